What follows belongs to an exercise in optimizing a design on an open flow for small area, a short achievable clock period and few clock cycles; a production flow would make more cautious choices.
RTL that was checked went through simulation tests only; none was proved equivalent to the original.
Order is by start time. A run may have started before the one above it ended, and the first run may already hold edits.
The series may have gaps, and a smaller design here may also do less where the tests do not look.
Only the layout flow was run in runs 2 to 5, 9 to 11, 18, 19, 31 to 33, 35, 38 and 40; the RTL was not checked for function there.

File: flow/run.sh
#!/bin/bash
# synth_recipe.tcl (not shown) runs the flow's synth.tcl, then flattens the netlist and writes it again
# the make line also repeats each setting of config.mk as NAME=value (left out here)
make -C /OpenROAD-flow-scripts/flow DESIGN_CONFIG=/design/flow/config.mk WORK_HOME=/design/flow/orfs CLKGATE_MAP_FILE= SYNTH_SCRIPT=/design/flow/synth_recipe.tcl finish
File: flow/config.mk
export PLATFORM = sky130hd
export DESIGN_NAME = Bin2BCD
export DESIGN_NICKNAME = Bin2BCD
export VERILOG_FILES = /design/flow/design.v
export SDC_FILE = /design/flow/constraint.sdc
export NUM_CORES = 4
export LEC_CHECK = 0
export CAP_MARGIN = 20
export CORE_MARGIN = 2
export CORE_UTILIZATION = 40
export SLEW_MARGIN = 20
File: flow/constraint.sdc
create_clock -name core_clock -period 3.0 [get_ports {clk}]
set_input_delay 0.6000 -clock core_clock [delete_from_list [all_inputs] [get_ports {clk}]]
set_output_delay 0.6000 -clock core_clock [all_outputs]
set_load 0.01 [all_outputs]
File: flow/design.v
`timescale 1ns / 1ps
module Bin2BCD(
    input clk,
    input rst,
    input en,
    input [11:0] bin_d_in,
    output [15:0] bcd_d_out,
    output rdy
    );
    parameter IDLE = 3'b000;
    parameter SETUP = 3'b001;
    parameter ADD = 3'b010;
    parameter SHIFT = 3'b011;
    parameter DONE = 3'b100;
    reg [11:0] bin_data;
    reg [27:0] bcd_data;
    reg [2:0] state;
    reg busy;
    reg [3:0] sh_counter;
    reg [1:0] add_counter;
    reg result_rdy;
    always @(posedge clk)
        if(rst)
            begin
                state <= IDLE;
                busy <= 0;
                sh_counter <= 0;
                add_counter <= 0;
                result_rdy <= 0;
            end
        else
        begin
            if(en)
                begin
                    if(~busy)
                        begin
                        bcd_data <= {16'b0, bin_d_in};
                        state <= SETUP;
                        end
                end
            case(state)
                IDLE:
                    begin
                        result_rdy <=0;
                        busy <= 0;
                    end
                SETUP:
                    begin
                        busy <= 1;
                        state <= ADD;
                    end
                ADD:
                    begin
                    case(add_counter)
                        0:
                            begin
                                if(bcd_data[15:12] > 4)
                                begin
                                    bcd_data[27:12] <= bcd_data[27:12] + 3;
                                end
                                add_counter <= add_counter + 1;
                            end
                        1:
                            begin
                                if(bcd_data[19:16] > 4)
                                begin
                                    bcd_data[27:16] <= bcd_data[27:16] + 3;
                                end
                                add_counter <= add_counter + 1;
                            end
                        2:
                            begin
                                if((add_counter == 2) && (bcd_data[23:20] > 4))
                                begin
                                    bcd_data[27:20] <= bcd_data[27:20] + 3;
                                end
                                add_counter <= add_counter + 1;
                            end
                        3:
                            begin
                                if((add_counter == 3) && (bcd_data[27:24] > 4))
                                begin
                                    bcd_data[27:24] <= bcd_data[27:24] + 3;
                                end
                                add_counter <= 0;
                                state   <= SHIFT;
                            end
                    endcase
                    end
                SHIFT:
                    begin
                    sh_counter <= sh_counter + 1;
                    bcd_data <= bcd_data <<1;
                    if (sh_counter == 11)
                        begin
                            sh_counter <= 0;
                            state <= DONE;
                        end
                    else
                        begin
                            state <= ADD;
                        end
                    end
                DONE:
                    begin
                        result_rdy <= 1;
                        state <= IDLE;
                    end
                    default:
                        begin
                            state <= IDLE;
                        end
             endcase
        end
        assign bcd_d_out = bcd_data[27:12];
        assign rdy = result_rdy;
endmodule
==> results of run 1 <==
[metal layers]
metal / track usage (%) / up-vias
li1: - / 1526
met3: 3.76 / 26
met4: 8.93 / 0
met2: 33.4 / 147
met5: 0 / -
met1: 28.8 / 1461
[final cells by class]
| type | instances | area [µm²] |
|---|---|---|
| Inverter | 23 | 88.8 |
| Timing Repair Buffer | 44 | 408 |
| Clock buffer | 6 | 82.6 |
| Tap cell | 105 | 131 |
| Fill cell | 804 | 4520 |
| Multi-Input combinational cell | 311 | 1910 |
| Sequential cell | 39 | 1060 |
| Clock inverter | 2 | 15.0 |
[kinds of logic after synthesis]
group / Yosys count
AND/OR/NAND/NOR: 159
AO/OA/AOI/OAI: 125
buffers and inverters: 73
flip-flops: 39
adder cells (fa/ha/maj): 16
XOR/XNOR: 8
multiplexers: 3
[synth_stat cells, drive strengths merged, types with 2 or more instances]
library cell	n	area [µm²]
a211oi	4	30.0
a32oi	3	33.8
o2111a	2	22.5
nand4	2	18.8
inv	23	88.8
o22ai	5	31.3
nand2b	8	50.1
o221ai	4	35.0
or3	3	18.8
and2b	2	15.0
nor3	12	60.1
and3	6	37.5
a21oi	30	150
nand3	9	45.0
a221oi	4	35.0
xnor2	5	43.8
edfxtp	28	841
xor2	3	26.3
o211ai	6	45.0
o2111ai	4	35.0
dfxtp	11	220
nor2b	7	43.8
nor3b	3	22.5
ha	16	200
clkbuf	19	85.1
nor2	22	82.6
a31oi	12	75.1
a311oi	2	17.5
o21ai	26	130
and2	4	25.0
a21bo	2	20.0
o31ai	5	37.5
a222oi	2	20.0
a22oi	2	15.0
mux2i	2	20.0
buf	31	241
nand2	68	255
and3b	2	17.5
o31a	2	17.5
nor4	6	37.5
[final timing paths]
| path | to | cells past startpoint | slack (ns) | start |
|---|---|---|---|---|
| hold reg to reg | sh_counter[1] | 2 | 0.48 | sh_counter[1] |
| setup / recovery | bcd_data[26] | 7 | 0.53 | bcd_data[20] |
| hold / removal | sh_counter[1] | 2 | 0.48 | sh_counter[1] |
| setup reg to reg | bcd_data[26] | 7 | 0.53 | bcd_data[20] |
[registers in the layout (all words and copies together), names as in the netlist]
name and cells:
sh_counter 4, result_rdy 1, add_counter 2, busy 1, bcd_data 28, state 3
[worst max-delay path: cells and delay by family (launching register included)]
family | cells | cell delay (ns)
AND/OR/NAND/NOR | 1 | 0.18
buffers and inverters | 1 | 0.20
AO/OA/AOI/OAI | 4 | 0.98
adder cells (fa/ha/maj) | 1 | 0.28
flip-flops | 1 | 0.59
[stage by stage]
stage,setup slack [ns],cells,hold WS [ns],util (%),cell area (µm²)
2_1_floorplan,0.924,423,0.453,-,3390
3_3_place_gp,0.637,522,0.463,43.8,3600
3_5_place_dp,0.576,522,0.471,43.8,3600
4_1_cts,0.585,530,0.483,45.0,3700
5_1_grt,0.363,530,0.518,45.0,3700
6_report,0.526,530,0.479,45.0,3700
==> summary.md, run 1 <==
| Metric | Value |
|---|---|
| Total GRT Usage | `21.3%` |
| DIE AREA | `0.00923 mm²` |
| Routed met3 length | `703 µm` |
| Arrival @ worst endpoint | `2.53 ns` |
| Via count of the first global-routing pass | `2,876` |
| Crit-path max FO | `11` |
| Mapped cell area | `0.00339 mm²` |
| Clock Latency Late Sink | `0.31 ns` |
| Starting Density | `41.3%` |
| Area delta synth->final | `9.15%` |
| Critical-path cell list | `inv_1, ha_1, nand2b_1, a32oi_2, a31oi_1, o31ai_1, a31oi_1` |
| Wirelength, routed | `9400 µm` |
| CTS clk-pin slew, worst paths | `0.10 ns` |
| Max-cap violations | `0` |
| H-tree depth | `2` |
| Antenna violations before repair | `0` |
| Avg Cell Area, Syn | `8.01 µm²` |
| Synth Net Count | `454` |
| Worst slew pin tran | `0.663 ns` |
| Distinct cells, synth | `64` |
| Routed Antenna Nets | `0` |
| Clock Path Buffers | `2` |
| Num Clock Sinks | `39` |
| Slew headroom | `55.8%` |
| Initial DRC count | `359` |
| Adder-Cell Fraction of Synth Area | `5.91%` |
| Largest family of logic cells by synthesized area | `compound AO/OA/AOI/OAI gates` |
| Most frequent cells in the layout | `nand2_1 (68), clkdlybuf4s50_1 (31), a21oi_1 (30), edfxtp_1 (28), o21ai_0 (26)` |
| Synth Area in XOR/XNOR | `2.07%` |
| M1 WL | `4120 µm` |
| Top-Level Pins | `32` |
| Maximum number of pins on one net before global-route repair | `18` |
| Slowest CP cell | `edfxtp_1` |
| CP Class | `reg -> reg` |
| Post-synth EDFFs | `28` |
| Hold_buf cts | `0` |
| Final critical-path required period | `2.47 ns` |
| Worst setup skew after layout | `0.0131 ns` |
| Worst Setup Start Kind | `flop` |
| Mux contribution to synthesized area | `0.923%` |
| Die Y-Extent | `96.1 µm` |
| Synth Register Bits | `39` |
| CTS tree | `done` |
| Routed wire length per instance | `17.7 µm` |
| DRC viols | `0` |
| Final hold violations | `0` |
| Async set-or-reset flop fraction in the synthesized netlist | `0%` |
| Syn Inst Count | `423` |
| Sequential share of the synthesized area | `31.3%` |
| IO Port Bufs | `31` |
| Vias | `3,160` |
| 1st-pass router iterations | `5` |
| Root Driver | `clkbuf_8` |
| Gp weighted congestion | `0.903` |
| Final Setup Violations | `0` |
| CP Capture Type | `flop` |
| Most used DFF post-synth | `edfxtp_1` |
| Met2 Routed Length | `4300 µm` |
| Synth warnings | `1` |
| Compound-cell area share of the yosys netlist | `24.8%` |
| RSZ-0062 raised after global routing | `no` |
| Setup Buffers After CTS | `0` |
| Drt via density | `5.96` |
| Setup TNS | `0 ns` |
| Fin crit share | `82.5%` |
| First-pass GRT wire length | `14,900 µm` |
| Post-DP HPWL | `6550 µm` |
| Post-synthesis simple-gate area fraction | `22.7%` |
| N_diodes | `0` |
| Commonest non-fill, non-tap cell in the layout | `nand2_1` |
| Worst path most repeated cell | `a31oi_1` |
| Worst hold-check path type | `reg -> reg` |
| Status | `finished clean` |
| Uppermost layer routed | `met4` |
| Fin nets | `455` |
| Core area | `0.00822 mm²` |
| Critical Path RT | `3.06 ns` |
| Post-cts resize count | `0` |
| CP peak stage delay | `0.59 ns` |
| Pins Over Slew Limit | `0` |
| Row count | `33` |
| Grt total ovfl | `0` |
| CTS Buf Count | `5` |
| Fmax | `404 MHz` |
| Die width | `96.1 µm` |
| Share of cells above drive strength 1 | `6.82%` |
Testbench counts, summed over its fixed seeds: cycles 131,072.
Power of run 1 is not shown: the default activity estimate is doubtful for this run.
==> run 2: changes to the inputs <==
==> flow/design.v (replaced) <==
module Bin2BCD(
    input clk,
    input rst,
    input en,
    input [11:0] bin_d_in,
    output [15:0] bcd_d_out,
    output rdy
    );
    reg [11:0] bin_q;
    reg        rdy_q;
    always @(posedge clk) begin
        if (en) bin_q <= bin_d_in;
        rdy_q <= en & ~rst;
    end
    function [3:0] add3(input [3:0] d);
        add3 = (d > 4) ? d + 4'd3 : d;
    endfunction
    reg [27:0] s;
    integer i;
    always @* begin
        s = {16'b0, bin_q};
        for (i = 0; i < 12; i = i + 1) begin
            s[15:12] = add3(s[15:12]);
            s[19:16] = add3(s[19:16]);
            s[23:20] = add3(s[23:20]);
            s[27:24] = add3(s[27:24]);
            s = s << 1;
        end
    end
    assign bcd_d_out = s[27:12];
    assign rdy = rdy_q;
endmodule
==> run 2 against run 1 <==
Net effect: now fails the layout checks on setup timing; final area increased by 61%; wire length is 38% higher; sequential share of layout area shrank 22 points; area after synthesis is 11% lower; non-clock buffer count up 221; count of clock-buffer cells in the layout down 3; critical path depth increased by 22; first-iteration DRC count decreased by 25%; fmax is 62% lower; synthesized cell count down 7.1%; global-route usage rose by 5.0 points; critical endpoint is now bcd_d_out[5]; highest routed layer unchanged.
==> summary.md, run 2 <==
| Metric | Value |
|---|---|
| Gp weighted congestion | `0.918` |
| Fmax | `153 MHz` |
| RSZ-0062 raised after global routing | `yes` |
| Hold path depth | `2` |
| Starting Density | `41.4%` |
| Status | `complete, but fails checks` |
| Critical path depth in cells | `29` |
| IO Port Bufs | `30` |
| Critical Path RT | `2.40 ns` |
| Top-area cell type share of the netlist area | `12.0%` |
| H-tree depth | `1` |
| Hold_buf cts | `0` |
| Synth top cells by count | `nor2_1 (40), nand2_1 (22), inv_1 (21), a21oi_1 (19), ha_1 (18)` |
| Worst Setup Start Kind | `flop` |
| Most common cell in the netlist | `nor2_1` |
| Share of cells above drive strength 1 | `61.3%` |
| Core area | `0.00725 mm²` |
| Clock Path Buffers | `2` |
| Routed wire length per instance | `17.5 µm` |
| Crit. Startpoint | `bin_q[9]` |
| Commonest non-fill, non-tap cell in the layout | `buf_4` |
| Most used DFF post-synth | `edfxtp_1` |
| Row count | `31` |
| Initial DRC count | `271` |
| Worst slew pin tran | `0.769 ns` |
| Fin crit share | `218%` |
| Root Driver | `clkbuf_8` |
| Post-DP Area | `0.00492 mm²` |
| Top-Level Pins | `32` |
| Num Clock Sinks | `13` |
| Vias | `4,381` |
| Largest area contributor in the netlist | `edfxtp_1` |
| Grt total ovfl | `0` |
| CP peak stage delay | `0.43 ns` |
| Arrival @ worst endpoint | `5.94 ns` |
| WP buf/inv | `5` |
| DIE AREA | `0.00821 mm²` |
| Max-cap violations | `0` |
| Synth warnings | `1` |
| Die Y-Extent | `90.6 µm` |
| Delay-heaviest family, CP | `simple AND/OR/NAND/NOR gates` |
| CTS tree | `done` |
| Final WS setup | `-3.54 ns` |
| Final hold violations | `0` |
| Sequential share of the synthesized area | `12.7%` |
| CTS Buf Count | `3` |
| Worst path most repeated cell | `ha_4` |
| Routed Antenna Nets | `0` |
| DRC viols | `0` |
| Max reg flops | `12` |
| CP Capture Type | `output port` |
| Via count of the first global-routing pass | `4,044` |
| 1st-pass router iterations | `5` |
| Antenna violations before repair | `0` |
| Hold path startpoint | `rst` |
| Reg with most FFs | `bin_q` |
| First-pass GRT wire length | `18,400 µm` |
| CP Class | `reg -> out` |
| Fill count | `442` |
| Final Setup Violations | `14` |
| Maximum number of pins on one net before global-route repair | `14` |
| Fin nets | `673` |
| N_diodes | `0` |
| Synth Net Count | `426` |
| Total GRT Usage | `26.3%` |
| Most frequent cells in the layout | `buf_4 (213), nor2_1 (29), buf_6 (21), clkdlybuf4s50_1 (16), nand2_1 (15)` |
| Drt via density | `5.94` |
| Synth Register Bits | `13` |
| CTS clk-pin slew, worst paths | `0.08 ns` |
| Die width | `90.6 µm` |
| Synth top area cells | `edfxtp_1 (12%), ha_1 (7.5%), nor2_1 (5.0%)` |
| SO Faults | `setup timing` |
| WHS | `0.870 ns` |
| Mapped cell area | `0.00300 mm²` |
| Slew headroom | `48.6%` |
| Pins Over Slew Limit | `0` |
| Post-DP HPWL | `7840 µm` |
| Top flop regs | `bin_q: 12 flops, rdy_q: 1 flops` |
| Wirelength, routed | `13,000 µm` |
| Avg Cell Area, Syn | `7.64 µm²` |
| Syn Inst Count | `393` |
| Crit-path max FO | `8` |
| Slowest CP cell | `or3b_4` |
| Distinct cells, synth | `90` |
| Worst hold-check path type | `in -> reg` |
| Post-route cell area | `0.00595 mm²` |
| Post-synth EDFFs | `12` |
| Area delta synth->final | `98.4%` |
| Async set-or-reset flop fraction in the synthesized netlist | `0%` |
| Final critical-path required period | `6.54 ns` |
| Hold endpoint | `rdy_q` |
| Final core occ | `82.1%` |
run 2: cell types whose count changed after synthesis, sizes merged, moves of 10 or more:
cell    delta
edfxtp    -16
nand2     -45
buf       -22
dfxtp     -10
a21oi     -10
nor2      +21
run 2: per-stage QoR:
step	cells	TNS, ns	worst slack [ns]
floorplan	393	-39.45	-3.16
global placement	663	-45.28	-3.50
detailed placement	663	-48.30	-3.82
CTS	705	-44.09	-3.44
global route	738	-48.30	-3.75
finish	738	-45.36	-3.54
run 2: area by class of cell:
| class | count | area [µm²] | area share [%] |
|---|---|---|---|
| Multi-Input combinational cell | 335 | 3210 | 54.0 |
| Inverter | 22 | 90.1 | 1.51 |
| Clock buffer | 3 | 41.3 | 0.693 |
| Timing Repair Buffer | 265 | 2100 | 35.3 |
| Tap cell | 99 | 124 | 2.08 |
| Sequential cell | 13 | 380 | 6.39 |
| Clock inverter | 1 | 5.00 | 0.0841 |
run 2: repair_timing:
item	in CTS	in global routing
resized for setup	109	59
buffers inserted	39	34
pin swaps	44	34
setup endpoints to repair	14	14
run 2: how the worst max path moves through the flow:
stage              endpoint  slack, ns
2_1_floorplan  bcd_d_out[6]      -3.16
3_3_place_gp   bcd_d_out[6]      -3.50
3_5_place_dp   bcd_d_out[6]      -3.82
4_1_cts        bcd_d_out[6]      -3.44
5_1_grt        bcd_d_out[6]      -3.75
6_report       bcd_d_out[5]      -3.54
run 2: logic make-up (layout without fill, tap and decap cells):
family | Yosys count | count (layout) | synth area share [%]
flip-flops | 13 | 13 | 12.7
AO/OA/AOI/OAI | 146 | 146 | 37.2
multiplexers | 14 | 14 | 4.79
buffers and inverters | 45 | 291 | 6.59
adder cells (fa/ha/maj) | 21 | 21 | 8.50
XOR/XNOR | 11 | 11 | 4.29
other | 1 | 1 | 0.125
AND/OR/NAND/NOR | 142 | 142 | 25.8
run 2: metal layers:
| metal | GRT usage [%] | up-vias | routed length [µm] |
|---|---|---|---|
| met3 | 2.09 | 34 | 644 |
| met1 | 33.3 | 2115 | 5280 |
| met2 | 48.6 | 200 | 6750 |
| met5 | 0 | - | 0 |
| li1 | - | 2032 | - |
| met4 | 5.38 | 0 | 275 |
Power of run 2 is not shown: the default activity estimate is doubtful for this run.
==> run 3: changes to the inputs <==
==> flow/design.v (replaced) <==
module Bin2BCD(
    input clk,
    input rst,
    input en,
    input [11:0] bin_d_in,
    output [15:0] bcd_d_out,
    output rdy
    );
    function [3:0] add3(input [3:0] d);
        case (d)
            4'd5: add3 = 4'd8;
            4'd6: add3 = 4'd9;
            4'd7: add3 = 4'd10;
            4'd8: add3 = 4'd11;
            4'd9: add3 = 4'd12;
            default: add3 = d;
        endcase
    endfunction
    reg [27:0] s;
    integer i;
    always @* begin
        s = {16'b0, bin_d_in};
        for (i = 0; i < 12; i = i + 1) begin
            s[15:12] = add3(s[15:12]);
            s[19:16] = add3(s[19:16]);
            s[23:20] = add3(s[23:20]);
            s[27:24] = add3(s[27:24]);
            s = s << 1;
        end
    end
    reg [15:0] bcd_q;
    reg        rdy_q;
    always @(posedge clk) begin
        if (en) bcd_q <= s[27:12];
        rdy_q <= en & ~rst;
    end
    assign bcd_d_out = bcd_q;
    assign rdy = rdy_q;
endmodule
==> run 3 against run 2 <==
Net effect: critical endpoint is now bcd_q[9]; sequential share of layout area rose by 3.8 points; non-clock buffer count fell by 87; synthesized cell count fell by 12%; final cell count fell by 22%; fmax rose by 81%; highest routed layer unchanged; via count fell by 25%; the layout still fails its checks (setup timing); critical path depth fell by 14; worst hold slack improved by 0.023 ns.
==> summary.md, run 3 <==
| Metric | Value |
|---|---|
| CTS tree | `done` |
| Synth warnings | `1` |
| CTS clk-pin slew, worst paths | `0.06 ns` |
| Syn Inst Count | `345` |
| Wirelength, routed | `8770 µm` |
| Synth top area cells | `edfxtp_1 (18%), o21ai_0 (6.3%), nor2_1 (5.4%)` |
| Die Y-Extent | `84 µm` |
| DRC viols | `0` |
| Fill count | `425` |
| Area delta synth->final | `80.3%` |
| Synth top cells by count | `nor2_1 (37), o21ai_0 (32), nand2_1 (30), a21oi_1 (24), clkbuf_1 (17)` |
| Num Clock Sinks | `16` |
| 1st-pass router iterations | `4` |
| Worst hold-check path type | `in -> reg` |
| Gp weighted congestion | `0.948` |
| Avg Cell Area, Syn | `7.42 µm²` |
| Die width | `84 µm` |
| Root Driver | `clkbuf_8` |
| Sequential share of the synthesized area | `18.4%` |
| Reg with most FFs | `bcd_q` |
| Synth Net Count | `360` |
| Top-Level Pins | `32` |
| Max-cap violations | `0` |
| Distinct cells, synth | `84` |
| Final critical-path required period | `3.60 ns` |
| Setup WS pre-CTS | `-1.16 ns` |
| Drt via density | `5.74` |
| Post-DP HPWL | `5600 µm` |
| RSZ-0062 raised after global routing | `yes` |
| Synth Register Bits | `16` |
| Critical Path RT | `2.99 ns` |
| Most frequent cells in the layout | `buf_4 (122), nor2_1 (29), nand2_1 (25), clkdlybuf4s50_1 (24), buf_6 (22)` |
| H-tree depth | `1` |
| Routed Antenna Nets | `0` |
| Crit-path max FO | `5` |
| Pins Over Slew Limit | `0` |
| Fmax | `277 MHz` |
| N_diodes | `0` |
| Starting Density | `40.8%` |
| Async set-or-reset flop fraction in the synthesized netlist | `0%` |
| Most common cell in the netlist | `nor2_1` |
| Slowest CP cell | `or4_4` |
| Final Setup Violations | `14` |
| Delay-heaviest family, CP | `simple AND/OR/NAND/NOR gates` |
| Final hold violations | `0` |
| Routed wire length per instance | `15.3 µm` |
| Mapped cell area | `0.00256 mm²` |
| Crit. Startpoint | `bin_d_in[11]` |
| IO Port Bufs | `30` |
| Setup TNS | `-6.17 ns` |
| Share of cells above drive strength 1 | `51.9%` |
| Hold path depth | `2` |
| Via count of the first global-routing pass | `3,275` |
| Core area | `0.00628 mm²` |
| Critical path depth in cells | `15` |
| Slew headroom | `56.7%` |
| Worst slew pin tran | `0.648 ns` |
| Post-synth EDFFs | `15` |
| Total GRT Usage | `24.1%` |
| CTS Buf Count | `3` |
| Clock Path Buffers | `2` |
| Hold_buf cts | `0` |
| Fin nets | `511` |
| First-pass GRT wire length | `14,600 µm` |
| CP peak stage delay | `0.46 ns` |
| Max reg flops | `15` |
| Antenna violations before repair | `0` |
| Maximum number of pins on one net before global-route repair | `19` |
| SO Faults | `setup timing` |
| CP Class | `in -> reg` |
| Worst Setup Start Kind | `input pin` |
| Grt total ovfl | `0` |
| CP Capture Type | `flop` |
| Status | `complete, but fails checks` |
| Final WS setup | `-0.605 ns` |
| Vias | `3,281` |
| Top-area cell type share of the netlist area | `17.6%` |
| Fin crit share | `120%` |
| Most used DFF post-synth | `edfxtp_1` |
| DIE AREA | `0.00706 mm²` |
| Top flop regs | `bcd_q: 15 flops, rdy_q: 1 flops` |
| Critical Path End | `bcd_q[9]` |
| Initial DRC count | `178` |
| Arrival @ worst endpoint | `3.59 ns` |
| Commonest non-fill, non-tap cell in the layout | `buf_4` |
| Row count | `29` |
| Critical-path cell list | `buf_8, buf_6, or3b_4, a32oi_4, nor3_4, buf_6, nor2_4, nor3_4, o41ai_4, o221ai_2, or4_4, a31oi_4, nor2_4, mux2_4, o211ai_2` |
| WP buf/inv | `3` |
| Largest area contributor in the netlist | `edfxtp_1` |
## run 3: cell count changes in the layout (fill, tap and decap cells not counted), moves of 7 or more
cell | previous run | this run
buf_2 | 13 | 3
clkdlybuf4s50_1 | 16 | 24
buf_4 | 213 | 122
nor3_1 | 13 | 5
a21oi_1 | 11 | 18
o21ai_0 | 6 | 21
nand2_1 | 15 | 25
## run 3: worst min path at each step
stage                     from     to  slack (ns)
final                      rst  rdy_q        0.89
after global routing       rst  rdy_q        0.91
after CTS                  rst  rdy_q        0.90
after detailed placement   rst  rdy_q        1.14
after global placement     rst  rdy_q        1.14
after floorplan            rst  rdy_q        0.67
## run 3: cell type report
cell class                 count  area (µm²)  share of cell area, %
clock buffer                   4        55.1                   1.19
sequential                    16         470                   10.2
tap                           77        96.3                   2.09
multi-input combinational    288        2430                   52.6
timing repair buffer         178        1530                   33.1
inverter                       9        36.3                  0.786
## run 3: routing by layer
metal	GRT usage (%)	up-vias	part of all wire [%]
met3	2.08	22	3.5
li1	-	1603	-
met5	0	-	0
met4	8.21	0	2.2
met2	44.4	94	51
met1	29.3	1562	43
## run 3: what timing repair did
| item | CTS | global route |
|---|---|---|
| endpoints found under the setup margin | 14 | 14 |
| pin swaps | 31 | 22 |
| gates resized for setup | 97 | 39 |
| setup buffers | 28 | 11 |
| cloned | 3 | 0 |
## run 3: cells by family after synthesis
| group | synth area share, % |
|---|---|
| AO/OA/AOI/OAI | 37.6 |
| XOR/XNOR | 2.39 |
| adder cells (fa/ha/maj) | 0.782 |
| buffers and inverters | 7.92 |
| flip-flops | 18.4 |
| multiplexers | 4.59 |
| other | 0.146 |
| AND/OR/NAND/NOR | 28.2 |
## run 3: through the flow
stage,hold slack [ns],util (%),area (µm²),cells
after global placement,1.14,60.2,3780,529
after floorplan,0.672,-,2750,345
after CTS,0.897,70.1,4400,564
final,0.893,73.5,4610,572
after global routing,0.906,73.5,4610,572
after detailed placement,1.14,60.2,3780,529
Power of run 3 is not shown: the default activity estimate is doubtful for this run.
==> run 4: changes to the inputs <==
==> flow/design.v (replaced) <==
module Bin2BCD(
    input clk,
    input rst,
    input en,
    input [11:0] bin_d_in,
    output [15:0] bcd_d_out,
    output rdy
    );
    function [3:0] add3(input [3:0] d);
        case (d)
            4'd5: add3 = 4'd8;
            4'd6: add3 = 4'd9;
            4'd7: add3 = 4'd10;
            4'd8: add3 = 4'd11;
            4'd9: add3 = 4'd12;
            default: add3 = d;
        endcase
    endfunction
    reg [21:0] a;
    integer i;
    always @* begin
        a = {10'b0, bin_d_in};
        for (i = 0; i < 8; i = i + 1) begin
            a[15:12] = add3(a[15:12]);
            a[19:16] = add3(a[19:16]);
            a = a << 1;
        end
    end
    reg [13:0] mid_q;    
    reg        rdy_q;
    always @(posedge clk) begin
        if (en) mid_q <= a[21:8];
        rdy_q <= en & ~rst;
    end
    reg [27:0] s;
    integer j;
    always @* begin
        s = {6'b0, mid_q, 8'b0};
        for (j = 0; j < 4; j = j + 1) begin
            s[15:12] = add3(s[15:12]);
            s[19:16] = add3(s[19:16]);
            s[23:20] = add3(s[23:20]);
            s[27:24] = add3(s[27:24]);
            s = s << 1;
        end
    end
    assign bcd_d_out = s[27:12];
    assign rdy = rdy_q;
endmodule
==> run 4 against run 3 <==
Net effect: the layout still fails its checks (setup timing); area after synthesis is 2.1% higher; global-route usage is 2.9 points lower; worst hold slack worse by 0.0058 ns; synthesized cell count is 8.7% higher; utilization is 10 points lower; fmax is 9.2% higher; via count is 0.88% higher; final cell count is 2.8% lower; critical path depth is 6 lower; flip-flop and latch count is 1 lower; critical path type is now reg -> out.
==> summary.md, run 4 <==
| Metric | Value |
|---|---|
| Status | `complete, but fails checks` |
| SO Faults | `setup timing` |
| Maximum number of pins on one net before global-route repair | `25` |
| Die Y-Extent | `84.8 µm` |
| Grt total ovfl | `0` |
| Commonest non-fill, non-tap cell in the layout | `buf_4` |
| Area delta synth->final | `53.4%` |
| Compound-cell area share of the yosys netlist | `35.4%` |
| DIE AREA | `0.00719 mm²` |
| CP Capture Type | `output port` |
| N_diodes | `0` |
| Total GRT Usage | `21.2%` |
| Wirelength, routed | `8180 µm` |
| IO Port Bufs | `30` |
| CP peak stage delay | `0.47 ns` |
| Synth Register Bits | `15` |
| Async set-or-reset flop fraction in the synthesized netlist | `0%` |
| Most frequent cells in the layout | `buf_4 (94), o21ai_0 (26), a21oi_1 (25), nor2_1 (24), nand2_1 (20)` |
| Post-synthesis simple-gate area fraction | `35.6%` |
| RSZ-0062 raised after global routing | `yes` |
| Fin nets | `495` |
| Max reg flops | `14` |
| Top-Level Pins | `32` |
| WP buf/inv | `2` |
| Critical-path cell list | `buf_4, nor4bb_4, a21o_4, o41ai_4, and3_4, a21oi_4, a22o_1, or3_1, buf_2` |
| Largest area contributor in the netlist | `edfxtp_1` |
| Mapped cell area | `0.00261 mm²` |
| 1st-pass router iterations | `5` |
| Core area | `0.00635 mm²` |
| M1 GR Usage | `30.0%` |
| Num Clock Sinks | `15` |
| Synth top area cells | `edfxtp_1 (16%), a21oi_1 (5.7%), o21ai_0 (5.4%)` |
| Fill count | `522` |
| WHS | `0.887 ns` |
| Mux contribution to synthesized area | `2.16%` |
| Starting Density | `41.1%` |
| Root Driver | `clkbuf_8` |
| Gp weighted congestion | `0.912` |
| Storage cell area | `440 µm²` |
| Top flop regs | `mid_q: 14 flops, rdy_q: 1 flops` |
| Synth top cells by count | `a21oi_1 (30), nor2_1 (28), o21ai_0 (28), clkbuf_1 (23), nand2_1 (22)` |
| Non-Filler Instances | `556` |
| Grt met2 use | `35.2%` |
| Share of cells above drive strength 1 | `38.8%` |
| Final hold violations | `0` |
| Antenna violations before repair | `0` |
| Arrival @ worst endpoint | `2.70 ns` |
| DRC viols | `0` |
| Die width | `84.8 µm` |
| Grt met3 use | `1.17%` |
| GRT busiest layer | `met2` |
| Initial DRC count | `286` |
| Inst Count DP | `525` |
| Final Setup Violations | `13` |
| Worst hold-check path type | `in -> reg` |
| Most used DFF post-synth | `edfxtp_1` |
| Synth Net Count | `390` |
| Fin crit share | `110%` |
| Drt via density | `5.95` |
| Most common cell in the netlist | `a21oi_1` |
| Sequential share of the synthesized area | `16.9%` |
| Syn Inst Count | `375` |
| Routed wire length per instance | `14.7 µm` |
| Critical Path RT | `2.40 ns` |
| Row count | `29` |
| Routed Antenna Nets | `0` |
| Final WS setup | `-0.302 ns` |
| Worst slew pin tran | `0.612 ns` |
| Area occupied by multi-input gates | `0.00228 mm²` |
| CTS Buf Count | `3` |
| Slowest CP cell | `edfxtp_1` |
| Delay-heaviest family, CP | `compound AO/OA/AOI/OAI gates` |
| Vias | `3,310` |
| Hold_buf cts | `0` |
| Distinct cells, synth | `76` |
| Via count of the first global-routing pass | `2,939` |
| Pins Over Slew Limit | `0` |
| Avg Cell Area, Syn | `6.97 µm²` |
| Fmax | `303 MHz` |
| CTS tree | `done` |
| Synth warnings | `1` |
| CTS clk-pin slew, worst paths | `0.06 ns` |
| Adder-Cell Fraction of Synth Area | `0.383%` |
| Top-area cell type share of the netlist area | `16.1%` |
| Post-synth EDFFs | `14` |
| H-tree depth | `1` |
| Slew headroom | `59.1%` |
| Clock Path Buffers | `2` |
| CP Class | `reg -> out` |
| Crit-path max FO | `5` |
| Max-cap violations | `0` |
| Worst Setup Start Kind | `flop` |
| Reg with most FFs | `mid_q` |
| Final core occ | `63.1%` |
| Largest family of logic cells by synthesized area | `simple AND/OR/NAND/NOR gates` |
| Post-DP HPWL | `5710 µm` |
| Final critical-path required period | `3.30 ns` |
| Synth Area in XOR/XNOR | `1.68%` |
| First-pass GRT wire length | `13,100 µm` |
[run 4: area by class of cell]
cell class	instances	share of cell area [%]
Clock buffer	3	1.03
Inverter	11	1.03
Sequential cell	15	11.0
Tap cell	77	2.40
Timing Repair Buffer	136	27.4
Multi-Input combinational cell	313	56.9
Clock inverter	1	0.187
[run 4: repair_timing]
item / in CTS / in global routing
pin swaps: 23 / 18
endpoints found under the hold margin: 0 / 0
resized for setup: 85 / 47
setup buffers: 20 / 7
endpoints found under the setup margin: 13 / 14
[run 4: final timing paths]
path	startpoint	to	slack, ns	cells past startpoint
setup / recovery	mid_q[6]	bcd_d_out[9]	-0.30	9
hold / removal	rst	rdy_q	0.89	2
[run 4: cells by family after synthesis]
kind of cell / count (synthesis)
muxes: 5
xor gates and xnor gates: 5
other: 1
DFF: 15
buffers and inverters: 47
and+or+nand+nor: 163
AOI/OAI and AO/OA: 138
adders and majority gates: 1
[run 4: through the flow]
stage	area (µm²)	TNS [ns]	worst slack, ns
after floorplan	2610	0	0.143
after global placement	3440	-3.36	-0.385
after detailed placement	3440	-4.01	-0.442
after CTS	3770	-2.09	-0.301
after global routing	4010	-3.43	-0.398
final	4010	-2.15	-0.302
[run 4: routing by layer]
layer | vias up | wire, µm
li1 | 1635 | -
met1 | 1549 | 3760
met2 | 115 | 3920
met3 | 11 | 404
met4 | 0 | 99
met5 | - | 0
Power of run 4 is not shown: the default activity estimate is doubtful for this run.
==> run 5: changes to the inputs <==
--- a/flow/design.v
+++ b/flow/design.v
@@ -16,17 +16,19 @@
             default: add3 = d;
         endcase
     endfunction
-    reg [21:0] a;
+    reg [27:0] a;
     integer i;
     always @* begin
-        a = {10'b0, bin_d_in};
+        a = {16'b0, bin_d_in};
         for (i = 0; i < 8; i = i + 1) begin
             a[15:12] = add3(a[15:12]);
             a[19:16] = add3(a[19:16]);
+            a[23:20] = add3(a[23:20]);
+            a[27:24] = add3(a[27:24]);
             a = a << 1;
         end
     end
-    reg [13:0] mid_q;    
+    reg [13:0] mid_q;
     reg        rdy_q;
     always @(posedge clk) begin
         if (en) mid_q <= a[21:8];
@@ -35,7 +37,8 @@
     reg [27:0] s;
     integer j;
     always @* begin
-        s = {6'b0, mid_q, 8'b0};
+        s = 28'b0;
+        s[21:8] = mid_q;
         for (j = 0; j < 4; j = j + 1) begin
             s[15:12] = add3(s[15:12]);
             s[19:16] = add3(s[19:16]);
--- a/flow/config.mk
+++ b/flow/config.mk
@@ -5,6 +5,7 @@
 export SDC_FILE = /design/flow/constraint.sdc
 export NUM_CORES = 4
 export LEC_CHECK = 0
+export ABC_AREA = 1
 export CAP_MARGIN = 20
 export CORE_MARGIN = 2
 export CORE_UTILIZATION = 40
==> run 5 against run 4 <==
Net effect: still fails the layout checks on setup timing; critical path depth up 9; count of clock-buffer cells in the layout unchanged; global-route usage down 5.2 points; worst hold slack worse by 0.025 ns; fmax up 9.3%; final area down 28%; die area down 22%; flip-flop and latch count unchanged; critical path type unchanged; highest routed layer unchanged.
==> summary.md, run 5 <==
| Metric | Value |
|---|---|
| Post-DP HPWL | `3280 µm` |
| Root Driver | `clkbuf_8` |
| Total GRT Usage | `16.0%` |
| Initial DRC count | `52` |
| RSZ-0062 raised after global routing | `yes` |
| Final critical-path required period | `3.02 ns` |
| Wirelength, routed | `4330 µm` |
| Async set-or-reset flop fraction in the synthesized netlist | `0%` |
| Num Clock Sinks | `15` |
| Reg with most FFs | `mid_q` |
| CP Class | `reg -> out` |
| Gp weighted congestion | `0.839` |
| 1st-pass router iterations | `4` |
| Synth Net Count | `350` |
| Commonest non-fill, non-tap cell in the layout | `nand2_1` |
| Vias | `2,178` |
| Critical Path RT | `2.40 ns` |
| Area occupied by multi-input gates | `0.00157 mm²` |
| Grt total ovfl | `0` |
| Arrival @ worst endpoint | `2.42 ns` |
| DRC viols | `0` |
| Storage cell area | `440 µm²` |
| Synth top area cells | `edfxtp_1 (21%), nand2_1 (15%), nand3_1 (8.2%)` |
| Most common cell in the netlist | `nand2_1` |
| Drt via density | `4.66` |
| Routed wire length per instance | `9.28 µm` |
| Core area | `0.00479 mm²` |
| Fmax | `331 MHz` |
| CTS clk-pin slew, worst paths | `0.07 ns` |
| Fin nets | `416` |
| First-pass GRT wire length | `7360 µm` |
| Max-cap violations | `0` |
| Sequential share of the synthesized area | `21.9%` |
| Avg Cell Area, Syn | `6.01 µm²` |
| Most frequent cells in the layout | `nand2_1 (62), inv_1 (36), buf_4 (32), nor2_1 (31), nand2_2 (30)` |
| Starting Density | `42.1%` |
| Largest area contributor in the netlist | `edfxtp_1` |
| Post-synth EDFFs | `14` |
| SO Faults | `setup timing` |
| Synth top cells by count | `nand2_1 (80), nor2_1 (44), inv_1 (41), nand3_1 (33), inv_2 (23)` |
| Worst hold-check path type | `in -> reg` |
| Fill count | `489` |
| Final Setup Violations | `2` |
| DIE AREA | `0.00562 mm²` |
| Routed Antenna Nets | `0` |
| Die Y-Extent | `74.9 µm` |
| Crit-path max FO | `6` |
| Row count | `25` |
| Worst Setup Start Kind | `flop` |
| Synth warnings | `1` |
| Max reg flops | `14` |
| Fin crit share | `101%` |
| Pins Over Slew Limit | `0` |
| Area delta synth->final | `44.1%` |
| Status | `complete, but fails checks` |
| CP Capture Type | `output port` |
| Share of cells above drive strength 1 | `42.0%` |
| CTS tree | `done` |
| Worst slew pin tran | `0.665 ns` |
| Synth Register Bits | `15` |
| N_diodes | `0` |
| Final WS setup | `-0.0195 ns` |
| Top-Level Pins | `32` |
| Most used DFF post-synth | `edfxtp_1` |
| Top flop regs | `mid_q: 14 flops, rdy_q: 1 flops` |
| Inst Count DP | `448` |
| Die width | `74.9 µm` |
| Slew headroom | `55.5%` |
| Maximum number of pins on one net before global-route repair | `16` |
| Clock Path Buffers | `2` |
| IO Port Bufs | `30` |
| Via count of the first global-routing pass | `1,896` |
| Mapped cell area | `0.00201 mm²` |
| Syn Inst Count | `335` |
| Top-area cell type share of the netlist area | `20.9%` |
| Non-Filler Instances | `467` |
| Antenna violations before repair | `0` |
| Final hold violations | `0` |
| CTS Buf Count | `3` |
| Distinct cells, synth | `25` |
| H-tree depth | `1` |
run 5: cell types whose count changed in the layout (fill, tap and decap cells not counted), sizes merged, moves of 6 or more:
cell and delta:
a21o -7, and3 -6, nand2b -11, nor3 -19, nor2b -15, nand3 +30
a21oi -22, a31oi -8, inv +55, buf -76, nor2 +25, o21ai -7
nand2 +85
run 5: final cells by class:
type                            count  share of cell area (%)
Multi-Input combinational cell    254                    54.0
Timing Repair Buffer               63                    17.8
Inverter                           64                    8.54
Tap cell                           67                    2.89
Sequential cell                    15                    15.2
Clock inverter                      1                   0.172
Clock buffer                        3                    1.42
run 5: kinds of logic (layout without fill, tap and decap cells):
logic type	Yosys count	count (layout)	synth area share [%]
buffers and inverters	66	131	12.7
other	1	1	0.186
DFF	15	15	21.9
and+or+nand+nor	211	211	53.8
AOI/OAI and AO/OA	42	42	11.5
run 5: stage by stage:
stage	utilization (%)	setup TNS (ns)	setup slack (ns)	hold slack, ns	instance area (µm²)
after floorplan	-	0	0.526	0.671	2010
after global placement	52.6	-0.162	-0.0749	1.12	2520
after detailed placement	52.6	-0.504	-0.118	1.13	2520
after CTS	56.0	-0.468	-0.193	0.858	2680
after global routing	60.6	-1.40	-0.194	0.889	2900
final	60.6	-0.0389	-0.0195	0.862	2900
run 5: worst paths after layout:
check / startpoint / to / slack, ns / cells past startpoint
min: rst / rdy_q / 0.86 / 2
max: mid_q[7] / bcd_d_out[7] / -0.02 / 18
run 5: layer usage:
metal	part of all wire, %	routed length [µm]	track usage (%)
met2	51	2190	28.0
met1	46	2010	20.8
met5	0	0	0
met4	0.81	35	4.76
met3	2.2	97	1.47
run 5: critical path, cell delays in order, from the launching register on:
cell      delay [ns]
edfxtp_1        0.48
inv_2           0.13
nand3_1         0.09
nand2_1         0.10
nand2_2         0.08
inv_2           0.10
nand2_4         0.07
inv_4           0.07
nand2_4         0.07
nand3_4         0.11
nand3_4         0.10
nand2_4         0.12
nand2_4         0.05
nor2_4          0.13
nand3_2         0.12
nand2_2         0.11
nand2_2         0.06
o21ai_2         0.05
buf_2           0.14
run 5: repair_timing:
| item | CTS | global route |
|---|---|---|
| setup buffers | 7 | 8 |
| hold buffers | 0 | 0 |
| cloned | 0 | 0 |
| gates resized for setup | 40 | 75 |
| pin swaps | 15 | 32 |
| setup endpoints to repair | 12 | 13 |
Power of run 5 is not shown: the default activity estimate is doubtful for this run.
==> run 6: changes to the inputs <==
--- a/flow/design.v
+++ b/flow/design.v
@@ -20,7 +20,7 @@
     integer i;
     always @* begin
         a = {16'b0, bin_d_in};
-        for (i = 0; i < 8; i = i + 1) begin
+        for (i = 0; i < 9; i = i + 1) begin
             a[15:12] = add3(a[15:12]);
             a[19:16] = add3(a[19:16]);
             a[23:20] = add3(a[23:20]);
@@ -31,15 +31,15 @@
     reg [13:0] mid_q;
     reg        rdy_q;
     always @(posedge clk) begin
-        if (en) mid_q <= a[21:8];
+        if (en) mid_q <= a[22:9];
         rdy_q <= en & ~rst;
     end
     reg [27:0] s;
     integer j;
     always @* begin
         s = 28'b0;
-        s[21:8] = mid_q;
-        for (j = 0; j < 4; j = j + 1) begin
+        s[22:9] = mid_q;
+        for (j = 0; j < 3; j = j + 1) begin
             s[15:12] = add3(s[15:12]);
             s[19:16] = add3(s[19:16]);
             s[23:20] = add3(s[23:20]);
==> run 6 against run 5 <==
Net effect: now clean on timing, DRC and antenna; count of clock-buffer cells in the layout increased by 1; via count is 12% lower; utilization is 1.4 points higher; first-iteration DRC count fell by 31%; highest routed layer unchanged.
==> summary.md, run 6 <==
| Metric | Value |
|---|---|
| Status | `finished clean` |
| Gp weighted congestion | `0.860` |
| Synth top cells by count | `nand2_1 (78), inv_1 (53), nor2_1 (35), nand3_1 (28), o21ai_0 (24)` |
| Hold path depth | `2` |
| CP Class | `reg -> out` |
| First-pass GRT wire length | `6350 µm` |
| Synth warnings | `1` |
| Largest area contributor in the netlist | `edfxtp_1` |
| Hold_buf cts | `0` |
| Initial DRC count | `36` |
| N_diodes | `0` |
| CP peak stage delay | `0.41 ns` |
| Critical Path RT | `2.40 ns` |
| Most common cell in the netlist | `nand2_1` |
| Crit-path max FO | `3` |
| Core area | `0.00400 mm²` |
| Async set-or-reset flop fraction in the synthesized netlist | `0%` |
| Root Driver | `clkbuf_8` |
| Routed wire length per instance | `9.79 µm` |
| Wirelength, routed | `3960 µm` |
| Die Y-Extent | `68.6 µm` |
| Antenna violations before repair | `0` |
| Slew headroom | `52.2%` |
| RSZ-0062 raised after global routing | `yes` |
| Reg with most FFs | `mid_q` |
| Top-area cell type share of the netlist area | `25.2%` |
| Max reg flops | `14` |
| Pins Over Slew Limit | `0` |
| Total GRT Usage | `17.0%` |
| DRC viols | `0` |
| IO Port Bufs | `30` |
| Mapped cell area | `0.00167 mm²` |
| Distinct cells, synth | `29` |
| Synth Net Count | `301` |
| Post-synth EDFFs | `14` |
| Worst slew pin tran | `0.715 ns` |
| WHS | `0.877 ns` |
| Syn Inst Count | `286` |
| Max-cap violations | `0` |
| Top flop regs | `mid_q: 14 flops, rdy_q: 1 flops` |
| Most frequent cells in the layout | `nand2_1 (64), inv_1 (49), buf_4 (36), nand3_1 (25), nor2_1 (24)` |
| WP buf/inv | `6` |
| Synth top area cells | `edfxtp_1 (25%), nand2_1 (18%), inv_1 (12%)` |
| Clock Path Buffers | `2` |
| Post-DP HPWL | `2980 µm` |
| Delay-heaviest family, CP | `buffers and inverters` |
| Worst path most repeated cell | `buf_4` |
| Fmax | `340 MHz` |
| Sequential share of the synthesized area | `26.4%` |
| 1st-pass router iterations | `4` |
| Fin nets | `371` |
| Area delta synth->final | `48.6%` |
| Hold path startpoint | `rst` |
| Num Clock Sinks | `15` |
| Final hold violations | `0` |
| Arrival @ worst endpoint | `2.34 ns` |
| Worst hold-check path type | `in -> reg` |
| H-tree depth | `1` |
| Critical-path cell list | `buf_4, buf_4, nor3_2, a21oi_2, inv_1, nor2_4, o21ai_4, nand2_1, nor2_2, inv_1, o211ai_1, buf_4, nand3_2, nand3_1, buf_2` |
| Top-Level Pins | `32` |
| Slowest CP cell | `edfxtp_1` |
| Fin crit share | `98.0%` |
| DIE AREA | `0.00471 mm²` |
| Drt via density | `4.74` |
| Die width | `68.6 µm` |
| CP Capture Type | `output port` |
| Share of cells above drive strength 1 | `33.5%` |
| CTS clk-pin slew, worst paths | `0.06 ns` |
| CTS tree | `done` |
| Maximum number of pins on one net before global-route repair | `16` |
| Vias | `1,921` |
| Row count | `23` |
| CTS Buf Count | `3` |
| Hold endpoint | `rdy_q` |
| Grt total ovfl | `0` |
| Routed Antenna Nets | `0` |
| Worst Setup Start Kind | `flop` |
| Avg Cell Area, Syn | `5.84 µm²` |
| Commonest non-fill, non-tap cell in the layout | `nand2_1` |
| Most used DFF post-synth | `edfxtp_1` |
| Final critical-path required period | `2.94 ns` |
| Starting Density | `41.8%` |
| Final Setup Violations | `0` |
| Synth Register Bits | `15` |
| Final core occ | `62.1%` |
| Via count of the first global-routing pass | `1,645` |
## run 6: changes by cell type after synthesis, sizes merged, moves of 3 or more
cell	before	now
nand3	44	30
nor2	54	37
o21ai	26	32
nand2	108	85
a21oi	10	7
inv	64	60
## run 6: how the worst max path moves through the flow
stage                     startpoint           end  slack (ns)  cells past startpoint
final                       mid_q[4]  bcd_d_out[5]        0.06                     15
after global routing        mid_q[9]  bcd_d_out[5]        -0.1                     13
after CTS                   mid_q[4]  bcd_d_out[8]      -0.003                     15
after detailed placement    mid_q[8]  bcd_d_out[8]       -0.13                     11
after global placement      mid_q[4]  bcd_d_out[5]       -0.07                     15
after floorplan             mid_q[7]  bcd_d_out[9]        0.41                     12
## run 6: kinds of logic after synthesis
group,count (synthesis),share of synthesized area [%]
buffers and inverters,62,14.4
DFF,15,26.4
and+or+nand+nor,159,41.0
other,1,0.225
AOI/OAI and AO/OA,49,18.0
## run 6: metrics by stage
stage	worst slack [ns]	cell area [µm²]	instances	TNS [ns]
3_3_place_gp	-0.0661	2240	394	-0.229
6_report	0.0594	2480	405	0
3_5_place_dp	-0.132	2240	394	-0.620
5_1_grt	-0.0982	2480	405	-0.439
2_1_floorplan	0.407	1670	286	0
4_1_cts	-0.00336	2320	401	-0.00336
## run 6: timing repair
item                       CTS  global route
pin swaps                    5            13
setup endpoints to repair   12            17
resized for setup           33            72
setup buffers                3             4
## run 6: layout make-up
cell class	count	area [µm²]
Clock buffer	4	45.0
Fill cell	409	1520
Inverter	60	228
Multi-Input combinational cell	209	1170
Sequential cell	15	440
Tap cell	50	62.6
Timing Repair Buffer	67	538
## run 6: routing by layer
metal	track usage, %	wire length, µm	vias to the layer above
met2	30.5	1970	23
met1	21.4	1870	842
met4	6.00	38	0
met3	1.14	84	2
met5	0	0	-
li1	-	-	1054
Testbench counts for the RTL of run 6, summed over its fixed seeds: cycles 4,096.
Power of run 6 is not shown: the default activity estimate is doubtful for this run.
==> run 7: changes to the inputs <==
--- a/flow/config.mk
+++ b/flow/config.mk
@@ -9,4 +9,5 @@
 export CAP_MARGIN = 20
 export CORE_MARGIN = 2
 export CORE_UTILIZATION = 40
+export SETUP_SLACK_MARGIN = 0.5
 export SLEW_MARGIN = 20
==> run 7 against run 6 <==
Net effect: still clean; final area up 16%; count of clock-buffer cells in the layout shrank 1; critical path type unchanged; synthesized cell count is the same; area after synthesis did not move; final cell count rose by 5.9%; utilization increased by 9.7 points; sequential share of layout area shrank 2.4 points; via count grew 10%; non-clock buffer count rose by 24; critical endpoint is now bcd_d_out[7].
==> summary.md, run 7 <==
| Metric | Value |
|---|---|
| Status | `finished clean` |
| Routed wire length per instance | `11.4 µm` |
| Starting Density | `41.8%` |
| Final critical-path required period | `2.95 ns` |
| Arrival @ worst endpoint | `2.35 ns` |
| Antenna violations before repair | `0` |
| Synth Register Bits | `15` |
| Root Driver | `clkbuf_8` |
| Grt total ovfl | `0` |
| Synth warnings | `1` |
| Most common cell in the netlist | `nand2_1` |
| Sequential share of the synthesized area | `26.4%` |
| Top-Level Pins | `32` |
| Routed Antenna Nets | `0` |
| Reg with most FFs | `mid_q` |
| Wirelength, routed | `4910 µm` |
| CTS Buf Count | `3` |
| Largest area contributor in the netlist | `edfxtp_1` |
| Mux contribution to synthesized area | `0%` |
| Num Clock Sinks | `15` |
| Post-DP HPWL | `3070 µm` |
| Worst hold-check path type | `in -> reg` |
| Compound-cell area share of the yosys netlist | `18.0%` |
| Async set-or-reset flop fraction in the synthesized netlist | `0%` |
| Die Y-Extent | `68.6 µm` |
| Max reg flops | `14` |
| DRC viols | `0` |
| Row count | `23` |
| Commonest non-fill, non-tap cell in the layout | `buf_4` |
| Synth top cells by count | `nand2_1 (78), inv_1 (53), nor2_1 (35), nand3_1 (28), o21ai_0 (24)` |
| Critical-path cell list | `buf_4, nand2_4, nor2_4, a21oi_4, nand2_4, o21ai_4, nand2_2, nor2_4, inv_2, o211ai_1, buf_4, nand2_1, o21ai_1, buf_2` |
| Most used DFF post-synth | `edfxtp_1` |
| Synth Net Count | `301` |
| Fin nets | `395` |
| Vias | `2,113` |
| Maximum number of pins on one net before global-route repair | `16` |
| Crit-path max FO | `3` |
| Critical Path RT | `2.40 ns` |
| CP Capture Type | `output port` |
| Via count of the first global-routing pass | `1,924` |
| Largest family of logic cells by synthesized area | `simple AND/OR/NAND/NOR gates` |
| Fmax | `338 MHz` |
| Synth Area in XOR/XNOR | `0%` |
| Post-synth EDFFs | `14` |
| N_diodes | `0` |
| Post-synthesis simple-gate area fraction | `41.0%` |
| CTS clk-pin slew, worst paths | `0.06 ns` |
| Syn Inst Count | `286` |
| Core area | `0.00400 mm²` |
| Slowest CP cell | `edfxtp_1` |
| Area delta synth->final | `71.9%` |
| Initial DRC count | `83` |
| H-tree depth | `1` |
| First-pass GRT wire length | `7410 µm` |
| Final Setup Violations | `0` |
| Fin crit share | `98.5%` |
| Share of cells above drive strength 1 | `50.1%` |
| CP Class | `reg -> out` |
| Pins Over Slew Limit | `0` |
| Worst slew pin tran | `0.729 ns` |
| Final hold violations | `0` |
| Area occupied by multi-input gates | `0.00137 mm²` |
| Gp weighted congestion | `0.820` |
| CTS tree | `done` |
| Adder-Cell Fraction of Synth Area | `0%` |
| Avg Cell Area, Syn | `5.84 µm²` |
| Top-area cell type share of the netlist area | `25.2%` |
| Fill count | `328` |
| 1st-pass router iterations | `4` |
| Top flop regs | `mid_q: 14 flops, rdy_q: 1 flops` |
| Max-cap violations | `0` |
| Worst Setup Start Kind | `flop` |
| Slew headroom | `51.2%` |
| Clock Path Buffers | `2` |
| Total GRT Usage | `20.3%` |
| Storage cell area | `440 µm²` |
| Drt via density | `4.93` |
| Distinct cells, synth | `29` |
| CP peak stage delay | `0.43 ns` |
| Die width | `68.6 µm` |
| RSZ-0062 raised after global routing | `yes` |
| Synth top area cells | `edfxtp_1 (25%), nand2_1 (18%), inv_1 (12%)` |
| DIE AREA | `0.00471 mm²` |
| Hold path depth | `2` |
| Final core occ | `71.8%` |
| Mapped cell area | `0.00167 mm²` |
| Most frequent cells in the layout | `buf_4 (54), nand2_1 (52), inv_1 (37), nand2_2 (22), nor2_1 (22)` |
| Hold_buf cts | `0` |
| IO Port Bufs | `30` |
## run 7: cell counts after synthesis
Identical to the previous run, type by type.
## run 7: metal layers
layer  track usage (%)  vias to the layer above  part of all wire [%]
met1              21.4                      962                    40
met4              8.25                        0                   2.3
met2              40.6                       36                    56
met5                 0                        -                     0
li1                  -                     1104                     -
met3              1.46                       11                   1.9
## run 7: per-stage QoR
step           hold WS, ns  setup TNS (ns)  std cells  worst slack, ns  area (µm²)
2_1_floorplan        0.671               0        286            0.515        1670
3_3_place_gp          1.13          -0.128        392          -0.0415        2230
3_5_place_dp          1.13          -0.244        392          -0.0564        2230
4_1_cts              0.871               0        421            0.157        2580
5_1_grt              0.786          -0.177        429          -0.0864        2870
6_report             0.773               0        429           0.0450        2870
## run 7: area by class of cell
type	instances	share of cell area, %
clock buffers	3	1.44
well taps	50	2.18
repair buffers	91	25.1
flip-flops and latches	15	15.3
multi-input cells	209	47.7
inverters	60	8.02
clock inverters	1	0.174
## run 7: path summary, 6_finish.rpt
check                     from            to  slack, ns
hold / removal    bin_d_in[11]     mid_q[13]       0.77
setup / recovery      mid_q[6]  bcd_d_out[7]       0.05
## run 7: kinds of logic after synthesis
logic type | Yosys count
and+or+nand+nor | 159
buffers and inverters | 62
AOI/OAI and AO/OA | 49
DFF | 15
other | 1
## run 7: worst max-delay path: cells and delay by family, from the launching register on
family	cells	cell delay, ns
and+or+nand+nor	6	0.50
buffers and inverters	4	0.51
AOI/OAI and AO/OA	4	0.68
DFF	1	0.43
## run 7: repair_timing
item	CTS	global route
resized for setup	125	75
setup endpoints to repair	21	21
setup buffers	25	8
pin swaps	32	33
Power of run 7 is not shown: the default activity estimate is doubtful for this run.
==> run 8: changes to the inputs <==
--- a/flow/config.mk
+++ b/flow/config.mk
@@ -9,5 +9,5 @@
 export CAP_MARGIN = 20
 export CORE_MARGIN = 2
 export CORE_UTILIZATION = 40
-export SETUP_SLACK_MARGIN = 0.5
+export SETUP_SLACK_MARGIN = 0.8
 export SLEW_MARGIN = 20
==> run 8 against run 7 <==
Net effect: now fails the layout checks on setup timing; global-route usage shrank 0.71 points; sequential share of layout area shrank 1.2 points; final area grew 8.6%; final cell count shrank 1.9%; wire length grew 1.3%; worst hold slack gained 0.018 ns; first-iteration DRC count shrank 52%; count of clock-buffer cells in the layout is the same; die area is the same; setup slack lost 0.074 ns; critical path depth grew 3; utilization grew 6.2 points; highest routed layer unchanged.
==> summary.md, run 8 <==
| Metric | Value |
|---|---|
| Largest area contributor in the netlist | `edfxtp_1` |
| Most used DFF post-synth | `edfxtp_1` |
| Slowest CP cell | `edfxtp_1` |
| Num Clock Sinks | `15` |
| Commonest non-fill, non-tap cell in the layout | `buf_4` |
| DRC viols | `0` |
| Die width | `68.6 µm` |
| Synth Net Count | `301` |
| Root Driver | `clkbuf_8` |
| Critical-path cell list | `inv_2, nand2_4, nand2_4, o21ai_2, or2_4, nand2_4, inv_4, nand2_4, nand2_4, nor2_4, inv_2, o211ai_1, buf_4, buf_6, nand3_2, nand3_2, buf_6` |
| Routed Antenna Nets | `0` |
| Worst Setup Start Kind | `flop` |
| Clock Path Buffers | `2` |
| Top-Level Pins | `32` |
| WP buf/inv | `6` |
| Row count | `23` |
| Final Setup Violations | `2` |
| IO Port Bufs | `30` |
| Final critical-path required period | `3.03 ns` |
| Core area | `0.00400 mm²` |
| Most common cell in the netlist | `nand2_1` |
| Distinct cells, synth | `29` |
| Syn Inst Count | `286` |
| Via count of the first global-routing pass | `1,818` |
| Worst slew pin tran | `0.696 ns` |
| Fmax | `330 MHz` |
| First-pass GRT wire length | `7210 µm` |
| Synth warnings | `1` |
| Mapped cell area | `0.00167 mm²` |
| Pins Over Slew Limit | `0` |
| Async set-or-reset flop fraction in the synthesized netlist | `0%` |
| Reg with most FFs | `mid_q` |
| Area delta synth->final | `86.7%` |
| CP peak stage delay | `0.43 ns` |
| WHS | `0.791 ns` |
| Slew headroom | `53.5%` |
| Synth Register Bits | `15` |
| RSZ-0062 raised after global routing | `yes` |
| Arrival @ worst endpoint | `2.43 ns` |
| Share of cells above drive strength 1 | `63.9%` |
| Gp weighted congestion | `0.792` |
| Delay-heaviest family, CP | `simple AND/OR/NAND/NOR gates` |
| Wirelength, routed | `4970 µm` |
| Sequential share of the synthesized area | `26.4%` |
| CP Capture Type | `output port` |
| Drt via density | `5.03` |
| Avg Cell Area, Syn | `5.84 µm²` |
| Starting Density | `41.8%` |
| Post-synth EDFFs | `14` |
| Post-DP HPWL | `2910 µm` |
| CTS Buf Count | `3` |
| CTS tree | `done` |
| Vias | `2,119` |
| Worst path most repeated cell | `nand2_4` |
| Initial DRC count | `40` |
| Status | `complete, but fails checks` |
| Top flop regs | `mid_q: 14 flops, rdy_q: 1 flops` |
| Fin crit share | `101%` |
| Setup TNS | `-0.0293 ns` |
| 1st-pass router iterations | `4` |
| Synth top area cells | `edfxtp_1 (25%), nand2_1 (18%), inv_1 (12%)` |
| CP Class | `reg -> out` |
| Most frequent cells in the layout | `buf_4 (43), nand2_2 (35), nand2_1 (32), inv_1 (27), inv_2 (26)` |
| Final hold violations | `0` |
| Fin nets | `387` |
| Crit-path max FO | `4` |
| Worst hold-check path type | `in -> reg` |
| Antenna violations before repair | `0` |
| Max-cap violations | `0` |
| Max reg flops | `14` |
| Die Y-Extent | `68.6 µm` |
| H-tree depth | `1` |
| Synth top cells by count | `nand2_1 (78), inv_1 (53), nor2_1 (35), nand3_1 (28), o21ai_0 (24)` |
| DIE AREA | `0.00471 mm²` |
| Top-area cell type share of the netlist area | `25.2%` |
| Maximum number of pins on one net before global-route repair | `16` |
| CTS clk-pin slew, worst paths | `0.07 ns` |
| Routed wire length per instance | `11.8 µm` |
| Critical Path RT | `2.40 ns` |
| N_diodes | `0` |
| Final WS setup | `-0.0289 ns` |
| Grt total ovfl | `0` |
| Total GRT Usage | `19.6%` |
| SO Faults | `setup timing` |
-- run 8: cell counts after synthesis --
Identical to the previous run, type by type.
-- run 8: cell families after synthesis --
family | after synthesis | share of synthesized area [%]
other cells | 1 | 0.225
flops | 15 | 26.4
compound gates | 49 | 18.0
simple gates | 159 | 41.0
buf+inv | 62 | 14.4
-- run 8: worst paths after layout --
path                        start  cells after the start      endpoint  slack (ns)
worst min-delay path  bin_d_in[9]                      2     mid_q[13]        0.79
worst max-delay path     mid_q[4]                     17  bcd_d_out[5]       -0.03
-- run 8: metrics by stage --
step / worst slack [ns] / cells / cell area (µm²) / utilization [%]
2_1_floorplan: 0.656 / 286 / 1760 / -
3_3_place_gp: -0.0294 / 380 / 2220 / 55.6
3_5_place_dp: -0.0809 / 380 / 2220 / 55.6
4_1_cts: 0.0540 / 415 / 2700 / 67.5
5_1_grt: -0.179 / 421 / 3120 / 77.9
6_report: -0.0289 / 421 / 3120 / 77.9
-- run 8: final cells by class --
class                      instances  area (µm²)
clock buffer                       3        41.3
multi-input combinational        209        1620
sequential                        15         440
fill                             270         882
tap                               50        62.6
inverter                          60         243
clock inverter                     1        5.00
timing repair buffer              83         702
-- run 8: layer usage --
layer	vias to the layer above	track usage, %	wire length [µm]
li1	1090	-	-
met1	992	23.6	1960
met2	31	36.7	2830
met3	6	1.30	103
met4	0	6.00	72
met5	-	0	0
-- run 8: what timing repair did --
item | CTS | global route
hold endpoints to repair | 0 | 0
buffers inserted | 31 | 6
setup endpoints to repair | 22 | 21
pin swaps | 48 | 45
resized for setup | 153 | 113
gates cloned | 0 | 0
hold buffers | 0 | 0
Power of run 8 is not shown: the default activity estimate is doubtful for this run.
==> run 9: changes to the inputs <==
--- a/flow/design.v
+++ b/flow/design.v
@@ -20,7 +20,7 @@
     integer i;
     always @* begin
         a = {16'b0, bin_d_in};
-        for (i = 0; i < 9; i = i + 1) begin
+        for (i = 0; i < 10; i = i + 1) begin
             a[15:12] = add3(a[15:12]);
             a[19:16] = add3(a[19:16]);
             a[23:20] = add3(a[23:20]);
@@ -28,18 +28,18 @@
             a = a << 1;
         end
     end
-    reg [13:0] mid_q;
+    reg [14:0] mid_q;
     reg        rdy_q;
     always @(posedge clk) begin
-        if (en) mid_q <= a[22:9];
+        if (en) mid_q <= a[24:10];
         rdy_q <= en & ~rst;
     end
     reg [27:0] s;
     integer j;
     always @* begin
         s = 28'b0;
-        s[22:9] = mid_q;
-        for (j = 0; j < 3; j = j + 1) begin
+        s[24:10] = mid_q;
+        for (j = 0; j < 2; j = j + 1) begin
             s[15:12] = add3(s[15:12]);
             s[19:16] = add3(s[19:16]);
             s[23:20] = add3(s[23:20]);
--- a/flow/config.mk
+++ b/flow/config.mk
@@ -9,5 +9,5 @@
 export CAP_MARGIN = 20
 export CORE_MARGIN = 2
 export CORE_UTILIZATION = 40
-export SETUP_SLACK_MARGIN = 0.8
+export SETUP_SLACK_MARGIN = 0.5
 export SLEW_MARGIN = 20
==> run 9 against run 8 <==
Net effect: now clean on timing, DRC and antenna; first-iteration DRC count fell by 18%; global-route usage shrank 0.70 points; utilization shrank 1.8 points; count of clock-buffer cells in the layout rose by 1; wire length rose by 14%; critical endpoint is now mid_q[5]; largest cell class unchanged.
==> summary.md, run 9 <==
| Metric | Value |
|---|---|
| Critical Path RT | `3.00 ns` |
| CTS Buf Count | `3` |
| Sequential share of the synthesized area | `26.5%` |
| Via count of the first global-routing pass | `2,031` |
| Final hold violations | `0` |
| Maximum number of pins on one net before global-route repair | `17` |
| Post-synth EDFFs | `15` |
| Worst slew pin tran | `0.722 ns` |
| Arrival @ worst endpoint | `2.63 ns` |
| Reg with most FFs | `mid_q` |
| Fin nets | `395` |
| Status | `finished clean` |
| 1st-pass router iterations | `4` |
| CP Capture Type | `flop` |
| Mapped cell area | `0.00177 mm²` |
| Max reg flops | `15` |
| Final critical-path required period | `2.63 ns` |
| IO Port Bufs | `30` |
| H-tree depth | `1` |
| Inst Count DP | `382` |
| Core area | `0.00432 mm²` |
| Initial DRC count | `33` |
| Synth top area cells | `edfxtp_1 (25%), nand2_1 (17%), inv_1 (10%)` |
| Top-Level Pins | `32` |
| WHS | `0.874 ns` |
| Worst Setup Start Kind | `input pin` |
| Synth Net Count | `301` |
| Share of cells above drive strength 1 | `60.9%` |
| Final Setup Violations | `0` |
| Most frequent cells in the layout | `buf_4 (47), nand2_2 (36), nand2_1 (36), inv_1 (32), nor2_1 (20)` |
| Post-DP Area | `0.00224 mm²` |
| Distinct cells, synth | `31` |
| Total GRT Usage | `18.9%` |
| CTS clk-pin slew, worst paths | `0.06 ns` |
| Die width | `70.6 µm` |
| CP Class | `in -> reg` |
| First-pass GRT wire length | `7890 µm` |
| CTS tree | `done` |
| RSZ-0062 raised after global routing | `yes` |
| Hold_buf cts | `0` |
| Slew headroom | `51.7%` |
| Grt total ovfl | `0` |
| Crit-path max FO | `5` |
| Pins Over Slew Limit | `0` |
| Antenna violations before repair | `0` |
| Root Driver | `clkbuf_8` |
| Synth Register Bits | `16` |
| Setup TNS | `0 ns` |
| N_diodes | `0` |
| Gp weighted congestion | `0.837` |
| Max-cap violations | `0` |
| DRC viols | `0` |
| Area delta synth->final | `85.8%` |
| Async set-or-reset flop fraction in the synthesized netlist | `0%` |
| Hold path depth | `2` |
| Wirelength, routed | `5680 µm` |
| Synth warnings | `1` |
| Starting Density | `41.0%` |
| Routed Antenna Nets | `0` |
| Fin crit share | `87.6%` |
| Worst hold-check path type | `in -> reg` |
| Drt via density | `5.08` |
| Routed wire length per instance | `13.2 µm` |
| Most common cell in the netlist | `nand2_1` |
| Num Clock Sinks | `16` |
| Top-area cell type share of the netlist area | `25.4%` |
| Die Y-Extent | `70.6 µm` |
| Syn Inst Count | `286` |
| Row count | `24` |
| DIE AREA | `0.00498 mm²` |
| Top flop regs | `mid_q: 15 flops, rdy_q: 1 flops` |
| Clock Path Buffers | `2` |
| Avg Cell Area, Syn | `6.20 µm²` |
| Post-DP HPWL | `2890 µm` |
| Synth top cells by count | `nand2_1 (78), inv_1 (47), nor2_1 (31), nand3_1 (24), edfxtp_1 (15)` |
| Most used DFF post-synth | `edfxtp_1` |
| Commonest non-fill, non-tap cell in the layout | `buf_4` |
| Non-Filler Instances | `431` |
| Vias | `2,189` |
| Fmax | `381 MHz` |
| Post-route cell area | `0.00329 mm²` |
| Largest area contributor in the netlist | `edfxtp_1` |
## run 9: stage by stage
step | util (%) | worst slack (ns)
floorplan | - | 0.560
global placement | 51.9 | -0.201
detailed placement | 51.9 | -0.188
CTS | 63.9 | 0.352
global route | 76.2 | 0.231
finish | 76.2 | 0.372
## run 9: layout make-up
cell class,instances,area [µm²]
multi-input cells,210,1650
clock buffers,4,55.1
inverters,57,251
repair buffers,92,800
flip-flops and latches,16,470
fillers,297,1030
well taps,52,65.1
## run 9: path summary, 6_finish.rpt
kind                    to         start
setup / recovery  mid_q[5]  bin_d_in[10]
hold / removal       rdy_q           rst
## run 9: what timing repair did
| action | 4_1_cts | 5_1_grt |
|---|---|---|
| pin swaps | 50 | 74 |
| buffers inserted | 31 | 14 |
| setup endpoints to repair | 23 | 23 |
| resized for setup | 119 | 141 |
| endpoints found under the hold margin | 0 | 0 |
## run 9: layer usage
layer / GRT usage, % / share of wire (%) / wire, µm
met1: 20.6 / 38 / 2140
met3: 1.71 / 1.8 / 105
met5: 0 / 0 / 0
met2: 36.6 / 58 / 3300
met4: 8.60 / 2.3 / 133
## run 9: worst max-delay path, stage by stage
cell     delay, ns
buf_6         0.10
o21ai_4       0.19
nand2_4       0.08
nand2_2       0.08
nand2_2       0.06
nand3_2       0.08
nand2_2       0.09
nand2_2       0.10
nand2_4       0.10
nand2_2       0.09
nand2_2       0.08
inv_2         0.08
nor2_4        0.04
buf_4         0.13
o21ai_4       0.19
nor2_1        0.08
nand2_2       0.09
nand2_2       0.06
nand2_1       0.08
nand2_2       0.07
nand2_1       0.08
o21ai_1       0.06
## run 9: logic make-up after synthesis
group	synth area share (%)
simple gates	42.9
buf+inv	13.3
compound gates	16.5
xor+xnor	0.494
other cells	0.212
flops	26.5
Power of run 9 is not shown: the default activity estimate is doubtful for this run.
==> run 10: changes to the inputs <==
--- a/flow/design.v
+++ b/flow/design.v
@@ -20,7 +20,7 @@
     integer i;
     always @* begin
         a = {16'b0, bin_d_in};
-        for (i = 0; i < 10; i = i + 1) begin
+        for (i = 0; i < 11; i = i + 1) begin
             a[15:12] = add3(a[15:12]);
             a[19:16] = add3(a[19:16]);
             a[23:20] = add3(a[23:20]);
@@ -31,15 +31,15 @@
     reg [14:0] mid_q;
     reg        rdy_q;
     always @(posedge clk) begin
-        if (en) mid_q <= a[24:10];
+        if (en) mid_q <= a[25:11];
         rdy_q <= en & ~rst;
     end
     reg [27:0] s;
     integer j;
     always @* begin
         s = 28'b0;
-        s[24:10] = mid_q;
-        for (j = 0; j < 2; j = j + 1) begin
+        s[25:11] = mid_q;
+        for (j = 0; j < 1; j = j + 1) begin
             s[15:12] = add3(s[15:12]);
             s[19:16] = add3(s[19:16]);
             s[23:20] = add3(s[23:20]);
==> run 10 against run 9 <==
Net effect: final area shrank 13%; die area decreased by 1.6%; worst hold slack improved by 0.0078 ns; global-route usage fell by 2.3 points; synthesized cell count is 0.35% higher; utilization is 8.7 points lower; highest routed layer unchanged; flip-flop and latch count is the same; sequential share of layout area increased by 2.1 points; setup slack lost 0.24 ns; wire length fell by 25%; area after synthesis fell by 1.7%; non-clock buffer count is 23 lower.
==> summary.md, run 10 <==
| Metric | Value |
|---|---|
| Worst hold-check path type | `in -> reg` |
| Hold_buf cts | `0` |
| Drt via density | `4.83` |
| Critical Path RT | `3.00 ns` |
| Synth top area cells | `edfxtp_1 (26%), nand2_1 (18%), inv_1 (8.6%)` |
| Worst path most repeated cell | `nand2_1` |
| Routed Antenna Nets | `0` |
| CP Capture Type | `flop` |
| Crit-path max FO | `6` |
| CP Class | `in -> reg` |
| Mapped cell area | `0.00174 mm²` |
| Worst slew pin tran | `0.694 ns` |
| Synth Register Bits | `16` |
| Via count of the first global-routing pass | `1,725` |
| First-pass GRT wire length | `6950 µm` |
| Final hold violations | `0` |
| Max reg flops | `15` |
| Final core occ | `67.5%` |
| Commonest non-fill, non-tap cell in the layout | `nand2_1` |
| Final critical-path required period | `2.87 ns` |
| Routed wire length per instance | `10.4 µm` |
| Core area | `0.00426 mm²` |
| Top-area cell type share of the netlist area | `25.8%` |
| Crit. Startpoint | `bin_d_in[9]` |
| Reg with most FFs | `mid_q` |
| Critical-path cell list | `buf_6, buf_6, nor2_4, nand2_2, nand3_2, nand2_4, nand3_4, nand3_4, nand2_4, nand3_4, o21ai_1, nand2_4, nand2_1, nand2_2, nor2_4, nor2_4, o21ai_2, nand2_1, nand2_2, nor2_1, nand2_1, nand2_1` |
| CTS clk-pin slew, worst paths | `0.06 ns` |
| Post-DP HPWL | `2930 µm` |
| Most frequent cells in the layout | `nand2_1 (53), inv_1 (36), buf_4 (34), clkdlybuf4s50_1 (25), nand2_2 (24)` |
| Die Y-Extent | `70.0 µm` |
| CP peak stage delay | `0.22 ns` |
| Total GRT Usage | `16.6%` |
| Pins Over Slew Limit | `0` |
| Vias | `1,970` |
| Clock Path Buffers | `2` |
| Hold path startpoint | `rst` |
| Distinct cells, synth | `23` |
| Slowest CP cell | `o21ai_1` |
| Fin nets | `372` |
| Hold path depth | `2` |
| Final Setup Violations | `0` |
| Synth top cells by count | `nand2_1 (82), inv_1 (40), nand3_1 (29), nor2_1 (27), inv_2 (16)` |
| Num Clock Sinks | `16` |
| CTS Buf Count | `3` |
| Arrival @ worst endpoint | `2.86 ns` |
| Fin crit share | `95.6%` |
| Largest area contributor in the netlist | `edfxtp_1` |
| Root Driver | `clkbuf_8` |
| DRC viols | `0` |
| Area delta synth->final | `65.0%` |
| Share of cells above drive strength 1 | `44.9%` |
| Avg Cell Area, Syn | `6.07 µm²` |
| Gp weighted congestion | `0.804` |
| Status | `finished clean` |
| Top flop regs | `mid_q: 15 flops, rdy_q: 1 flops` |
| Maximum number of pins on one net before global-route repair | `17` |
| Row count | `24` |
| Top-Level Pins | `32` |
| Setup TNS | `0 ns` |
| Initial DRC count | `111` |
| Fmax | `349 MHz` |
| Hold endpoint | `rdy_q` |
| 1st-pass router iterations | `4` |
| Max-cap violations | `0` |
| Antenna violations before repair | `0` |
| Setup WS pre-CTS | `-0.497 ns` |
| Post-synth EDFFs | `15` |
| Die width | `70.0 µm` |
| Most common cell in the netlist | `nand2_1` |
| DIE AREA | `0.00490 mm²` |
| Wirelength, routed | `4250 µm` |
| Most used DFF post-synth | `edfxtp_1` |
| Synth warnings | `1` |
| Slew headroom | `53.6%` |
| Starting Density | `40.9%` |
| H-tree depth | `1` |
| Worst Setup Start Kind | `input pin` |
| IO Port Bufs | `30` |
| CTS tree | `done` |
| Syn Inst Count | `287` |
| N_diodes | `0` |
| RSZ-0062 raised after global routing | `yes` |
| Synth Net Count | `302` |
| Grt total ovfl | `0` |
| Sequential share of the synthesized area | `27.0%` |
| Async set-or-reset flop fraction in the synthesized netlist | `0%` |
| Final WS setup | `0.131 ns` |
==> run 10: cell types whose count changed in the layout (fill, tap and decap cells not counted), moves of 6 or more <==
cell | before | now
buf_4 | 47 | 34
buf_6 | 18 | 6
clkdlybuf4s50_1 | 13 | 25
nand2_1 | 36 | 53
nand2_2 | 36 | 24
nand3_1 | 7 | 14
nor2_4 | 14 | 8
==> run 10: kinds of logic after synthesis <==
logic type	count (synthesis)	synth area share, %
AO/OA/AOI/OAI	37	13.8
AND/OR/NAND/NOR	173	45.2
flip-flops	16	27.0
other	1	0.215
buffers and inverters	60	13.8
==> run 10: worst max path at each step <==
stage,to
floorplan,mid_q[6]
global placement,mid_q[6]
detailed placement,mid_q[6]
CTS,mid_q[11]
global route,mid_q[8]
finish,mid_q[8]
==> run 10: critical path, delay by kind of cell <==
family          cells  cell delay, ns
buf+inv             2            0.21
simple gates       18            1.67
compound gates      2            0.37
==> run 10: repair_timing <==
item,CTS,global route
endpoints found under the setup margin,13,13
pin swaps,40,36
buffers inserted,9,2
gates cloned,0,0
hold endpoints to repair,0,0
gates resized for setup,68,47
==> run 10: cell type report <==
class	instances	area, µm²
Clock buffer	4	45.0
Fill cell	376	1390
Inverter	56	215
Multi-Input combinational cell	211	1480
Sequential cell	16	470
Tap cell	52	65.1
Timing Repair Buffer	69	597
==> run 10: through the flow <==
stage | hold slack (ns) | cell area (µm²) | cells
3_3_place_gp | 1.13 | 2360 | 393
6_report | 0.882 | 2880 | 408
4_1_cts | 0.882 | 2660 | 406
5_1_grt | 0.900 | 2880 | 408
3_5_place_dp | 1.13 | 2360 | 393
2_1_floorplan | 0.671 | 1810 | 287
==> run 10: per-layer routing <==
metal | up-vias | part of all wire [%] | global-route usage [%]
li1 | 1059 | - | -
met1 | 888 | 45 | 21.5
met2 | 21 | 53 | 29.5
met3 | 2 | 1.6 | 1.01
met4 | 0 | 0.52 | 5.13
met5 | - | 0 | 0
Power of run 10 is not shown: the default activity estimate is doubtful for this run.
==> run 11: changes to the inputs <==
==> flow/design.v (replaced) <==
module Bin2BCD(
    input clk,
    input rst,
    input en,
    input [11:0] bin_d_in,
    output [15:0] bcd_d_out,
    output rdy
    );
    wire [13:0] mid;
    wire p_new_n27, p_new_n28, p_new_n29, p_new_n30, p_new_n31, p_new_n32, p_new_n33, p_new_n34, p_new_n35, p_new_n36, p_new_n37, p_new_n38, p_new_n39, p_new_n40, p_new_n41, p_new_n42, p_new_n43, p_new_n44, p_new_n45, p_new_n46, p_new_n47, p_new_n48, p_new_n49, p_new_n50, p_new_n51, p_new_n52, p_new_n53, p_new_n54, p_new_n55, p_new_n56, p_new_n57, p_new_n58, p_new_n59, p_new_n60, p_new_n61, p_new_n62, p_new_n63, p_new_n64, p_new_n65, p_new_n66, p_new_n67, p_new_n68, p_new_n69, p_new_n70, p_new_n71, p_new_n72, p_new_n73, p_new_n74, p_new_n75, p_new_n76, p_new_n77, p_new_n78, p_new_n79, p_new_n80, p_new_n81, p_new_n83, p_new_n84, p_new_n86, p_new_n87, p_new_n89, p_new_n91, p_new_n92, p_new_n93, p_new_n94, p_new_n95, p_new_n96, p_new_n97, p_new_n98, p_new_n99, p_new_n100, p_new_n101, p_new_n102, p_new_n103, p_new_n104, p_new_n105, p_new_n106, p_new_n107, p_new_n108, p_new_n109, p_new_n110, p_new_n111, p_new_n112, p_new_n113, p_new_n114, p_new_n115, p_new_n117, p_new_n118, p_new_n120;
    assign p_new_n27 = ~bin_d_in[9] & bin_d_in[11];
    assign p_new_n28 = bin_d_in[10] & ~p_new_n27;
    assign p_new_n29 = ~bin_d_in[8] & p_new_n28;
    assign p_new_n30 = bin_d_in[9] & ~bin_d_in[11];
    assign p_new_n31 = ~bin_d_in[10] & p_new_n27;
    assign p_new_n32 = bin_d_in[8] & p_new_n31;
    assign p_new_n33 = p_new_n27 & ~p_new_n32;
    assign p_new_n34 = ~p_new_n30 & ~p_new_n33;
    assign p_new_n35 = ~p_new_n29 & ~p_new_n34;
    assign p_new_n36 = ~bin_d_in[8] & ~p_new_n31;
    assign p_new_n37 = ~p_new_n28 & ~p_new_n32;
    assign p_new_n38 = ~p_new_n36 & p_new_n37;
    assign p_new_n39 = p_new_n29 & p_new_n30;
    assign p_new_n40 = ~p_new_n38 & ~p_new_n39;
    assign p_new_n41 = ~bin_d_in[7] & p_new_n40;
    assign p_new_n42 = p_new_n35 & p_new_n41;
    assign p_new_n43 = ~bin_d_in[8] & ~p_new_n30;
    assign p_new_n44 = p_new_n28 & ~p_new_n43;
    assign p_new_n45 = ~p_new_n37 & ~p_new_n44;
    assign p_new_n46 = bin_d_in[7] & p_new_n45;
    assign p_new_n47 = ~p_new_n42 & ~p_new_n46;
    assign p_new_n48 = ~bin_d_in[7] & p_new_n45;
    assign p_new_n49 = p_new_n35 & ~p_new_n41;
    assign p_new_n50 = ~p_new_n45 & ~p_new_n49;
    assign p_new_n51 = ~bin_d_in[7] & ~p_new_n50;
    assign p_new_n52 = ~p_new_n40 & ~p_new_n51;
    assign p_new_n53 = ~p_new_n48 & ~p_new_n52;
    assign p_new_n54 = ~bin_d_in[6] & ~p_new_n53;
    assign p_new_n55 = bin_d_in[7] & p_new_n50;
    assign p_new_n56 = ~p_new_n51 & ~p_new_n55;
    assign p_new_n57 = p_new_n54 & p_new_n56;
    assign p_new_n58 = ~p_new_n53 & ~p_new_n57;
    assign p_new_n59 = p_new_n47 & ~p_new_n58;
    assign p_new_n60 = bin_d_in[6] & p_new_n59;
    assign p_new_n61 = ~bin_d_in[6] & ~p_new_n59;
    assign p_new_n62 = ~p_new_n60 & ~p_new_n61;
    assign p_new_n63 = ~bin_d_in[5] & p_new_n62;
    assign p_new_n64 = p_new_n56 & ~p_new_n61;
    assign p_new_n65 = ~p_new_n54 & ~p_new_n64;
    assign p_new_n66 = p_new_n63 & p_new_n65;
    assign p_new_n67 = bin_d_in[6] & ~p_new_n47;
    assign p_new_n68 = ~p_new_n57 & ~p_new_n67;
    assign p_new_n69 = bin_d_in[5] & ~p_new_n68;
    assign p_new_n70 = ~p_new_n66 & ~p_new_n69;
    assign p_new_n71 = ~bin_d_in[5] & ~p_new_n68;
    assign p_new_n72 = ~p_new_n63 & p_new_n65;
    assign p_new_n73 = p_new_n68 & ~p_new_n72;
    assign p_new_n74 = ~bin_d_in[5] & ~p_new_n73;
    assign p_new_n75 = ~p_new_n62 & ~p_new_n74;
    assign p_new_n76 = ~p_new_n71 & ~p_new_n75;
    assign p_new_n77 = ~bin_d_in[4] & ~p_new_n76;
    assign p_new_n78 = bin_d_in[5] & p_new_n73;
    assign p_new_n79 = ~p_new_n74 & ~p_new_n78;
    assign p_new_n80 = p_new_n77 & p_new_n79;
    assign p_new_n81 = ~p_new_n76 & ~p_new_n80;
    assign mid[7] = ~p_new_n70 | p_new_n81;
    assign p_new_n83 = bin_d_in[4] & mid[7];
    assign p_new_n84 = ~bin_d_in[4] & ~mid[7];
    assign mid[4] = ~p_new_n83 & ~p_new_n84;
    assign p_new_n86 = ~bin_d_in[4] & ~p_new_n70;
    assign p_new_n87 = ~p_new_n77 & ~p_new_n79;
    assign mid[5] = p_new_n86 | p_new_n87;
    assign p_new_n89 = bin_d_in[4] & ~p_new_n70;
    assign mid[6] = p_new_n80 | p_new_n89;
    assign p_new_n91 = bin_d_in[11] & ~p_new_n31;
    assign p_new_n92 = ~p_new_n44 & p_new_n91;
    assign p_new_n93 = p_new_n50 & p_new_n92;
    assign p_new_n94 = ~p_new_n31 & ~p_new_n44;
    assign p_new_n95 = ~p_new_n93 & p_new_n94;
    assign p_new_n96 = ~p_new_n59 & ~p_new_n95;
    assign p_new_n97 = ~p_new_n50 & ~p_new_n94;
    assign p_new_n98 = ~p_new_n93 & ~p_new_n97;
    assign p_new_n99 = p_new_n59 & p_new_n98;
    assign p_new_n100 = ~p_new_n96 & ~p_new_n99;
    assign p_new_n101 = ~p_new_n91 & ~p_new_n94;
    assign p_new_n102 = p_new_n59 & p_new_n101;
    assign p_new_n103 = ~p_new_n93 & ~p_new_n102;
    assign p_new_n104 = ~p_new_n100 & ~p_new_n103;
    assign p_new_n105 = p_new_n59 & p_new_n93;
    assign p_new_n106 = p_new_n50 & ~p_new_n91;
    assign p_new_n107 = ~p_new_n92 & ~p_new_n106;
    assign p_new_n108 = ~p_new_n102 & p_new_n107;
    assign p_new_n109 = ~p_new_n105 & ~p_new_n108;
    assign p_new_n110 = ~p_new_n104 & p_new_n109;
    assign p_new_n111 = p_new_n73 & ~p_new_n110;
    assign p_new_n112 = ~p_new_n73 & p_new_n110;
    assign p_new_n113 = ~p_new_n111 & ~p_new_n112;
    assign p_new_n114 = ~p_new_n100 & p_new_n103;
    assign p_new_n115 = p_new_n73 & p_new_n114;
    assign mid[8] = ~p_new_n113 & ~p_new_n115;
    assign p_new_n117 = p_new_n100 & ~p_new_n111;
    assign p_new_n118 = p_new_n73 & p_new_n104;
    assign mid[9] = p_new_n117 | p_new_n118;
    assign p_new_n120 = ~p_new_n104 & ~p_new_n111;
    assign mid[10] = ~mid[8] & ~p_new_n120;
    assign mid[11] = ~p_new_n110 & ~p_new_n115;
    assign mid[12] = p_new_n96 | ~p_new_n98;
    assign mid[13] = p_new_n91 & ~p_new_n93;
    assign mid[0] = bin_d_in[0];
    assign mid[1] = bin_d_in[1];
    assign mid[2] = bin_d_in[2];
    assign mid[3] = bin_d_in[3];
    reg [13:0] mid_q;
    reg        rdy_q;
    always @(posedge clk) begin
        if (en) mid_q <= mid;
        rdy_q <= en & ~rst;
    end
    wire q_new_n32, q_new_n33, q_new_n34, q_new_n35, q_new_n36, q_new_n37, q_new_n38, q_new_n39, q_new_n40, q_new_n41, q_new_n42, q_new_n43, q_new_n44, q_new_n45, q_new_n46, q_new_n47, q_new_n48, q_new_n49, q_new_n50, q_new_n51, q_new_n52, q_new_n53, q_new_n54, q_new_n55, q_new_n56, q_new_n57, q_new_n58, q_new_n60, q_new_n61, q_new_n63, q_new_n64, q_new_n66, q_new_n68, q_new_n69, q_new_n70, q_new_n71, q_new_n72, q_new_n73, q_new_n74, q_new_n75, q_new_n76, q_new_n77, q_new_n78, q_new_n79, q_new_n80, q_new_n81, q_new_n82, q_new_n83, q_new_n84, q_new_n85, q_new_n86, q_new_n87, q_new_n88, q_new_n89, q_new_n90, q_new_n91, q_new_n92, q_new_n93, q_new_n94, q_new_n95, q_new_n97, q_new_n98, q_new_n100, q_new_n101, q_new_n103, q_new_n104, q_new_n106, q_new_n107, q_new_n108, q_new_n109, q_new_n110, q_new_n111, q_new_n112, q_new_n113, q_new_n114, q_new_n115, q_new_n116, q_new_n117, q_new_n118, q_new_n119, q_new_n120, q_new_n121, q_new_n122, q_new_n123, q_new_n124, q_new_n125, q_new_n127, q_new_n128, q_new_n130, q_new_n131, q_new_n133, q_new_n134, q_new_n136;
    assign q_new_n32 = ~mid_q[3] & mid_q[6];
    assign q_new_n33 = ~mid_q[3] & mid_q[5];
    assign q_new_n34 = mid_q[4] & ~q_new_n33;
    assign q_new_n35 = ~q_new_n32 & ~q_new_n34;
    assign q_new_n36 = ~mid_q[2] & ~q_new_n35;
    assign q_new_n37 = mid_q[4] & q_new_n33;
    assign q_new_n38 = mid_q[3] & ~mid_q[5];
    assign q_new_n39 = ~mid_q[6] & q_new_n38;
    assign q_new_n40 = ~q_new_n32 & ~q_new_n39;
    assign q_new_n41 = ~q_new_n37 & q_new_n40;
    assign q_new_n42 = q_new_n36 & q_new_n41;
    assign q_new_n43 = ~mid_q[4] & q_new_n33;
    assign q_new_n44 = mid_q[3] & mid_q[6];
    assign q_new_n45 = ~q_new_n43 & ~q_new_n44;
    assign q_new_n46 = mid_q[2] & ~q_new_n45;
    assign q_new_n47 = ~q_new_n42 & ~q_new_n46;
    assign q_new_n48 = ~mid_q[2] & ~q_new_n45;
    assign q_new_n49 = ~q_new_n36 & ~q_new_n41;
    assign q_new_n50 = ~q_new_n48 & ~q_new_n49;
    assign q_new_n51 = ~mid_q[1] & ~q_new_n50;
    assign q_new_n52 = ~q_new_n35 & ~q_new_n42;
    assign q_new_n53 = q_new_n45 & ~q_new_n52;
    assign q_new_n54 = mid_q[2] & ~q_new_n53;
    assign q_new_n55 = ~mid_q[2] & q_new_n53;
    assign q_new_n56 = ~q_new_n54 & ~q_new_n55;
    assign q_new_n57 = q_new_n51 & ~q_new_n56;
    assign q_new_n58 = ~q_new_n50 & ~q_new_n57;
    assign bcd_d_out[4] = ~q_new_n47 | q_new_n58;
    assign q_new_n60 = mid_q[1] & bcd_d_out[4];
    assign q_new_n61 = ~mid_q[1] & ~bcd_d_out[4];
    assign bcd_d_out[1] = ~q_new_n60 & ~q_new_n61;
    assign q_new_n63 = ~mid_q[1] & ~q_new_n47;
    assign q_new_n64 = ~q_new_n51 & q_new_n56;
    assign bcd_d_out[2] = q_new_n63 | q_new_n64;
    assign q_new_n66 = mid_q[1] & ~q_new_n47;
    assign bcd_d_out[3] = q_new_n57 | q_new_n66;
    assign q_new_n68 = mid_q[5] & ~q_new_n43;
    assign q_new_n69 = ~mid_q[6] & ~q_new_n68;
    assign q_new_n70 = ~mid_q[7] & mid_q[9];
    assign q_new_n71 = ~mid_q[8] & q_new_n70;
    assign q_new_n72 = mid_q[7] & mid_q[10];
    assign q_new_n73 = ~q_new_n71 & ~q_new_n72;
    assign q_new_n74 = ~q_new_n69 & ~q_new_n73;
    assign q_new_n75 = ~mid_q[7] & mid_q[10];
    assign q_new_n76 = mid_q[8] & ~q_new_n70;
    assign q_new_n77 = ~q_new_n75 & ~q_new_n76;
    assign q_new_n78 = mid_q[7] & ~mid_q[9];
    assign q_new_n79 = ~mid_q[10] & q_new_n78;
    assign q_new_n80 = mid_q[8] & q_new_n70;
    assign q_new_n81 = ~q_new_n75 & ~q_new_n80;
    assign q_new_n82 = ~q_new_n79 & q_new_n81;
    assign q_new_n83 = q_new_n69 & q_new_n82;
    assign q_new_n84 = ~q_new_n77 & q_new_n83;
    assign q_new_n85 = ~q_new_n74 & ~q_new_n84;
    assign q_new_n86 = q_new_n69 & ~q_new_n73;
    assign q_new_n87 = ~q_new_n77 & ~q_new_n83;
    assign q_new_n88 = q_new_n73 & ~q_new_n87;
    assign q_new_n89 = q_new_n69 & ~q_new_n88;
    assign q_new_n90 = ~q_new_n82 & ~q_new_n89;
    assign q_new_n91 = ~q_new_n86 & ~q_new_n90;
    assign q_new_n92 = ~q_new_n69 & q_new_n88;
    assign q_new_n93 = ~q_new_n89 & ~q_new_n92;
    assign q_new_n94 = q_new_n53 & q_new_n93;
    assign q_new_n95 = ~q_new_n91 & ~q_new_n94;
    assign bcd_d_out[8] = ~q_new_n85 | q_new_n95;
    assign q_new_n97 = ~q_new_n53 & ~bcd_d_out[8];
    assign q_new_n98 = q_new_n53 & bcd_d_out[8];
    assign bcd_d_out[5] = q_new_n97 | q_new_n98;
    assign q_new_n100 = q_new_n53 & ~q_new_n85;
    assign q_new_n101 = ~q_new_n93 & ~q_new_n98;
    assign bcd_d_out[6] = q_new_n100 | q_new_n101;
    assign q_new_n103 = ~q_new_n53 & ~q_new_n85;
    assign q_new_n104 = ~q_new_n91 & q_new_n94;
    assign bcd_d_out[7] = q_new_n103 | q_new_n104;
    assign q_new_n106 = ~mid_q[11] & mid_q[13];
    assign q_new_n107 = ~mid_q[12] & q_new_n106;
    assign q_new_n108 = mid_q[9] & ~q_new_n71;
    assign q_new_n109 = ~mid_q[10] & ~q_new_n108;
    assign q_new_n110 = mid_q[12] & ~q_new_n106;
    assign q_new_n111 = q_new_n109 & q_new_n110;
    assign q_new_n112 = ~q_new_n107 & ~q_new_n111;
    assign q_new_n113 = q_new_n107 & q_new_n109;
    assign q_new_n114 = mid_q[11] & ~mid_q[13];
    assign q_new_n115 = q_new_n111 & q_new_n114;
    assign q_new_n116 = ~q_new_n113 & ~q_new_n115;
    assign q_new_n117 = ~q_new_n112 & q_new_n116;
    assign q_new_n118 = ~q_new_n106 & ~q_new_n114;
    assign q_new_n119 = q_new_n112 & ~q_new_n118;
    assign q_new_n120 = ~q_new_n113 & ~q_new_n119;
    assign q_new_n121 = ~q_new_n107 & ~q_new_n110;
    assign q_new_n122 = ~q_new_n109 & q_new_n121;
    assign q_new_n123 = q_new_n116 & ~q_new_n122;
    assign q_new_n124 = q_new_n88 & q_new_n123;
    assign q_new_n125 = ~q_new_n120 & ~q_new_n124;
    assign bcd_d_out[12] = q_new_n117 | q_new_n125;
    assign q_new_n127 = ~q_new_n88 & ~bcd_d_out[12];
    assign q_new_n128 = q_new_n88 & bcd_d_out[12];
    assign bcd_d_out[9] = q_new_n127 | q_new_n128;
    assign q_new_n130 = q_new_n88 & q_new_n117;
    assign q_new_n131 = ~q_new_n123 & ~q_new_n128;
    assign bcd_d_out[10] = q_new_n130 | q_new_n131;
    assign q_new_n133 = ~q_new_n88 & q_new_n117;
    assign q_new_n134 = ~q_new_n120 & q_new_n124;
    assign bcd_d_out[11] = q_new_n133 | q_new_n134;
    assign q_new_n136 = q_new_n109 & q_new_n118;
    assign bcd_d_out[13] = ~q_new_n121 & ~q_new_n136;
    assign bcd_d_out[14] = mid_q[13] & ~q_new_n107;
    assign bcd_d_out[15] = 1'b0;
    assign bcd_d_out[0] = mid_q[0];
    assign rdy = rdy_q;
endmodule
--- a/flow/config.mk
+++ b/flow/config.mk
@@ -9,5 +9,4 @@
 export CAP_MARGIN = 20
 export CORE_MARGIN = 2
 export CORE_UTILIZATION = 40
-export SETUP_SLACK_MARGIN = 0.5
 export SLEW_MARGIN = 20
==> run 11 against run 10 <==
Net effect: the layout now fails its checks (setup timing); flip-flop and latch count is 1 lower; final cell count is 8.8% lower; utilization is 6.6 points higher; worst hold slack worse by 0.032 ns; area after synthesis is 13% lower; synthesized cell count is 23% lower; setup slack worse by 0.32 ns; sequential share of layout area hardly changed; die area is 13% lower; fmax is 10% lower; critical endpoint is now mid_q[4]; wire length is 6.4% lower; non-clock buffer count is 31 higher.
==> summary.md, run 11 <==
| Metric | Value |
|---|---|
| Status | `complete, but fails checks` |
| SO Faults | `setup timing` |
| Worst hold-check path type | `in -> reg` |
| DIE AREA | `0.00429 mm²` |
| CTS tree | `done` |
| Final critical-path required period | `3.19 ns` |
| Reg with most FFs | `mid_q` |
| Worst slew pin tran | `0.656 ns` |
| Fill count | `291` |
| CTS Buf Count | `3` |
| Post-synth EDFFs | `14` |
| Starting Density | `41.6%` |
| Die width | `65.5 µm` |
| CP Capture Type | `flop` |
| Num Clock Sinks | `15` |
| CP Class | `in -> reg` |
| Syn Inst Count | `222` |
| Core area | `0.00363 mm²` |
| Max reg flops | `14` |
| Grt met3 use | `1.20%` |
| 1st-pass router iterations | `4` |
| Mux contribution to synthesized area | `0%` |
| Maximum number of pins on one net before global-route repair | `16` |
| Critical Path RT | `3.01 ns` |
| Area occupied by multi-input gates | `0.00110 mm²` |
| RSZ-0062 raised after global routing | `yes` |
| Mapped cell area | `0.00151 mm²` |
| Largest area contributor in the netlist | `edfxtp_1` |
| Crit-path max FO | `4` |
| Adder-Cell Fraction of Synth Area | `9.11%` |
| Most common cell in the netlist | `nand2_1` |
| Fmax | `313 MHz` |
| Root Driver | `clkbuf_8` |
| Initial DRC count | `52` |
| Pins Over Slew Limit | `0` |
| GRT busiest layer | `met2` |
| Final hold violations | `0` |
| Synth Register Bits | `15` |
| Slew headroom | `56.1%` |
| Synth top cells by count | `nand2_1 (55), inv_1 (53), edfxtp_1 (14), nand3_1 (13), nor2_1 (13)` |
| Share of cells above drive strength 1 | `47.5%` |
| Routed wire length per instance | `10.7 µm` |
| Top-Level Pins | `32` |
| Die Y-Extent | `65.5 µm` |
| Synth Net Count | `248` |
| N_diodes | `0` |
| Synth top area cells | `edfxtp_1 (28%), nand2_1 (14%), inv_1 (13%)` |
| Row count | `22` |
| Fin nets | `351` |
| Grt total ovfl | `0` |
| Hold_buf cts | `0` |
| Final Setup Violations | `6` |
| Gp weighted congestion | `0.808` |
| Max-cap violations | `0` |
| Top-area cell type share of the netlist area | `27.8%` |
| Synth warnings | `1` |
| Area delta synth->final | `78.1%` |
| Antenna violations before repair | `0` |
| Most used DFF post-synth | `edfxtp_1` |
| Drt via density | `4.67` |
| Most frequent cells in the layout | `buf_4 (70), nand2_1 (47), inv_1 (43), clkdlybuf4s50_1 (17), edfxtp_1 (14)` |
| IO Port Bufs | `30` |
| Distinct cells, synth | `28` |
| Sequential share of the synthesized area | `29.1%` |
| Routed Antenna Nets | `0` |
| Total GRT Usage | `18.9%` |
| Compound-cell area share of the yosys netlist | `12.7%` |
| CTS clk-pin slew, worst paths | `0.06 ns` |
| Synth Area in XOR/XNOR | `1.16%` |
| Via count of the first global-routing pass | `1,645` |
| Wirelength, routed | `3980 µm` |
| Storage cell area | `440 µm²` |
| Worst Setup Start Kind | `input pin` |
| Setup WS pre-CTS | `-0.843 ns` |
| Vias | `1,736` |
| Async set-or-reset flop fraction in the synthesized netlist | `0%` |
| Arrival @ worst endpoint | `3.20 ns` |
| Largest family of logic cells by synthesized area | `simple AND/OR/NAND/NOR gates` |
| Post-synthesis simple-gate area fraction | `33.0%` |
| Grt met2 use | `35.6%` |
| First-pass GRT wire length | `6470 µm` |
| Avg Cell Area, Syn | `6.81 µm²` |
| Fin crit share | `106%` |
| M1 GR Usage | `22.3%` |
| Post-DP HPWL | `2560 µm` |
| Top flop regs | `mid_q: 14 flops, rdy_q: 1 flops` |
| Clock Path Buffers | `2` |
| DRC viols | `0` |
| H-tree depth | `1` |
| Final WS setup | `-0.193 ns` |
| Commonest non-fill, non-tap cell in the layout | `buf_4` |
## run 11: final cells by class
class	instances	area share, %
multi-input combinational	150	40.9
timing repair buffer	100	30.3
sequential	15	16.4
inverter	55	8.50
tap	48	2.23
clock buffer	3	1.53
clock inverter	1	0.186
## run 11: cells by family after synthesis
kind of cell / after synthesis
other: 1
and+or+nand+nor: 106
xor gates and xnor gates: 2
adders and majority gates: 11
AOI/OAI and AO/OA: 30
buffers and inverters: 57
DFF: 15
## run 11: layer usage
metal | routed length, µm | part of all wire, %
met5 | 0 | 0
met4 | 72 | 1.8
met2 | 2120 | 53
met3 | 96 | 2.4
met1 | 1690 | 42
## run 11: worst paths after layout
kind                         start   endpoint  slack, ns  depth (start not counted)
worst max-delay path   bin_d_in[9]   mid_q[4]      -0.19                         25
worst min-delay path  bin_d_in[11]  mid_q[13]       0.85                          4
## run 11: critical path: stages
cell	delay, ns
buf_12	0.12
inv_12	0.06
nand4_1	0.15
buf_4	0.17
nand2_1	0.10
nand2_2	0.10
nand2_4	0.10
ha_4	0.13
inv_1	0.04
nand2_1	0.08
nand2_2	0.07
o21ai_4	0.08
nand2_4	0.08
ha_4	0.15
or2_4	0.25
nand2_4	0.07
nor2_4	0.04
nor2_4	0.11
inv_2	0.06
ha_4	0.15
or2_4	0.23
nand2_4	0.07
o21ai_4	0.07
nand3_2	0.07
nand2_1	0.06
## run 11: per-stage QoR
stage,hold WS [ns],TNS [ns],instances,utilization [%],cell area (µm²)
2_1_floorplan,0.671,-0.500,222,-,1600
3_3_place_gp,1.13,-5.64,339,61.9,2250
3_5_place_dp,1.15,-5.81,339,61.9,2250
4_1_cts,0.873,-0.458,367,70.5,2560
5_1_grt,0.886,-1.52,372,74.1,2690
6_report,0.849,-0.688,372,74.1,2690
## run 11: repair_timing
item | CTS | global route
setup endpoints to repair | 15 | 14
gates resized for setup | 55 | 38
setup buffers | 25 | 6
pin swaps | 24 | 21
gates cloned | 0 | 0
Power of run 11 is not shown: the default activity estimate is doubtful for this run.
==> run 12: changes to the inputs <==
==> flow/design.v (replaced) <==
module Bin2BCD(
    input clk,
    input rst,
    input en,
    input [11:0] bin_d_in,
    output [15:0] bcd_d_out,
    output rdy
    );
    function [2:0] mod5(input [3:0] d);
        begin
            mod5[2] = (d[2] & ~d[1] & ~d[0]) | (d[3] & d[0]);
            mod5[1] = (d[1] & ~d[2]) | (d[1] & d[0]) | (d[3] & ~d[0]);
            mod5[0] = (~d[3] & ~d[2] & d[0]) | (d[2] & d[1] & ~d[0]) | (d[3] & ~d[0]);
        end
    endfunction
    function ge5(input [3:0] d);
        ge5 = d[3] | (d[2] & (d[1] | d[0]));
    endfunction
    wire [3:0] a0_0 = {3'd0, bin_d_in[11]};
    wire [3:0] a1_0 = {a0_0[2:0], bin_d_in[10]};
    wire [3:0] a2_0 = {a1_0[2:0], bin_d_in[9]};
    wire [3:0] a3_0 = {mod5(a2_0), bin_d_in[8]};
    wire [3:0] a3_1 = {3'd0, ge5(a2_0)};
    wire [3:0] a4_0 = {mod5(a3_0), bin_d_in[7]};
    wire [3:0] a4_1 = {a3_1[2:0], ge5(a3_0)};
    wire [3:0] a5_0 = {mod5(a4_0), bin_d_in[6]};
    wire [3:0] a5_1 = {a4_1[2:0], ge5(a4_0)};
    wire [3:0] a6_0 = {mod5(a5_0), bin_d_in[5]};
    wire [3:0] a6_1 = {mod5(a5_1), ge5(a5_0)};
    wire [3:0] a6_2 = {3'd0, ge5(a5_1)};
    wire [3:0] a7_0 = {mod5(a6_0), bin_d_in[4]};
    wire [3:0] a7_1 = {mod5(a6_1), ge5(a6_0)};
    wire [3:0] a7_2 = {a6_2[2:0], ge5(a6_1)};
    wire [3:0] a8_0 = {mod5(a7_0), bin_d_in[3]};
    wire [3:0] a8_1 = {mod5(a7_1), ge5(a7_0)};
    wire [3:0] a8_2 = {a7_2[2:0], ge5(a7_1)};
    reg [13:0] mid_q;
    reg        rdy_q;
    always @(posedge clk) begin
        if (en) mid_q <= {a8_2[2:0], a8_1[3:0], a8_0[3:0], bin_d_in[2:0]};
        rdy_q <= en & ~rst;
    end
    wire [3:0] m_2 = {1'b0, mid_q[13:11]};
    wire [3:0] m_1 = {mid_q[10:7]};
    wire [3:0] m_0 = {mid_q[6:3]};
    wire [3:0] b9_0 = {mod5(m_0), mid_q[2]};
    wire [3:0] b9_1 = {mod5(m_1), ge5(m_0)};
    wire [3:0] b9_2 = {mod5(m_2), ge5(m_1)};
    wire [3:0] b9_3 = {3'd0, ge5(m_2)};
    wire [3:0] b10_0 = {mod5(b9_0), mid_q[1]};
    wire [3:0] b10_1 = {mod5(b9_1), ge5(b9_0)};
    wire [3:0] b10_2 = {mod5(b9_2), ge5(b9_1)};
    wire [3:0] b10_3 = {b9_3[2:0], ge5(b9_2)};
    wire [3:0] b11_0 = {mod5(b10_0), mid_q[0]};
    wire [3:0] b11_1 = {mod5(b10_1), ge5(b10_0)};
    wire [3:0] b11_2 = {mod5(b10_2), ge5(b10_1)};
    wire [3:0] b11_3 = {b10_3[2:0], ge5(b10_2)};
    assign bcd_d_out = {b11_3, b11_2, b11_1, b11_0};
    assign rdy = rdy_q;
endmodule
==> run 12 against run 11 <==
Net effect: non-clock buffer count shrank 64; flip-flop and latch count unchanged; die area rose by 12%; highest routed layer unchanged; fmax increased by 13%; now clean on timing, DRC and antenna; final cell count up 0.27%; setup slack gained 0.36 ns; wire length shrank 19%.
==> summary.md, run 12 <==
| Metric | Value |
|---|---|
| Wirelength, routed | `3240 µm` |
| CTS Buf Count | `3` |
| Total GRT Usage | `13.6%` |
| Worst Setup Start Kind | `flop` |
| Most common cell in the netlist | `nand2_1` |
| IO Port Bufs | `30` |
| Crit-path max FO | `3` |
| Die Y-Extent | `69.2 µm` |
| Synth Net Count | `304` |
| Worst path most repeated cell | `inv_1` |
| Num Clock Sinks | `15` |
| Commonest non-fill, non-tap cell in the layout | `nand2_1` |
| Distinct cells, synth | `27` |
| Post-synth EDFFs | `14` |
| Final critical-path required period | `2.83 ns` |
| Async set-or-reset flop fraction in the synthesized netlist | `0%` |
| Maximum number of pins on one net before global-route repair | `16` |
| Share of cells above drive strength 1 | `15.8%` |
| Routed wire length per instance | `8.69 µm` |
| 1st-pass router iterations | `4` |
| N_diodes | `0` |
| Arrival @ worst endpoint | `2.23 ns` |
| Top-area cell type share of the netlist area | `24.7%` |
| Worst slew pin tran | `0.630 ns` |
| Root Driver | `clkbuf_8` |
| Most frequent cells in the layout | `nand2_1 (73), inv_1 (52), nand3_1 (38), nor2_1 (27), clkdlybuf4s50_1 (21)` |
| Die width | `69.2 µm` |
| Sequential share of the synthesized area | `25.9%` |
| H-tree depth | `1` |
| Largest area contributor in the netlist | `edfxtp_1` |
| Starting Density | `41.9%` |
| CP Capture Type | `output port` |
| Top flop regs | `mid_q: 14 flops, rdy_q: 1 flops` |
| Worst hold-check path type | `in -> reg` |
| Synth warnings | `1` |
| Synth Register Bits | `15` |
| Critical-path cell list | `inv_1, o21ai_0, nor2_2, inv_1, o22ai_2, inv_1, or2_2, nand3_1, clkdlybuf4s50_1` |
| Final hold violations | `0` |
| Max reg flops | `14` |
| Drt via density | `4.76` |
| Status | `finished clean` |
| Mapped cell area | `0.00170 mm²` |
| Antenna violations before repair | `0` |
| Syn Inst Count | `289` |
| Fin nets | `339` |
| Fin crit share | `94.5%` |
| Fmax | `353 MHz` |
| Final Setup Violations | `0` |
| CTS tree | `done` |
| CP Class | `reg -> out` |
| Initial DRC count | `53` |
| DIE AREA | `0.00479 mm²` |
| Max-cap violations | `0` |
| Via count of the first global-routing pass | `1,531` |
| DRC viols | `0` |
| Avg Cell Area, Syn | `5.88 µm²` |
| Synth top area cells | `edfxtp_1 (25%), nand2_1 (16%), inv_1 (12%)` |
| Reg with most FFs | `mid_q` |
| CTS clk-pin slew, worst paths | `0.06 ns` |
| Post-DP HPWL | `2710 µm` |
| Synth top cells by count | `nand2_1 (73), inv_1 (54), nand3_1 (38), nor2_1 (30), o21ai_0 (19)` |
| Top-Level Pins | `32` |
| Critical Path RT | `2.40 ns` |
| Pins Over Slew Limit | `0` |
| First-pass GRT wire length | `5730 µm` |
| Final core occ | `53.3%` |
| Routed Antenna Nets | `0` |
| Slowest CP cell | `clkdlybuf4s50_1` |
| Vias | `1,775` |
| Row count | `23` |
| Gp weighted congestion | `0.804` |
| CP peak stage delay | `0.53 ns` |
| Most used DFF post-synth | `edfxtp_1` |
| Core area | `0.00406 mm²` |
| Slew headroom | `57.9%` |
| Grt total ovfl | `0` |
| Area delta synth->final | `27.4%` |
| Clock Path Buffers | `2` |
-- run 12: layout make-up --
type	instances	area (µm²)
clock buffers	3	41.3
clock inverters	1	5.00
fillers	417	1890
inverters	58	218
multi-input cells	210	1030
flip-flops and latches	15	440
well taps	50	62.6
repair buffers	36	364
-- run 12: worst paths after layout --
path / to / from / depth (start not counted) / slack [ns]
setup / recovery: bcd_d_out[1] / mid_q[6] / 9 / 0.17
hold / removal: rdy_q / rst / 2 / 0.87
-- run 12: metal layers --
layer	global-route usage (%)	share of wire (%)	vias to the layer above
met3	1.16	1.9	3
met1	17.6	49	757
met2	23.8	48	26
li1	-	-	989
met5	0	0	-
met4	4.79	0.83	0
-- run 12: critical path, delay by kind of cell, from the launching register on --
kind / cells / cell delay, ns
buffers and inverters: 4 / 0.80
and+or+nand+nor: 3 / 0.50
DFF: 1 / 0.43
AOI/OAI and AO/OA: 2 / 0.25
-- run 12: what timing repair did --
action | in CTS | in global routing
setup buffers | 0 | 6
pin swaps | 0 | 1
hold buffers | 0 | 0
setup endpoints to repair | 2 | 11
gates cloned | 0 | 0
hold endpoints to repair | 0 | 0
resized for setup | 3 | 22
-- run 12: logic make-up (layout without fill, tap and decap cells) --
family	after synthesis	in the layout	synth area share, %
buffers and inverters	64	98	15.5
other	1	1	0.221
DFF	15	15	25.9
AOI/OAI and AO/OA	41	41	13.8
and+or+nand+nor	168	168	44.6
-- run 12: per-stage QoR --
stage                     setup slack [ns]  instance area, µm²  hold slack, ns  cells  setup TNS, ns
after global routing               -0.0176                2160           0.904    373        -0.0176
final                                0.166                2160           0.873    373              0
after detailed placement             0.183                2020            1.12    363              0
after global placement               0.194                2020            1.12    363              0
after floorplan                      0.878                1700           0.671    289              0
after CTS                          0.00640                2070           0.871    367              0
Testbench counts for the RTL of run 12, summed over its fixed seeds: cycles 4,096.
Power of run 12 is not shown: the default activity estimate is doubtful for this run.
==> run 13: changes to the inputs <==
==> flow/flow/run.sh (new file) <==
#!/bin/bash
set -euo pipefail
bash standard.sh synth > synth.log 2>&1
export BUFFER_PORTS_ARGS="-buffer_cell sky130_fd_sc_hd__buf_1"
export DONT_USE_CELLS="sky130_fd_sc_hd__clkdlybuf4s50_1 sky130_fd_sc_hd__clkdlybuf4s50_2 sky130_fd_sc_hd__clkdlybuf4s25_1 sky130_fd_sc_hd__clkdlybuf4s25_2 sky130_fd_sc_hd__clkdlybuf4s15_1 sky130_fd_sc_hd__clkdlybuf4s15_2 sky130_fd_sc_hd__clkdlybuf4s18_1 sky130_fd_sc_hd__clkdlybuf4s18_2 sky130_fd_sc_hd__dlymetal6s2s_1 sky130_fd_sc_hd__dlymetal6s4s_1 sky130_fd_sc_hd__dlymetal6s6s_1 sky130_fd_sc_hd__dlygate4sd1_1 sky130_fd_sc_hd__dlygate4sd2_1 sky130_fd_sc_hd__dlygate4sd3_1"
bash standard.sh > layout.log 2>&1
==> flow/standard.sh (new file) <==
#!/bin/bash
# synth_recipe.tcl (not shown) runs the flow's synth.tcl, then flattens the netlist and writes it again
# the make line also repeats each setting of config.mk as NAME=value (left out here)
make -C /OpenROAD-flow-scripts/flow DESIGN_CONFIG=/design/flow/config.mk WORK_HOME=/design/flow/orfs CLKGATE_MAP_FILE= SYNTH_SCRIPT=/design/flow/synth_recipe.tcl "${@:-finish}"
removed: flow/run.sh
==> run 13 against run 12 <==
Net effect: still clean on timing, DRC and antenna; die area stayed put; critical path depth rose by 2; worst hold slack got worse by 0.38 ns; area after synthesis stayed put; wire length down 4.5%; critical path type unchanged; largest cell class unchanged.
==> summary.md, run 13 <==
| Metric | Value |
|---|---|
| Worst slew pin tran | `0.800 ns` |
| Maximum number of pins on one net before global-route repair | `16` |
| Storage cell area | `440 µm²` |
| Synth warnings | `1` |
| Worst hold-check path type | `in -> reg` |
| Slowest CP cell | `edfxtp_1` |
| Grt total ovfl | `0` |
| Non-Filler Instances | `367` |
| Post-synth EDFFs | `14` |
| Most frequent cells in the layout | `nand2_1 (73), inv_1 (54), nand3_1 (38), nor2_1 (30), buf_1 (30)` |
| Total GRT Usage | `13.5%` |
| Avg Cell Area, Syn | `5.88 µm²` |
| Hold_buf cts | `0` |
| Antenna violations before repair | `0` |
| Sequential share of the synthesized area | `25.9%` |
| Most common cell in the netlist | `nand2_1` |
| DIE AREA | `0.00479 mm²` |
| Worst Setup Start Kind | `flop` |
| Distinct cells, synth | `27` |
| M1 WL | `1550 µm` |
| Vias | `1,715` |
| Arrival @ worst endpoint | `2.11 ns` |
| Uppermost layer routed | `met4` |
| Most used DFF post-synth | `edfxtp_1` |
| Via count of the first global-routing pass | `1,457` |
| Slew headroom | `46.7%` |
| Core area | `0.00406 mm²` |
| Initial DRC count | `44` |
| CTS tree | `done` |
| CTS clk-pin slew, worst paths | `0.06 ns` |
| Clock Path Buffers | `2` |
| Syn Inst Count | `289` |
| First-pass GRT wire length | `5600 µm` |
| Pins Over Slew Limit | `0` |
| Critical Path RT | `2.40 ns` |
| Fin nets | `333` |
| Die Y-Extent | `69.2 µm` |
| Final critical-path required period | `2.71 ns` |
| Fin crit share | `90.5%` |
| Post-DP HPWL | `2650 µm` |
| DRC viols | `0` |
| Gp weighted congestion | `0.786` |
| Status | `finished clean` |
| N_diodes | `0` |
| Crit-path max FO | `5` |
| CTS Buf Count | `3` |
| H-tree depth | `1` |
| Wirelength, routed | `3100 µm` |
| Top-area cell type share of the netlist area | `24.7%` |
| Fill count | `440` |
| Setup TNS | `0 ns` |
| 1st-pass router iterations | `5` |
| Setup Buffers After CTS | `0` |
| Area occupied by multi-input gates | `996 µm²` |
| Num Clock Sinks | `15` |
| Max reg flops | `14` |
| RSZ-0062 raised after global routing | `no` |
| Share of cells above drive strength 1 | `10.4%` |
| Post-cts resize count | `0` |
| Synth Register Bits | `15` |
| Drt via density | `4.67` |
| Synth top cells by count | `nand2_1 (73), inv_1 (54), nand3_1 (38), nor2_1 (30), o21ai_0 (19)` |
| Top flop regs | `mid_q: 14 flops, rdy_q: 1 flops` |
| Routed met3 length | `64 µm` |
| Async set-or-reset flop fraction in the synthesized netlist | `0%` |
| Routed wire length per instance | `8.44 µm` |
| Post-route cell area | `0.00188 mm²` |
| Reg with most FFs | `mid_q` |
| Max-cap violations | `0` |
| Inst Count DP | `363` |
| Synth Net Count | `304` |
| CP Capture Type | `output port` |
| Row count | `23` |
| Largest area contributor in the netlist | `edfxtp_1` |
| Critical-path cell list | `inv_1, nand2_1, a21oi_1, inv_1, nor2_1, inv_1, a21oi_1, inv_1, or2_2, nand3_1, buf_1` |
| CP Class | `reg -> out` |
| Top-Level Pins | `32` |
| CP peak stage delay | `0.43 ns` |
| Synth top area cells | `edfxtp_1 (25%), nand2_1 (16%), inv_1 (12%)` |
| Fmax | `368 MHz` |
| Mapped cell area | `0.00170 mm²` |
| Area delta synth->final | `10.4%` |
| Die width | `69.2 µm` |
| Routed Antenna Nets | `0` |
| Final core occ | `46.2%` |
| Met2 Routed Length | `1450 µm` |
| Starting Density | `41.9%` |
| Final hold violations | `0` |
| IO Port Bufs | `30` |
| Final Setup Violations | `0` |
| Post-DP Area | `0.00183 mm²` |
| Root Driver | `clkbuf_8` |
| Worst path most repeated cell | `inv_1` |
| Commonest non-fill, non-tap cell in the layout | `nand2_1` |
==> run 13: metal layers <==
metal	global-route usage [%]	up-vias
met5	0	-
met2	23.3	27
li1	-	970
met3	1.02	3
met1	17.5	715
met4	5.23	0
==> run 13: final cells by class <==
| class | count | share of cell area [%] |
|---|---|---|
| Clock buffer | 3 | 2.20 |
| Sequential cell | 15 | 23.5 |
| Multi-Input combinational cell | 210 | 53.1 |
| Timing Repair Buffer | 30 | 6.00 |
| Clock inverter | 1 | 0.267 |
| Inverter | 58 | 11.6 |
| Tap cell | 50 | 3.34 |
==> run 13: worst max-delay path: cells and delay by family, from the launching register on <==
family / cells / cell delay, ns
flip-flops: 1 / 0.43
AND/OR/NAND/NOR: 4 / 0.53
buffers and inverters: 5 / 0.54
AO/OA/AOI/OAI: 2 / 0.36
==> run 13: per-stage QoR <==
step / setup WS (ns) / hold WS, ns
CTS: 0.272 / 0.489
finish: 0.286 / 0.495
floorplan: 0.878 / 0.671
global route: 0.0798 / 0.501
global placement: 0.539 / 0.756
detailed placement: 0.557 / 0.757
==> run 13: cells by family after synthesis <==
logic type             Yosys count  share of synthesized area (%)
DFF                             15                           25.9
AOI/OAI and AO/OA               41                           13.8
other                            1                          0.221
and+or+nand+nor                168                           44.6
buffers and inverters           64                           15.5
==> run 13: worst paths after layout <==
kind | start | to | slack [ns] | cells past startpoint
worst max-delay path | mid_q[3] | bcd_d_out[9] | 0.29 | 11
worst min-delay path | rst | rdy_q | 0.50 | 2
Power of run 13 is not shown: the default activity estimate is doubtful for this run.
==> run 14: changes to the inputs <==
--- a/flow/design.v
+++ b/flow/design.v
@@ -34,23 +34,24 @@
     wire [3:0] a8_0 = {mod5(a7_0), bin_d_in[3]};
     wire [3:0] a8_1 = {mod5(a7_1), ge5(a7_0)};
     wire [3:0] a8_2 = {a7_2[2:0], ge5(a7_1)};
-    reg [13:0] mid_q;
+    wire [3:0] a9_0 = {mod5(a8_0), bin_d_in[2]};
+    wire [3:0] a9_1 = {mod5(a8_1), ge5(a8_0)};
+    wire [3:0] a9_2 = {mod5(a8_2), ge5(a8_1)};
+    wire [3:0] a9_3 = {3'd0, ge5(a8_2)};
+    reg [14:0] mid_q;
     reg        rdy_q;
     always @(posedge clk) begin
-        if (en) mid_q <= {a8_2[2:0], a8_1[3:0], a8_0[3:0], bin_d_in[2:0]};
+        if (en) mid_q <= {a9_3[0:0], a9_2[3:0], a9_1[3:0], a9_0[3:0], bin_d_in[1:0]};
         rdy_q <= en & ~rst;
     end
-    wire [3:0] m_2 = {1'b0, mid_q[13:11]};
-    wire [3:0] m_1 = {mid_q[10:7]};
-    wire [3:0] m_0 = {mid_q[6:3]};
-    wire [3:0] b9_0 = {mod5(m_0), mid_q[2]};
-    wire [3:0] b9_1 = {mod5(m_1), ge5(m_0)};
-    wire [3:0] b9_2 = {mod5(m_2), ge5(m_1)};
-    wire [3:0] b9_3 = {3'd0, ge5(m_2)};
-    wire [3:0] b10_0 = {mod5(b9_0), mid_q[1]};
-    wire [3:0] b10_1 = {mod5(b9_1), ge5(b9_0)};
-    wire [3:0] b10_2 = {mod5(b9_2), ge5(b9_1)};
-    wire [3:0] b10_3 = {b9_3[2:0], ge5(b9_2)};
+    wire [3:0] m_3 = {3'b0, mid_q[14:14]};
+    wire [3:0] m_2 = {mid_q[13:10]};
+    wire [3:0] m_1 = {mid_q[9:6]};
+    wire [3:0] m_0 = {mid_q[5:2]};
+    wire [3:0] b10_0 = {mod5(m_0), mid_q[1]};
+    wire [3:0] b10_1 = {mod5(m_1), ge5(m_0)};
+    wire [3:0] b10_2 = {mod5(m_2), ge5(m_1)};
+    wire [3:0] b10_3 = {m_3[2:0], ge5(m_2)};
     wire [3:0] b11_0 = {mod5(b10_0), mid_q[0]};
     wire [3:0] b11_1 = {mod5(b10_1), ge5(b10_0)};
     wire [3:0] b11_2 = {mod5(b10_2), ge5(b10_1)};
==> run 14 against run 13 <==
Net effect: still clean on timing, DRC and antenna; area after synthesis increased by 3.1%; final area rose by 3.4%; worst hold slack improved by 0.0053 ns; count of clock-buffer cells in the layout up 1; final cell count is 0.54% higher; critical path depth up 7; via count is 2.7% higher; non-clock buffer count unchanged; flip-flop and latch count increased by 1; utilization fell by 1.1 points.
==> summary.md, run 14 <==
| Metric | Value |
|---|---|
| Vias | `1,762` |
| Mapped cell area | `0.00175 mm²` |
| Status | `finished clean` |
| Post-DP Area | `0.00188 mm²` |
| Gp weighted congestion | `0.855` |
| Most used DFF post-synth | `edfxtp_1` |
| Core area | `0.00429 mm²` |
| CTS Buf Count | `3` |
| First-pass GRT wire length | `5690 µm` |
| Post-synthesis simple-gate area fraction | `47.5%` |
| Synth Area in XOR/XNOR | `0%` |
| Synth Register Bits | `16` |
| Routed met3 length | `51 µm` |
| Row count | `24` |
| Share of cells above drive strength 1 | `11.4%` |
| Critical Path RT | `2.99 ns` |
| Synth top cells by count | `nand2_1 (81), inv_1 (42), nor2_1 (34), nand3_1 (31), edfxtp_1 (15)` |
| IO Port Bufs | `30` |
| Storage cell area | `470 µm²` |
| Met2 Routed Length | `1450 µm` |
| CP peak stage delay | `0.18 ns` |
| Pins Over Slew Limit | `0` |
| Non-Filler Instances | `369` |
| 1st-pass router iterations | `4` |
| Routed wire length per instance | `8.41 µm` |
| Initial DRC count | `54` |
| Setup TNS | `0 ns` |
| Worst hold-check path type | `in -> reg` |
| Post-route cell area | `0.00194 mm²` |
| Maximum number of pins on one net before global-route repair | `17` |
| Post-DP HPWL | `2640 µm` |
| M1 WL | `1580 µm` |
| CP Capture Type | `flop` |
| N_diodes | `0` |
| Adder-Cell Fraction of Synth Area | `0%` |
| Via count of the first global-routing pass | `1,532` |
| Drt via density | `4.78` |
| Setup Buffers After CTS | `0` |
| Worst path most repeated cell | `nand2_1` |
| Area delta synth->final | `10.7%` |
| H-tree depth | `1` |
| Post-cts resize count | `0` |
| Max reg flops | `15` |
| Crit-path max FO | `5` |
| DIE AREA | `0.00492 mm²` |
| Final critical-path required period | `2.52 ns` |
| Most common cell in the netlist | `nand2_1` |
| Routed Antenna Nets | `0` |
| Crit. Startpoint | `bin_d_in[9]` |
| CTS tree | `done` |
| Uppermost layer routed | `met4` |
| Post-synth EDFFs | `15` |
| Final Setup Violations | `0` |
| Largest area contributor in the netlist | `edfxtp_1` |
| CTS clk-pin slew, worst paths | `0.06 ns` |
| Wirelength, routed | `3100 µm` |
| Inst Count DP | `365` |
| Async set-or-reset flop fraction in the synthesized netlist | `0%` |
| Avg Cell Area, Syn | `6.06 µm²` |
| Synth Net Count | `304` |
| Delay-heaviest family, CP | `simple AND/OR/NAND/NOR gates` |
| Die width | `70.2 µm` |
| Num Clock Sinks | `16` |
| Synth top area cells | `edfxtp_1 (26%), nand2_1 (17%), inv_1 (9.0%)` |
| WP buf/inv | `3` |
| Die Y-Extent | `70.2 µm` |
| Commonest non-fill, non-tap cell in the layout | `nand2_1` |
| Hold path startpoint | `rst` |
| Fin crit share | `84.0%` |
| Arrival @ worst endpoint | `2.51 ns` |
| Slew headroom | `48.2%` |
| Worst Setup Start Kind | `input pin` |
| Fin nets | `333` |
| Mux contribution to synthesized area | `0%` |
| Starting Density | `40.8%` |
| Fill count | `453` |
| Top-area cell type share of the netlist area | `25.7%` |
| Top flop regs | `mid_q: 15 flops, rdy_q: 1 flops` |
| DRC viols | `0` |
| Final hold violations | `0` |
| Sequential share of the synthesized area | `26.9%` |
| Antenna violations before repair | `0` |
| Distinct cells, synth | `32` |
| Most frequent cells in the layout | `nand2_1 (81), inv_1 (42), nor2_1 (34), nand3_1 (31), buf_1 (30)` |
| Largest family of logic cells by synthesized area | `simple AND/OR/NAND/NOR gates` |
| Clock Path Buffers | `2` |
| Top-Level Pins | `32` |
| Max-cap violations | `0` |
| Syn Inst Count | `289` |
| Worst slew pin tran | `0.777 ns` |
| Area occupied by multi-input gates | `0.00105 mm²` |
| Synth warnings | `1` |
| Compound-cell area share of the yosys netlist | `12.4%` |
| Root Driver | `clkbuf_8` |
| Slowest CP cell | `buf_1` |
| CP Class | `in -> reg` |
| Hold_buf cts | `0` |
| Fmax | `397 MHz` |
| Total GRT Usage | `13.3%` |
| Reg with most FFs | `mid_q` |
| Grt total ovfl | `0` |
| RSZ-0062 raised after global routing | `no` |
| Critical-path cell list | `buf_1, inv_2, nand2_1, nor2_2, nand2_1, nand2_1, nor2_1, nand2_1, nand2_1, nand4_1, inv_1, nand3_1, nand2_1, nor2_1, nand2_1, nand3_1, o21ai_1, nand2_1` |
run 14: changes by cell type after synthesis, moves of 4 or more:
cell / change
inv_1: -12
nand2_1: +8
nand3_1: -7
o21ai_0: -5
nor2_1: +4
run 14: final cells by class:
cell class | count | share of cell area, %
clock buffer | 4 | 2.84
inverter | 49 | 9.48
multi-input combinational | 218 | 54.3
sequential | 16 | 24.3
tap | 52 | 3.35
timing repair buffer | 30 | 5.81
run 14: layer usage:
layer  global-route usage (%)  vias to the layer above
met3                     1.01                        2
met4                     3.42                        0
met1                     16.9                      753
met5                        0                        -
li1                         -                      988
met2                     24.2                       19
run 14: logic make-up (layout without fill, tap and decap cells):
group | count (synthesis) | count (layout)
AO/OA/AOI/OAI | 37 | 37
AND/OR/NAND/NOR | 180 | 180
flip-flops | 16 | 16
other | 1 | 1
buffers and inverters | 55 | 83
run 14: final timing paths:
path	endpoint	depth (start not counted)
max	mid_q[10]	18
min	rdy_q	2
run 14: stage by stage:
stage,hold slack [ns],setup WS [ns],util [%]
2_1_floorplan,0.671,0.686,-
3_3_place_gp,0.753,0.234,43.9
3_5_place_dp,0.756,0.244,43.9
4_1_cts,0.498,0.498,45.2
5_1_grt,0.506,0.0926,45.2
6_report,0.501,0.479,45.2
Testbench counts for the RTL of run 14, summed over its fixed seeds: cycles 4,096.
Power of run 14 is not shown: the default activity estimate is doubtful for this run.
==> run 15: changes to the inputs <==
--- a/flow/config.mk
+++ b/flow/config.mk
@@ -8,5 +8,6 @@
 export ABC_AREA = 1
 export CAP_MARGIN = 20
 export CORE_MARGIN = 2
-export CORE_UTILIZATION = 40
+export CORE_UTILIZATION = 70
+export PLACE_DENSITY = 0.85
 export SLEW_MARGIN = 20
==> run 15 against run 14 <==
Net effect: via count grew 2.1%; still clean; highest routed layer unchanged; global-route usage grew 12 points; sequential share of layout area grew 0.59 points; wire length grew 5.4%; worst hold slack lost 0.039 ns; setup slack gained 0.037 ns.
==> summary.md, run 15 <==
| Metric | Value |
|---|---|
| Async set-or-reset flop fraction in the synthesized netlist | `0%` |
| Synth warnings | `1` |
| First-pass GRT wire length | `5640 µm` |
| Distinct cells, synth | `32` |
| Uppermost layer routed | `met4` |
| Top-area cell type share of the netlist area | `25.7%` |
| Num Clock Sinks | `16` |
| Setup TNS | `0 ns` |
| Max-cap violations | `0` |
| Gp weighted congestion | `0.777` |
| Top flop regs | `mid_q: 15 flops, rdy_q: 1 flops` |
| Most frequent cells in the layout | `nand2_1 (81), inv_1 (42), nor2_1 (34), nand3_1 (31), buf_1 (30)` |
| Antenna violations before repair | `0` |
| Final critical-path required period | `2.48 ns` |
| Setup Buffers After CTS | `0` |
| Drt via density | `5.18` |
| Wirelength, routed | `3270 µm` |
| Status | `finished clean` |
| Crit-path max FO | `7` |
| Sequential share of the synthesized area | `26.9%` |
| Most used DFF post-synth | `edfxtp_1` |
| Final Setup Violations | `0` |
| Synth top area cells | `edfxtp_1 (26%), nand2_1 (17%), inv_1 (9.0%)` |
| Die width | `54.0 µm` |
| Initial DRC count | `50` |
| Total GRT Usage | `25.8%` |
| Slew headroom | `45.1%` |
| Post-cts resize count | `0` |
| Synth top cells by count | `nand2_1 (81), inv_1 (42), nor2_1 (34), nand3_1 (31), edfxtp_1 (15)` |
| Core area | `0.00243 mm²` |
| CP Class | `in -> reg` |
| Top-Level Pins | `32` |
| Maximum number of pins on one net before global-route repair | `17` |
| Post-DP HPWL | `2750 µm` |
| Met2 Routed Length | `1640 µm` |
| Fin crit share | `82.8%` |
| H-tree depth | `1` |
| Mapped cell area | `0.00175 mm²` |
| Post-synth EDFFs | `15` |
| Max reg flops | `15` |
| Routed Antenna Nets | `0` |
| Routed wire length per instance | `9.43 µm` |
| Root Driver | `clkbuf_4` |
| N_diodes | `0` |
| Synth Register Bits | `16` |
| Worst Setup Start Kind | `input pin` |
| Starting Density | `72.0%` |
| Post-route cell area | `0.00189 mm²` |
| RSZ-0062 raised after global routing | `no` |
| M1 WL | `1530 µm` |
| Post-DP Area | `0.00186 mm²` |
| CTS tree | `done` |
| Arrival @ worst endpoint | `2.53 ns` |
| Syn Inst Count | `289` |
| Avg Cell Area, Syn | `6.06 µm²` |
| Commonest non-fill, non-tap cell in the layout | `nand2_1` |
| Die Y-Extent | `54.0 µm` |
| Hold_buf cts | `0` |
| Worst hold-check path type | `in -> reg` |
| Critical Path RT | `3.05 ns` |
| DRC viols | `0` |
| Clock Path Buffers | `2` |
| Share of cells above drive strength 1 | `11.4%` |
| Fin nets | `333` |
| IO Port Bufs | `30` |
| Area delta synth->final | `8.07%` |
| Synth Net Count | `304` |
| Routed met3 length | `64 µm` |
| Worst slew pin tran | `0.824 ns` |
| DIE AREA | `0.00292 mm²` |
| CTS clk-pin slew, worst paths | `0.09 ns` |
| CTS Buf Count | `3` |
| Vias | `1,799` |
| Most common cell in the netlist | `nand2_1` |
| Via count of the first global-routing pass | `1,490` |
| Largest area contributor in the netlist | `edfxtp_1` |
| Fill count | `218` |
| 1st-pass router iterations | `4` |
| Fmax | `403 MHz` |
| Grt total ovfl | `0` |
| Reg with most FFs | `mid_q` |
| Final hold violations | `0` |
| CP Capture Type | `flop` |
| Row count | `18` |
| Pins Over Slew Limit | `0` |
run 15: cell counts after synthesis:
No cell type changed its count.
run 15: cell type report:
| type | count | area (µm²) | share of cell area (%) |
|---|---|---|---|
| Sequential cell | 16 | 470 | 24.9 |
| Tap cell | 30 | 37.5 | 1.98 |
| Timing Repair Buffer | 30 | 113 | 5.95 |
| Inverter | 49 | 184 | 9.72 |
| Clock buffer | 4 | 36.3 | 1.92 |
| Multi-Input combinational cell | 218 | 1050 | 55.6 |
run 15: final timing paths:
kind | start | endpoint | slack (ns) | depth (start not counted)
worst min-delay path | bin_d_in[1] | mid_q[1] | 0.46 | 1
worst max-delay path | bin_d_in[10] | mid_q[10] | 0.52 | 15
run 15: worst max-delay path: stages:
cell     delay, ns
buf_1         0.23
nand2_1       0.11
nand2_1       0.11
nand2_2       0.07
o21a_1        0.24
nand2_2       0.11
nand4_2       0.09
nand2_2       0.12
nand3_1       0.16
nand2_1       0.17
nor2_1        0.05
nand2_1       0.05
nand3_1       0.14
o21ai_1       0.18
nand2_1       0.09
run 15: layer usage:
metal	up-vias	GRT usage, %
met4	0	10.0
met3	3	2.50
met1	783	30.9
li1	984	-
met5	-	0
met2	29	47.0
run 15: logic make-up after synthesis:
logic type / count (synthesis) / synth area share (%)
and+or+nand+nor: 180 / 47.5
buffers and inverters: 55 / 13.1
AOI/OAI and AO/OA: 37 / 12.4
DFF: 16 / 26.9
other: 1 / 0.214
run 15: stage by stage:
step           std cells  worst slack (ns)  hold WS [ns]  util, %
2_1_floorplan        289             0.686         0.671        -
3_5_place_dp         343             0.224         0.770     76.3
3_3_place_gp         343             0.290         0.767     76.3
4_1_cts              347             0.547         0.452     77.8
6_report             347             0.516         0.462     77.8
5_1_grt              347             0.200         0.452     77.8
Power of run 15 is not shown: the default activity estimate is doubtful for this run.
==> run 16: changes to the inputs <==
--- a/flow/config.mk
+++ b/flow/config.mk
@@ -9,5 +9,9 @@
 export CAP_MARGIN = 20
 export CORE_MARGIN = 2
 export CORE_UTILIZATION = 70
+export CTS_BUF_LIST = sky130_fd_sc_hd__clkbuf_4
+export CTS_CLUSTER_DIAMETER = 100
+export CTS_CLUSTER_SIZE = 30
 export PLACE_DENSITY = 0.85
+export SETUP_SLACK_MARGIN = 0.6
 export SLEW_MARGIN = 20
==> run 16 against run 15 <==
Net effect: synthesized cell count is the same; via count grew 35%; die area is the same; critical endpoint is now mid_q[4]; largest cell class unchanged; highest routed layer unchanged.
==> summary.md, run 16 <==
| Metric | Value |
|---|---|
| Mapped cell area | `0.00175 mm²` |
| Clock Path Buffers | `2` |
| Num Clock Sinks | `16` |
| Post-synthesis simple-gate area fraction | `47.5%` |
| Top-area cell type share of the netlist area | `25.7%` |
| Top flop regs | `mid_q: 15 flops, rdy_q: 1 flops` |
| Final critical-path required period | `2.67 ns` |
| Setup TNS | `0 ns` |
| Drt via density | `6.83` |
| Arrival @ worst endpoint | `2.75 ns` |
| Mux contribution to synthesized area | `0%` |
| Post-DP HPWL | `2750 µm` |
| Slew headroom | `42.1%` |
| IO Port Bufs | `30` |
| Final Setup Violations | `0` |
| Storage cell area | `470 µm²` |
| Row count | `18` |
| Vias | `2,424` |
| Worst slew pin tran | `0.868 ns` |
| Fmax | `374 MHz` |
| Synth Area in XOR/XNOR | `0%` |
| Routed Antenna Nets | `0` |
| H-tree depth | `1` |
| First-pass GRT wire length | `5700 µm` |
| Worst Setup Start Kind | `input pin` |
| Pins Over Slew Limit | `0` |
| DIE AREA | `0.00292 mm²` |
| Synth warnings | `1` |
| CP peak stage delay | `0.22 ns` |
| Fin nets | `341` |
| Root Driver | `clkbuf_4` |
| Crit-path max FO | `5` |
| Synth Register Bits | `16` |
| Sequential share of the synthesized area | `26.9%` |
| Avg Cell Area, Syn | `6.06 µm²` |
| Syn Inst Count | `289` |
| Grt total ovfl | `0` |
| Starting Density | `72.0%` |
| Status | `finished clean` |
| Die Y-Extent | `54.0 µm` |
| Synth Net Count | `304` |
| Adder-Cell Fraction of Synth Area | `0%` |
| Compound-cell area share of the yosys netlist | `12.4%` |
| CTS tree | `done` |
| Initial DRC count | `241` |
| Wirelength, routed | `7060 µm` |
| Final hold violations | `0` |
| Reg with most FFs | `mid_q` |
| Max reg flops | `15` |
| Routed wire length per instance | `19.9 µm` |
| Synth top cells by count | `nand2_1 (81), inv_1 (42), nor2_1 (34), nand3_1 (31), edfxtp_1 (15)` |
| Maximum number of pins on one net before global-route repair | `17` |
| Total GRT Usage | `25.8%` |
| Distinct cells, synth | `32` |
| Post-synth EDFFs | `15` |
| Max-cap violations | `0` |
| Most used DFF post-synth | `edfxtp_1` |
| Largest family of logic cells by synthesized area | `simple AND/OR/NAND/NOR gates` |
| DRC viols | `0` |
| 1st-pass router iterations | `5` |
| Worst hold-check path type | `in -> reg` |
| Top-Level Pins | `32` |
| Via count of the first global-routing pass | `1,510` |
| Critical-path cell list | `buf_8, inv_6, nand2_4, nor2_4, nand2_2, nand2_4, nand2_2, nand2_2, nand2_4, nand2_4, nand2_4, nand2_4, nand2_4, nand2_2, nand2_2, nand2_2, nand2_1, nand2_2, inv_2, o21ai_1, nand2_1` |
| Die width | `54.0 µm` |
| Commonest non-fill, non-tap cell in the layout | `nand2_1` |
| CTS Buf Count | `3` |
| Fill count | `76` |
| Synth top area cells | `edfxtp_1 (26%), nand2_1 (17%), inv_1 (9.0%)` |
| Area delta synth->final | `30.7%` |
| Gp weighted congestion | `0.777` |
| Most common cell in the netlist | `nand2_1` |
| Area occupied by multi-input gates | `0.00134 mm²` |
| N_diodes | `0` |
| Fin crit share | `89.1%` |
| Core area | `0.00243 mm²` |
| Final WS setup | `0.328 ns` |
| CP Capture Type | `flop` |
| RSZ-0062 raised after global routing | `yes` |
| Critical Path RT | `3.08 ns` |
| CP Class | `in -> reg` |
| Share of cells above drive strength 1 | `32.3%` |
| Largest area contributor in the netlist | `edfxtp_1` |
| Antenna violations before repair | `0` |
| Hold_buf cts | `0` |
| Async set-or-reset flop fraction in the synthesized netlist | `0%` |
| Slowest CP cell | `nor2_4` |
| Most frequent cells in the layout | `nand2_1 (51), inv_1 (40), nand2_2 (29), nor2_1 (29)` |
| Setup WS pre-CTS | `0.224 ns` |
| CTS clk-pin slew, worst paths | `0.11 ns` |
-- run 16: metrics by stage --
stage               std cells  cell area [µm²]  hold WS [ns]  utilization [%]
detailed placement        343             1860         0.770             76.3
floorplan                 289             1750         0.671                -
global placement          343             1860         0.767             76.3
finish                    355             2290         0.443             94.1
CTS                       347             1890         0.460             77.8
global route              355             2290         0.458             94.1
-- run 16: metal layers --
layer  share of wire [%]  wire [µm]  vias up  track usage, %
li1                    -          -     1007               -
met1                  32       2270     1057            30.9
met3                  14        957       91            2.50
met4                 9.0        634        0            8.75
met2                  45       3200      269            47.8
met5                   0          0        -               0
-- run 16: timing repair --
| item | CTS | global route |
|---|---|---|
| endpoints found under the setup margin | 7 | 16 |
| gates resized for setup | 4 | 96 |
| setup buffers | 0 | 8 |
| endpoints found under the hold margin | 0 | 0 |
| pin swaps | 0 | 35 |
-- run 16: cell type report --
type	count	share of cell area, %
clock inverters	1	0.164
multi-input cells	218	58.7
flip-flops and latches	16	20.5
clock buffers	3	0.984
repair buffers	38	9.51
well taps	30	1.64
inverters	49	8.47
-- run 16: final timing paths --
path  depth (start not counted)       end        start  slack (ns)
max                          21  mid_q[4]  bin_d_in[9]        0.33
min                           2     rdy_q          rst        0.44
-- run 16: logic make-up (layout without fill, tap and decap cells) --
kind of cell	count (synthesis)	after routing
simple gates	180	180
flops	16	16
compound gates	37	37
other cells	1	1
buf+inv	55	91
-- run 16: critical path, delay by kind of cell --
family / cells / cell delay [ns]
compound gates: 1 / 0.14
simple gates: 17 / 1.74
buf+inv: 3 / 0.22
Power of run 16 is not shown: the default activity estimate is doubtful for this run.
==> run 17: changes to the inputs <==
==> flow/flow/run.sh (replaced) <==
#!/bin/bash
set -euo pipefail
export CUSTOM_ABC_SCRIPT=$PWD/flow/abc_custom.script
sed "s|SYNTH_SCRIPT=[^ ]*|SYNTH_SCRIPT=$PWD/flow/synth_custom.tcl|" standard.sh > standard_custom.sh
bash standard_custom.sh synth > synth.log 2>&1
export BUFFER_PORTS_ARGS="-buffer_cell sky130_fd_sc_hd__buf_1"
export DONT_USE_CELLS="sky130_fd_sc_hd__clkdlybuf4s50_1 sky130_fd_sc_hd__clkdlybuf4s50_2 sky130_fd_sc_hd__clkdlybuf4s25_1 sky130_fd_sc_hd__clkdlybuf4s25_2 sky130_fd_sc_hd__clkdlybuf4s15_1 sky130_fd_sc_hd__clkdlybuf4s15_2 sky130_fd_sc_hd__clkdlybuf4s18_1 sky130_fd_sc_hd__clkdlybuf4s18_2 sky130_fd_sc_hd__dlymetal6s2s_1 sky130_fd_sc_hd__dlymetal6s4s_1 sky130_fd_sc_hd__dlymetal6s6s_1 sky130_fd_sc_hd__dlygate4sd1_1 sky130_fd_sc_hd__dlygate4sd2_1 sky130_fd_sc_hd__dlygate4sd3_1"
bash standard.sh > layout.log 2>&1
==> flow/flow/abc_custom.script (new file) <==
strash
dch
amap
topo
stime -c
buffer -c
upsize -c
dnsize -c
==> flow/flow/synth_custom.tcl (new file) <==
# The standard flow's synthesis script (synth_recipe.tcl) with one change: Yosys's abc
# pass uses flow/abc_custom.script instead of the ORFS area or speed script.
proc synth {args} { yosys synth -nofsm -noshare {*}$args }
proc abc {args} {
  set i [lsearch -exact $args -script]
  if { $i >= 0 } { lset args [expr {$i + 1}] $::env(CUSTOM_ABC_SCRIPT) }
  yosys abc {*}$args
}
source $::env(SCRIPTS_DIR)/synth.tcl
# left out here: clear keep_hierarchy, flatten, clean up, hide names made inside functions, write 1_2_yosys.v
--- a/flow/config.mk
+++ b/flow/config.mk
@@ -13,5 +13,5 @@
 export CTS_CLUSTER_DIAMETER = 100
 export CTS_CLUSTER_SIZE = 30
 export PLACE_DENSITY = 0.85
-export SETUP_SLACK_MARGIN = 0.6
+export SETUP_SLACK_MARGIN = 0.3
 export SLEW_MARGIN = 20
==> run 17 against run 16 <==
Net effect: the flow now stops in 4_1_cts; synthesized cell count fell by 31%; area after synthesis is 15% lower.
==> summary.md, run 17 <==
| Metric | Value |
|---|---|
| Status | `aborted with a tool error` |
| Exit stage | `4_1_cts` |
| Tool error | `[ERROR DPL-0038] Utilization greater than 100%, impossible to legalize` |
| Largest area contributor in the netlist | `edfxtp_1` |
| Root Driver | `clkbuf_4` |
| H-tree depth | `1` |
| Synth Register Bits | `16` |
| Gp weighted congestion | `0.771` |
| Hold_buf cts | `0` |
| Sequential share of the synthesized area | `31.5%` |
| Most used DFF post-synth | `edfxtp_1` |
| Synth warnings | `1` |
| Die Y-Extent | `50.2 µm` |
| Starting Density | `75.4%` |
| Post-DP HPWL | `3030 µm` |
| Die width | `50.2 µm` |
| Post-cts resize count | `58` |
| Most common cell in the netlist | `nor2_1` |
| Setup WS pre-CTS | `-0.582 ns` |
| Top-Level Pins | `32` |
| Avg Cell Area, Syn | `7.51 µm²` |
| Synth top cells by count | `nor2_1 (35), inv_1 (26), edfxtp_1 (15), nand2_1 (15)` |
| Mapped cell area | `0.00149 mm²` |
| Setup Buffers After CTS | `14` |
| Distinct cells, synth | `37` |
| CTS Buf Count | `3` |
| Syn Inst Count | `199` |
| Post-synth EDFFs | `15` |
| Synth top area cells | `edfxtp_1 (30%), nor2_1 (8.8%), inv_1 (6.5%)` |
| Row count | `16` |
| Clock Path Buffers | `2` |
| IO Port Bufs | `30` |
| Async set-or-reset flop fraction in the synthesized netlist | `0%` |
| Synth Net Count | `214` |
| Num Clock Sinks | `16` |
| Top-area cell type share of the netlist area | `30.2%` |
==> run 17: cell types whose count changed after synthesis, moves of 3 or more <==
cell,before,now
a21oi_1,6,10
a22oi_1,0,4
a31oi_1,0,6
inv_1,42,26
nand2_1,81,15
nand2_2,11,1
nand3_1,31,0
nand3_2,5,0
nand4_1,5,0
nor2b_1,0,4
nor3_1,3,8
o21ai_0,14,11
o22ai_1,2,11
==> run 17: how the worst min path moves through the flow <==
stage,startpoint,to
after global placement,rst,rdy_q
after detailed placement,rst,rdy_q
after floorplan,rst,rdy_q
==> run 17: metrics by stage <==
| step | hold WS [ns] | utilization (%) | TNS (ns) | instances | instance area, µm² |
|---|---|---|---|---|---|
| floorplan | 0.672 | - | -0.175 | 199 | 1510 |
| global placement | 0.751 | 90.2 | -2.62 | 273 | 1790 |
| detailed placement | 0.767 | 90.2 | -5.02 | 273 | 1790 |
==> run 17: kinds of logic after synthesis <==
kind of cell / share of synthesized area, %
flops: 31.5
buf+inv: 11.3
other cells: 0.251
simple gates: 22.7
compound gates: 34.3
==> run 18: changes to the inputs <==
--- a/flow/design.v
+++ b/flow/design.v
@@ -6,6 +6,18 @@
     output [15:0] bcd_d_out,
     output rdy
     );
+    wire [14:0] mid;
+    b2b_pre u_pre (.bin_d_in(bin_d_in), .mid(mid));
+    reg [14:0] mid_q;
+    reg        rdy_q;
+    always @(posedge clk) begin
+        if (en) mid_q <= mid;
+        rdy_q <= en & ~rst;
+    end
+    b2b_post u_post (.mid_q(mid_q), .bcd_d_out(bcd_d_out));
+    assign rdy = rdy_q;
+endmodule
+module b2b_pre(input [11:0] bin_d_in, output [14:0] mid);
     function [2:0] mod5(input [3:0] d);
         begin
             mod5[2] = (d[2] & ~d[1] & ~d[0]) | (d[3] & d[0]);
@@ -38,12 +50,19 @@
     wire [3:0] a9_1 = {mod5(a8_1), ge5(a8_0)};
     wire [3:0] a9_2 = {mod5(a8_2), ge5(a8_1)};
     wire [3:0] a9_3 = {3'd0, ge5(a8_2)};
-    reg [14:0] mid_q;
-    reg        rdy_q;
-    always @(posedge clk) begin
-        if (en) mid_q <= {a9_3[0:0], a9_2[3:0], a9_1[3:0], a9_0[3:0], bin_d_in[1:0]};
-        rdy_q <= en & ~rst;
-    end
+    assign mid = {a9_3[0:0], a9_2[3:0], a9_1[3:0], a9_0[3:0], bin_d_in[1:0]};
+endmodule
+module b2b_post(input [14:0] mid_q, output [15:0] bcd_d_out);
+    function [2:0] mod5(input [3:0] d);
+        begin
+            mod5[2] = (d[2] & ~d[1] & ~d[0]) | (d[3] & d[0]);
+            mod5[1] = (d[1] & ~d[2]) | (d[1] & d[0]) | (d[3] & ~d[0]);
+            mod5[0] = (~d[3] & ~d[2] & d[0]) | (d[2] & d[1] & ~d[0]) | (d[3] & ~d[0]);
+        end
+    endfunction
+    function ge5(input [3:0] d);
+        ge5 = d[3] | (d[2] & (d[1] | d[0]));
+    endfunction
     wire [3:0] m_3 = {3'b0, mid_q[14:14]};
     wire [3:0] m_2 = {mid_q[13:10]};
     wire [3:0] m_1 = {mid_q[9:6]};
@@ -57,5 +76,4 @@
     wire [3:0] b11_2 = {mod5(b10_2), ge5(b10_1)};
     wire [3:0] b11_3 = {b10_3[2:0], ge5(b10_2)};
     assign bcd_d_out = {b11_3, b11_2, b11_1, b11_0};
-    assign rdy = rdy_q;
 endmodule
--- a/flow/flow/run.sh
+++ b/flow/flow/run.sh
@@ -1,6 +1,7 @@
 #!/bin/bash
 set -euo pipefail
-export CUSTOM_ABC_SCRIPT=$PWD/flow/abc_custom.script
+export ABC_POST_SCRIPT=$PWD/flow/abc_post.script
+[ -f flow/abc_pre.script ] && export ABC_PRE_SCRIPT=$PWD/flow/abc_pre.script
 sed "s|SYNTH_SCRIPT=[^ ]*|SYNTH_SCRIPT=$PWD/flow/synth_custom.tcl|" standard.sh > standard_custom.sh
 bash standard_custom.sh synth > synth.log 2>&1
 export BUFFER_PORTS_ARGS="-buffer_cell sky130_fd_sc_hd__buf_1"
==> flow/flow/abc_post.script (new file) <==
strash
dch
amap
topo
stime -c
buffer -c
upsize -c
dnsize -c
==> flow/flow/synth_custom.tcl (replaced) <==
# The standard flow's synthesis script (synth_recipe.tcl) with one change: Yosys's abc
# pass maps each module with its own ABC script. b2b_pre (the logic before
# the register) and the top keep the ORFS script; b2b_post (the logic after
# the register, which has timing slack to spare) uses flow/abc_post.script.
proc synth {args} { yosys synth -nofsm -noshare {*}$args }
proc abc {args} {
  set i [lsearch -exact $args -script]
  foreach {sel var} {b2b_pre ABC_PRE_SCRIPT b2b_post ABC_POST_SCRIPT Bin2BCD ABC_TOP_SCRIPT} {
    set a $args
    if { [info exists ::env($var)] && $::env($var) ne "" } {
      lset a [expr {$i + 1}] $::env($var)
    }
    yosys abc {*}$a $sel
  }
}
source $::env(SCRIPTS_DIR)/synth.tcl
# left out here: clear keep_hierarchy, flatten, clean up, hide names made inside functions, write 1_2_yosys.v
--- a/flow/config.mk
+++ b/flow/config.mk
@@ -15,3 +15,5 @@
 export PLACE_DENSITY = 0.85
 export SETUP_SLACK_MARGIN = 0.3
 export SLEW_MARGIN = 20
+export SYNTH_HIERARCHICAL = 1
+export SYNTH_MINIMUM_KEEP_SIZE = 0
removed: flow/flow/abc_custom.script
==> run 18 against run 17 <==
Net effect: now clean on timing, DRC and antenna; synthesized cell count rose by 45%; area after synthesis up 27%.
==> summary.md, run 18 <==
| Metric | Value |
|---|---|
| Status | `finished clean` |
| Post-synth EDFFs | `15` |
| Synth top area cells | `edfxtp_1 (24%), nand2_1 (14%), nand3_1 (8.7%)` |
| Wirelength, routed | `3400 µm` |
| Grt total ovfl | `0` |
| Share of cells above drive strength 1 | `21.7%` |
| Fin nets | `325` |
| Hold path startpoint | `rst` |
| Drt via density | `5.41` |
| Mapped cell area | `0.00189 mm²` |
| Worst hold-check path type | `in -> reg` |
| Avg Cell Area, Syn | `6.54 µm²` |
| Sequential share of the synthesized area | `24.9%` |
| Synth Net Count | `304` |
| Setup TNS | `0 ns` |
| Async set-or-reset flop fraction in the synthesized netlist | `0%` |
| Routed Antenna Nets | `0` |
| Maximum number of pins on one net before global-route repair | `17` |
| Starting Density | `75.0%` |
| Die width | `56.0 µm` |
| CTS tree | `done` |
| Synth top cells by count | `nand2_1 (68), nand3_1 (33), nor2_1 (29), inv_1 (26), nand2_2 (18)` |
| Final hold violations | `0` |
| CP Capture Type | `flop` |
| Fin crit share | `82.7%` |
| Pins Over Slew Limit | `0` |
| H-tree depth | `1` |
| Most common cell in the netlist | `nand2_1` |
| Most used DFF post-synth | `edfxtp_1` |
| Hold path depth | `2` |
| DIE AREA | `0.00313 mm²` |
| Syn Inst Count | `289` |
| CTS clk-pin slew, worst paths | `0.08 ns` |
| Top-area cell type share of the netlist area | `23.8%` |
| Root Driver | `clkbuf_4` |
| Routed wire length per instance | `10.0 µm` |
| Most frequent cells in the layout | `nand2_1 (67), nand3_1 (32), nor2_1 (29), buf_1 (28), inv_1 (26)` |
| Crit-path max FO | `5` |
| Largest area contributor in the netlist | `edfxtp_1` |
| Clock Path Buffers | `2` |
| Critical Path RT | `3.01 ns` |
| Hold_buf cts | `0` |
| Crit. Startpoint | `bin_d_in[9]` |
| Worst Setup Start Kind | `input pin` |
| Max-cap violations | `0` |
| Total GRT Usage | `22.5%` |
| Slew headroom | `50.1%` |
| DRC viols | `0` |
| Reg with most FFs | `mid_q` |
| Max reg flops | `15` |
| Final Setup Violations | `0` |
| 1st-pass router iterations | `4` |
| IO Port Bufs | `30` |
| Via count of the first global-routing pass | `1,566` |
| First-pass GRT wire length | `6030 µm` |
| Hold endpoint | `rdy_q` |
| CP Class | `in -> reg` |
| Commonest non-fill, non-tap cell in the layout | `nand2_1` |
| Initial DRC count | `93` |
| Distinct cells, synth | `35` |
| Arrival @ worst endpoint | `2.49 ns` |
| RSZ-0062 raised after global routing | `yes` |
| Post-DP HPWL | `2810 µm` |
| Num Clock Sinks | `16` |
| CTS Buf Count | `3` |
| Vias | `1,833` |
| Gp weighted congestion | `0.804` |
| Fmax | `403 MHz` |
| Core area | `0.00252 mm²` |
| Top flop regs | `mid_q: 15 flops, rdy_q: 1 flops` |
| Top-Level Pins | `32` |
| Row count | `18` |
| Final critical-path required period | `2.48 ns` |
| Worst slew pin tran | `0.748 ns` |
| N_diodes | `0` |
| Synth Register Bits | `16` |
| Area delta synth->final | `4.30%` |
| Synth warnings | `9` |
| Antenna violations before repair | `0` |
| Die Y-Extent | `56.0 µm` |
## run 18: changes by cell type after synthesis, sizes merged, moves of 4 or more
cell,change
a21oi,-4
buf,+8
inv,+6
nand2,+72
nand3,+37
nand4,+4
nor2b,-4
nor3,-5
o21ai,-6
o22ai,-6
## run 18: final cells by class
class | instances | area, µm²
Timing Repair Buffer | 30 | 115
Tap cell | 30 | 37.5
Clock inverter | 1 | 3.75
Inverter | 38 | 143
Fill cell | 193 | 551
Sequential cell | 16 | 470
Multi-Input combinational cell | 221 | 1180
Clock buffer | 3 | 22.5
## run 18: critical path, stage by stage
cell	delay, ns
buf_1	0.13
inv_2	0.12
nand2_2	0.09
nor2_2	0.15
nand2_1	0.10
nand2_2	0.12
nor2_1	0.05
nor2_1	0.09
nand3_1	0.09
nand2_2	0.13
nand2_2	0.09
nand2_1	0.07
nand2_1	0.12
inv_1	0.10
nor2_1	0.06
nor2_2	0.18
inv_2	0.06
nand2_1	0.08
nand3_1	0.08
## run 18: worst max-delay path by stage
stage	to	slack, ns	cells past startpoint
finish	mid_q[7]	0.52	19
global route	mid_q[10]	0.27	19
CTS	mid_q[7]	0.40	18
detailed placement	mid_q[7]	0.13	18
global placement	mid_q[7]	0.18	18
floorplan	mid_q[10]	0.54	20
## run 18: metrics by stage
stage | hold WS, ns | util (%) | cells | setup slack, ns | cell area (µm²)
2_1_floorplan | 0.667 | - | 289 | 0.536 | 1890
3_5_place_dp | 0.782 | 76.6 | 335 | 0.130 | 1930
3_3_place_gp | 0.769 | 76.6 | 335 | 0.177 | 1930
5_1_grt | 0.503 | 78.2 | 339 | 0.265 | 1970
6_report | 0.499 | 78.2 | 339 | 0.518 | 1970
4_1_cts | 0.495 | 77.6 | 339 | 0.396 | 1960
## run 18: cells by family after synthesis
logic type             Yosys count  share of synthesized area, %
buffers and inverters           52                          13.3
DFF                             16                          24.9
and+or+nand+nor                178                          45.6
other                            1                         0.198
AOI/OAI and AO/OA               42                          16.0
## run 18: per-layer routing
metal	up-vias	track usage (%)	share of wire, %	wire, µm
li1	991	-	-	-
met1	800	30.0	47	1590
met2	38	40.2	49	1670
met3	4	0.930	2.9	99
met4	0	5.44	1.4	46
met5	-	0	0	0
## run 18: repair_timing
item                       4_1_cts  5_1_grt
resized for setup                0        5
setup buffers                    0        0
hold endpoints to repair         0        0
setup endpoints to repair        0        8
## run 18: modules after synthesis (local to each module, per instance)
module / flip-flops and latches / copies in the design / cell area, µm²
b2b_post: 0 / 1 / 403
Bin2BCD: 16 / 1 / 480
b2b_pre: 0 / 1 / 1010
Power of run 18 is not shown: the default activity estimate is doubtful for this run.
==> run 19: changes to the inputs <==
--- a/flow/flow/run.sh
+++ b/flow/flow/run.sh
@@ -1,6 +1,6 @@
 #!/bin/bash
 set -euo pipefail
-export ABC_POST_SCRIPT=$PWD/flow/abc_post.script
+[ -f flow/abc_post.script ] && export ABC_POST_SCRIPT=$PWD/flow/abc_post.script
 [ -f flow/abc_pre.script ] && export ABC_PRE_SCRIPT=$PWD/flow/abc_pre.script
 sed "s|SYNTH_SCRIPT=[^ ]*|SYNTH_SCRIPT=$PWD/flow/synth_custom.tcl|" standard.sh > standard_custom.sh
 bash standard_custom.sh synth > synth.log 2>&1
removed: flow/flow/abc_post.script
==> run 19 against run 18 <==
Net effect: first-iteration DRC count up 7.5%; still clean on timing, DRC and antenna; setup slack better by 0.072 ns; global-route usage about the same; worst hold slack worse by 0.020 ns; synthesized cell count up 13%; critical path depth unchanged; sequential share of layout area down 1.2 points; final area up 5.5%; fmax up 3.0%; flip-flop and latch count unchanged; critical endpoint unchanged.
==> summary.md, run 19 <==
| Metric | Value |
|---|---|
| Vias | `1,942` |
| Setup TNS | `0 ns` |
| First-pass GRT wire length | `6090 µm` |
| Sequential share of the synthesized area | `23.5%` |
| Routed Antenna Nets | `0` |
| Slew headroom | `50.3%` |
| Final hold violations | `0` |
| Synth warnings | `9` |
| Synth Register Bits | `16` |
| Most used DFF post-synth | `edfxtp_1` |
| Via count of the first global-routing pass | `1,631` |
| Worst hold-check path type | `in -> reg` |
| Final Setup Violations | `0` |
| Compound-cell area share of the yosys netlist | `7.43%` |
| H-tree depth | `1` |
| Wirelength, routed | `3440 µm` |
| Final critical-path required period | `2.41 ns` |
| Starting Density | `73.3%` |
| Worst Setup Start Kind | `input pin` |
| 1st-pass router iterations | `4` |
| Commonest non-fill, non-tap cell in the layout | `nand2_1` |
| Initial DRC count | `100` |
| Maximum number of pins on one net before global-route repair | `17` |
| Area delta synth->final | `3.75%` |
| Fill count | `237` |
| CTS clk-pin slew, worst paths | `0.08 ns` |
| Row count | `19` |
| Max reg flops | `15` |
| CP Capture Type | `flop` |
| DRC viols | `0` |
| Critical Path RT | `3.03 ns` |
| Final core occ | `76.1%` |
| CTS tree | `done` |
| Gp weighted congestion | `0.792` |
| Max-cap violations | `0` |
| Core area | `0.00273 mm²` |
| Async set-or-reset flop fraction in the synthesized netlist | `0%` |
| Synth top area cells | `edfxtp_1 (22%), nand2_1 (19%), nand3_1 (12%)` |
| Num Clock Sinks | `16` |
| Synth Net Count | `342` |
| Top-Level Pins | `32` |
| Top-area cell type share of the netlist area | `22.5%` |
| Synth Area in XOR/XNOR | `0%` |
| Pins Over Slew Limit | `0` |
| Reg with most FFs | `mid_q` |
| Adder-Cell Fraction of Synth Area | `0%` |
| Grt total ovfl | `0` |
| IO Port Bufs | `30` |
| Largest area contributor in the netlist | `edfxtp_1` |
| Antenna violations before repair | `0` |
| Share of cells above drive strength 1 | `20.2%` |
| Mapped cell area | `0.00200 mm²` |
| DIE AREA | `0.00331 mm²` |
| N_diodes | `0` |
| Fin nets | `363` |
| CTS Buf Count | `3` |
| Total GRT Usage | `22.5%` |
| Arrival @ worst endpoint | `2.44 ns` |
| Routed wire length per instance | `9.10 µm` |
| Fmax | `415 MHz` |
| Most frequent cells in the layout | `nand2_1 (101), nand3_1 (49), nor2_1 (29), inv_1 (28), buf_1 (28)` |
| Hold_buf cts | `0` |
| Post-synthesis simple-gate area fraction | `55.6%` |
| Status | `finished clean` |
| Syn Inst Count | `327` |
| Distinct cells, synth | `26` |
| Root Driver | `clkbuf_4` |
| Avg Cell Area, Syn | `6.13 µm²` |
| Setup Buffers After CTS | `0` |
| Post-synth EDFFs | `15` |
| Largest family of logic cells by synthesized area | `simple AND/OR/NAND/NOR gates` |
| Synth top cells by count | `nand2_1 (101), nand3_1 (49), nor2_1 (29), inv_1 (28), nand2_2 (21)` |
| Inst Count DP | `374` |
| CP Class | `in -> reg` |
| Worst slew pin tran | `0.746 ns` |
| Non-Filler Instances | `378` |
| Mux contribution to synthesized area | `0%` |
| Most common cell in the netlist | `nand2_1` |
| Die width | `57.5 µm` |
| Fin crit share | `80.3%` |
| RSZ-0062 raised after global routing | `no` |
| Top flop regs | `mid_q: 15 flops, rdy_q: 1 flops` |
| Clock Path Buffers | `2` |
| Post-cts resize count | `0` |
| Crit-path max FO | `5` |
| Drt via density | `5.14` |
| Die Y-Extent | `57.5 µm` |
| Post-DP HPWL | `2900 µm` |
-- run 19: changes by cell type after synthesis, sizes merged, moves of 2 or more --
| cell | change |
|---|---|
| a31oi | -3 |
| nor3 | -4 |
| a221oi | -2 |
| o22ai | -6 |
| inv | +4 |
| a21oi | -4 |
| nand3 | +20 |
| nand2 | +37 |
| a22oi | -2 |
-- run 19: modules after synthesis (local to each module, per instance) --
module    times used  cells inside
Bin2BCD            1            18
b2b_post           1           108
b2b_pre            1           201
-- run 19: kinds of logic (layout without fill, tap and decap cells) --
| group | count (synthesis) | after routing |
|---|---|---|
| AO/OA/AOI/OAI | 24 | 24 |
| buffers and inverters | 56 | 76 |
| flip-flops | 16 | 16 |
| other | 1 | 1 |
| AND/OR/NAND/NOR | 230 | 230 |
-- run 19: path summary, 6_finish.rpt --
path | startpoint | cells past startpoint | to
setup / recovery | bin_d_in[9] | 19 | mid_q[7]
hold / removal | bin_d_in[2] | 1 | mid_q[2]
-- run 19: final cells by class --
class	instances	area [µm²]	area share, %
clock buffers	3	22.5	1.08
clock inverters	1	3.75	0.181
flip-flops and latches	16	470	22.6
repair buffers	30	115	5.54
inverters	42	158	7.58
well taps	31	38.8	1.87
multi-input cells	255	1270	61.1
-- run 19: layer usage --
metal  up-vias  GRT usage, %  wire length (µm)
li1       1083             -                 -
met1       814          27.1              1590
met2        40          41.7              1700
met3         5          1.13                97
met4         0          8.64                55
met5         -             0                 0
-- run 19: worst max-delay path: stages --
cell,delay (ns)
buf_1,0.13
inv_2,0.11
nand2_2,0.08
nor2_2,0.15
nand2_1,0.10
nand2_2,0.11
nor2_1,0.05
nor2_1,0.09
nand3_1,0.09
nand2_2,0.13
nand2_2,0.10
nand2_1,0.07
nand2_1,0.10
inv_1,0.10
nor2_1,0.06
nor2_2,0.16
inv_2,0.05
nand2_1,0.07
nand3_1,0.09
-- run 19: through the flow --
step / hold WS, ns / setup WS, ns / instance area, µm²
2_1_floorplan: 0.667 / 0.536 / 2000
3_3_place_gp: 0.771 / 0.156 / 2050
3_5_place_dp: 0.771 / 0.163 / 2050
4_1_cts: 0.479 / 0.460 / 2070
5_1_grt: 0.479 / 0.303 / 2080
6_report: 0.479 / 0.590 / 2080
Power of run 19 is not shown: the default activity estimate is doubtful for this run.
==> run 20: changes to the inputs <==
--- a/flow/design.v
+++ b/flow/design.v
@@ -6,18 +6,6 @@
     output [15:0] bcd_d_out,
     output rdy
     );
-    wire [14:0] mid;
-    b2b_pre u_pre (.bin_d_in(bin_d_in), .mid(mid));
-    reg [14:0] mid_q;
-    reg        rdy_q;
-    always @(posedge clk) begin
-        if (en) mid_q <= mid;
-        rdy_q <= en & ~rst;
-    end
-    b2b_post u_post (.mid_q(mid_q), .bcd_d_out(bcd_d_out));
-    assign rdy = rdy_q;
-endmodule
-module b2b_pre(input [11:0] bin_d_in, output [14:0] mid);
     function [2:0] mod5(input [3:0] d);
         begin
             mod5[2] = (d[2] & ~d[1] & ~d[0]) | (d[3] & d[0]);
@@ -50,19 +38,12 @@
     wire [3:0] a9_1 = {mod5(a8_1), ge5(a8_0)};
     wire [3:0] a9_2 = {mod5(a8_2), ge5(a8_1)};
     wire [3:0] a9_3 = {3'd0, ge5(a8_2)};
-    assign mid = {a9_3[0:0], a9_2[3:0], a9_1[3:0], a9_0[3:0], bin_d_in[1:0]};
-endmodule
-module b2b_post(input [14:0] mid_q, output [15:0] bcd_d_out);
-    function [2:0] mod5(input [3:0] d);
-        begin
-            mod5[2] = (d[2] & ~d[1] & ~d[0]) | (d[3] & d[0]);
-            mod5[1] = (d[1] & ~d[2]) | (d[1] & d[0]) | (d[3] & ~d[0]);
-            mod5[0] = (~d[3] & ~d[2] & d[0]) | (d[2] & d[1] & ~d[0]) | (d[3] & ~d[0]);
-        end
-    endfunction
-    function ge5(input [3:0] d);
-        ge5 = d[3] | (d[2] & (d[1] | d[0]));
-    endfunction
+    reg [14:0] mid_q;
+    reg        rdy_q;
+    always @(posedge clk) begin
+        if (en) mid_q <= {a9_3[0:0], a9_2[3:0], a9_1[3:0], a9_0[3:0], bin_d_in[1:0]};
+        rdy_q <= en & ~rst;
+    end
     wire [3:0] m_3 = {3'b0, mid_q[14:14]};
     wire [3:0] m_2 = {mid_q[13:10]};
     wire [3:0] m_1 = {mid_q[9:6]};
@@ -76,4 +57,5 @@
     wire [3:0] b11_2 = {mod5(b10_2), ge5(b10_1)};
     wire [3:0] b11_3 = {b10_3[2:0], ge5(b10_2)};
     assign bcd_d_out = {b11_3, b11_2, b11_1, b11_0};
+    assign rdy = rdy_q;
 endmodule
--- a/flow/flow/run.sh
+++ b/flow/flow/run.sh
@@ -1,6 +1,6 @@
 #!/bin/bash
 set -euo pipefail
-[ -f flow/abc_post.script ] && export ABC_POST_SCRIPT=$PWD/flow/abc_post.script
+export ABC_POST_SCRIPT=$PWD/flow/abc_post.script
 [ -f flow/abc_pre.script ] && export ABC_PRE_SCRIPT=$PWD/flow/abc_pre.script
 sed "s|SYNTH_SCRIPT=[^ ]*|SYNTH_SCRIPT=$PWD/flow/synth_custom.tcl|" standard.sh > standard_custom.sh
 bash standard_custom.sh synth > synth.log 2>&1
==> flow/flow/abc_post.script (new file) <==
strash
dch
amap
topo
stime -c
buffer -c
upsize -c
dnsize -c
==> flow/flow/synth_custom.tcl (replaced) <==
# The standard flow's synthesis script (synth_recipe.tcl) with one change: Yosys's abc
# pass maps the logic after the register (the fan-out cone of mid_q, which
# has timing slack to spare) with flow/abc_post.script, and then the rest
# of the logic with the ORFS script as usual.
proc synth {args} { yosys synth -nofsm -noshare {*}$args }
proc abc {args} {
  set i [lsearch -exact $args -script]
  if { [info exists ::env(ABC_POST_SCRIPT)] && $::env(ABC_POST_SCRIPT) ne "" } {
    set a $args
    lset a [expr {$i + 1}] $::env(ABC_POST_SCRIPT)
    yosys select -set post_cone w:mid_q %co*
    yosys abc {*}$a @post_cone
  }
  yosys abc {*}$args
}
source $::env(SCRIPTS_DIR)/synth.tcl
# left out here: clear keep_hierarchy, flatten, clean up, hide names made inside functions, write 1_2_yosys.v
--- a/flow/config.mk
+++ b/flow/config.mk
@@ -15,5 +15,3 @@
 export PLACE_DENSITY = 0.85
 export SETUP_SLACK_MARGIN = 0.3
 export SLEW_MARGIN = 20
-export SYNTH_HIERARCHICAL = 1
-export SYNTH_MINIMUM_KEEP_SIZE = 0
==> run 20 against run 19 <==
Net effect: non-clock buffer count stayed put; via count is 6.9% lower; critical endpoint is now mid_q[10]; global-route usage is 2.9 points higher; final area is 8.4% lower; synthesized cell count is 12% lower; still clean on timing, DRC and antenna; largest cell class unchanged; utilization is 2.3 points higher; critical path type unchanged; area after synthesis is 13% lower; critical path depth is 3 lower; sequential share of layout area is 2.1 points higher; count of clock-buffer cells in the layout stayed put; final cell count is 8.2% lower.
==> summary.md, run 20 <==
| Metric | Value |
|---|---|
| Antenna violations before repair | `0` |
| Starting Density | `72.0%` |
| Routed Antenna Nets | `0` |
| CP Capture Type | `flop` |
| Wirelength, routed | `3340 µm` |
| Vias | `1,808` |
| Fmax | `411 MHz` |
| Pins Over Slew Limit | `0` |
| Slowest CP cell | `buf_1` |
| CP Class | `in -> reg` |
| Final Setup Violations | `0` |
| Worst path most repeated cell | `nand2_1` |
| Delay-heaviest family, CP | `simple AND/OR/NAND/NOR gates` |
| Initial DRC count | `35` |
| WP buf/inv | `3` |
| CTS tree | `done` |
| Setup Buffers After CTS | `0` |
| Status | `finished clean` |
| Post-DP HPWL | `2750 µm` |
| DIE AREA | `0.00292 mm²` |
| Arrival @ worst endpoint | `2.48 ns` |
| Hold_buf cts | `0` |
| Total GRT Usage | `25.4%` |
| Avg Cell Area, Syn | `6.06 µm²` |
| Synth Net Count | `304` |
| Max reg flops | `15` |
| Slew headroom | `45.5%` |
| Largest area contributor in the netlist | `edfxtp_1` |
| Grt total ovfl | `0` |
| Drt via density | `5.21` |
| RSZ-0062 raised after global routing | `yes` |
| Share of cells above drive strength 1 | `13.6%` |
| Critical-path cell list | `buf_1, inv_1, nand2_1, nand2_1, nor2_1, nand2_1, nand2_1, nand4_1, inv_1, nand3_1, nand2_2, nor2_1, nand2_1, nand3_1, o21ai_2, nand2_1` |
| Final hold violations | `0` |
| IO Port Bufs | `30` |
| Root Driver | `clkbuf_4` |
| Most frequent cells in the layout | `nand2_1 (80), inv_1 (42), nor2_1 (34), nand3_1 (31), buf_1 (27)` |
| CTS Buf Count | `3` |
| Synth top cells by count | `nand2_1 (81), inv_1 (42), nor2_1 (34), nand3_1 (31), edfxtp_1 (15)` |
| Setup TNS | `0 ns` |
| 1st-pass router iterations | `4` |
| Maximum number of pins on one net before global-route repair | `17` |
| Row count | `18` |
| Core area | `0.00243 mm²` |
| Worst slew pin tran | `0.818 ns` |
| Top flop regs | `mid_q: 15 flops, rdy_q: 1 flops` |
| Top-area cell type share of the netlist area | `25.7%` |
| Post-cts resize count | `0` |
| CTS clk-pin slew, worst paths | `0.09 ns` |
| Critical path depth in cells | `16` |
| N_diodes | `0` |
| Critical Path End | `mid_q[10]` |
| Most used DFF post-synth | `edfxtp_1` |
| Max-cap violations | `0` |
| Fin crit share | `81.2%` |
| DRC viols | `0` |
| Fin nets | `333` |
| Distinct cells, synth | `32` |
| Worst Setup Start Kind | `input pin` |
| Area delta synth->final | `8.79%` |
| CP peak stage delay | `0.19 ns` |
| H-tree depth | `1` |
| Num Clock Sinks | `16` |
| Commonest non-fill, non-tap cell in the layout | `nand2_1` |
| Synth Register Bits | `16` |
| Final critical-path required period | `2.44 ns` |
| Reg with most FFs | `mid_q` |
| Via count of the first global-routing pass | `1,486` |
| Die width | `54.0 µm` |
| Most common cell in the netlist | `nand2_1` |
| Mapped cell area | `0.00175 mm²` |
| Gp weighted congestion | `0.777` |
| Post-synth EDFFs | `15` |
| Die Y-Extent | `54.0 µm` |
| Crit. Startpoint | `bin_d_in[8]` |
| Sequential share of the synthesized area | `26.9%` |
| Worst hold-check path type | `in -> reg` |
| Async set-or-reset flop fraction in the synthesized netlist | `0%` |
| Synth warnings | `1` |
| Crit-path max FO | `6` |
| Synth top area cells | `edfxtp_1 (26%), nand2_1 (17%), inv_1 (9.0%)` |
| Top-Level Pins | `32` |
| Clock Path Buffers | `2` |
| First-pass GRT wire length | `5610 µm` |
| Critical Path RT | `3.04 ns` |
| Routed wire length per instance | `9.63 µm` |
| Syn Inst Count | `289` |
-- run 20: cell types whose count changed in the layout (fill, tap and decap cells not counted), sizes merged, moves of 3 or more --
cell | previous run | this run
nand3 | 57 | 36
inv | 42 | 49
nand2 | 125 | 93
o21ai | 16 | 21
nor3 | 0 | 3
-- run 20: logic make-up after synthesis --
logic type,share of synthesized area (%)
AND/OR/NAND/NOR,47.5
other,0.214
buffers and inverters,13.1
flip-flops,26.9
AO/OA/AOI/OAI,12.4
-- run 20: worst min-delay path by stage --
stage / start / end / slack, ns / cells after the start
2_1_floorplan: rst / rdy_q / 0.67 / 1
3_3_place_gp: rst / rdy_q / 0.77 / 2
3_5_place_dp: bin_d_in[0] / mid_q[0] / 0.77 / 1
4_1_cts: rst / rdy_q / 0.46 / 2
5_1_grt: bin_d_in[1] / mid_q[1] / 0.46 / 1
6_report: bin_d_in[1] / mid_q[1] / 0.47 / 1
-- run 20: area by class of cell --
cell class,count,area [µm²]
fillers,210,527
repair buffers,30,116
inverters,49,184
clock inverters,1,3.75
well taps,30,37.5
clock buffers,3,22.5
flip-flops and latches,16,470
multi-input cells,218,1070
-- run 20: metal layers --
layer | GRT usage (%) | vias to the layer above | share of wire (%)
met5 | 0 | - | 0
met4 | 8.75 | 0 | 0.87
met3 | 2.50 | 3 | 2.5
met2 | 46.3 | 33 | 50
met1 | 30.9 | 785 | 47
li1 | - | 987 | -
-- run 20: metrics by stage --
stage | cell area [µm²] | utilization, % | hold WS, ns | setup WS (ns) | cells
after detailed placement | 1860 | 76.3 | 0.770 | 0.224 | 343
after floorplan | 1750 | - | 0.671 | 0.686 | 289
after global placement | 1860 | 76.3 | 0.767 | 0.290 | 343
after global routing | 1910 | 78.3 | 0.460 | 0.293 | 347
after CTS | 1880 | 77.4 | 0.460 | 0.538 | 347
final | 1910 | 78.3 | 0.467 | 0.565 | 347
Testbench counts for the RTL of run 20, summed over its fixed seeds: cycles 4,096.
Power of run 20 is not shown: the default activity estimate is doubtful for this run.
==> run 21: changes to the inputs <==
==> flow/flow/synth_custom.tcl (replaced) <==
# The standard flow's synthesis script (synth_recipe.tcl) with one change: Yosys's abc
# pass maps the logic after the register (the generic gates in the fan-in
# cone of bcd_d_out, which have timing slack to spare) with flow/abc_post.script, and then the rest
# of the logic with the ORFS script as usual.
proc synth {args} { yosys synth -nofsm -noshare {*}$args }
proc abc {args} {
  set i [lsearch -exact $args -script]
  if { [info exists ::env(ABC_POST_SCRIPT)] && $::env(ABC_POST_SCRIPT) ne "" } {
    set a $args
    lset a [expr {$i + 1}] $::env(ABC_POST_SCRIPT)
    yosys select -set post_cone o:bcd_d_out %ci* t:\$_*_ %i
    yosys abc {*}$a @post_cone
  }
  yosys abc {*}$args
}
source $::env(SCRIPTS_DIR)/synth.tcl
# left out here: clear keep_hierarchy, flatten, clean up, hide names made inside functions, write 1_2_yosys.v
==> run 21 against run 20 <==
Net effect: the flow now stops in 4_1_cts; area after synthesis decreased by 15%; synthesized cell count decreased by 30%.
==> summary.md, run 21 <==
| Metric | Value |
|---|---|
| Die Y-Extent | `50.1 µm` |
| Die width | `50.1 µm` |
| Post-DP HPWL | `2810 µm` |
| Status | `aborted with a tool error` |
| Avg Cell Area, Syn | `7.35 µm²` |
| Exit stage | `4_1_cts` |
| Post-cts resize count | `48` |
| Most common cell in the netlist | `nor2_1` |
| Tool error | `[ERROR DPL-0038] Utilization greater than 100%, impossible to legalize` |
| Post-synth EDFFs | `15` |
| Top-area cell type share of the netlist area | `30.3%` |
| Synth Net Count | `217` |
| Synth Register Bits | `16` |
| Hold_buf cts | `0` |
| Most used DFF post-synth | `edfxtp_1` |
| Largest area contributor in the netlist | `edfxtp_1` |
| Synth warnings | `1` |
| Sequential share of the synthesized area | `31.7%` |
| CTS Buf Count | `3` |
| Distinct cells, synth | `33` |
| Clock Path Buffers | `2` |
| Mapped cell area | `0.00149 mm²` |
| Starting Density | `74.9%` |
| Root Driver | `clkbuf_4` |
| IO Port Bufs | `30` |
| Synth top area cells | `edfxtp_1 (30%), nor2_1 (8.6%), inv_1 (7.1%)` |
| Async set-or-reset flop fraction in the synthesized netlist | `0%` |
| Setup Buffers After CTS | `13` |
| Gp weighted congestion | `0.746` |
| H-tree depth | `1` |
| Row count | `16` |
| Synth top cells by count | `nor2_1 (34), inv_1 (28), edfxtp_1 (15), nand2_1 (15), o21ai_0 (15)` |
| Top-Level Pins | `32` |
| Num Clock Sinks | `16` |
| Syn Inst Count | `202` |
-- run 21: changes by cell type after synthesis, moves of 6 or more --
cell / before / now
nand2_1: 81 / 15
nand3_1: 31 / 0
inv_1: 42 / 28
nand2_2: 11 / 1
o22ai_1: 2 / 10
a21oi_1: 6 / 13
nor3_1: 3 / 9
-- run 21: metrics by stage --
stage / setup TNS, ns / worst slack, ns / instances / instance area [µm²]
floorplan: -0.0483 / -0.0401 / 202 / 1530
detailed placement: -4.78 / -0.638 / 275 / 1790
global placement: -2.44 / -0.331 / 275 / 1790
-- run 21: kinds of logic after synthesis --
family | after synthesis | synth area share [%]
and+or+nand+nor | 69 | 21.2
DFF | 16 | 31.7
AOI/OAI and AO/OA | 74 | 34.6
buffers and inverters | 42 | 12.2
other | 1 | 0.252
-- run 21: worst min-delay path by stage --
stage          cells after the start  slack (ns)       end        start
2_1_floorplan                      1        0.67     rdy_q          rst
3_3_place_gp                       1        0.77  mid_q[1]  bin_d_in[1]
3_5_place_dp                       1        0.77  mid_q[1]  bin_d_in[1]
==> run 22: changes to the inputs <==
--- a/flow/flow/synth_custom.tcl
+++ b/flow/flow/synth_custom.tcl
@@ -8,7 +8,7 @@
   if { [info exists ::env(ABC_POST_SCRIPT)] && $::env(ABC_POST_SCRIPT) ne "" } {
     set a $args
     lset a [expr {$i + 1}] $::env(ABC_POST_SCRIPT)
-    yosys select -set post_cone o:bcd_d_out %ci* t:\$_*_ %i
+    yosys select -set post_cone o:bcd_d_out %ci*:-sky130_fd_sc_hd__edfxtp_1[D,DE,CLK]:-sky130_fd_sc_hd__dfxtp_1[D,CLK] t:\$_*_ %i
     yosys abc {*}$a @post_cone
   }
   yosys abc {*}$args
==> run 22 against run 21 <==
Net effect: the run fails in 1_2_yosys.
==> summary.md, run 22 <==
| Metric | Value |
|---|---|
| Synth warnings | `1` |
| Tool error | `ERROR: TCL interpreter returned an error: invalid command name "D,DE,CLK"` |
| Exit stage | `1_2_yosys` |
| Status | `aborted with a tool error` |
==> run 23: changes to the inputs <==
--- a/flow/flow/synth_custom.tcl
+++ b/flow/flow/synth_custom.tcl
@@ -8,7 +8,7 @@
   if { [info exists ::env(ABC_POST_SCRIPT)] && $::env(ABC_POST_SCRIPT) ne "" } {
     set a $args
     lset a [expr {$i + 1}] $::env(ABC_POST_SCRIPT)
-    yosys select -set post_cone o:bcd_d_out %ci*:-sky130_fd_sc_hd__edfxtp_1[D,DE,CLK]:-sky130_fd_sc_hd__dfxtp_1[D,CLK] t:\$_*_ %i
+    yosys select -set post_cone o:bcd_d_out {%ci*:-sky130_fd_sc_hd__edfxtp_1[D,DE,CLK]:-sky130_fd_sc_hd__dfxtp_1[D,CLK]} t:\$_*_ %i
     yosys abc {*}$a @post_cone
   }
   yosys abc {*}$args
==> run 23 against run 22 <==
Net effect: now clean on timing, DRC and antenna.
==> summary.md, run 23 <==
| Metric | Value |
|---|---|
| Status | `finished clean` |
| Vias | `1,846` |
| 1st-pass router iterations | `4` |
| Die width | `55.2 µm` |
| Synth top cells by count | `nand2_1 (64), nor2_1 (29), inv_1 (26), nand3_1 (26), nand2_2 (22)` |
| Final hold violations | `0` |
| Routed wire length per instance | `10.1 µm` |
| Worst slew pin tran | `0.760 ns` |
| RSZ-0062 raised after global routing | `no` |
| H-tree depth | `1` |
| Arrival @ worst endpoint | `2.47 ns` |
| Antenna violations before repair | `0` |
| CTS tree | `done` |
| Share of cells above drive strength 1 | `21.4%` |
| First-pass GRT wire length | `6110 µm` |
| Async set-or-reset flop fraction in the synthesized netlist | `0%` |
| Setup Buffers After CTS | `0` |
| IO Port Bufs | `30` |
| Commonest non-fill, non-tap cell in the layout | `nand2_1` |
| Post-DP HPWL | `2800 µm` |
| Final Setup Violations | `0` |
| Non-Filler Instances | `334` |
| Top-Level Pins | `32` |
| Clock Path Buffers | `2` |
| Avg Cell Area, Syn | `6.65 µm²` |
| Inst Count DP | `330` |
| Top flop regs | `mid_q: 15 flops, rdy_q: 1 flops` |
| Maximum number of pins on one net before global-route repair | `17` |
| Core area | `0.00248 mm²` |
| Initial DRC count | `115` |
| CP Capture Type | `flop` |
| Crit-path max FO | `6` |
| Post-synth EDFFs | `15` |
| Syn Inst Count | `276` |
| Max-cap violations | `0` |
| Top-area cell type share of the netlist area | `24.5%` |
| Pins Over Slew Limit | `0` |
| Max reg flops | `15` |
| N_diodes | `0` |
| CP Class | `in -> reg` |
| CTS Buf Count | `3` |
| Worst hold-check path type | `in -> reg` |
| Grt total ovfl | `0` |
| Drt via density | `5.53` |
| DIE AREA | `0.00305 mm²` |
| CTS clk-pin slew, worst paths | `0.08 ns` |
| Routed Antenna Nets | `0` |
| Fill count | `195` |
| Starting Density | `74.1%` |
| Distinct cells, synth | `33` |
| Sequential share of the synthesized area | `25.6%` |
| Synth Net Count | `291` |
| Synth top area cells | `edfxtp_1 (25%), nand2_1 (13%), nand2_2 (7.5%)` |
| Slew headroom | `49.3%` |
| Final critical-path required period | `2.42 ns` |
| Area delta synth->final | `7.16%` |
| Fin nets | `320` |
| Mapped cell area | `0.00184 mm²` |
| Synth Register Bits | `16` |
| Gp weighted congestion | `0.878` |
| Post-cts resize count | `0` |
| Total GRT Usage | `23.8%` |
| Most used DFF post-synth | `edfxtp_1` |
| Setup WS pre-CTS | `0.299 ns` |
| Root Driver | `clkbuf_4` |
| Most frequent cells in the layout | `nand2_1 (64), buf_1 (30), nor2_1 (29), inv_1 (26), nand3_1 (26)` |
| Row count | `18` |
| Die Y-Extent | `55.2 µm` |
| Fmax | `413 MHz` |
| Hold_buf cts | `0` |
| DRC viols | `0` |
| Synth warnings | `1` |
| Worst Setup Start Kind | `input pin` |
| Setup TNS | `0 ns` |
| Wirelength, routed | `3380 µm` |
| Most common cell in the netlist | `nand2_1` |
| Reg with most FFs | `mid_q` |
| Critical Path RT | `3.05 ns` |
| Largest area contributor in the netlist | `edfxtp_1` |
| Via count of the first global-routing pass | `1,569` |
| Num Clock Sinks | `16` |
| Fin crit share | `80.7%` |
| Final WS setup | `0.578 ns` |
| Final core occ | `79.4%` |
run 23: metal layers:
metal | GRT usage (%) | up-vias | wire length, µm
met5 | 0 | - | 0
met4 | 11.1 | 0 | 58
met3 | 1.17 | 5 | 144
met2 | 40.1 | 58 | 1660
met1 | 31.3 | 803 | 1520
li1 | - | 980 | -
run 23: cells by family (layout without fill, tap and decap cells):
kind of cell / Yosys count / count (layout) / synth area share, %
flops: 16 / 16 / 25.6
buf+inv: 43 / 71 / 10.0
simple gates: 174 / 174 / 47.9
other cells: 1 / 1 / 0.204
compound gates: 42 / 42 / 16.3
run 23: final timing paths:
| kind | cells after the start | start | endpoint | slack, ns |
|---|---|---|---|---|
| worst max-delay path | 16 | bin_d_in[10] | mid_q[10] | 0.58 |
| worst min-delay path | 2 | rst | rdy_q | 0.45 |
run 23: worst max-delay path: stages:
cell	delay [ns]
buf_1	0.24
inv_2	0.07
nand3_2	0.11
nor2_2	0.05
nor2_2	0.12
nand2_2	0.10
nand3_1	0.12
nand3_2	0.11
nand2_1	0.12
nand3_2	0.10
nand3_1	0.12
nand3_1	0.13
a21oi_2	0.25
nand3_1	0.11
nand2_1	0.08
nand2_1	0.05
run 23: metrics by stage:
stage | hold WS [ns] | area (µm²)
floorplan | 0.671 | 1840
global placement | 0.754 | 1940
global route | 0.453 | 1970
CTS | 0.450 | 1970
finish | 0.448 | 1970
detailed placement | 0.760 | 1940
run 23: area by class of cell:
| class | count | area, µm² | area share [%] |
|---|---|---|---|
| inverter | 37 | 139 | 7.06 |
| multi-input combinational | 217 | 1180 | 60.1 |
| tap | 30 | 37.5 | 1.91 |
| clock buffer | 3 | 22.5 | 1.15 |
| sequential | 16 | 470 | 23.9 |
| clock inverter | 1 | 3.75 | 0.191 |
| timing repair buffer | 30 | 113 | 5.73 |
Power of run 23 is not shown: the default activity estimate is doubtful for this run.
==> run 24: changes to the inputs <==
==> flow/flow/run.sh (replaced) <==
#!/bin/bash
set -euo pipefail
bash standard.sh synth > synth.log 2>&1
export BUFFER_PORTS_ARGS="-buffer_cell sky130_fd_sc_hd__buf_1"
export DONT_USE_CELLS="sky130_fd_sc_hd__clkdlybuf4s50_1 sky130_fd_sc_hd__clkdlybuf4s50_2 sky130_fd_sc_hd__clkdlybuf4s25_1 sky130_fd_sc_hd__clkdlybuf4s25_2 sky130_fd_sc_hd__clkdlybuf4s15_1 sky130_fd_sc_hd__clkdlybuf4s15_2 sky130_fd_sc_hd__clkdlybuf4s18_1 sky130_fd_sc_hd__clkdlybuf4s18_2 sky130_fd_sc_hd__dlymetal6s2s_1 sky130_fd_sc_hd__dlymetal6s4s_1 sky130_fd_sc_hd__dlymetal6s6s_1 sky130_fd_sc_hd__dlygate4sd1_1 sky130_fd_sc_hd__dlygate4sd2_1 sky130_fd_sc_hd__dlygate4sd3_1"
bash standard.sh > layout.log 2>&1
--- a/flow/config.mk
+++ b/flow/config.mk
@@ -8,10 +8,8 @@
 export ABC_AREA = 1
 export CAP_MARGIN = 20
 export CORE_MARGIN = 2
-export CORE_UTILIZATION = 70
+export CORE_UTILIZATION = 40
 export CTS_BUF_LIST = sky130_fd_sc_hd__clkbuf_4
 export CTS_CLUSTER_DIAMETER = 100
 export CTS_CLUSTER_SIZE = 30
-export PLACE_DENSITY = 0.85
-export SETUP_SLACK_MARGIN = 0.3
 export SLEW_MARGIN = 20
removed: flow/flow/abc_post.script
removed: flow/flow/synth_custom.tcl
==> run 24 against run 23 <==
Net effect: still clean; wire length is 8.7% lower; critical path depth is 2 higher; area after synthesis is 4.6% lower; final area down 2.9%; die area increased by 62%; sequential share of layout area grew 0.70 points; via count shrank 4.6%; count of clock-buffer cells in the layout unchanged; final cell count increased by 10%; first-iteration DRC count is 60% lower; global-route usage down 11 points; fmax shrank 2.4%.
==> summary.md, run 24 <==
| Metric | Value |
|---|---|
| Status | `finished clean` |
| Total GRT Usage | `13.2%` |
| Synth top cells by count | `nand2_1 (81), inv_1 (42), nor2_1 (34), nand3_1 (31), edfxtp_1 (15)` |
| Synth top area cells | `edfxtp_1 (26%), nand2_1 (17%), inv_1 (9.0%)` |
| CP Capture Type | `flop` |
| Die width | `70.2 µm` |
| RSZ-0062 raised after global routing | `no` |
| Routed wire length per instance | `8.37 µm` |
| Pins Over Slew Limit | `0` |
| Row count | `24` |
| Initial DRC count | `46` |
| CTS tree | `done` |
| Hold_buf cts | `0` |
| Post-synth EDFFs | `15` |
| Clock Path Buffers | `2` |
| Setup TNS | `0 ns` |
| Most used DFF post-synth | `edfxtp_1` |
| Distinct cells, synth | `32` |
| Drt via density | `4.78` |
| Antenna violations before repair | `0` |
| Crit-path max FO | `5` |
| Async set-or-reset flop fraction in the synthesized netlist | `0%` |
| 1st-pass router iterations | `4` |
| DIE AREA | `0.00492 mm²` |
| Max reg flops | `15` |
| Num Clock Sinks | `16` |
| Synth warnings | `1` |
| Wirelength, routed | `3090 µm` |
| Final critical-path required period | `2.48 ns` |
| Gp weighted congestion | `0.855` |
| Starting Density | `40.8%` |
| Max-cap violations | `0` |
| Post-DP HPWL | `2640 µm` |
| DRC viols | `0` |
| Reg with most FFs | `mid_q` |
| Synth Register Bits | `16` |
| CTS clk-pin slew, worst paths | `0.09 ns` |
| CTS Buf Count | `3` |
| Root Driver | `clkbuf_4` |
| Maximum number of pins on one net before global-route repair | `17` |
| Fin nets | `333` |
| Avg Cell Area, Syn | `6.06 µm²` |
| Slew headroom | `48.0%` |
| Synth Net Count | `304` |
| Vias | `1,762` |
| Most frequent cells in the layout | `nand2_1 (81), inv_1 (42), nor2_1 (34), nand3_1 (31), buf_1 (30)` |
| Mapped cell area | `0.00175 mm²` |
| Via count of the first global-routing pass | `1,525` |
| Die Y-Extent | `70.2 µm` |
| Grt total ovfl | `0` |
| First-pass GRT wire length | `5680 µm` |
| Top-area cell type share of the netlist area | `25.7%` |
| Post-cts resize count | `0` |
| Final hold violations | `0` |
| Worst slew pin tran | `0.780 ns` |
| Syn Inst Count | `289` |
| Largest area contributor in the netlist | `edfxtp_1` |
| N_diodes | `0` |
| IO Port Bufs | `30` |
| Share of cells above drive strength 1 | `11.0%` |
| CP Class | `in -> reg` |
| Top flop regs | `mid_q: 15 flops, rdy_q: 1 flops` |
| Arrival @ worst endpoint | `2.51 ns` |
| Sequential share of the synthesized area | `26.9%` |
| Top-Level Pins | `32` |
| Commonest non-fill, non-tap cell in the layout | `nand2_1` |
| Fin crit share | `82.7%` |
| Worst hold-check path type | `in -> reg` |
| Fmax | `403 MHz` |
| Critical Path RT | `3.03 ns` |
| H-tree depth | `1` |
| Most common cell in the netlist | `nand2_1` |
| Core area | `0.00429 mm²` |
| Final Setup Violations | `0` |
| WHS | `0.464 ns` |
| Worst Setup Start Kind | `input pin` |
| Routed Antenna Nets | `0` |
| Area delta synth->final | `9.07%` |
| Setup Buffers After CTS | `0` |
-- run 24: cell types whose count changed after synthesis, sizes merged, moves of 3 or more --
cell / before / now
o22ai: 6 / 2
o21ai: 13 / 21
a31oi: 3 / 0
a21oi: 13 / 8
inv: 36 / 48
nand2: 87 / 93
-- run 24: worst paths after layout --
path	end	from	cells after the start	slack, ns
setup / recovery	mid_q[10]	bin_d_in[9]	18	0.52
hold / removal	rdy_q	rst	2	0.46
-- run 24: cells by family after synthesis --
| family | count (synthesis) | synth area share (%) |
|---|---|---|
| AO/OA/AOI/OAI | 37 | 12.4 |
| buffers and inverters | 55 | 13.1 |
| AND/OR/NAND/NOR | 180 | 47.5 |
| flip-flops | 16 | 26.9 |
| other | 1 | 0.214 |
-- run 24: metal layers --
metal | vias up | global-route usage, % | wire length, µm
li1 | 989 | - | -
met1 | 752 | 17.0 | 1570
met2 | 19 | 23.9 | 1450
met3 | 2 | 0.577 | 50
met4 | 0 | 4.06 | 21
met5 | - | 0 | 0
-- run 24: cell type report --
cell class | instances | area (µm²)
fill | 458 | 2380
clock buffer | 3 | 22.5
multi-input combinational | 218 | 1050
clock inverter | 1 | 3.75
inverter | 49 | 184
sequential | 16 | 470
tap | 52 | 65.1
timing repair buffer | 30 | 113
-- run 24: critical path: stages --
cell and delay, ns:
buf_1 0.18, inv_2 0.06, nand2_1 0.07, nor2_2 0.06, nand2_1 0.10, nand2_1 0.05
nor2_1 0.14, nand2_1 0.07, nand2_1 0.11, nand4_1 0.13, inv_1 0.11, nand3_1 0.16
nand2_1 0.17, nor2_1 0.05, nand2_1 0.06, nand3_1 0.15, o21ai_1 0.15, nand2_1 0.07
-- run 24: metrics by stage --
step	cells	setup WS (ns)	utilization (%)	cell area, µm²
after floorplan	289	0.686	-	1750
after global placement	365	0.234	43.9	1880
after detailed placement	365	0.244	43.9	1880
after CTS	369	0.539	44.5	1910
after global routing	369	0.140	44.5	1910
final	369	0.518	44.5	1910
Power of run 24 is not shown: the default activity estimate is doubtful for this run.
==> run 25: changes to the inputs <==
--- a/flow/config.mk
+++ b/flow/config.mk
@@ -12,4 +12,5 @@
 export CTS_BUF_LIST = sky130_fd_sc_hd__clkbuf_4
 export CTS_CLUSTER_DIAMETER = 100
 export CTS_CLUSTER_SIZE = 30
+export SETUP_SLACK_MARGIN = 0.45
 export SLEW_MARGIN = 20
==> run 25 against run 24 <==
Net effect: still clean; sequential share of layout area decreased by 1.2 points; via count increased by 1.5%; non-clock buffer count increased by 2; final area increased by 5.2%; count of clock-buffer cells in the layout unchanged; synthesized cell count unchanged; global-route usage unchanged; critical path depth decreased by 2; area after synthesis unchanged; flip-flop and latch count unchanged; wire length increased by 4.0%; highest routed layer unchanged.
==> summary.md, run 25 <==
| Metric | Value |
|---|---|
| Status | `finished clean` |
| Async set-or-reset flop fraction in the synthesized netlist | `0%` |
| Worst slew pin tran | `0.777 ns` |
| CTS clk-pin slew, worst paths | `0.09 ns` |
| Synth top cells by count | `nand2_1 (81), inv_1 (42), nor2_1 (34), nand3_1 (31), edfxtp_1 (15)` |
| Sequential share of the synthesized area | `26.9%` |
| Setup TNS | `0 ns` |
| Initial DRC count | `50` |
| Delay-heaviest family, CP | `simple AND/OR/NAND/NOR gates` |
| Worst hold-check path type | `in -> reg` |
| Post-synthesis simple-gate area fraction | `47.5%` |
| Area occupied by multi-input gates | `0.00113 mm²` |
| Mux contribution to synthesized area | `0%` |
| Routed Antenna Nets | `0` |
| Hold endpoint | `rdy_q` |
| RSZ-0062 raised after global routing | `yes` |
| Fill count | `450` |
| Arrival @ worst endpoint | `2.41 ns` |
| Setup WS pre-CTS | `0.244 ns` |
| Synth Net Count | `304` |
| CTS Buf Count | `3` |
| DRC viols | `0` |
| Vias | `1,788` |
| Compound-cell area share of the yosys netlist | `12.4%` |
| Mapped cell area | `0.00175 mm²` |
| N_diodes | `0` |
| Synth Area in XOR/XNOR | `0%` |
| Maximum number of pins on one net before global-route repair | `17` |
| Share of cells above drive strength 1 | `17.9%` |
| Critical-path cell list | `clkbuf_2, inv_2, nand2_1, nor2_4, nor2_1, nor2_2, nand2_1, nand2_1, nand4_1, o21ai_0, inv_1, nand2_2, nand3_2, or2_1, a21oi_2, a21boi_1` |
| CP Class | `in -> reg` |
| Synth Register Bits | `16` |
| Reg with most FFs | `mid_q` |
| Fin crit share | `79.6%` |
| Clock Path Buffers | `2` |
| Slowest CP cell | `or2_1` |
| Row count | `24` |
| Synth warnings | `1` |
| Post-DP Area | `0.00188 mm²` |
| Die width | `70.2 µm` |
| Max reg flops | `15` |
| Critical Path RT | `3.02 ns` |
| CP peak stage delay | `0.24 ns` |
| Avg Cell Area, Syn | `6.06 µm²` |
| Largest area contributor in the netlist | `edfxtp_1` |
| Final hold violations | `0` |
| Via count of the first global-routing pass | `1,525` |
| CP Capture Type | `flop` |
| Final core occ | `46.8%` |
| DIE AREA | `0.00492 mm²` |
| Top flop regs | `mid_q: 15 flops, rdy_q: 1 flops` |
| Wirelength, routed | `3210 µm` |
| Fmax | `419 MHz` |
| Top-Level Pins | `32` |
| Antenna violations before repair | `0` |
| Worst path most repeated cell | `nand2_1` |
| Final WS setup | `0.613 ns` |
| Storage cell area | `470 µm²` |
| Distinct cells, synth | `32` |
| Hold path startpoint | `rst` |
| Hold path depth | `2` |
| Post-route cell area | `0.00201 mm²` |
| CTS tree | `done` |
| Most common cell in the netlist | `nand2_1` |
| Hold_buf cts | `0` |
| WP buf/inv | `3` |
| Core area | `0.00429 mm²` |
| Final critical-path required period | `2.39 ns` |
| Routed wire length per instance | `8.66 µm` |
| Fin nets | `335` |
| Most frequent cells in the layout | `nand2_1 (74), inv_1 (42), nor2_1 (31), nand3_1 (29), buf_1 (26)` |
| Synth top area cells | `edfxtp_1 (26%), nand2_1 (17%), inv_1 (9.0%)` |
| Crit-path max FO | `5` |
| Syn Inst Count | `289` |
| Num Clock Sinks | `16` |
| Drt via density | `4.82` |
| Area delta synth->final | `14.7%` |
| IO Port Bufs | `30` |
| Slew headroom | `48.2%` |
| H-tree depth | `1` |
| Gp weighted congestion | `0.855` |
| Post-DP HPWL | `2640 µm` |
| Starting Density | `40.8%` |
| Final Setup Violations | `0` |
| Commonest non-fill, non-tap cell in the layout | `nand2_1` |
| Worst Setup Start Kind | `input pin` |
| Grt total ovfl | `0` |
| Largest family of logic cells by synthesized area | `simple AND/OR/NAND/NOR gates` |
| First-pass GRT wire length | `5680 µm` |
| Post-synth EDFFs | `15` |
| Root Driver | `clkbuf_4` |
| 1st-pass router iterations | `4` |
| Most used DFF post-synth | `edfxtp_1` |
| Pins Over Slew Limit | `0` |
| Total GRT Usage | `13.2%` |
| Adder-Cell Fraction of Synth Area | `0%` |
| Die Y-Extent | `70.2 µm` |
| Top-area cell type share of the netlist area | `25.7%` |
| Max-cap violations | `0` |
[run 25: cell counts after synthesis]
Identical to the previous run, type by type.
[run 25: layer usage]
metal | GRT usage, % | wire length [µm]
met1 | 17.0 | 1610
met2 | 23.9 | 1510
met3 | 0.577 | 63
met4 | 4.06 | 21
met5 | 0 | 0
[run 25: area by class of cell]
class | count | area share (%)
clock inverter | 1 | 0.187
inverter | 49 | 9.15
tap | 52 | 3.24
clock buffer | 3 | 1.12
multi-input combinational | 218 | 56.2
sequential | 16 | 23.4
timing repair buffer | 32 | 6.72
[run 25: timing repair]
| item | in CTS | in global routing |
|---|---|---|
| buffers inserted | 0 | 2 |
| gates resized for setup | 0 | 28 |
| endpoints found under the setup margin | 0 | 12 |
[run 25: per-stage QoR]
stage	hold WS, ns	instances
final	0.463	371
after global placement	0.753	365
after global routing	0.458	371
after CTS	0.453	369
after detailed placement	0.756	365
after floorplan	0.671	289
[run 25: cell families (layout without fill, tap and decap cells)]
kind of cell / after synthesis / in the layout
buffers and inverters: 55 / 85
AND/OR/NAND/NOR: 180 / 180
other: 1 / 1
flip-flops: 16 / 16
AO/OA/AOI/OAI: 37 / 37
[run 25: how the worst max path moves through the flow]
stage | from | slack [ns] | cells after the start | endpoint
after CTS | bin_d_in[9] | 0.54 | 18 | mid_q[10]
after floorplan | bin_d_in[9] | 0.69 | 20 | mid_q[4]
after global placement | bin_d_in[9] | 0.23 | 17 | mid_q[10]
after global routing | bin_d_in[11] | 0.42 | 16 | mid_q[14]
final | bin_d_in[9] | 0.61 | 16 | mid_q[14]
after detailed placement | bin_d_in[9] | 0.24 | 18 | mid_q[10]
Power of run 25 is not shown: the default activity estimate is doubtful for this run.
==> run 26: changes to the inputs <==
--- a/flow/config.mk
+++ b/flow/config.mk
@@ -12,5 +12,6 @@
 export CTS_BUF_LIST = sky130_fd_sc_hd__clkbuf_4
 export CTS_CLUSTER_DIAMETER = 100
 export CTS_CLUSTER_SIZE = 30
-export SETUP_SLACK_MARGIN = 0.45
+export PLACE_DENSITY = 0.8
+export SETUP_SLACK_MARGIN = 0.3
 export SLEW_MARGIN = 20
==> run 26 against run 25 <==
Net effect: still clean on timing, DRC and antenna; via count rose by 0.17%; synthesized cell count unchanged; first-iteration DRC count increased by 12%; critical path type unchanged; final cell count down 0.54%; flip-flop and latch count unchanged; worst hold slack gained 0.0079 ns.
==> summary.md, run 26 <==
| Metric | Value |
|---|---|
| Status | `finished clean` |
| Row count | `24` |
| Area delta synth->final | `9.43%` |
| Max reg flops | `15` |
| Pins Over Slew Limit | `0` |
| Worst path most repeated cell | `nand2_1` |
| IO Port Bufs | `30` |
| Synth warnings | `1` |
| Slew headroom | `46.1%` |
| H-tree depth | `1` |
| Top-Level Pins | `32` |
| Async set-or-reset flop fraction in the synthesized netlist | `0%` |
| Total GRT Usage | `12.9%` |
| Root Driver | `clkbuf_4` |
| Fin nets | `333` |
| Vias | `1,791` |
| CP Capture Type | `flop` |
| Most frequent cells in the layout | `nand2_1 (81), inv_1 (42), nor2_1 (34), nand3_1 (31), buf_1 (28)` |
| Most used DFF post-synth | `edfxtp_1` |
| Die Y-Extent | `70.2 µm` |
| Max-cap violations | `0` |
| Routed wire length per instance | `8.48 µm` |
| 1st-pass router iterations | `4` |
| Clock Path Buffers | `2` |
| Reg with most FFs | `mid_q` |
| Setup TNS | `0 ns` |
| Final hold violations | `0` |
| Syn Inst Count | `289` |
| Antenna violations before repair | `0` |
| N_diodes | `0` |
| CTS tree | `done` |
| Synth Register Bits | `16` |
| Crit-path max FO | `5` |
| Routed Antenna Nets | `0` |
| Hold_buf cts | `0` |
| Core area | `0.00429 mm²` |
| Sequential share of the synthesized area | `26.9%` |
| Post-DP HPWL | `2710 µm` |
| Share of cells above drive strength 1 | `12.3%` |
| Maximum number of pins on one net before global-route repair | `17` |
| Critical-path cell list | `buf_1, inv_1, nand2_1, nand2_1, nand2_2, nand2_1, nand2_2, nand2_1, nand2_2, nand2_4, nand2_2, nand2_1, nand2_1, nand2_1, nand2_1, nand2_2, nand2_1, nand2_1, nand2_2, inv_2, o21ai_1, nand2_1` |
| Wirelength, routed | `3130 µm` |
| Num Clock Sinks | `16` |
| Worst slew pin tran | `0.809 ns` |
| Gp weighted congestion | `0.856` |
| Synth top area cells | `edfxtp_1 (26%), nand2_1 (17%), inv_1 (9.0%)` |
| First-pass GRT wire length | `5640 µm` |
| Final Setup Violations | `0` |
| CP peak stage delay | `0.16 ns` |
| Die width | `70.2 µm` |
| Final critical-path required period | `2.45 ns` |
| Via count of the first global-routing pass | `1,490` |
| Synth top cells by count | `nand2_1 (81), inv_1 (42), nor2_1 (34), nand3_1 (31), edfxtp_1 (15)` |
| Fin crit share | `81.7%` |
| Inst Count DP | `365` |
| Arrival @ worst endpoint | `2.48 ns` |
| Most common cell in the netlist | `nand2_1` |
| Largest area contributor in the netlist | `edfxtp_1` |
| CTS Buf Count | `3` |
| Top-area cell type share of the netlist area | `25.7%` |
| Post-cts resize count | `0` |
| Starting Density | `40.8%` |
| Grt total ovfl | `0` |
| DIE AREA | `0.00492 mm²` |
| Drt via density | `4.85` |
| Slowest CP cell | `buf_1` |
| Avg Cell Area, Syn | `6.06 µm²` |
| Worst hold-check path type | `in -> reg` |
| Fill count | `466` |
| Non-Filler Instances | `369` |
| Area occupied by multi-input gates | `0.00106 mm²` |
| Top flop regs | `mid_q: 15 flops, rdy_q: 1 flops` |
| RSZ-0062 raised after global routing | `no` |
| Critical Path RT | `3.03 ns` |
| CP Class | `in -> reg` |
| Post-synth EDFFs | `15` |
| Distinct cells, synth | `32` |
| CTS clk-pin slew, worst paths | `0.08 ns` |
| Setup Buffers After CTS | `0` |
| Initial DRC count | `56` |
| Fmax | `408 MHz` |
| Storage cell area | `470 µm²` |
| Worst Setup Start Kind | `input pin` |
| Synth Net Count | `304` |
| Commonest non-fill, non-tap cell in the layout | `nand2_1` |
| Mapped cell area | `0.00175 mm²` |
| DRC viols | `0` |
-- run 26: metrics by stage --
step                util [%]  hold slack, ns  worst slack, ns  area [µm²]
floorplan                  -           0.671            0.686        1750
global placement        43.9           0.756            0.286        1880
detailed placement      43.9           0.754            0.243        1880
CTS                     44.5           0.464            0.531        1910
global route            44.6           0.459            0.317        1920
finish                  44.6           0.471            0.549        1920
-- run 26: worst paths after layout --
path         start        to  slack (ns)  cells past startpoint
max   bin_d_in[11]  mid_q[4]        0.55                     22
min            rst     rdy_q        0.47                      2
-- run 26: per-layer routing --
metal / vias up / global-route usage [%] / part of all wire [%]
met4: 0 / 2.56 / 0.67
li1: 986 / - / -
met1: 776 / 17.3 / 50
met2: 27 / 23.3 / 47
met5: - / 0 / 0
met3: 2 / 0.577 / 2.2
-- run 26: layout make-up --
class	count	area share [%]
sequential	16	24.5
inverter	49	9.60
tap	52	3.39
clock inverter	1	0.196
clock buffer	3	1.17
multi-input combinational	218	55.1
timing repair buffer	30	6.01
-- run 26: critical path: cells and delay by family --
| kind | cells | cell delay, ns |
|---|---|---|
| buf+inv | 3 | 0.31 |
| simple gates | 18 | 1.47 |
| compound gates | 1 | 0.10 |
-- run 26: kinds of logic (layout without fill, tap and decap cells) --
kind of cell           after synthesis  after routing  share of synthesized area [%]
and+or+nand+nor                    180            180                           47.5
buffers and inverters               55             83                           13.1
AOI/OAI and AO/OA                   37             37                           12.4
DFF                                 16             16                           26.9
other                                1              1                          0.214
Power of run 26 is not shown: the default activity estimate is doubtful for this run.
==> run 27: changes to the inputs <==
--- a/flow/config.mk
+++ b/flow/config.mk
@@ -12,6 +12,5 @@
 export CTS_BUF_LIST = sky130_fd_sc_hd__clkbuf_4
 export CTS_CLUSTER_DIAMETER = 100
 export CTS_CLUSTER_SIZE = 30
-export PLACE_DENSITY = 0.8
 export SETUP_SLACK_MARGIN = 0.3
 export SLEW_MARGIN = 20
==> run 27 against run 26 <==
Net effect: still clean on timing, DRC and antenna; sequential share of layout area is 0.16 points lower; worst hold slack worse by 0.0068 ns; fmax is 1.8% higher; die area stayed put; critical path type unchanged; highest routed layer unchanged.
==> summary.md, run 27 <==
| Metric | Value |
|---|---|
| Critical Path RT | `3.02 ns` |
| Total GRT Usage | `13.2%` |
| Synth Area in XOR/XNOR | `0%` |
| Largest area contributor in the netlist | `edfxtp_1` |
| Routed Antenna Nets | `0` |
| Num Clock Sinks | `16` |
| Setup TNS | `0 ns` |
| IO Port Bufs | `30` |
| Max-cap violations | `0` |
| Routed wire length per instance | `8.35 µm` |
| Sequential share of the synthesized area | `26.9%` |
| Die width | `70.2 µm` |
| Synth warnings | `1` |
| Arrival @ worst endpoint | `2.43 ns` |
| CP Class | `in -> reg` |
| Row count | `24` |
| Final core occ | `44.9%` |
| Synth top cells by count | `nand2_1 (81), inv_1 (42), nor2_1 (34), nand3_1 (31), edfxtp_1 (15)` |
| Fin nets | `333` |
| Largest family of logic cells by synthesized area | `simple AND/OR/NAND/NOR gates` |
| Synth Register Bits | `16` |
| Top flop regs | `mid_q: 15 flops, rdy_q: 1 flops` |
| Share of cells above drive strength 1 | `12.6%` |
| Mapped cell area | `0.00175 mm²` |
| CTS clk-pin slew, worst paths | `0.09 ns` |
| Most frequent cells in the layout | `nand2_1 (80), inv_1 (42), nor2_1 (34), nand3_1 (30), buf_1 (28)` |
| Die Y-Extent | `70.2 µm` |
| Grt met3 use | `0.577%` |
| Critical-path cell list | `clkbuf_2, nand2_1, nand2_1, nand2_1, clkinv_1, o21a_1, nand2_2, nand3_2, nand3_1, nand3_2, nand2_1, nand2_1, or2_1, a21oi_2, a21boi_1` |
| Async set-or-reset flop fraction in the synthesized netlist | `0%` |
| 1st-pass router iterations | `4` |
| H-tree depth | `1` |
| Core area | `0.00429 mm²` |
| DIE AREA | `0.00492 mm²` |
| Mux contribution to synthesized area | `0%` |
| Top-Level Pins | `32` |
| Fin crit share | `80.2%` |
| CTS tree | `done` |
| Syn Inst Count | `289` |
| Slowest CP cell | `o21a_1` |
| Post-DP HPWL | `2640 µm` |
| Grt met2 use | `23.9%` |
| Max reg flops | `15` |
| Avg Cell Area, Syn | `6.06 µm²` |
| Slew headroom | `47.9%` |
| Commonest non-fill, non-tap cell in the layout | `nand2_1` |
| Worst hold-check path type | `in -> reg` |
| Compound-cell area share of the yosys netlist | `12.4%` |
| Worst Setup Start Kind | `input pin` |
| Post-synthesis simple-gate area fraction | `47.5%` |
| Fmax | `415 MHz` |
| Worst slew pin tran | `0.781 ns` |
| Hold_buf cts | `0` |
| Clock Path Buffers | `2` |
| Synth Net Count | `304` |
| Final hold violations | `0` |
| CTS Buf Count | `3` |
| Distinct cells, synth | `32` |
| Initial DRC count | `40` |
| Final critical-path required period | `2.41 ns` |
| Most common cell in the netlist | `nand2_1` |
| Worst path most repeated cell | `nand2_1` |
| M1 GR Usage | `17.0%` |
| CP peak stage delay | `0.24 ns` |
| Vias | `1,765` |
| Wirelength, routed | `3080 µm` |
| Final Setup Violations | `0` |
| First-pass GRT wire length | `5680 µm` |
| Fill count | `456` |
| Synth top area cells | `edfxtp_1 (26%), nand2_1 (17%), inv_1 (9.0%)` |
| Gp weighted congestion | `0.855` |
| Status | `finished clean` |
| Top-area cell type share of the netlist area | `25.7%` |
| Reg with most FFs | `mid_q` |
| Starting Density | `40.8%` |
| Most used DFF post-synth | `edfxtp_1` |
| Adder-Cell Fraction of Synth Area | `0%` |
| CP Capture Type | `flop` |
| Pins Over Slew Limit | `0` |
| Antenna violations before repair | `0` |
| Post-synth EDFFs | `15` |
| Grt total ovfl | `0` |
| Via count of the first global-routing pass | `1,525` |
| DRC viols | `0` |
| Maximum number of pins on one net before global-route repair | `17` |
| RSZ-0062 raised after global routing | `no` |
| Area delta synth->final | `10.1%` |
| GRT busiest layer | `met2` |
| N_diodes | `0` |
| Drt via density | `4.78` |
| Root Driver | `clkbuf_4` |
| Crit-path max FO | `7` |
-- run 27: cell counts after synthesis --
No cell type changed its count.
-- run 27: what timing repair did --
action,4_1_cts,5_1_grt
setup endpoints to repair,0,7
setup buffers,0,0
resized for setup,0,6
-- run 27: final timing paths --
path          from   endpoint  depth (start not counted)
max   bin_d_in[10]  mid_q[14]                         15
min            rst      rdy_q                          2
-- run 27: final cells by class --
class | instances | area (µm²) | share of cell area, %
Inverter | 49 | 184 | 9.53
Clock inverter | 1 | 3.75 | 0.195
Timing Repair Buffer | 30 | 115 | 5.97
Multi-Input combinational cell | 218 | 1070 | 55.4
Tap cell | 52 | 65.1 | 3.37
Clock buffer | 3 | 22.5 | 1.17
Sequential cell | 16 | 470 | 24.4
-- run 27: critical path, delay by kind of cell --
kind | cells | cell delay (ns)
buf+inv | 2 | 0.25
simple gates | 10 | 1.04
compound gates | 3 | 0.52
-- run 27: per-layer routing --
| metal | part of all wire [%] | vias to the layer above |
|---|---|---|
| met5 | 0 | - |
| met4 | 0.68 | 0 |
| met3 | 2.1 | 2 |
| met2 | 47 | 21 |
| met1 | 51 | 753 |
| li1 | - | 989 |
-- run 27: through the flow --
| stage | hold slack (ns) | instance area [µm²] | worst slack [ns] | instances |
|---|---|---|---|---|
| finish | 0.464 | 1930 | 0.593 | 369 |
| global placement | 0.753 | 1880 | 0.234 | 365 |
| global route | 0.458 | 1930 | 0.306 | 369 |
| detailed placement | 0.756 | 1880 | 0.244 | 365 |
| floorplan | 0.671 | 1750 | 0.686 | 289 |
| CTS | 0.453 | 1910 | 0.539 | 369 |
-- run 27: kinds of logic after synthesis --
logic type,count (synthesis)
AOI/OAI and AO/OA,37
and+or+nand+nor,180
DFF,16
buffers and inverters,55
other,1
Power of run 27 is not shown: the default activity estimate is doubtful for this run.
==> run 28: changes to the inputs <==
--- a/flow/config.mk
+++ b/flow/config.mk
@@ -12,5 +12,6 @@
 export CTS_BUF_LIST = sky130_fd_sc_hd__clkbuf_4
 export CTS_CLUSTER_DIAMETER = 100
 export CTS_CLUSTER_SIZE = 30
+export GPL_TIMING_DRIVEN = 1
 export SETUP_SLACK_MARGIN = 0.3
 export SLEW_MARGIN = 20
==> run 28 against run 27 <==
Net effect: highest routed layer unchanged; largest cell class unchanged; critical path depth is the same; final area is the same; final cell count unchanged; critical path type unchanged; via count is the same.
==> summary.md, run 28 <==
| Metric | Value |
|---|---|
| CTS clk-pin slew, worst paths | `0.09 ns` |
| CTS tree | `done` |
| Wirelength, routed | `3080 µm` |
| Routed wire length per instance | `8.35 µm` |
| H-tree depth | `1` |
| Async set-or-reset flop fraction in the synthesized netlist | `0%` |
| Fill count | `456` |
| Row count | `24` |
| N_diodes | `0` |
| Clock Path Buffers | `2` |
| Setup TNS | `0 ns` |
| 1st-pass router iterations | `4` |
| Area occupied by multi-input gates | `0.00107 mm²` |
| Total GRT Usage | `13.2%` |
| Max-cap violations | `0` |
| Most frequent cells in the layout | `nand2_1 (80), inv_1 (42), nor2_1 (34), nand3_1 (30), buf_1 (28)` |
| Avg Cell Area, Syn | `6.06 µm²` |
| Die Y-Extent | `70.2 µm` |
| Final hold violations | `0` |
| Worst slew pin tran | `0.781 ns` |
| Synth top area cells | `edfxtp_1 (26%), nand2_1 (17%), inv_1 (9.0%)` |
| Syn Inst Count | `289` |
| Pins Over Slew Limit | `0` |
| Sequential share of the synthesized area | `26.9%` |
| Commonest non-fill, non-tap cell in the layout | `nand2_1` |
| Starting Density | `40.8%` |
| Top-Level Pins | `32` |
| Arrival @ worst endpoint | `2.43 ns` |
| Die width | `70.2 µm` |
| Antenna violations before repair | `0` |
| Mapped cell area | `0.00175 mm²` |
| Critical-path cell list | `clkbuf_2, nand2_1, nand2_1, nand2_1, clkinv_1, o21a_1, nand2_2, nand3_2, nand3_1, nand3_2, nand2_1, nand2_1, or2_1, a21oi_2, a21boi_1` |
| Status | `finished clean` |
| Gp weighted congestion | `0.855` |
| Storage cell area | `470 µm²` |
| Worst path most repeated cell | `nand2_1` |
| Top-area cell type share of the netlist area | `25.7%` |
| Slowest CP cell | `o21a_1` |
| Most used DFF post-synth | `edfxtp_1` |
| CP peak stage delay | `0.24 ns` |
| Final Setup Violations | `0` |
| Critical Path RT | `3.02 ns` |
| Vias | `1,765` |
| Fin nets | `333` |
| Worst hold-check path type | `in -> reg` |
| Final critical-path required period | `2.41 ns` |
| Slew headroom | `47.9%` |
| Fin crit share | `80.2%` |
| Via count of the first global-routing pass | `1,525` |
| Synth Net Count | `304` |
| Crit-path max FO | `7` |
| Routed Antenna Nets | `0` |
| Initial DRC count | `40` |
| Worst Setup Start Kind | `input pin` |
| Reg with most FFs | `mid_q` |
| Share of cells above drive strength 1 | `12.6%` |
| Synth top cells by count | `nand2_1 (81), inv_1 (42), nor2_1 (34), nand3_1 (31), edfxtp_1 (15)` |
| Max reg flops | `15` |
| Fmax | `415 MHz` |
| DIE AREA | `0.00492 mm²` |
| Top flop regs | `mid_q: 15 flops, rdy_q: 1 flops` |
| Non-Filler Instances | `369` |
| Drt via density | `4.78` |
| First-pass GRT wire length | `5680 µm` |
| RSZ-0062 raised after global routing | `no` |
| Post-DP Area | `0.00188 mm²` |
| Post-DP HPWL | `2640 µm` |
| Post-synth EDFFs | `15` |
| WP buf/inv | `2` |
| WHS | `0.464 ns` |
| Maximum number of pins on one net before global-route repair | `17` |
| CTS Buf Count | `3` |
| DRC viols | `0` |
| Root Driver | `clkbuf_4` |
| Distinct cells, synth | `32` |
| Grt total ovfl | `0` |
| Num Clock Sinks | `16` |
| IO Port Bufs | `30` |
| Synth warnings | `1` |
| Post-route cell area | `0.00193 mm²` |
| Most common cell in the netlist | `nand2_1` |
| CP Class | `in -> reg` |
| Largest area contributor in the netlist | `edfxtp_1` |
| Inst Count DP | `365` |
| CP Capture Type | `flop` |
| Synth Register Bits | `16` |
| Area delta synth->final | `10.1%` |
| Delay-heaviest family, CP | `simple AND/OR/NAND/NOR gates` |
| Core area | `0.00429 mm²` |
## run 28: kinds of logic (layout without fill, tap and decap cells)
| kind of cell | Yosys count | count (layout) | synth area share, % |
|---|---|---|---|
| and+or+nand+nor | 180 | 180 | 47.5 |
| buffers and inverters | 55 | 83 | 13.1 |
| AOI/OAI and AO/OA | 37 | 37 | 12.4 |
| DFF | 16 | 16 | 26.9 |
| other | 1 | 1 | 0.214 |
## run 28: worst paths after layout
kind / from / to / slack (ns) / depth (start not counted)
worst max-delay path: bin_d_in[10] / mid_q[14] / 0.59 / 15
worst min-delay path: rst / rdy_q / 0.46 / 2
## run 28: layout make-up
type | count | area share, %
Tap cell | 52 | 3.37
Inverter | 49 | 9.53
Timing Repair Buffer | 30 | 5.97
Clock buffer | 3 | 1.17
Clock inverter | 1 | 0.195
Sequential cell | 16 | 24.4
Multi-Input combinational cell | 218 | 55.4
## run 28: what timing repair did
action | CTS | global route
hold buffers | 0 | 0
resized for setup | 0 | 6
endpoints found under the setup margin | 0 | 7
buffers inserted | 0 | 0
## run 28: per-layer routing
| metal | GRT usage [%] | part of all wire [%] | vias to the layer above |
|---|---|---|---|
| li1 | - | - | 989 |
| met1 | 17.0 | 51 | 753 |
| met2 | 23.9 | 47 | 21 |
| met3 | 0.577 | 2.1 | 2 |
| met4 | 4.06 | 0.68 | 0 |
| met5 | 0 | 0 | - |
## run 28: stage by stage
| stage | util (%) | setup WS, ns |
|---|---|---|
| floorplan | - | 0.686 |
| global placement | 43.9 | 0.234 |
| detailed placement | 43.9 | 0.244 |
| CTS | 44.5 | 0.539 |
| global route | 44.9 | 0.306 |
| finish | 44.9 | 0.593 |
Power of run 28 is not shown: the default activity estimate is doubtful for this run.
==> run 29: changes to the inputs <==
--- a/flow/config.mk
+++ b/flow/config.mk
@@ -12,6 +12,5 @@
 export CTS_BUF_LIST = sky130_fd_sc_hd__clkbuf_4
 export CTS_CLUSTER_DIAMETER = 100
 export CTS_CLUSTER_SIZE = 30
-export GPL_TIMING_DRIVEN = 1
-export SETUP_SLACK_MARGIN = 0.3
+export SETUP_SLACK_MARGIN = 0.2
 export SLEW_MARGIN = 20
==> run 29 against run 28 <==
Net effect: setup slack worse by 0.030 ns; non-clock buffer count stayed put; final cell count stayed put; global-route usage stayed put; fmax is 1.2% lower; wire length is 0.32% higher; sequential share of layout area is 0.063 points higher; final area is 0.26% lower; highest routed layer unchanged.
==> summary.md, run 29 <==
| Metric | Value |
|---|---|
| Status | `finished clean` |
| Critical Path RT | `3.02 ns` |
| Synth Register Bits | `16` |
| Sequential share of the synthesized area | `26.9%` |
| Vias | `1,766` |
| IO Port Bufs | `30` |
| Area delta synth->final | `9.86%` |
| Largest family of logic cells by synthesized area | `simple AND/OR/NAND/NOR gates` |
| Share of cells above drive strength 1 | `12.0%` |
| Most frequent cells in the layout | `nand2_1 (80), inv_1 (42), nor2_1 (34), nand3_1 (30), buf_1 (29)` |
| Non-Filler Instances | `369` |
| CTS tree | `done` |
| Synth top area cells | `edfxtp_1 (26%), nand2_1 (17%), inv_1 (9.0%)` |
| Synth warnings | `1` |
| Grt total ovfl | `0` |
| Max reg flops | `15` |
| Final hold violations | `0` |
| Via count of the first global-routing pass | `1,525` |
| Area occupied by multi-input gates | `0.00106 mm²` |
| CTS clk-pin slew, worst paths | `0.09 ns` |
| Commonest non-fill, non-tap cell in the layout | `nand2_1` |
| Syn Inst Count | `289` |
| Hold_buf cts | `0` |
| Storage cell area | `470 µm²` |
| Distinct cells, synth | `32` |
| Worst Setup Start Kind | `input pin` |
| Largest area contributor in the netlist | `edfxtp_1` |
| CP Capture Type | `flop` |
| Final Setup Violations | `0` |
| Clock Path Buffers | `2` |
| Mux contribution to synthesized area | `0%` |
| Post-synth EDFFs | `15` |
| Final critical-path required period | `2.44 ns` |
| Synth Area in XOR/XNOR | `0%` |
| Fmax | `410 MHz` |
| N_diodes | `0` |
| Synth Net Count | `304` |
| Arrival @ worst endpoint | `2.46 ns` |
| Avg Cell Area, Syn | `6.06 µm²` |
| Top flop regs | `mid_q: 15 flops, rdy_q: 1 flops` |
| Post-synthesis simple-gate area fraction | `47.5%` |
| Setup TNS | `0 ns` |
| Row count | `24` |
| RSZ-0062 raised after global routing | `no` |
| Setup Buffers After CTS | `0` |
| Drt via density | `4.79` |
| Fill count | `455` |
| Fin nets | `333` |
| Maximum number of pins on one net before global-route repair | `17` |
| Reg with most FFs | `mid_q` |
| Total GRT Usage | `13.2%` |
| Post-DP HPWL | `2640 µm` |
| CTS Buf Count | `3` |
| Initial DRC count | `41` |
| Most common cell in the netlist | `nand2_1` |
| Synth top cells by count | `nand2_1 (81), inv_1 (42), nor2_1 (34), nand3_1 (31), edfxtp_1 (15)` |
| H-tree depth | `1` |
| Wirelength, routed | `3090 µm` |
| Die width | `70.2 µm` |
| Pins Over Slew Limit | `0` |
| Starting Density | `40.8%` |
| Async set-or-reset flop fraction in the synthesized netlist | `0%` |
| Routed wire length per instance | `8.38 µm` |
| First-pass GRT wire length | `5680 µm` |
| Most used DFF post-synth | `edfxtp_1` |
| Top-area cell type share of the netlist area | `25.7%` |
| Core area | `0.00429 mm²` |
| Top-Level Pins | `32` |
| Antenna violations before repair | `0` |
| Final WS setup | `0.564 ns` |
| Root Driver | `clkbuf_4` |
| CP Class | `in -> reg` |
| Max-cap violations | `0` |
| Gp weighted congestion | `0.855` |
| Worst hold-check path type | `in -> reg` |
| DIE AREA | `0.00492 mm²` |
| Compound-cell area share of the yosys netlist | `12.4%` |
| Inst Count DP | `365` |
| Die Y-Extent | `70.2 µm` |
| Mapped cell area | `0.00175 mm²` |
| DRC viols | `0` |
| Adder-Cell Fraction of Synth Area | `0%` |
| Crit-path max FO | `5` |
| 1st-pass router iterations | `4` |
| Slew headroom | `48.0%` |
| Routed Antenna Nets | `0` |
| Worst slew pin tran | `0.780 ns` |
| Fin crit share | `81.2%` |
| Post-cts resize count | `0` |
| Num Clock Sinks | `16` |
| Setup WS pre-CTS | `0.244 ns` |
[run 29: final cells by class]
class	instances	area share, %
multi-input combinational	218	55.3
tap	52	3.38
sequential	16	24.4
clock buffer	3	1.17
inverter	49	9.56
clock inverter	1	0.195
timing repair buffer	30	5.92
[run 29: cells by family (layout without fill, tap and decap cells)]
family / count (synthesis) / in the layout
other: 1 / 1
AO/OA/AOI/OAI: 37 / 37
AND/OR/NAND/NOR: 180 / 180
flip-flops: 16 / 16
buffers and inverters: 55 / 83
[run 29: worst paths after layout]
path | endpoint | slack (ns) | cells after the start | start
worst min-delay path | rdy_q | 0.46 | 2 | rst
worst max-delay path | mid_q[14] | 0.56 | 17 | bin_d_in[9]
[run 29: layer usage]
metal / part of all wire (%) / wire, µm / track usage, % / vias up
met5: 0 / 0 / 0 / -
met4: 0.68 / 21 / 4.06 / 0
met3: 1.9 / 59 / 0.577 / 2
met2: 47 / 1450 / 23.9 / 25
met1: 51 / 1560 / 17.0 / 751
li1: - / - / - / 988
[run 29: worst max-delay path: stages]
cell      delay [ns]
buf_1           0.18
inv_2           0.06
nand2_1         0.10
nor2_4          0.05
nand2_1         0.09
nand2_1         0.05
nor2_1          0.14
nand2_1         0.07
nand2_1         0.11
nand4_1         0.14
o21ai_0         0.11
inv_1           0.07
nand2_2         0.08
nand3_2         0.08
or2_1           0.24
a21oi_2         0.19
a21boi_1        0.08
[run 29: through the flow]
| stage | hold WS [ns] | area (µm²) | util [%] |
|---|---|---|---|
| after floorplan | 0.671 | 1750 | - |
| after global placement | 0.753 | 1880 | 43.9 |
| after detailed placement | 0.756 | 1880 | 43.9 |
| after CTS | 0.453 | 1910 | 44.5 |
| after global routing | 0.458 | 1920 | 44.8 |
| final | 0.464 | 1920 | 44.8 |
Power of run 29 is not shown: the default activity estimate is doubtful for this run.
==> run 30: changes to the inputs <==
--- a/flow/design.v
+++ b/flow/design.v
@@ -34,24 +34,23 @@
     wire [3:0] a8_0 = {mod5(a7_0), bin_d_in[3]};
     wire [3:0] a8_1 = {mod5(a7_1), ge5(a7_0)};
     wire [3:0] a8_2 = {a7_2[2:0], ge5(a7_1)};
-    wire [3:0] a9_0 = {mod5(a8_0), bin_d_in[2]};
-    wire [3:0] a9_1 = {mod5(a8_1), ge5(a8_0)};
-    wire [3:0] a9_2 = {mod5(a8_2), ge5(a8_1)};
-    wire [3:0] a9_3 = {3'd0, ge5(a8_2)};
-    reg [14:0] mid_q;
+    reg [13:0] mid_q;
     reg        rdy_q;
     always @(posedge clk) begin
-        if (en) mid_q <= {a9_3[0:0], a9_2[3:0], a9_1[3:0], a9_0[3:0], bin_d_in[1:0]};
+        if (en) mid_q <= {a8_2[2:0], a8_1[3:0], a8_0[3:0], bin_d_in[2:0]};
         rdy_q <= en & ~rst;
     end
-    wire [3:0] m_3 = {3'b0, mid_q[14:14]};
-    wire [3:0] m_2 = {mid_q[13:10]};
-    wire [3:0] m_1 = {mid_q[9:6]};
-    wire [3:0] m_0 = {mid_q[5:2]};
-    wire [3:0] b10_0 = {mod5(m_0), mid_q[1]};
-    wire [3:0] b10_1 = {mod5(m_1), ge5(m_0)};
-    wire [3:0] b10_2 = {mod5(m_2), ge5(m_1)};
-    wire [3:0] b10_3 = {m_3[2:0], ge5(m_2)};
+    wire [3:0] m_2 = {1'b0, mid_q[13:11]};
+    wire [3:0] m_1 = {mid_q[10:7]};
+    wire [3:0] m_0 = {mid_q[6:3]};
+    wire [3:0] b9_0 = {mod5(m_0), mid_q[2]};
+    wire [3:0] b9_1 = {mod5(m_1), ge5(m_0)};
+    wire [3:0] b9_2 = {mod5(m_2), ge5(m_1)};
+    wire [3:0] b9_3 = {3'd0, ge5(m_2)};
+    wire [3:0] b10_0 = {mod5(b9_0), mid_q[1]};
+    wire [3:0] b10_1 = {mod5(b9_1), ge5(b9_0)};
+    wire [3:0] b10_2 = {mod5(b9_2), ge5(b9_1)};
+    wire [3:0] b10_3 = {b9_3[2:0], ge5(b9_2)};
     wire [3:0] b11_0 = {mod5(b10_0), mid_q[0]};
     wire [3:0] b11_1 = {mod5(b10_1), ge5(b10_0)};
     wire [3:0] b11_2 = {mod5(b10_2), ge5(b10_1)};
--- a/flow/config.mk
+++ b/flow/config.mk
@@ -12,5 +12,5 @@
 export CTS_BUF_LIST = sky130_fd_sc_hd__clkbuf_4
 export CTS_CLUSTER_DIAMETER = 100
 export CTS_CLUSTER_SIZE = 30
-export SETUP_SLACK_MARGIN = 0.2
+export SETUP_SLACK_MARGIN = 0.3
 export SLEW_MARGIN = 20
==> run 30 against run 29 <==
Net effect: non-clock buffer count is 3 higher; critical path depth shrank 6; global-route usage is 0.39 points higher; fmax is 5.6% lower; setup slack lost 0.14 ns; critical endpoint is now bcd_d_out[9].
==> summary.md, run 30 <==
| Metric | Value |
|---|---|
| Grt total ovfl | `0` |
| WP buf/inv | `5` |
| Hold path startpoint | `rst` |
| Top-area cell type share of the netlist area | `24.7%` |
| Worst path most repeated cell | `inv_1` |
| CTS tree | `done` |
| Most used DFF post-synth | `edfxtp_1` |
| Area delta synth->final | `12.2%` |
| Most frequent cells in the layout | `nand2_1 (73), inv_1 (54), nand3_1 (38), nor2_1 (27), buf_1 (25)` |
| Drt via density | `4.68` |
| Gp weighted congestion | `0.786` |
| Routed wire length per instance | `8.54 µm` |
| Antenna violations before repair | `0` |
| Via count of the first global-routing pass | `1,459` |
| Starting Density | `41.9%` |
| Crit-path max FO | `4` |
| Vias | `1,731` |
| Wirelength, routed | `3160 µm` |
| Die width | `69.2 µm` |
| Crit. Startpoint | `mid_q[3]` |
| Arrival @ worst endpoint | `1.98 ns` |
| Mapped cell area | `0.00170 mm²` |
| Post-synth EDFFs | `14` |
| Slowest CP cell | `edfxtp_1` |
| Pins Over Slew Limit | `0` |
| Distinct cells, synth | `27` |
| Clock Path Buffers | `2` |
| Row count | `23` |
| Top flop regs | `mid_q: 14 flops, rdy_q: 1 flops` |
| Total GRT Usage | `13.6%` |
| Worst Setup Start Kind | `flop` |
| Worst slew pin tran | `0.786 ns` |
| Num Clock Sinks | `15` |
| Slew headroom | `47.6%` |
| Core area | `0.00406 mm²` |
| Root Driver | `clkbuf_4` |
| Fmax | `387 MHz` |
| Most common cell in the netlist | `nand2_1` |
| 1st-pass router iterations | `4` |
| Critical-path cell list | `inv_1, nand2_1, a21oi_2, inv_1, nor2_1, inv_1, a21oi_2, inv_1, or2_2, nand3_1, buf_2` |
| Status | `finished clean` |
| CTS Buf Count | `3` |
| Setup TNS | `0 ns` |
| Fill count | `440` |
| H-tree depth | `1` |
| RSZ-0062 raised after global routing | `yes` |
| Synth Register Bits | `15` |
| Synth warnings | `1` |
| Synth top cells by count | `nand2_1 (73), inv_1 (54), nand3_1 (38), nor2_1 (30), o21ai_0 (19)` |
| Commonest non-fill, non-tap cell in the layout | `nand2_1` |
| Hold_buf cts | `0` |
| Die Y-Extent | `69.2 µm` |
| Max reg flops | `14` |
| Initial DRC count | `44` |
| IO Port Bufs | `30` |
| Critical Path RT | `2.40 ns` |
| CTS clk-pin slew, worst paths | `0.09 ns` |
| DRC viols | `0` |
| Largest area contributor in the netlist | `edfxtp_1` |
| Sequential share of the synthesized area | `25.9%` |
| Worst hold-check path type | `in -> reg` |
| Top-Level Pins | `32` |
| Routed Antenna Nets | `0` |
| Syn Inst Count | `289` |
| DIE AREA | `0.00479 mm²` |
| First-pass GRT wire length | `5620 µm` |
| Fin crit share | `86.0%` |
| Avg Cell Area, Syn | `5.88 µm²` |
| Reg with most FFs | `mid_q` |
| Synth top area cells | `edfxtp_1 (25%), nand2_1 (16%), inv_1 (12%)` |
| Async set-or-reset flop fraction in the synthesized netlist | `0%` |
| Max-cap violations | `0` |
| Synth Net Count | `304` |
| Fin nets | `336` |
| Maximum number of pins on one net before global-route repair | `16` |
| Final hold violations | `0` |
| CP Capture Type | `output port` |
| Delay-heaviest family, CP | `simple AND/OR/NAND/NOR gates` |
| Share of cells above drive strength 1 | `14.7%` |
| Final critical-path required period | `2.58 ns` |
| N_diodes | `0` |
| Post-DP HPWL | `2650 µm` |
| Final Setup Violations | `0` |
| CP peak stage delay | `0.45 ns` |
| CP Class | `reg -> out` |
[run 30: cell types whose count changed after synthesis, moves of 3 or more]
cell / previous run / this run
a21oi_1: 6 / 9
o21ai_1: 6 / 3
nand2_1: 81 / 73
o21ai_0: 14 / 19
nand3_1: 31 / 38
inv_1: 42 / 54
nand4_1: 5 / 2
nor2_1: 34 / 30
inv_2: 6 / 3
[run 30: logic make-up after synthesis]
| family | count (synthesis) | share of synthesized area [%] |
|---|---|---|
| compound gates | 41 | 13.8 |
| flops | 15 | 25.9 |
| buf+inv | 64 | 15.5 |
| simple gates | 168 | 44.6 |
| other cells | 1 | 0.221 |
[run 30: layout make-up]
class	instances	area (µm²)	area share (%)
Clock inverter	1	5.00	0.263
Timing Repair Buffer	33	141	7.42
Tap cell	50	62.6	3.28
Multi-Input combinational cell	210	1020	53.3
Sequential cell	15	440	23.1
Clock buffer	3	22.5	1.18
Inverter	58	218	11.4
[run 30: layer usage]
metal	part of all wire [%]	vias to the layer above	global-route usage, %
met5	0	-	0
met4	1.7	0	5.88
met3	1.7	5	1.02
met2	47	22	23.4
met1	49	724	17.6
li1	-	980	-
[run 30: path summary, 6_finish.rpt]
| path | endpoint | slack [ns] | cells after the start |
|---|---|---|---|
| setup / recovery | bcd_d_out[9] | 0.42 | 11 |
| hold / removal | rdy_q | 0.45 | 2 |
[run 30: through the flow]
step / instance area, µm² / hold slack (ns) / setup WS, ns / cells / util, %
finish: 1910 / 0.452 / 0.419 / 370 / 47.0
global route: 1910 / 0.440 / 0.258 / 370 / 47.0
CTS: 1870 / 0.441 / 0.295 / 368 / 46.1
detailed placement: 1830 / 0.757 / 0.557 / 363 / 45.1
global placement: 1830 / 0.756 / 0.539 / 363 / 45.1
floorplan: 1700 / 0.671 / 0.878 / 289 / -
[run 30: timing repair]
item	CTS	global route
endpoints found under the hold margin	0	0
pin swaps	0	1
setup endpoints to repair	2	11
buffers inserted	1	2
gates resized for setup	2	12
gates cloned	0	0
Testbench counts for the RTL of run 30, summed over its fixed seeds: cycles 4,096.
Power of run 30 is not shown: the default activity estimate is doubtful for this run.
==> run 31: changes to the inputs <==
==> flow/design.v (replaced) <==
module Bin2BCD(
    input clk,
    input rst,
    input en,
    input [11:0] bin_d_in,
    output [15:0] bcd_d_out,
    output rdy
    );
    wire [14:0] mid;
    wire p_new_n28, p_new_n29, p_new_n30, p_new_n31, p_new_n32, p_new_n33, p_new_n34, p_new_n35, p_new_n36, p_new_n37, p_new_n38, p_new_n39, p_new_n40, p_new_n41, p_new_n42, p_new_n43, p_new_n44, p_new_n45, p_new_n46, p_new_n47, p_new_n48, p_new_n49, p_new_n50, p_new_n51, p_new_n52, p_new_n53, p_new_n54, p_new_n55, p_new_n56, p_new_n57, p_new_n58, p_new_n59, p_new_n60, p_new_n61, p_new_n62, p_new_n63, p_new_n64, p_new_n65, p_new_n66, p_new_n67, p_new_n68, p_new_n69, p_new_n70, p_new_n71, p_new_n72, p_new_n73, p_new_n74, p_new_n75, p_new_n76, p_new_n77, p_new_n78, p_new_n79, p_new_n80, p_new_n81, p_new_n82, p_new_n83, p_new_n84, p_new_n85, p_new_n86, p_new_n87, p_new_n88, p_new_n89, p_new_n90, p_new_n91, p_new_n92, p_new_n93, p_new_n94, p_new_n95, p_new_n96, p_new_n97, p_new_n98, p_new_n99, p_new_n100, p_new_n101, p_new_n102, p_new_n103, p_new_n104, p_new_n106, p_new_n107, p_new_n109, p_new_n110, p_new_n111, p_new_n113, p_new_n115, p_new_n116, p_new_n117, p_new_n118, p_new_n119, p_new_n120, p_new_n121, p_new_n122, p_new_n123, p_new_n124, p_new_n125, p_new_n126, p_new_n127, p_new_n128, p_new_n129, p_new_n130, p_new_n131, p_new_n132, p_new_n133, p_new_n134, p_new_n135, p_new_n136, p_new_n137, p_new_n138, p_new_n139, p_new_n140, p_new_n141, p_new_n142, p_new_n143, p_new_n144, p_new_n145, p_new_n146, p_new_n147, p_new_n148, p_new_n149, p_new_n150, p_new_n151, p_new_n152, p_new_n153, p_new_n154, p_new_n155, p_new_n156, p_new_n157, p_new_n158, p_new_n159, p_new_n160, p_new_n161, p_new_n162, p_new_n163, p_new_n165, p_new_n167, p_new_n168, p_new_n169, p_new_n171, p_new_n173, p_new_n174, p_new_n175, p_new_n176, p_new_n177, p_new_n179, p_new_n182;
    assign p_new_n28 = bin_d_in[9] & ~bin_d_in[11];
    assign p_new_n29 = ~bin_d_in[9] & bin_d_in[11];
    assign p_new_n30 = bin_d_in[10] & ~p_new_n29;
    assign p_new_n31 = ~bin_d_in[8] & p_new_n30;
    assign p_new_n32 = p_new_n28 & p_new_n31;
    assign p_new_n33 = ~bin_d_in[10] & p_new_n29;
    assign p_new_n34 = bin_d_in[8] & ~p_new_n30;
    assign p_new_n35 = ~p_new_n33 & p_new_n34;
    assign p_new_n36 = ~bin_d_in[8] & p_new_n33;
    assign p_new_n37 = ~p_new_n32 & ~p_new_n36;
    assign p_new_n38 = ~p_new_n35 & p_new_n37;
    assign p_new_n39 = bin_d_in[8] & p_new_n33;
    assign p_new_n40 = ~bin_d_in[8] & ~p_new_n28;
    assign p_new_n41 = p_new_n30 & p_new_n40;
    assign p_new_n42 = ~p_new_n39 & ~p_new_n41;
    assign p_new_n43 = ~bin_d_in[7] & p_new_n42;
    assign p_new_n44 = p_new_n38 & p_new_n43;
    assign p_new_n45 = bin_d_in[10] & p_new_n29;
    assign p_new_n46 = ~p_new_n28 & ~p_new_n45;
    assign p_new_n47 = ~p_new_n31 & ~p_new_n46;
    assign p_new_n48 = ~p_new_n36 & ~p_new_n47;
    assign p_new_n49 = p_new_n42 & p_new_n48;
    assign p_new_n50 = bin_d_in[7] & p_new_n49;
    assign p_new_n51 = ~bin_d_in[7] & ~p_new_n49;
    assign p_new_n52 = ~p_new_n50 & ~p_new_n51;
    assign p_new_n53 = ~p_new_n44 & ~p_new_n52;
    assign p_new_n54 = ~bin_d_in[7] & ~p_new_n42;
    assign p_new_n55 = ~bin_d_in[7] & ~p_new_n48;
    assign p_new_n56 = ~p_new_n38 & ~p_new_n55;
    assign p_new_n57 = ~p_new_n54 & ~p_new_n56;
    assign p_new_n58 = ~bin_d_in[6] & ~p_new_n57;
    assign p_new_n59 = p_new_n53 & p_new_n58;
    assign p_new_n60 = bin_d_in[7] & ~p_new_n42;
    assign p_new_n61 = p_new_n38 & p_new_n55;
    assign p_new_n62 = ~p_new_n60 & ~p_new_n61;
    assign p_new_n63 = bin_d_in[6] & ~p_new_n62;
    assign p_new_n64 = bin_d_in[6] & p_new_n57;
    assign p_new_n65 = p_new_n62 & ~p_new_n64;
    assign p_new_n66 = ~p_new_n63 & ~p_new_n65;
    assign p_new_n67 = ~p_new_n59 & ~p_new_n66;
    assign p_new_n68 = ~bin_d_in[6] & ~p_new_n62;
    assign p_new_n69 = p_new_n53 & ~p_new_n58;
    assign p_new_n70 = ~p_new_n68 & ~p_new_n69;
    assign p_new_n71 = ~bin_d_in[5] & ~p_new_n70;
    assign p_new_n72 = ~p_new_n67 & p_new_n71;
    assign p_new_n73 = ~bin_d_in[6] & ~p_new_n53;
    assign p_new_n74 = ~p_new_n57 & p_new_n73;
    assign p_new_n75 = ~p_new_n63 & ~p_new_n74;
    assign p_new_n76 = bin_d_in[5] & ~p_new_n75;
    assign p_new_n77 = bin_d_in[5] & p_new_n70;
    assign p_new_n78 = p_new_n75 & ~p_new_n77;
    assign p_new_n79 = ~p_new_n76 & ~p_new_n78;
    assign p_new_n80 = ~p_new_n72 & ~p_new_n79;
    assign p_new_n81 = ~bin_d_in[5] & ~p_new_n75;
    assign p_new_n82 = ~p_new_n67 & ~p_new_n71;
    assign p_new_n83 = ~p_new_n81 & ~p_new_n82;
    assign p_new_n84 = ~bin_d_in[4] & ~p_new_n83;
    assign p_new_n85 = ~p_new_n80 & p_new_n84;
    assign p_new_n86 = p_new_n67 & p_new_n71;
    assign p_new_n87 = ~p_new_n76 & ~p_new_n86;
    assign p_new_n88 = ~bin_d_in[4] & p_new_n87;
    assign p_new_n89 = p_new_n83 & p_new_n87;
    assign p_new_n90 = bin_d_in[4] & ~p_new_n89;
    assign p_new_n91 = ~p_new_n88 & ~p_new_n90;
    assign p_new_n92 = ~p_new_n85 & ~p_new_n91;
    assign p_new_n93 = ~bin_d_in[4] & ~p_new_n87;
    assign p_new_n94 = ~p_new_n80 & ~p_new_n84;
    assign p_new_n95 = ~p_new_n93 & ~p_new_n94;
    assign p_new_n96 = ~bin_d_in[3] & ~p_new_n95;
    assign p_new_n97 = ~p_new_n92 & p_new_n96;
    assign p_new_n98 = bin_d_in[4] & ~p_new_n87;
    assign p_new_n99 = p_new_n80 & p_new_n84;
    assign p_new_n100 = ~p_new_n98 & ~p_new_n99;
    assign p_new_n101 = ~bin_d_in[3] & p_new_n100;
    assign p_new_n102 = p_new_n95 & p_new_n100;
    assign p_new_n103 = bin_d_in[3] & ~p_new_n102;
    assign p_new_n104 = ~p_new_n101 & ~p_new_n103;
    assign mid[3] = p_new_n97 | p_new_n104;
    assign p_new_n106 = ~bin_d_in[3] & ~p_new_n100;
    assign p_new_n107 = ~p_new_n92 & ~p_new_n96;
    assign mid[4] = p_new_n106 | p_new_n107;
    assign p_new_n109 = bin_d_in[3] & ~p_new_n100;
    assign p_new_n110 = ~bin_d_in[3] & p_new_n92;
    assign p_new_n111 = ~p_new_n95 & p_new_n110;
    assign mid[5] = p_new_n109 | p_new_n111;
    assign p_new_n113 = ~p_new_n95 & ~p_new_n110;
    assign mid[6] = ~p_new_n100 | p_new_n113;
    assign p_new_n115 = ~bin_d_in[5] & p_new_n67;
    assign p_new_n116 = ~p_new_n70 & ~p_new_n115;
    assign p_new_n117 = p_new_n75 & ~p_new_n116;
    assign p_new_n118 = ~p_new_n57 & ~p_new_n73;
    assign p_new_n119 = p_new_n62 & ~p_new_n118;
    assign p_new_n120 = p_new_n30 & ~p_new_n40;
    assign p_new_n121 = ~bin_d_in[9] & ~bin_d_in[10];
    assign p_new_n122 = bin_d_in[11] & ~p_new_n121;
    assign p_new_n123 = ~p_new_n120 & p_new_n122;
    assign p_new_n124 = ~p_new_n44 & ~p_new_n49;
    assign p_new_n125 = p_new_n123 & ~p_new_n124;
    assign p_new_n126 = p_new_n119 & p_new_n125;
    assign p_new_n127 = ~p_new_n122 & ~p_new_n124;
    assign p_new_n128 = ~p_new_n123 & ~p_new_n127;
    assign p_new_n129 = ~p_new_n33 & ~p_new_n120;
    assign p_new_n130 = ~p_new_n122 & ~p_new_n129;
    assign p_new_n131 = p_new_n119 & p_new_n130;
    assign p_new_n132 = p_new_n128 & ~p_new_n131;
    assign p_new_n133 = ~p_new_n126 & ~p_new_n132;
    assign p_new_n134 = p_new_n117 & ~p_new_n133;
    assign p_new_n135 = p_new_n124 & ~p_new_n129;
    assign p_new_n136 = ~p_new_n125 & ~p_new_n135;
    assign p_new_n137 = p_new_n119 & p_new_n136;
    assign p_new_n138 = ~p_new_n125 & ~p_new_n130;
    assign p_new_n139 = ~p_new_n119 & ~p_new_n138;
    assign p_new_n140 = ~p_new_n137 & ~p_new_n139;
    assign p_new_n141 = p_new_n134 & p_new_n140;
    assign p_new_n142 = ~p_new_n119 & p_new_n125;
    assign p_new_n143 = p_new_n119 & ~p_new_n128;
    assign p_new_n144 = p_new_n130 & p_new_n143;
    assign p_new_n145 = ~p_new_n142 & ~p_new_n144;
    assign p_new_n146 = ~p_new_n117 & ~p_new_n145;
    assign p_new_n147 = ~p_new_n117 & p_new_n133;
    assign p_new_n148 = p_new_n145 & ~p_new_n147;
    assign p_new_n149 = ~p_new_n146 & ~p_new_n148;
    assign p_new_n150 = ~p_new_n141 & ~p_new_n149;
    assign p_new_n151 = p_new_n80 & p_new_n88;
    assign p_new_n152 = ~p_new_n89 & ~p_new_n151;
    assign p_new_n153 = p_new_n117 & ~p_new_n145;
    assign p_new_n154 = ~p_new_n134 & p_new_n140;
    assign p_new_n155 = ~p_new_n153 & ~p_new_n154;
    assign p_new_n156 = ~p_new_n152 & ~p_new_n155;
    assign p_new_n157 = ~p_new_n150 & p_new_n156;
    assign p_new_n158 = p_new_n134 & ~p_new_n140;
    assign p_new_n159 = ~p_new_n146 & ~p_new_n158;
    assign p_new_n160 = ~p_new_n152 & ~p_new_n159;
    assign p_new_n161 = p_new_n152 & p_new_n155;
    assign p_new_n162 = p_new_n159 & p_new_n161;
    assign p_new_n163 = ~p_new_n157 & ~p_new_n160;
    assign mid[7] = p_new_n162 | ~p_new_n163;
    assign p_new_n165 = ~p_new_n150 & ~p_new_n156;
    assign mid[8] = p_new_n160 | p_new_n165;
    assign p_new_n167 = p_new_n152 & ~p_new_n159;
    assign p_new_n168 = p_new_n150 & ~p_new_n152;
    assign p_new_n169 = ~p_new_n155 & p_new_n168;
    assign mid[9] = p_new_n167 | p_new_n169;
    assign p_new_n171 = ~p_new_n155 & ~p_new_n168;
    assign mid[10] = ~p_new_n159 | p_new_n171;
    assign p_new_n173 = ~p_new_n124 & p_new_n129;
    assign p_new_n174 = p_new_n122 & ~p_new_n173;
    assign p_new_n175 = p_new_n117 & ~p_new_n140;
    assign p_new_n176 = ~p_new_n133 & ~p_new_n175;
    assign p_new_n177 = p_new_n145 & ~p_new_n176;
    assign mid[11] = ~p_new_n174 & ~p_new_n177;
    assign p_new_n179 = ~p_new_n125 & p_new_n143;
    assign mid[12] = ~p_new_n138 & ~p_new_n179;
    assign mid[13] = p_new_n174 & p_new_n177;
    assign p_new_n182 = p_new_n177 & ~mid[12];
    assign mid[14] = p_new_n174 & ~p_new_n182;
    assign mid[0] = bin_d_in[0];
    assign mid[1] = bin_d_in[1];
    assign mid[2] = bin_d_in[2];
    reg [14:0] mid_q;
    reg        rdy_q;
    always @(posedge clk) begin
        if (en) mid_q <= mid;
        rdy_q <= en & ~rst;
    end
    wire q_new_n33, q_new_n34, q_new_n35, q_new_n36, q_new_n37, q_new_n38, q_new_n39, q_new_n40, q_new_n41, q_new_n42, q_new_n43, q_new_n44, q_new_n46, q_new_n47, q_new_n48, q_new_n50, q_new_n51, q_new_n53, q_new_n54, q_new_n56, q_new_n57, q_new_n58, q_new_n59, q_new_n60, q_new_n61, q_new_n62, q_new_n63, q_new_n64, q_new_n65, q_new_n66, q_new_n67, q_new_n68, q_new_n69, q_new_n70, q_new_n71, q_new_n73, q_new_n75, q_new_n76, q_new_n77, q_new_n78, q_new_n80, q_new_n81, q_new_n83, q_new_n84, q_new_n85, q_new_n86, q_new_n87, q_new_n88, q_new_n89, q_new_n90, q_new_n91, q_new_n92, q_new_n93, q_new_n94, q_new_n96, q_new_n97, q_new_n98, q_new_n100, q_new_n101, q_new_n103, q_new_n104, q_new_n106;
    assign q_new_n33 = ~mid_q[2] & mid_q[4];
    assign q_new_n34 = ~mid_q[3] & q_new_n33;
    assign q_new_n35 = mid_q[2] & mid_q[5];
    assign q_new_n36 = ~q_new_n34 & ~q_new_n35;
    assign q_new_n37 = mid_q[3] & q_new_n33;
    assign q_new_n38 = mid_q[2] & ~mid_q[4];
    assign q_new_n39 = ~mid_q[5] & ~q_new_n38;
    assign q_new_n40 = ~q_new_n35 & ~q_new_n39;
    assign q_new_n41 = ~q_new_n37 & ~q_new_n40;
    assign q_new_n42 = ~mid_q[1] & q_new_n41;
    assign q_new_n43 = q_new_n36 & ~q_new_n42;
    assign q_new_n44 = ~mid_q[1] & ~mid_q[3];
    assign bcd_d_out[3] = ~q_new_n43 & ~q_new_n44;
    assign q_new_n46 = mid_q[3] & ~q_new_n33;
    assign q_new_n47 = ~bcd_d_out[3] & q_new_n46;
    assign q_new_n48 = ~mid_q[5] & ~q_new_n34;
    assign bcd_d_out[4] = q_new_n47 | ~q_new_n48;
    assign q_new_n50 = ~mid_q[1] & bcd_d_out[4];
    assign q_new_n51 = mid_q[1] & ~bcd_d_out[4];
    assign bcd_d_out[1] = q_new_n50 | q_new_n51;
    assign q_new_n53 = ~q_new_n41 & ~q_new_n50;
    assign q_new_n54 = ~mid_q[1] & ~q_new_n36;
    assign bcd_d_out[2] = q_new_n53 | q_new_n54;
    assign q_new_n56 = mid_q[4] & ~q_new_n34;
    assign q_new_n57 = ~mid_q[5] & ~q_new_n56;
    assign q_new_n58 = mid_q[6] & ~mid_q[8];
    assign q_new_n59 = mid_q[7] & q_new_n58;
    assign q_new_n60 = ~mid_q[6] & ~mid_q[7];
    assign q_new_n61 = mid_q[8] & q_new_n60;
    assign q_new_n62 = ~mid_q[9] & ~q_new_n61;
    assign q_new_n63 = ~q_new_n59 & q_new_n62;
    assign q_new_n64 = q_new_n57 & ~q_new_n63;
    assign q_new_n65 = ~mid_q[9] & q_new_n58;
    assign q_new_n66 = mid_q[8] & ~q_new_n60;
    assign q_new_n67 = ~mid_q[9] & ~q_new_n66;
    assign q_new_n68 = ~mid_q[6] & ~q_new_n67;
    assign q_new_n69 = ~q_new_n65 & ~q_new_n68;
    assign q_new_n70 = mid_q[7] & q_new_n69;
    assign q_new_n71 = ~q_new_n57 & q_new_n70;
    assign bcd_d_out[8] = ~q_new_n63 | q_new_n71;
    assign q_new_n73 = ~q_new_n57 & ~bcd_d_out[8];
    assign bcd_d_out[5] = q_new_n64 | q_new_n73;
    assign q_new_n75 = ~q_new_n64 & q_new_n69;
    assign q_new_n76 = ~mid_q[6] & ~q_new_n61;
    assign q_new_n77 = ~q_new_n62 & ~q_new_n76;
    assign q_new_n78 = q_new_n64 & ~q_new_n77;
    assign bcd_d_out[6] = ~q_new_n75 & ~q_new_n78;
    assign q_new_n80 = q_new_n57 & ~q_new_n70;
    assign q_new_n81 = ~q_new_n57 & ~q_new_n77;
    assign bcd_d_out[7] = ~q_new_n80 & ~q_new_n81;
    assign q_new_n83 = ~mid_q[11] & q_new_n67;
    assign q_new_n84 = ~mid_q[10] & mid_q[12];
    assign q_new_n85 = mid_q[11] & q_new_n84;
    assign q_new_n86 = mid_q[10] & mid_q[13];
    assign q_new_n87 = mid_q[10] & ~mid_q[12];
    assign q_new_n88 = ~mid_q[13] & ~q_new_n87;
    assign q_new_n89 = ~q_new_n86 & ~q_new_n88;
    assign q_new_n90 = ~q_new_n85 & ~q_new_n89;
    assign q_new_n91 = q_new_n67 & q_new_n90;
    assign q_new_n92 = ~mid_q[11] & q_new_n84;
    assign q_new_n93 = ~q_new_n86 & ~q_new_n92;
    assign q_new_n94 = ~q_new_n91 & q_new_n93;
    assign bcd_d_out[11] = ~q_new_n83 & ~q_new_n94;
    assign q_new_n96 = mid_q[11] & ~q_new_n84;
    assign q_new_n97 = ~bcd_d_out[11] & q_new_n96;
    assign q_new_n98 = ~mid_q[13] & ~q_new_n92;
    assign bcd_d_out[12] = q_new_n97 | ~q_new_n98;
    assign q_new_n100 = q_new_n67 & bcd_d_out[12];
    assign q_new_n101 = ~q_new_n67 & ~bcd_d_out[12];
    assign bcd_d_out[9] = q_new_n100 | q_new_n101;
    assign q_new_n103 = q_new_n90 & ~q_new_n100;
    assign q_new_n104 = q_new_n94 & q_new_n100;
    assign bcd_d_out[10] = ~q_new_n103 & ~q_new_n104;
    assign q_new_n106 = mid_q[12] & ~q_new_n92;
    assign bcd_d_out[13] = mid_q[13] | q_new_n106;
    assign bcd_d_out[15] = 1'b0;
    assign bcd_d_out[0] = mid_q[0];
    assign bcd_d_out[14] = mid_q[14];
    assign rdy = rdy_q;
endmodule
==> run 31 against run 30 <==
Net effect: fmax increased by 3.6%; sequential share of layout area increased by 2.5 points; largest cell class unchanged; critical path type unchanged; setup slack improved by 0.091 ns.
==> summary.md, run 31 <==
| Metric | Value |
|---|---|
| Max-cap violations | `0` |
| Die Y-Extent | `68.2 µm` |
| CTS Buf Count | `3` |
| DRC viols | `0` |
| Top-Level Pins | `32` |
| CP Class | `reg -> out` |
| Setup Buffers After CTS | `0` |
| Worst path most repeated cell | `nand3_1` |
| Worst slew pin tran | `0.813 ns` |
| Wirelength, routed | `2920 µm` |
| WHS | `0.459 ns` |
| Fill count | `429` |
| Setup WS pre-CTS | `0.352 ns` |
| Initial DRC count | `35` |
| Synth Net Count | `292` |
| RSZ-0062 raised after global routing | `no` |
| Setup TNS | `0 ns` |
| Fin nets | `324` |
| Share of cells above drive strength 1 | `11.4%` |
| Critical Path RT | `2.40 ns` |
| Row count | `23` |
| Inst Count DP | `352` |
| H-tree depth | `1` |
| Num Clock Sinks | `16` |
| Post-synth EDFFs | `15` |
| Final critical-path required period | `2.49 ns` |
| Antenna violations before repair | `0` |
| Synth top cells by count | `nand2_1 (85), inv_1 (49), nor2_1 (30), nand3_1 (24), edfxtp_1 (15)` |
| CTS tree | `done` |
| Mapped cell area | `0.00165 mm²` |
| First-pass GRT wire length | `5100 µm` |
| Most common cell in the netlist | `nand2_1` |
| IO Port Bufs | `30` |
| Non-Filler Instances | `356` |
| Final Setup Violations | `0` |
| Reg with most FFs | `mid_q` |
| Commonest non-fill, non-tap cell in the layout | `nand2_1` |
| Arrival @ worst endpoint | `1.89 ns` |
| Hold_buf cts | `0` |
| Gp weighted congestion | `0.860` |
| Status | `finished clean` |
| Pins Over Slew Limit | `0` |
| Most used DFF post-synth | `edfxtp_1` |
| DIE AREA | `0.00465 mm²` |
| Crit-path max FO | `3` |
| Most frequent cells in the layout | `nand2_1 (85), inv_1 (49), nor2_1 (30), buf_1 (29), nand3_1 (24)` |
| Die width | `68.2 µm` |
| CTS clk-pin slew, worst paths | `0.09 ns` |
| Distinct cells, synth | `24` |
| Starting Density | `41.5%` |
| Routed Antenna Nets | `0` |
| Final WS setup | `0.510 ns` |
| Slowest CP cell | `edfxtp_1` |
| Hold path depth | `2` |
| Vias | `1,637` |
| Syn Inst Count | `275` |
| Fmax | `402 MHz` |
| Storage cell area | `470 µm²` |
| Area occupied by multi-input gates | `960 µm²` |
| Grt total ovfl | `0` |
| Routed wire length per instance | `8.21 µm` |
| Top-area cell type share of the netlist area | `27.3%` |
| Total GRT Usage | `13.7%` |
| Via count of the first global-routing pass | `1,360` |
| WP buf/inv | `2` |
| Post-DP HPWL | `2470 µm` |
| Maximum number of pins on one net before global-route repair | `17` |
| Fin crit share | `83.0%` |
| Core area | `0.00397 mm²` |
| Drt via density | `4.60` |
| 1st-pass router iterations | `4` |
| Largest area contributor in the netlist | `edfxtp_1` |
| N_diodes | `0` |
| Avg Cell Area, Syn | `5.99 µm²` |
| Async set-or-reset flop fraction in the synthesized netlist | `0%` |
| Slew headroom | `45.8%` |
| Area delta synth->final | `11.4%` |
| Final hold violations | `0` |
| Top flop regs | `mid_q: 15 flops, rdy_q: 1 flops` |
| Critical-path cell list | `nor2_1, o21ai_1, inv_1, a21oi_2, nand3_1, nand3_1, ha_1, mux2i_1, buf_1` |
| Worst hold-check path type | `in -> reg` |
| Synth top area cells | `edfxtp_1 (27%), nand2_1 (19%), inv_1 (11%)` |
| Delay-heaviest family, CP | `flip-flops` |
| Synth Register Bits | `16` |
| Sequential share of the synthesized area | `28.5%` |
| Root Driver | `clkbuf_4` |
| Post-cts resize count | `0` |
| Max reg flops | `15` |
| CP Capture Type | `output port` |
| Critical path depth in cells | `9` |
| Clock Path Buffers | `2` |
| Worst Setup Start Kind | `flop` |
| CP peak stage delay | `0.39 ns` |
| Synth warnings | `1` |
run 31: worst paths after layout:
| path | to | slack, ns | from |
|---|---|---|---|
| setup / recovery | bcd_d_out[10] | 0.51 | mid_q[6] |
| hold / removal | rdy_q | 0.46 | rst |
run 31: cell families (layout without fill, tap and decap cells):
group	Yosys count	in the layout	share of synthesized area, %
simple gates	163	163	43.4
fa+ha+maj	2	2	1.52
compound gates	35	35	12.0
other cells	1	1	0.228
flops	16	16	28.5
mux	1	1	0.607
buf+inv	57	88	13.7
run 31: cell type report:
cell class                      count  area share, %
Tap cell                           50           3.41
Inverter                           54           11.0
Multi-Input combinational cell    202           52.3
Clock buffer                        3           1.23
Clock inverter                      1          0.204
Timing Repair Buffer               30           6.20
Sequential cell                    16           25.6
run 31: through the flow:
| step | util (%) | instance area (µm²) |
|---|---|---|
| floorplan | - | 1650 |
| global placement | 45.3 | 1800 |
| detailed placement | 45.3 | 1800 |
| CTS | 46.0 | 1830 |
| global route | 46.2 | 1840 |
| finish | 46.2 | 1840 |
run 31: layer usage:
metal / global-route usage (%) / routed length [µm] / vias to the layer above / share of wire, %
met3: 0.493 / 62 / 2 / 2.1
li1: - / - / 925 / -
met1: 17.4 / 1480 / 693 / 51
met2: 24.4 / 1350 / 17 / 46
met4: 5.25 / 26 / 0 / 0.89
met5: 0 / 0 / - / 0
Power of run 31 is not shown: the default activity estimate is doubtful for this run.
--- run 32: outline of the changes from run 31 ---
flow/design.v: 256 -> 277 lines; modules unchanged: 0
  Bin2BCD: edited, 256 -> 277 lines, shown in part
==> module Bin2BCD as of run 32, first 9 of 277 lines <==
module Bin2BCD(
    input clk,
    input rst,
    input en,
    input [11:0] bin_d_in,
    output [15:0] bcd_d_out,
    output rdy
    );
    wire [14:0] mid;
==> run 32 against run 31 <==
Net effect: still clean on timing, DRC and antenna; die area rose by 4.6%; setup slack gained 0.014 ns; first-iteration DRC count grew 5.7%; final area up 4.8%; synthesized cell count down 1.5%; non-clock buffer count up 1; sequential share of layout area down 1.2 points; utilization is 0.84 points higher; critical path type unchanged; flip-flop and latch count unchanged; area after synthesis up 4.9%; count of clock-buffer cells in the layout is the same.
==> summary.md, run 32 <==
| Metric | Value |
|---|---|
| Mapped cell area | `0.00173 mm²` |
| Share of cells above drive strength 1 | `18.5%` |
| Post-synth EDFFs | `15` |
| Arrival @ worst endpoint | `1.88 ns` |
| Fmax | `404 MHz` |
| Num Clock Sinks | `16` |
| N_diodes | `0` |
| Core area | `0.00409 mm²` |
| DRC viols | `0` |
| Via count of the first global-routing pass | `1,360` |
| Worst Setup Start Kind | `flop` |
| Post-route cell area | `0.00192 mm²` |
| Synth Register Bits | `16` |
| Avg Cell Area, Syn | `6.38 µm²` |
| Critical Path RT | `2.40 ns` |
| Clock Path Buffers | `2` |
| Fill count | `434` |
| Sequential share of the synthesized area | `27.2%` |
| Slew headroom | `48.0%` |
| Grt total ovfl | `0` |
| Most common cell in the netlist | `nand2_1` |
| Maximum number of pins on one net before global-route repair | `17` |
| CP Class | `reg -> out` |
| Max-cap violations | `0` |
| Post-DP HPWL | `2550 µm` |
| Initial DRC count | `37` |
| Fin crit share | `82.5%` |
| Grt met3 use | `0.872%` |
| Top-Level Pins | `32` |
| Vias | `1,621` |
| Die width | `69.8 µm` |
| Hold path startpoint | `rst` |
| Die Y-Extent | `69.8 µm` |
| RSZ-0062 raised after global routing | `no` |
| DIE AREA | `0.00487 mm²` |
| GRT busiest layer | `met2` |
| Syn Inst Count | `271` |
| Async set-or-reset flop fraction in the synthesized netlist | `0%` |
| Worst slew pin tran | `0.780 ns` |
| Synth top area cells | `edfxtp_1 (26%), nand2_1 (15%), inv_1 (9.1%)` |
| Area delta synth->final | `11.2%` |
| Largest area contributor in the netlist | `edfxtp_1` |
| Final WS setup | `0.524 ns` |
| Distinct cells, synth | `27` |
| Critical-path cell list | `nor2_1, o21ai_1, inv_1, a21oi_2, nand3_1, nand3_1, ha_1, mux2i_1, buf_1` |
| Hold endpoint | `rdy_q` |
| Slowest CP cell | `edfxtp_1` |
| First-pass GRT wire length | `5350 µm` |
| Root Driver | `clkbuf_4` |
| Antenna violations before repair | `0` |
| Routed wire length per instance | `8.46 µm` |
| Drt via density | `4.59` |
| Worst path most repeated cell | `nand3_1` |
| Total GRT Usage | `12.6%` |
| Grt met2 use | `21.4%` |
| Synth Net Count | `292` |
| Status | `finished clean` |
| Wirelength, routed | `2990 µm` |
| Gp weighted congestion | `0.878` |
| Setup WS pre-CTS | `0.161 ns` |
| Max reg flops | `15` |
| Synth warnings | `1` |
| Top-area cell type share of the netlist area | `26.0%` |
| Final hold violations | `0` |
| Commonest non-fill, non-tap cell in the layout | `nand2_1` |
| CTS Buf Count | `3` |
| Hold path depth | `2` |
| 1st-pass router iterations | `4` |
| Pins Over Slew Limit | `0` |
| IO Port Bufs | `30` |
| Final core occ | `47.1%` |
| Worst hold-check path type | `in -> reg` |
| Row count | `23` |
| Most used DFF post-synth | `edfxtp_1` |
| M1 GR Usage | `17.2%` |
| Synth top cells by count | `nand2_1 (70), inv_1 (42), nand3_1 (25), nor2_1 (21), nand2_2 (20)` |
| Hold_buf cts | `0` |
| Setup TNS | `0 ns` |
| Top flop regs | `mid_q: 15 flops, rdy_q: 1 flops` |
| CP peak stage delay | `0.40 ns` |
| Final Setup Violations | `0` |
| Fin nets | `325` |
| H-tree depth | `1` |
| Crit-path max FO | `3` |
| Most frequent cells in the layout | `nand2_1 (70), inv_1 (41), buf_1 (27), nand3_1 (25), nor2_1 (21)` |
| Reg with most FFs | `mid_q` |
| Final critical-path required period | `2.48 ns` |
| Routed Antenna Nets | `0` |
| CP Capture Type | `output port` |
| Starting Density | `42.3%` |
| CTS clk-pin slew, worst paths | `0.08 ns` |
| Post-DP Area | `0.00188 mm²` |
| CTS tree | `done` |
## run 32: changes by cell type in the layout (fill, tap and decap cells not counted), sizes merged, moves of 4 or more
cell | before | now
nand2 | 99 | 91
ha | 2 | 6
nand3 | 25 | 29
nor2 | 35 | 31
## run 32: metrics by stage
step | cells | hold WS (ns)
finish | 353 | 0.471
global route | 353 | 0.482
CTS | 352 | 0.460
detailed placement | 348 | 0.761
global placement | 348 | 0.756
floorplan | 271 | 0.671
## run 32: worst max path at each step
stage / start / endpoint / cells after the start
6_report: mid_q[6] / bcd_d_out[10] / 9
3_5_place_dp: bin_d_in[9] / mid_q[3] / 18
5_1_grt: bin_d_in[8] / mid_q[3] / 19
4_1_cts: mid_q[6] / bcd_d_out[10] / 9
2_1_floorplan: bin_d_in[8] / mid_q[3] / 18
3_3_place_gp: bin_d_in[9] / mid_q[3] / 17
## run 32: final cells by class
type                            count  area (µm²)  share of cell area [%]
Multi-Input combinational cell    198        1040                    53.9
Sequential cell                    16         470                    24.5
Inverter                           54         203                    10.5
Timing Repair Buffer               31         124                    6.44
Tap cell                           50        62.6                    3.25
Clock buffer                        3        22.5                    1.17
Clock inverter                      1        3.75                   0.195
## run 32: per-layer routing
layer | vias up | part of all wire, %
met5 | - | 0
met4 | 0 | 0.87
met3 | 2 | 2.3
met2 | 22 | 43
met1 | 669 | 54
li1 | 928 | -
## run 32: logic make-up after synthesis
group,after synthesis,synth area share (%)
compound gates,33,10.3
fa+ha+maj,6,4.34
buf+inv,57,13.0
flops,16,27.2
mux,1,0.579
other cells,1,0.217
simple gates,157,44.3
## run 32: worst max-delay path, delay by kind of cell, from the launching register on
kind                     cells  cell delay [ns]
AO/OA/AOI/OAI                2             0.34
adder cells (fa/ha/maj)      1             0.17
buffers and inverters        2             0.27
flip-flops                   1             0.40
multiplexers                 1             0.17
AND/OR/NAND/NOR              3             0.25
## run 32: timing repair
action                                  4_1_cts  5_1_grt
endpoints found under the setup margin        0        7
setup buffers                                 0        1
resized for setup                             0        6
Power of run 32 is not shown: the default activity estimate is doubtful for this run.
==> run 33: changes to the inputs <==
==> flow/design.v (replaced) <==
module Bin2BCD(
    input clk,
    input rst,
    input en,
    input [11:0] bin_d_in,
    output [15:0] bcd_d_out,
    output rdy
    );
    wire [14:0] mid;
    wire p_new_n28, p_new_n29, p_new_n30, p_new_n31, p_new_n32, p_new_n33, p_new_n34, p_new_n35, p_new_n36, p_new_n37, p_new_n38, p_new_n39, p_new_n40, p_new_n41, p_new_n42, p_new_n43, p_new_n44, p_new_n45, p_new_n46, p_new_n47, p_new_n48, p_new_n49, p_new_n50, p_new_n51, p_new_n52, p_new_n53, p_new_n54, p_new_n55, p_new_n56, p_new_n57, p_new_n58, p_new_n59, p_new_n60, p_new_n61, p_new_n62, p_new_n63, p_new_n64, p_new_n65, p_new_n66, p_new_n67, p_new_n68, p_new_n69, p_new_n70, p_new_n71, p_new_n72, p_new_n73, p_new_n74, p_new_n75, p_new_n76, p_new_n77, p_new_n78, p_new_n79, p_new_n80, p_new_n81, p_new_n82, p_new_n83, p_new_n84, p_new_n85, p_new_n86, p_new_n87, p_new_n88, p_new_n89, p_new_n90, p_new_n91, p_new_n92, p_new_n93, p_new_n94, p_new_n95, p_new_n96, p_new_n97, p_new_n98, p_new_n99, p_new_n100, p_new_n101, p_new_n102, p_new_n103, p_new_n104, p_new_n106, p_new_n107, p_new_n109, p_new_n110, p_new_n111, p_new_n113, p_new_n115, p_new_n116, p_new_n117, p_new_n118, p_new_n119, p_new_n120, p_new_n121, p_new_n122, p_new_n123, p_new_n124, p_new_n125, p_new_n126, p_new_n127, p_new_n128, p_new_n129, p_new_n130, p_new_n131, p_new_n132, p_new_n133, p_new_n134, p_new_n135, p_new_n136, p_new_n137, p_new_n138, p_new_n139, p_new_n140, p_new_n141, p_new_n142, p_new_n143, p_new_n144, p_new_n145, p_new_n146, p_new_n147, p_new_n148, p_new_n149, p_new_n150, p_new_n151, p_new_n152, p_new_n153, p_new_n154, p_new_n155, p_new_n156, p_new_n157, p_new_n158, p_new_n159, p_new_n160, p_new_n161, p_new_n162, p_new_n163, p_new_n165, p_new_n167, p_new_n168, p_new_n169, p_new_n171, p_new_n173, p_new_n174, p_new_n175, p_new_n176, p_new_n177, p_new_n179, p_new_n182;
    assign p_new_n28 = bin_d_in[9] & ~bin_d_in[11];
    assign p_new_n29 = ~bin_d_in[9] & bin_d_in[11];
    assign p_new_n30 = bin_d_in[10] & ~p_new_n29;
    assign p_new_n31 = ~bin_d_in[8] & p_new_n30;
    assign p_new_n32 = p_new_n28 & p_new_n31;
    assign p_new_n33 = ~bin_d_in[10] & p_new_n29;
    assign p_new_n34 = bin_d_in[8] & ~p_new_n30;
    assign p_new_n35 = ~p_new_n33 & p_new_n34;
    assign p_new_n36 = ~bin_d_in[8] & p_new_n33;
    assign p_new_n37 = ~p_new_n32 & ~p_new_n36;
    assign p_new_n38 = ~p_new_n35 & p_new_n37;
    assign p_new_n39 = bin_d_in[8] & p_new_n33;
    assign p_new_n40 = ~bin_d_in[8] & ~p_new_n28;
    assign p_new_n41 = p_new_n30 & p_new_n40;
    assign p_new_n42 = ~p_new_n39 & ~p_new_n41;
    assign p_new_n43 = ~bin_d_in[7] & p_new_n42;
    assign p_new_n44 = p_new_n38 & p_new_n43;
    assign p_new_n45 = bin_d_in[10] & p_new_n29;
    assign p_new_n46 = ~p_new_n28 & ~p_new_n45;
    assign p_new_n47 = ~p_new_n31 & ~p_new_n46;
    assign p_new_n48 = ~p_new_n36 & ~p_new_n47;
    assign p_new_n49 = p_new_n42 & p_new_n48;
    assign p_new_n50 = bin_d_in[7] & p_new_n49;
    assign p_new_n51 = ~bin_d_in[7] & ~p_new_n49;
    assign p_new_n52 = ~p_new_n50 & ~p_new_n51;
    assign p_new_n53 = ~p_new_n44 & ~p_new_n52;
    assign p_new_n54 = ~bin_d_in[7] & ~p_new_n42;
    assign p_new_n55 = ~bin_d_in[7] & ~p_new_n48;
    assign p_new_n56 = ~p_new_n38 & ~p_new_n55;
    assign p_new_n57 = ~p_new_n54 & ~p_new_n56;
    assign p_new_n58 = ~bin_d_in[6] & ~p_new_n57;
    assign p_new_n59 = p_new_n53 & p_new_n58;
    assign p_new_n60 = bin_d_in[7] & ~p_new_n42;
    assign p_new_n61 = p_new_n38 & p_new_n55;
    assign p_new_n62 = ~p_new_n60 & ~p_new_n61;
    assign p_new_n63 = bin_d_in[6] & ~p_new_n62;
    assign p_new_n64 = bin_d_in[6] & p_new_n57;
    assign p_new_n65 = p_new_n62 & ~p_new_n64;
    assign p_new_n66 = ~p_new_n63 & ~p_new_n65;
    assign p_new_n67 = ~p_new_n59 & ~p_new_n66;
    assign p_new_n68 = ~bin_d_in[6] & ~p_new_n62;
    assign p_new_n69 = p_new_n53 & ~p_new_n58;
    assign p_new_n70 = ~p_new_n68 & ~p_new_n69;
    assign p_new_n71 = ~bin_d_in[5] & ~p_new_n70;
    assign p_new_n72 = ~p_new_n67 & p_new_n71;
    assign p_new_n73 = ~bin_d_in[6] & ~p_new_n53;
    assign p_new_n74 = ~p_new_n57 & p_new_n73;
    assign p_new_n75 = ~p_new_n63 & ~p_new_n74;
    assign p_new_n76 = bin_d_in[5] & ~p_new_n75;
    assign p_new_n77 = bin_d_in[5] & p_new_n70;
    assign p_new_n78 = p_new_n75 & ~p_new_n77;
    assign p_new_n79 = ~p_new_n76 & ~p_new_n78;
    assign p_new_n80 = ~p_new_n72 & ~p_new_n79;
    assign p_new_n81 = ~bin_d_in[5] & ~p_new_n75;
    assign p_new_n82 = ~p_new_n67 & ~p_new_n71;
    assign p_new_n83 = ~p_new_n81 & ~p_new_n82;
    assign p_new_n84 = ~bin_d_in[4] & ~p_new_n83;
    assign p_new_n85 = ~p_new_n80 & p_new_n84;
    assign p_new_n86 = p_new_n67 & p_new_n71;
    assign p_new_n87 = ~p_new_n76 & ~p_new_n86;
    assign p_new_n88 = ~bin_d_in[4] & p_new_n87;
    assign p_new_n89 = p_new_n83 & p_new_n87;
    assign p_new_n90 = bin_d_in[4] & ~p_new_n89;
    assign p_new_n91 = ~p_new_n88 & ~p_new_n90;
    assign p_new_n92 = ~p_new_n85 & ~p_new_n91;
    assign p_new_n93 = ~bin_d_in[4] & ~p_new_n87;
    assign p_new_n94 = ~p_new_n80 & ~p_new_n84;
    assign p_new_n95 = ~p_new_n93 & ~p_new_n94;
    assign p_new_n96 = ~bin_d_in[3] & ~p_new_n95;
    assign p_new_n97 = ~p_new_n92 & p_new_n96;
    assign p_new_n98 = bin_d_in[4] & ~p_new_n87;
    assign p_new_n99 = p_new_n80 & p_new_n84;
    assign p_new_n100 = ~p_new_n98 & ~p_new_n99;
    assign p_new_n101 = ~bin_d_in[3] & p_new_n100;
    assign p_new_n102 = p_new_n95 & p_new_n100;
    assign p_new_n103 = bin_d_in[3] & ~p_new_n102;
    assign p_new_n104 = ~p_new_n101 & ~p_new_n103;
    assign mid[3] = p_new_n97 | p_new_n104;
    assign p_new_n106 = ~bin_d_in[3] & ~p_new_n100;
    assign p_new_n107 = ~p_new_n92 & ~p_new_n96;
    assign mid[4] = p_new_n106 | p_new_n107;
    assign p_new_n109 = bin_d_in[3] & ~p_new_n100;
    assign p_new_n110 = ~bin_d_in[3] & p_new_n92;
    assign p_new_n111 = ~p_new_n95 & p_new_n110;
    assign mid[5] = p_new_n109 | p_new_n111;
    assign p_new_n113 = ~p_new_n95 & ~p_new_n110;
    assign mid[6] = ~p_new_n100 | p_new_n113;
    assign p_new_n115 = ~bin_d_in[5] & p_new_n67;
    assign p_new_n116 = ~p_new_n70 & ~p_new_n115;
    assign p_new_n117 = p_new_n75 & ~p_new_n116;
    assign p_new_n118 = ~p_new_n57 & ~p_new_n73;
    assign p_new_n119 = p_new_n62 & ~p_new_n118;
    assign p_new_n120 = p_new_n30 & ~p_new_n40;
    assign p_new_n121 = ~bin_d_in[9] & ~bin_d_in[10];
    assign p_new_n122 = bin_d_in[11] & ~p_new_n121;
    assign p_new_n123 = ~p_new_n120 & p_new_n122;
    assign p_new_n124 = ~p_new_n44 & ~p_new_n49;
    assign p_new_n125 = p_new_n123 & ~p_new_n124;
    assign p_new_n126 = p_new_n119 & p_new_n125;
    assign p_new_n127 = ~p_new_n122 & ~p_new_n124;
    assign p_new_n128 = ~p_new_n123 & ~p_new_n127;
    assign p_new_n129 = ~p_new_n33 & ~p_new_n120;
    assign p_new_n130 = ~p_new_n122 & ~p_new_n129;
    assign p_new_n131 = p_new_n119 & p_new_n130;
    assign p_new_n132 = p_new_n128 & ~p_new_n131;
    assign p_new_n133 = ~p_new_n126 & ~p_new_n132;
    assign p_new_n134 = p_new_n117 & ~p_new_n133;
    assign p_new_n135 = p_new_n124 & ~p_new_n129;
    assign p_new_n136 = ~p_new_n125 & ~p_new_n135;
    assign p_new_n137 = p_new_n119 & p_new_n136;
    assign p_new_n138 = ~p_new_n125 & ~p_new_n130;
    assign p_new_n139 = ~p_new_n119 & ~p_new_n138;
    assign p_new_n140 = ~p_new_n137 & ~p_new_n139;
    assign p_new_n141 = p_new_n134 & p_new_n140;
    assign p_new_n142 = ~p_new_n119 & p_new_n125;
    assign p_new_n143 = p_new_n119 & ~p_new_n128;
    assign p_new_n144 = p_new_n130 & p_new_n143;
    assign p_new_n145 = ~p_new_n142 & ~p_new_n144;
    assign p_new_n146 = ~p_new_n117 & ~p_new_n145;
    assign p_new_n147 = ~p_new_n117 & p_new_n133;
    assign p_new_n148 = p_new_n145 & ~p_new_n147;
    assign p_new_n149 = ~p_new_n146 & ~p_new_n148;
    assign p_new_n150 = ~p_new_n141 & ~p_new_n149;
    assign p_new_n151 = p_new_n80 & p_new_n88;
    assign p_new_n152 = ~p_new_n89 & ~p_new_n151;
    assign p_new_n153 = p_new_n117 & ~p_new_n145;
    assign p_new_n154 = ~p_new_n134 & p_new_n140;
    assign p_new_n155 = ~p_new_n153 & ~p_new_n154;
    assign p_new_n156 = ~p_new_n152 & ~p_new_n155;
    assign p_new_n157 = ~p_new_n150 & p_new_n156;
    assign p_new_n158 = p_new_n134 & ~p_new_n140;
    assign p_new_n159 = ~p_new_n146 & ~p_new_n158;
    assign p_new_n160 = ~p_new_n152 & ~p_new_n159;
    assign p_new_n161 = p_new_n152 & p_new_n155;
    assign p_new_n162 = p_new_n159 & p_new_n161;
    assign p_new_n163 = ~p_new_n157 & ~p_new_n160;
    assign mid[7] = p_new_n162 | ~p_new_n163;
    assign p_new_n165 = ~p_new_n150 & ~p_new_n156;
    assign mid[8] = p_new_n160 | p_new_n165;
    assign p_new_n167 = p_new_n152 & ~p_new_n159;
    assign p_new_n168 = p_new_n150 & ~p_new_n152;
    assign p_new_n169 = ~p_new_n155 & p_new_n168;
    assign mid[9] = p_new_n167 | p_new_n169;
    assign p_new_n171 = ~p_new_n155 & ~p_new_n168;
    assign mid[10] = ~p_new_n159 | p_new_n171;
    assign p_new_n173 = ~p_new_n124 & p_new_n129;
    assign p_new_n174 = p_new_n122 & ~p_new_n173;
    assign p_new_n175 = p_new_n117 & ~p_new_n140;
    assign p_new_n176 = ~p_new_n133 & ~p_new_n175;
    assign p_new_n177 = p_new_n145 & ~p_new_n176;
    assign mid[11] = ~p_new_n174 & ~p_new_n177;
    assign p_new_n179 = ~p_new_n125 & p_new_n143;
    assign mid[12] = ~p_new_n138 & ~p_new_n179;
    assign mid[13] = p_new_n174 & p_new_n177;
    assign p_new_n182 = p_new_n177 & ~mid[12];
    assign mid[14] = p_new_n174 & ~p_new_n182;
    assign mid[0] = bin_d_in[0];
    assign mid[1] = bin_d_in[1];
    assign mid[2] = bin_d_in[2];
    reg [14:0] mid_q;
    reg        rdy_q;
    always @(posedge clk) begin
        if (en) mid_q <= mid;
        rdy_q <= en & ~rst;
    end
    wire q_new_n33, q_new_n34, q_new_n35, q_new_n36, q_new_n37, q_new_n38, q_new_n39, q_new_n40, q_new_n41, q_new_n42, q_new_n43, q_new_n44, q_new_n45, q_new_n46, q_new_n47, q_new_n49, q_new_n50, q_new_n51, q_new_n52, q_new_n54, q_new_n56, q_new_n58, q_new_n59, q_new_n60, q_new_n61, q_new_n62, q_new_n63, q_new_n64, q_new_n65, q_new_n66, q_new_n67, q_new_n68, q_new_n69, q_new_n70, q_new_n71, q_new_n72, q_new_n73, q_new_n74, q_new_n76, q_new_n77, q_new_n78, q_new_n79, q_new_n81, q_new_n83, q_new_n85, q_new_n86, q_new_n87, q_new_n88, q_new_n89, q_new_n90, q_new_n91, q_new_n92, q_new_n93, q_new_n94, q_new_n95, q_new_n96, q_new_n97, q_new_n98, q_new_n99, q_new_n100, q_new_n101, q_new_n103, q_new_n104, q_new_n105, q_new_n106, q_new_n108, q_new_n110, q_new_n112;
    assign q_new_n33 = mid_q[2] & mid_q[5];
    assign q_new_n34 = ~mid_q[2] & mid_q[4];
    assign q_new_n35 = ~mid_q[3] & q_new_n34;
    assign q_new_n36 = ~q_new_n33 & ~q_new_n35;
    assign q_new_n37 = mid_q[3] & ~q_new_n34;
    assign q_new_n38 = ~mid_q[2] & mid_q[5];
    assign q_new_n39 = ~q_new_n37 & ~q_new_n38;
    assign q_new_n40 = ~mid_q[1] & ~q_new_n39;
    assign q_new_n41 = mid_q[3] & q_new_n34;
    assign q_new_n42 = mid_q[2] & ~mid_q[4];
    assign q_new_n43 = ~mid_q[5] & q_new_n42;
    assign q_new_n44 = ~q_new_n38 & ~q_new_n43;
    assign q_new_n45 = ~q_new_n41 & q_new_n44;
    assign q_new_n46 = q_new_n40 & q_new_n45;
    assign q_new_n47 = ~q_new_n39 & ~q_new_n46;
    assign bcd_d_out[4] = ~q_new_n36 | q_new_n47;
    assign q_new_n49 = mid_q[1] & ~bcd_d_out[4];
    assign q_new_n50 = q_new_n40 & ~q_new_n45;
    assign q_new_n51 = ~mid_q[1] & ~q_new_n36;
    assign q_new_n52 = ~q_new_n50 & ~q_new_n51;
    assign bcd_d_out[1] = q_new_n49 | ~q_new_n52;
    assign q_new_n54 = ~q_new_n40 & ~q_new_n45;
    assign bcd_d_out[2] = q_new_n51 | q_new_n54;
    assign q_new_n56 = mid_q[1] & ~q_new_n36;
    assign bcd_d_out[3] = q_new_n46 | q_new_n56;
    assign q_new_n58 = mid_q[4] & ~q_new_n35;
    assign q_new_n59 = ~mid_q[5] & ~q_new_n58;
    assign q_new_n60 = mid_q[6] & mid_q[9];
    assign q_new_n61 = ~mid_q[6] & mid_q[8];
    assign q_new_n62 = ~mid_q[7] & q_new_n61;
    assign q_new_n63 = ~q_new_n60 & ~q_new_n62;
    assign q_new_n64 = mid_q[7] & ~q_new_n61;
    assign q_new_n65 = ~mid_q[6] & mid_q[9];
    assign q_new_n66 = ~q_new_n64 & ~q_new_n65;
    assign q_new_n67 = q_new_n59 & ~q_new_n66;
    assign q_new_n68 = mid_q[7] & q_new_n61;
    assign q_new_n69 = mid_q[6] & ~mid_q[8];
    assign q_new_n70 = ~mid_q[9] & q_new_n69;
    assign q_new_n71 = ~q_new_n65 & ~q_new_n70;
    assign q_new_n72 = ~q_new_n68 & q_new_n71;
    assign q_new_n73 = q_new_n67 & q_new_n72;
    assign q_new_n74 = ~q_new_n66 & ~q_new_n73;
    assign bcd_d_out[8] = ~q_new_n63 | q_new_n74;
    assign q_new_n76 = ~q_new_n59 & ~bcd_d_out[8];
    assign q_new_n77 = q_new_n67 & ~q_new_n72;
    assign q_new_n78 = q_new_n59 & ~q_new_n63;
    assign q_new_n79 = ~q_new_n77 & ~q_new_n78;
    assign bcd_d_out[5] = q_new_n76 | ~q_new_n79;
    assign q_new_n81 = ~q_new_n67 & ~q_new_n72;
    assign bcd_d_out[6] = q_new_n78 | q_new_n81;
    assign q_new_n83 = ~q_new_n59 & ~q_new_n63;
    assign bcd_d_out[7] = q_new_n73 | q_new_n83;
    assign q_new_n85 = mid_q[8] & ~q_new_n62;
    assign q_new_n86 = ~mid_q[9] & ~q_new_n85;
    assign q_new_n87 = mid_q[10] & mid_q[13];
    assign q_new_n88 = ~mid_q[10] & mid_q[12];
    assign q_new_n89 = ~mid_q[11] & q_new_n88;
    assign q_new_n90 = ~q_new_n87 & ~q_new_n89;
    assign q_new_n91 = mid_q[11] & ~q_new_n88;
    assign q_new_n92 = ~mid_q[10] & mid_q[13];
    assign q_new_n93 = ~q_new_n91 & ~q_new_n92;
    assign q_new_n94 = q_new_n86 & ~q_new_n93;
    assign q_new_n95 = mid_q[11] & q_new_n88;
    assign q_new_n96 = mid_q[10] & ~mid_q[12];
    assign q_new_n97 = ~mid_q[13] & q_new_n96;
    assign q_new_n98 = ~q_new_n92 & ~q_new_n97;
    assign q_new_n99 = ~q_new_n95 & q_new_n98;
    assign q_new_n100 = q_new_n94 & q_new_n99;
    assign q_new_n101 = ~q_new_n93 & ~q_new_n100;
    assign bcd_d_out[12] = ~q_new_n90 | q_new_n101;
    assign q_new_n103 = ~q_new_n86 & ~bcd_d_out[12];
    assign q_new_n104 = q_new_n94 & ~q_new_n99;
    assign q_new_n105 = q_new_n86 & ~q_new_n90;
    assign q_new_n106 = ~q_new_n104 & ~q_new_n105;
    assign bcd_d_out[9] = q_new_n103 | ~q_new_n106;
    assign q_new_n108 = ~q_new_n94 & ~q_new_n99;
    assign bcd_d_out[10] = q_new_n105 | q_new_n108;
    assign q_new_n110 = ~q_new_n86 & ~q_new_n90;
    assign bcd_d_out[11] = q_new_n100 | q_new_n110;
    assign q_new_n112 = mid_q[12] & ~q_new_n89;
    assign bcd_d_out[13] = mid_q[13] | q_new_n112;
    assign bcd_d_out[15] = 1'b0;
    assign bcd_d_out[0] = mid_q[0];
    assign bcd_d_out[14] = mid_q[14];
    assign rdy = rdy_q;
endmodule
==> run 33 against run 32 <==
Net effect: count of clock-buffer cells in the layout did not move; still clean on timing, DRC and antenna; wire length rose by 4.0%; flip-flop and latch count did not move.
==> summary.md, run 33 <==
| Metric | Value |
|---|---|
| Status | `finished clean` |
| Setup WS pre-CTS | `0.247 ns` |
| Wirelength, routed | `3110 µm` |
| Synth warnings | `1` |
| Routed Antenna Nets | `0` |
| Slowest CP cell | `buf_1` |
| Most frequent cells in the layout | `nand2_1 (87), inv_1 (52), buf_1 (29), nor2_1 (25), nand3_1 (23)` |
| Worst hold-check path type | `in -> reg` |
| Compound-cell area share of the yosys netlist | `14.7%` |
| Routed met3 length | `83 µm` |
| Met2 Routed Length | `1530 µm` |
| First-pass GRT wire length | `5510 µm` |
| Synth Register Bits | `16` |
| Most used DFF post-synth | `edfxtp_1` |
| Syn Inst Count | `284` |
| Distinct cells, synth | `27` |
| Post-synthesis simple-gate area fraction | `44.1%` |
| Critical-path cell list | `buf_1, nor2_2, nand2_1, inv_2, nand2_2, nand2_4, nor2_1, nor2_1, nor2_2, nand2_2, nand2_4, nor2_2, nand2_1, nand2_1, nor2_2, nand2_2, nand2_2, nand2_2, nand2_1, nand2_1` |
| Final hold violations | `0` |
| Uppermost layer routed | `met4` |
| RSZ-0062 raised after global routing | `no` |
| N_diodes | `0` |
| Grt total ovfl | `0` |
| IO Port Bufs | `30` |
| Total GRT Usage | `13.2%` |
| Die width | `69.4 µm` |
| DRC viols | `0` |
| CTS tree | `done` |
| Gp weighted congestion | `0.815` |
| Setup TNS | `0 ns` |
| Largest family of logic cells by synthesized area | `simple AND/OR/NAND/NOR gates` |
| Area delta synth->final | `10.5%` |
| Max reg flops | `15` |
| Adder-Cell Fraction of Synth Area | `0%` |
| CP peak stage delay | `0.21 ns` |
| Antenna violations before repair | `0` |
| Worst slew pin tran | `0.818 ns` |
| Largest area contributor in the netlist | `edfxtp_1` |
| Crit-path max FO | `6` |
| Final core occ | `46.6%` |
| Avg Cell Area, Syn | `6.02 µm²` |
| Top-Level Pins | `32` |
| Routed wire length per instance | `8.51 µm` |
| Mapped cell area | `0.00171 mm²` |
| Reg with most FFs | `mid_q` |
| Share of cells above drive strength 1 | `12.4%` |
| H-tree depth | `1` |
| Worst Setup Start Kind | `input pin` |
| Synth top area cells | `edfxtp_1 (26%), nand2_1 (19%), inv_1 (11%)` |
| Core area | `0.00406 mm²` |
| Die Y-Extent | `69.4 µm` |
| Commonest non-fill, non-tap cell in the layout | `nand2_1` |
| Top flop regs | `mid_q: 15 flops, rdy_q: 1 flops` |
| Starting Density | `42.2%` |
| M1 WL | `1470 µm` |
| Inst Count DP | `361` |
| Post-synth EDFFs | `15` |
| Root Driver | `clkbuf_4` |
| Sequential share of the synthesized area | `27.5%` |
| Initial DRC count | `39` |
| Most common cell in the netlist | `nand2_1` |
| Non-Filler Instances | `365` |
| Max-cap violations | `0` |
| Post-DP HPWL | `2670 µm` |
| Synth Area in XOR/XNOR | `0%` |
| Final WS setup | `0.548 ns` |
| Maximum number of pins on one net before global-route repair | `17` |
| Via count of the first global-routing pass | `1,431` |
| Synth Net Count | `299` |
| Fin crit share | `81.7%` |
| Async set-or-reset flop fraction in the synthesized netlist | `0%` |
| Top-area cell type share of the netlist area | `26.3%` |
| Final critical-path required period | `2.45 ns` |
| Final Setup Violations | `0` |
| Fin nets | `331` |
| Drt via density | `4.77` |
| Num Clock Sinks | `16` |
| Arrival @ worst endpoint | `2.50 ns` |
| Slew headroom | `45.5%` |
| Critical Path RT | `3.04 ns` |
| 1st-pass router iterations | `4` |
| Row count | `23` |
| Fmax | `408 MHz` |
| Clock Path Buffers | `2` |
| Pins Over Slew Limit | `0` |
| Mux contribution to synthesized area | `0%` |
| CP Capture Type | `flop` |
| DIE AREA | `0.00481 mm²` |
| Vias | `1,741` |
| CP Class | `in -> reg` |
| CTS clk-pin slew, worst paths | `0.09 ns` |
| CTS Buf Count | `3` |
| Synth top cells by count | `nand2_1 (87), inv_1 (52), nor2_1 (25), nand3_1 (23), nand2_2 (17)` |
-- run 33: cell families (layout without fill, tap and decap cells) --
logic type,Yosys count,count (layout)
simple gates,167,167
flops,16,16
compound gates,42,42
other cells,1,1
buf+inv,58,89
-- run 33: worst paths after layout --
check | from | cells past startpoint | endpoint | slack [ns]
worst max-delay path | bin_d_in[10] | 20 | mid_q[8] | 0.55
worst min-delay path | rst | 2 | rdy_q | 0.47
-- run 33: stage by stage --
step | instance area (µm²) | hold WS, ns
floorplan | 1710 | 0.671
finish | 1890 | 0.472
CTS | 1890 | 0.460
detailed placement | 1860 | 0.771
global route | 1890 | 0.463
global placement | 1860 | 0.752
-- run 33: metal layers --
metal  vias to the layer above  GRT usage, %
li1                        961             -
met3                         2          1.45
met4                         0          4.58
met2                        27          23.8
met5                         -             0
met1                       751          16.2
-- run 33: what timing repair did --
| item | 4_1_cts | 5_1_grt |
|---|---|---|
| gates resized for setup | 0 | 1 |
| setup buffers | 0 | 0 |
| hold buffers | 0 | 0 |
| setup endpoints to repair | 0 | 5 |
-- run 33: final cells by class --
cell class                 count  area (µm²)
timing repair buffer          30         114
inverter                      55         208
clock buffer                   3        22.5
tap                           50        62.6
multi-input combinational    210        1010
fill                         447        2170
sequential                    16         470
clock inverter                 1        3.75
-- run 33: worst max-delay path, delay by kind of cell --
kind	cells	cell delay, ns
AND/OR/NAND/NOR	18	1.64
buffers and inverters	2	0.26
Power of run 33 is not shown: the default activity estimate is doubtful for this run.
==> run 34: changes to the inputs <==
--- a/flow/design.v
+++ b/flow/design.v
@@ -173,20 +173,20 @@
         if (en) mid_q <= mid;
         rdy_q <= en & ~rst;
     end
-    wire q_new_n33, q_new_n34, q_new_n35, q_new_n36, q_new_n37, q_new_n38, q_new_n39, q_new_n40, q_new_n41, q_new_n42, q_new_n43, q_new_n44, q_new_n45, q_new_n46, q_new_n47, q_new_n49, q_new_n50, q_new_n51, q_new_n52, q_new_n54, q_new_n56, q_new_n58, q_new_n59, q_new_n60, q_new_n61, q_new_n62, q_new_n63, q_new_n64, q_new_n65, q_new_n66, q_new_n67, q_new_n68, q_new_n69, q_new_n70, q_new_n71, q_new_n72, q_new_n73, q_new_n74, q_new_n76, q_new_n77, q_new_n78, q_new_n79, q_new_n81, q_new_n83, q_new_n85, q_new_n86, q_new_n87, q_new_n88, q_new_n89, q_new_n90, q_new_n91, q_new_n92, q_new_n93, q_new_n94, q_new_n95, q_new_n96, q_new_n97, q_new_n98, q_new_n99, q_new_n100, q_new_n101, q_new_n103, q_new_n104, q_new_n105, q_new_n106, q_new_n108, q_new_n110, q_new_n112;
+    wire q_new_n33, q_new_n34, q_new_n35, q_new_n36, q_new_n37, q_new_n38, q_new_n39, q_new_n40, q_new_n41, q_new_n42, q_new_n43, q_new_n44, q_new_n45, q_new_n46, q_new_n47, q_new_n49, q_new_n50, q_new_n51, q_new_n52, q_new_n54, q_new_n56, q_new_n58, q_new_n59, q_new_n60, q_new_n61, q_new_n62, q_new_n63, q_new_n64, q_new_n65, q_new_n66, q_new_n67, q_new_n68, q_new_n69, q_new_n70, q_new_n71, q_new_n72, q_new_n73, q_new_n74, q_new_n76, q_new_n77, q_new_n79, q_new_n80, q_new_n82, q_new_n84, q_new_n85, q_new_n86, q_new_n87, q_new_n88, q_new_n89, q_new_n90, q_new_n91, q_new_n92, q_new_n93, q_new_n94, q_new_n95, q_new_n96, q_new_n97, q_new_n98, q_new_n99, q_new_n100, q_new_n102, q_new_n103, q_new_n105, q_new_n106, q_new_n108, q_new_n110;
     assign q_new_n33 = mid_q[2] & mid_q[5];
     assign q_new_n34 = ~mid_q[2] & mid_q[4];
     assign q_new_n35 = ~mid_q[3] & q_new_n34;
     assign q_new_n36 = ~q_new_n33 & ~q_new_n35;
-    assign q_new_n37 = mid_q[3] & ~q_new_n34;
-    assign q_new_n38 = ~mid_q[2] & mid_q[5];
+    assign q_new_n37 = ~mid_q[2] & mid_q[5];
+    assign q_new_n38 = mid_q[3] & ~q_new_n34;
     assign q_new_n39 = ~q_new_n37 & ~q_new_n38;
     assign q_new_n40 = ~mid_q[1] & ~q_new_n39;
-    assign q_new_n41 = mid_q[3] & q_new_n34;
-    assign q_new_n42 = mid_q[2] & ~mid_q[4];
-    assign q_new_n43 = ~mid_q[5] & q_new_n42;
-    assign q_new_n44 = ~q_new_n38 & ~q_new_n43;
-    assign q_new_n45 = ~q_new_n41 & q_new_n44;
+    assign q_new_n41 = mid_q[2] & ~mid_q[4];
+    assign q_new_n42 = ~mid_q[5] & q_new_n41;
+    assign q_new_n43 = mid_q[3] & q_new_n34;
+    assign q_new_n44 = ~q_new_n37 & ~q_new_n43;
+    assign q_new_n45 = ~q_new_n42 & q_new_n44;
     assign q_new_n46 = q_new_n40 & q_new_n45;
     assign q_new_n47 = ~q_new_n39 & ~q_new_n46;
     assign bcd_d_out[4] = ~q_new_n36 | q_new_n47;
@@ -205,56 +205,54 @@
     assign q_new_n61 = ~mid_q[6] & mid_q[8];
     assign q_new_n62 = ~mid_q[7] & q_new_n61;
     assign q_new_n63 = ~q_new_n60 & ~q_new_n62;
-    assign q_new_n64 = mid_q[7] & ~q_new_n61;
-    assign q_new_n65 = ~mid_q[6] & mid_q[9];
+    assign q_new_n64 = ~mid_q[6] & mid_q[9];
+    assign q_new_n65 = mid_q[7] & ~q_new_n61;
     assign q_new_n66 = ~q_new_n64 & ~q_new_n65;
     assign q_new_n67 = q_new_n59 & ~q_new_n66;
-    assign q_new_n68 = mid_q[7] & q_new_n61;
-    assign q_new_n69 = mid_q[6] & ~mid_q[8];
-    assign q_new_n70 = ~mid_q[9] & q_new_n69;
-    assign q_new_n71 = ~q_new_n65 & ~q_new_n70;
-    assign q_new_n72 = ~q_new_n68 & q_new_n71;
+    assign q_new_n68 = mid_q[6] & ~mid_q[8];
+    assign q_new_n69 = ~mid_q[9] & q_new_n68;
+    assign q_new_n70 = mid_q[7] & q_new_n61;
+    assign q_new_n71 = ~q_new_n64 & ~q_new_n70;
+    assign q_new_n72 = ~q_new_n69 & q_new_n71;
     assign q_new_n73 = q_new_n67 & q_new_n72;
     assign q_new_n74 = ~q_new_n66 & ~q_new_n73;
     assign bcd_d_out[8] = ~q_new_n63 | q_new_n74;
-    assign q_new_n76 = ~q_new_n59 & ~bcd_d_out[8];
-    assign q_new_n77 = q_new_n67 & ~q_new_n72;
-    assign q_new_n78 = q_new_n59 & ~q_new_n63;
-    assign q_new_n79 = ~q_new_n77 & ~q_new_n78;
-    assign bcd_d_out[5] = q_new_n76 | ~q_new_n79;
-    assign q_new_n81 = ~q_new_n67 & ~q_new_n72;
-    assign bcd_d_out[6] = q_new_n78 | q_new_n81;
-    assign q_new_n83 = ~q_new_n59 & ~q_new_n63;
-    assign bcd_d_out[7] = q_new_n73 | q_new_n83;
-    assign q_new_n85 = mid_q[8] & ~q_new_n62;
-    assign q_new_n86 = ~mid_q[9] & ~q_new_n85;
-    assign q_new_n87 = mid_q[10] & mid_q[13];
-    assign q_new_n88 = ~mid_q[10] & mid_q[12];
-    assign q_new_n89 = ~mid_q[11] & q_new_n88;
-    assign q_new_n90 = ~q_new_n87 & ~q_new_n89;
-    assign q_new_n91 = mid_q[11] & ~q_new_n88;
-    assign q_new_n92 = ~mid_q[10] & mid_q[13];
-    assign q_new_n93 = ~q_new_n91 & ~q_new_n92;
-    assign q_new_n94 = q_new_n86 & ~q_new_n93;
-    assign q_new_n95 = mid_q[11] & q_new_n88;
-    assign q_new_n96 = mid_q[10] & ~mid_q[12];
-    assign q_new_n97 = ~mid_q[13] & q_new_n96;
-    assign q_new_n98 = ~q_new_n92 & ~q_new_n97;
-    assign q_new_n99 = ~q_new_n95 & q_new_n98;
-    assign q_new_n100 = q_new_n94 & q_new_n99;
-    assign q_new_n101 = ~q_new_n93 & ~q_new_n100;
-    assign bcd_d_out[12] = ~q_new_n90 | q_new_n101;
-    assign q_new_n103 = ~q_new_n86 & ~bcd_d_out[12];
-    assign q_new_n104 = q_new_n94 & ~q_new_n99;
-    assign q_new_n105 = q_new_n86 & ~q_new_n90;
-    assign q_new_n106 = ~q_new_n104 & ~q_new_n105;
-    assign bcd_d_out[9] = q_new_n103 | ~q_new_n106;
-    assign q_new_n108 = ~q_new_n94 & ~q_new_n99;
-    assign bcd_d_out[10] = q_new_n105 | q_new_n108;
-    assign q_new_n110 = ~q_new_n86 & ~q_new_n90;
-    assign bcd_d_out[11] = q_new_n100 | q_new_n110;
-    assign q_new_n112 = mid_q[12] & ~q_new_n89;
-    assign bcd_d_out[13] = mid_q[13] | q_new_n112;
+    assign q_new_n76 = q_new_n59 & bcd_d_out[8];
+    assign q_new_n77 = ~q_new_n59 & ~bcd_d_out[8];
+    assign bcd_d_out[5] = q_new_n76 | q_new_n77;
+    assign q_new_n79 = q_new_n59 & ~q_new_n63;
+    assign q_new_n80 = ~q_new_n67 & ~q_new_n72;
+    assign bcd_d_out[6] = q_new_n79 | q_new_n80;
+    assign q_new_n82 = ~q_new_n59 & ~q_new_n63;
+    assign bcd_d_out[7] = q_new_n73 | q_new_n82;
+    assign q_new_n84 = mid_q[8] & ~q_new_n62;
+    assign q_new_n85 = ~mid_q[9] & ~q_new_n84;
+    assign q_new_n86 = mid_q[10] & mid_q[13];
+    assign q_new_n87 = ~mid_q[10] & mid_q[12];
+    assign q_new_n88 = ~mid_q[11] & q_new_n87;
+    assign q_new_n89 = ~q_new_n86 & ~q_new_n88;
+    assign q_new_n90 = ~mid_q[10] & mid_q[13];
+    assign q_new_n91 = mid_q[11] & ~q_new_n87;
+    assign q_new_n92 = ~q_new_n90 & ~q_new_n91;
+    assign q_new_n93 = q_new_n85 & ~q_new_n92;
+    assign q_new_n94 = mid_q[10] & ~mid_q[12];
+    assign q_new_n95 = ~mid_q[13] & q_new_n94;
+    assign q_new_n96 = mid_q[11] & q_new_n87;
+    assign q_new_n97 = ~q_new_n90 & ~q_new_n96;
+    assign q_new_n98 = ~q_new_n95 & q_new_n97;
+    assign q_new_n99 = q_new_n93 & q_new_n98;
+    assign q_new_n100 = ~q_new_n92 & ~q_new_n99;
+    assign bcd_d_out[12] = ~q_new_n89 | q_new_n100;
+    assign q_new_n102 = q_new_n85 & bcd_d_out[12];
+    assign q_new_n103 = ~q_new_n85 & ~bcd_d_out[12];
+    assign bcd_d_out[9] = q_new_n102 | q_new_n103;
+    assign q_new_n105 = q_new_n85 & ~q_new_n89;
+    assign q_new_n106 = ~q_new_n93 & ~q_new_n98;
+    assign bcd_d_out[10] = q_new_n105 | q_new_n106;
+    assign q_new_n108 = ~q_new_n85 & ~q_new_n89;
+    assign bcd_d_out[11] = q_new_n99 | q_new_n108;
+    assign q_new_n110 = mid_q[12] & ~q_new_n88;
+    assign bcd_d_out[13] = mid_q[13] | q_new_n110;
     assign bcd_d_out[15] = 1'b0;
     assign bcd_d_out[0] = mid_q[0];
     assign bcd_d_out[14] = mid_q[14];
==> run 34 against run 33 <==
Net effect: still clean; area after synthesis fell by 3.8%; sequential share of layout area grew 0.78 points; synthesized cell count decreased by 2.5%; worst hold slack got worse by 0.0033 ns; flip-flop and latch count stayed put; count of clock-buffer cells in the layout increased by 1; setup slack improved by 0.010 ns; wire length fell by 4.7%; utilization down 0.44 points; critical path depth stayed put; fmax is 0.41% higher; global-route usage decreased by 0.086 points; critical path type unchanged; highest routed layer unchanged.
==> summary.md, run 34 <==
| Metric | Value |
|---|---|
| Clock Path Buffers | `2` |
| Final Setup Violations | `0` |
| Antenna violations before repair | `0` |
| Critical Path RT | `3.03 ns` |
| Total GRT Usage | `13.1%` |
| Sequential share of the synthesized area | `28.6%` |
| Area occupied by multi-input gates | `971 µm²` |
| Post-DP HPWL | `2500 µm` |
| Most frequent cells in the layout | `nand2_1 (96), inv_1 (39), buf_1 (28), nand3_1 (27), nor2_1 (22)` |
| Top-Level Pins | `32` |
| Mapped cell area | `0.00165 mm²` |
| Via count of the first global-routing pass | `1,313` |
| Avg Cell Area, Syn | `5.94 µm²` |
| Reg with most FFs | `mid_q` |
| DRC viols | `0` |
| CTS clk-pin slew, worst paths | `0.08 ns` |
| Initial DRC count | `54` |
| Slew headroom | `47.7%` |
| Fin crit share | `81.4%` |
| Maximum number of pins on one net before global-route repair | `17` |
| DIE AREA | `0.00464 mm²` |
| Row count | `23` |
| Worst Setup Start Kind | `input pin` |
| Critical-path cell list | `buf_1, nor2_2, nand2_1, inv_2, nand2_2, nand2_2, nor2_2, nor2_1, nor2_2, nand2_1, nand2_2, nand2_1, nand2_1, nand2_2, nand2_2, inv_2, nand2_1, nand3_1, o21ai_1, nand2_1` |
| CTS Buf Count | `3` |
| IO Port Bufs | `30` |
| Routed wire length per instance | `8.27 µm` |
| Pins Over Slew Limit | `0` |
| Distinct cells, synth | `24` |
| CTS tree | `done` |
| Worst path most repeated cell | `nand2_1` |
| CP peak stage delay | `0.21 ns` |
| Largest area contributor in the netlist | `edfxtp_1` |
| Async set-or-reset flop fraction in the synthesized netlist | `0%` |
| Vias | `1,688` |
| Routed Antenna Nets | `0` |
| 1st-pass router iterations | `4` |
| Synth Register Bits | `16` |
| Drt via density | `4.72` |
| Slowest CP cell | `buf_1` |
| RSZ-0062 raised after global routing | `no` |
| Fill count | `438` |
| H-tree depth | `1` |
| Synth Net Count | `292` |
| Max reg flops | `15` |
| Most common cell in the netlist | `nand2_1` |
| Max-cap violations | `0` |
| Wirelength, routed | `2960 µm` |
| Synth top cells by count | `nand2_1 (96), inv_1 (39), nand3_1 (27), nor2_1 (23), edfxtp_1 (15)` |
| Fin nets | `324` |
| Post-synth EDFFs | `15` |
| Worst hold-check path type | `in -> reg` |
| Status | `finished clean` |
| Share of cells above drive strength 1 | `12.0%` |
| Die Y-Extent | `68.1 µm` |
| Crit-path max FO | `6` |
| First-pass GRT wire length | `4900 µm` |
| Arrival @ worst endpoint | `2.47 ns` |
| Synth top area cells | `edfxtp_1 (27%), nand2_1 (22%), inv_1 (8.9%)` |
| Worst slew pin tran | `0.784 ns` |
| Syn Inst Count | `277` |
| Gp weighted congestion | `0.820` |
| Final critical-path required period | `2.44 ns` |
| Area delta synth->final | `11.4%` |
| Root Driver | `clkbuf_4` |
| Hold_buf cts | `0` |
| Top-area cell type share of the netlist area | `27.4%` |
| N_diodes | `0` |
| Grt total ovfl | `0` |
| Starting Density | `41.4%` |
| CP Capture Type | `flop` |
| Setup TNS | `0 ns` |
| Storage cell area | `470 µm²` |
| Fmax | `410 MHz` |
| Core area | `0.00397 mm²` |
| Die width | `68.1 µm` |
| Num Clock Sinks | `16` |
| Commonest non-fill, non-tap cell in the layout | `nand2_1` |
| Synth warnings | `1` |
| Top flop regs | `mid_q: 15 flops, rdy_q: 1 flops` |
| Final hold violations | `0` |
| Most used DFF post-synth | `edfxtp_1` |
| CP Class | `in -> reg` |
-- run 34: cell types whose count changed in the layout (fill, tap and decap cells not counted), sizes merged, moves of 2 or more --
| cell | delta |
|---|---|
| nand3 | +2 |
| o22ai | +6 |
| clkinv | -2 |
| o221ai | -3 |
| xor2 | +2 |
| nor2 | -2 |
| o21ai | -3 |
| nor3 | -2 |
| a211oi | -2 |
| inv | -5 |
| clkbuf | +2 |
-- run 34: worst paths after layout --
kind / from / to / slack, ns / cells after the start
max: bin_d_in[10] / mid_q[6] / 0.56 / 20
min: rst / rdy_q / 0.47 / 2
-- run 34: cell type report --
type / count / share of cell area (%)
clock buffers: 4 / 1.64
repair buffers: 30 / 6.28
flip-flops and latches: 16 / 25.7
multi-input cells: 209 / 53.0
well taps: 50 / 3.41
inverters: 49 / 10.0
-- run 34: timing repair --
item | 4_1_cts | 5_1_grt
endpoints found under the setup margin | 0 | 9
gates resized for setup | 0 | 3
buffers inserted | 0 | 0
endpoints found under the hold margin | 0 | 0
-- run 34: per-stage QoR --
stage	util, %	setup slack, ns	std cells	cell area (µm²)	hold slack, ns
floorplan	-	0.667	277	1650	0.671
global placement	45.3	0.237	354	1800	0.753
detailed placement	45.3	0.248	354	1800	0.763
CTS	46.0	0.552	358	1830	0.456
global route	46.2	0.306	358	1830	0.462
finish	46.2	0.558	358	1830	0.469
-- run 34: critical path, delay by kind of cell --
family | cells | cell delay, ns
AO/OA/AOI/OAI | 1 | 0.13
AND/OR/NAND/NOR | 16 | 1.42
buffers and inverters | 3 | 0.30
-- run 34: kinds of logic after synthesis --
family / count (synthesis) / share of synthesized area, %
xor+xnor: 2 / 1.06
compound gates: 41 / 14.4
flops: 16 / 28.6
buf+inv: 52 / 12.5
simple gates: 165 / 43.1
other cells: 1 / 0.228
-- run 34: layer usage --
layer	part of all wire [%]	global-route usage, %
met2	47	23.8
met1	50	16.6
met5	0	0
met4	0.44	4.50
met3	2.6	0.493
Testbench counts for the RTL of run 34, summed over its fixed seeds: cycles 4,096.
Power of run 34 is not shown: the default activity estimate is doubtful for this run.
==> run 35: changes to the inputs <==
--- a/flow/design.v
+++ b/flow/design.v
@@ -167,51 +167,52 @@
     assign mid[0] = bin_d_in[0];
     assign mid[1] = bin_d_in[1];
     assign mid[2] = bin_d_in[2];
-    reg [14:0] mid_q;
+    reg [14:0] mid_q;    
     reg        rdy_q;
     always @(posedge clk) begin
-        if (en) mid_q <= mid;
+        if (en) mid_q <= ~mid;
         rdy_q <= en & ~rst;
     end
+    wire [14:0] mid_n = ~mid_q;
     wire q_new_n33, q_new_n34, q_new_n35, q_new_n36, q_new_n37, q_new_n38, q_new_n39, q_new_n40, q_new_n41, q_new_n42, q_new_n43, q_new_n44, q_new_n45, q_new_n46, q_new_n47, q_new_n49, q_new_n50, q_new_n51, q_new_n52, q_new_n54, q_new_n56, q_new_n58, q_new_n59, q_new_n60, q_new_n61, q_new_n62, q_new_n63, q_new_n64, q_new_n65, q_new_n66, q_new_n67, q_new_n68, q_new_n69, q_new_n70, q_new_n71, q_new_n72, q_new_n73, q_new_n74, q_new_n76, q_new_n77, q_new_n79, q_new_n80, q_new_n82, q_new_n84, q_new_n85, q_new_n86, q_new_n87, q_new_n88, q_new_n89, q_new_n90, q_new_n91, q_new_n92, q_new_n93, q_new_n94, q_new_n95, q_new_n96, q_new_n97, q_new_n98, q_new_n99, q_new_n100, q_new_n102, q_new_n103, q_new_n105, q_new_n106, q_new_n108, q_new_n110;
-    assign q_new_n33 = mid_q[2] & mid_q[5];
-    assign q_new_n34 = ~mid_q[2] & mid_q[4];
-    assign q_new_n35 = ~mid_q[3] & q_new_n34;
+    assign q_new_n33 = mid_n[2] & mid_n[5];
+    assign q_new_n34 = ~mid_n[2] & mid_n[4];
+    assign q_new_n35 = ~mid_n[3] & q_new_n34;
     assign q_new_n36 = ~q_new_n33 & ~q_new_n35;
-    assign q_new_n37 = ~mid_q[2] & mid_q[5];
-    assign q_new_n38 = mid_q[3] & ~q_new_n34;
+    assign q_new_n37 = ~mid_n[2] & mid_n[5];
+    assign q_new_n38 = mid_n[3] & ~q_new_n34;
     assign q_new_n39 = ~q_new_n37 & ~q_new_n38;
-    assign q_new_n40 = ~mid_q[1] & ~q_new_n39;
-    assign q_new_n41 = mid_q[2] & ~mid_q[4];
-    assign q_new_n42 = ~mid_q[5] & q_new_n41;
-    assign q_new_n43 = mid_q[3] & q_new_n34;
+    assign q_new_n40 = ~mid_n[1] & ~q_new_n39;
+    assign q_new_n41 = mid_n[2] & ~mid_n[4];
+    assign q_new_n42 = ~mid_n[5] & q_new_n41;
+    assign q_new_n43 = mid_n[3] & q_new_n34;
     assign q_new_n44 = ~q_new_n37 & ~q_new_n43;
     assign q_new_n45 = ~q_new_n42 & q_new_n44;
     assign q_new_n46 = q_new_n40 & q_new_n45;
     assign q_new_n47 = ~q_new_n39 & ~q_new_n46;
     assign bcd_d_out[4] = ~q_new_n36 | q_new_n47;
-    assign q_new_n49 = mid_q[1] & ~bcd_d_out[4];
+    assign q_new_n49 = mid_n[1] & ~bcd_d_out[4];
     assign q_new_n50 = q_new_n40 & ~q_new_n45;
-    assign q_new_n51 = ~mid_q[1] & ~q_new_n36;
+    assign q_new_n51 = ~mid_n[1] & ~q_new_n36;
     assign q_new_n52 = ~q_new_n50 & ~q_new_n51;
     assign bcd_d_out[1] = q_new_n49 | ~q_new_n52;
     assign q_new_n54 = ~q_new_n40 & ~q_new_n45;
     assign bcd_d_out[2] = q_new_n51 | q_new_n54;
-    assign q_new_n56 = mid_q[1] & ~q_new_n36;
+    assign q_new_n56 = mid_n[1] & ~q_new_n36;
     assign bcd_d_out[3] = q_new_n46 | q_new_n56;
-    assign q_new_n58 = mid_q[4] & ~q_new_n35;
-    assign q_new_n59 = ~mid_q[5] & ~q_new_n58;
-    assign q_new_n60 = mid_q[6] & mid_q[9];
-    assign q_new_n61 = ~mid_q[6] & mid_q[8];
-    assign q_new_n62 = ~mid_q[7] & q_new_n61;
+    assign q_new_n58 = mid_n[4] & ~q_new_n35;
+    assign q_new_n59 = ~mid_n[5] & ~q_new_n58;
+    assign q_new_n60 = mid_n[6] & mid_n[9];
+    assign q_new_n61 = ~mid_n[6] & mid_n[8];
+    assign q_new_n62 = ~mid_n[7] & q_new_n61;
     assign q_new_n63 = ~q_new_n60 & ~q_new_n62;
-    assign q_new_n64 = ~mid_q[6] & mid_q[9];
-    assign q_new_n65 = mid_q[7] & ~q_new_n61;
+    assign q_new_n64 = ~mid_n[6] & mid_n[9];
+    assign q_new_n65 = mid_n[7] & ~q_new_n61;
     assign q_new_n66 = ~q_new_n64 & ~q_new_n65;
     assign q_new_n67 = q_new_n59 & ~q_new_n66;
-    assign q_new_n68 = mid_q[6] & ~mid_q[8];
-    assign q_new_n69 = ~mid_q[9] & q_new_n68;
-    assign q_new_n70 = mid_q[7] & q_new_n61;
+    assign q_new_n68 = mid_n[6] & ~mid_n[8];
+    assign q_new_n69 = ~mid_n[9] & q_new_n68;
+    assign q_new_n70 = mid_n[7] & q_new_n61;
     assign q_new_n71 = ~q_new_n64 & ~q_new_n70;
     assign q_new_n72 = ~q_new_n69 & q_new_n71;
     assign q_new_n73 = q_new_n67 & q_new_n72;
@@ -225,19 +226,19 @@
     assign bcd_d_out[6] = q_new_n79 | q_new_n80;
     assign q_new_n82 = ~q_new_n59 & ~q_new_n63;
     assign bcd_d_out[7] = q_new_n73 | q_new_n82;
-    assign q_new_n84 = mid_q[8] & ~q_new_n62;
-    assign q_new_n85 = ~mid_q[9] & ~q_new_n84;
-    assign q_new_n86 = mid_q[10] & mid_q[13];
-    assign q_new_n87 = ~mid_q[10] & mid_q[12];
-    assign q_new_n88 = ~mid_q[11] & q_new_n87;
+    assign q_new_n84 = mid_n[8] & ~q_new_n62;
+    assign q_new_n85 = ~mid_n[9] & ~q_new_n84;
+    assign q_new_n86 = mid_n[10] & mid_n[13];
+    assign q_new_n87 = ~mid_n[10] & mid_n[12];
+    assign q_new_n88 = ~mid_n[11] & q_new_n87;
     assign q_new_n89 = ~q_new_n86 & ~q_new_n88;
-    assign q_new_n90 = ~mid_q[10] & mid_q[13];
-    assign q_new_n91 = mid_q[11] & ~q_new_n87;
+    assign q_new_n90 = ~mid_n[10] & mid_n[13];
+    assign q_new_n91 = mid_n[11] & ~q_new_n87;
     assign q_new_n92 = ~q_new_n90 & ~q_new_n91;
     assign q_new_n93 = q_new_n85 & ~q_new_n92;
-    assign q_new_n94 = mid_q[10] & ~mid_q[12];
-    assign q_new_n95 = ~mid_q[13] & q_new_n94;
-    assign q_new_n96 = mid_q[11] & q_new_n87;
+    assign q_new_n94 = mid_n[10] & ~mid_n[12];
+    assign q_new_n95 = ~mid_n[13] & q_new_n94;
+    assign q_new_n96 = mid_n[11] & q_new_n87;
     assign q_new_n97 = ~q_new_n90 & ~q_new_n96;
     assign q_new_n98 = ~q_new_n95 & q_new_n97;
     assign q_new_n99 = q_new_n93 & q_new_n98;
@@ -251,10 +252,10 @@
     assign bcd_d_out[10] = q_new_n105 | q_new_n106;
     assign q_new_n108 = ~q_new_n85 & ~q_new_n89;
     assign bcd_d_out[11] = q_new_n99 | q_new_n108;
-    assign q_new_n110 = mid_q[12] & ~q_new_n88;
-    assign bcd_d_out[13] = mid_q[13] | q_new_n110;
+    assign q_new_n110 = mid_n[12] & ~q_new_n88;
+    assign bcd_d_out[13] = mid_n[13] | q_new_n110;
     assign bcd_d_out[15] = 1'b0;
-    assign bcd_d_out[0] = mid_q[0];
-    assign bcd_d_out[14] = mid_q[14];
+    assign bcd_d_out[0] = mid_n[0];
+    assign bcd_d_out[14] = mid_n[14];
     assign rdy = rdy_q;
 endmodule
==> run 35 against run 34 <==
Net effect: fmax is 3.4% lower; highest routed layer unchanged; flip-flop and latch count stayed put; via count down 0.24%; still clean.
==> summary.md, run 35 <==
| Metric | Value |
|---|---|
| Critical Path RT | `2.40 ns` |
| Hold_buf cts | `0` |
| Final core occ | `47.5%` |
| DRC viols | `0` |
| Final Setup Violations | `0` |
| Drt via density | `4.72` |
| Area delta synth->final | `14.9%` |
| Top-Level Pins | `32` |
| Fin crit share | `84.3%` |
| Antenna violations before repair | `0` |
| Share of cells above drive strength 1 | `15.0%` |
| Setup TNS | `0 ns` |
| Row count | `23` |
| Max-cap violations | `0` |
| Avg Cell Area, Syn | `6.05 µm²` |
| Worst slew pin tran | `0.785 ns` |
| Sequential share of the synthesized area | `28.5%` |
| Top flop regs | `mid_q: 15 flops, rdy_q: 1 flops` |
| Final hold violations | `0` |
| H-tree depth | `1` |
| Syn Inst Count | `273` |
| Arrival @ worst endpoint | `1.93 ns` |
| Reg with most FFs | `mid_q` |
| Most used DFF post-synth | `edfxtp_1` |
| Max reg flops | `15` |
| Most common cell in the netlist | `nand2_1` |
| CP Class | `reg -> out` |
| Root Driver | `clkbuf_4` |
| Synth top cells by count | `nand2_1 (86), inv_1 (47), nand3_1 (28), nor2_1 (24), edfxtp_1 (15)` |
| RSZ-0062 raised after global routing | `yes` |
| Starting Density | `41.3%` |
| Post-synth EDFFs | `15` |
| Synth Register Bits | `16` |
| Crit-path max FO | `4` |
| Status | `finished clean` |
| Core area | `0.00400 mm²` |
| Vias | `1,684` |
| Routed Antenna Nets | `0` |
| Hold path depth | `2` |
| Fin nets | `323` |
| Num Clock Sinks | `16` |
| Pins Over Slew Limit | `0` |
| Post-route cell area | `0.00190 mm²` |
| Synth top area cells | `edfxtp_1 (27%), nand2_1 (20%), inv_1 (11%)` |
| Post-DP HPWL | `2510 µm` |
| CTS tree | `done` |
| Final critical-path required period | `2.53 ns` |
| Synth warnings | `1` |
| Maximum number of pins on one net before global-route repair | `17` |
| Wirelength, routed | `3000 µm` |
| CP Capture Type | `output port` |
| Die width | `68.3 µm` |
| Gp weighted congestion | `0.780` |
| Largest area contributor in the netlist | `edfxtp_1` |
| Initial DRC count | `55` |
| Grt total ovfl | `0` |
| Routed wire length per instance | `8.39 µm` |
| Clock Path Buffers | `2` |
| Via count of the first global-routing pass | `1,301` |
| Worst Setup Start Kind | `flop` |
| Total GRT Usage | `12.9%` |
| Fmax | `396 MHz` |
| First-pass GRT wire length | `4880 µm` |
| Mapped cell area | `0.00165 mm²` |
| N_diodes | `0` |
| Most frequent cells in the layout | `nand2_1 (83), inv_1 (45), nand3_1 (28), buf_1 (25), nor2_1 (22)` |
| Commonest non-fill, non-tap cell in the layout | `nand2_1` |
| Slew headroom | `47.7%` |
| Synth Net Count | `288` |
| Async set-or-reset flop fraction in the synthesized netlist | `0%` |
| Post-DP Area | `0.00182 mm²` |
| Worst hold-check path type | `in -> reg` |
| IO Port Bufs | `30` |
| Distinct cells, synth | `30` |
| DIE AREA | `0.00466 mm²` |
| 1st-pass router iterations | `4` |
| CTS clk-pin slew, worst paths | `0.08 ns` |
| Die Y-Extent | `68.3 µm` |
| Top-area cell type share of the netlist area | `27.3%` |
| CTS Buf Count | `3` |
run 35: cell count changes after synthesis, sizes merged, moves of 3 or more:
cell / delta
nand2: -6
o21ai: -6
nand4: +5
o22ai: -4
o221ai: +3
or2: +3
run 35: stage by stage:
step | instances | worst slack, ns | hold slack [ns]
CTS | 356 | 0.342 | 0.465
floorplan | 273 | 0.647 | 0.671
global route | 357 | 0.273 | 0.491
detailed placement | 352 | 0.183 | 0.755
global placement | 352 | 0.173 | 0.752
finish | 357 | 0.472 | 0.474
run 35: layout make-up:
type                            instances  area, µm²
Timing Repair Buffer                   31        126
Inverter                               51        191
Fill cell                             438       2100
Multi-Input combinational cell        205       1020
Tap cell                               50       62.6
Sequential cell                        16        470
Clock buffer                            4       30.0
run 35: worst max-delay path, stage by stage, from the launching register on:
cell and delay [ns]:
edfxtp_1 0.35, inv_1 0.09, nor2_2 0.16, nand2_1 0.08, nand2_1 0.06, nand2_1 0.08
inv_1 0.08, nand2_1 0.06, or2_2 0.30, nand2_1 0.06, nand2_1 0.07, xor2_1 0.13
clkbuf_2 0.14
run 35: worst paths after layout:
check                     from           end  slack, ns
worst min-delay path       rst         rdy_q       0.47
worst max-delay path  mid_q[6]  bcd_d_out[9]       0.47
run 35: timing repair:
action / CTS / global route
resized for setup: 0 / 18
buffers inserted: 0 / 1
endpoints found under the setup margin: 0 / 10
run 35: per-layer routing:
layer  global-route usage, %  vias up  share of wire [%]
met1                    17.3      707                 50
met4                    3.00        0               0.53
met2                    23.1       24                 46
met5                       0        -                  0
met3                   0.493        2                2.6
li1                        -      951                  -
run 35: cells by family (layout without fill, tap and decap cells):
family	count (synthesis)	count (layout)	share of synthesized area (%)
other cells	1	1	0.227
buf+inv	52	86	12.0
flops	16	16	28.5
simple gates	167	167	45.1
compound gates	35	35	13.1
xor+xnor	2	2	1.06
Power of run 35 is not shown: the default activity estimate is doubtful for this run.
==> run 36: changes to the inputs <==
==> flow/design.v: back to that of run 34 <==
==> flow/flow/run.sh (replaced) <==
#!/bin/bash
set -euo pipefail
export CUSTOM_ABC_SCRIPT=$PWD/flow/abc_custom.script
sed "s|SYNTH_SCRIPT=[^ ]*|SYNTH_SCRIPT=$PWD/flow/synth_custom.tcl|" standard.sh > standard_custom.sh
bash standard_custom.sh synth > synth.log 2>&1
export BUFFER_PORTS_ARGS="-buffer_cell sky130_fd_sc_hd__buf_1"
export DONT_USE_CELLS="sky130_fd_sc_hd__clkdlybuf4s50_1 sky130_fd_sc_hd__clkdlybuf4s50_2 sky130_fd_sc_hd__clkdlybuf4s25_1 sky130_fd_sc_hd__clkdlybuf4s25_2 sky130_fd_sc_hd__clkdlybuf4s15_1 sky130_fd_sc_hd__clkdlybuf4s15_2 sky130_fd_sc_hd__clkdlybuf4s18_1 sky130_fd_sc_hd__clkdlybuf4s18_2 sky130_fd_sc_hd__dlymetal6s2s_1 sky130_fd_sc_hd__dlymetal6s4s_1 sky130_fd_sc_hd__dlymetal6s6s_1 sky130_fd_sc_hd__dlygate4sd1_1 sky130_fd_sc_hd__dlygate4sd2_1 sky130_fd_sc_hd__dlygate4sd3_1"
bash standard.sh > layout.log 2>&1
==> flow/flow/abc_custom.script (new file) <==
strash
dch
map -B 0.9
topo
==> flow/flow/synth_custom.tcl (new file) <==
# The standard flow's synthesis script (synth_recipe.tcl) with one change: Yosys's abc
# pass uses flow/abc_custom.script instead of the ORFS area or speed script.
proc synth {args} { yosys synth -nofsm -noshare {*}$args }
proc abc {args} {
  set i [lsearch -exact $args -script]
  if { $i >= 0 } { lset args [expr {$i + 1}] $::env(CUSTOM_ABC_SCRIPT) }
  yosys abc {*}$args
}
source $::env(SCRIPTS_DIR)/synth.tcl
# left out here: clear keep_hierarchy, flatten, clean up, hide names made inside functions, write 1_2_yosys.v
==> run 36 against run 35 <==
Net effect: still clean; flip-flop and latch count did not move; via count rose by 1.7%; final cell count rose by 1.4%; fmax rose by 3.9%; critical path type unchanged.
==> summary.md, run 36 <==
| Metric | Value |
|---|---|
| Status | `finished clean` |
| H-tree depth | `1` |
| CTS tree | `done` |
| Antenna violations before repair | `0` |
| Final Setup Violations | `0` |
| Setup TNS | `0 ns` |
| Routed wire length per instance | `8.51 µm` |
| Fmax | `411 MHz` |
| Top flop regs | `mid_q: 15 flops, rdy_q: 1 flops` |
| Commonest non-fill, non-tap cell in the layout | `nand2_1` |
| Vias | `1,713` |
| Slowest CP cell | `edfxtp_1` |
| Max-cap violations | `0` |
| Drt via density | `4.73` |
| Sequential share of the synthesized area | `29.7%` |
| Die width | `66.9 µm` |
| Post-DP HPWL | `2550 µm` |
| Reg with most FFs | `mid_q` |
| Post-DP Area | `0.00177 mm²` |
| Crit-path max FO | `4` |
| Worst Setup Start Kind | `flop` |
| Delay-heaviest family, CP | `simple AND/OR/NAND/NOR gates` |
| Pins Over Slew Limit | `0` |
| Critical-path cell list | `nor2_1, nand2_1, nand2_1, nand2_1, nor2_1, nand2_1, nand2_1, nand2_1, xor2_1, buf_1` |
| DIE AREA | `0.00447 mm²` |
| CTS clk-pin slew, worst paths | `0.09 ns` |
| Grt total ovfl | `0` |
| Synth top area cells | `edfxtp_1 (28%), nand2_1 (25%), clkinv_1 (12%)` |
| Most used DFF post-synth | `edfxtp_1` |
| Hold path depth | `2` |
| Syn Inst Count | `277` |
| Top-area cell type share of the netlist area | `28.5%` |
| WP buf/inv | `1` |
| Synth Register Bits | `16` |
| Synth Net Count | `292` |
| Avg Cell Area, Syn | `5.71 µm²` |
| Area delta synth->final | `19.4%` |
| Final hold violations | `0` |
| Routed met3 length | `90 µm` |
| Initial DRC count | `34` |
| CP Class | `reg -> out` |
| Gp weighted congestion | `0.795` |
| CP peak stage delay | `0.44 ns` |
| Distinct cells, synth | `16` |
| Worst hold-check path type | `in -> reg` |
| Via count of the first global-routing pass | `1,456` |
| Arrival @ worst endpoint | `1.83 ns` |
| Setup WS pre-CTS | `0.0632 ns` |
| Fin nets | `330` |
| Synth warnings | `1` |
| Fin crit share | `81.1%` |
| Critical Path RT | `2.40 ns` |
| Slew headroom | `46.1%` |
| Post-synth EDFFs | `15` |
| Worst slew pin tran | `0.809 ns` |
| Mapped cell area | `0.00158 mm²` |
| CTS Buf Count | `3` |
| Hold endpoint | `rdy_q` |
| Final critical-path required period | `2.43 ns` |
| Uppermost layer routed | `met4` |
| Die Y-Extent | `66.9 µm` |
| Core area | `0.00374 mm²` |
| Most common cell in the netlist | `nand2_1` |
| Hold path startpoint | `rst` |
| Max reg flops | `15` |
| Final WS setup | `0.566 ns` |
| Synth top cells by count | `nand2_1 (106), clkinv_1 (49), nor2_1 (29), nand3_1 (28), o21ai_0 (17)` |
| Async set-or-reset flop fraction in the synthesized netlist | `0%` |
| Share of cells above drive strength 1 | `13.1%` |
| Most frequent cells in the layout | `nand2_1 (95), clkinv_1 (44), nand3_1 (26), buf_1 (26), nor2_1 (24)` |
| Root Driver | `clkbuf_4` |
| Largest area contributor in the netlist | `edfxtp_1` |
| Row count | `22` |
| CP Capture Type | `output port` |
| DRC viols | `0` |
| N_diodes | `0` |
| Post-route cell area | `0.00189 mm²` |
| Maximum number of pins on one net before global-route repair | `17` |
| Final core occ | `50.4%` |
| Worst path most repeated cell | `nand2_1` |
| Met2 Routed Length | `1490 µm` |
| Top-Level Pins | `32` |
| IO Port Bufs | `30` |
| M1 WL | `1480 µm` |
| First-pass GRT wire length | `5440 µm` |
| 1st-pass router iterations | `4` |
| Starting Density | `42.2%` |
| Wirelength, routed | `3080 µm` |
| RSZ-0062 raised after global routing | `no` |
| Routed Antenna Nets | `0` |
| Clock Path Buffers | `2` |
| Num Clock Sinks | `16` |
| Total GRT Usage | `15.2%` |
## run 36: stage by stage
step	hold WS [ns]	cells
after floorplan	0.671	277
after global placement	0.767	357
after detailed placement	0.774	357
after CTS	0.468	361
after global routing	0.466	362
final	0.475	362
## run 36: area by class of cell
type                       count  area [µm²]
fill                         402        1860
multi-input combinational    209         985
clock inverter                 1        3.75
tap                           48        60.1
clock buffer                   3        22.5
inverter                      49         184
timing repair buffer          36         163
sequential                    16         470
## run 36: timing repair
action | CTS | global route
resized for setup | 0 | 42
setup buffers | 0 | 1
endpoints found under the setup margin | 0 | 11
hold buffers | 0 | 0
## run 36: cell families after synthesis
kind of cell / Yosys count / share of synthesized area [%]
compound gates: 41 / 14.2
xor+xnor: 2 / 1.11
buf+inv: 52 / 13.1
flops: 16 / 29.7
other cells: 1 / 0.237
simple gates: 165 / 41.7
## run 36: worst max path at each step
stage,from,end,slack (ns),cells past startpoint
6_report,mid_q[2],bcd_d_out[5],0.57,10
5_1_grt,bin_d_in[10],mid_q[7],0.31,17
4_1_cts,bin_d_in[10],mid_q[8],0.35,20
3_5_place_dp,bin_d_in[10],mid_q[8],0.06,20
3_3_place_gp,bin_d_in[9],mid_q[6],0.02,18
2_1_floorplan,bin_d_in[9],mid_q[8],0.57,18
## run 36: metal layers
metal	track usage, %	vias up
met4	6.38	0
li1	-	967
met5	0	-
met1	17.2	715
met2	28.1	29
met3	2.03	2
Testbench counts for the RTL of run 36, summed over its fixed seeds: cycles 4,096.
Power of run 36 is not shown: the default activity estimate is doubtful for this run.
==> run 37: changes to the inputs <==
==> flow/flow/abc_custom.script (replaced) <==
strash
dch
map -B 0.9
topo
stime -c
dnsize -c
==> run 37 against run 36 <==
Net effect: worst hold slack did not move; non-clock buffer count did not move; utilization did not move; setup slack did not move; fmax did not move; largest cell class unchanged; global-route usage did not move; final cell count did not move; area after synthesis did not move; flip-flop and latch count did not move.
==> summary.md, run 37 <==
| Metric | Value |
|---|---|
| N_diodes | `0` |
| Slowest CP cell | `edfxtp_1` |
| DIE AREA | `0.00447 mm²` |
| Drt via density | `4.73` |
| Most frequent cells in the layout | `nand2_1 (95), clkinv_1 (44), nand3_1 (26), buf_1 (26), nor2_1 (24)` |
| Fmax | `411 MHz` |
| Top-area cell type share of the netlist area | `28.5%` |
| Critical Path RT | `2.40 ns` |
| Routed Antenna Nets | `0` |
| Initial DRC count | `34` |
| Maximum number of pins on one net before global-route repair | `17` |
| Setup TNS | `0 ns` |
| Post-synth EDFFs | `15` |
| Starting Density | `42.2%` |
| Top flop regs | `mid_q: 15 flops, rdy_q: 1 flops` |
| CP peak stage delay | `0.44 ns` |
| Row count | `22` |
| Sequential share of the synthesized area | `29.7%` |
| Worst hold-check path type | `in -> reg` |
| Die width | `66.9 µm` |
| Avg Cell Area, Syn | `5.71 µm²` |
| DRC viols | `0` |
| Synth warnings | `1` |
| Final critical-path required period | `2.43 ns` |
| Final WS setup | `0.566 ns` |
| Syn Inst Count | `277` |
| Crit. Startpoint | `mid_q[2]` |
| Setup WS pre-CTS | `0.0632 ns` |
| Synth Register Bits | `16` |
| Synth top cells by count | `nand2_1 (106), clkinv_1 (49), nor2_1 (29), nand3_1 (28), o21ai_0 (17)` |
| Top-Level Pins | `32` |
| Fin nets | `330` |
| First-pass GRT wire length | `5440 µm` |
| CTS clk-pin slew, worst paths | `0.09 ns` |
| Synth top area cells | `edfxtp_1 (28%), nand2_1 (25%), clkinv_1 (12%)` |
| Status | `finished clean` |
| Synth Net Count | `292` |
| Total GRT Usage | `15.2%` |
| Die Y-Extent | `66.9 µm` |
| Max-cap violations | `0` |
| CTS tree | `done` |
| RSZ-0062 raised after global routing | `no` |
| Critical-path cell list | `nor2_1, nand2_1, nand2_1, nand2_1, nor2_1, nand2_1, nand2_1, nand2_1, xor2_1, buf_1` |
| Pins Over Slew Limit | `0` |
| CP Class | `reg -> out` |
| Share of cells above drive strength 1 | `13.1%` |
| Mapped cell area | `0.00158 mm²` |
| Routed wire length per instance | `8.51 µm` |
| Crit-path max FO | `4` |
| Final Setup Violations | `0` |
| Arrival @ worst endpoint | `1.83 ns` |
| Critical Path End | `bcd_d_out[5]` |
| Async set-or-reset flop fraction in the synthesized netlist | `0%` |
| Gp weighted congestion | `0.795` |
| Worst slew pin tran | `0.809 ns` |
| Commonest non-fill, non-tap cell in the layout | `nand2_1` |
| Distinct cells, synth | `16` |
| Worst path most repeated cell | `nand2_1` |
| Fin crit share | `81.1%` |
| Antenna violations before repair | `0` |
| Wirelength, routed | `3080 µm` |
| Via count of the first global-routing pass | `1,456` |
| Grt total ovfl | `0` |
| Most used DFF post-synth | `edfxtp_1` |
| IO Port Bufs | `30` |
| Max reg flops | `15` |
| Slew headroom | `46.1%` |
| Root Driver | `clkbuf_4` |
| CTS Buf Count | `3` |
| Final hold violations | `0` |
| Largest area contributor in the netlist | `edfxtp_1` |
| H-tree depth | `1` |
| 1st-pass router iterations | `4` |
| Area delta synth->final | `19.4%` |
| Worst Setup Start Kind | `flop` |
| Clock Path Buffers | `2` |
| Post-DP HPWL | `2550 µm` |
| Reg with most FFs | `mid_q` |
| Vias | `1,713` |
| Num Clock Sinks | `16` |
| Most common cell in the netlist | `nand2_1` |
| Core area | `0.00374 mm²` |
| CP Capture Type | `output port` |
[run 37: routing by layer]
| metal | track usage [%] | up-vias | routed length [µm] |
|---|---|---|---|
| li1 | - | 967 | - |
| met1 | 17.2 | 715 | 1480 |
| met2 | 28.1 | 29 | 1490 |
| met3 | 2.03 | 2 | 90 |
| met4 | 6.38 | 0 | 29 |
| met5 | 0 | - | 0 |
[run 37: how the worst min path moves through the flow]
stage / endpoint / cells past startpoint / slack, ns / start
3_5_place_dp: mid_q[1] / 1 / 0.77 / bin_d_in[1]
2_1_floorplan: rdy_q / 1 / 0.67 / rst
6_report: rdy_q / 2 / 0.47 / rst
3_3_place_gp: mid_q[1] / 1 / 0.77 / bin_d_in[1]
5_1_grt: mid_q[2] / 1 / 0.47 / bin_d_in[2]
4_1_cts: rdy_q / 2 / 0.47 / rst
[run 37: kinds of logic (layout without fill, tap and decap cells)]
logic type	Yosys count	after routing	share of synthesized area (%)
xor+xnor	2	2	1.11
other cells	1	1	0.237
buf+inv	52	89	13.1
simple gates	165	165	41.7
flops	16	16	29.7
compound gates	41	41	14.2
[run 37: area by class of cell]
| type | instances | area (µm²) |
|---|---|---|
| fillers | 402 | 1860 |
| inverters | 49 | 184 |
| clock inverters | 1 | 3.75 |
| multi-input cells | 209 | 985 |
| clock buffers | 3 | 22.5 |
| well taps | 48 | 60.1 |
| flip-flops and latches | 16 | 470 |
| repair buffers | 36 | 163 |
[run 37: per-stage QoR]
step | utilization [%] | area [µm²] | std cells | hold WS [ns]
CTS | 48.0 | 1800 | 361 | 0.468
finish | 50.4 | 1890 | 362 | 0.475
global route | 50.4 | 1890 | 362 | 0.466
floorplan | - | 1580 | 277 | 0.671
global placement | 47.3 | 1770 | 357 | 0.767
detailed placement | 47.3 | 1770 | 357 | 0.774
[run 37: critical path, delay by kind of cell (launching register included)]
kind | cells | cell delay [ns]
simple gates | 8 | 0.83
flops | 1 | 0.44
buf+inv | 1 | 0.16
xor+xnor | 1 | 0.14
[run 37: what timing repair did]
action,in CTS,in global routing
hold buffers,0,0
hold endpoints to repair,0,0
resized for setup,0,42
endpoints found under the setup margin,0,11
setup buffers,0,1
Power of run 37 is not shown: the default activity estimate is doubtful for this run.
==> run 38: changes to the inputs <==
==> flow/design.v (replaced) <==
module Bin2BCD(
    input clk,
    input rst,
    input en,
    input [11:0] bin_d_in,
    output [15:0] bcd_d_out,
    output rdy
    );
    wire [14:0] mid;
    wire p_new_n28, p_new_n29, p_new_n30, p_new_n31, p_new_n32, p_new_n33, p_new_n34, p_new_n35, p_new_n36, p_new_n37, p_new_n38, p_new_n39, p_new_n40, p_new_n41, p_new_n42, p_new_n43, p_new_n44, p_new_n45, p_new_n46, p_new_n47, p_new_n48, p_new_n49, p_new_n50, p_new_n51, p_new_n52, p_new_n53, p_new_n54, p_new_n55, p_new_n56, p_new_n57, p_new_n58, p_new_n59, p_new_n60, p_new_n61, p_new_n62, p_new_n63, p_new_n64, p_new_n65, p_new_n66, p_new_n67, p_new_n68, p_new_n69, p_new_n70, p_new_n71, p_new_n72, p_new_n73, p_new_n74, p_new_n75, p_new_n76, p_new_n77, p_new_n78, p_new_n79, p_new_n80, p_new_n81, p_new_n82, p_new_n83, p_new_n84, p_new_n85, p_new_n86, p_new_n87, p_new_n88, p_new_n89, p_new_n90, p_new_n91, p_new_n92, p_new_n93, p_new_n94, p_new_n95, p_new_n96, p_new_n97, p_new_n98, p_new_n99, p_new_n100, p_new_n101, p_new_n102, p_new_n104, p_new_n106, p_new_n107, p_new_n108, p_new_n110, p_new_n112, p_new_n113, p_new_n114, p_new_n115, p_new_n116, p_new_n117, p_new_n118, p_new_n119, p_new_n120, p_new_n121, p_new_n122, p_new_n123, p_new_n124, p_new_n125, p_new_n126, p_new_n127, p_new_n128, p_new_n129, p_new_n130, p_new_n131, p_new_n132, p_new_n133, p_new_n134, p_new_n135, p_new_n136, p_new_n137, p_new_n138, p_new_n139, p_new_n140, p_new_n141, p_new_n142, p_new_n143, p_new_n144, p_new_n145, p_new_n146, p_new_n147, p_new_n148, p_new_n149, p_new_n150, p_new_n151, p_new_n152, p_new_n153, p_new_n154, p_new_n155, p_new_n156, p_new_n157, p_new_n158, p_new_n159, p_new_n160, p_new_n161, p_new_n163, p_new_n165, p_new_n166, p_new_n167, p_new_n169, p_new_n171, p_new_n172, p_new_n173, p_new_n174, p_new_n175, p_new_n177, p_new_n180;
    assign p_new_n28 = ~bin_d_in[9] & bin_d_in[11];
    assign p_new_n29 = bin_d_in[8] & ~bin_d_in[10];
    assign p_new_n30 = p_new_n28 & p_new_n29;
    assign p_new_n31 = bin_d_in[10] & ~p_new_n28;
    assign p_new_n32 = ~p_new_n30 & ~p_new_n31;
    assign p_new_n33 = bin_d_in[9] & ~bin_d_in[11];
    assign p_new_n34 = ~bin_d_in[8] & ~p_new_n33;
    assign p_new_n35 = ~bin_d_in[10] & p_new_n28;
    assign p_new_n36 = ~p_new_n34 & ~p_new_n35;
    assign p_new_n37 = ~p_new_n32 & ~p_new_n36;
    assign p_new_n38 = bin_d_in[7] & p_new_n37;
    assign p_new_n39 = ~bin_d_in[8] & bin_d_in[10];
    assign p_new_n40 = p_new_n33 & p_new_n39;
    assign p_new_n41 = ~bin_d_in[8] & ~p_new_n35;
    assign p_new_n42 = p_new_n32 & ~p_new_n41;
    assign p_new_n43 = ~p_new_n40 & ~p_new_n42;
    assign p_new_n44 = p_new_n28 & ~p_new_n29;
    assign p_new_n45 = p_new_n33 & ~p_new_n39;
    assign p_new_n46 = ~p_new_n44 & ~p_new_n45;
    assign p_new_n47 = ~bin_d_in[7] & ~p_new_n46;
    assign p_new_n48 = p_new_n43 & p_new_n47;
    assign p_new_n49 = ~p_new_n38 & ~p_new_n48;
    assign p_new_n50 = bin_d_in[6] & ~p_new_n49;
    assign p_new_n51 = ~bin_d_in[7] & p_new_n37;
    assign p_new_n52 = ~p_new_n43 & ~p_new_n47;
    assign p_new_n53 = ~p_new_n51 & ~p_new_n52;
    assign p_new_n54 = ~p_new_n43 & p_new_n47;
    assign p_new_n55 = ~p_new_n37 & p_new_n46;
    assign p_new_n56 = bin_d_in[7] & p_new_n55;
    assign p_new_n57 = ~p_new_n51 & ~p_new_n56;
    assign p_new_n58 = ~p_new_n54 & p_new_n57;
    assign p_new_n59 = ~bin_d_in[6] & p_new_n58;
    assign p_new_n60 = ~p_new_n53 & p_new_n59;
    assign p_new_n61 = ~p_new_n50 & ~p_new_n60;
    assign p_new_n62 = bin_d_in[5] & ~p_new_n61;
    assign p_new_n63 = ~bin_d_in[6] & ~p_new_n53;
    assign p_new_n64 = ~p_new_n58 & p_new_n63;
    assign p_new_n65 = p_new_n49 & p_new_n53;
    assign p_new_n66 = bin_d_in[6] & p_new_n65;
    assign p_new_n67 = ~bin_d_in[6] & ~p_new_n49;
    assign p_new_n68 = ~p_new_n66 & ~p_new_n67;
    assign p_new_n69 = ~p_new_n64 & p_new_n68;
    assign p_new_n70 = ~p_new_n58 & ~p_new_n63;
    assign p_new_n71 = ~p_new_n67 & ~p_new_n70;
    assign p_new_n72 = ~bin_d_in[5] & ~p_new_n71;
    assign p_new_n73 = p_new_n69 & p_new_n72;
    assign p_new_n74 = ~p_new_n62 & ~p_new_n73;
    assign p_new_n75 = ~bin_d_in[4] & ~p_new_n74;
    assign p_new_n76 = bin_d_in[5] & p_new_n71;
    assign p_new_n77 = p_new_n61 & p_new_n76;
    assign p_new_n78 = ~p_new_n69 & p_new_n72;
    assign p_new_n79 = ~bin_d_in[5] & ~p_new_n61;
    assign p_new_n80 = ~p_new_n78 & ~p_new_n79;
    assign p_new_n81 = ~p_new_n77 & p_new_n80;
    assign p_new_n82 = ~p_new_n69 & ~p_new_n72;
    assign p_new_n83 = ~p_new_n79 & ~p_new_n82;
    assign p_new_n84 = ~bin_d_in[4] & ~p_new_n83;
    assign p_new_n85 = ~p_new_n81 & ~p_new_n84;
    assign p_new_n86 = ~p_new_n75 & ~p_new_n85;
    assign p_new_n87 = ~bin_d_in[3] & ~p_new_n86;
    assign p_new_n88 = p_new_n74 & p_new_n83;
    assign p_new_n89 = ~bin_d_in[4] & p_new_n88;
    assign p_new_n90 = ~bin_d_in[4] & p_new_n74;
    assign p_new_n91 = p_new_n81 & p_new_n90;
    assign p_new_n92 = bin_d_in[4] & ~p_new_n88;
    assign p_new_n93 = ~p_new_n91 & ~p_new_n92;
    assign p_new_n94 = ~p_new_n89 & p_new_n93;
    assign p_new_n95 = p_new_n87 & p_new_n94;
    assign p_new_n96 = bin_d_in[4] & ~p_new_n74;
    assign p_new_n97 = p_new_n81 & p_new_n84;
    assign p_new_n98 = ~p_new_n96 & ~p_new_n97;
    assign p_new_n99 = p_new_n86 & p_new_n98;
    assign p_new_n100 = bin_d_in[3] & p_new_n99;
    assign p_new_n101 = ~bin_d_in[3] & ~p_new_n98;
    assign p_new_n102 = ~p_new_n100 & ~p_new_n101;
    assign mid[3] = p_new_n95 | ~p_new_n102;
    assign p_new_n104 = ~p_new_n87 & p_new_n94;
    assign mid[4] = p_new_n101 | p_new_n104;
    assign p_new_n106 = bin_d_in[3] & ~p_new_n98;
    assign p_new_n107 = ~bin_d_in[3] & ~p_new_n94;
    assign p_new_n108 = ~p_new_n86 & p_new_n107;
    assign mid[5] = p_new_n106 | p_new_n108;
    assign p_new_n110 = p_new_n98 & p_new_n107;
    assign mid[6] = ~p_new_n99 & ~p_new_n110;
    assign p_new_n112 = p_new_n31 & ~p_new_n34;
    assign p_new_n113 = ~bin_d_in[9] & ~bin_d_in[10];
    assign p_new_n114 = bin_d_in[11] & ~p_new_n113;
    assign p_new_n115 = ~p_new_n112 & p_new_n114;
    assign p_new_n116 = ~bin_d_in[7] & ~p_new_n37;
    assign p_new_n117 = p_new_n43 & p_new_n116;
    assign p_new_n118 = ~p_new_n55 & ~p_new_n117;
    assign p_new_n119 = p_new_n115 & ~p_new_n118;
    assign p_new_n120 = p_new_n49 & p_new_n59;
    assign p_new_n121 = ~p_new_n65 & ~p_new_n120;
    assign p_new_n122 = p_new_n119 & ~p_new_n121;
    assign p_new_n123 = ~p_new_n114 & ~p_new_n118;
    assign p_new_n124 = ~p_new_n115 & ~p_new_n123;
    assign p_new_n125 = ~p_new_n35 & ~p_new_n112;
    assign p_new_n126 = ~p_new_n114 & ~p_new_n125;
    assign p_new_n127 = ~p_new_n121 & p_new_n126;
    assign p_new_n128 = p_new_n124 & ~p_new_n127;
    assign p_new_n129 = ~p_new_n122 & ~p_new_n128;
    assign p_new_n130 = ~bin_d_in[5] & p_new_n69;
    assign p_new_n131 = ~p_new_n71 & ~p_new_n130;
    assign p_new_n132 = p_new_n61 & ~p_new_n131;
    assign p_new_n133 = p_new_n119 & p_new_n121;
    assign p_new_n134 = ~p_new_n121 & ~p_new_n124;
    assign p_new_n135 = p_new_n126 & p_new_n134;
    assign p_new_n136 = ~p_new_n133 & ~p_new_n135;
    assign p_new_n137 = ~p_new_n132 & p_new_n136;
    assign p_new_n138 = p_new_n129 & p_new_n137;
    assign p_new_n139 = p_new_n132 & ~p_new_n136;
    assign p_new_n140 = ~p_new_n129 & p_new_n132;
    assign p_new_n141 = p_new_n118 & ~p_new_n125;
    assign p_new_n142 = ~p_new_n119 & ~p_new_n141;
    assign p_new_n143 = ~p_new_n121 & ~p_new_n142;
    assign p_new_n144 = ~p_new_n119 & ~p_new_n126;
    assign p_new_n145 = p_new_n121 & p_new_n144;
    assign p_new_n146 = ~p_new_n143 & ~p_new_n145;
    assign p_new_n147 = p_new_n140 & ~p_new_n146;
    assign p_new_n148 = ~p_new_n139 & ~p_new_n147;
    assign p_new_n149 = ~p_new_n138 & p_new_n148;
    assign p_new_n150 = ~p_new_n88 & ~p_new_n91;
    assign p_new_n151 = ~p_new_n140 & ~p_new_n146;
    assign p_new_n152 = ~p_new_n139 & ~p_new_n151;
    assign p_new_n153 = ~p_new_n150 & ~p_new_n152;
    assign p_new_n154 = ~p_new_n149 & p_new_n153;
    assign p_new_n155 = ~p_new_n132 & ~p_new_n136;
    assign p_new_n156 = p_new_n140 & p_new_n146;
    assign p_new_n157 = ~p_new_n155 & ~p_new_n156;
    assign p_new_n158 = p_new_n150 & p_new_n157;
    assign p_new_n159 = p_new_n152 & p_new_n158;
    assign p_new_n160 = ~p_new_n150 & ~p_new_n157;
    assign p_new_n161 = ~p_new_n159 & ~p_new_n160;
    assign mid[7] = p_new_n154 | ~p_new_n161;
    assign p_new_n163 = ~p_new_n149 & ~p_new_n153;
    assign mid[8] = p_new_n160 | p_new_n163;
    assign p_new_n165 = p_new_n150 & ~p_new_n157;
    assign p_new_n166 = p_new_n149 & ~p_new_n150;
    assign p_new_n167 = ~p_new_n152 & p_new_n166;
    assign mid[9] = p_new_n165 | p_new_n167;
    assign p_new_n169 = ~p_new_n152 & ~p_new_n166;
    assign mid[10] = ~p_new_n157 | p_new_n169;
    assign p_new_n171 = ~p_new_n118 & p_new_n125;
    assign p_new_n172 = p_new_n114 & ~p_new_n171;
    assign p_new_n173 = p_new_n132 & p_new_n146;
    assign p_new_n174 = ~p_new_n129 & ~p_new_n173;
    assign p_new_n175 = p_new_n136 & ~p_new_n174;
    assign mid[11] = ~p_new_n172 & ~p_new_n175;
    assign p_new_n177 = ~p_new_n119 & p_new_n134;
    assign mid[12] = ~p_new_n144 & ~p_new_n177;
    assign mid[13] = p_new_n172 & p_new_n175;
    assign p_new_n180 = p_new_n175 & ~mid[12];
    assign mid[14] = p_new_n172 & ~p_new_n180;
    assign mid[0] = bin_d_in[0];
    assign mid[1] = bin_d_in[1];
    assign mid[2] = bin_d_in[2];
    reg [14:0] mid_q;
    reg        rdy_q;
    always @(posedge clk) begin
        if (en) mid_q <= mid;
        rdy_q <= en & ~rst;
    end
    wire q_new_n33, q_new_n34, q_new_n35, q_new_n36, q_new_n37, q_new_n38, q_new_n39, q_new_n40, q_new_n41, q_new_n42, q_new_n43, q_new_n44, q_new_n45, q_new_n46, q_new_n47, q_new_n49, q_new_n50, q_new_n51, q_new_n52, q_new_n54, q_new_n56, q_new_n58, q_new_n59, q_new_n60, q_new_n61, q_new_n62, q_new_n63, q_new_n64, q_new_n65, q_new_n66, q_new_n67, q_new_n68, q_new_n69, q_new_n70, q_new_n71, q_new_n72, q_new_n73, q_new_n74, q_new_n76, q_new_n77, q_new_n79, q_new_n80, q_new_n82, q_new_n84, q_new_n85, q_new_n86, q_new_n87, q_new_n88, q_new_n89, q_new_n90, q_new_n91, q_new_n92, q_new_n93, q_new_n94, q_new_n95, q_new_n96, q_new_n97, q_new_n98, q_new_n99, q_new_n100, q_new_n102, q_new_n103, q_new_n105, q_new_n106, q_new_n108, q_new_n110;
    assign q_new_n33 = mid_q[2] & mid_q[5];
    assign q_new_n34 = ~mid_q[2] & mid_q[4];
    assign q_new_n35 = ~mid_q[3] & q_new_n34;
    assign q_new_n36 = ~q_new_n33 & ~q_new_n35;
    assign q_new_n37 = ~mid_q[2] & mid_q[5];
    assign q_new_n38 = mid_q[3] & ~q_new_n34;
    assign q_new_n39 = ~q_new_n37 & ~q_new_n38;
    assign q_new_n40 = ~mid_q[1] & ~q_new_n39;
    assign q_new_n41 = mid_q[2] & ~mid_q[4];
    assign q_new_n42 = ~mid_q[5] & q_new_n41;
    assign q_new_n43 = mid_q[3] & q_new_n34;
    assign q_new_n44 = ~q_new_n37 & ~q_new_n43;
    assign q_new_n45 = ~q_new_n42 & q_new_n44;
    assign q_new_n46 = q_new_n40 & q_new_n45;
    assign q_new_n47 = ~q_new_n39 & ~q_new_n46;
    assign bcd_d_out[4] = ~q_new_n36 | q_new_n47;
    assign q_new_n49 = mid_q[1] & ~bcd_d_out[4];
    assign q_new_n50 = q_new_n40 & ~q_new_n45;
    assign q_new_n51 = ~mid_q[1] & ~q_new_n36;
    assign q_new_n52 = ~q_new_n50 & ~q_new_n51;
    assign bcd_d_out[1] = q_new_n49 | ~q_new_n52;
    assign q_new_n54 = ~q_new_n40 & ~q_new_n45;
    assign bcd_d_out[2] = q_new_n51 | q_new_n54;
    assign q_new_n56 = mid_q[1] & ~q_new_n36;
    assign bcd_d_out[3] = q_new_n46 | q_new_n56;
    assign q_new_n58 = mid_q[4] & ~q_new_n35;
    assign q_new_n59 = ~mid_q[5] & ~q_new_n58;
    assign q_new_n60 = mid_q[6] & mid_q[9];
    assign q_new_n61 = ~mid_q[6] & mid_q[8];
    assign q_new_n62 = ~mid_q[7] & q_new_n61;
    assign q_new_n63 = ~q_new_n60 & ~q_new_n62;
    assign q_new_n64 = ~mid_q[6] & mid_q[9];
    assign q_new_n65 = mid_q[7] & ~q_new_n61;
    assign q_new_n66 = ~q_new_n64 & ~q_new_n65;
    assign q_new_n67 = q_new_n59 & ~q_new_n66;
    assign q_new_n68 = mid_q[6] & ~mid_q[8];
    assign q_new_n69 = ~mid_q[9] & q_new_n68;
    assign q_new_n70 = mid_q[7] & q_new_n61;
    assign q_new_n71 = ~q_new_n64 & ~q_new_n70;
    assign q_new_n72 = ~q_new_n69 & q_new_n71;
    assign q_new_n73 = q_new_n67 & q_new_n72;
    assign q_new_n74 = ~q_new_n66 & ~q_new_n73;
    assign bcd_d_out[8] = ~q_new_n63 | q_new_n74;
    assign q_new_n76 = q_new_n59 & bcd_d_out[8];
    assign q_new_n77 = ~q_new_n59 & ~bcd_d_out[8];
    assign bcd_d_out[5] = q_new_n76 | q_new_n77;
    assign q_new_n79 = q_new_n59 & ~q_new_n63;
    assign q_new_n80 = ~q_new_n67 & ~q_new_n72;
    assign bcd_d_out[6] = q_new_n79 | q_new_n80;
    assign q_new_n82 = ~q_new_n59 & ~q_new_n63;
    assign bcd_d_out[7] = q_new_n73 | q_new_n82;
    assign q_new_n84 = mid_q[8] & ~q_new_n62;
    assign q_new_n85 = ~mid_q[9] & ~q_new_n84;
    assign q_new_n86 = mid_q[10] & mid_q[13];
    assign q_new_n87 = ~mid_q[10] & mid_q[12];
    assign q_new_n88 = ~mid_q[11] & q_new_n87;
    assign q_new_n89 = ~q_new_n86 & ~q_new_n88;
    assign q_new_n90 = ~mid_q[10] & mid_q[13];
    assign q_new_n91 = mid_q[11] & ~q_new_n87;
    assign q_new_n92 = ~q_new_n90 & ~q_new_n91;
    assign q_new_n93 = q_new_n85 & ~q_new_n92;
    assign q_new_n94 = mid_q[10] & ~mid_q[12];
    assign q_new_n95 = ~mid_q[13] & q_new_n94;
    assign q_new_n96 = mid_q[11] & q_new_n87;
    assign q_new_n97 = ~q_new_n90 & ~q_new_n96;
    assign q_new_n98 = ~q_new_n95 & q_new_n97;
    assign q_new_n99 = q_new_n93 & q_new_n98;
    assign q_new_n100 = ~q_new_n92 & ~q_new_n99;
    assign bcd_d_out[12] = ~q_new_n89 | q_new_n100;
    assign q_new_n102 = q_new_n85 & bcd_d_out[12];
    assign q_new_n103 = ~q_new_n85 & ~bcd_d_out[12];
    assign bcd_d_out[9] = q_new_n102 | q_new_n103;
    assign q_new_n105 = q_new_n85 & ~q_new_n89;
    assign q_new_n106 = ~q_new_n93 & ~q_new_n98;
    assign bcd_d_out[10] = q_new_n105 | q_new_n106;
    assign q_new_n108 = ~q_new_n85 & ~q_new_n89;
    assign bcd_d_out[11] = q_new_n99 | q_new_n108;
    assign q_new_n110 = mid_q[12] & ~q_new_n88;
    assign bcd_d_out[13] = mid_q[13] | q_new_n110;
    assign bcd_d_out[15] = 1'b0;
    assign bcd_d_out[0] = mid_q[0];
    assign bcd_d_out[14] = mid_q[14];
    assign rdy = rdy_q;
endmodule
==> flow/flow/run.sh (replaced) <==
#!/bin/bash
set -euo pipefail
bash standard.sh synth > synth.log 2>&1
export BUFFER_PORTS_ARGS="-buffer_cell sky130_fd_sc_hd__buf_1"
export DONT_USE_CELLS="sky130_fd_sc_hd__clkdlybuf4s50_1 sky130_fd_sc_hd__clkdlybuf4s50_2 sky130_fd_sc_hd__clkdlybuf4s25_1 sky130_fd_sc_hd__clkdlybuf4s25_2 sky130_fd_sc_hd__clkdlybuf4s15_1 sky130_fd_sc_hd__clkdlybuf4s15_2 sky130_fd_sc_hd__clkdlybuf4s18_1 sky130_fd_sc_hd__clkdlybuf4s18_2 sky130_fd_sc_hd__dlymetal6s2s_1 sky130_fd_sc_hd__dlymetal6s4s_1 sky130_fd_sc_hd__dlymetal6s6s_1 sky130_fd_sc_hd__dlygate4sd1_1 sky130_fd_sc_hd__dlygate4sd2_1 sky130_fd_sc_hd__dlygate4sd3_1"
bash standard.sh > layout.log 2>&1
removed: flow/flow/abc_custom.script
removed: flow/flow/synth_custom.tcl
==> run 38 against run 37 <==
Net effect: die area grew 10%; final cell count decreased by 0.28%; wire length down 0.81%; largest cell class unchanged; sequential share of layout area is 0.67 points lower.
==> summary.md, run 38 <==
| Metric | Value |
|---|---|
| Status | `finished clean` |
| 1st-pass router iterations | `4` |
| Avg Cell Area, Syn | `6.31 µm²` |
| Worst Setup Start Kind | `flop` |
| Slew headroom | `46.4%` |
| Storage cell area | `470 µm²` |
| Delay-heaviest family, CP | `simple AND/OR/NAND/NOR gates` |
| Reg with most FFs | `mid_q` |
| Die width | `70.2 µm` |
| Most common cell in the netlist | `nand2_1` |
| Distinct cells, synth | `26` |
| Critical-path cell list | `nor2_1, nand2_1, nand2_1, nand2_1, nor2_1, nand2_1, nand2_1, nand2_1, xor2_1, buf_1` |
| DIE AREA | `0.00493 mm²` |
| CP Capture Type | `output port` |
| Final hold violations | `0` |
| Most used DFF post-synth | `edfxtp_1` |
| Routed wire length per instance | `8.47 µm` |
| Root Driver | `clkbuf_4` |
| Gp weighted congestion | `0.798` |
| Top-Level Pins | `32` |
| CTS tree | `done` |
| Top-area cell type share of the netlist area | `25.7%` |
| Maximum number of pins on one net before global-route repair | `17` |
| CP peak stage delay | `0.43 ns` |
| Final critical-path required period | `2.40 ns` |
| Most frequent cells in the layout | `nand2_1 (85), inv_1 (42), buf_1 (30), nand3_1 (23), nor2_1 (20)` |
| DRC viols | `0` |
| Final core occ | `45.2%` |
| Sequential share of the synthesized area | `26.8%` |
| Mapped cell area | `0.00176 mm²` |
| Wirelength, routed | `3060 µm` |
| Via count of the first global-routing pass | `1,541` |
| Fill count | `459` |
| Clock Path Buffers | `2` |
| Worst hold-check path type | `in -> reg` |
| Vias | `1,665` |
| Top flop regs | `mid_q: 15 flops, rdy_q: 1 flops` |
| Crit-path max FO | `4` |
| Synth top cells by count | `nand2_1 (85), inv_1 (42), nand3_1 (23), nor2_1 (20), nand2_2 (19)` |
| Routed Antenna Nets | `0` |
| Post-DP HPWL | `2650 µm` |
| Initial DRC count | `52` |
| WP buf/inv | `1` |
| Setup WS pre-CTS | `0.336 ns` |
| Fin nets | `325` |
| Num Clock Sinks | `16` |
| Arrival @ worst endpoint | `1.80 ns` |
| Critical Path RT | `2.40 ns` |
| Commonest non-fill, non-tap cell in the layout | `nand2_1` |
| Row count | `24` |
| First-pass GRT wire length | `5870 µm` |
| Max-cap violations | `0` |
| Setup TNS | `0 ns` |
| Setup Buffers After CTS | `0` |
| Synth warnings | `1` |
| Slowest CP cell | `edfxtp_1` |
| Hold_buf cts | `0` |
| CTS clk-pin slew, worst paths | `0.08 ns` |
| RSZ-0062 raised after global routing | `no` |
| N_diodes | `0` |
| Post-synth EDFFs | `15` |
| Final Setup Violations | `0` |
| Post-cts resize count | `0` |
| Max reg flops | `15` |
| H-tree depth | `1` |
| Antenna violations before repair | `0` |
| Fmax | `416 MHz` |
| Synth Register Bits | `16` |
| Final WS setup | `0.598 ns` |
| Starting Density | `40.9%` |
| Worst slew pin tran | `0.804 ns` |
| Worst path most repeated cell | `nand2_1` |
| Drt via density | `4.61` |
| IO Port Bufs | `30` |
| Die Y-Extent | `70.2 µm` |
| Share of cells above drive strength 1 | `18.8%` |
| Pins Over Slew Limit | `0` |
| Area delta synth->final | `10.5%` |
| Grt total ovfl | `0` |
| Area occupied by multi-input gates | `0.00106 mm²` |
| Largest area contributor in the netlist | `edfxtp_1` |
| Total GRT Usage | `13.7%` |
| Syn Inst Count | `278` |
| Fin crit share | `80.1%` |
| Synth top area cells | `edfxtp_1 (26%), nand2_1 (18%), inv_1 (9.0%)` |
| CTS Buf Count | `3` |
| Async set-or-reset flop fraction in the synthesized netlist | `0%` |
| Core area | `0.00429 mm²` |
| CP Class | `reg -> out` |
| Synth Net Count | `293` |
run 38: cell count changes after synthesis, moves of 4 or more:
cell,before,now
nor2_1,29,20
o21ai_0,17,8
inv_1,0,42
nand3_2,0,5
nand2_2,0,19
nand2_1,106,85
nand3_1,28,23
inv_2,0,11
nor2_4,0,4
clkinv_1,49,0
a21oi_1,11,5
nand2_4,0,4
o21ai_1,0,5
nor2_2,0,5
run 38: cells by family after synthesis:
group | synth area share [%]
other cells | 0.214
compound gates | 12.0
buf+inv | 12.6
xor+xnor | 0.998
simple gates | 47.3
flops | 26.8
run 38: worst paths after layout:
path                  from  cells after the start      endpoint  slack (ns)
setup / recovery  mid_q[2]                     10  bcd_d_out[5]        0.60
hold / removal         rst                      2         rdy_q        0.47
run 38: per-stage QoR:
stage,area [µm²],hold slack [ns],instances
2_1_floorplan,1760,0.671,278
3_3_place_gp,1910,0.756,357
3_5_place_dp,1910,0.756,357
4_1_cts,1940,0.458,361
5_1_grt,1940,0.458,361
6_report,1940,0.465,361
run 38: area by class of cell:
type                    count  share of cell area (%)
clock buffers               4                    1.55
inverters                  53                    10.3
multi-input cells         206                    54.8
flip-flops and latches     16                    24.2
well taps                  52                    3.35
repair buffers             30                    5.80
run 38: layer usage:
metal,vias up,track usage [%],routed length (µm)
met2,21,23.8,1420
li1,943,-,-
met1,699,17.9,1540
met4,0,4.70,21
met3,2,1.01,73
met5,-,0,0
Power of run 38 is not shown: the default activity estimate is doubtful for this run.
==> run 39: changes to the inputs <==
==> flow/design.v: back to that of run 34 <==
--- a/flow/config.mk
+++ b/flow/config.mk
@@ -12,5 +12,5 @@
 export CTS_BUF_LIST = sky130_fd_sc_hd__clkbuf_4
 export CTS_CLUSTER_DIAMETER = 100
 export CTS_CLUSTER_SIZE = 30
-export SETUP_SLACK_MARGIN = 0.3
+export SETUP_SLACK_MARGIN = 0.4
 export SLEW_MARGIN = 20
==> run 39 against run 38 <==
Net effect: still clean on timing, DRC and antenna; fmax is 0.55% higher; first-iteration DRC count is 1.9% lower; setup slack better by 0.013 ns; worst hold slack better by 0.0033 ns; global-route usage is 0.60 points lower; critical path type is now in -> reg.
==> summary.md, run 39 <==
| Metric | Value |
|---|---|
| Most frequent cells in the layout | `nand2_1 (96), inv_1 (39), nand3_1 (26), buf_1 (26), nor2_1 (21)` |
| Die Y-Extent | `68.1 µm` |
| Root Driver | `clkbuf_4` |
| Max reg flops | `15` |
| CP Class | `in -> reg` |
| Core area | `0.00397 mm²` |
| DRC viols | `0` |
| H-tree depth | `1` |
| Routed Antenna Nets | `0` |
| Delay-heaviest family, CP | `simple AND/OR/NAND/NOR gates` |
| Top-Level Pins | `32` |
| Worst path most repeated cell | `nand2_1` |
| Synth Net Count | `292` |
| Fmax | `419 MHz` |
| Maximum number of pins on one net before global-route repair | `17` |
| Critical Path RT | `3.04 ns` |
| Vias | `1,673` |
| Distinct cells, synth | `24` |
| Synth top area cells | `edfxtp_1 (27%), nand2_1 (22%), inv_1 (8.9%)` |
| Row count | `23` |
| Mapped cell area | `0.00165 mm²` |
| Post-DP Area | `0.00180 mm²` |
| Post-synth EDFFs | `15` |
| Post-route cell area | `0.00185 mm²` |
| Worst hold-check path type | `in -> reg` |
| CTS tree | `done` |
| IO Port Bufs | `30` |
| Post-DP HPWL | `2500 µm` |
| Die width | `68.1 µm` |
| Most used DFF post-synth | `edfxtp_1` |
| CTS Buf Count | `3` |
| Critical-path cell list | `clkbuf_2, nor2_4, nand2_1, nand2_1, nor2_1, nor2_1, nand3_1, nand2_2, nor2_1, nor2_2, nand3_1, a21oi_2, nand2_1, nand2_1, nand2_1, nand2_1, nand2_1` |
| Post-cts resize count | `0` |
| Fin crit share | `79.6%` |
| Final critical-path required period | `2.39 ns` |
| Fin nets | `324` |
| CTS clk-pin slew, worst paths | `0.08 ns` |
| Grt total ovfl | `0` |
| N_diodes | `0` |
| Wirelength, routed | `2990 µm` |
| RSZ-0062 raised after global routing | `yes` |
| Slew headroom | `47.8%` |
| Total GRT Usage | `13.1%` |
| Via count of the first global-routing pass | `1,313` |
| Pins Over Slew Limit | `0` |
| Largest area contributor in the netlist | `edfxtp_1` |
| Initial DRC count | `51` |
| Worst Setup Start Kind | `input pin` |
| CP peak stage delay | `0.22 ns` |
| Synth Register Bits | `16` |
| Top flop regs | `mid_q: 15 flops, rdy_q: 1 flops` |
| Commonest non-fill, non-tap cell in the layout | `nand2_1` |
| Syn Inst Count | `277` |
| Sequential share of the synthesized area | `28.6%` |
| Drt via density | `4.67` |
| WP buf/inv | `1` |
| Arrival @ worst endpoint | `2.43 ns` |
| Hold_buf cts | `0` |
| 1st-pass router iterations | `4` |
| Critical path depth in cells | `17` |
| Final hold violations | `0` |
| Status | `finished clean` |
| Top-area cell type share of the netlist area | `27.4%` |
| First-pass GRT wire length | `4900 µm` |
| Gp weighted congestion | `0.820` |
| Reg with most FFs | `mid_q` |
| Antenna violations before repair | `0` |
| Share of cells above drive strength 1 | `13.3%` |
| Routed wire length per instance | `8.35 µm` |
| DIE AREA | `0.00464 mm²` |
| Worst slew pin tran | `0.784 ns` |
| Synth warnings | `1` |
| Hold path depth | `2` |
| Synth top cells by count | `nand2_1 (96), inv_1 (39), nand3_1 (27), nor2_1 (23), edfxtp_1 (15)` |
| Area delta synth->final | `12.3%` |
| Async set-or-reset flop fraction in the synthesized netlist | `0%` |
| Crit-path max FO | `5` |
| Num Clock Sinks | `16` |
| Final Setup Violations | `0` |
| Slowest CP cell | `a21oi_2` |
| Most common cell in the netlist | `nand2_1` |
| Setup TNS | `0 ns` |
| Clock Path Buffers | `2` |
| Setup Buffers After CTS | `0` |
| CP Capture Type | `flop` |
| Starting Density | `41.4%` |
| Avg Cell Area, Syn | `5.94 µm²` |
| Max-cap violations | `0` |
-- run 39: changes by cell type in the layout (fill, tap and decap cells not counted), sizes merged, moves of 3 or more --
cell,before,now
a21oi,8,11
buf,30,26
inv,53,49
clkbuf,4,8
-- run 39: cell type report --
cell class | instances | area (µm²)
tap | 50 | 62.6
timing repair buffer | 30 | 118
clock buffer | 4 | 30.0
inverter | 49 | 184
multi-input combinational | 209 | 983
fill | 442 | 2120
sequential | 16 | 470
-- run 39: final timing paths --
check / from / to / slack [ns]
max: bin_d_in[9] / mid_q[8] / 0.61
min: rst / rdy_q / 0.47
-- run 39: kinds of logic (layout without fill, tap and decap cells) --
kind of cell / count (synthesis) / in the layout / share of synthesized area, %
buffers and inverters: 52 / 83 / 12.5
AO/OA/AOI/OAI: 41 / 41 / 14.4
other: 1 / 1 / 0.228
AND/OR/NAND/NOR: 165 / 165 / 43.1
XOR/XNOR: 2 / 2 / 1.06
flip-flops: 16 / 16 / 28.6
-- run 39: per-layer routing --
metal,track usage [%],share of wire (%)
met1,16.6,50
met2,23.8,47
met3,0.493,2.9
met4,4.50,0.43
met5,0,0
-- run 39: stage by stage --
stage	utilization, %	hold WS [ns]	setup WS [ns]	instances
5_1_grt	46.5	0.462	0.361	358
3_3_place_gp	45.3	0.753	0.237	354
3_5_place_dp	45.3	0.763	0.248	354
6_report	46.5	0.469	0.611	358
4_1_cts	46.0	0.456	0.552	358
2_1_floorplan	-	0.671	0.667	277
Testbench counts for the RTL of run 39, summed over its fixed seeds: cycles 4,096.
Power of run 39 is not shown: the default activity estimate is doubtful for this run.
==> run 40: changes to the inputs <==
==> flow/design.v (replaced) <==
module Bin2BCD(
    input clk,
    input rst,
    input en,
    input [11:0] bin_d_in,
    output [15:0] bcd_d_out,
    output rdy
    );
    function [2:0] mod5(input [3:0] d);
        begin
            mod5[2] = (d[2] & ~d[1] & ~d[0]) | (d[3] & d[0]);
            mod5[1] = (d[1] & ~d[2]) | (d[1] & d[0]) | (d[3] & ~d[0]);
            mod5[0] = (~d[3] & ~d[2] & d[0]) | (d[2] & d[1] & ~d[0]) | (d[3] & ~d[0]);
        end
    endfunction
    function ge5(input [3:0] d);
        ge5 = d[3] | (d[2] & (d[1] | d[0]));
    endfunction
    wire [3:0] a0_0 = {3'd0, bin_d_in[11]};
    wire [3:0] a1_0 = {a0_0[2:0], bin_d_in[10]};
    wire [3:0] a2_0 = {a1_0[2:0], bin_d_in[9]};
    wire [3:0] a3_0 = {mod5(a2_0), bin_d_in[8]};
    wire [3:0] a3_1 = {3'd0, ge5(a2_0)};
    wire [3:0] a4_0 = {mod5(a3_0), bin_d_in[7]};
    wire [3:0] a4_1 = {a3_1[2:0], ge5(a3_0)};
    wire [3:0] a5_0 = {mod5(a4_0), bin_d_in[6]};
    wire [3:0] a5_1 = {a4_1[2:0], ge5(a4_0)};
    wire [3:0] a6_0 = {mod5(a5_0), bin_d_in[5]};
    wire [3:0] a6_1 = {mod5(a5_1), ge5(a5_0)};
    wire [3:0] a6_2 = {3'd0, ge5(a5_1)};
    wire [3:0] a7_0 = {mod5(a6_0), bin_d_in[4]};
    wire [3:0] a7_1 = {mod5(a6_1), ge5(a6_0)};
    wire [3:0] a7_2 = {a6_2[2:0], ge5(a6_1)};
    wire [3:0] a8_0 = {mod5(a7_0), bin_d_in[3]};
    wire [3:0] a8_1 = {mod5(a7_1), ge5(a7_0)};
    wire [3:0] a8_2 = {a7_2[2:0], ge5(a7_1)};
    wire [3:0] a9_0 = {mod5(a8_0), bin_d_in[2]};
    wire [3:0] a9_1 = {mod5(a8_1), ge5(a8_0)};
    wire [3:0] a9_2 = {mod5(a8_2), ge5(a8_1)};
    wire [3:0] a9_3 = {3'd0, ge5(a8_2)};
    wire [14:0] mid = {a9_3[0:0], a9_2[3:0], a9_1[3:0], a9_0[3:0], bin_d_in[1:0]};
    reg [14:0] mid_q;
    reg        rdy_q;
    always @(posedge clk) begin
        if (en) mid_q <= mid;
        rdy_q <= en & ~rst;
    end
    wire q_new_n33, q_new_n34, q_new_n35, q_new_n36, q_new_n37, q_new_n38, q_new_n39, q_new_n40, q_new_n41, q_new_n42, q_new_n43, q_new_n44, q_new_n45, q_new_n46, q_new_n47, q_new_n49, q_new_n50, q_new_n51, q_new_n52, q_new_n54, q_new_n56, q_new_n58, q_new_n59, q_new_n60, q_new_n61, q_new_n62, q_new_n63, q_new_n64, q_new_n65, q_new_n66, q_new_n67, q_new_n68, q_new_n69, q_new_n70, q_new_n71, q_new_n72, q_new_n73, q_new_n74, q_new_n76, q_new_n77, q_new_n79, q_new_n80, q_new_n82, q_new_n84, q_new_n85, q_new_n86, q_new_n87, q_new_n88, q_new_n89, q_new_n90, q_new_n91, q_new_n92, q_new_n93, q_new_n94, q_new_n95, q_new_n96, q_new_n97, q_new_n98, q_new_n99, q_new_n100, q_new_n102, q_new_n103, q_new_n105, q_new_n106, q_new_n108, q_new_n110;
    assign q_new_n33 = mid_q[2] & mid_q[5];
    assign q_new_n34 = ~mid_q[2] & mid_q[4];
    assign q_new_n35 = ~mid_q[3] & q_new_n34;
    assign q_new_n36 = ~q_new_n33 & ~q_new_n35;
    assign q_new_n37 = ~mid_q[2] & mid_q[5];
    assign q_new_n38 = mid_q[3] & ~q_new_n34;
    assign q_new_n39 = ~q_new_n37 & ~q_new_n38;
    assign q_new_n40 = ~mid_q[1] & ~q_new_n39;
    assign q_new_n41 = mid_q[2] & ~mid_q[4];
    assign q_new_n42 = ~mid_q[5] & q_new_n41;
    assign q_new_n43 = mid_q[3] & q_new_n34;
    assign q_new_n44 = ~q_new_n37 & ~q_new_n43;
    assign q_new_n45 = ~q_new_n42 & q_new_n44;
    assign q_new_n46 = q_new_n40 & q_new_n45;
    assign q_new_n47 = ~q_new_n39 & ~q_new_n46;
    assign bcd_d_out[4] = ~q_new_n36 | q_new_n47;
    assign q_new_n49 = mid_q[1] & ~bcd_d_out[4];
    assign q_new_n50 = q_new_n40 & ~q_new_n45;
    assign q_new_n51 = ~mid_q[1] & ~q_new_n36;
    assign q_new_n52 = ~q_new_n50 & ~q_new_n51;
    assign bcd_d_out[1] = q_new_n49 | ~q_new_n52;
    assign q_new_n54 = ~q_new_n40 & ~q_new_n45;
    assign bcd_d_out[2] = q_new_n51 | q_new_n54;
    assign q_new_n56 = mid_q[1] & ~q_new_n36;
    assign bcd_d_out[3] = q_new_n46 | q_new_n56;
    assign q_new_n58 = mid_q[4] & ~q_new_n35;
    assign q_new_n59 = ~mid_q[5] & ~q_new_n58;
    assign q_new_n60 = mid_q[6] & mid_q[9];
    assign q_new_n61 = ~mid_q[6] & mid_q[8];
    assign q_new_n62 = ~mid_q[7] & q_new_n61;
    assign q_new_n63 = ~q_new_n60 & ~q_new_n62;
    assign q_new_n64 = ~mid_q[6] & mid_q[9];
    assign q_new_n65 = mid_q[7] & ~q_new_n61;
    assign q_new_n66 = ~q_new_n64 & ~q_new_n65;
    assign q_new_n67 = q_new_n59 & ~q_new_n66;
    assign q_new_n68 = mid_q[6] & ~mid_q[8];
    assign q_new_n69 = ~mid_q[9] & q_new_n68;
    assign q_new_n70 = mid_q[7] & q_new_n61;
    assign q_new_n71 = ~q_new_n64 & ~q_new_n70;
    assign q_new_n72 = ~q_new_n69 & q_new_n71;
    assign q_new_n73 = q_new_n67 & q_new_n72;
    assign q_new_n74 = ~q_new_n66 & ~q_new_n73;
    assign bcd_d_out[8] = ~q_new_n63 | q_new_n74;
    assign q_new_n76 = q_new_n59 & bcd_d_out[8];
    assign q_new_n77 = ~q_new_n59 & ~bcd_d_out[8];
    assign bcd_d_out[5] = q_new_n76 | q_new_n77;
    assign q_new_n79 = q_new_n59 & ~q_new_n63;
    assign q_new_n80 = ~q_new_n67 & ~q_new_n72;
    assign bcd_d_out[6] = q_new_n79 | q_new_n80;
    assign q_new_n82 = ~q_new_n59 & ~q_new_n63;
    assign bcd_d_out[7] = q_new_n73 | q_new_n82;
    assign q_new_n84 = mid_q[8] & ~q_new_n62;
    assign q_new_n85 = ~mid_q[9] & ~q_new_n84;
    assign q_new_n86 = mid_q[10] & mid_q[13];
    assign q_new_n87 = ~mid_q[10] & mid_q[12];
    assign q_new_n88 = ~mid_q[11] & q_new_n87;
    assign q_new_n89 = ~q_new_n86 & ~q_new_n88;
    assign q_new_n90 = ~mid_q[10] & mid_q[13];
    assign q_new_n91 = mid_q[11] & ~q_new_n87;
    assign q_new_n92 = ~q_new_n90 & ~q_new_n91;
    assign q_new_n93 = q_new_n85 & ~q_new_n92;
    assign q_new_n94 = mid_q[10] & ~mid_q[12];
    assign q_new_n95 = ~mid_q[13] & q_new_n94;
    assign q_new_n96 = mid_q[11] & q_new_n87;
    assign q_new_n97 = ~q_new_n90 & ~q_new_n96;
    assign q_new_n98 = ~q_new_n95 & q_new_n97;
    assign q_new_n99 = q_new_n93 & q_new_n98;
    assign q_new_n100 = ~q_new_n92 & ~q_new_n99;
    assign bcd_d_out[12] = ~q_new_n89 | q_new_n100;
    assign q_new_n102 = q_new_n85 & bcd_d_out[12];
    assign q_new_n103 = ~q_new_n85 & ~bcd_d_out[12];
    assign bcd_d_out[9] = q_new_n102 | q_new_n103;
    assign q_new_n105 = q_new_n85 & ~q_new_n89;
    assign q_new_n106 = ~q_new_n93 & ~q_new_n98;
    assign bcd_d_out[10] = q_new_n105 | q_new_n106;
    assign q_new_n108 = ~q_new_n85 & ~q_new_n89;
    assign bcd_d_out[11] = q_new_n99 | q_new_n108;
    assign q_new_n110 = mid_q[12] & ~q_new_n88;
    assign bcd_d_out[13] = mid_q[13] | q_new_n110;
    assign bcd_d_out[15] = 1'b0;
    assign bcd_d_out[0] = mid_q[0];
    assign bcd_d_out[14] = mid_q[14];
    assign rdy = rdy_q;
endmodule
==> run 40 against run 39 <==
Net effect: synthesized cell count down 0.36%; wire length increased by 17%; via count increased by 6.8%; first-iteration DRC count up 65%; non-clock buffer count increased by 1; setup slack got worse by 0.0065 ns; fmax down 0.27%; critical endpoint is now bcd_d_out[9]; critical path depth down 7; final cell count stayed put; count of clock-buffer cells in the layout is 1 lower; die area is 5.1% higher; utilization up 1.4 points.
==> summary.md, run 40 <==
| Metric | Value |
|---|---|
| Fmax | `417 MHz` |
| CTS clk-pin slew, worst paths | `0.10 ns` |
| Setup TNS | `0 ns` |
| Fin crit share | `79.9%` |
| M1 WL | `1730 µm` |
| Via count of the first global-routing pass | `1,462` |
| Most used DFF post-synth | `edfxtp_1` |
| Max reg flops | `15` |
| Top-Level Pins | `32` |
| IO Port Bufs | `30` |
| N_diodes | `0` |
| Mapped cell area | `0.00173 mm²` |
| Final Setup Violations | `0` |
| Arrival @ worst endpoint | `1.80 ns` |
| Top-area cell type share of the netlist area | `26.0%` |
| Synth Net Count | `291` |
| Critical Path RT | `2.40 ns` |
| Clock Path Buffers | `2` |
| Uppermost layer routed | `met4` |
| Final critical-path required period | `2.40 ns` |
| RSZ-0062 raised after global routing | `no` |
| Critical-path cell list | `nor2_1, nand2_1, nand2_1, nand2_1, nor2_1, nand2_1, nand2_1, nand2_1, xor2_1, buf_1` |
| Crit-path max FO | `4` |
| Area delta synth->final | `12.8%` |
| Share of cells above drive strength 1 | `17.9%` |
| Num Clock Sinks | `16` |
| Total GRT Usage | `14.1%` |
| Final hold violations | `0` |
| First-pass GRT wire length | `5860 µm` |
| Post-synth EDFFs | `15` |
| Largest area contributor in the netlist | `edfxtp_1` |
| Most common cell in the netlist | `nand2_1` |
| WHS | `0.449 ns` |
| Maximum number of pins on one net before global-route repair | `17` |
| Top flop regs | `mid_q: 15 flops, rdy_q: 1 flops` |
| Routed Antenna Nets | `0` |
| Grt total ovfl | `0` |
| Hold path startpoint | `rst` |
| Reg with most FFs | `mid_q` |
| Async set-or-reset flop fraction in the synthesized netlist | `0%` |
| Vias | `1,787` |
| CTS Buf Count | `3` |
| Gp weighted congestion | `0.823` |
| Wirelength, routed | `3500 µm` |
| Slew headroom | `43.9%` |
| Sequential share of the synthesized area | `27.1%` |
| CP peak stage delay | `0.42 ns` |
| Die Y-Extent | `69.8 µm` |
| Worst Setup Start Kind | `flop` |
| Worst slew pin tran | `0.841 ns` |
| Slowest CP cell | `edfxtp_1` |
| DIE AREA | `0.00488 mm²` |
| Root Driver | `clkbuf_4` |
| Max-cap violations | `0` |
| Synth warnings | `1` |
| Non-Filler Instances | `358` |
| Crit. Startpoint | `mid_q[6]` |
| Inst Count DP | `353` |
| Pins Over Slew Limit | `0` |
| Avg Cell Area, Syn | `6.28 µm²` |
| Initial DRC count | `84` |
| DRC viols | `0` |
| Worst path most repeated cell | `nand2_1` |
| Routed wire length per instance | `9.76 µm` |
| Status | `finished clean` |
| Distinct cells, synth | `33` |
| Synth top cells by count | `nand2_1 (85), inv_1 (39), nand3_1 (30), nand2_2 (18), nor2_1 (18)` |
| Worst hold-check path type | `in -> reg` |
| Synth top area cells | `edfxtp_1 (26%), nand2_1 (18%), nand3_1 (8.7%)` |
| Delay-heaviest family, CP | `simple AND/OR/NAND/NOR gates` |
| Die width | `69.8 µm` |
| CP Class | `reg -> out` |
| Row count | `23` |
| Core area | `0.00409 mm²` |
| H-tree depth | `1` |
| Synth Register Bits | `16` |
| Commonest non-fill, non-tap cell in the layout | `nand2_1` |
| Post-DP HPWL | `2830 µm` |
| Fin nets | `324` |
| Met2 Routed Length | `1610 µm` |
| WP buf/inv | `1` |
| Starting Density | `42.4%` |
| CP Capture Type | `output port` |
| Antenna violations before repair | `0` |
| Most frequent cells in the layout | `nand2_1 (84), inv_1 (37), buf_1 (27), nand3_1 (25), nand2_2 (19)` |
| 1st-pass router iterations | `4` |
| CTS tree | `done` |
| Routed met3 length | `106 µm` |
| Drt via density | `4.99` |
| Syn Inst Count | `276` |
run 40: cell count changes after synthesis, sizes merged, moves of 2 or more:
cell,change
nand4,+9
inv,-6
nor2,-6
nand3,+5
o22ai,-4
o21ai,-3
a21oi,-2
run 40: path summary, 6_finish.rpt:
check | to | cells after the start | slack [ns]
hold / removal | rdy_q | 2 | 0.45
setup / recovery | bcd_d_out[9] | 10 | 0.60
run 40: kinds of logic after synthesis:
family	Yosys count	share of synthesized area, %
simple gates	177	49.0
buf+inv	46	10.6
compound gates	34	12.0
flops	16	27.1
xor+xnor	2	1.01
other cells	1	0.216
run 40: final cells by class:
cell class              count  area (µm²)
clock buffers               3        22.5
clock inverters             1        3.75
fillers                   430        2130
inverters                  43         161
multi-input cells         214        1110
flip-flops and latches     16         470
well taps                  50        62.6
repair buffers             31         124
run 40: stage by stage:
stage	setup slack [ns]	cell area (µm²)	util (%)
finish	0.604	1960	47.9
global route	0.401	1960	47.9
CTS	0.561	1910	46.8
detailed placement	0.295	1890	46.2
global placement	0.299	1890	46.2
floorplan	0.698	1730	-
run 40: what timing repair did:
item / 4_1_cts / 5_1_grt
resized for setup: 0 / 13
endpoints found under the setup margin: 0 / 9
endpoints found under the hold margin: 0 / 0
buffers inserted: 0 / 1
hold buffers: 0 / 0
run 40: per-layer routing:
metal / up-vias / GRT usage, %
met1: 783 / 19.3
met3: 4 / 1.02
met5: - / 0
li1: 969 / -
met4: 0 / 4.49
met2: 31 / 23.6
Power of run 40 is not shown: the default activity estimate is doubtful for this run.
==> run 41: changes to the inputs <==
==> flow/design.v: back to that of run 34 <==
==> flow/flow/run.sh (replaced) <==
#!/bin/bash
set -euo pipefail
bash standard.sh synth > synth.log 2>&1
export BUFFER_PORTS_ARGS="-buffer_cell sky130_fd_sc_hd__buf_1"
export DONT_USE_CELLS="sky130_fd_sc_hd__clkdlybuf4s50_1 sky130_fd_sc_hd__clkdlybuf4s50_2 sky130_fd_sc_hd__clkdlybuf4s25_1 sky130_fd_sc_hd__clkdlybuf4s25_2 sky130_fd_sc_hd__clkdlybuf4s15_1 sky130_fd_sc_hd__clkdlybuf4s15_2 sky130_fd_sc_hd__clkdlybuf4s18_1 sky130_fd_sc_hd__clkdlybuf4s18_2 sky130_fd_sc_hd__dlymetal6s2s_1 sky130_fd_sc_hd__dlymetal6s4s_1 sky130_fd_sc_hd__dlymetal6s6s_1 sky130_fd_sc_hd__dlygate4sd1_1 sky130_fd_sc_hd__dlygate4sd2_1 sky130_fd_sc_hd__dlygate4sd3_1"
export CTS_ARGS="-repair_clock_nets -buf_list sky130_fd_sc_hd__clkbuf_8 -root_buf sky130_fd_sc_hd__clkbuf_8"
bash standard.sh > layout.log 2>&1
==> run 41 against run 40 <==
Net effect: critical path type is now in -> reg; first-iteration DRC count is 44% lower; final area is 1.5% lower; utilization is 0.63 points higher; non-clock buffer count is 1 lower; global-route usage is 0.70 points lower; highest routed layer unchanged; area after synthesis is 5.1% lower.
==> summary.md, run 41 <==
| Metric | Value |
|---|---|
| Status | `finished clean` |
| IO Port Bufs | `30` |
| Post-DP HPWL | `2500 µm` |
| Maximum number of pins on one net before global-route repair | `17` |
| Final WS setup | `0.543 ns` |
| CTS clk-pin slew, worst paths | `0.06 ns` |
| Hold_buf cts | `0` |
| N_diodes | `0` |
| Setup Buffers After CTS | `0` |
| CTS Buf Count | `3` |
| Grt met2 use | `23.8%` |
| Most frequent cells in the layout | `nand2_1 (85), inv_1 (40), buf_1 (26), nand3_1 (24), nor2_1 (21)` |
| DIE AREA | `0.00464 mm²` |
| Initial DRC count | `47` |
| First-pass GRT wire length | `4910 µm` |
| Final critical-path required period | `2.46 ns` |
| H-tree depth | `1` |
| Synth Net Count | `292` |
| Most used DFF post-synth | `edfxtp_1` |
| Synth top area cells | `edfxtp_1 (27%), nand2_1 (22%), inv_1 (8.9%)` |
| Commonest non-fill, non-tap cell in the layout | `nand2_1` |
| Drt via density | `4.76` |
| Num Clock Sinks | `16` |
| Area delta synth->final | `17.1%` |
| Post-cts resize count | `0` |
| Critical Path End | `mid_q[7]` |
| CP Class | `in -> reg` |
| Setup WS pre-CTS | `0.248 ns` |
| GRT busiest layer | `met2` |
| Inst Count DP | `354` |
| Synth top cells by count | `nand2_1 (96), inv_1 (39), nand3_1 (27), nor2_1 (23), edfxtp_1 (15)` |
| Final hold violations | `0` |
| Fin nets | `324` |
| CP Capture Type | `flop` |
| DRC viols | `0` |
| Mapped cell area | `0.00165 mm²` |
| Max-cap violations | `0` |
| 1st-pass router iterations | `4` |
| Largest area contributor in the netlist | `edfxtp_1` |
| Synth Register Bits | `16` |
| Crit. Startpoint | `bin_d_in[9]` |
| Post-synth EDFFs | `15` |
| Total GRT Usage | `13.4%` |
| Core area | `0.00397 mm²` |
| Grt met3 use | `0.987%` |
| Pins Over Slew Limit | `0` |
| Worst Setup Start Kind | `input pin` |
| Slew headroom | `48.6%` |
| Synth warnings | `1` |
| Critical Path RT | `2.99 ns` |
| Avg Cell Area, Syn | `5.94 µm²` |
| Vias | `1,704` |
| Routed wire length per instance | `8.85 µm` |
| Crit-path max FO | `5` |
| Wirelength, routed | `3170 µm` |
| Share of cells above drive strength 1 | `18.2%` |
| Setup TNS | `0 ns` |
| Non-Filler Instances | `358` |
| Fin crit share | `81.9%` |
| Async set-or-reset flop fraction in the synthesized netlist | `0%` |
| M1 GR Usage | `16.5%` |
| Top-area cell type share of the netlist area | `27.4%` |
| Worst hold-check path type | `in -> reg` |
| Top-Level Pins | `32` |
| Reg with most FFs | `mid_q` |
| Antenna violations before repair | `0` |
| CTS tree | `done` |
| Starting Density | `41.4%` |
| Die width | `68.1 µm` |
| Root Driver | `clkbuf_8` |
| Distinct cells, synth | `24` |
| Sequential share of the synthesized area | `28.6%` |
| Routed Antenna Nets | `0` |
| RSZ-0062 raised after global routing | `no` |
| Final Setup Violations | `0` |
| Grt total ovfl | `0` |
| Fmax | `407 MHz` |
| Syn Inst Count | `277` |
| Arrival @ worst endpoint | `2.45 ns` |
| Top flop regs | `mid_q: 15 flops, rdy_q: 1 flops` |
| Via count of the first global-routing pass | `1,313` |
| Hold path depth | `2` |
| Gp weighted congestion | `0.820` |
| Max reg flops | `15` |
| Clock Path Buffers | `2` |
| Row count | `23` |
| Worst slew pin tran | `0.771 ns` |
| Most common cell in the netlist | `nand2_1` |
| Die Y-Extent | `68.1 µm` |
-- run 41: logic make-up after synthesis --
kind of cell | count (synthesis) | synth area share, %
and+or+nand+nor | 165 | 43.1
buffers and inverters | 52 | 12.5
AOI/OAI and AO/OA | 41 | 14.4
DFF | 16 | 28.6
xor gates and xnor gates | 2 | 1.06
other | 1 | 0.228
-- run 41: worst min path at each step --
stage	to	from	slack (ns)
after floorplan	rdy_q	rst	0.67
after global placement	rdy_q	rst	0.75
after detailed placement	rdy_q	rst	0.76
after CTS	rdy_q	rst	0.50
after global routing	rdy_q	rst	0.51
final	rdy_q	rst	0.51
-- run 41: stage by stage --
stage | util [%] | area [µm²] | hold WS [ns]
2_1_floorplan | - | 1650 | 0.671
3_3_place_gp | 45.3 | 1800 | 0.753
3_5_place_dp | 45.3 | 1800 | 0.763
4_1_cts | 46.4 | 1840 | 0.501
5_1_grt | 48.5 | 1930 | 0.511
6_report | 48.5 | 1930 | 0.507
-- run 41: area by class of cell --
| cell class | instances | area (µm²) |
|---|---|---|
| clock inverter | 1 | 3.75 |
| inverter | 49 | 186 |
| clock buffer | 3 | 41.3 |
| fill | 430 | 2040 |
| tap | 50 | 62.6 |
| timing repair buffer | 30 | 120 |
| sequential | 16 | 470 |
| multi-input combinational | 209 | 1040 |
-- run 41: per-layer routing --
| layer | share of wire (%) | vias to the layer above |
|---|---|---|
| met3 | 2.6 | 5 |
| met5 | 0 | - |
| met1 | 47 | 718 |
| met4 | 1.8 | 0 |
| met2 | 48 | 30 |
| li1 | - | 951 |
-- run 41: critical path: stages --
cell	delay [ns]
clkbuf_4	0.16
nor2_4	0.14
nand2_1	0.11
nand3_1	0.10
nand3_1	0.11
nand2_2	0.13
nand2_2	0.08
nand2_2	0.08
nand2_2	0.07
nand2_2	0.10
nor2_1	0.05
nand2_1	0.11
nand2_1	0.07
nor2_2	0.15
nand2_1	0.08
nand2_2	0.12
nor2_1	0.05
nand2_1	0.05
nand3_1	0.07
Testbench counts for the RTL of run 41, summed over its fixed seeds: cycles 4,096.
Power of run 41 is not shown: the default activity estimate is doubtful for this run.
==> run 42: changes to the inputs <==
==> flow/flow/run.sh (replaced) <==
#!/bin/bash
set -euo pipefail
bash standard.sh synth > synth.log 2>&1
export BUFFER_PORTS_ARGS="-buffer_cell sky130_fd_sc_hd__buf_1"
export DONT_USE_CELLS="sky130_fd_sc_hd__clkdlybuf4s50_1 sky130_fd_sc_hd__clkdlybuf4s50_2 sky130_fd_sc_hd__clkdlybuf4s25_1 sky130_fd_sc_hd__clkdlybuf4s25_2 sky130_fd_sc_hd__clkdlybuf4s15_1 sky130_fd_sc_hd__clkdlybuf4s15_2 sky130_fd_sc_hd__clkdlybuf4s18_1 sky130_fd_sc_hd__clkdlybuf4s18_2 sky130_fd_sc_hd__dlymetal6s2s_1 sky130_fd_sc_hd__dlymetal6s4s_1 sky130_fd_sc_hd__dlymetal6s6s_1 sky130_fd_sc_hd__dlygate4sd1_1 sky130_fd_sc_hd__dlygate4sd2_1 sky130_fd_sc_hd__dlygate4sd3_1"
bash standard.sh > layout.log 2>&1
--- a/flow/config.mk
+++ b/flow/config.mk
@@ -12,5 +12,5 @@
 export CTS_BUF_LIST = sky130_fd_sc_hd__clkbuf_4
 export CTS_CLUSTER_DIAMETER = 100
 export CTS_CLUSTER_SIZE = 30
-export SETUP_SLACK_MARGIN = 0.4
+export SETUP_SLACK_MARGIN = 0.5
 export SLEW_MARGIN = 20
==> run 42 against run 41 <==
Net effect: final area is 1.4% higher; setup slack better by 0.096 ns; fmax grew 4.1%; synthesized cell count did not move; worst hold slack worse by 0.039 ns; critical path type unchanged; first-iteration DRC count down 17%.
==> summary.md, run 42 <==
| Metric | Value |
|---|---|
| Largest area contributor in the netlist | `edfxtp_1` |
| Gp weighted congestion | `0.820` |
| Fin nets | `325` |
| Synth warnings | `1` |
| Core area | `0.00397 mm²` |
| CTS tree | `done` |
| Top-Level Pins | `32` |
| Final hold violations | `0` |
| Hold_buf cts | `0` |
| Wirelength, routed | `3190 µm` |
| Drt via density | `4.76` |
| Setup TNS | `0 ns` |
| Most frequent cells in the layout | `nand2_1 (80), inv_1 (39), buf_1 (25), nand2_2 (24), nand3_1 (22)` |
| Commonest non-fill, non-tap cell in the layout | `nand2_1` |
| Antenna violations before repair | `0` |
| Worst hold-check path type | `in -> reg` |
| Starting Density | `41.4%` |
| Avg Cell Area, Syn | `5.94 µm²` |
| N_diodes | `0` |
| Die Y-Extent | `68.1 µm` |
| Pins Over Slew Limit | `0` |
| Max-cap violations | `0` |
| Arrival @ worst endpoint | `2.39 ns` |
| Num Clock Sinks | `16` |
| Fmax | `424 MHz` |
| Top flop regs | `mid_q: 15 flops, rdy_q: 1 flops` |
| Syn Inst Count | `277` |
| Most used DFF post-synth | `edfxtp_1` |
| Reg with most FFs | `mid_q` |
| Total GRT Usage | `13.1%` |
| Sequential share of the synthesized area | `28.6%` |
| Share of cells above drive strength 1 | `22.3%` |
| CP Class | `in -> reg` |
| Worst Setup Start Kind | `input pin` |
| Synth Net Count | `292` |
| 1st-pass router iterations | `4` |
| Die width | `68.1 µm` |
| Post-synth EDFFs | `15` |
| Area delta synth->final | `18.8%` |
| Fin crit share | `78.7%` |
| Routed Antenna Nets | `0` |
| Crit-path max FO | `6` |
| Worst slew pin tran | `0.775 ns` |
| Initial DRC count | `39` |
| Synth Register Bits | `16` |
| Critical Path RT | `3.03 ns` |
| Async set-or-reset flop fraction in the synthesized netlist | `0%` |
| RSZ-0062 raised after global routing | `no` |
| Post-DP HPWL | `2500 µm` |
| Mapped cell area | `0.00165 mm²` |
| Slew headroom | `48.4%` |
| Distinct cells, synth | `24` |
| Synth top area cells | `edfxtp_1 (27%), nand2_1 (22%), inv_1 (8.9%)` |
| Clock Path Buffers | `2` |
| IO Port Bufs | `30` |
| Final Setup Violations | `0` |
| H-tree depth | `1` |
| DRC viols | `0` |
| Row count | `23` |
| Most common cell in the netlist | `nand2_1` |
| DIE AREA | `0.00464 mm²` |
| Root Driver | `clkbuf_4` |
| Grt total ovfl | `0` |
| Final critical-path required period | `2.36 ns` |
| Status | `finished clean` |
| Synth top cells by count | `nand2_1 (96), inv_1 (39), nand3_1 (27), nor2_1 (23), edfxtp_1 (15)` |
| First-pass GRT wire length | `4900 µm` |
| CTS clk-pin slew, worst paths | `0.08 ns` |
| Max reg flops | `15` |
| Vias | `1,710` |
| Maximum number of pins on one net before global-route repair | `17` |
| CP Capture Type | `flop` |
| CTS Buf Count | `3` |
| Routed wire length per instance | `8.87 µm` |
| Via count of the first global-routing pass | `1,313` |
| Top-area cell type share of the netlist area | `27.4%` |
[run 42: cell types whose count changed in the layout (fill, tap and decap cells not counted), moves of 2 or more]
cell	delta
nand2_1	-5
nand2_2	+5
clkbuf_4	+4
clkbuf_8	-3
buf_4	+2
nand3_1	-2
nand3_2	+2
nor2_1	-2
nor2_2	+2
[run 42: worst max-delay path, stage by stage]
cell and delay, ns:
clkbuf_4 0.15, nor2_4 0.14, nand2_2 0.09, nand2_1 0.07, nor2_1 0.05, nor2_2 0.12, nand2_1 0.10, nand3_1 0.11
nand3_1 0.09, nand2_2 0.12, inv_2 0.05, nand2_1 0.10, nand2_1 0.07, nor2_2 0.15, nand2_1 0.08, nand2_2 0.12
nor2_1 0.05, nand2_1 0.05, nand3_1 0.07
[run 42: final cells by class]
class	instances	area, µm²
Inverter	49	186
Timing Repair Buffer	31	131
Fill cell	430	2020
Multi-Input combinational cell	209	1070
Tap cell	50	62.6
Clock buffer	4	30.0
Sequential cell	16	470
[run 42: final timing paths]
| kind | depth (start not counted) | slack (ns) | to | from |
|---|---|---|---|---|
| worst min-delay path | 2 | 0.47 | rdy_q | rst |
| worst max-delay path | 19 | 0.64 | mid_q[7] | bin_d_in[10] |
[run 42: stage by stage]
stage / setup slack, ns / util, % / cell area (µm²) / hold WS [ns] / instances
after floorplan: 0.667 / - / 1650 / 0.671 / 277
after global placement: 0.237 / 45.3 / 1800 / 0.753 / 354
after detailed placement: 0.248 / 45.3 / 1800 / 0.763 / 354
after CTS: 0.552 / 46.0 / 1830 / 0.456 / 358
after global routing: 0.430 / 49.2 / 1950 / 0.462 / 359
final: 0.639 / 49.2 / 1950 / 0.467 / 359
[run 42: metal layers]
layer	wire (µm)	track usage, %
met5	0	0
met4	15	4.50
met3	78	0.493
met2	1570	23.8
met1	1520	16.6
[run 42: cell families (layout without fill, tap and decap cells)]
family,count (synthesis),count (layout),share of synthesized area (%)
compound gates,41,41,14.4
xor+xnor,2,2,1.06
buf+inv,52,84,12.5
flops,16,16,28.6
other cells,1,1,0.228
simple gates,165,165,43.1
[run 42: timing repair]
action	CTS	global route
resized for setup	0	45
buffers inserted	0	1
setup endpoints to repair	0	13
Power of run 42 is not shown: the default activity estimate is doubtful for this run.

separate check: timing with driven ports:
No port has a modelled driver above. Below, the same layouts with a new extraction and two added sets of constraints. Step 1, drivers: a clkbuf_16 drives clk and a buf_2 each remaining input, both assumed. Step 2, shift: input delay + t, output delay - t, t = (earliest + latest rising clock arrival at the registers) / 2. This alone moves slack from input paths to output paths. Three values: ideal ports, drivers, drivers and shift; two values: the first two.
| run | t (ns) | setup slack, ns | hold slack, ns |
|---|---|---|---|
| run 1 | 0.335 | 0.526 / 0.526 / 0.526 | 0.479 / 0.479 / 0.479 |
| run 2 | 0.280 | -3.543 / -3.571 / -3.290 | 0.870 / 0.864 / 1.144 |
| run 3 | 0.263 | -0.605 / -0.620 / -0.882 | 0.893 / 0.893 / 1.155 |
| run 4 | 0.269 | -0.302 / -0.324 / -0.056 | 0.887 / 0.889 / 1.157 |
| run 5 | 0.270 | -0.019 / -0.042 / 0.054 | 0.862 / 0.859 / 1.129 |
| run 6 | 0.266 | 0.059 / 0.034 / -0.007 | 0.877 / 0.878 / 1.144 |
| run 7 | 0.272 | 0.045 / 0.021 / 0.293 | 0.773 / 0.770 / 1.041 |
| run 8 | 0.276 | -0.029 / -0.054 / 0.221 | 0.791 / 0.826 / 1.102 |
| run 9 | 0.268 | 0.372 / 0.364 / 0.096 | 0.874 / 0.875 / 1.143 |
| run 10 | 0.267 | 0.131 / 0.119 / -0.147 | 0.882 / 0.885 / 1.151 |
| run 11 | 0.267 | -0.193 / -0.218 / -0.485 | 0.849 / 0.864 / 1.131 |
| run 12 | 0.266 | 0.166 / 0.145 / 0.176 | 0.873 / 0.878 / 1.144 |
| run 13 | 0.269 | 0.286 / 0.265 / 0.534 | 0.495 / 0.499 / 0.768 |
| run 14 | 0.261 | 0.479 / 0.478 / 0.217 | 0.501 / 0.505 / 0.766 |
| run 15 | 0.311 | 0.516 / 0.512 / 0.200 | 0.462 / 0.468 / 0.780 |
| run 16 | 0.330 | 0.328 / 0.309 / -0.021 | 0.443 / 0.450 / 0.780 |
| run 18 | 0.282 | 0.518 / 0.519 / 0.237 | 0.499 / 0.502 / 0.784 |
| run 19 | 0.303 | 0.590 / 0.591 / 0.288 | 0.479 / 0.487 / 0.790 |
| run 20 | 0.306 | 0.565 / 0.560 / 0.253 | 0.467 / 0.473 / 0.780 |
| run 23 | 0.308 | 0.578 / 0.576 / 0.268 | 0.448 / 0.452 / 0.760 |
| run 24 | 0.289 | 0.518 / 0.514 / 0.225 | 0.464 / 0.470 / 0.759 |
| run 25 | 0.290 | 0.613 / 0.611 / 0.321 | 0.463 / 0.469 / 0.759 |
| run 26 | 0.286 | 0.549 / 0.547 / 0.261 | 0.471 / 0.478 / 0.765 |
| run 27 | 0.289 | 0.593 / 0.591 / 0.302 | 0.464 / 0.470 / 0.759 |
| run 28 | 0.289 | 0.593 / 0.591 / 0.302 | 0.464 / 0.470 / 0.759 |
| run 29 | 0.289 | 0.564 / 0.560 / 0.271 | 0.464 / 0.470 / 0.759 |
| run 30 | 0.305 | 0.419 / 0.398 / 0.553 | 0.452 / 0.456 / 0.761 |
| run 31 | 0.297 | 0.510 / 0.490 / 0.336 | 0.459 / 0.465 / 0.762 |
| run 32 | 0.290 | 0.524 / 0.505 / 0.254 | 0.471 / 0.480 / 0.771 |
| run 33 | 0.295 | 0.548 / 0.546 / 0.251 | 0.472 / 0.475 / 0.770 |
| run 34 | 0.292 | 0.558 / 0.555 / 0.263 | 0.469 / 0.475 / 0.767 |
| run 35 | 0.286 | 0.472 / 0.453 / 0.216 | 0.474 / 0.479 / 0.765 |
| run 36 | 0.295 | 0.566 / 0.544 / 0.274 | 0.475 / 0.475 / 0.770 |
| run 37 | 0.295 | 0.566 / 0.544 / 0.274 | 0.475 / 0.475 / 0.770 |
| run 38 | 0.294 | 0.598 / 0.578 / 0.356 | 0.465 / 0.469 / 0.763 |
| run 39 | 0.292 | 0.611 / 0.608 / 0.316 | 0.469 / 0.475 / 0.767 |
| run 40 | 0.306 | 0.604 / 0.583 / 0.314 | 0.449 / 0.455 / 0.761 |
| run 41 | 0.266 | 0.543 / 0.546 / 0.281 | 0.507 / 0.506 / 0.772 |
| run 42 | 0.292 | 0.639 / 0.636 / 0.344 | 0.467 / 0.473 / 0.766 |
With both steps, setup timing fails in run 6, run 10 and run 16, where it was met with ideal ports. For run 16, which loses most, drivers alone change the setup slack by -0.019 ns; drivers and shift together by -0.349 ns.
